Background: an optimization exercise with open tools, aiming at small area, a short achievable clock period and few clock cycles. Do not read the settings as production practice.
In this exercise RTL edits were held to simulation tests only and were not proved equivalent to the original.
Order is by start time. A run may have started before the one above it ended, and the first run may already hold edits.
The series may have gaps, and a smaller design here may also do less where the tests do not look.
Power and IR drop assume default switching activity.

===== config.mk =====
export PLATFORM = sky130hd
export DESIGN_NAME = Milestone1
export DESIGN_NICKNAME = Milestone1
export VERILOG_FILES = /design/flow/design.v
export SDC_FILE = /design/flow/constraint.sdc
export NUM_CORES = 4
export LEC_CHECK = 0
export CAP_MARGIN = 20
export CORE_MARGIN = 2
export CORE_UTILIZATION = 40
export SLEW_MARGIN = 20

===== constraint.sdc =====
create_clock -name core_clock -period 11.5 [get_ports {CLOCK_50}]
set_input_delay 2.3000 -clock core_clock [delete_from_list [all_inputs] [get_ports {CLOCK_50}]]
set_output_delay 2.3000 -clock core_clock [all_outputs]
set_load 0.01 [all_outputs]

===== design.v =====
`timescale 1ns/100ps
`default_nettype none
module Milestone1(
		input logic CLOCK_50,                    
		input  logic		Resetn,						 
		input logic start,
		output logic finish,
		input logic [15:0] SRAM_read_data,
		output logic [17:0] SRAM_address,
		output logic [15:0] SRAM_write_data,
		output logic SRAM_we_n
);
typedef enum logic [5:0] {
	S_m1_IDLE,
	S_lead_in_1,
	S_lead_in_2,
	S_lead_in_3,
	S_lead_in_4,
	S_lead_in_5,
	S_lead_in_6,
	S_lead_in_7,
	S_lead_in_8,
	S_lead_in_9,
	S_lead_in_10,
	S_lead_in_11,
	S_lead_in_12,
	S_lead_in_13,
	S_lead_in_14,
	S_lead_in_15,
	S_lead_in_16,
	S_lead_in_17,
	S_lead_in_18,
	S_lead_in_19,
	S_lead_in_20,
	S_lead_in_21,
	S_lead_in_22,
	S_common_0,
	S_common_1,
	S_common_2,
	S_common_3,
	S_common_4,
	S_common_5,
	S_common_6,
	S_common_7,
	S_common_8,
	S_common_9,
	S_common_10,
	S_common_11,
	S_lead_out_common_0,
	S_lead_out_common_1,
	S_lead_out_common_2,
	S_lead_out_common_3,
	S_lead_out_common_4,
	S_lead_out_common_5,
	S_lead_out_0,
	S_lead_out_1,
	S_lead_out_2,
	S_lead_out_3,
	S_lead_out_4,
	S_lead_out_5,
	S_lead_out_6,
	S_lead_out_7,
	S_lead_out_8,
	S_lead_out_9
}m1_state_type;
m1_state_type state;
logic [7:0] sram_u_data [5:0];
logic [7:0] u0_buf;
logic [7:0] sram_v_data [5:0];
logic [15:0] u_buf;
logic [15:0] v_buf;
logic [32:0] y_even;
logic [32:0] y_odd;
logic [31:0] u_prime_odd;
logic [31:0] u_prime_even;
logic [31:0] v_prime_odd;
logic [31:0] v_prime_even;
logic [31:0] sum_u_prime;
logic [31:0] sum_v_prime;
logic [31:0] y_multi_buf_even; 
logic [31:0] y_multi_buf_odd; 
logic [31:0] multi_sum_even;
logic [31:0] multi_sum_odd;
logic [17:0] y_addr;
logic [17:0] u_addr;
logic [17:0] v_addr;
logic [17:0] RGB_addr;
logic [17:0] uv_stop_addr;
logic [17:0] y_addr_finish_row;
logic [17:0] y_addr_into_common_out;
logic [7:0] R_even;
logic [7:0] G_even;
logic [7:0] B_even;
logic [7:0] R_odd;
logic [7:0] G_odd;
logic [7:0] B_odd;
logic [7:0] R_odd_buf;
logic [31:0] op1,op2,op3,op4,op5,op6,op7,op8;
logic [31:0] m1,m2,m3,m4;
logic [7:0] R_even_data;
logic [7:0] G_even_data;
logic [7:0] B_even_data;
logic [7:0] R_odd_data;
logic [7:0] G_odd_data;
logic [7:0] B_odd_data;
assign m1=op1*op2;
assign m2=op3*op4;
assign m3=op5*op6;
assign m4=op7*op8;
assign R_even_data=(multi_sum_even[31]==1'b1)?8'd0:((|multi_sum_even[30:24])?8'd255:multi_sum_even[23:16]);
assign G_even_data=(multi_sum_even[31]==1'b1)?8'd0:((|multi_sum_even[30:24])?8'd255:multi_sum_even[23:16]);
assign B_even_data=(multi_sum_even[31]==1'b1)?8'd0:((|multi_sum_even[30:24])?8'd255:multi_sum_even[23:16]);
assign R_odd_data=(multi_sum_odd[31]==1'b1)?8'd0:((|multi_sum_odd[30:24])?8'd255:multi_sum_odd[23:16]);
assign G_odd_data=(multi_sum_odd[31]==1'b1)?8'd0:((|multi_sum_odd[30:24])?8'd255:multi_sum_odd[23:16]);
assign B_odd_data=(multi_sum_odd[31]==1'b1)?8'd0:((|multi_sum_odd[30:24])?8'd255:multi_sum_odd[23:16]);
always_ff @ (posedge CLOCK_50 or negedge Resetn) begin
	if (~Resetn) begin
		finish<=1'b0;
		SRAM_we_n <= 1'b1;  
		SRAM_write_data <= 16'd0;
		SRAM_address <= 18'd0;
		sram_u_data[0]<=8'd0;
		sram_u_data[1]<=8'd0;
		sram_u_data[2]<=8'd0;
		sram_u_data[3]<=8'd0;
		sram_u_data[4]<=8'd0;
		sram_u_data[5]<=8'd0;
		u0_buf<=8'd0;
		sram_v_data[0]<=8'd0;
		sram_v_data[1]<=8'd0;
		sram_v_data[2]<=8'd0;
		sram_v_data[3]<=8'd0;
		sram_v_data[4]<=8'd0;
		sram_v_data[5]<=8'd0;
		u_buf<=16'd0;
		v_buf<=16'd0;
		y_even<=32'd0;
		y_odd<=32'd0;
		u_prime_odd<=32'd0;
		u_prime_even<=32'd0;
		v_prime_odd<=32'd0;
		v_prime_even<=32'd0;
		sum_u_prime<=32'd0;
		sum_v_prime<=32'd0;
		y_multi_buf_even<=32'd0;
		y_multi_buf_odd<=32'd0;
		multi_sum_even<=32'd0;
		multi_sum_odd<=32'd0;
		y_addr<=18'd0;
		u_addr<=18'd38400;
		v_addr<=18'd57600;
		RGB_addr<=18'd146944;
		uv_stop_addr<=18'd79;  
		y_addr_finish_row<=18'd159;  
		y_addr_into_common_out<=18'd156;  
		R_even<=8'd0;
		G_even<=8'd0;
		B_even<=8'd0;
		R_odd<=8'd0;
		G_odd<=8'd0;
		B_odd<=8'd0;
		R_odd_buf<=8'd0;
		state<=S_m1_IDLE;
	end 
	else begin
	y_even[31:8] <= 24'd0;
	case (state)
		S_m1_IDLE: begin
			if (start==1'b1)begin
				SRAM_address<=u_addr;
				u_addr<=u_addr+18'd1;
				state<=S_lead_in_1;
			end
		end
		S_lead_in_1: begin
			SRAM_address<=v_addr;
			v_addr<=v_addr+18'd1;
			state<=S_lead_in_2;
		end
		S_lead_in_2: begin
			state<=S_lead_in_3;
		end
		S_lead_in_3: begin
			u_buf<=SRAM_read_data;
			sram_u_data[0]<= sram_u_data[1];
			sram_u_data[1]<= sram_u_data[2];
			sram_u_data[2]<= sram_u_data[3];
			sram_u_data[3]<= sram_u_data[4];
			sram_u_data[4]<= sram_u_data[5];
			sram_u_data[5]<= SRAM_read_data[15:8];
			state<=S_lead_in_4;
		end
		S_lead_in_4: begin
			v_buf<=SRAM_read_data;
			SRAM_address<=u_addr;
			u_addr<=u_addr+18'd1;
			sram_u_data[0]<= sram_u_data[1];
			sram_u_data[1]<= sram_u_data[2];
			sram_u_data[2]<= sram_u_data[3];
			sram_u_data[3]<= sram_u_data[4];
			sram_u_data[4]<= sram_u_data[5];
			sram_u_data[5]<= u_buf[15:8];
			sram_v_data[0]<= sram_v_data[1];
			sram_v_data[1]<= sram_v_data[2];
			sram_v_data[2]<= sram_v_data[3];
			sram_v_data[3]<= sram_v_data[4];
			sram_v_data[4]<= sram_v_data[5];
			sram_v_data[5]<= SRAM_read_data[15:8];
			state<=S_lead_in_5;
		end
		S_lead_in_5: begin
			SRAM_address<=v_addr;
			v_addr<=v_addr+18'd1;
			sram_u_data[0]<= sram_u_data[1];
			sram_u_data[1]<= sram_u_data[2];
			sram_u_data[2]<= sram_u_data[3];
			sram_u_data[3]<= sram_u_data[4];
			sram_u_data[4]<= sram_u_data[5];
			sram_u_data[5]<= u_buf[15:8];
			sram_v_data[0]<= sram_v_data[1];
			sram_v_data[1]<= sram_v_data[2];
			sram_v_data[2]<= sram_v_data[3];
			sram_v_data[3]<= sram_v_data[4];
			sram_v_data[4]<= sram_v_data[5];
			sram_v_data[5]<= v_buf[15:8];
			state<=S_lead_in_6;
		end
		S_lead_in_6: begin
			sram_u_data[0]<= sram_u_data[1];
			sram_u_data[1]<= sram_u_data[2];
			sram_u_data[2]<= sram_u_data[3];
			sram_u_data[3]<= sram_u_data[4];
			sram_u_data[4]<= sram_u_data[5];
			sram_u_data[5]<= u_buf[7:0];
			sram_v_data[0]<= sram_v_data[1];
			sram_v_data[1]<= sram_v_data[2];
			sram_v_data[2]<= sram_v_data[3];
			sram_v_data[3]<= sram_v_data[4];
			sram_v_data[4]<= sram_v_data[5];
			sram_v_data[5]<= v_buf[15:8];
			state<=S_lead_in_7;
		end
		S_lead_in_7: begin
			u_buf<=SRAM_read_data;
			sram_u_data[0]<= sram_u_data[1];
			sram_u_data[1]<= sram_u_data[2];
			sram_u_data[2]<= sram_u_data[3];
			sram_u_data[3]<= sram_u_data[4];
			sram_u_data[4]<= sram_u_data[5];
			sram_u_data[5]<= SRAM_read_data[15:8];
			sram_v_data[0]<= sram_v_data[1];
			sram_v_data[1]<= sram_v_data[2];
			sram_v_data[2]<= sram_v_data[3];
			sram_v_data[3]<= sram_v_data[4];
			sram_v_data[4]<= sram_v_data[5];
			sram_v_data[5]<= v_buf[7:0];
			state<=S_lead_in_8;
			end
		S_lead_in_8: begin
			v_buf<=SRAM_read_data;
			sram_u_data[0]<= sram_u_data[1];
			sram_u_data[1]<= sram_u_data[2];
			sram_u_data[2]<= sram_u_data[3];
			sram_u_data[3]<= sram_u_data[4];
			sram_u_data[4]<= sram_u_data[5];
			sram_u_data[5]<= u_buf[7:0];
			sram_v_data[0]<= sram_v_data[1];
			sram_v_data[1]<= sram_v_data[2];
			sram_v_data[2]<= sram_v_data[3];
			sram_v_data[3]<= sram_v_data[4];
			sram_v_data[4]<= sram_v_data[5];
			sram_v_data[5]<= SRAM_read_data[15:8];
			state<=S_lead_in_9;
		end
		S_lead_in_9: begin
			u0_buf<=sram_u_data[0];
			sram_v_data[0]<= sram_v_data[1];
			sram_v_data[1]<= sram_v_data[2];
			sram_v_data[2]<= sram_v_data[3];
			sram_v_data[3]<= sram_v_data[4];
			sram_v_data[4]<= sram_v_data[5];
			sram_v_data[5]<= v_buf[7:0];
			state<=S_lead_in_10;
		end
		S_lead_in_10: begin
			sum_u_prime<=m1;
			sum_v_prime<=m2;
			state<=S_lead_in_11;
		end
		S_lead_in_11:begin
			SRAM_address<=u_addr;
			sum_u_prime<=sum_u_prime-m1;
			sum_v_prime<=sum_v_prime-m2;
			state<=S_lead_in_12;
		end
		S_lead_in_12:begin
			SRAM_address<=v_addr;
			sum_u_prime<=sum_u_prime+m1;
			sum_v_prime<=sum_v_prime+m2;
			state<=S_lead_in_13;
		end
		S_lead_in_13:begin
			SRAM_address<=y_addr;
			y_addr<=y_addr+18'd1;
			sum_u_prime<=sum_u_prime+m1;
			sum_v_prime<=sum_v_prime+m2;
			state<=S_lead_in_14;
		end
		S_lead_in_14:begin
			sum_u_prime<=sum_u_prime-m1;
			sum_v_prime<=sum_v_prime-m2;
			sram_u_data[0]<= sram_u_data[1];
			sram_u_data[1]<= sram_u_data[2];
			sram_u_data[2]<= sram_u_data[3];
			sram_u_data[3]<= sram_u_data[4];
			sram_u_data[4]<= sram_u_data[5];
			sram_u_data[5]<= SRAM_read_data[15:8];
			state<=S_lead_in_15;
		end
		S_lead_in_15:begin
			u0_buf<=sram_u_data[0];
			sum_u_prime<=sum_u_prime+m1+32'd128;
			sum_v_prime<=sum_v_prime+m2+32'd128;
			sram_v_data[0]<= sram_v_data[1];
			sram_v_data[1]<= sram_v_data[2];
			sram_v_data[2]<= sram_v_data[3];
			sram_v_data[3]<= sram_v_data[4];
			sram_v_data[4]<= sram_v_data[5];
			sram_v_data[5]<= SRAM_read_data[15:8];
			state<=S_lead_in_16;
		end
		S_lead_in_16:begin
			y_even[7:0]<= SRAM_read_data[15:8];
			y_odd[7:0]<= SRAM_read_data[7:0];
			u_prime_odd<={{8{sum_u_prime[31]}},sum_u_prime[31:8]};  
			u_prime_even<={24'd0,sram_u_data[1]};
			v_prime_odd<={{8{sum_v_prime[31]}},sum_v_prime[31:8]};  
			v_prime_even<={24'd0,sram_v_data[1]};
			sum_u_prime<=m1;
			sum_v_prime<=m2;
			state<=S_lead_in_17;
		end
		S_lead_in_17:begin
			SRAM_address<=u_addr;
			u_addr<=u_addr+18'd1;
			sum_u_prime<=sum_u_prime-m1;
			sum_v_prime<=sum_v_prime-m2;
			y_multi_buf_even<=m3;
			y_multi_buf_odd<=m4;
			multi_sum_even<=m3;
			multi_sum_odd<=m4;
			state<=S_lead_in_18;
		end
		S_lead_in_18:begin
			SRAM_address<=v_addr;
			v_addr<=v_addr+18'd1;
			sum_u_prime<=sum_u_prime+m1;
			sum_v_prime<=sum_v_prime+m2;
			multi_sum_even<=multi_sum_even+m3;
			multi_sum_odd<=multi_sum_odd+m4;
			state<=S_lead_in_19;
		end
		S_lead_in_19:begin
			SRAM_address<=y_addr;
			y_addr<=y_addr+18'd1;
			sum_u_prime<=sum_u_prime+m1;
			sum_v_prime<=sum_v_prime+m2;
			multi_sum_even<=y_multi_buf_even-m3;
			multi_sum_odd<=y_multi_buf_odd-m4;
			R_even<=R_even_data;
			R_odd<=R_odd_data;
			state<=S_lead_in_20;
		end
		S_lead_in_20:begin
			sram_u_data[0]<= sram_u_data[1];
			sram_u_data[1]<= sram_u_data[2];
			sram_u_data[2]<= sram_u_data[3];
			sram_u_data[3]<= sram_u_data[4];
			sram_u_data[4]<= sram_u_data[5];
			sram_u_data[5]<= SRAM_read_data[7:0];
			sum_u_prime<=sum_u_prime-m1;
			sum_v_prime<=sum_v_prime-m2;
			multi_sum_even<=multi_sum_even-m3;
			multi_sum_odd<=multi_sum_odd-m4;
			R_odd_buf<=R_odd;
			state<=S_lead_in_21;
		end
		S_lead_in_21:begin
			sram_v_data[0]<= sram_v_data[1];
			sram_v_data[1]<= sram_v_data[2];
			sram_v_data[2]<= sram_v_data[3];
			sram_v_data[3]<= sram_v_data[4];
			sram_v_data[4]<= sram_v_data[5];
			sram_v_data[5]<= SRAM_read_data[7:0];
			sum_u_prime<=sum_u_prime+m1+32'd128;
			sum_v_prime<=sum_v_prime+m2+32'd128;
			u0_buf<=sram_u_data[0];
			multi_sum_even<=y_multi_buf_even+m3;
			multi_sum_odd<=y_multi_buf_odd+m4;
			G_even<=G_even_data;
			G_odd<=G_odd_data;
			state<=S_common_0;
		end
		S_common_0:begin
			y_even[7:0]<= SRAM_read_data[15:8];
			y_odd[7:0]<= SRAM_read_data[7:0];
			u_prime_odd<={{8{sum_u_prime[31]}},sum_u_prime[31:8]};  
			u_prime_even<={24'd0,sram_u_data[1]};
			v_prime_odd<={{8{sum_v_prime[31]}},sum_v_prime[31:8]};  
			v_prime_even<={24'd0,sram_v_data[1]};
			sum_u_prime<=m1;
			sum_v_prime<=m2;
			B_even<=B_even_data;
			B_odd<=B_odd_data;
			SRAM_we_n <= 1'b0;
			SRAM_address<=RGB_addr;
			RGB_addr<=RGB_addr+18'd1;
			SRAM_write_data <= {{R_even}, {G_even}};
			state<=S_common_1;
		end
		S_common_1:begin
			SRAM_address<=u_addr;
			SRAM_we_n <= 1'b1;
			sum_u_prime<=sum_u_prime-m1;
			sum_v_prime<=sum_v_prime-m2;
			y_multi_buf_even<=m3;
			y_multi_buf_odd<=m4;
			multi_sum_even<=m3;
			multi_sum_odd<=m4;
			state<=S_common_2;
		end
		S_common_2:begin
			SRAM_address<=v_addr;
			sum_u_prime<=sum_u_prime+m1;
			sum_v_prime<=sum_v_prime+m2;
			multi_sum_even<=multi_sum_even+m3;
			multi_sum_odd<=multi_sum_odd+m4;
			state<=S_common_3;
		end
		S_common_3:begin
			SRAM_address<=y_addr;
			y_addr<=y_addr+18'd1;
			sum_u_prime<=sum_u_prime+m1;
			sum_v_prime<=sum_v_prime+m2;
			multi_sum_even<=y_multi_buf_even-m3;
			multi_sum_odd<=y_multi_buf_odd-m4;
			R_even<=R_even_data;
			R_odd<=R_odd_data;
			state<=S_common_4;
		end
		S_common_4:begin
			sram_u_data[0]<= sram_u_data[1];
			sram_u_data[1]<= sram_u_data[2];
			sram_u_data[2]<= sram_u_data[3];
			sram_u_data[3]<= sram_u_data[4];
			sram_u_data[4]<= sram_u_data[5];
			sram_u_data[5]<= SRAM_read_data[15:8];
			sum_u_prime<=sum_u_prime-m1;
			sum_v_prime<=sum_v_prime-m2;
			multi_sum_even<=multi_sum_even-m3;
			multi_sum_odd<=multi_sum_odd-m4;
			R_odd_buf<=R_odd;
			SRAM_we_n <= 1'b0;
			SRAM_address<=RGB_addr;
			RGB_addr<=RGB_addr+18'd1;
			SRAM_write_data <= {{B_even}, {R_odd_buf}};
			state<=S_common_5;
		end
		S_common_5:begin
			sram_v_data[0]<= sram_v_data[1];
			sram_v_data[1]<= sram_v_data[2];
			sram_v_data[2]<= sram_v_data[3];
			sram_v_data[3]<= sram_v_data[4];
			sram_v_data[4]<= sram_v_data[5];
			sram_v_data[5]<= SRAM_read_data[15:8];
			sum_u_prime<=sum_u_prime+m1+32'd128;
			sum_v_prime<=sum_v_prime+m2+32'd128;
			u0_buf<=sram_u_data[0];
			multi_sum_even<=y_multi_buf_even+m3;
			multi_sum_odd<=y_multi_buf_odd+m4;
			G_even<=G_even_data;
			G_odd<=G_odd_data;
			SRAM_address<=RGB_addr;
			RGB_addr<=RGB_addr+18'd1;
			SRAM_address<=RGB_addr;
			RGB_addr<=RGB_addr+18'd1;
			SRAM_write_data <= {{G_odd}, {B_odd}};
			state<=S_common_6;
		end
		S_common_6:begin
			y_even[7:0]<= SRAM_read_data[15:8];
			y_odd[7:0]<= SRAM_read_data[7:0];
			u_prime_odd<={{8{sum_u_prime[31]}},sum_u_prime[31:8]};  
			u_prime_even<={24'd0,sram_u_data[1]};
			v_prime_odd<={{8{sum_v_prime[31]}},sum_v_prime[31:8]};  
			v_prime_even<={24'd0,sram_v_data[1]};
			sum_u_prime<=m1;
			sum_v_prime<=m2;		
			B_even<=B_even_data;
			B_odd<=B_odd_data;
			SRAM_address<=RGB_addr;
			RGB_addr<=RGB_addr+18'd1;
			SRAM_write_data <= {{R_even}, {G_even}};
			state<=S_common_7;
		end
		S_common_7:begin
			if (u_addr<uv_stop_addr+18'd38400)begin  
				SRAM_address<=u_addr;
				u_addr<=u_addr+18'd1;
			end
			else 
				SRAM_address<=u_addr;
			SRAM_we_n <= 1'b1;
			sum_u_prime<=sum_u_prime-m1;
			sum_v_prime<=sum_v_prime-m2;
			y_multi_buf_even<=m3;
			y_multi_buf_odd<=m4;
			multi_sum_even<=m3;
			multi_sum_odd<=m4;
			state<=S_common_8;
		end
		S_common_8:begin
			if (v_addr<uv_stop_addr+18'd57600)begin  
				SRAM_address<=v_addr;
				v_addr<=v_addr+18'd1;
			end
			else begin
				SRAM_address<=v_addr;
				uv_stop_addr<=uv_stop_addr+18'd80;
			end
			sum_u_prime<=sum_u_prime+m1;
			sum_v_prime<=sum_v_prime+m2;
			multi_sum_even<=multi_sum_even+m3;
			multi_sum_odd<=multi_sum_odd+m4;
			state<=S_common_9;
		end
		S_common_9:begin
			SRAM_address<=y_addr;
			y_addr<=y_addr+18'd1;
			sum_u_prime<=sum_u_prime+m1;
			sum_v_prime<=sum_v_prime+m2;
			multi_sum_even<=y_multi_buf_even-m3;
			multi_sum_odd<=y_multi_buf_odd-m4;
			R_even<=R_even_data;
			R_odd<=R_odd_data;
			state<=S_common_10;
		end
		S_common_10:begin
			sram_u_data[0]<= sram_u_data[1];
			sram_u_data[1]<= sram_u_data[2];
			sram_u_data[2]<= sram_u_data[3];
			sram_u_data[3]<= sram_u_data[4];
			sram_u_data[4]<= sram_u_data[5];
			sram_u_data[5]<= SRAM_read_data[7:0];
			sum_u_prime<=sum_u_prime-m1;
			sum_v_prime<=sum_v_prime-m2;
			multi_sum_even<=multi_sum_even-m3;
			multi_sum_odd<=multi_sum_odd-m4;
			R_odd_buf<=R_odd;
			SRAM_we_n <= 1'b0;
			SRAM_address<=RGB_addr;
			RGB_addr<=RGB_addr+18'd1;
			SRAM_write_data <= {{B_even}, {R_odd_buf}};
			state<=S_common_11;
		end
		S_common_11:begin
			sram_v_data[0]<= sram_v_data[1];
			sram_v_data[1]<= sram_v_data[2];
			sram_v_data[2]<= sram_v_data[3];
			sram_v_data[3]<= sram_v_data[4];
			sram_v_data[4]<= sram_v_data[5];
			sram_v_data[5]<= SRAM_read_data[7:0];
			sum_u_prime<=sum_u_prime+m1+32'd128;
			sum_v_prime<=sum_v_prime+m2+32'd128;
			u0_buf<=sram_u_data[0];
			multi_sum_even<=y_multi_buf_even+m3;
			multi_sum_odd<=y_multi_buf_odd+m4;
			G_even<=G_even_data;
			G_odd<=G_odd_data;
			SRAM_address<=RGB_addr;
			RGB_addr<=RGB_addr+18'd1;
			SRAM_write_data <= {{G_odd}, {B_odd}};
			if (y_addr<y_addr_into_common_out)   
				state<=S_common_0;
			else begin
				y_addr_into_common_out<=y_addr_into_common_out+18'd160;
				state<=S_lead_out_common_0;
			end
		end
		S_lead_out_common_0:begin
			y_even[7:0]<= SRAM_read_data[15:8];
			y_odd[7:0]<= SRAM_read_data[7:0];
			u_prime_odd<={{8{sum_u_prime[31]}},sum_u_prime[31:8]};  
			u_prime_even<={24'd0,sram_u_data[1]};
			v_prime_odd<={{8{sum_v_prime[31]}},sum_v_prime[31:8]};  
			v_prime_even<={24'd0,sram_v_data[1]};
			sum_u_prime<=m1;
			sum_v_prime<=m2;
			B_even<=B_even_data;
			B_odd<=B_odd_data;
			SRAM_address<=RGB_addr;
			RGB_addr<=RGB_addr+18'd1;
			SRAM_write_data <= {{R_even}, {G_even}};
			state<=S_lead_out_common_1;
		end
		S_lead_out_common_1:begin
			SRAM_address<=u_addr;
			SRAM_we_n <= 1'b1;
			sum_u_prime<=sum_u_prime-m1;
			sum_v_prime<=sum_v_prime-m2;
			y_multi_buf_even<=m3;
			y_multi_buf_odd<=m4;
			multi_sum_even<=m3;
			multi_sum_odd<=m4;
			state<=S_lead_out_common_2;
		end
		S_lead_out_common_2:begin
			SRAM_address<=v_addr;
			sum_u_prime<=sum_u_prime+m1;
			sum_v_prime<=sum_v_prime+m2;
			multi_sum_even<=multi_sum_even+m3;
			multi_sum_odd<=multi_sum_odd+m4;
			state<=S_lead_out_common_3;
		end
		S_lead_out_common_3:begin
			SRAM_address<=y_addr; 
			sum_u_prime<=sum_u_prime+m1;
			sum_v_prime<=sum_v_prime+m2;
			multi_sum_even<=y_multi_buf_even-m3;
			multi_sum_odd<=y_multi_buf_odd-m4;
			R_even<=R_even_data;
			R_odd<=R_odd_data;
			state<=S_lead_out_common_4;
		end
		S_lead_out_common_4:begin
			sram_u_data[0]<= sram_u_data[1];
			sram_u_data[1]<= sram_u_data[2];
			sram_u_data[2]<= sram_u_data[3];
			sram_u_data[3]<= sram_u_data[4];
			sram_u_data[4]<= sram_u_data[5];
			sram_u_data[5]<= SRAM_read_data[7:0];
			sum_u_prime<=sum_u_prime-m1;
			sum_v_prime<=sum_v_prime-m2;
			multi_sum_even<=multi_sum_even-m3;
			multi_sum_odd<=multi_sum_odd-m4;
			R_odd_buf<=R_odd;
			SRAM_we_n <= 1'b0;
			SRAM_address<=RGB_addr;
			RGB_addr<=RGB_addr+18'd1;
			SRAM_write_data <= {{B_even}, {R_odd_buf}};
			state<=S_lead_out_common_5;
		end
		S_lead_out_common_5:begin
			sram_v_data[0]<= sram_v_data[1];
			sram_v_data[1]<= sram_v_data[2];
			sram_v_data[2]<= sram_v_data[3];
			sram_v_data[3]<= sram_v_data[4];
			sram_v_data[4]<= sram_v_data[5];
			sram_v_data[5]<= SRAM_read_data[7:0];
			sum_u_prime<=sum_u_prime+m1+32'd128;
			sum_v_prime<=sum_v_prime+m2+32'd128;
			u0_buf<=sram_u_data[0];
			multi_sum_even<=y_multi_buf_even+m3;
			multi_sum_odd<=y_multi_buf_odd+m4;
			G_even<=G_even_data;
			G_odd<=G_odd_data;
			SRAM_address<=RGB_addr;
			RGB_addr<=RGB_addr+18'd1;
			SRAM_write_data <= {{G_odd}, {B_odd}};
			if (y_addr<y_addr_finish_row) begin
				y_addr<=y_addr+18'd1; 
				state<=S_lead_out_common_0;
			end
			else begin     
				state<=S_lead_out_0;
				y_addr_finish_row<=y_addr_finish_row+18'd160;
			end
		end
		S_lead_out_0:begin
			y_even[7:0]<= SRAM_read_data[15:8];
			y_odd[7:0]<= SRAM_read_data[7:0];
			u_prime_odd<={{8{sum_u_prime[31]}},sum_u_prime[31:8]};  
			u_prime_even<={24'd0,sram_u_data[1]};
			v_prime_odd<={{8{sum_v_prime[31]}},sum_v_prime[31:8]};  
			v_prime_even<={24'd0,sram_v_data[1]};
			B_even<=B_even_data;
			B_odd<=B_odd_data;
			SRAM_address<=RGB_addr;
			RGB_addr<=RGB_addr+18'd1;
			SRAM_write_data <= {{R_even}, {G_even}};
			state<=S_lead_out_1;
		end
		S_lead_out_1:begin
			y_multi_buf_even<=m3;
			y_multi_buf_odd<=m4;
			multi_sum_even<=m3;
			multi_sum_odd<=m4;
			SRAM_address<=RGB_addr;
			RGB_addr<=RGB_addr+18'd1;
			SRAM_write_data <= {{B_even}, {R_odd_buf}};
			state<=S_lead_out_2;
		end
		S_lead_out_2:begin
			multi_sum_even<=multi_sum_even+m3;
			multi_sum_odd<=multi_sum_odd+m4;
			SRAM_address<=RGB_addr;
			RGB_addr<=RGB_addr+18'd1;
			SRAM_write_data <= {{G_odd}, {B_odd}};
			state<=S_lead_out_3;
		end
		S_lead_out_3:begin
			SRAM_we_n <= 1'b1;
			multi_sum_even<=y_multi_buf_even-m3;
			multi_sum_odd<=y_multi_buf_odd-m4;
			R_even<=R_even_data;
			R_odd<=R_odd_data;
			state<=S_lead_out_4;
		end
		S_lead_out_4:begin
			multi_sum_even<=multi_sum_even-m3;
			multi_sum_odd<=multi_sum_odd-m4;
			R_odd_buf<=R_odd;
			state<=S_lead_out_5;
		end
		S_lead_out_5:begin
			multi_sum_even<=y_multi_buf_even+m3;
			multi_sum_odd<=y_multi_buf_odd+m4;
			G_even<=G_even_data;
			G_odd<=G_odd_data;
			state<=S_lead_out_6;
		end
		S_lead_out_6:begin
			B_even<=B_even_data;
			B_odd<=B_odd_data;
			SRAM_we_n <= 1'b0;
			SRAM_address<=RGB_addr;
			RGB_addr<=RGB_addr+18'd1;
			SRAM_write_data <= {{R_even}, {G_even}};
			state<=S_lead_out_7;
		end
		S_lead_out_7:begin
			SRAM_address<=RGB_addr;
			RGB_addr<=RGB_addr+18'd1;
			SRAM_write_data <= {{B_even}, {R_odd_buf}};
			state<=S_lead_out_8;
		end
		S_lead_out_8:begin
			SRAM_we_n <= 1'b0;
			SRAM_address<=RGB_addr;
			RGB_addr<=RGB_addr+18'd1;
			SRAM_write_data <= {{G_odd}, {B_odd}};
			state<=S_lead_out_9;
		end
		S_lead_out_9:begin
			SRAM_we_n <= 1'b1;
			if(y_addr < 18'd38399) begin
				u_addr<=u_addr+18'd1;
				v_addr<=v_addr+18'd1;
				y_addr<=y_addr+18'd1;
				state<=S_m1_IDLE;
			end
			else 
			finish<=1'b1;
		end
		default: state <= S_m1_IDLE;		
	endcase
	end
end
always_comb begin
	op1=32'd0;
	op2=32'd0;
	op3=32'd0;
	op4=32'd0;
	op5=32'd0;
	op6=32'd0;
	op7=32'd0;
	op8=32'd0;
	if (state==S_lead_in_10)begin
		op1={24'd0,sram_u_data[5]};
		op2=32'd21;
		op3={24'd0,sram_v_data[5]};
		op4=32'd21;
	end
	else if (state==S_lead_in_11) begin
		op1={24'd0,sram_u_data[4]};
		op2=32'd52;
		op3={24'd0,sram_v_data[4]};
		op4=32'd52;
	end
	else if (state==S_lead_in_12) begin
		op1={24'd0,sram_u_data[3]};
		op2=32'd159;
		op3={24'd0,sram_v_data[3]};
		op4=32'd159;
	end
	else if (state==S_lead_in_13) begin
		op1={24'd0,sram_u_data[2]};
		op2=32'd159;
		op3={24'd0,sram_v_data[2]};
		op4=32'd159;
	end
	else if (state==S_lead_in_14) begin
		op1={24'd0,sram_u_data[1]};
		op2=32'd52;
		op3={24'd0,sram_v_data[1]};
		op4=32'd52;
	end
	else if (state==S_lead_in_15) begin
		op1={24'd0,u0_buf};
		op2=32'd21;
		op3={24'd0,sram_v_data[0]};
		op4=32'd21;
	end
	else if ((state==S_lead_in_16) | (state==S_common_0) | (state==S_common_6)
				| (state==S_lead_out_common_0))begin
		op1={24'd0,sram_u_data[5]};
		op2=32'd21;
		op3={24'd0,sram_v_data[5]};
		op4=32'd21;
	end
	else if ((state==S_lead_in_17) | (state==S_common_1) | (state==S_common_7)
				| (state==S_lead_out_common_1))begin
		op1={24'd0,sram_u_data[4]};
		op2=32'd52;
		op3={24'd0,sram_v_data[4]};
		op4=32'd52;
		op5=y_even-32'd16;
		op6=32'd76284;
		op7=y_odd-32'd16;
		op8=32'd76284;
	end
	else if ((state==S_lead_in_18) | (state==S_common_2) | (state==S_common_8)
				| (state==S_lead_out_common_2))begin
		op1={24'd0,sram_u_data[3]};
		op2=32'd159;
		op3={24'd0,sram_v_data[3]};
		op4=32'd159;
		op5=v_prime_even-32'd128;
		op6=32'd104595;
		op7=v_prime_odd-32'd128;
		op8=32'd104595;
	end
	else if ((state==S_lead_in_19) | (state==S_common_3) | (state==S_common_9)
				| (state==S_lead_out_common_3))begin
		op1={24'd0,sram_u_data[2]};
		op2=32'd159;
		op3={24'd0,sram_v_data[2]};
		op4=32'd159;
		op5=u_prime_even-32'd128;
		op6=32'd25624;
		op7=u_prime_odd-32'd128;
		op8=32'd25624;
	end
	else if ((state==S_lead_in_20) | (state==S_common_4) | (state==S_common_10)
				| (state==S_lead_out_common_4))begin
		op1={24'd0,sram_u_data[1]};
		op2=32'd52;
		op3={24'd0,sram_v_data[1]};
		op4=32'd52;
		op5=v_prime_even-32'd128;
		op6=32'd53281;
		op7=v_prime_odd-32'd128;
		op8=32'd53281;
	end
	else if ((state==S_lead_in_21) | (state==S_common_5) | (state==S_common_11)
				| (state==S_lead_out_common_5))begin
		op1={24'd0,u0_buf};
		op2=32'd21;
		op3={24'd0,sram_v_data[0]};
		op4=32'd21;
		op5=u_prime_even-32'd128;
		op6=32'd132251;
		op7=u_prime_odd-32'd128;
		op8=32'd132251;
	end
	else if (state==S_lead_out_1)begin
		op5=y_even-32'd16;
		op6=32'd76284;
		op7=y_odd-32'd16;
		op8=32'd76284;
	end
	else if (state==S_lead_out_2)begin
		op5=v_prime_even-32'd128;
		op6=32'd104595;
		op7=v_prime_odd-32'd128;
		op8=32'd104595;
	end
	else if (state==S_lead_out_3)begin
		op5=u_prime_even-32'd128;
		op6=32'd25624;
		op7=u_prime_odd-32'd128;
		op8=32'd25624;
	end
	else if (state==S_lead_out_4)begin
		op5=v_prime_even-32'd128;
		op6=32'd53281;
		op7=v_prime_odd-32'd128;
		op8=32'd53281;
	end
	else if (state==S_lead_out_5)begin
		op5=u_prime_even-32'd128;
		op6=32'd132251;
		op7=u_prime_odd-32'd128;
		op8=32'd132251;
	end
end 
endmodule

===== run.sh =====
#!/bin/bash
# synth_recipe.tcl (not shown) runs the flow's synth.tcl, then flattens the netlist and writes it again
# the make line also repeats each setting of config.mk as NAME=value (left out here)
make -C /OpenROAD-flow-scripts/flow DESIGN_CONFIG=/design/flow/config.mk WORK_HOME=/design/flow/orfs CLKGATE_MAP_FILE= SYNTH_SCRIPT=/design/flow/synth_recipe.tcl finish

==> run_results.csv, run 1 <==
group,metric,value,unit
critical_path,cpMaxStageDelayCell,"buf_4",
timing,hold_violations,0,
logic_synthesis,synth_cell_types,119,
clocking,cts-root-buf,"clkbuf_16",
timing,rsz0062_at_grt,"yes",
final_layout,drive_above_1_share,0.0989,
drt,wl_per_cell,21.2,um
logic_synthesis,synth_compound_area_frac,0.171,
critical_path,cp_max_fo,39,
placed_design,place_area,72400,um2
drt,drt-pass1-iter-count,12,
logic_synthesis,synthAdderAreaFrac,0.258,
logic_synthesis,ys_async_sr_fraction,1.00,
global_route,antenna_found_initial,5,
logic_synthesis,synth.area.top_cells,"dfrtp_1, fa_1, ha_1",
timing,skew,87.7,ps
logic_synthesis,synth_enable_flop_cells,0,
drt,drt_drc_violations_left,0,
logic_synthesis,yosysWarnings,3,
outcome,status,"timing/DRC/antenna clean",
clocking,cts_buffer_depth,3,
drt,avgViaCountPerCell,5.65,
placed_design,io_buffers,54,
clocking,insertion_delay,750,ps
timing,max_freq,91.0,MHz
clocking,clk_transition_reported_paths,60,ps
drt,drt-initial-drc-count,5831,
floorplanning,start_util,0.403,
logic_synthesis,synthesis.area,68300,um2
flow_run,maxCapViolations,0,
logic_synthesis,ys_seq_elements,618,
timing,slew_viol_final,0,
timing,period_needed,10990,ps
placed_design,dp_hpwl,166,mm
global_route,grt_pass1_wl,343,mm
critical_path,required,12040,ps
floorplanning,die_w,417,um
floorplanning,core_region_area,169000,um2
critical_path,worst-setup-path-type,"reg -> reg",
logic_synthesis,synth_xor_area_frac,0.0725,
critical_path,cp-end-kind,"flip-flop",
logic_synthesis,yosys.area_share.simple,0.158,
timing,finalCritPeriodShare,0.955,
logic_synthesis,synth_nets,9018,
clocking,ctsHtreeMaxLevel,3,
logic_synthesis,ys.flop_type,"dfrtp_1",
logic_synthesis,synth_top_family_by_area,"adder cells",
drt,vias,57918,
floorplanning,placementRows,151,
floorplanning,die_area,174000,um2
logic_synthesis,postSynthAreaPerCell,8.61,um2
drt,antenna_left,0,
logic_synthesis,yosysTopAreaCell,"dfrtp_1",
clocking,clock-sinks,618,
floorplanning,die_height,417,um
final_layout,fin_area,75500,um2
worst_hold_path,min_path_type,"reg -> reg",
clocking,cts_tree,"done",
final_layout,fin_nets,9058,
global_route,grt-ovfl-total,0,
timing,worst_pin_slew,1040,ps
critical_path,crit_arrival,11530,ps
timing,final-setup-viol-count,0,
final_layout,post-route-util,0.445,
placed_design,gp_congestion,0.967,
logic_synthesis,synth-seq-area-share,0.227,
timing,relSlewSlack,0.308,
final_layout,areaGrowthSynthToFinish,10.5,%
logic_synthesis,muxShareOfSynthArea,0.0366,
logic_synthesis,synth_cells,7927,
drt,routed_wl,217,mm
critical_path,cp-start-kind,"flip-flop",
global_route,grt_pass1_vias,58225,
floorplanning,io_pins,55,
global_route,grt_util_all_layers,0.249,
critical_path,cpPeakStageDelay,630,ps
global_route,grt_max_degree,125,
timing,holdWs,463,ps
logic_synthesis,synth_top_area_share,0.220,
clocking,cts_buffers,78,
cell families after synthesis:
| kind of cell | count (synthesis) |
|---|---|
| buf+inv | 1375 |
| mux | 223 |
| flops | 618 |
| compound gates | 1756 |
| simple gates | 2321 |
| xor+xnor | 562 |
| fa+ha+maj | 1072 |
area by class of cell:
class,count,area (um2)
diodes,1,2.50
clock buffers,110,2190
clock inverters,35,519
fillers,16548,94000
inverters,998,3750
multi-input cells,5934,48000
flip-flops and latches,618,15500
well taps,2218,2780
repair buffers,337,2770
critical path: cells and delay by family (launching register included):
kind,cells,cell delay [ps]
adder cells (fa/ha/maj),8,3400
AO/OA/AOI/OAI,10,2320
AND/OR/NAND/NOR,13,2220
buffers and inverters,9,1570
XOR/XNOR,3,730
flip-flops,1,510
cell usage in the layout, fill, tap and decap left out, types with 79 or more instances in the layout:
cell       synthesis  routed
nand2b_1         128     128
fa_1             559     559
a21o_1           123     122
nand3_1          118     117
mux2_2           211     211
buf_4              6     273
dfrtp_1          600     596
inv_1            994     994
nand2_1          654     651
nor3_1           143     140
o21ai_0          404     399
a21oi_1          410     401
xnor2_1          370     369
nor2_1           834     824
clkbuf_16          0      79
ha_1             513     512
xor2_1           189     189
synthesized netlist by cell type, types with 18 or more instances:
| library cell | number |
|---|---|
| a21oi_1 | 410 |
| a21boi_0 | 37 |
| nand2_1 | 654 |
| nor2_1 | 834 |
| o221ai_1 | 69 |
| nand3_1 | 118 |
| o21a_1 | 62 |
| o22ai_1 | 64 |
| nor3b_1 | 20 |
| or3_1 | 41 |
| and3_1 | 57 |
| dfstp_2 | 18 |
| buf_1 | 38 |
| nand4_1 | 69 |
| dfrtp_1 | 600 |
| nor2b_1 | 63 |
| and2_1 | 42 |
| a222oi_1 | 56 |
| xnor2_1 | 370 |
| nor3_1 | 143 |
| o211ai_1 | 29 |
| inv_1 | 994 |
| a21o_1 | 123 |
| ha_1 | 513 |
| a31oi_1 | 50 |
| a22oi_1 | 59 |
| clkbuf_1 | 296 |
| o21bai_1 | 58 |
| fa_1 | 559 |
| a211oi_1 | 31 |
| xor2_1 | 189 |
| nor4_1 | 33 |
| a211o_1 | 30 |
| o31ai_1 | 25 |
| buf_2 | 28 |
| a221oi_1 | 43 |
| nand2b_1 | 128 |
| o21ai_1 | 21 |
| or2_2 | 23 |
| mux2_2 | 211 |
| o21ai_0 | 404 |
metrics by stage:
step	worst slack, ps	TNS, ps	cells
final	513	0	10251
after global routing	-80.9	-117	10251
after CTS	220	0	10244
after detailed placement	268	0	10099
after global placement	364	0	10099
after floorplan	913	0	7927
state kept, by name, summed over array words and instances (netlist names), 24 cells and up:
name              flops
y_multi_buf_even     32
sum_u_prime          32
sram_u_data          48
sum_v_prime          32
y_multi_buf_odd      32
v_prime_odd          24
sram_v_data          48
multi_sum_odd        32
multi_sum_even       32
u_prime_odd          24
repair_timing:
item / 4_1_cts / 5_1_grt
setup buffers: 0 / 5
endpoints found under the setup margin: 0 / 25
hold buffers: 0 / 0
resized for setup: 0 / 56
final timing paths:
| kind | start | endpoint | slack, ps | cells past startpoint |
|---|---|---|---|---|
| hold / removal | finish | finish | 460 | 1 |
| min in group asynchronous | Resetn | multi_sum_even[22] | 1560 | 1 |
| hold reg to reg | finish | finish | 460 | 1 |
| setup / recovery | state[0] | multi_sum_even[29] | 510 | 43 |
| setup reg to reg | state[0] | multi_sum_even[29] | 510 | 43 |
| max in group asynchronous | Resetn | sum_v_prime[21] | 7560 | 3 |
metal layers:
metal | up-vias | GRT usage | routed length, um
li1 | 27015 | - | -
met1 | 28592 | 0.348 | 98400
met2 | 1907 | 0.396 | 97600
met3 | 400 | 0.0293 | 13000
met4 | 4 | 0.0897 | 8100
met5 | - | 0 | 27
Testbench counts, summed over its fixed seeds: cycles 940,800.
Power of run 1 is left out: the tool's default activity adds up to more than one toggle a clock period on the data nets, which glitch-free logic cannot reach.
==> inputs of run 2 (changes only) <==
==> design.v (replaced) <==
`timescale 1ns/100ps
`default_nettype none
module Milestone1(
		input  logic        CLOCK_50,
		input  logic        Resetn,
		input  logic        start,
		output logic        finish,
		input  logic [15:0] SRAM_read_data,
		output logic [17:0] SRAM_address,
		output logic [15:0] SRAM_write_data,
		output logic        SRAM_we_n
);
localparam logic [2:0] S_IDLE = 3'd0, S_PRO = 3'd1, S_RUN = 3'd2, S_DONE = 3'd3;
logic [2:0]  state;
logic [3:0]  ph;         
logic [6:0]  kcol;       
logic [15:0] ya;         
logic [15:0] ua;         
logic [16:0] rgb;        
logic [7:0]  wu [0:5];
logic [7:0]  wv [0:5];
logic [7:0]  pu, pv;     
logic [15:0] yw;         
logic [9:0]  uo, vo;     
logic [7:0]  bbuf;       
logic        fir_v;
logic [7:0]  f0, f1, f2, f3, f4, f5;
logic [8:0]  fp1, fp2, fp3;
logic [17:0] fsum;
logic [9:0]  fout;
always_comb begin
	if (fir_v) begin
		f0 = wv[0]; f1 = wv[1]; f2 = wv[2]; f3 = wv[3]; f4 = wv[4]; f5 = wv[5];
	end else begin
		f0 = wu[0]; f1 = wu[1]; f2 = wu[2]; f3 = wu[3]; f4 = wu[4]; f5 = wu[5];
	end
	fp1 = {1'b0, f2} + {1'b0, f3};
	fp2 = {1'b0, f1} + {1'b0, f4};
	fp3 = {1'b0, f0} + {1'b0, f5};
	fp1n = ~fp1; fp2n = ~fp2; fp3n = ~fp3;
	fout = fsum[17:8];
end
logic f_1, f_2, f_3, f_4, f_5, f_6, f_7, f_8;
logic f_9, f_10, f_11, f_12, f_13, f_14, f_15, f_16;
logic f_17, f_18, f_19, f_20, f_21, f_22, f_23, f_24;
logic f_25, f_26, f_27, f_28, f_29, f_30, f_31, f_32;
logic f_33, f_34, f_35, f_36, f_37, f_38, f_39, f_40;
logic f_41, f_42, f_43, f_44, f_45, f_46, f_47, f_48;
logic f_49, f_50, f_51, f_52, f_53, f_54, f_55, f_56;
logic f_57, f_58, f_59, f_60, f_61, f_62, f_63, f_64;
logic f_65, f_66, f_67, f_68, f_69, f_70, f_71, f_72;
logic f_73, f_74, f_75, f_76, f_77, f_78, f_79, f_80;
logic f_81, f_82, f_83, f_84, f_85, f_86, f_87, f_88;
logic f_89, f_90, f_91, f_92, f_93, f_94, f_95, f_96;
logic f_97, f_98, f_99, f_100, f_101, f_102, f_103, f_104;
logic f_105, f_106, f_107, f_108, f_109, f_110, f_111, f_112;
logic f_113, f_114, f_115, f_116, f_117, f_118, f_119, f_120;
logic f_121, f_122, f_123, f_124, f_125, f_126, f_127, f_128;
logic f_129, f_130, f_131, f_132, f_133, f_134, f_135, f_136;
logic f_137, f_138, f_139, f_140, f_141, f_142;
m1_ha u_f_1 (.a(fp1n[7]), .b(fp1[2]), .s(f_1), .co(f_2));
m1_ha u_f_3 (.a(fp1n[8]), .b(fp1[3]), .s(f_3), .co(f_4));
m1_ha u_f_5 (.a(fp1n[5]), .b(fp1[0]), .s(f_5), .co(f_6));
m1_fa u_f_7 (.a(fp1n[6]), .b(fp1[1]), .c(fp2n[4]), .s(f_7), .co(f_8));
m1_fa u_f_9 (.a(fp2[2]), .b(fp2n[0]), .c(fp3[6]), .s(f_9), .co(f_10));
m1_fa u_f_11 (.a(f_1), .b(fp1[0]), .c(fp2n[5]), .s(f_11), .co(f_12));
m1_fa u_f_13 (.a(fp2[3]), .b(fp2n[1]), .c(fp3[7]), .s(f_13), .co(f_14));
m1_ha u_f_15 (.a(fp3[5]), .b(fp3[3]), .s(f_15), .co(f_16));
m1_fa u_f_17 (.a(f_2), .b(f_3), .c(fp1[1]), .s(f_17), .co(f_18));
m1_fa u_f_19 (.a(fp2n[6]), .b(fp2[4]), .c(fp2n[2]), .s(f_19), .co(f_20));
m1_fa u_f_21 (.a(fp3[8]), .b(fp3[6]), .c(fp3[4]), .s(f_21), .co(f_22));
m1_fa u_f_23 (.a(f_4), .b(fp1[4]), .c(fp1[2]), .s(f_23), .co(f_24));
m1_fa u_f_25 (.a(fp2n[7]), .b(fp2[5]), .c(fp2n[3]), .s(f_25), .co(f_26));
assign f_27 = ~(fp3[7] ^ fp3[5]);
assign f_28 = fp3[7] | fp3[5];
m1_fa u_f_29 (.a(fp1[5]), .b(fp1[3]), .c(fp2n[8]), .s(f_29), .co(f_30));
m1_fa u_f_31 (.a(fp2[6]), .b(fp2n[4]), .c(fp3[8]), .s(f_31), .co(f_32));
assign f_33 = ~fp3[6];
assign f_34 = fp3[6];
m1_fa u_f_35 (.a(fp1[6]), .b(fp1[4]), .c(fp2[7]), .s(f_35), .co(f_36));
m1_ha u_f_37 (.a(fp1[7]), .b(fp1[5]), .s(f_37), .co(f_38));
m1_ha u_f_39 (.a(fp1n[2]), .b(fp2n[0]), .s(f_39), .co(f_40));
m1_ha u_f_41 (.a(fp1n[3]), .b(fp2n[1]), .s(f_41), .co(f_42));
m1_fa u_f_43 (.a(fp1n[4]), .b(fp2n[2]), .c(fp2[0]), .s(f_43), .co(f_44));
m1_ha u_f_45 (.a(fp3[4]), .b(fp3[2]), .s(f_45), .co(f_46));
m1_fa u_f_47 (.a(f_5), .b(fp2n[3]), .c(fp2[1]), .s(f_47), .co(f_48));
m1_fa u_f_49 (.a(fp3[5]), .b(fp3[3]), .c(fp3[1]), .s(f_49), .co(f_50));
m1_fa u_f_51 (.a(f_6), .b(f_7), .c(f_9), .s(f_51), .co(f_52));
assign f_53 = ~(fp3[4] ^ fp3[2]);
assign f_54 = fp3[4] | fp3[2];
m1_fa u_f_55 (.a(f_8), .b(f_10), .c(f_11), .s(f_55), .co(f_56));
assign f_57 = ~(f_13 ^ f_15);
assign f_58 = f_13 | f_15;
m1_fa u_f_59 (.a(f_12), .b(f_14), .c(f_16), .s(f_59), .co(f_60));
m1_fa u_f_61 (.a(f_17), .b(f_19), .c(f_21), .s(f_61), .co(f_62));
m1_fa u_f_63 (.a(f_18), .b(f_20), .c(f_22), .s(f_63), .co(f_64));
m1_fa u_f_65 (.a(f_23), .b(f_25), .c(f_27), .s(f_65), .co(f_66));
m1_fa u_f_67 (.a(f_24), .b(f_26), .c(f_28), .s(f_67), .co(f_68));
m1_fa u_f_69 (.a(f_29), .b(f_31), .c(f_33), .s(f_69), .co(f_70));
m1_fa u_f_71 (.a(f_30), .b(f_32), .c(f_34), .s(f_71), .co(f_72));
m1_fa u_f_73 (.a(f_35), .b(fp2n[5]), .c(fp3[7]), .s(f_73), .co(f_74));
m1_fa u_f_75 (.a(f_36), .b(f_37), .c(fp2[8]), .s(f_75), .co(f_76));
assign f_77 = ~(fp2n[6] ^ fp3[8]);
assign f_78 = fp2n[6] | fp3[8];
m1_fa u_f_79 (.a(f_38), .b(fp1[8]), .c(fp1[6]), .s(f_79), .co(f_80));
assign f_81 = ~fp2n[7];
assign f_82 = fp2n[7];
m1_ha u_f_83 (.a(fp1[7]), .b(fp2n[8]), .s(f_83), .co(f_84));
m1_ha u_f_85 (.a(f_39), .b(fp3[2]), .s(f_85), .co(f_86));
m1_fa u_f_87 (.a(f_40), .b(f_41), .c(fp3[3]), .s(f_87), .co(f_88));
m1_fa u_f_89 (.a(f_42), .b(f_43), .c(f_45), .s(f_89), .co(f_90));
m1_fa u_f_91 (.a(f_44), .b(f_46), .c(f_47), .s(f_91), .co(f_92));
m1_fa u_f_93 (.a(f_48), .b(f_50), .c(f_51), .s(f_93), .co(f_94));
m1_fa u_f_95 (.a(f_52), .b(f_54), .c(f_55), .s(f_95), .co(f_96));
m1_fa u_f_97 (.a(f_56), .b(f_58), .c(f_59), .s(f_97), .co(f_98));
m1_fa u_f_99 (.a(f_60), .b(f_62), .c(f_63), .s(f_99), .co(f_100));
m1_fa u_f_101 (.a(f_64), .b(f_66), .c(f_67), .s(f_101), .co(f_102));
m1_fa u_f_103 (.a(f_68), .b(f_70), .c(f_71), .s(f_103), .co(f_104));
m1_fa u_f_105 (.a(f_72), .b(f_74), .c(f_75), .s(f_105), .co(f_106));
m1_fa u_f_107 (.a(f_76), .b(f_78), .c(f_79), .s(f_107), .co(f_108));
m1_fa u_f_109 (.a(f_80), .b(f_82), .c(f_83), .s(f_109), .co(f_110));
m1_ha u_f_111 (.a(fp1n[0]), .b(fp3[0]), .s(f_111), .co(f_112));
m1_ha u_f_113 (.a(fp1n[1]), .b(fp3[1]), .s(f_113), .co(f_114));
assign f_115 = ~(f_85 ^ fp3[0]);
assign f_116 = f_85 | fp3[0];
m1_fa u_f_117 (.a(f_86), .b(f_87), .c(fp3[1]), .s(f_117), .co(f_118));
m1_fa u_f_119 (.a(f_88), .b(f_89), .c(fp3[0]), .s(f_119), .co(f_120));
m1_fa u_f_121 (.a(f_90), .b(f_91), .c(f_49), .s(f_121), .co(f_122));
m1_fa u_f_123 (.a(f_92), .b(f_93), .c(f_53), .s(f_123), .co(f_124));
m1_fa u_f_125 (.a(f_94), .b(f_95), .c(f_57), .s(f_125), .co(f_126));
m1_fa u_f_127 (.a(f_96), .b(f_97), .c(f_61), .s(f_127), .co(f_128));
m1_fa u_f_129 (.a(f_98), .b(f_99), .c(f_65), .s(f_129), .co(f_130));
m1_fa u_f_131 (.a(f_100), .b(f_101), .c(f_69), .s(f_131), .co(f_132));
m1_fa u_f_133 (.a(f_102), .b(f_103), .c(f_73), .s(f_133), .co(f_134));
m1_fa u_f_135 (.a(f_104), .b(f_105), .c(f_77), .s(f_135), .co(f_136));
m1_fa u_f_137 (.a(f_106), .b(f_107), .c(f_81), .s(f_137), .co(f_138));
assign f_139 = ~(f_108 ^ f_109);
assign f_140 = f_108 | f_109;
m1_fa u_f_141 (.a(f_110), .b(f_84), .c(fp1[8]), .s(f_141), .co(f_142));
assign fsum = {1'b1, f_142, f_140, f_138, f_136, f_134, f_132, f_130, f_128, f_126, f_124, f_122, f_120, f_118, f_116, f_114, f_112, f_111} + {1'b0, 1'b1, f_141, f_139, f_137, f_135, f_133, f_131, f_129, f_127, f_125, f_123, f_121, f_119, f_117, f_115, f_113, 1'b1};
logic        sel_hi, sel_odd;
logic [7:0]  py;
logic [9:0]  xu, xv, xun, xvn;
logic [7:0]  pyn;
logic [8:0]  fp1n, fp2n, fp3n;
logic [27:0] sr, sg, sb;
logic [7:0]  cr, cg, cb;
function automatic logic [7:0] clip(input logic [27:0] s);
	clip = s[27] ? 8'd0 : ((|s[26:24]) ? 8'd255 : s[23:16]);
endfunction
always_comb begin
	py = sel_hi ? yw[15:8] : yw[7:0];
	xu = sel_odd ? {~uo[9], uo[8:0]} : {2'b10, wu[2]};
	xv = sel_odd ? {~vo[9], vo[8:0]} : {2'b10, wv[2]};
	pyn = ~py; xun = ~xu; xvn = ~xv;
	cr = clip(sr);
	cg = clip(sg);
	cb = clip(sb);
end
logic csr_1, csr_2, csr_3, csr_4, csr_5, csr_6, csr_7, csr_8;
logic csr_9, csr_10, csr_11, csr_12, csr_13, csr_14, csr_15, csr_16;
logic csr_17, csr_18, csr_19, csr_20, csr_21, csr_22, csr_23, csr_24;
logic csr_25, csr_26, csr_27, csr_28, csr_29, csr_30, csr_31, csr_32;
logic csr_33, csr_34, csr_35, csr_36, csr_37, csr_38, csr_39, csr_40;
logic csr_41, csr_42, csr_43, csr_44, csr_45, csr_46, csr_47, csr_48;
logic csr_49, csr_50, csr_51, csr_52, csr_53, csr_54, csr_55, csr_56;
logic csr_57, csr_58, csr_59, csr_60, csr_61, csr_62, csr_63, csr_64;
logic csr_65, csr_66, csr_67, csr_68, csr_69, csr_70, csr_71, csr_72;
logic csr_73, csr_74, csr_75, csr_76, csr_77, csr_78, csr_79, csr_80;
logic csr_81, csr_82, csr_83, csr_84, csr_85, csr_86, csr_87, csr_88;
logic csr_89, csr_90, csr_91, csr_92, csr_93, csr_94, csr_95, csr_96;
logic csr_97, csr_98, csr_99, csr_100, csr_101, csr_102, csr_103, csr_104;
logic csr_105, csr_106, csr_107, csr_108, csr_109, csr_110, csr_111, csr_112;
logic csr_113, csr_114, csr_115, csr_116, csr_117, csr_118, csr_119, csr_120;
logic csr_121, csr_122, csr_123, csr_124, csr_125, csr_126, csr_127, csr_128;
logic csr_129, csr_130, csr_131, csr_132, csr_133, csr_134, csr_135, csr_136;
logic csr_137, csr_138, csr_139, csr_140, csr_141, csr_142, csr_143, csr_144;
logic csr_145, csr_146, csr_147, csr_148, csr_149, csr_150, csr_151, csr_152;
logic csr_153, csr_154, csr_155, csr_156, csr_157, csr_158, csr_159, csr_160;
logic csr_161, csr_162, csr_163, csr_164, csr_165, csr_166, csr_167, csr_168;
logic csr_169, csr_170, csr_171, csr_172, csr_173, csr_174, csr_175, csr_176;
logic csr_177, csr_178, csr_179, csr_180, csr_181, csr_182, csg_1, csg_2;
logic csg_3, csg_4, csg_5, csg_6, csg_7, csg_8, csg_9, csg_10;
logic csg_11, csg_12, csg_13, csg_14, csg_15, csg_16, csg_17, csg_18;
logic csg_19, csg_20, csg_21, csg_22, csg_23, csg_24, csg_25, csg_26;
logic csg_27, csg_28, csg_29, csg_30, csg_31, csg_32, csg_33, csg_34;
logic csg_35, csg_36, csg_37, csg_38, csg_39, csg_40, csg_41, csg_42;
logic csg_43, csg_44, csg_45, csg_46, csg_47, csg_48, csg_49, csg_50;
logic csg_51, csg_52, csg_53, csg_54, csg_55, csg_56, csg_57, csg_58;
logic csg_59, csg_60, csg_61, csg_62, csg_63, csg_64, csg_65, csg_66;
logic csg_67, csg_68, csg_69, csg_70, csg_71, csg_72, csg_73, csg_74;
logic csg_75, csg_76, csg_77, csg_78, csg_79, csg_80, csg_81, csg_82;
logic csg_83, csg_84, csg_85, csg_86, csg_87, csg_88, csg_89, csg_90;
logic csg_91, csg_92, csg_93, csg_94, csg_95, csg_96, csg_97, csg_98;
logic csg_99, csg_100, csg_101, csg_102, csg_103, csg_104, csg_105, csg_106;
logic csg_107, csg_108, csg_109, csg_110, csg_111, csg_112, csg_113, csg_114;
logic csg_115, csg_116, csg_117, csg_118, csg_119, csg_120, csg_121, csg_122;
logic csg_123, csg_124, csg_125, csg_126, csg_127, csg_128, csg_129, csg_130;
logic csg_131, csg_132, csg_133, csg_134, csg_135, csg_136, csg_137, csg_138;
logic csg_139, csg_140, csg_141, csg_142, csg_143, csg_144, csg_145, csg_146;
logic csg_147, csg_148, csg_149, csg_150, csg_151, csg_152, csg_153, csg_154;
logic csg_155, csg_156, csg_157, csg_158, csg_159, csg_160, csg_161, csg_162;
logic csg_163, csg_164, csg_165, csg_166, csg_167, csg_168, csg_169, csg_170;
logic csg_171, csg_172, csg_173, csg_174, csg_175, csg_176, csg_177, csg_178;
logic csg_179, csg_180, csg_181, csg_182, csg_183, csg_184, csg_185, csg_186;
logic csg_187, csg_188, csg_189, csg_190, csg_191, csg_192, csg_193, csg_194;
logic csg_195, csg_196, csg_197, csg_198, csg_199, csg_200, csg_201, csg_202;
logic csg_203, csg_204, csg_205, csg_206, csg_207, csg_208, csg_209, csg_210;
logic csg_211, csg_212, csg_213, csg_214, csg_215, csg_216, csg_217, csg_218;
logic csg_219, csg_220, csg_221, csg_222, csg_223, csg_224, csg_225, csg_226;
logic csb_1, csb_2, csb_3, csb_4, csb_5, csb_6, csb_7, csb_8;
logic csb_9, csb_10, csb_11, csb_12, csb_13, csb_14, csb_15, csb_16;
logic csb_17, csb_18, csb_19, csb_20, csb_21, csb_22, csb_23, csb_24;
logic csb_25, csb_26, csb_27, csb_28, csb_29, csb_30, csb_31, csb_32;
logic csb_33, csb_34, csb_35, csb_36, csb_37, csb_38, csb_39, csb_40;
logic csb_41, csb_42, csb_43, csb_44, csb_45, csb_46, csb_47, csb_48;
logic csb_49, csb_50, csb_51, csb_52, csb_53, csb_54, csb_55, csb_56;
logic csb_57, csb_58, csb_59, csb_60, csb_61, csb_62, csb_63, csb_64;
logic csb_65, csb_66, csb_67, csb_68, csb_69, csb_70, csb_71, csb_72;
logic csb_73, csb_74, csb_75, csb_76, csb_77, csb_78, csb_79, csb_80;
logic csb_81, csb_82, csb_83, csb_84, csb_85, csb_86, csb_87, csb_88;
logic csb_89, csb_90, csb_91, csb_92, csb_93, csb_94, csb_95, csb_96;
logic csb_97, csb_98, csb_99, csb_100, csb_101, csb_102, csb_103, csb_104;
logic csb_105, csb_106, csb_107, csb_108, csb_109, csb_110, csb_111, csb_112;
logic csb_113, csb_114, csb_115, csb_116, csb_117, csb_118, csb_119, csb_120;
logic csb_121, csb_122, csb_123, csb_124, csb_125, csb_126, csb_127, csb_128;
logic csb_129, csb_130, csb_131, csb_132, csb_133, csb_134, csb_135, csb_136;
logic csb_137, csb_138, csb_139, csb_140, csb_141, csb_142, csb_143, csb_144;
logic csb_145, csb_146, csb_147, csb_148;
m1_fa u_csr_1 (.a(py[4]), .b(py[2]), .c(py[0]), .s(csr_1), .co(csr_2));
m1_fa u_csr_3 (.a(py[5]), .b(py[3]), .c(py[1]), .s(csr_3), .co(csr_4));
m1_fa u_csr_5 (.a(py[6]), .b(py[4]), .c(py[2]), .s(csr_5), .co(csr_6));
m1_fa u_csr_7 (.a(py[7]), .b(py[5]), .c(py[3]), .s(csr_7), .co(csr_8));
m1_ha u_csr_9 (.a(py[0]), .b(xv[9]), .s(csr_9), .co(csr_10));
m1_fa u_csr_11 (.a(py[6]), .b(py[4]), .c(py[1]), .s(csr_11), .co(csr_12));
m1_ha u_csr_13 (.a(xvn[6]), .b(xv[4]), .s(csr_13), .co(csr_14));
m1_fa u_csr_15 (.a(py[7]), .b(py[5]), .c(py[2]), .s(csr_15), .co(csr_16));
m1_ha u_csr_17 (.a(xvn[7]), .b(xv[5]), .s(csr_17), .co(csr_18));
m1_fa u_csr_19 (.a(py[6]), .b(py[3]), .c(xvn[8]), .s(csr_19), .co(csr_20));
m1_fa u_csr_21 (.a(py[7]), .b(py[4]), .c(xvn[9]), .s(csr_21), .co(csr_22));
m1_ha u_csr_23 (.a(pyn[4]), .b(xvn[6]), .s(csr_23), .co(csr_24));
m1_fa u_csr_25 (.a(pyn[5]), .b(xvn[7]), .c(xv[5]), .s(csr_25), .co(csr_26));
m1_ha u_csr_27 (.a(xv[3]), .b(xv[0]), .s(csr_27), .co(csr_28));
m1_fa u_csr_29 (.a(pyn[6]), .b(xvn[8]), .c(xv[6]), .s(csr_29), .co(csr_30));
m1_ha u_csr_31 (.a(xv[4]), .b(xv[1]), .s(csr_31), .co(csr_32));
m1_fa u_csr_33 (.a(pyn[7]), .b(py[0]), .c(xvn[9]), .s(csr_33), .co(csr_34));
m1_fa u_csr_35 (.a(xv[7]), .b(xv[5]), .c(xv[2]), .s(csr_35), .co(csr_36));
m1_fa u_csr_37 (.a(py[1]), .b(xv[8]), .c(xv[6]), .s(csr_37), .co(csr_38));
m1_fa u_csr_39 (.a(py[2]), .b(py[0]), .c(xv[9]), .s(csr_39), .co(csr_40));
m1_ha u_csr_41 (.a(xv[7]), .b(xv[4]), .s(csr_41), .co(csr_42));
m1_fa u_csr_43 (.a(py[3]), .b(py[1]), .c(xv[8]), .s(csr_43), .co(csr_44));
assign csr_45 = ~(xv[5] ^ xvn[1]);
assign csr_46 = xv[5] | xvn[1];
m1_fa u_csr_47 (.a(csr_1), .b(xv[9]), .c(xv[6]), .s(csr_47), .co(csr_48));
assign csr_49 = ~(xvn[2] ^ xv[0]);
assign csr_50 = xvn[2] | xv[0];
m1_fa u_csr_51 (.a(csr_2), .b(csr_3), .c(xv[7]), .s(csr_51), .co(csr_52));
assign csr_53 = ~(xvn[3] ^ xv[1]);
assign csr_54 = xvn[3] | xv[1];
m1_fa u_csr_55 (.a(csr_4), .b(csr_5), .c(xv[8]), .s(csr_55), .co(csr_56));
m1_fa u_csr_57 (.a(xvn[4]), .b(xv[2]), .c(xvn[0]), .s(csr_57), .co(csr_58));
m1_fa u_csr_59 (.a(csr_6), .b(csr_7), .c(csr_9), .s(csr_59), .co(csr_60));
m1_fa u_csr_61 (.a(xvn[5]), .b(xv[3]), .c(xvn[1]), .s(csr_61), .co(csr_62));
m1_fa u_csr_63 (.a(csr_8), .b(csr_10), .c(csr_11), .s(csr_63), .co(csr_64));
m1_fa u_csr_65 (.a(csr_13), .b(xvn[2]), .c(xv[0]), .s(csr_65), .co(csr_66));
m1_fa u_csr_67 (.a(csr_12), .b(csr_14), .c(csr_15), .s(csr_67), .co(csr_68));
m1_fa u_csr_69 (.a(csr_17), .b(xvn[3]), .c(xv[1]), .s(csr_69), .co(csr_70));
m1_fa u_csr_71 (.a(csr_16), .b(csr_18), .c(csr_19), .s(csr_71), .co(csr_72));
m1_fa u_csr_73 (.a(xv[6]), .b(xvn[4]), .c(xv[2]), .s(csr_73), .co(csr_74));
m1_fa u_csr_75 (.a(csr_20), .b(csr_21), .c(xv[7]), .s(csr_75), .co(csr_76));
assign csr_77 = ~(xvn[5] ^ xv[3]);
assign csr_78 = xvn[5] | xv[3];
m1_fa u_csr_79 (.a(csr_22), .b(py[5]), .c(xv[8]), .s(csr_79), .co(csr_80));
m1_ha u_csr_81 (.a(xvn[6]), .b(xv[4]), .s(csr_81), .co(csr_82));
m1_fa u_csr_83 (.a(py[6]), .b(xv[9]), .c(xvn[7]), .s(csr_83), .co(csr_84));
assign csr_85 = ~xv[5];
assign csr_86 = xv[5];
m1_fa u_csr_87 (.a(py[7]), .b(xvn[8]), .c(xv[6]), .s(csr_87), .co(csr_88));
m1_ha u_csr_89 (.a(pyn[0]), .b(xvn[2]), .s(csr_89), .co(csr_90));
m1_ha u_csr_91 (.a(pyn[1]), .b(xvn[3]), .s(csr_91), .co(csr_92));
m1_fa u_csr_93 (.a(pyn[2]), .b(xvn[4]), .c(xv[2]), .s(csr_93), .co(csr_94));
m1_fa u_csr_95 (.a(pyn[3]), .b(xvn[5]), .c(xv[3]), .s(csr_95), .co(csr_96));
m1_fa u_csr_97 (.a(csr_23), .b(xv[4]), .c(xv[2]), .s(csr_97), .co(csr_98));
m1_fa u_csr_99 (.a(csr_24), .b(csr_25), .c(csr_27), .s(csr_99), .co(csr_100));
m1_fa u_csr_101 (.a(csr_26), .b(csr_28), .c(csr_29), .s(csr_101), .co(csr_102));
m1_fa u_csr_103 (.a(csr_30), .b(csr_32), .c(csr_33), .s(csr_103), .co(csr_104));
m1_fa u_csr_105 (.a(csr_34), .b(csr_36), .c(csr_37), .s(csr_105), .co(csr_106));
m1_fa u_csr_107 (.a(csr_38), .b(csr_39), .c(csr_41), .s(csr_107), .co(csr_108));
m1_fa u_csr_109 (.a(csr_40), .b(csr_42), .c(csr_43), .s(csr_109), .co(csr_110));
m1_fa u_csr_111 (.a(csr_44), .b(csr_46), .c(csr_47), .s(csr_111), .co(csr_112));
m1_fa u_csr_113 (.a(csr_48), .b(csr_50), .c(csr_51), .s(csr_113), .co(csr_114));
m1_fa u_csr_115 (.a(csr_52), .b(csr_54), .c(csr_55), .s(csr_115), .co(csr_116));
m1_fa u_csr_117 (.a(csr_56), .b(csr_58), .c(csr_59), .s(csr_117), .co(csr_118));
m1_fa u_csr_119 (.a(csr_60), .b(csr_62), .c(csr_63), .s(csr_119), .co(csr_120));
m1_fa u_csr_121 (.a(csr_64), .b(csr_66), .c(csr_67), .s(csr_121), .co(csr_122));
m1_fa u_csr_123 (.a(csr_68), .b(csr_70), .c(csr_71), .s(csr_123), .co(csr_124));
m1_fa u_csr_125 (.a(csr_72), .b(csr_74), .c(csr_75), .s(csr_125), .co(csr_126));
m1_fa u_csr_127 (.a(csr_76), .b(csr_78), .c(csr_79), .s(csr_127), .co(csr_128));
m1_fa u_csr_129 (.a(csr_80), .b(csr_82), .c(csr_83), .s(csr_129), .co(csr_130));
m1_fa u_csr_131 (.a(csr_84), .b(csr_86), .c(csr_87), .s(csr_131), .co(csr_132));
m1_fa u_csr_133 (.a(csr_88), .b(xvn[9]), .c(xv[7]), .s(csr_133), .co(csr_134));
m1_ha u_csr_135 (.a(csr_89), .b(xv[0]), .s(csr_135), .co(csr_136));
m1_fa u_csr_137 (.a(csr_90), .b(csr_91), .c(xv[1]), .s(csr_137), .co(csr_138));
m1_fa u_csr_139 (.a(csr_92), .b(csr_93), .c(xv[0]), .s(csr_139), .co(csr_140));
m1_fa u_csr_141 (.a(csr_94), .b(csr_95), .c(xv[1]), .s(csr_141), .co(csr_142));
assign csr_143 = ~(csr_96 ^ csr_97);
assign csr_144 = csr_96 | csr_97;
assign csr_145 = ~(csr_98 ^ csr_99);
assign csr_146 = csr_98 | csr_99;
m1_fa u_csr_147 (.a(csr_100), .b(csr_101), .c(csr_31), .s(csr_147), .co(csr_148));
m1_fa u_csr_149 (.a(csr_102), .b(csr_103), .c(csr_35), .s(csr_149), .co(csr_150));
m1_fa u_csr_151 (.a(csr_104), .b(csr_105), .c(xv[3]), .s(csr_151), .co(csr_152));
m1_fa u_csr_153 (.a(csr_106), .b(csr_107), .c(xvn[0]), .s(csr_153), .co(csr_154));
m1_fa u_csr_155 (.a(csr_108), .b(csr_109), .c(csr_45), .s(csr_155), .co(csr_156));
m1_fa u_csr_157 (.a(csr_110), .b(csr_111), .c(csr_49), .s(csr_157), .co(csr_158));
m1_fa u_csr_159 (.a(csr_112), .b(csr_113), .c(csr_53), .s(csr_159), .co(csr_160));
m1_fa u_csr_161 (.a(csr_114), .b(csr_115), .c(csr_57), .s(csr_161), .co(csr_162));
m1_fa u_csr_163 (.a(csr_116), .b(csr_117), .c(csr_61), .s(csr_163), .co(csr_164));
m1_fa u_csr_165 (.a(csr_118), .b(csr_119), .c(csr_65), .s(csr_165), .co(csr_166));
m1_fa u_csr_167 (.a(csr_120), .b(csr_121), .c(csr_69), .s(csr_167), .co(csr_168));
m1_fa u_csr_169 (.a(csr_122), .b(csr_123), .c(csr_73), .s(csr_169), .co(csr_170));
m1_fa u_csr_171 (.a(csr_124), .b(csr_125), .c(csr_77), .s(csr_171), .co(csr_172));
m1_fa u_csr_173 (.a(csr_126), .b(csr_127), .c(csr_81), .s(csr_173), .co(csr_174));
m1_fa u_csr_175 (.a(csr_128), .b(csr_129), .c(csr_85), .s(csr_175), .co(csr_176));
assign csr_177 = ~(csr_130 ^ csr_131);
assign csr_178 = csr_130 | csr_131;
assign csr_179 = ~(csr_132 ^ csr_133);
assign csr_180 = csr_132 | csr_133;
m1_ha u_csr_181 (.a(csr_134), .b(xv[8]), .s(csr_181), .co(csr_182));
assign sr = {1'b1, csr_182, csr_180, csr_178, csr_176, csr_174, csr_172, csr_170, csr_168, csr_166, csr_164, csr_162, csr_160, csr_158, csr_156, csr_154, csr_152, csr_150, csr_148, csr_146, csr_144, csr_142, csr_140, csr_138, csr_136, csr_135, xvn[1], xvn[0]} + {1'b0, xv[9], csr_181, csr_179, csr_177, csr_175, csr_173, csr_171, csr_169, csr_167, csr_165, csr_163, csr_161, csr_159, csr_157, csr_155, csr_153, csr_151, csr_149, csr_147, csr_145, csr_143, csr_141, csr_139, csr_137, 1'b1, 1'b0, 1'b1};
m1_ha u_csg_1 (.a(py[5]), .b(py[3]), .s(csg_1), .co(csg_2));
m1_ha u_csg_3 (.a(py[7]), .b(py[5]), .s(csg_3), .co(csg_4));
m1_ha u_csg_5 (.a(py[6]), .b(py[4]), .s(csg_5), .co(csg_6));
m1_ha u_csg_7 (.a(py[7]), .b(py[5]), .s(csg_7), .co(csg_8));
m1_ha u_csg_9 (.a(pyn[7]), .b(py[0]), .s(csg_9), .co(csg_10));
m1_ha u_csg_11 (.a(py[2]), .b(py[0]), .s(csg_11), .co(csg_12));
m1_fa u_csg_13 (.a(py[3]), .b(py[1]), .c(xu[9]), .s(csg_13), .co(csg_14));
m1_ha u_csg_15 (.a(xun[7]), .b(xun[2]), .s(csg_15), .co(csg_16));
m1_fa u_csg_17 (.a(py[4]), .b(py[2]), .c(py[0]), .s(csg_17), .co(csg_18));
m1_fa u_csg_19 (.a(xun[8]), .b(xun[3]), .c(xu[0]), .s(csg_19), .co(csg_20));
m1_ha u_csg_21 (.a(xvn[8]), .b(xvn[1]), .s(csg_21), .co(csg_22));
m1_fa u_csg_23 (.a(csg_1), .b(py[1]), .c(xun[9]), .s(csg_23), .co(csg_24));
m1_fa u_csg_25 (.a(xun[4]), .b(xu[1]), .c(xvn[9]), .s(csg_25), .co(csg_26));
assign csg_27 = ~(xvn[2] ^ xv[0]);
assign csg_28 = xvn[2] | xv[0];
m1_fa u_csg_29 (.a(csg_2), .b(py[6]), .c(py[4]), .s(csg_29), .co(csg_30));
m1_fa u_csg_31 (.a(py[2]), .b(xun[5]), .c(xu[2]), .s(csg_31), .co(csg_32));
m1_fa u_csg_33 (.a(xun[0]), .b(xvn[3]), .c(xv[1]), .s(csg_33), .co(csg_34));
m1_fa u_csg_35 (.a(csg_3), .b(py[3]), .c(py[0]), .s(csg_35), .co(csg_36));
m1_fa u_csg_37 (.a(xun[6]), .b(xu[3]), .c(xun[1]), .s(csg_37), .co(csg_38));
m1_fa u_csg_39 (.a(xvn[4]), .b(xv[2]), .c(xvn[0]), .s(csg_39), .co(csg_40));
m1_fa u_csg_41 (.a(csg_4), .b(csg_5), .c(py[1]), .s(csg_41), .co(csg_42));
m1_fa u_csg_43 (.a(xun[7]), .b(xu[4]), .c(xun[2]), .s(csg_43), .co(csg_44));
m1_fa u_csg_45 (.a(xvn[5]), .b(xv[3]), .c(xvn[1]), .s(csg_45), .co(csg_46));
m1_fa u_csg_47 (.a(csg_6), .b(csg_7), .c(py[2]), .s(csg_47), .co(csg_48));
m1_fa u_csg_49 (.a(xun[8]), .b(xu[5]), .c(xun[3]), .s(csg_49), .co(csg_50));
m1_fa u_csg_51 (.a(xvn[6]), .b(xv[4]), .c(xvn[2]), .s(csg_51), .co(csg_52));
m1_fa u_csg_53 (.a(csg_8), .b(py[6]), .c(py[3]), .s(csg_53), .co(csg_54));
m1_fa u_csg_55 (.a(xun[9]), .b(xu[6]), .c(xun[4]), .s(csg_55), .co(csg_56));
m1_fa u_csg_57 (.a(xvn[7]), .b(xv[5]), .c(xvn[3]), .s(csg_57), .co(csg_58));
m1_fa u_csg_59 (.a(py[7]), .b(py[4]), .c(xu[7]), .s(csg_59), .co(csg_60));
m1_fa u_csg_61 (.a(xun[5]), .b(xvn[8]), .c(xv[6]), .s(csg_61), .co(csg_62));
m1_fa u_csg_63 (.a(py[5]), .b(xu[8]), .c(xun[6]), .s(csg_63), .co(csg_64));
m1_ha u_csg_65 (.a(xvn[9]), .b(xv[7]), .s(csg_65), .co(csg_66));
m1_ha u_csg_67 (.a(py[6]), .b(xu[9]), .s(csg_67), .co(csg_68));
m1_ha u_csg_69 (.a(pyn[3]), .b(xu[2]), .s(csg_69), .co(csg_70));
m1_fa u_csg_71 (.a(pyn[4]), .b(xu[3]), .c(xun[1]), .s(csg_71), .co(csg_72));
m1_fa u_csg_73 (.a(pyn[5]), .b(xu[4]), .c(xun[2]), .s(csg_73), .co(csg_74));
m1_fa u_csg_75 (.a(pyn[6]), .b(xu[5]), .c(xun[3]), .s(csg_75), .co(csg_76));
m1_ha u_csg_77 (.a(xvn[8]), .b(xvn[3]), .s(csg_77), .co(csg_78));
m1_fa u_csg_79 (.a(csg_9), .b(xu[6]), .c(xun[4]), .s(csg_79), .co(csg_80));
assign csg_81 = ~(xvn[9] ^ xvn[4]);
assign csg_82 = xvn[9] | xvn[4];
m1_fa u_csg_83 (.a(csg_10), .b(py[1]), .c(xu[7]), .s(csg_83), .co(csg_84));
m1_fa u_csg_85 (.a(xun[5]), .b(xun[0]), .c(xvn[5]), .s(csg_85), .co(csg_86));
m1_fa u_csg_87 (.a(csg_11), .b(xu[8]), .c(xun[6]), .s(csg_87), .co(csg_88));
assign csg_89 = ~(xun[1] ^ xvn[6]);
assign csg_90 = xun[1] | xvn[6];
m1_fa u_csg_91 (.a(csg_12), .b(csg_13), .c(csg_15), .s(csg_91), .co(csg_92));
assign csg_93 = ~(xvn[7] ^ xvn[0]);
assign csg_94 = xvn[7] | xvn[0];
m1_fa u_csg_95 (.a(csg_14), .b(csg_16), .c(csg_17), .s(csg_95), .co(csg_96));
assign csg_97 = ~(csg_19 ^ csg_21);
assign csg_98 = csg_19 | csg_21;
m1_fa u_csg_99 (.a(csg_18), .b(csg_20), .c(csg_22), .s(csg_99), .co(csg_100));
m1_fa u_csg_101 (.a(csg_23), .b(csg_25), .c(csg_27), .s(csg_101), .co(csg_102));
m1_fa u_csg_103 (.a(csg_24), .b(csg_26), .c(csg_28), .s(csg_103), .co(csg_104));
m1_fa u_csg_105 (.a(csg_29), .b(csg_31), .c(csg_33), .s(csg_105), .co(csg_106));
m1_fa u_csg_107 (.a(csg_30), .b(csg_32), .c(csg_34), .s(csg_107), .co(csg_108));
m1_fa u_csg_109 (.a(csg_35), .b(csg_37), .c(csg_39), .s(csg_109), .co(csg_110));
m1_fa u_csg_111 (.a(csg_36), .b(csg_38), .c(csg_40), .s(csg_111), .co(csg_112));
m1_fa u_csg_113 (.a(csg_41), .b(csg_43), .c(csg_45), .s(csg_113), .co(csg_114));
m1_fa u_csg_115 (.a(csg_42), .b(csg_44), .c(csg_46), .s(csg_115), .co(csg_116));
m1_fa u_csg_117 (.a(csg_47), .b(csg_49), .c(csg_51), .s(csg_117), .co(csg_118));
m1_fa u_csg_119 (.a(csg_48), .b(csg_50), .c(csg_52), .s(csg_119), .co(csg_120));
m1_fa u_csg_121 (.a(csg_53), .b(csg_55), .c(csg_57), .s(csg_121), .co(csg_122));
m1_fa u_csg_123 (.a(csg_54), .b(csg_56), .c(csg_58), .s(csg_123), .co(csg_124));
m1_fa u_csg_125 (.a(csg_59), .b(csg_61), .c(xvn[4]), .s(csg_125), .co(csg_126));
m1_fa u_csg_127 (.a(csg_60), .b(csg_62), .c(csg_63), .s(csg_127), .co(csg_128));
assign csg_129 = ~(csg_65 ^ xvn[5]);
assign csg_130 = csg_65 | xvn[5];
m1_fa u_csg_131 (.a(csg_64), .b(csg_66), .c(csg_67), .s(csg_131), .co(csg_132));
m1_fa u_csg_133 (.a(xun[7]), .b(xv[8]), .c(xvn[6]), .s(csg_133), .co(csg_134));
m1_fa u_csg_135 (.a(csg_68), .b(py[7]), .c(xun[8]), .s(csg_135), .co(csg_136));
assign csg_137 = ~(xv[9] ^ xvn[7]);
assign csg_138 = xv[9] | xvn[7];
m1_ha u_csg_139 (.a(csg_69), .b(xun[0]), .s(csg_139), .co(csg_140));
m1_fa u_csg_141 (.a(csg_70), .b(csg_71), .c(xvn[6]), .s(csg_141), .co(csg_142));
m1_fa u_csg_143 (.a(csg_72), .b(csg_73), .c(xvn[7]), .s(csg_143), .co(csg_144));
m1_fa u_csg_145 (.a(csg_74), .b(csg_75), .c(csg_77), .s(csg_145), .co(csg_146));
m1_fa u_csg_147 (.a(csg_76), .b(csg_78), .c(csg_79), .s(csg_147), .co(csg_148));
m1_fa u_csg_149 (.a(csg_80), .b(csg_82), .c(csg_83), .s(csg_149), .co(csg_150));
m1_fa u_csg_151 (.a(csg_84), .b(csg_86), .c(csg_87), .s(csg_151), .co(csg_152));
m1_fa u_csg_153 (.a(csg_88), .b(csg_90), .c(csg_91), .s(csg_153), .co(csg_154));
m1_fa u_csg_155 (.a(csg_92), .b(csg_94), .c(csg_95), .s(csg_155), .co(csg_156));
m1_fa u_csg_157 (.a(csg_96), .b(csg_98), .c(csg_99), .s(csg_157), .co(csg_158));
m1_fa u_csg_159 (.a(csg_100), .b(csg_102), .c(csg_103), .s(csg_159), .co(csg_160));
m1_fa u_csg_161 (.a(csg_104), .b(csg_106), .c(csg_107), .s(csg_161), .co(csg_162));
m1_fa u_csg_163 (.a(csg_108), .b(csg_110), .c(csg_111), .s(csg_163), .co(csg_164));
m1_fa u_csg_165 (.a(csg_112), .b(csg_114), .c(csg_115), .s(csg_165), .co(csg_166));
m1_fa u_csg_167 (.a(csg_116), .b(csg_118), .c(csg_119), .s(csg_167), .co(csg_168));
m1_fa u_csg_169 (.a(csg_120), .b(csg_122), .c(csg_123), .s(csg_169), .co(csg_170));
m1_fa u_csg_171 (.a(csg_124), .b(csg_126), .c(csg_127), .s(csg_171), .co(csg_172));
m1_fa u_csg_173 (.a(csg_128), .b(csg_130), .c(csg_131), .s(csg_173), .co(csg_174));
m1_fa u_csg_175 (.a(csg_132), .b(csg_134), .c(csg_135), .s(csg_175), .co(csg_176));
m1_fa u_csg_177 (.a(csg_136), .b(csg_138), .c(xun[9]), .s(csg_177), .co(csg_178));
m1_ha u_csg_179 (.a(pyn[0]), .b(xvn[2]), .s(csg_179), .co(csg_180));
m1_fa u_csg_181 (.a(pyn[1]), .b(xu[0]), .c(xvn[3]), .s(csg_181), .co(csg_182));
m1_fa u_csg_183 (.a(pyn[2]), .b(xu[1]), .c(xvn[4]), .s(csg_183), .co(csg_184));
m1_fa u_csg_185 (.a(csg_139), .b(xvn[5]), .c(xvn[0]), .s(csg_185), .co(csg_186));
m1_fa u_csg_187 (.a(csg_140), .b(csg_141), .c(xvn[1]), .s(csg_187), .co(csg_188));
m1_fa u_csg_189 (.a(csg_142), .b(csg_143), .c(xvn[2]), .s(csg_189), .co(csg_190));
assign csg_191 = ~(csg_144 ^ csg_145);
assign csg_192 = csg_144 | csg_145;
m1_fa u_csg_193 (.a(csg_146), .b(csg_147), .c(csg_81), .s(csg_193), .co(csg_194));
m1_fa u_csg_195 (.a(csg_148), .b(csg_149), .c(csg_85), .s(csg_195), .co(csg_196));
m1_fa u_csg_197 (.a(csg_150), .b(csg_151), .c(csg_89), .s(csg_197), .co(csg_198));
m1_fa u_csg_199 (.a(csg_152), .b(csg_153), .c(csg_93), .s(csg_199), .co(csg_200));
m1_fa u_csg_201 (.a(csg_154), .b(csg_155), .c(csg_97), .s(csg_201), .co(csg_202));
m1_fa u_csg_203 (.a(csg_156), .b(csg_157), .c(csg_101), .s(csg_203), .co(csg_204));
m1_fa u_csg_205 (.a(csg_158), .b(csg_159), .c(csg_105), .s(csg_205), .co(csg_206));
m1_fa u_csg_207 (.a(csg_160), .b(csg_161), .c(csg_109), .s(csg_207), .co(csg_208));
m1_fa u_csg_209 (.a(csg_162), .b(csg_163), .c(csg_113), .s(csg_209), .co(csg_210));
m1_fa u_csg_211 (.a(csg_164), .b(csg_165), .c(csg_117), .s(csg_211), .co(csg_212));
m1_fa u_csg_213 (.a(csg_166), .b(csg_167), .c(csg_121), .s(csg_213), .co(csg_214));
m1_fa u_csg_215 (.a(csg_168), .b(csg_169), .c(csg_125), .s(csg_215), .co(csg_216));
m1_fa u_csg_217 (.a(csg_170), .b(csg_171), .c(csg_129), .s(csg_217), .co(csg_218));
m1_fa u_csg_219 (.a(csg_172), .b(csg_173), .c(csg_133), .s(csg_219), .co(csg_220));
m1_fa u_csg_221 (.a(csg_174), .b(csg_175), .c(csg_137), .s(csg_221), .co(csg_222));
m1_fa u_csg_223 (.a(csg_176), .b(csg_177), .c(xvn[8]), .s(csg_223), .co(csg_224));
m1_ha u_csg_225 (.a(csg_178), .b(xvn[9]), .s(csg_225), .co(csg_226));
assign sg = {1'b1, csg_226, csg_224, csg_222, csg_220, csg_218, csg_216, csg_214, csg_212, csg_210, csg_208, csg_206, csg_204, csg_202, csg_200, csg_198, csg_196, csg_194, csg_192, csg_190, csg_188, csg_186, csg_184, csg_182, csg_180, csg_179, xvn[1], xvn[0]} + {1'b0, 1'b1, csg_225, csg_223, csg_221, csg_219, csg_217, csg_215, csg_213, csg_211, csg_209, csg_207, csg_205, csg_203, csg_201, csg_199, csg_197, csg_195, csg_193, csg_191, csg_189, csg_187, csg_185, csg_183, csg_181, 1'b1, 1'b0, 1'b1};
m1_ha u_csb_1 (.a(py[5]), .b(py[3]), .s(csb_1), .co(csb_2));
m1_ha u_csb_3 (.a(py[6]), .b(py[4]), .s(csb_3), .co(csb_4));
m1_fa u_csb_5 (.a(py[7]), .b(py[5]), .c(py[3]), .s(csb_5), .co(csb_6));
m1_ha u_csb_7 (.a(pyn[4]), .b(xun[6]), .s(csb_7), .co(csb_8));
m1_fa u_csb_9 (.a(pyn[5]), .b(xun[7]), .c(xun[5]), .s(csb_9), .co(csb_10));
m1_ha u_csb_11 (.a(xu[2]), .b(xu[0]), .s(csb_11), .co(csb_12));
m1_fa u_csb_13 (.a(pyn[6]), .b(xun[8]), .c(xun[6]), .s(csb_13), .co(csb_14));
m1_ha u_csb_15 (.a(xu[3]), .b(xu[1]), .s(csb_15), .co(csb_16));
m1_fa u_csb_17 (.a(pyn[7]), .b(py[0]), .c(xun[9]), .s(csb_17), .co(csb_18));
m1_fa u_csb_19 (.a(xun[7]), .b(xu[4]), .c(xu[2]), .s(csb_19), .co(csb_20));
m1_fa u_csb_21 (.a(py[1]), .b(xun[8]), .c(xu[5]), .s(csb_21), .co(csb_22));
assign csb_23 = ~(xu[3] ^ xu[0]);
assign csb_24 = xu[3] | xu[0];
m1_fa u_csb_25 (.a(py[2]), .b(py[0]), .c(xun[9]), .s(csb_25), .co(csb_26));
m1_fa u_csb_27 (.a(xu[6]), .b(xu[4]), .c(xu[1]), .s(csb_27), .co(csb_28));
m1_fa u_csb_29 (.a(py[3]), .b(py[1]), .c(xu[7]), .s(csb_29), .co(csb_30));
m1_ha u_csb_31 (.a(xu[5]), .b(xu[2]), .s(csb_31), .co(csb_32));
m1_fa u_csb_33 (.a(py[4]), .b(py[2]), .c(py[0]), .s(csb_33), .co(csb_34));
m1_fa u_csb_35 (.a(xu[8]), .b(xu[6]), .c(xu[3]), .s(csb_35), .co(csb_36));
m1_fa u_csb_37 (.a(csb_1), .b(py[1]), .c(xu[9]), .s(csb_37), .co(csb_38));
assign csb_39 = ~(xu[7] ^ xu[4]);
assign csb_40 = xu[7] | xu[4];
m1_fa u_csb_41 (.a(csb_2), .b(csb_3), .c(py[2]), .s(csb_41), .co(csb_42));
assign csb_43 = ~(xu[8] ^ xu[5]);
assign csb_44 = xu[8] | xu[5];
m1_fa u_csb_45 (.a(csb_4), .b(csb_5), .c(py[0]), .s(csb_45), .co(csb_46));
assign csb_47 = ~(xu[9] ^ xu[6]);
assign csb_48 = xu[9] | xu[6];
m1_fa u_csb_49 (.a(csb_6), .b(py[6]), .c(py[4]), .s(csb_49), .co(csb_50));
m1_fa u_csb_51 (.a(py[1]), .b(xu[7]), .c(xu[0]), .s(csb_51), .co(csb_52));
m1_fa u_csb_53 (.a(py[7]), .b(py[5]), .c(py[2]), .s(csb_53), .co(csb_54));
m1_ha u_csb_55 (.a(xu[8]), .b(xu[1]), .s(csb_55), .co(csb_56));
m1_fa u_csb_57 (.a(py[6]), .b(py[3]), .c(xu[9]), .s(csb_57), .co(csb_58));
m1_ha u_csb_59 (.a(pyn[1]), .b(xun[3]), .s(csb_59), .co(csb_60));
m1_ha u_csb_61 (.a(pyn[2]), .b(xun[4]), .s(csb_61), .co(csb_62));
m1_fa u_csb_63 (.a(pyn[3]), .b(xun[5]), .c(xun[3]), .s(csb_63), .co(csb_64));
m1_fa u_csb_65 (.a(csb_7), .b(xun[4]), .c(xu[1]), .s(csb_65), .co(csb_66));
m1_fa u_csb_67 (.a(csb_8), .b(csb_9), .c(csb_11), .s(csb_67), .co(csb_68));
m1_fa u_csb_69 (.a(csb_10), .b(csb_12), .c(csb_13), .s(csb_69), .co(csb_70));
m1_fa u_csb_71 (.a(csb_14), .b(csb_16), .c(csb_17), .s(csb_71), .co(csb_72));
m1_fa u_csb_73 (.a(csb_18), .b(csb_20), .c(csb_21), .s(csb_73), .co(csb_74));
m1_fa u_csb_75 (.a(csb_22), .b(csb_24), .c(csb_25), .s(csb_75), .co(csb_76));
m1_fa u_csb_77 (.a(csb_26), .b(csb_28), .c(csb_29), .s(csb_77), .co(csb_78));
m1_fa u_csb_79 (.a(csb_30), .b(csb_32), .c(csb_33), .s(csb_79), .co(csb_80));
m1_fa u_csb_81 (.a(csb_34), .b(csb_36), .c(csb_37), .s(csb_81), .co(csb_82));
m1_fa u_csb_83 (.a(csb_38), .b(csb_40), .c(csb_41), .s(csb_83), .co(csb_84));
m1_fa u_csb_85 (.a(csb_42), .b(csb_44), .c(csb_45), .s(csb_85), .co(csb_86));
m1_fa u_csb_87 (.a(csb_46), .b(csb_48), .c(csb_49), .s(csb_87), .co(csb_88));
m1_fa u_csb_89 (.a(csb_50), .b(csb_52), .c(csb_53), .s(csb_89), .co(csb_90));
m1_fa u_csb_91 (.a(csb_54), .b(csb_56), .c(csb_57), .s(csb_91), .co(csb_92));
m1_fa u_csb_93 (.a(csb_58), .b(py[7]), .c(py[4]), .s(csb_93), .co(csb_94));
m1_ha u_csb_95 (.a(py[5]), .b(xu[4]), .s(csb_95), .co(csb_96));
m1_ha u_csb_97 (.a(py[6]), .b(xu[5]), .s(csb_97), .co(csb_98));
m1_ha u_csb_99 (.a(py[7]), .b(xu[6]), .s(csb_99), .co(csb_100));
m1_ha u_csb_101 (.a(pyn[0]), .b(xun[2]), .s(csb_101), .co(csb_102));
assign csb_103 = ~(csb_59 ^ xun[1]);
assign csb_104 = csb_59 | xun[1];
m1_fa u_csb_105 (.a(csb_60), .b(csb_61), .c(xun[2]), .s(csb_105), .co(csb_106));
m1_fa u_csb_107 (.a(csb_62), .b(csb_63), .c(xu[0]), .s(csb_107), .co(csb_108));
assign csb_109 = ~(csb_64 ^ csb_65);
assign csb_110 = csb_64 | csb_65;
assign csb_111 = ~(csb_66 ^ csb_67);
assign csb_112 = csb_66 | csb_67;
m1_fa u_csb_113 (.a(csb_68), .b(csb_69), .c(csb_15), .s(csb_113), .co(csb_114));
m1_fa u_csb_115 (.a(csb_70), .b(csb_71), .c(csb_19), .s(csb_115), .co(csb_116));
m1_fa u_csb_117 (.a(csb_72), .b(csb_73), .c(csb_23), .s(csb_117), .co(csb_118));
m1_fa u_csb_119 (.a(csb_74), .b(csb_75), .c(csb_27), .s(csb_119), .co(csb_120));
m1_fa u_csb_121 (.a(csb_76), .b(csb_77), .c(csb_31), .s(csb_121), .co(csb_122));
m1_fa u_csb_123 (.a(csb_78), .b(csb_79), .c(csb_35), .s(csb_123), .co(csb_124));
m1_fa u_csb_125 (.a(csb_80), .b(csb_81), .c(csb_39), .s(csb_125), .co(csb_126));
m1_fa u_csb_127 (.a(csb_82), .b(csb_83), .c(csb_43), .s(csb_127), .co(csb_128));
m1_fa u_csb_129 (.a(csb_84), .b(csb_85), .c(csb_47), .s(csb_129), .co(csb_130));
m1_fa u_csb_131 (.a(csb_86), .b(csb_87), .c(csb_51), .s(csb_131), .co(csb_132));
m1_fa u_csb_133 (.a(csb_88), .b(csb_89), .c(csb_55), .s(csb_133), .co(csb_134));
m1_fa u_csb_135 (.a(csb_90), .b(csb_91), .c(xu[2]), .s(csb_135), .co(csb_136));
m1_fa u_csb_137 (.a(csb_92), .b(csb_93), .c(xu[3]), .s(csb_137), .co(csb_138));
assign csb_139 = ~(csb_94 ^ csb_95);
assign csb_140 = csb_94 | csb_95;
assign csb_141 = ~(csb_96 ^ csb_97);
assign csb_142 = csb_96 | csb_97;
assign csb_143 = ~(csb_98 ^ csb_99);
assign csb_144 = csb_98 | csb_99;
m1_ha u_csb_145 (.a(csb_100), .b(xu[7]), .s(csb_145), .co(csb_146));
assign csb_147 = ~xu[8];
assign csb_148 = xu[8];
assign sb = {1'b1, csb_148, csb_146, csb_144, csb_142, csb_140, csb_138, csb_136, csb_134, csb_132, csb_130, csb_128, csb_126, csb_124, csb_122, csb_120, csb_118, csb_116, csb_114, csb_112, csb_110, csb_108, csb_106, csb_104, csb_102, csb_101, xun[1], xun[0]} + {1'b0, xu[9], csb_147, csb_145, csb_143, csb_141, csb_139, csb_137, csb_135, csb_133, csb_131, csb_129, csb_127, csb_125, csb_123, csb_121, csb_119, csb_117, csb_115, csb_113, csb_111, csb_109, csb_107, csb_105, csb_103, xun[0], 1'b0, 1'b1};
always_comb begin
	fir_v   = (ph == 4'd2) || (ph == 4'd5);
	sel_hi  = (ph == 4'd3) || (ph == 4'd6);
	sel_odd = !sel_hi;
end
wire edge_dup = (kcol >= 7'd78);
always_ff @(posedge CLOCK_50 or negedge Resetn) begin
	if (!Resetn) begin
		state     <= S_IDLE;
		ph        <= 4'd0;
		kcol      <= 7'd0;
		ya        <= 16'd0;
		ua        <= 16'd38400;
		rgb       <= 17'h03E00;
		finish    <= 1'b0;
		SRAM_we_n <= 1'b1;
	end else begin
		case (state)
		S_IDLE: begin
			if (start) begin
				state <= S_PRO;
				ph    <= 4'd0;
			end
		end
		S_PRO: begin
			ph <= ph + 4'd1;
			if (ph == 4'd0 || ph == 4'd4) ua <= ua + 16'd1;
			if (ph == 4'd5) begin
				ya    <= ya + 16'd1;
				state <= S_RUN;
				ph    <= 4'd0;
			end
		end
		S_RUN: begin
			ph <= (ph == 4'd9) ? 4'd0 : ph + 4'd1;
			if (ph == 4'd1 && !edge_dup) ua <= ua + 16'd1;
			if (ph == 4'd2 || (ph == 4'd9 && kcol != 7'd79)) ya <= ya + 16'd1;
			if (ph >= 4'd3 && ph <= 4'd8) begin
				SRAM_we_n <= 1'b0;
				rgb <= rgb + 17'd1;
			end else
				SRAM_we_n <= 1'b1;
			if (ph == 4'd9) begin
				if (kcol == 7'd79) begin
					kcol <= 7'd0;
					if (ya == 16'd38400) begin
						state  <= S_DONE;
						finish <= 1'b1;
					end else begin
						state <= S_PRO;
						ph    <= 4'd0;
					end
				end else
					kcol <= kcol + 7'd1;
			end
		end
		default: begin
			SRAM_we_n <= 1'b1;
		end
		endcase
	end
end
wire [16:0] va = {1'b0, ua} + 17'd19200;
always_ff @(posedge CLOCK_50) begin
	case (state)
	S_IDLE: SRAM_address <= {1'b0, va};
	S_PRO: begin
		case (ph)
			4'd0, 4'd4: SRAM_address <= {2'b00, ua};
			4'd3:       SRAM_address <= {1'b0, va};
			4'd5:       SRAM_address <= {2'b00, ya};
			default: ;
		endcase
	end
	S_RUN: begin
		case (ph)
			4'd0: SRAM_address <= {1'b0, va};
			4'd1: SRAM_address <= {2'b00, ua};
			4'd2: SRAM_address <= {2'b00, ya};
			4'd9: SRAM_address <= (kcol == 7'd79) ? {1'b0, va} : {2'b00, ya};
			default: SRAM_address <= {1'b1, rgb};
		endcase
	end
	default: ;
	endcase
end
logic u_load, u_dup, u_pend, v_load, v_dup, v_pend;
wire  first = (kcol == 7'd0);
always_comb begin
	v_load = (state == S_PRO && ph == 4'd2) || (state == S_RUN && ((first && ph == 4'd0) || (ph == 4'd3 && !edge_dup)));
	v_dup  = (state == S_PRO && (ph == 4'd3 || ph == 4'd4)) || (state == S_RUN && edge_dup && (ph == 4'd3 || ph == 4'd6));
	v_pend = (state == S_PRO && ph == 4'd5) || (state == S_RUN && ((first && ph == 4'd1) || (ph == 4'd6 && !edge_dup)));
	u_load = (state == S_PRO && ph == 4'd3) || (state == S_RUN && ((first && ph == 4'd1) || (ph == 4'd4 && !edge_dup)));
	u_dup  = (state == S_PRO && (ph == 4'd4 || ph == 4'd5)) || (state == S_RUN && edge_dup && (ph == 4'd4 || ph == 4'd6));
	u_pend = (state == S_RUN && ((first && (ph == 4'd0 || ph == 4'd2)) || (ph == 4'd6 && !edge_dup)));
end
always_ff @(posedge CLOCK_50) begin
	if (u_load || u_dup || u_pend) begin
		wu[0] <= wu[1]; wu[1] <= wu[2]; wu[2] <= wu[3]; wu[3] <= wu[4]; wu[4] <= wu[5];
		if (u_load) wu[5] <= SRAM_read_data[15:8];
		else if (u_pend) wu[5] <= pu;
	end
	if (u_load) pu <= SRAM_read_data[7:0];
	if (v_load || v_dup || v_pend) begin
		wv[0] <= wv[1]; wv[1] <= wv[2]; wv[2] <= wv[3]; wv[3] <= wv[4]; wv[4] <= wv[5];
		if (v_load) wv[5] <= SRAM_read_data[15:8];
		else if (v_pend) wv[5] <= pv;
	end
	if (v_load) pv <= SRAM_read_data[7:0];
	if (state == S_RUN && (ph == 4'd2 || ph == 4'd5))
		yw <= SRAM_read_data;
	if (state == S_RUN && (ph == 4'd2 || ph == 4'd5)) vo <= fout;
	if (state == S_RUN && (ph == 4'd3 || ph == 4'd6)) uo <= fout;
	if (state == S_RUN) begin
		case (ph)
			4'd3, 4'd6: begin SRAM_write_data <= {cr, cg}; bbuf <= cb; end
			4'd4, 4'd7: SRAM_write_data <= {bbuf, cr};
			4'd5, 4'd8: SRAM_write_data <= {cg, cb};
			default: ;
		endcase
	end
end
endmodule
module m1_fa(input logic a, input logic b, input logic c, output logic s, output logic co);
	assign {co, s} = {1'b0, a} + {1'b0, b} + {1'b0, c};
endmodule
module m1_ha(input logic a, input logic b, output logic s, output logic co);
	assign {co, s} = {1'b0, a} + {1'b0, b};
endmodule
--- a/config.mk
+++ b/config.mk
@@ -10,2 +10,4 @@
 export CORE_UTILIZATION = 40
 export SLEW_MARGIN = 20
+export SYNTH_HIERARCHICAL = 1
+export SYNTH_MINIMUM_KEEP_SIZE = 0
==> run 2 against run 1 <==
Compared with the run above: largest cell class unchanged; register-to-register slack better by 2600 ps; highest routed layer is now met4; via count down 74%; die area down 67%; final cell count down 73%; clock skew down 58 ps; non-clock buffer count down 245; worst hold slack worse by 19 ps; count of clock-buffer cells in the layout down 77; final area down 67%; synthesized cell count down 76%.
==> run_results.csv, run 2 <==
group,metric,value,unit
critical_path,reg2reg_depth,27,
timing,period_needed,8360,ps
flow_run,maxCapViolations,0,
clocking,insertion_delay,570,ps
critical_path,crit_arrival,8660,ps
logic_synthesis,synth.most_common_cell,"fa_1",
floorplanning,io_pins,55,
logic_synthesis,ys.flop_type,"edfxtp_1",
drt,drt-initial-drc-count,1276,
clocking,cts_resized,0,
timing,final-setup-viol-count,0,
logic_synthesis,synth_cell_types,78,
clocking,cts_setup_buffers,0,
critical_path,cp-start-kind,"flip-flop",
placed_design,gp_congestion,0.864,
drt,avgViaCountPerCell,5.45,
drt,drt_drc_violations_left,0,
logic_synthesis,ys_async_sr_fraction,0.252,
critical_path,worst-setup-path-type,"reg -> reg",
logic_synthesis,synth.area.top_cells,"edfxtp_1, fa_1, ha_1",
timing,finalCritPeriodShare,0.727,
floorplanning,die_height,240,um
final_layout,layout_commonest_cell,"fa_1",
clocking,cts_buffers,27,
logic_synthesis,yosys-top-cells-count,"fa_1, ha_1, inv_1",
global_route,grt_pass1_wl,88.0,mm
logic_synthesis,yosysTopAreaCell,"edfxtp_1",
clocking,ctsHtreeMaxLevel,1,
critical_path,required,11790,ps
global_route,grt_util_all_layers,0.197,
timing,slew_viol_final,0,
logic_synthesis,postSynthAreaPerCell,11.9,um2
floorplanning,placementRows,86,
floorplanning,core_region_area,55100,um2
drt,drt-pass1-iter-count,8,
logic_synthesis,synth_top_area_share,0.256,
logic_synthesis,synth_nets,2370,
timing,worst_pin_slew,915,ps
logic_synthesis,synthesis.area,22300,um2
final_layout,n_antenna_cell,0,
final_layout,fin_nets,2449,
logic_synthesis,synth_cells,1879,
global_route,grt_pass1_vias,15485,
global_route,grt-ovfl-total,0,
critical_path,cp-end-kind,"flip-flop",
final_layout,stdcell_count,2727,
clocking,cts_buffer_depth,3,
timing,relSlewSlack,0.385,
floorplanning,start_util,0.404,
clocking,cts-root-buf,"clkbuf_16",
global_route,antenna_found_initial,0,
final_layout,drive_above_1_share,0.0950,
logic_synthesis,synth_enable_flop_cells,190,
clocking,cts_tree,"done",
drt,antenna_left,0,
placed_design,dp_cells,2677,
final_layout,fillers,5129,
floorplanning,die_w,240,um
critical_path,cp_max_fo,31,
timing,tns,0,ps
floorplanning,die_area,57600,um2
clocking,clk_transition_reported_paths,60,ps
timing,skew,29.8,ps
final_layout,mostFrequentLayoutCells,"fa_1, ha_1, inv_1",
logic_synthesis,synth-seq-area-share,0.329,
drt,routed_wl,55.3,mm
placed_design,dp_hpwl,43.9,mm
final_layout,reg_top3,"wu (48), wv (48), SRAM_address (18)",
global_route,grt_max_degree,65,
timing,hold_violations,0,
worst_hold_path,min_path_cells,0,
logic_synthesis,yosysWarnings,9,
clocking,clock-sinks,254,
placed_design,io_buffers,54,
worst_hold_path,min_path_type,"reg -> reg",
timing,max_freq,120,MHz
timing,rsz0062_at_grt,"no",
final_layout,areaGrowthSynthToFinish,11.1,%
clocking,ctsHoldBuffers,0,
drt,vias,14863,
outcome,status,"timing/DRC/antenna clean",
drt,wl_per_cell,20.3,um
logic_synthesis,ys_seq_elements,254,
[run 2: changes by cell type in the layout (fill, tap and decap cells not counted), sizes merged, moves of 244 or more]
| cell | change |
|---|---|
| inv | -796 |
| nor2 | -738 |
| nand2 | -568 |
| dfrtp | -546 |
| o21ai | -359 |
| a21oi | -336 |
| ha | -304 |
| fa | -296 |
| xnor2 | -294 |
| buf | -244 |
[run 2: worst paths after layout]
| kind | start | endpoint | slack [ps] |
|---|---|---|---|
| setup / recovery | ph[2] | vo[8] | 3140 |
| hold / removal | wv[4][6] | wv[3][6] | 440 |
| setup reg to reg | ph[2] | vo[8] | 3140 |
| hold reg to reg | wv[4][6] | wv[3][6] | 440 |
| max in group asynchronous | Resetn | rgb[15] | 9010 |
| min in group asynchronous | Resetn | ua[13] | 1920 |
[run 2: cell type report]
type / count / area, um2 / area share
Clock buffer: 33 / 708 / 0.0286
Inverter: 200 / 751 / 0.0303
Timing Repair Buffer: 92 / 825 / 0.0333
Clock inverter: 17 / 173 / 0.00698
Sequential cell: 254 / 7320 / 0.296
Tap cell: 748 / 936 / 0.0378
Multi-Input combinational cell: 1383 / 14000 / 0.567
[run 2: critical path, stage by stage (launching register included)]
cell      delay, ps
dfrtp_1         810
nand2_1         140
nor2_1          120
a21oi_1         100
nor2_4          520
buf_4           500
mux2_2          390
ha_1            310
inv_1            60
nor2_1          110
nor2_1           70
o21bai_1        120
a21oi_1         110
xnor2_1         450
inv_1           130
fa_1            580
fa_1            440
fa_1            520
fa_1            430
ha_1            200
or4_1           510
a21oi_1         170
o21ai_0         190
nand2_1         100
o21ai_0         190
o41ai_1         450
o21bai_1        160
xnor2_1         170
[run 2: cells by family after synthesis]
group | synth area share
flops | 0.329
mux | 0.0451
compound gates | 0.104
xor+xnor | 0.0424
simple gates | 0.0838
fa+ha+maj | 0.354
buf+inv | 0.0421
[run 2: metal layers]
metal,vias to the layer above,share of wire,global-route usage
li1,6868,-,-
met1,7529,0.45,0.274
met2,405,0.48,0.329
met3,61,0.049,0.0263
met4,0,0.017,0.0414
met5,-,0,0
[run 2: modules after synthesis (local to each module, per instance)]
module,area (um2),cells
m1_ha,12.5,1
m1_fa,20.0,1
Milestone1,16400,1566
[run 2: stage by stage]
| step | area (um2) | util | setup WS, ps | hold slack, ps |
|---|---|---|---|---|
| 3_5_place_dp | 23900 | 0.433 | 3160 | 427 |
| 6_report | 24700 | 0.449 | 3140 | 444 |
| 4_1_cts | 24700 | 0.449 | 3120 | 443 |
| 5_1_grt | 24700 | 0.449 | 2600 | 454 |
| 3_3_place_gp | 23800 | 0.433 | 3240 | 423 |
| 2_1_floorplan | 22300 | - | 3760 | 420 |
Testbench counts for the RTL of run 2, summed over its fixed seeds: cycles 773,764.
Power of run 2 is left out for the same reason.
==> inputs of run 3 (changes only) <==
--- a/design.v
+++ b/design.v
@@ -11,6 +11,6 @@
 		output logic        SRAM_we_n
 );
-localparam logic [2:0] S_IDLE = 3'd0, S_PRO = 3'd1, S_RUN = 3'd2, S_DONE = 3'd3;
-logic [2:0]  state;
+localparam logic [1:0] S_IDLE = 2'd0, S_PRO = 2'd1, S_RUN = 2'd2, S_DONE = 2'd3;
+logic [1:0]  state;
 logic [3:0]  ph;         
 logic [6:0]  kcol;       
@@ -21,21 +21,28 @@
 logic [7:0]  wv [0:5];
 logic [7:0]  pu, pv;     
-logic [15:0] yw;         
-logic [9:0]  uo, vo;     
+logic [7:0]  ylo;        
+logic [9:0]  vo;         
 logic [7:0]  bbuf;       
-logic        fir_v;
-logic [7:0]  f0, f1, f2, f3, f4, f5;
+wire run   = (state == S_RUN);
+wire pro   = (state == S_PRO);
+wire first = (kcol == 7'd0);
+wire edge_dup = (kcol >= 7'd78);
+logic        fsel_v;     
 logic [8:0]  fp1, fp2, fp3;
+always_ff @(posedge CLOCK_50) begin
+	if (fsel_v) begin
+		fp1 <= {1'b0, wv[2]} + {1'b0, wv[3]};
+		fp2 <= {1'b0, wv[1]} + {1'b0, wv[4]};
+		fp3 <= {1'b0, wv[0]} + {1'b0, wv[5]};
+	end else begin
+		fp1 <= {1'b0, wu[2]} + {1'b0, wu[3]};
+		fp2 <= {1'b0, wu[1]} + {1'b0, wu[4]};
+		fp3 <= {1'b0, wu[0]} + {1'b0, wu[5]};
+	end
+end
+logic [8:0]  fp1n, fp2n, fp3n;
 logic [17:0] fsum;
 logic [9:0]  fout;
 always_comb begin
-	if (fir_v) begin
-		f0 = wv[0]; f1 = wv[1]; f2 = wv[2]; f3 = wv[3]; f4 = wv[4]; f5 = wv[5];
-	end else begin
-		f0 = wu[0]; f1 = wu[1]; f2 = wu[2]; f3 = wu[3]; f4 = wu[4]; f5 = wu[5];
-	end
-	fp1 = {1'b0, f2} + {1'b0, f3};
-	fp2 = {1'b0, f1} + {1'b0, f4};
-	fp3 = {1'b0, f0} + {1'b0, f5};
 	fp1n = ~fp1; fp2n = ~fp2; fp3n = ~fp3;
 	fout = fsum[17:8];
@@ -139,9 +146,6 @@
 m1_fa u_f_141 (.a(f_110), .b(f_84), .c(fp1[8]), .s(f_141), .co(f_142));
 assign fsum = {1'b1, f_142, f_140, f_138, f_136, f_134, f_132, f_130, f_128, f_126, f_124, f_122, f_120, f_118, f_116, f_114, f_112, f_111} + {1'b0, 1'b1, f_141, f_139, f_137, f_135, f_133, f_131, f_129, f_127, f_125, f_123, f_121, f_119, f_117, f_115, f_113, 1'b1};
-logic        sel_hi, sel_odd;
-logic [7:0]  py;
+logic [7:0]  py, pyn;
 logic [9:0]  xu, xv, xun, xvn;
-logic [7:0]  pyn;
-logic [8:0]  fp1n, fp2n, fp3n;
 logic [27:0] sr, sg, sb;
 logic [7:0]  cr, cg, cb;
@@ -150,7 +154,4 @@
 endfunction
 always_comb begin
-	py = sel_hi ? yw[15:8] : yw[7:0];
-	xu = sel_odd ? {~uo[9], uo[8:0]} : {2'b10, wu[2]};
-	xv = sel_odd ? {~vo[9], vo[8:0]} : {2'b10, wv[2]};
 	pyn = ~py; xun = ~xu; xvn = ~xv;
 	cr = clip(sr);
@@ -537,10 +538,4 @@
 assign csb_148 = xu[8];
 assign sb = {1'b1, csb_148, csb_146, csb_144, csb_142, csb_140, csb_138, csb_136, csb_134, csb_132, csb_130, csb_128, csb_126, csb_124, csb_122, csb_120, csb_118, csb_116, csb_114, csb_112, csb_110, csb_108, csb_106, csb_104, csb_102, csb_101, xun[1], xun[0]} + {1'b0, xu[9], csb_147, csb_145, csb_143, csb_141, csb_139, csb_137, csb_135, csb_133, csb_131, csb_129, csb_127, csb_125, csb_123, csb_121, csb_119, csb_117, csb_115, csb_113, csb_111, csb_109, csb_107, csb_105, csb_103, xun[0], 1'b0, 1'b1};
-always_comb begin
-	fir_v   = (ph == 4'd2) || (ph == 4'd5);
-	sel_hi  = (ph == 4'd3) || (ph == 4'd6);
-	sel_odd = !sel_hi;
-end
-wire edge_dup = (kcol >= 7'd78);
 always_ff @(posedge CLOCK_50 or negedge Resetn) begin
 	if (!Resetn) begin
@@ -553,5 +548,7 @@
 		finish    <= 1'b0;
 		SRAM_we_n <= 1'b1;
+		fsel_v    <= 1'b0;
 	end else begin
+		fsel_v <= run && (ph == 4'd0 || ph == 4'd3);
 		case (state)
 		S_IDLE: begin
@@ -564,5 +561,5 @@
 			ph <= ph + 4'd1;
 			if (ph == 4'd0 || ph == 4'd4) ua <= ua + 16'd1;
-			if (ph == 4'd5) begin
+			if (ph == 4'd6) begin
 				ya    <= ya + 16'd1;
 				state <= S_RUN;
@@ -600,36 +597,26 @@
 end
 wire [16:0] va = {1'b0, ua} + 17'd19200;
+logic sel_va, sel_ya, sel_rgb;
+always_comb begin
+	sel_va  = (state == S_IDLE) || (pro && ph == 4'd3) ||
+	          (run && (ph == 4'd0 || (ph == 4'd9 && kcol == 7'd79)));
+	sel_ya  = (pro && ph == 4'd6) ||
+	          (run && (ph == 4'd2 || (ph == 4'd9 && kcol != 7'd79)));
+	sel_rgb = run && ph >= 4'd3 && ph <= 4'd8;
+end
 always_ff @(posedge CLOCK_50) begin
-	case (state)
-	S_IDLE: SRAM_address <= {1'b0, va};
-	S_PRO: begin
-		case (ph)
-			4'd0, 4'd4: SRAM_address <= {2'b00, ua};
-			4'd3:       SRAM_address <= {1'b0, va};
-			4'd5:       SRAM_address <= {2'b00, ya};
-			default: ;
-		endcase
-	end
-	S_RUN: begin
-		case (ph)
-			4'd0: SRAM_address <= {1'b0, va};
-			4'd1: SRAM_address <= {2'b00, ua};
-			4'd2: SRAM_address <= {2'b00, ya};
-			4'd9: SRAM_address <= (kcol == 7'd79) ? {1'b0, va} : {2'b00, ya};
-			default: SRAM_address <= {1'b1, rgb};
-		endcase
-	end
-	default: ;
-	endcase
+	if (sel_rgb)     SRAM_address <= {1'b1, rgb};
+	else if (sel_ya) SRAM_address <= {2'b00, ya};
+	else if (sel_va) SRAM_address <= {1'b0, va};
+	else             SRAM_address <= {2'b00, ua};
 end
 logic u_load, u_dup, u_pend, v_load, v_dup, v_pend;
-wire  first = (kcol == 7'd0);
 always_comb begin
-	v_load = (state == S_PRO && ph == 4'd2) || (state == S_RUN && ((first && ph == 4'd0) || (ph == 4'd3 && !edge_dup)));
-	v_dup  = (state == S_PRO && (ph == 4'd3 || ph == 4'd4)) || (state == S_RUN && edge_dup && (ph == 4'd3 || ph == 4'd6));
-	v_pend = (state == S_PRO && ph == 4'd5) || (state == S_RUN && ((first && ph == 4'd1) || (ph == 4'd6 && !edge_dup)));
-	u_load = (state == S_PRO && ph == 4'd3) || (state == S_RUN && ((first && ph == 4'd1) || (ph == 4'd4 && !edge_dup)));
-	u_dup  = (state == S_PRO && (ph == 4'd4 || ph == 4'd5)) || (state == S_RUN && edge_dup && (ph == 4'd4 || ph == 4'd6));
-	u_pend = (state == S_RUN && ((first && (ph == 4'd0 || ph == 4'd2)) || (ph == 4'd6 && !edge_dup)));
+	v_load = (pro && (ph == 4'd2 || ph == 4'd6)) || (run && ph == 4'd3 && !edge_dup);
+	v_dup  = (pro && (ph == 4'd3 || ph == 4'd4)) || (run && edge_dup && (ph == 4'd3 || ph == 4'd6));
+	v_pend = (pro && ph == 4'd5) || (run && ((first && ph == 4'd0) || (ph == 4'd6 && !edge_dup)));
+	u_load = (pro && ph == 4'd3) || (run && ((first && ph == 4'd0) || (ph == 4'd4 && !edge_dup)));
+	u_dup  = (pro && (ph == 4'd4 || ph == 4'd5)) || (run && edge_dup && (ph == 4'd4 || ph == 4'd6));
+	u_pend = (pro && ph == 4'd6) || (run && ((first && ph == 4'd1) || (ph == 4'd6 && !edge_dup)));
 end
 always_ff @(posedge CLOCK_50) begin
@@ -646,16 +633,27 @@
 	end
 	if (v_load) pv <= SRAM_read_data[7:0];
-	if (state == S_RUN && (ph == 4'd2 || ph == 4'd5))
-		yw <= SRAM_read_data;
-	if (state == S_RUN && (ph == 4'd2 || ph == 4'd5)) vo <= fout;
-	if (state == S_RUN && (ph == 4'd3 || ph == 4'd6)) uo <= fout;
-	if (state == S_RUN) begin
-		case (ph)
-			4'd3, 4'd6: begin SRAM_write_data <= {cr, cg}; bbuf <= cb; end
-			4'd4, 4'd7: SRAM_write_data <= {bbuf, cr};
-			4'd5, 4'd8: SRAM_write_data <= {cg, cb};
-			default: ;
-		endcase
-	end
+end
+always_ff @(posedge CLOCK_50) begin
+	if (ph == 4'd2 || ph == 4'd5) ylo <= SRAM_read_data[7:0];
+	if (ph == 4'd2 || ph == 4'd5) vo <= fout;
+	case (ph)
+		4'd2, 4'd5: begin
+			py <= SRAM_read_data[15:8];
+			xu <= {2'b10, wu[2]};
+			xv <= {2'b10, wv[2]};
+		end
+		4'd3, 4'd6: begin
+			py <= ylo;
+			xu <= {~fout[9], fout[8:0]};
+			xv <= {~vo[9], vo[8:0]};
+		end
+		default: ;
+	endcase
+	bbuf <= cb;
+	case (ph)
+		4'd3, 4'd6: SRAM_write_data <= {cr, cg};
+		4'd4, 4'd7: SRAM_write_data <= {bbuf, cr};
+		default:    SRAM_write_data <= {cg, cb};
+	endcase
 end
 endmodule
==> run 3 against run 2 <==
Compared with the run above: still clean on timing, DRC and antenna; via count fell by 0.29%; final cell count grew 3.6%; critical path depth down 12; fmax up 31%; routed wire length up 0.87%; sequential share of layout area grew 1.2 points; final area up 2.0%; setup slack improved by 2000 ps.
==> run_results.csv, run 3 <==
group,metric,value,unit
outcome,status,"timing/DRC/antenna clean",
drt,drt_drc_violations_left,0,
final_layout,mostFrequentLayoutCells,"fa_1, ha_1, inv_1",
critical_path,rr_startpoint,"py[5]",
drt,drt-pass1-iter-count,5,
clocking,cts_buffers,31,
timing,relSlewSlack,0.275,
timing,tns,0,ps
critical_path,r2r_slack,5120,ps
timing,period_needed,6380,ps
global_route,antenna_found_initial,0,
clocking,cts-root-buf,"clkbuf_16",
clocking,clk_transition_reported_paths,60,ps
clocking,clock-sinks,292,
critical_path,cp_max_fo,16,
final_layout,n_antenna_cell,0,
floorplanning,placementRows,87,
logic_synthesis,synth.most_common_cell,"fa_1",
floorplanning,die_w,243,um
floorplanning,start_util,0.404,
clocking,ctsHtreeMaxLevel,1,
logic_synthesis,synth-seq-area-share,0.341,
critical_path,crit_arrival,6810,ps
timing,final-setup-viol-count,0,
timing,finalCritPeriodShare,0.555,
floorplanning,die_area,58900,um2
global_route,grt_util_all_layers,0.195,
logic_synthesis,synth_top_area_share,0.234,
logic_synthesis,ys.flop_type,"edfxtp_1",
logic_synthesis,synth_cell_types,70,
floorplanning,core_region_area,56400,um2
logic_synthesis,postSynthAreaPerCell,11.5,um2
critical_path,cp-start-kind,"flip-flop",
final_layout,drive_above_1_share,0.0580,
placed_design,io_buffers,54,
floorplanning,io_pins,55,
worst_hold_path,hold_end,"wu[4][4]",
critical_path,required,11930,ps
critical_path,r2r-end,"SRAM_write_data[2]",
critical_path,crit_chain,"ha_1, fa_1, fa_1, fa_1, fa_1, ha_1, nand3_1, a2111oi_0, nand2_1, a31o_2, a31oi_2, nor4b_1, nand3b_1, o41ai_1, o211ai_1",
timing,worst_pin_slew,1090,ps
logic_synthesis,yosysTopAreaCell,"fa_1",
placed_design,gp_congestion,0.877,
final_layout,reg_top3,"wu (48), wv (48), SRAM_address (18)",
global_route,grt_max_degree,66,
clocking,ctsHoldBuffers,0,
logic_synthesis,synth_nets,2496,
placed_design,dp_hpwl,44.3,mm
global_route,grt-ovfl-total,0,
global_route,grt_pass1_vias,16243,
critical_path,worst-setup-path-type,"reg -> reg",
logic_synthesis,synth_cells,1978,
logic_synthesis,synth.area.top_cells,"fa_1, edfxtp_1, ha_1",
critical_path,cp-end-kind,"flip-flop",
critical_path,cpPeakStageDelay,980,ps
critical_path,cp.depth,15,
final_layout,layout_commonest_cell,"fa_1",
clocking,cts_setup_buffers,0,
clocking,cts_tree,"done",
clocking,cts_resized,0,
logic_synthesis,yosys-top-cells-count,"fa_1, ha_1, inv_1",
worst_hold_path,min_path_cells,0,
timing,slew_viol_final,0,
logic_synthesis,ys_async_sr_fraction,0.223,
clocking,insertion_delay,600,ps
drt,routed_wl,55.8,mm
drt,vias,14820,
worst_hold_path,hp-start,"wu[5][4]",
timing,skew,26.8,ps
global_route,grt_pass1_wl,90.9,mm
floorplanning,die_height,243,um
timing,rsz0062_at_grt,"no",
critical_path,crit_family,"adder cells",
critical_path,worst-path-buf-inv,0,
logic_synthesis,yosysWarnings,9,
critical_path,cpMostUsedCell,"fa_1",
logic_synthesis,synth_enable_flop_cells,158,
final_layout,areaGrowthSynthToFinish,10.7,%
critical_path,cpMaxStageDelayCell,"edfxtp_1",
critical_path,reg2reg_depth,15,
clocking,cts_buffer_depth,3,
worst_hold_path,min_path_type,"reg -> reg",
timing,max_freq,157,MHz
final_layout,fin_nets,2561,
timing,hold_violations,0,
drt,wl_per_cell,19.8,um
flow_run,maxCapViolations,0,
logic_synthesis,synthesis.area,22800,um2
drt,antenna_left,0,
logic_synthesis,ys_seq_elements,292,
drt,drt-initial-drc-count,1022,
drt,avgViaCountPerCell,5.25,
-- run 3: cell types whose count changed after synthesis, sizes merged, moves of 16 or more --
cell,change
a222oi,-18
dfxtp,+69
edfxtp,-32
ha,+24
mux2,-32
nand2,+47
nor3,-16
o21ai,+29
o21bai,-16
-- run 3: layout make-up --
cell class,count,area (um2)
fill,5283,31100
timing repair buffer,65,618
clock inverter,14,118
inverter,203,762
tap,756,946
clock buffer,44,856
sequential,292,7760
multi-input combinational,1450,14200
-- run 3: logic make-up after synthesis --
kind of cell | Yosys count | share of synthesized area
flip-flops | 292 | 0.341
multiplexers | 55 | 0.0260
buffers and inverters | 236 | 0.0398
XOR/XNOR | 115 | 0.0442
AND/OR/NAND/NOR | 441 | 0.0928
AO/OA/AOI/OAI | 340 | 0.0951
adder cells (fa/ha/maj) | 499 | 0.361
-- run 3: metrics by stage --
stage                     hold slack, ps  area [um2]  setup WS, ps   util  instances
after global routing                 464       25200          4570  0.448       2824
after floorplan                      409       22800          6110      -       1978
after CTS                            455       25200          5200  0.447       2824
final                                453       25200          5120  0.448       2824
after global placement               427       24200          5180  0.430       2766
after detailed placement             439       24300          5220  0.430       2766
-- run 3: worst max-delay path by stage --
stage | start | endpoint | slack (ps)
floorplan | py[7] | SRAM_write_data[3] | 6110
global placement | py[5] | SRAM_write_data[11] | 5180
detailed placement | py[5] | SRAM_write_data[3] | 5220
CTS | py[5] | SRAM_write_data[3] | 5200
global route | py[5] | SRAM_write_data[7] | 4570
finish | py[5] | SRAM_write_data[2] | 5120
-- run 3: Yosys stat by module, one instance, submodules excluded --
module      flip-flops and latches  area (um2)
m1_fa                            0        20.0
Milestone1                     292       16900
m1_ha                            0        12.5
-- run 3: layer usage --
layer | vias to the layer above | track usage | share of wire
li1 | 6992 | - | -
met3 | 53 | 0.0172 | 0.033
met1 | 7489 | 0.271 | 0.46
met2 | 286 | 0.334 | 0.49
met4 | 0 | 0.0377 | 0.018
met5 | - | 0 | 0
-- run 3: worst register-to-register path, stage by stage (launching register included) --
cell and delay, ps:
edfxtp_1 980, ha_1 400, fa_1 450, fa_1 470, fa_1 590, fa_1 430, ha_1 370, nand3_1 100
a2111oi_0 420, nand2_1 100, a31o_2 250, a31oi_2 330, nor4b_1 90, nand3b_1 570, o41ai_1 550, o211ai_1 140
Testbench counts for the RTL of run 3, summed over its fixed seeds: cycles 774,724.
Power of run 3 is left out for the same reason.
==> inputs of run 4 (changes only) <==
--- a/config.mk
+++ b/config.mk
@@ -6,4 +6,5 @@
 export NUM_CORES = 4
 export LEC_CHECK = 0
+export ABC_CLOCK_PERIOD_IN_PS = 4000
 export CAP_MARGIN = 20
 export CORE_MARGIN = 2
==> run 4 against run 3 <==
Compared with the run above: still clean on timing, DRC and antenna; final cell count did not move; first-iteration DRC count did not move; non-clock buffer count did not move; global-route usage did not move; sequential share of layout area did not move; setup slack did not move; via count did not move; clock skew did not move; die area did not move; synthesized area did not move; routed wire length did not move; core utilization did not move; critical path type unchanged.
==> run_results.csv, run 4 <==
group,metric,value,unit
clocking,cts-root-buf,"clkbuf_16",
critical_path,worst-setup-path-type,"reg -> reg",
clocking,cts_setup_buffers,0,
clocking,cts_tree,"done",
timing,finalCritPeriodShare,0.555,
critical_path,cp_max_fo,16,
outcome,status,"timing/DRC/antenna clean",
timing,hold_violations,0,
floorplanning,io_pins,55,
logic_synthesis,synth_cells,1978,
clocking,cts_buffer_depth,3,
worst_hold_path,min_path_cells,0,
global_route,grt_max_degree,66,
floorplanning,die_height,243,um
final_layout,areaGrowthSynthToFinish,10.7,%
worst_hold_path,hold_end,"wu[4][4]",
clocking,cts_buffers,31,
worst_hold_path,min_path_type,"reg -> reg",
clocking,clock-sinks,292,
final_layout,drive_above_1_share,0.0580,
floorplanning,die_area,58900,um2
clocking,cts_resized,0,
drt,drt-initial-drc-count,1022,
timing,final-setup-viol-count,0,
logic_synthesis,ys_async_sr_fraction,0.223,
logic_synthesis,synthesis.area,22800,um2
drt,avgViaCountPerCell,5.25,
floorplanning,core_region_area,56400,um2
critical_path,crit_arrival,6810,ps
logic_synthesis,ys.flop_type,"edfxtp_1",
clocking,ctsHoldBuffers,0,
drt,drt_drc_violations_left,0,
drt,wl_per_cell,19.8,um
drt,drt-pass1-iter-count,5,
logic_synthesis,synth_nets,2496,
timing,period_needed,6380,ps
final_layout,reg_top3,"wu (48), wv (48), SRAM_address (18)",
critical_path,r2r_slack,5120,ps
global_route,antenna_found_initial,0,
logic_synthesis,postSynthAreaPerCell,11.5,um2
floorplanning,die_w,243,um
timing,skew,26.8,ps
critical_path,rr_startpoint,"py[5]",
logic_synthesis,synth-seq-area-share,0.341,
timing,max_freq,157,MHz
logic_synthesis,ys_seq_elements,292,
critical_path,reg2reg_depth,15,
timing,rsz0062_at_grt,"no",
drt,antenna_left,0,
critical_path,required,11930,ps
final_layout,n_antenna_cell,0,
floorplanning,placementRows,87,
placed_design,gp_congestion,0.877,
timing,relSlewSlack,0.275,
critical_path,cp-start-kind,"flip-flop",
drt,routed_wl,55.8,mm
logic_synthesis,yosysTopAreaCell,"fa_1",
logic_synthesis,synth_cell_types,70,
logic_synthesis,synth_enable_flop_cells,158,
critical_path,r2r-end,"SRAM_write_data[2]",
logic_synthesis,synth_top_area_share,0.234,
clocking,ctsHtreeMaxLevel,1,
worst_hold_path,hp-start,"wu[5][4]",
timing,slew_viol_final,0,
clocking,insertion_delay,600,ps
logic_synthesis,yosys-top-cells-count,"fa_1, ha_1, inv_1",
final_layout,layout_commonest_cell,"fa_1",
critical_path,cp-end-kind,"flip-flop",
global_route,grt-ovfl-total,0,
timing,tns,0,ps
clocking,clk_transition_reported_paths,60,ps
placed_design,dp_hpwl,44.3,mm
final_layout,mostFrequentLayoutCells,"fa_1, ha_1, inv_1",
placed_design,io_buffers,54,
flow_run,maxCapViolations,0,
floorplanning,start_util,0.404,
global_route,grt_pass1_wl,90.9,mm
logic_synthesis,yosysWarnings,9,
timing,worst_pin_slew,1090,ps
global_route,grt_pass1_vias,16243,
logic_synthesis,synth.most_common_cell,"fa_1",
global_route,grt_util_all_layers,0.195,
logic_synthesis,synth.area.top_cells,"fa_1, edfxtp_1, ha_1",
drt,vias,14820,
final_layout,fin_nets,2561,
-- run 4: cell counts in the layout (fill, tap and decap cells not counted) --
No cell type changed its count.
-- run 4: cell families (layout without fill, tap and decap cells) --
kind of cell	count (synthesis)	count (layout)	synth area share
adders and majority gates	499	499	0.361
and+or+nand+nor	441	441	0.0928
AOI/OAI and AO/OA	340	340	0.0951
muxes	55	55	0.0260
xor gates and xnor gates	115	115	0.0442
DFF	292	292	0.341
buffers and inverters	236	326	0.0398
-- run 4: layout make-up --
| cell class | instances | area (um2) |
|---|---|---|
| sequential | 292 | 7760 |
| clock inverter | 14 | 118 |
| fill | 5283 | 31100 |
| tap | 756 | 946 |
| clock buffer | 44 | 856 |
| timing repair buffer | 65 | 618 |
| inverter | 203 | 762 |
| multi-input combinational | 1450 | 14200 |
-- run 4: routing by layer --
layer / up-vias / wire [um] / share of wire / global-route usage
met5: - / 0 / 0 / 0
met4: 0 / 1030 / 0.018 / 0.0377
met3: 53 / 1830 / 0.033 / 0.0172
met2: 286 / 27100 / 0.49 / 0.334
met1: 7489 / 25800 / 0.46 / 0.271
li1: 6992 / - / - / -
-- run 4: per-module statistics from Yosys, one instance, submodules excluded --
module	cell area (um2)	flops+latches
Milestone1	16900	292
m1_fa	20.0	0
m1_ha	12.5	0
-- run 4: worst max path at each step --
stage	startpoint	endpoint	slack (ps)
after floorplan	py[7]	SRAM_write_data[3]	6110
after global placement	py[5]	SRAM_write_data[11]	5180
after detailed placement	py[5]	SRAM_write_data[3]	5220
after CTS	py[5]	SRAM_write_data[3]	5200
after global routing	py[5]	SRAM_write_data[7]	4570
final	py[5]	SRAM_write_data[2]	5120
-- run 4: worst max-delay path, cell delays in order, from the launching register on --
cell,delay [ps]
edfxtp_1,980
ha_1,390
fa_1,450
fa_1,460
fa_1,580
fa_1,430
ha_1,370
nand3_1,100
a2111oi_0,420
nand2_1,100
a31o_2,250
a31oi_2,330
nor4b_1,90
nand3b_1,570
o41ai_1,540
o211ai_1,140
-- run 4: through the flow --
| step | setup WS [ps] | hold slack [ps] | cell area, um2 | utilization | cells |
|---|---|---|---|---|---|
| floorplan | 6110 | 409 | 22800 | - | 1978 |
| global placement | 5180 | 427 | 24200 | 0.430 | 2766 |
| detailed placement | 5220 | 439 | 24300 | 0.430 | 2766 |
| CTS | 5200 | 455 | 25200 | 0.447 | 2824 |
| global route | 4570 | 464 | 25200 | 0.448 | 2824 |
| finish | 5120 | 453 | 25200 | 0.448 | 2824 |
Power of run 4 is left out for the same reason.
==> inputs of run 5 (changes only) <==
--- a/design.v
+++ b/design.v
@@ -21,5 +21,5 @@
 logic [7:0]  wv [0:5];
 logic [7:0]  pu, pv;     
-logic [7:0]  ylo;        
+logic [15:0] yw;         
 logic [9:0]  vo;         
 logic [7:0]  bbuf;       
@@ -148,14 +148,27 @@
 logic [7:0]  py, pyn;
 logic [9:0]  xu, xv, xun, xvn;
-logic [27:0] sr, sg, sb;
+logic [11:0] sr_a, sr_b, sg_a, sg_b, sb_a, sb_b;
+logic [15:0] sr_lo, sg_lo, sb_lo;
+logic        sr_c, sg_c, sb_c;
+logic [11:0] rr_a, rr_b, rg_a, rg_b, rb_a, rb_b;
+logic        rr_c, rg_c, rb_c;
+logic [11:0] hr, hg, hb;
 logic [7:0]  cr, cg, cb;
-function automatic logic [7:0] clip(input logic [27:0] s);
-	clip = s[27] ? 8'd0 : ((|s[26:24]) ? 8'd255 : s[23:16]);
+function automatic logic [7:0] clip(input logic [11:0] s);
+	clip = s[11] ? 8'd0 : ((|s[10:8]) ? 8'd255 : s[7:0]);
 endfunction
+always_ff @(posedge CLOCK_50) begin
+	rr_a <= sr_a; rr_b <= sr_b; rr_c <= sr_c;
+	rg_a <= sg_a; rg_b <= sg_b; rg_c <= sg_c;
+	rb_a <= sb_a; rb_b <= sb_b; rb_c <= sb_c;
+end
 always_comb begin
 	pyn = ~py; xun = ~xu; xvn = ~xv;
-	cr = clip(sr);
-	cg = clip(sg);
-	cb = clip(sb);
+	hr = rr_a + rr_b + {11'd0, rr_c};
+	hg = rg_a + rg_b + {11'd0, rg_c};
+	hb = rb_a + rb_b + {11'd0, rb_c};
+	cr = clip(hr);
+	cg = clip(hg);
+	cb = clip(hb);
 end
 logic csr_1, csr_2, csr_3, csr_4, csr_5, csr_6, csr_7, csr_8;
@@ -329,5 +342,7 @@
 assign csr_180 = csr_132 | csr_133;
 m1_ha u_csr_181 (.a(csr_134), .b(xv[8]), .s(csr_181), .co(csr_182));
-assign sr = {1'b1, csr_182, csr_180, csr_178, csr_176, csr_174, csr_172, csr_170, csr_168, csr_166, csr_164, csr_162, csr_160, csr_158, csr_156, csr_154, csr_152, csr_150, csr_148, csr_146, csr_144, csr_142, csr_140, csr_138, csr_136, csr_135, xvn[1], xvn[0]} + {1'b0, xv[9], csr_181, csr_179, csr_177, csr_175, csr_173, csr_171, csr_169, csr_167, csr_165, csr_163, csr_161, csr_159, csr_157, csr_155, csr_153, csr_151, csr_149, csr_147, csr_145, csr_143, csr_141, csr_139, csr_137, 1'b1, 1'b0, 1'b1};
+assign {sr_c, sr_lo} = {1'b0, csr_160, csr_158, csr_156, csr_154, csr_152, csr_150, csr_148, csr_146, csr_144, csr_142, csr_140, csr_138, csr_136, csr_135, xvn[1], xvn[0]} + {1'b0, csr_161, csr_159, csr_157, csr_155, csr_153, csr_151, csr_149, csr_147, csr_145, csr_143, csr_141, csr_139, csr_137, 1'b1, 1'b0, 1'b1};
+assign sr_a = {1'b1, csr_182, csr_180, csr_178, csr_176, csr_174, csr_172, csr_170, csr_168, csr_166, csr_164, csr_162};
+assign sr_b = {1'b0, xv[9], csr_181, csr_179, csr_177, csr_175, csr_173, csr_171, csr_169, csr_167, csr_165, csr_163};
 m1_ha u_csg_1 (.a(py[5]), .b(py[3]), .s(csg_1), .co(csg_2));
 m1_ha u_csg_3 (.a(py[7]), .b(py[5]), .s(csg_3), .co(csg_4));
@@ -451,5 +466,7 @@
 m1_fa u_csg_223 (.a(csg_176), .b(csg_177), .c(xvn[8]), .s(csg_223), .co(csg_224));
 m1_ha u_csg_225 (.a(csg_178), .b(xvn[9]), .s(csg_225), .co(csg_226));
-assign sg = {1'b1, csg_226, csg_224, csg_222, csg_220, csg_218, csg_216, csg_214, csg_212, csg_210, csg_208, csg_206, csg_204, csg_202, csg_200, csg_198, csg_196, csg_194, csg_192, csg_190, csg_188, csg_186, csg_184, csg_182, csg_180, csg_179, xvn[1], xvn[0]} + {1'b0, 1'b1, csg_225, csg_223, csg_221, csg_219, csg_217, csg_215, csg_213, csg_211, csg_209, csg_207, csg_205, csg_203, csg_201, csg_199, csg_197, csg_195, csg_193, csg_191, csg_189, csg_187, csg_185, csg_183, csg_181, 1'b1, 1'b0, 1'b1};
+assign {sg_c, sg_lo} = {1'b0, csg_204, csg_202, csg_200, csg_198, csg_196, csg_194, csg_192, csg_190, csg_188, csg_186, csg_184, csg_182, csg_180, csg_179, xvn[1], xvn[0]} + {1'b0, csg_205, csg_203, csg_201, csg_199, csg_197, csg_195, csg_193, csg_191, csg_189, csg_187, csg_185, csg_183, csg_181, 1'b1, 1'b0, 1'b1};
+assign sg_a = {1'b1, csg_226, csg_224, csg_222, csg_220, csg_218, csg_216, csg_214, csg_212, csg_210, csg_208, csg_206};
+assign sg_b = {1'b0, 1'b1, csg_225, csg_223, csg_221, csg_219, csg_217, csg_215, csg_213, csg_211, csg_209, csg_207};
 m1_ha u_csb_1 (.a(py[5]), .b(py[3]), .s(csb_1), .co(csb_2));
 m1_ha u_csb_3 (.a(py[6]), .b(py[4]), .s(csb_3), .co(csb_4));
@@ -537,5 +554,7 @@
 assign csb_147 = ~xu[8];
 assign csb_148 = xu[8];
-assign sb = {1'b1, csb_148, csb_146, csb_144, csb_142, csb_140, csb_138, csb_136, csb_134, csb_132, csb_130, csb_128, csb_126, csb_124, csb_122, csb_120, csb_118, csb_116, csb_114, csb_112, csb_110, csb_108, csb_106, csb_104, csb_102, csb_101, xun[1], xun[0]} + {1'b0, xu[9], csb_147, csb_145, csb_143, csb_141, csb_139, csb_137, csb_135, csb_133, csb_131, csb_129, csb_127, csb_125, csb_123, csb_121, csb_119, csb_117, csb_115, csb_113, csb_111, csb_109, csb_107, csb_105, csb_103, xun[0], 1'b0, 1'b1};
+assign {sb_c, sb_lo} = {1'b0, csb_126, csb_124, csb_122, csb_120, csb_118, csb_116, csb_114, csb_112, csb_110, csb_108, csb_106, csb_104, csb_102, csb_101, xun[1], xun[0]} + {1'b0, csb_127, csb_125, csb_123, csb_121, csb_119, csb_117, csb_115, csb_113, csb_111, csb_109, csb_107, csb_105, csb_103, xun[0], 1'b0, 1'b1};
+assign sb_a = {1'b1, csb_148, csb_146, csb_144, csb_142, csb_140, csb_138, csb_136, csb_134, csb_132, csb_130, csb_128};
+assign sb_b = {1'b0, xu[9], csb_147, csb_145, csb_143, csb_141, csb_139, csb_137, csb_135, csb_133, csb_131, csb_129};
 always_ff @(posedge CLOCK_50 or negedge Resetn) begin
 	if (!Resetn) begin
@@ -550,5 +569,5 @@
 		fsel_v    <= 1'b0;
 	end else begin
-		fsel_v <= run && (ph == 4'd0 || ph == 4'd3);
+		fsel_v <= (run && (ph == 4'd9 || ph == 4'd2)) || (pro && ph == 4'd7);
 		case (state)
 		S_IDLE: begin
@@ -561,6 +580,6 @@
 			ph <= ph + 4'd1;
 			if (ph == 4'd0 || ph == 4'd4) ua <= ua + 16'd1;
-			if (ph == 4'd6) begin
-				ya    <= ya + 16'd1;
+			if (ph == 4'd1) ya <= ya + 16'd1;
+			if (ph == 4'd7) begin
 				state <= S_RUN;
 				ph    <= 4'd0;
@@ -569,6 +588,6 @@
 		S_RUN: begin
 			ph <= (ph == 4'd9) ? 4'd0 : ph + 4'd1;
-			if (ph == 4'd1 && !edge_dup) ua <= ua + 16'd1;
-			if (ph == 4'd2 || (ph == 4'd9 && kcol != 7'd79)) ya <= ya + 16'd1;
+			if (ph == 4'd0 && !edge_dup) ua <= ua + 16'd1;
+			if (ph == 4'd1 || (ph == 4'd2 && kcol != 7'd79)) ya <= ya + 16'd1;
 			if (ph >= 4'd3 && ph <= 4'd8) begin
 				SRAM_we_n <= 1'b0;
@@ -599,8 +618,7 @@
 logic sel_va, sel_ya, sel_rgb;
 always_comb begin
-	sel_va  = (state == S_IDLE) || (pro && ph == 4'd3) ||
-	          (run && (ph == 4'd0 || (ph == 4'd9 && kcol == 7'd79)));
-	sel_ya  = (pro && ph == 4'd6) ||
-	          (run && (ph == 4'd2 || (ph == 4'd9 && kcol != 7'd79)));
+	sel_va  = (state == S_IDLE) || (pro && (ph == 4'd3 || ph == 4'd7)) ||
+	          (run && ph == 4'd9);
+	sel_ya  = (pro && ph == 4'd1) || (run && (ph == 4'd1 || ph == 4'd2));
 	sel_rgb = run && ph >= 4'd3 && ph <= 4'd8;
 end
@@ -613,10 +631,10 @@
 logic u_load, u_dup, u_pend, v_load, v_dup, v_pend;
 always_comb begin
-	v_load = (pro && (ph == 4'd2 || ph == 4'd6)) || (run && ph == 4'd3 && !edge_dup);
-	v_dup  = (pro && (ph == 4'd3 || ph == 4'd4)) || (run && edge_dup && (ph == 4'd3 || ph == 4'd6));
-	v_pend = (pro && ph == 4'd5) || (run && ((first && ph == 4'd0) || (ph == 4'd6 && !edge_dup)));
-	u_load = (pro && ph == 4'd3) || (run && ((first && ph == 4'd0) || (ph == 4'd4 && !edge_dup)));
-	u_dup  = (pro && (ph == 4'd4 || ph == 4'd5)) || (run && edge_dup && (ph == 4'd4 || ph == 4'd6));
-	u_pend = (pro && ph == 4'd6) || (run && ((first && ph == 4'd1) || (ph == 4'd6 && !edge_dup)));
+	v_load = (pro && (ph == 4'd2 || ph == 4'd6)) || (run && ph == 4'd2 && !edge_dup);
+	v_dup  = (pro && (ph == 4'd3 || ph == 4'd4)) || (run && edge_dup && (ph == 4'd2 || ph == 4'd5));
+	v_pend = (pro && (ph == 4'd5 || ph == 4'd7)) || (run && ph == 4'd5 && !edge_dup);
+	u_load = (pro && (ph == 4'd3 || ph == 4'd7)) || (run && ph == 4'd3 && !edge_dup);
+	u_dup  = (pro && (ph == 4'd4 || ph == 4'd5)) || (run && edge_dup && (ph == 4'd3 || ph == 4'd5));
+	u_pend = (pro && ph == 4'd6) || (run && ((first && ph == 4'd0) || (ph == 4'd5 && !edge_dup)));
 end
 always_ff @(posedge CLOCK_50) begin
@@ -635,14 +653,20 @@
 end
 always_ff @(posedge CLOCK_50) begin
-	if (ph == 4'd2 || ph == 4'd5) ylo <= SRAM_read_data[7:0];
-	if (ph == 4'd2 || ph == 4'd5) vo <= fout;
+	if ((pro && ph == 4'd4) || (run && ph == 4'd5)) yw <= SRAM_read_data;
+	else if (run && ph == 4'd4) yw[7:0] <= SRAM_read_data[7:0];
+	if (ph == 4'd1 || ph == 4'd4) vo <= fout;
 	case (ph)
-		4'd2, 4'd5: begin
+		4'd1: begin
+			py <= yw[15:8];
+			xu <= {2'b10, wu[2]};
+			xv <= {2'b10, wv[2]};
+		end
+		4'd4: begin
 			py <= SRAM_read_data[15:8];
 			xu <= {2'b10, wu[2]};
 			xv <= {2'b10, wv[2]};
 		end
-		4'd3, 4'd6: begin
-			py <= ylo;
+		4'd2, 4'd5: begin
+			py <= yw[7:0];
 			xu <= {~fout[9], fout[8:0]};
 			xv <= {~vo[9], vo[8:0]};
--- a/config.mk
+++ b/config.mk
@@ -6,5 +6,4 @@
 export NUM_CORES = 4
 export LEC_CHECK = 0
-export ABC_CLOCK_PERIOD_IN_PS = 4000
 export CAP_MARGIN = 20
 export CORE_MARGIN = 2
==> run 5 against run 4 <==
Compared with the run above: non-clock buffer count did not move; clock skew rose by 14 ps; setup slack improved by 1700 ps; critical path depth fell by 1; first-iteration DRC count rose by 2.2%; routed wire length rose by 1.4%; count of clock-buffer cells in the layout rose by 12; critical path type unchanged; highest routed layer unchanged.
==> run_results.csv, run 5 <==
group,metric,value,unit
outcome,status,"timing/DRC/antenna clean",
floorplanning,placementRows,90,
final_layout,drive_above_1_share,0.0766,
logic_synthesis,synth_cell_types,81,
floorplanning,die_area,62900,um2
placed_design,gp_congestion,0.904,
global_route,antenna_found_initial,0,
logic_synthesis,ys.flop_type,"edfxtp_1",
clocking,cts-root-buf,"clkbuf_16",
logic_synthesis,synth-seq-area-share,0.384,
logic_synthesis,synth.area.top_cells,"fa_1, edfxtp_1, ha_1",
logic_synthesis,synth_top_area_share,0.223,
timing,period_needed,4710,ps
clocking,ctsHoldBuffers,0,
clocking,cts_resized,0,
critical_path,cp-start-kind,"flip-flop",
placed_design,dp_hpwl,44.1,mm
clocking,cts_buffer_depth,3,
drt,drt-initial-drc-count,1044,
critical_path,cp_max_fo,6,
critical_path,worst-setup-path-type,"reg -> reg",
logic_synthesis,ys_seq_elements,368,
final_layout,layout_commonest_cell,"fa_1",
logic_synthesis,ys_async_sr_fraction,0.177,
drt,drt_drc_violations_left,0,
logic_synthesis,yosysTopAreaCell,"fa_1",
worst_hold_path,min_path_type,"reg -> reg",
drt,antenna_left,0,
floorplanning,die_w,251,um
timing,slew_viol_final,0,
critical_path,required,11840,ps
final_layout,n_antenna_cell,0,
logic_synthesis,synth.most_common_cell,"fa_1",
floorplanning,die_height,251,um
logic_synthesis,postSynthAreaPerCell,12.3,um2
logic_synthesis,synth_top_family_by_area,"adder cells",
critical_path,cp-end-kind,"flip-flop",
logic_synthesis,synth_xor_area_frac,0.0388,
logic_synthesis,yosysWarnings,9,
timing,hold_violations,0,
logic_synthesis,muxShareOfSynthArea,0.0253,
drt,maxUsedRoutingLayer,"met4",
floorplanning,core_region_area,60400,um2
clocking,ctsHtreeMaxLevel,2,
final_layout,reg_top3,"wu (48), wv (48), SRAM_address (18)",
drt,routed_wl,56.6,mm
logic_synthesis,synthesis.area,24400,um2
logic_synthesis,yosys.area_share.simple,0.0691,
final_layout,areaGrowthSynthToFinish,12.0,%
placed_design,io_buffers,54,
timing,rsz0062_at_grt,"no",
drt,route.met3.wl,2.27,mm
clocking,cts_tree,"done",
global_route,grt_max_degree,66,
logic_synthesis,synth_enable_flop_cells,166,
clocking,clk_transition_reported_paths,60,ps
final_layout,mostFrequentLayoutCells,"fa_1, ha_1, inv_1",
logic_synthesis,synthAdderAreaFrac,0.343,
logic_synthesis,synth_compound_area_frac,0.0981,
clocking,cts_setup_buffers,0,
critical_path,crit_arrival,5050,ps
drt,drt-pass1-iter-count,5,
drt,met2_length,26.8,mm
global_route,grt_util_all_layers,0.185,
logic_synthesis,yosys-top-cells-count,"fa_1, ha_1, inv_1",
global_route,grt_pass1_vias,16061,
timing,tns,0,ps
clocking,clock-sinks,368,
timing,finalCritPeriodShare,0.410,
drt,wl_per_cell,19.7,um
timing,max_freq,212,MHz
floorplanning,io_pins,55,
floorplanning,start_util,0.404,
timing,relSlewSlack,0.298,
drt,m1WireLength,25.6,mm
final_layout,fin_nets,2582,
timing,skew,40.9,ps
logic_synthesis,synth_nets,2510,
logic_synthesis,synth_cells,1985,
timing,final-setup-viol-count,0,
timing,worst_pin_slew,1040,ps
clocking,insertion_delay,600,ps
drt,vias,15045,
drt,avgViaCountPerCell,5.24,
global_route,grt_pass1_wl,89.7,mm
flow_run,maxCapViolations,0,
clocking,cts_buffers,43,
global_route,grt-ovfl-total,0,
[run 5: cell types whose count changed in the layout (fill, tap and decap cells not counted), moves of 9 or more]
cell / previous run / this run
dfxtp_1: 69 / 137
nand2_1: 133 / 100
nor2_1: 107 / 79
a21oi_1: 89 / 67
inv_1: 201 / 219
nand3_1: 35 / 21
clkbuf_16: 32 / 44
nand2b_1: 22 / 10
o21a_1: 19 / 28
or3_1: 14 / 5
[run 5: Yosys stat by module (local to each module, per instance)]
module	times used	flops+latches
Milestone1	1	368
m1_ha	53	0
m1_fa	260	0
[run 5: critical path: stages, from the launching register on]
cell	delay (ps)
dfxtp_1	370
inv_1	70
ha_1	320
fa_1	560
fa_1	420
fa_1	520
fa_1	430
ha_1	290
o21ai_0	80
o21bai_1	190
a31oi_2	200
o311ai_1	440
a21oi_1	150
xnor2_1	160
mux2_2	270
[run 5: final timing paths]
check                         start        to  slack, ps  cells after the start
max in group asynchronous    Resetn     ua[3]       9020                      2
min in group asynchronous    Resetn   kcol[6]       1900                      2
setup reg to reg             fp1[7]     xu[6]       6790                     14
setup / recovery             fp1[7]     xu[6]       6790                     14
hold / removal             wu[3][5]  wu[2][5]        450                      0
hold reg to reg            wu[3][5]  wu[2][5]        450                      0
[run 5: layout make-up]
class | count | area (um2)
Clock buffer | 56 | 1200
Clock inverter | 21 | 293
Fill cell | 5483 | 33100
Inverter | 219 | 822
Multi-Input combinational cell | 1360 | 14000
Sequential cell | 368 | 9370
Tap cell | 782 | 978
Timing Repair Buffer | 65 | 618
[run 5: logic make-up after synthesis]
group | Yosys count
buffers and inverters | 257
multiplexers | 57
flip-flops | 368
adder cells (fa/ha/maj) | 506
AND/OR/NAND/NOR | 337
XOR/XNOR | 108
AO/OA/AOI/OAI | 352
[run 5: per-layer routing]
layer,GRT usage,up-vias
met3,0.0309,108
met5,0,-
li1,-,7039
met2,0.307,313
met4,0.0655,0
met1,0.245,7585
[run 5: through the flow]
stage,util,cell area (um2),setup WS [ps],hold WS [ps],cells
finish,0.452,27300,6790,450,2871
global route,0.452,27300,6550,460,2871
CTS,0.452,27300,6770,452,2871
detailed placement,0.428,25800,6780,439,2794
global placement,0.428,25800,6810,441,2794
floorplan,-,24400,7100,419,1985
Testbench counts for the RTL of run 5, summed over its fixed seeds: cycles 775,684.
Power of run 5 is left out for the same reason.
==> inputs of run 6 (changes only) <==
--- a/design.v
+++ b/design.v
@@ -16,5 +16,4 @@
 logic [6:0]  kcol;       
 logic [15:0] ya;         
-logic [15:0] ua;         
 logic [16:0] rgb;        
 logic [7:0]  wu [0:5];
@@ -563,5 +562,4 @@
 		kcol      <= 7'd0;
 		ya        <= 16'd0;
-		ua        <= 16'd38400;
 		rgb       <= 17'h03E00;
 		finish    <= 1'b0;
@@ -579,5 +577,4 @@
 		S_PRO: begin
 			ph <= ph + 4'd1;
-			if (ph == 4'd0 || ph == 4'd4) ua <= ua + 16'd1;
 			if (ph == 4'd1) ya <= ya + 16'd1;
 			if (ph == 4'd7) begin
@@ -588,5 +585,4 @@
 		S_RUN: begin
 			ph <= (ph == 4'd9) ? 4'd0 : ph + 4'd1;
-			if (ph == 4'd0 && !edge_dup) ua <= ua + 16'd1;
 			if (ph == 4'd1 || (ph == 4'd2 && kcol != 7'd79)) ya <= ya + 16'd1;
 			if (ph >= 4'd3 && ph <= 4'd8) begin
@@ -615,17 +611,24 @@
 	end
 end
-wire [16:0] va = {1'b0, ua} + 17'd19200;
-logic sel_va, sel_ya, sel_rgb;
+logic sel_v, sel_ya, sel_rgb;
+logic [1:0]  uv_off;
+logic [16:0] uv_addr;
 always_comb begin
-	sel_va  = (state == S_IDLE) || (pro && (ph == 4'd3 || ph == 4'd7)) ||
+	sel_v   = (state == S_IDLE) || (pro && (ph == 4'd3 || ph == 4'd7)) ||
 	          (run && ph == 4'd9);
 	sel_ya  = (pro && ph == 4'd1) || (run && (ph == 4'd1 || ph == 4'd2));
 	sel_rgb = run && ph >= 4'd3 && ph <= 4'd8;
+	if (state == S_IDLE || (pro && ph == 4'd0) || (run && kcol == 7'd79))
+		uv_off = 2'd0;
+	else if (pro && ph <= 4'd4)
+		uv_off = 2'd1;
+	else
+		uv_off = 2'd2;
+	uv_addr = {2'b00, ya[15:1]} + (sel_v ? 17'd57600 : 17'd38400) + {15'd0, uv_off};
 end
 always_ff @(posedge CLOCK_50) begin
 	if (sel_rgb)     SRAM_address <= {1'b1, rgb};
 	else if (sel_ya) SRAM_address <= {2'b00, ya};
-	else if (sel_va) SRAM_address <= {1'b0, va};
-	else             SRAM_address <= {2'b00, ua};
+	else             SRAM_address <= {1'b0, uv_addr};
 end
 logic u_load, u_dup, u_pend, v_load, v_dup, v_pend;
==> run 6 against run 5 <==
Compared with the run above: routed wire length is 2.7% lower; synthesized cell count is 0.71% higher; critical path depth is 1 lower; still clean on timing, DRC and antenna; setup slack worse by 250 ps; core utilization is 0.14 points higher.
==> run_results.csv, run 6 <==
group,metric,value,unit
outcome,status,"timing/DRC/antenna clean",
drt,drt-initial-drc-count,910,
global_route,grt.met1_usage,0.253,
drt,wl_per_cell,19.1,um
floorplanning,die_height,248,um
logic_synthesis,synth.area.top_cells,"fa_1, edfxtp_1, ha_1",
clocking,cts_buffer_depth,3,
timing,rsz0062_at_grt,"no",
logic_synthesis,postSynthAreaPerCell,11.9,um2
timing,max_freq,202,MHz
clocking,cts_buffers,42,
clocking,ctsHoldBuffers,0,
global_route,grt_busiest_layer,"met2",
timing,final-setup-viol-count,0,
placed_design,dp_hpwl,42.3,mm
floorplanning,start_util,0.403,
logic_synthesis,synth-seq-area-share,0.378,
final_layout,areaGrowthSynthToFinish,12.5,%
final_layout,regArea,8960,um2
timing,relSlewSlack,0.361,
global_route,grt_pass1_wl,88.7,mm
logic_synthesis,synth_cells,1999,
drt,vias,14995,
final_layout,n_antenna_cell,0,
critical_path,crit_arrival,5250,ps
critical_path,worst-setup-path-type,"reg -> reg",
timing,slew_viol_final,0,
logic_synthesis,synth_cell_types,71,
timing,skew,63.6,ps
critical_path,cp_max_fo,5,
timing,finalCritPeriodShare,0.431,
logic_synthesis,yosysTopAreaCell,"fa_1",
drt,antenna_left,0,
drt,routed_wl,55.1,mm
drt,drt-pass1-iter-count,5,
clocking,cts_tree,"done",
timing,timing.final.ws_setup,6540,ps
global_route,met3_usage,0.0283,
logic_synthesis,muxShareOfSynthArea,0.0195,
global_route,grt-ovfl-total,0,
clocking,ctsHtreeMaxLevel,2,
flow_run,maxCapViolations,0,
logic_synthesis,yosys-top-cells-count,"fa_1, ha_1, inv_1",
final_layout,reg_top3,"wu (48), wv (48), SRAM_address (18)",
placed_design,io_buffers,54,
final_layout,multi_input_area,13800,um2
global_route,grt_max_degree,50,
floorplanning,placementRows,89,
logic_synthesis,yosys.area_share.simple,0.0761,
logic_synthesis,synth_top_area_share,0.230,
critical_path,required,11790,ps
clocking,clk_transition_reported_paths,60,ps
clocking,cts_setup_buffers,0,
floorplanning,die_area,61300,um2
final_layout,fin_nets,2608,
floorplanning,io_pins,55,
logic_synthesis,synth_xor_area_frac,0.0340,
placed_design,post-place-ws,6550,ps
global_route,grt_util_all_layers,0.187,
logic_synthesis,synth_top_family_by_area,"adder cells",
placed_design,gp_congestion,0.862,
logic_synthesis,synthesis.area,23700,um2
drt,avgViaCountPerCell,5.20,
clocking,cts-root-buf,"clkbuf_16",
drt,drt_drc_violations_left,0,
global_route,grt_util_met2,0.312,
floorplanning,die_w,248,um
worst_hold_path,min_path_type,"reg -> reg",
logic_synthesis,ys.flop_type,"edfxtp_1",
logic_synthesis,synth_enable_flop_cells,166,
global_route,grt_pass1_vias,15956,
logic_synthesis,ys_seq_elements,352,
final_layout,mostFrequentLayoutCells,"fa_1, ha_1, inv_1",
timing,tns,0,ps
timing,holdWs,446,ps
timing,period_needed,4960,ps
clocking,clock-sinks,352,
clocking,insertion_delay,600,ps
final_layout,layout_commonest_cell,"fa_1",
logic_synthesis,synth.most_common_cell,"fa_1",
logic_synthesis,ys_async_sr_fraction,0.139,
timing,worst_pin_slew,958,ps
clocking,cts_resized,0,
timing,hold_violations,0,
critical_path,cp-end-kind,"flip-flop",
final_layout,fillers,5356,
logic_synthesis,synth_nets,2530,
logic_synthesis,synthAdderAreaFrac,0.356,
critical_path,cp-start-kind,"flip-flop",
global_route,antenna_found_initial,2,
logic_synthesis,yosysWarnings,9,
logic_synthesis,synth_compound_area_frac,0.0945,
final_layout,drive_above_1_share,0.0673,
floorplanning,core_region_area,58800,um2
==> run 6: cells by family after synthesis <==
kind of cell             after synthesis
adder cells (fa/ha/maj)              512
flip-flops                           352
multiplexers                          42
XOR/XNOR                              92
buffers and inverters                263
AND/OR/NAND/NOR                      381
AO/OA/AOI/OAI                        357
==> run 6: routing by layer <==
| layer | vias to the layer above | wire length, um |
|---|---|---|
| met5 | - | 0 |
| met4 | 0 | 1350 |
| met3 | 85 | 2310 |
| met2 | 311 | 26300 |
| met1 | 7545 | 25100 |
| li1 | 7054 | - |
==> run 6: metrics by stage <==
step            util  area (um2)  std cells
3_5_place_dp   0.429       25200       2806
6_report       0.454       26700       2884
5_1_grt        0.454       26700       2884
3_3_place_gp   0.429       25200       2806
2_1_floorplan      -       23700       1999
4_1_cts        0.454       26700       2884
==> run 6: path summary, 6_finish.rpt <==
kind / startpoint / end / slack, ps / cells past startpoint
min reg2reg: bbuf[3] / SRAM_write_data[11] / 450 / 2
max reg2reg: fp1[8] / xu[9] / 6540 / 13
min in group asynchronous: Resetn / ph[0] / 1790 / 2
max in group asynchronous: Resetn / kcol[2] / 9250 / 2
min: bbuf[3] / SRAM_write_data[11] / 450 / 2
max: fp1[8] / xu[9] / 6540 / 13
==> run 6: cell type report <==
type	instances	area share
clock buffers	53	0.0424
clock inverters	25	0.0107
inverters	226	0.0318
multi-input cells	1384	0.518
flip-flops and latches	352	0.336
well taps	773	0.0363
repair buffers	71	0.0249
==> run 6: critical path: stages (launching register included) <==
cell	delay [ps]
dfxtp_1	400
inv_1	70
ha_1	320
fa_1	490
fa_1	460
fa_1	540
fa_1	430
ha_1	370
nand3_1	120
a211oi_1	70
a311oi_4	410
a21oi_2	160
a31o_1	290
or4b_4	520
==> run 6: Yosys stat by module, one instance, submodules excluded <==
| module | times used | area, um2 | flip-flops and latches | cells inside |
|---|---|---|---|---|
| m1_ha | 53 | 12.5 | 0 | 1 |
| Milestone1 | 1 | 17900 | 352 | 1686 |
| m1_fa | 260 | 20.0 | 0 | 1 |
Testbench counts for the RTL of run 6, summed over its fixed seeds: cycles 775,684.
Power of run 6 is left out for the same reason.
==> inputs of run 7 (changes only) <==
==> flow/run.sh (new file) <==
#!/bin/bash
# Standard layout (unchanged synthesis), with timing repair aiming for a
# setup slack margin so that the achieved period, not just 11.5 ns, is
# optimised.  Each run writes its full output to a log of its own.
set -euo pipefail
bash standard.sh SETUP_SLACK_MARGIN=7.8 finish > standard.log 2>&1
==> standard.sh (new file) <==
#!/bin/bash
# synth_recipe.tcl (not shown) runs the flow's synth.tcl, then flattens the netlist and writes it again
# the make line also repeats each setting of config.mk as NAME=value (left out here)
make -C /OpenROAD-flow-scripts/flow DESIGN_CONFIG=/design/flow/config.mk WORK_HOME=/design/flow/orfs CLKGATE_MAP_FILE= SYNTH_SCRIPT=/design/flow/synth_recipe.tcl "${@:-finish}"
removed: run.sh
==> run 7 against run 6 <==
Compared with the run above: global-route usage grew 0.12 points; first-iteration DRC count up 4.5%; final cell count grew 3.2%; largest cell class unchanged.
==> run_results.csv, run 7 <==
group,metric,value,unit
drt,wl_per_cell,18.9,um
clocking,clk_transition_reported_paths,60,ps
clocking,cts_buffer_depth,3,
critical_path,rr_startpoint,"fp1[6]",
logic_synthesis,synth_cells,1999,
logic_synthesis,ys.flop_type,"edfxtp_1",
placed_design,dp_hpwl,42.2,mm
final_layout,multi_input_area,14100,um2
logic_synthesis,yosysTopAreaCell,"fa_1",
timing,rsz0062_at_grt,"yes",
critical_path,worst-setup-path-type,"reg -> reg",
critical_path,cpMostUsedCell,"fa_1",
drt,routed_wl,56.2,mm
critical_path,crit_family,"adder cells",
logic_synthesis,ys_seq_elements,352,
worst_hold_path,min_path_type,"reg -> reg",
logic_synthesis,yosysWarnings,9,
floorplanning,placementRows,89,
worst_hold_path,min_path_cells,0,
timing,relSlewSlack,0.285,
critical_path,r2r-end,"xu[9]",
floorplanning,die_w,248,um
critical_path,cp-start-kind,"flip-flop",
final_layout,n_antenna_cell,0,
critical_path,cp-end-kind,"flip-flop",
floorplanning,io_pins,55,
final_layout,mostFrequentLayoutCells,"fa_1, ha_1, inv_1",
worst_hold_path,hp-start,"wu[5][6]",
timing,max_freq,223,MHz
critical_path,cpMaxStageDelayCell,"fa_1",
logic_synthesis,synth_nets,2530,
global_route,grt_pass1_wl,89.1,mm
logic_synthesis,synth.area.top_cells,"fa_1, edfxtp_1, ha_1",
clocking,insertion_delay,600,ps
final_layout,reg_top3,"wu (48), wv (48), SRAM_address (18)",
outcome,status,"timing/DRC/antenna clean",
critical_path,crit_start,"fp1[6]",
clocking,cts-root-buf,"clkbuf_16",
logic_synthesis,synth_enable_flop_cells,166,
drt,antenna_left,0,
floorplanning,die_height,248,um
floorplanning,core_region_area,58800,um2
global_route,grt_util_all_layers,0.188,
timing,skew,37.8,ps
logic_synthesis,synth_cell_types,71,
final_layout,drive_above_1_share,0.139,
clocking,ctsHtreeMaxLevel,2,
global_route,grt_max_degree,50,
final_layout,fillers,5329,
logic_synthesis,postSynthAreaPerCell,11.9,um2
critical_path,r2r_slack,7020,ps
global_route,grt_pass1_vias,16268,
critical_path,crit_chain,"inv_4, fa_1, fa_1, fa_1, fa_1, ha_4, a211o_1, a21oi_2, a211oi_2, a311oi_4, a21oi_2, a31o_1, or4b_4",
placed_design,io_buffers,54,
logic_synthesis,synthesis.area,23700,um2
final_layout,fin_nets,2700,
critical_path,worst-path-buf-inv,1,
floorplanning,die_area,61300,um2
timing,period_needed,4480,ps
worst_hold_path,hold_end,"wu[4][6]",
drt,vias,15327,
clocking,ctsHoldBuffers,0,
drt,drt-initial-drc-count,951,
timing,hold_violations,0,
timing,finalCritPeriodShare,0.390,
logic_synthesis,yosys-top-cells-count,"fa_1, ha_1, inv_1",
placed_design,gp_congestion,0.848,
final_layout,regArea,8970,um2
flow_run,maxCapViolations,0,
timing,final-setup-viol-count,0,
drt,drt-pass1-iter-count,5,
logic_synthesis,synth-seq-area-share,0.378,
final_layout,layout_commonest_cell,"fa_1",
floorplanning,start_util,0.403,
clocking,clock-sinks,352,
drt,drt_drc_violations_left,0,
critical_path,cpPeakStageDelay,540,ps
logic_synthesis,synth_top_area_share,0.230,
global_route,antenna_found_initial,0,
critical_path,reg2reg_depth,13,
drt,avgViaCountPerCell,5.15,
timing,slew_viol_final,0,
logic_synthesis,synth.most_common_cell,"fa_1",
critical_path,cp_max_fo,3,
critical_path,required,11810,ps
final_layout,areaGrowthSynthToFinish,16.9,%
global_route,grt-ovfl-total,0,
timing,tns,0,ps
clocking,cts_buffers,42,
clocking,cts_tree,"done",
critical_path,crit_arrival,4800,ps
timing,worst_pin_slew,1070,ps
logic_synthesis,ys_async_sr_fraction,0.139,
==> run 7: cell counts after synthesis <==
Identical to the previous run, type by type.
==> run 7: worst max-delay path by stage <==
stage	end	slack, ps	cells after the start
6_report	xu[9]	7020	13
3_5_place_dp	xu[9]	6840	13
4_1_cts	xu[9]	6990	13
3_3_place_gp	xu[9]	6850	13
5_1_grt	xu[2]	6900	18
2_1_floorplan	xu[9]	7120	12
==> run 7: layer usage <==
metal	GRT usage	part of all wire	vias to the layer above
met1	0.251	0.45	7642
met5	0	0	-
li1	-	-	7227
met3	0.0294	0.049	95
met2	0.316	0.48	363
met4	0.0576	0.027	0
==> run 7: layout make-up <==
cell class,instances,area share
Multi-Input combinational cell,1384,0.509
Clock inverter,22,0.00744
Timing Repair Buffer,163,0.0507
Tap cell,773,0.0349
Sequential cell,352,0.324
Inverter,226,0.0319
Clock buffer,56,0.0428
==> run 7: cells by family after synthesis <==
| logic type | count (synthesis) | synth area share |
|---|---|---|
| flip-flops | 352 | 0.378 |
| AND/OR/NAND/NOR | 381 | 0.0761 |
| AO/OA/AOI/OAI | 357 | 0.0945 |
| XOR/XNOR | 92 | 0.0340 |
| adder cells (fa/ha/maj) | 512 | 0.356 |
| multiplexers | 42 | 0.0195 |
| buffers and inverters | 263 | 0.0417 |
==> run 7: metrics by stage <==
| stage | hold WS [ps] | setup WS [ps] | instance area (um2) | util | cells |
|---|---|---|---|---|---|
| floorplan | 415 | 7120 | 23900 | - | 1999 |
| global placement | 437 | 6850 | 25400 | 0.431 | 2805 |
| detailed placement | 440 | 6840 | 25400 | 0.432 | 2806 |
| CTS | 454 | 6990 | 27200 | 0.463 | 2936 |
| global route | 460 | 6900 | 27700 | 0.472 | 2976 |
| finish | 452 | 7020 | 27700 | 0.472 | 2976 |
==> run 7: repair_timing <==
| action | in CTS | in global routing |
|---|---|---|
| setup endpoints to repair | 61 | 30 |
| cloned | 0 | 1 |
| gates resized for setup | 72 | 40 |
| pin swaps | 24 | 25 |
| setup buffers | 52 | 39 |
==> run 7: per-module statistics from Yosys (local to each module, per instance) <==
module | cells inside | cell area, um2 | flip-flops and latches
Milestone1 | 1686 | 17900 | 352
m1_fa | 1 | 20.0 | 0
m1_ha | 1 | 12.5 | 0
Power of run 7 is left out for the same reason.
==> inputs of run 8 (changes only) <==
--- a/design.v
+++ b/design.v
@@ -28,21 +28,34 @@
 wire edge_dup = (kcol >= 7'd78);
 logic        fsel_v;     
-logic [8:0]  fp1, fp2, fp3;
-always_ff @(posedge CLOCK_50) begin
+logic [7:0]  f0, f1, f2, f3, f4, f5;
+logic [8:0]  fa, fb, fc;
+logic [9:0]  fe1, fe2, fe3;
+logic [11:0] fa5;
+logic [8:0]  fbr;
+always_comb begin
 	if (fsel_v) begin
-		fp1 <= {1'b0, wv[2]} + {1'b0, wv[3]};
-		fp2 <= {1'b0, wv[1]} + {1'b0, wv[4]};
-		fp3 <= {1'b0, wv[0]} + {1'b0, wv[5]};
+		f0 = wv[0]; f1 = wv[1]; f2 = wv[2]; f3 = wv[3]; f4 = wv[4]; f5 = wv[5];
 	end else begin
-		fp1 <= {1'b0, wu[2]} + {1'b0, wu[3]};
-		fp2 <= {1'b0, wu[1]} + {1'b0, wu[4]};
-		fp3 <= {1'b0, wu[0]} + {1'b0, wu[5]};
+		f0 = wu[0]; f1 = wu[1]; f2 = wu[2]; f3 = wu[3]; f4 = wu[4]; f5 = wu[5];
 	end
+	fa = {1'b0, f2} + {1'b0, f3};
+	fb = {1'b0, f1} + {1'b0, f4};
+	fc = {1'b0, f0} + {1'b0, f5};
+end
+always_ff @(posedge CLOCK_50) begin
+	fe1 <= {1'b0, fc} - {1'b0, fa};
+	fe2 <= {1'b0, fc} - {1'b0, fb};
+	fe3 <= {1'b0, fb} + {1'b0, fc};
+	fa5 <= {3'd0, fa} + {1'b0, fa, 2'b00};
+	fbr <= fb;
 end
-logic [8:0]  fp1n, fp2n, fp3n;
+logic [9:0]  ge1, ge2, ge1n, ge2n;
+logic [8:0]  fbrn;
 logic [17:0] fsum;
 logic [9:0]  fout;
 always_comb begin
-	fp1n = ~fp1; fp2n = ~fp2; fp3n = ~fp3;
+	ge1 = {~fe1[9], fe1[8:0]}; ge1n = ~ge1;
+	ge2 = {~fe2[9], fe2[8:0]}; ge2n = ~ge2;
+	fbrn = ~fbr;
 	fout = fsum[17:8];
 end
@@ -55,95 +68,51 @@
 logic f_49, f_50, f_51, f_52, f_53, f_54, f_55, f_56;
 logic f_57, f_58, f_59, f_60, f_61, f_62, f_63, f_64;
-logic f_65, f_66, f_67, f_68, f_69, f_70, f_71, f_72;
-logic f_73, f_74, f_75, f_76, f_77, f_78, f_79, f_80;
-logic f_81, f_82, f_83, f_84, f_85, f_86, f_87, f_88;
-logic f_89, f_90, f_91, f_92, f_93, f_94, f_95, f_96;
-logic f_97, f_98, f_99, f_100, f_101, f_102, f_103, f_104;
-logic f_105, f_106, f_107, f_108, f_109, f_110, f_111, f_112;
-logic f_113, f_114, f_115, f_116, f_117, f_118, f_119, f_120;
-logic f_121, f_122, f_123, f_124, f_125, f_126, f_127, f_128;
-logic f_129, f_130, f_131, f_132, f_133, f_134, f_135, f_136;
-logic f_137, f_138, f_139, f_140, f_141, f_142;
-m1_ha u_f_1 (.a(fp1n[7]), .b(fp1[2]), .s(f_1), .co(f_2));
-m1_ha u_f_3 (.a(fp1n[8]), .b(fp1[3]), .s(f_3), .co(f_4));
-m1_ha u_f_5 (.a(fp1n[5]), .b(fp1[0]), .s(f_5), .co(f_6));
-m1_fa u_f_7 (.a(fp1n[6]), .b(fp1[1]), .c(fp2n[4]), .s(f_7), .co(f_8));
-m1_fa u_f_9 (.a(fp2[2]), .b(fp2n[0]), .c(fp3[6]), .s(f_9), .co(f_10));
-m1_fa u_f_11 (.a(f_1), .b(fp1[0]), .c(fp2n[5]), .s(f_11), .co(f_12));
-m1_fa u_f_13 (.a(fp2[3]), .b(fp2n[1]), .c(fp3[7]), .s(f_13), .co(f_14));
-m1_ha u_f_15 (.a(fp3[5]), .b(fp3[3]), .s(f_15), .co(f_16));
-m1_fa u_f_17 (.a(f_2), .b(f_3), .c(fp1[1]), .s(f_17), .co(f_18));
-m1_fa u_f_19 (.a(fp2n[6]), .b(fp2[4]), .c(fp2n[2]), .s(f_19), .co(f_20));
-m1_fa u_f_21 (.a(fp3[8]), .b(fp3[6]), .c(fp3[4]), .s(f_21), .co(f_22));
-m1_fa u_f_23 (.a(f_4), .b(fp1[4]), .c(fp1[2]), .s(f_23), .co(f_24));
-m1_fa u_f_25 (.a(fp2n[7]), .b(fp2[5]), .c(fp2n[3]), .s(f_25), .co(f_26));
-assign f_27 = ~(fp3[7] ^ fp3[5]);
-assign f_28 = fp3[7] | fp3[5];
-m1_fa u_f_29 (.a(fp1[5]), .b(fp1[3]), .c(fp2n[8]), .s(f_29), .co(f_30));
-m1_fa u_f_31 (.a(fp2[6]), .b(fp2n[4]), .c(fp3[8]), .s(f_31), .co(f_32));
-assign f_33 = ~fp3[6];
-assign f_34 = fp3[6];
-m1_fa u_f_35 (.a(fp1[6]), .b(fp1[4]), .c(fp2[7]), .s(f_35), .co(f_36));
-m1_ha u_f_37 (.a(fp1[7]), .b(fp1[5]), .s(f_37), .co(f_38));
-m1_ha u_f_39 (.a(fp1n[2]), .b(fp2n[0]), .s(f_39), .co(f_40));
-m1_ha u_f_41 (.a(fp1n[3]), .b(fp2n[1]), .s(f_41), .co(f_42));
-m1_fa u_f_43 (.a(fp1n[4]), .b(fp2n[2]), .c(fp2[0]), .s(f_43), .co(f_44));
-m1_ha u_f_45 (.a(fp3[4]), .b(fp3[2]), .s(f_45), .co(f_46));
-m1_fa u_f_47 (.a(f_5), .b(fp2n[3]), .c(fp2[1]), .s(f_47), .co(f_48));
-m1_fa u_f_49 (.a(fp3[5]), .b(fp3[3]), .c(fp3[1]), .s(f_49), .co(f_50));
-m1_fa u_f_51 (.a(f_6), .b(f_7), .c(f_9), .s(f_51), .co(f_52));
-assign f_53 = ~(fp3[4] ^ fp3[2]);
-assign f_54 = fp3[4] | fp3[2];
-m1_fa u_f_55 (.a(f_8), .b(f_10), .c(f_11), .s(f_55), .co(f_56));
-assign f_57 = ~(f_13 ^ f_15);
-assign f_58 = f_13 | f_15;
-m1_fa u_f_59 (.a(f_12), .b(f_14), .c(f_16), .s(f_59), .co(f_60));
-m1_fa u_f_61 (.a(f_17), .b(f_19), .c(f_21), .s(f_61), .co(f_62));
-m1_fa u_f_63 (.a(f_18), .b(f_20), .c(f_22), .s(f_63), .co(f_64));
-m1_fa u_f_65 (.a(f_23), .b(f_25), .c(f_27), .s(f_65), .co(f_66));
-m1_fa u_f_67 (.a(f_24), .b(f_26), .c(f_28), .s(f_67), .co(f_68));
-m1_fa u_f_69 (.a(f_29), .b(f_31), .c(f_33), .s(f_69), .co(f_70));
-m1_fa u_f_71 (.a(f_30), .b(f_32), .c(f_34), .s(f_71), .co(f_72));
-m1_fa u_f_73 (.a(f_35), .b(fp2n[5]), .c(fp3[7]), .s(f_73), .co(f_74));
-m1_fa u_f_75 (.a(f_36), .b(f_37), .c(fp2[8]), .s(f_75), .co(f_76));
-assign f_77 = ~(fp2n[6] ^ fp3[8]);
-assign f_78 = fp2n[6] | fp3[8];
-m1_fa u_f_79 (.a(f_38), .b(fp1[8]), .c(fp1[6]), .s(f_79), .co(f_80));
-assign f_81 = ~fp2n[7];
-assign f_82 = fp2n[7];
-m1_ha u_f_83 (.a(fp1[7]), .b(fp2n[8]), .s(f_83), .co(f_84));
-m1_ha u_f_85 (.a(f_39), .b(fp3[2]), .s(f_85), .co(f_86));
-m1_fa u_f_87 (.a(f_40), .b(f_41), .c(fp3[3]), .s(f_87), .co(f_88));
-m1_fa u_f_89 (.a(f_42), .b(f_43), .c(f_45), .s(f_89), .co(f_90));
-m1_fa u_f_91 (.a(f_44), .b(f_46), .c(f_47), .s(f_91), .co(f_92));
-m1_fa u_f_93 (.a(f_48), .b(f_50), .c(f_51), .s(f_93), .co(f_94));
-m1_fa u_f_95 (.a(f_52), .b(f_54), .c(f_55), .s(f_95), .co(f_96));
-m1_fa u_f_97 (.a(f_56), .b(f_58), .c(f_59), .s(f_97), .co(f_98));
-m1_fa u_f_99 (.a(f_60), .b(f_62), .c(f_63), .s(f_99), .co(f_100));
-m1_fa u_f_101 (.a(f_64), .b(f_66), .c(f_67), .s(f_101), .co(f_102));
-m1_fa u_f_103 (.a(f_68), .b(f_70), .c(f_71), .s(f_103), .co(f_104));
-m1_fa u_f_105 (.a(f_72), .b(f_74), .c(f_75), .s(f_105), .co(f_106));
-m1_fa u_f_107 (.a(f_76), .b(f_78), .c(f_79), .s(f_107), .co(f_108));
-m1_fa u_f_109 (.a(f_80), .b(f_82), .c(f_83), .s(f_109), .co(f_110));
-m1_ha u_f_111 (.a(fp1n[0]), .b(fp3[0]), .s(f_111), .co(f_112));
-m1_ha u_f_113 (.a(fp1n[1]), .b(fp3[1]), .s(f_113), .co(f_114));
-assign f_115 = ~(f_85 ^ fp3[0]);
-assign f_116 = f_85 | fp3[0];
-m1_fa u_f_117 (.a(f_86), .b(f_87), .c(fp3[1]), .s(f_117), .co(f_118));
-m1_fa u_f_119 (.a(f_88), .b(f_89), .c(fp3[0]), .s(f_119), .co(f_120));
-m1_fa u_f_121 (.a(f_90), .b(f_91), .c(f_49), .s(f_121), .co(f_122));
-m1_fa u_f_123 (.a(f_92), .b(f_93), .c(f_53), .s(f_123), .co(f_124));
-m1_fa u_f_125 (.a(f_94), .b(f_95), .c(f_57), .s(f_125), .co(f_126));
-m1_fa u_f_127 (.a(f_96), .b(f_97), .c(f_61), .s(f_127), .co(f_128));
-m1_fa u_f_129 (.a(f_98), .b(f_99), .c(f_65), .s(f_129), .co(f_130));
-m1_fa u_f_131 (.a(f_100), .b(f_101), .c(f_69), .s(f_131), .co(f_132));
-m1_fa u_f_133 (.a(f_102), .b(f_103), .c(f_73), .s(f_133), .co(f_134));
-m1_fa u_f_135 (.a(f_104), .b(f_105), .c(f_77), .s(f_135), .co(f_136));
-m1_fa u_f_137 (.a(f_106), .b(f_107), .c(f_81), .s(f_137), .co(f_138));
-assign f_139 = ~(f_108 ^ f_109);
-assign f_140 = f_108 | f_109;
-m1_fa u_f_141 (.a(f_110), .b(f_84), .c(fp1[8]), .s(f_141), .co(f_142));
-assign fsum = {1'b1, f_142, f_140, f_138, f_136, f_134, f_132, f_130, f_128, f_126, f_124, f_122, f_120, f_118, f_116, f_114, f_112, f_111} + {1'b0, 1'b1, f_141, f_139, f_137, f_135, f_133, f_131, f_129, f_127, f_125, f_123, f_121, f_119, f_117, f_115, f_113, 1'b1};
+logic f_65, f_66, f_67, f_68, f_69, f_70;
+m1_fa u_f_1 (.a(ge1[6]), .b(ge2[4]), .c(fe3[2]), .s(f_1), .co(f_2));
+m1_fa u_f_3 (.a(ge1[7]), .b(ge2[5]), .c(fe3[3]), .s(f_3), .co(f_4));
+m1_ha u_f_5 (.a(fa5[2]), .b(fbrn[1]), .s(f_5), .co(f_6));
+m1_fa u_f_7 (.a(ge1[8]), .b(ge2[6]), .c(fe3[4]), .s(f_7), .co(f_8));
+m1_ha u_f_9 (.a(fa5[3]), .b(fbrn[2]), .s(f_9), .co(f_10));
+m1_fa u_f_11 (.a(ge1[9]), .b(ge2[7]), .c(fe3[5]), .s(f_11), .co(f_12));
+assign f_13 = ~(fa5[4] ^ fbrn[3]);
+assign f_14 = fa5[4] | fbrn[3];
+m1_fa u_f_15 (.a(ge2[8]), .b(fe3[6]), .c(fa5[5]), .s(f_15), .co(f_16));
+assign f_17 = ~fbrn[4];
+assign f_18 = fbrn[4];
+m1_fa u_f_19 (.a(ge2[9]), .b(fe3[7]), .c(fa5[6]), .s(f_19), .co(f_20));
+m1_ha u_f_21 (.a(fe3[8]), .b(fa5[7]), .s(f_21), .co(f_22));
+m1_ha u_f_23 (.a(fe3[9]), .b(fa5[8]), .s(f_23), .co(f_24));
+m1_ha u_f_25 (.a(ge1[5]), .b(ge2[3]), .s(f_25), .co(f_26));
+m1_fa u_f_27 (.a(f_1), .b(fa5[1]), .c(fbrn[0]), .s(f_27), .co(f_28));
+m1_fa u_f_29 (.a(f_2), .b(f_3), .c(f_5), .s(f_29), .co(f_30));
+m1_fa u_f_31 (.a(f_4), .b(f_6), .c(f_7), .s(f_31), .co(f_32));
+m1_fa u_f_33 (.a(f_8), .b(f_10), .c(f_11), .s(f_33), .co(f_34));
+m1_fa u_f_35 (.a(f_12), .b(f_14), .c(f_15), .s(f_35), .co(f_36));
+m1_fa u_f_37 (.a(f_16), .b(f_18), .c(f_19), .s(f_37), .co(f_38));
+m1_fa u_f_39 (.a(f_20), .b(f_21), .c(fbrn[6]), .s(f_39), .co(f_40));
+m1_fa u_f_41 (.a(f_22), .b(f_23), .c(fbrn[7]), .s(f_41), .co(f_42));
+m1_fa u_f_43 (.a(f_24), .b(fa5[9]), .c(fbrn[8]), .s(f_43), .co(f_44));
+m1_ha u_f_45 (.a(ge1[4]), .b(ge2[2]), .s(f_45), .co(f_46));
+m1_fa u_f_47 (.a(f_25), .b(fe3[1]), .c(fa5[0]), .s(f_47), .co(f_48));
+assign f_49 = ~(f_26 ^ f_27);
+assign f_50 = f_26 | f_27;
+assign f_51 = ~(f_28 ^ f_29);
+assign f_52 = f_28 | f_29;
+m1_fa u_f_53 (.a(f_30), .b(f_31), .c(f_9), .s(f_53), .co(f_54));
+m1_fa u_f_55 (.a(f_32), .b(f_33), .c(f_13), .s(f_55), .co(f_56));
+m1_fa u_f_57 (.a(f_34), .b(f_35), .c(f_17), .s(f_57), .co(f_58));
+m1_fa u_f_59 (.a(f_36), .b(f_37), .c(fbrn[5]), .s(f_59), .co(f_60));
+assign f_61 = ~(f_38 ^ f_39);
+assign f_62 = f_38 | f_39;
+assign f_63 = ~(f_40 ^ f_41);
+assign f_64 = f_40 | f_41;
+assign f_65 = ~(f_42 ^ f_43);
+assign f_66 = f_42 | f_43;
+m1_ha u_f_67 (.a(f_44), .b(fa5[10]), .s(f_67), .co(f_68));
+assign f_69 = ~fa5[11];
+assign f_70 = fa5[11];
+assign fsum = {f_70, f_68, f_66, f_64, f_62, f_60, f_58, f_56, f_54, f_52, f_50, f_48, f_46, f_45, ge1[3], ge1[2], ge1[1], ge1[0]} + {1'b1, f_69, f_67, f_65, f_63, f_61, f_59, f_57, f_55, f_53, f_51, f_49, f_47, fe3[0], ge2[1], ge2[0], 1'b0, 1'b0};
 logic [7:0]  py, pyn;
+logic [9:0]  ur, vr;     
 logic [9:0]  xu, xv, xun, xvn;
 logic [11:0] sr_a, sr_b, sg_a, sg_b, sb_a, sb_b;
@@ -163,5 +132,7 @@
 end
 always_comb begin
-	pyn = ~py; xun = ~xu; xvn = ~xv;
+	pyn = ~py;
+	xu = {~ur[9], ur[8:0]}; xun = ~xu;
+	xv = {~vr[9], vr[8:0]}; xvn = ~xv;
 	hr = rr_a + rr_b + {11'd0, rr_c};
 	hg = rg_a + rg_b + {11'd0, rg_c};
@@ -662,16 +633,16 @@
 		4'd1: begin
 			py <= yw[15:8];
-			xu <= {2'b10, wu[2]};
-			xv <= {2'b10, wv[2]};
+			ur <= {2'b00, wu[2]};
+			vr <= {2'b00, wv[2]};
 		end
 		4'd4: begin
 			py <= SRAM_read_data[15:8];
-			xu <= {2'b10, wu[2]};
-			xv <= {2'b10, wv[2]};
+			ur <= {2'b00, wu[2]};
+			vr <= {2'b00, wv[2]};
 		end
 		4'd2, 4'd5: begin
 			py <= yw[7:0];
-			xu <= {~fout[9], fout[8:0]};
-			xv <= {~vo[9], vo[8:0]};
+			ur <= fout;
+			vr <= vo;
 		end
 		default: ;
==> run 8 against run 7 <==
Compared with the run above: first-iteration DRC count increased by 7.2%; synthesized area grew 2.3%; fmax increased by 21%; via count up 0.38%; sequential share of layout area increased by 1.1 points; critical path depth fell by 1; synthesized cell count rose by 0.50%; count of clock-buffer cells in the layout unchanged; routed wire length up 1.1%; critical path type unchanged; critical endpoint is now ur[7]; largest cell class unchanged.
==> run_results.csv, run 8 <==
group,metric,value,unit
outcome,status,"timing/DRC/antenna clean",
worst_hold_path,min_path_type,"reg -> reg",
drt,drt_drc_violations_left,0,
floorplanning,core_region_area,60100,um2
clocking,cts-root-buf,"clkbuf_16",
floorplanning,die_area,62600,um2
worst_hold_path,hold_end,"wu[2][2]",
logic_synthesis,yosys-top-cells-count,"fa_1, ha_1, inv_1",
drt,drt-initial-drc-count,1019,
floorplanning,die_w,250,um
final_layout,layout_commonest_cell,"fa_1",
logic_synthesis,synth_enable_flop_cells,166,
logic_synthesis,synth.area.top_cells,"edfxtp_1, fa_1, dfxtp_1",
worst_hold_path,hp-start,"wu[3][2]",
logic_synthesis,synth_nets,2512,
drt,antenna_left,0,
drt,avgViaCountPerCell,5.18,
logic_synthesis,yosysWarnings,9,
drt,wl_per_cell,19.1,um
logic_synthesis,yosysTopAreaCell,"edfxtp_1",
final_layout,fillers,5479,
critical_path,cp-end-kind,"flip-flop",
clocking,ctsHtreeMaxLevel,2,
flow_run,maxCapViolations,0,
timing,skew,49.7,ps
global_route,grt_pass1_wl,90.5,mm
logic_synthesis,synth-seq-area-share,0.387,
global_route,grt-ovfl-total,0,
clocking,clk_transition_reported_paths,60,ps
timing,period_needed,3700,ps
timing,worst_pin_slew,997,ps
placed_design,dp_hpwl,43.0,mm
timing,relSlewSlack,0.333,
placed_design,gp_congestion,0.876,
placed_design,io_buffers,54,
floorplanning,start_util,0.403,
final_layout,drive_above_1_share,0.165,
final_layout,n_antenna_cell,0,
final_layout,reg_top3,"wu (48), wv (48), SRAM_address (18)",
final_layout,areaGrowthSynthToFinish,15.8,%
logic_synthesis,synth_top_area_share,0.205,
logic_synthesis,synth_cells,2009,
timing,max_freq,270,MHz
timing,rsz0062_at_grt,"yes",
critical_path,cp-start-kind,"flip-flop",
drt,routed_wl,56.8,mm
logic_synthesis,synth_cell_types,89,
global_route,grt_util_all_layers,0.184,
drt,vias,15386,
clocking,cts_tree,"done",
timing,tns,0,ps
critical_path,required,11790,ps
critical_path,reg2reg_depth,12,
floorplanning,die_height,250,um
global_route,grt_max_degree,50,
worst_hold_path,min_path_cells,0,
logic_synthesis,ys.flop_type,"edfxtp_1",
critical_path,crit_arrival,3990,ps
logic_synthesis,ys_async_sr_fraction,0.131,
logic_synthesis,synthesis.area,24300,um2
timing,slew_viol_final,0,
final_layout,mostFrequentLayoutCells,"fa_1, ha_1, inv_1",
logic_synthesis,ys_seq_elements,373,
critical_path,worst-setup-path-type,"reg -> reg",
timing,holdWs,434,ps
timing,final-setup-viol-count,0,
logic_synthesis,postSynthAreaPerCell,12.1,um2
clocking,clock-sinks,373,
clocking,cts_buffer_depth,3,
final_layout,fin_nets,2656,
clocking,cts_buffers,41,
critical_path,cp_max_fo,4,
critical_path,r2r-end,"ur[7]",
timing,hold_violations,0,
clocking,insertion_delay,580,ps
global_route,antenna_found_initial,3,
floorplanning,io_pins,55,
drt,drt-pass1-iter-count,5,
timing,finalCritPeriodShare,0.322,
global_route,grt_pass1_vias,16302,
critical_path,rr_startpoint,"fe3[4]",
critical_path,r2r_slack,7800,ps
floorplanning,placementRows,90,
run 8: cell types whose count changed after synthesis, moves of 15 or more:
cell	before	now
o21ai_1	1	23
dfxtp_1	137	158
a21oi_1	93	108
nor2_1	114	84
o21ai_0	114	58
fa_1	273	242
mux2_2	33	79
nand3_1	51	33
o21bai_1	5	32
run 8: Yosys stat by module, one instance, submodules excluded:
module | area [um2] | cells
m1_ha | 12.5 | 1
m1_fa | 20.0 | 1
Milestone1 | 19100 | 1732
run 8: worst max-delay path by stage:
stage	start	endpoint	slack, ps	depth (start not counted)
2_1_floorplan	py[3]	rg_c	7810	10
3_3_place_gp	py[5]	rb_c	7290	9
3_5_place_dp	fsel_v	fe1[8]	7310	12
4_1_cts	state[1]	SRAM_address[14]	7640	16
5_1_grt	fe3[4]	ur[7]	7680	12
6_report	fe3[4]	ur[7]	7800	12
run 8: cell type report:
class / instances / area (um2) / area share
Inverter: 228 / 875 / 0.0311
Sequential cell: 373 / 9390 / 0.334
Multi-Input combinational cell: 1373 / 14300 / 0.510
Timing Repair Buffer: 136 / 1150 / 0.0411
Tap cell: 782 / 978 / 0.0348
Clock inverter: 20 / 171 / 0.00610
Clock buffer: 56 / 1180 / 0.0421
run 8: per-stage QoR:
step	cell area, um2	setup slack (ps)	utilization	std cells
finish	28100	7800	0.467	2968
global route	28100	7680	0.467	2968
CTS	27500	7640	0.456	2928
detailed placement	25800	7310	0.428	2822
global placement	25800	7290	0.428	2822
floorplan	24300	7810	-	2009
run 8: cells by family after synthesis:
group | synth area share
xor gates and xnor gates | 0.0394
buffers and inverters | 0.0422
AOI/OAI and AO/OA | 0.101
muxes | 0.0391
and+or+nand+nor | 0.0673
adders and majority gates | 0.325
DFF | 0.387
run 8: layer usage:
metal / GRT usage / vias to the layer above / wire, um
met2: 0.317 / 299 / 28100
met4: 0.0595 / 0 / 1590
met1: 0.243 / 7751 / 25100
met5: 0 / - / 0
met3: 0.0213 / 99 / 2040
li1: - / 7237 / -
run 8: worst max-delay path: stages (launching register included):
cell and delay [ps]:
dfxtp_2 320, fa_1 560, fa_1 450, fa_1 620
ha_4 200, nor3_4 50, a31oi_2 170, o2111ai_2 150
and3_4 250, nor2_4 130, a21oi_4 80, xnor2_2 170
mux2_4 270
run 8: timing repair:
item                                   CTS  global route
hold buffers                             0             0
setup endpoints to repair               73            28
pin swaps                               16            36
gates resized for setup                 63            76
setup buffers                           30            40
endpoints found under the hold margin    0             0
Testbench counts for the RTL of run 8, summed over its fixed seeds: cycles 775,684.
Power of run 8 is left out for the same reason.
==> inputs of run 9 (changes only) <==
--- a/design.v
+++ b/design.v
@@ -116,13 +116,13 @@
 logic [9:0]  ur, vr;     
 logic [9:0]  xu, xv, xun, xvn;
-logic [11:0] sr_a, sr_b, sg_a, sg_b, sb_a, sb_b;
-logic [15:0] sr_lo, sg_lo, sb_lo;
+logic [15:0] sr_a, sr_b, sg_a, sg_b, sb_a, sb_b;
+logic [11:0] sr_lo, sg_lo, sb_lo;
 logic        sr_c, sg_c, sb_c;
-logic [11:0] rr_a, rr_b, rg_a, rg_b, rb_a, rb_b;
+logic [15:0] rr_a, rr_b, rg_a, rg_b, rb_a, rb_b;
 logic        rr_c, rg_c, rb_c;
-logic [11:0] hr, hg, hb;
+logic [15:0] hr, hg, hb;
 logic [7:0]  cr, cg, cb;
-function automatic logic [7:0] clip(input logic [11:0] s);
-	clip = s[11] ? 8'd0 : ((|s[10:8]) ? 8'd255 : s[7:0]);
+function automatic logic [7:0] clip(input logic [15:0] h);
+	clip = h[15] ? 8'd0 : ((|h[14:12]) ? 8'd255 : h[11:4]);
 endfunction
 always_ff @(posedge CLOCK_50) begin
@@ -135,7 +135,7 @@
 	xu = {~ur[9], ur[8:0]}; xun = ~xu;
 	xv = {~vr[9], vr[8:0]}; xvn = ~xv;
-	hr = rr_a + rr_b + {11'd0, rr_c};
-	hg = rg_a + rg_b + {11'd0, rg_c};
-	hb = rb_a + rb_b + {11'd0, rb_c};
+	hr = rr_a + rr_b + {15'd0, rr_c};
+	hg = rg_a + rg_b + {15'd0, rg_c};
+	hb = rb_a + rb_b + {15'd0, rb_c};
 	cr = clip(hr);
 	cg = clip(hg);
@@ -312,7 +312,7 @@
 assign csr_180 = csr_132 | csr_133;
 m1_ha u_csr_181 (.a(csr_134), .b(xv[8]), .s(csr_181), .co(csr_182));
-assign {sr_c, sr_lo} = {1'b0, csr_160, csr_158, csr_156, csr_154, csr_152, csr_150, csr_148, csr_146, csr_144, csr_142, csr_140, csr_138, csr_136, csr_135, xvn[1], xvn[0]} + {1'b0, csr_161, csr_159, csr_157, csr_155, csr_153, csr_151, csr_149, csr_147, csr_145, csr_143, csr_141, csr_139, csr_137, 1'b1, 1'b0, 1'b1};
-assign sr_a = {1'b1, csr_182, csr_180, csr_178, csr_176, csr_174, csr_172, csr_170, csr_168, csr_166, csr_164, csr_162};
-assign sr_b = {1'b0, xv[9], csr_181, csr_179, csr_177, csr_175, csr_173, csr_171, csr_169, csr_167, csr_165, csr_163};
+assign {sr_c, sr_lo} = {1'b0, csr_152, csr_150, csr_148, csr_146, csr_144, csr_142, csr_140, csr_138, csr_136, csr_135, xvn[1], xvn[0]} + {1'b0, csr_153, csr_151, csr_149, csr_147, csr_145, csr_143, csr_141, csr_139, csr_137, 1'b1, 1'b0, 1'b1};
+assign sr_a = {1'b1, csr_182, csr_180, csr_178, csr_176, csr_174, csr_172, csr_170, csr_168, csr_166, csr_164, csr_162, csr_160, csr_158, csr_156, csr_154};
+assign sr_b = {1'b0, xv[9], csr_181, csr_179, csr_177, csr_175, csr_173, csr_171, csr_169, csr_167, csr_165, csr_163, csr_161, csr_159, csr_157, csr_155};
 m1_ha u_csg_1 (.a(py[5]), .b(py[3]), .s(csg_1), .co(csg_2));
 m1_ha u_csg_3 (.a(py[7]), .b(py[5]), .s(csg_3), .co(csg_4));
@@ -436,7 +436,7 @@
 m1_fa u_csg_223 (.a(csg_176), .b(csg_177), .c(xvn[8]), .s(csg_223), .co(csg_224));
 m1_ha u_csg_225 (.a(csg_178), .b(xvn[9]), .s(csg_225), .co(csg_226));
-assign {sg_c, sg_lo} = {1'b0, csg_204, csg_202, csg_200, csg_198, csg_196, csg_194, csg_192, csg_190, csg_188, csg_186, csg_184, csg_182, csg_180, csg_179, xvn[1], xvn[0]} + {1'b0, csg_205, csg_203, csg_201, csg_199, csg_197, csg_195, csg_193, csg_191, csg_189, csg_187, csg_185, csg_183, csg_181, 1'b1, 1'b0, 1'b1};
-assign sg_a = {1'b1, csg_226, csg_224, csg_222, csg_220, csg_218, csg_216, csg_214, csg_212, csg_210, csg_208, csg_206};
-assign sg_b = {1'b0, 1'b1, csg_225, csg_223, csg_221, csg_219, csg_217, csg_215, csg_213, csg_211, csg_209, csg_207};
+assign {sg_c, sg_lo} = {1'b0, csg_196, csg_194, csg_192, csg_190, csg_188, csg_186, csg_184, csg_182, csg_180, csg_179, xvn[1], xvn[0]} + {1'b0, csg_197, csg_195, csg_193, csg_191, csg_189, csg_187, csg_185, csg_183, csg_181, 1'b1, 1'b0, 1'b1};
+assign sg_a = {1'b1, csg_226, csg_224, csg_222, csg_220, csg_218, csg_216, csg_214, csg_212, csg_210, csg_208, csg_206, csg_204, csg_202, csg_200, csg_198};
+assign sg_b = {1'b0, 1'b1, csg_225, csg_223, csg_221, csg_219, csg_217, csg_215, csg_213, csg_211, csg_209, csg_207, csg_205, csg_203, csg_201, csg_199};
 m1_ha u_csb_1 (.a(py[5]), .b(py[3]), .s(csb_1), .co(csb_2));
 m1_ha u_csb_3 (.a(py[6]), .b(py[4]), .s(csb_3), .co(csb_4));
@@ -524,7 +524,7 @@
 assign csb_147 = ~xu[8];
 assign csb_148 = xu[8];
-assign {sb_c, sb_lo} = {1'b0, csb_126, csb_124, csb_122, csb_120, csb_118, csb_116, csb_114, csb_112, csb_110, csb_108, csb_106, csb_104, csb_102, csb_101, xun[1], xun[0]} + {1'b0, csb_127, csb_125, csb_123, csb_121, csb_119, csb_117, csb_115, csb_113, csb_111, csb_109, csb_107, csb_105, csb_103, xun[0], 1'b0, 1'b1};
-assign sb_a = {1'b1, csb_148, csb_146, csb_144, csb_142, csb_140, csb_138, csb_136, csb_134, csb_132, csb_130, csb_128};
-assign sb_b = {1'b0, xu[9], csb_147, csb_145, csb_143, csb_141, csb_139, csb_137, csb_135, csb_133, csb_131, csb_129};
+assign {sb_c, sb_lo} = {1'b0, csb_118, csb_116, csb_114, csb_112, csb_110, csb_108, csb_106, csb_104, csb_102, csb_101, xun[1], xun[0]} + {1'b0, csb_119, csb_117, csb_115, csb_113, csb_111, csb_109, csb_107, csb_105, csb_103, xun[0], 1'b0, 1'b1};
+assign sb_a = {1'b1, csb_148, csb_146, csb_144, csb_142, csb_140, csb_138, csb_136, csb_134, csb_132, csb_130, csb_128, csb_126, csb_124, csb_122, csb_120};
+assign sb_b = {1'b0, xu[9], csb_147, csb_145, csb_143, csb_141, csb_139, csb_137, csb_135, csb_133, csb_131, csb_129, csb_127, csb_125, csb_123, csb_121};
 always_ff @(posedge CLOCK_50 or negedge Resetn) begin
 	if (!Resetn) begin
==> run 9 against run 8 <==
Compared with the run above: still clean on timing, DRC and antenna; sequential share of layout area up 1.5 points; critical path depth decreased by 1; routed wire length is 0.36% lower; synthesized area is 2.0% higher; critical path type unchanged; highest routed layer unchanged.
==> run_results.csv, run 9 <==
group,metric,value,unit
clocking,cts_buffer_depth,3,
timing,slew_viol_final,0,
floorplanning,io_pins,55,
logic_synthesis,synth_nets,2544,
placed_design,dp_cells,2862,
logic_synthesis,ys_async_sr_fraction,0.123,
clocking,insertion_delay,590,ps
worst_hold_path,min_path_type,"reg -> reg",
critical_path,r2r-end,"vo[9]",
floorplanning,die_w,253,um
logic_synthesis,synthesis.area,24700,um2
timing,finalCritPeriodShare,0.326,
clocking,cts_tree,"done",
timing,tns,0,ps
timing,skew,21.1,ps
clocking,ctsHtreeMaxLevel,2,
drt,antenna_left,0,
floorplanning,start_util,0.403,
timing,final-setup-viol-count,0,
logic_synthesis,ys.flop_type,"dfxtp_1",
logic_synthesis,synth.most_common_cell,"ha_1",
final_layout,n_antenna_cell,0,
logic_synthesis,synth_cell_types,87,
worst_hold_path,hold_end,"SRAM_write_data[15]",
final_layout,layout_commonest_cell,"ha_1",
critical_path,cpPeakStageDelay,580,ps
floorplanning,die_area,63900,um2
drt,drt-pass1-iter-count,5,
placed_design,gp_congestion,0.864,
critical_path,required,11830,ps
clocking,clk_transition_reported_paths,60,ps
logic_synthesis,synth_cells,2044,
critical_path,crit_arrival,4070,ps
final_layout,mostFrequentLayoutCells,"ha_1, fa_1, inv_1",
drt,drt_drc_violations_left,0,
outcome,status,"timing/DRC/antenna clean",
global_route,grt_util_all_layers,0.179,
final_layout,drive_above_1_share,0.134,
logic_synthesis,synth_top_area_share,0.201,
final_layout,areaGrowthSynthToFinish,14.1,%
final_layout,stdcell_count,2969,
placed_design,dp_hpwl,42.1,mm
global_route,grt_pass1_vias,16176,
final_layout,fin_nets,2642,
logic_synthesis,yosys-top-cells-count,"ha_1, fa_1, inv_1",
clocking,cts_buffers,46,
floorplanning,die_height,253,um
global_route,grt_max_degree,50,
critical_path,r2r_slack,7750,ps
drt,wl_per_cell,19.1,um
drt,avgViaCountPerCell,5.22,
critical_path,cp-end-kind,"flip-flop",
global_route,antenna_found_initial,2,
logic_synthesis,synth-seq-area-share,0.399,
final_layout,reg_top3,"wu (48), wv (48), SRAM_address (18)",
clocking,clock-sinks,397,
floorplanning,placementRows,91,
logic_synthesis,postSynthAreaPerCell,12.1,um2
logic_synthesis,yosysWarnings,9,
logic_synthesis,synth.area.top_cells,"edfxtp_1, fa_1, dfxtp_1",
critical_path,worst-setup-path-type,"reg -> reg",
drt,routed_wl,56.6,mm
logic_synthesis,ys_seq_elements,397,
critical_path,cp_max_fo,3,
final_layout,multi_input_area,14100,um2
drt,drt-initial-drc-count,692,
critical_path,cpMaxStageDelayCell,"fa_2",
floorplanning,core_region_area,61400,um2
timing,hold_violations,0,
logic_synthesis,synth_enable_flop_cells,166,
drt,vias,15513,
critical_path,cp-start-kind,"flip-flop",
worst_hold_path,min_path_cells,2,
clocking,cts-root-buf,"clkbuf_16",
global_route,grt_pass1_wl,89.0,mm
timing,rsz0062_at_grt,"yes",
critical_path,crit_chain,"fa_2, fa_1, fa_1, ha_4, nand4_1, or2_4, a21oi_4, o2111a_2, o31ai_4, and3_4, or2_4",
global_route,grt-ovfl-total,0,
final_layout,regArea,9870,um2
logic_synthesis,yosysTopAreaCell,"edfxtp_1",
placed_design,io_buffers,54,
critical_path,reg2reg_depth,11,
final_layout,fillers,5505,
critical_path,rr_startpoint,"fe1[8]",
timing,max_freq,267,MHz
flow_run,maxCapViolations,0,
timing,worst_pin_slew,979,ps
timing,period_needed,3750,ps
timing,relSlewSlack,0.346,
worst_hold_path,hp-start,"bbuf[7]",
## run 9: cell types whose count changed in the layout (fill, tap and decap cells not counted), sizes merged, moves of 7 or more
cell	change
a21oi	+7
buf	-46
clkbuf	+8
dfxtp	+24
o21ai	-9
or2	+7
## run 9: modules after synthesis (local to each module, per instance)
module / times used / flops+latches
Milestone1: 1 / 397
m1_ha: 48 / 0
m1_fa: 229 / 0
## run 9: how the worst max path moves through the flow
stage / end / cells past startpoint / slack (ps) / startpoint
after floorplan: vo[9] / 13 / 7820 / fe1[9]
after global placement: fa5[10] / 16 / 7510 / fsel_v
after detailed placement: fa5[10] / 15 / 7430 / fsel_v
after CTS: fa5[10] / 15 / 7750 / fsel_v
after global routing: fa5[10] / 15 / 7620 / fsel_v
final: vo[9] / 11 / 7750 / fe1[8]
## run 9: critical path: cells and delay by family, from the launching register on
family | cells | cell delay [ps]
adders and majority gates | 4 | 1840
and+or+nand+nor | 4 | 750
AOI/OAI and AO/OA | 3 | 580
DFF | 1 | 330
## run 9: layout make-up
| class | count | share of cell area |
|---|---|---|
| Clock buffer | 64 | 0.0460 |
| Tap cell | 790 | 0.0350 |
| Multi-Input combinational cell | 1383 | 0.501 |
| Clock inverter | 21 | 0.00896 |
| Inverter | 223 | 0.0298 |
| Timing Repair Buffer | 91 | 0.0291 |
| Sequential cell | 397 | 0.350 |
## run 9: repair_timing
item / CTS / global route
hold buffers: 0 / 0
endpoints found under the hold margin: 0 / 0
gates cloned: 1 / 2
setup buffers: 5 / 14
setup endpoints to repair: 60 / 104
resized for setup: 65 / 39
pin swaps: 17 / 19
## run 9: logic make-up after synthesis
group | synth area share
adders and majority gates | 0.315
and+or+nand+nor | 0.0657
xor gates and xnor gates | 0.0400
DFF | 0.399
buffers and inverters | 0.0424
muxes | 0.0391
AOI/OAI and AO/OA | 0.0992
## run 9: per-layer routing
layer / track usage / share of wire / vias up
met1: 0.247 / 0.46 / 7825
met2: 0.293 / 0.48 / 319
met4: 0.0529 / 0.024 / 0
met3: 0.0251 / 0.040 / 92
li1: - / - / 7277
met5: 0 / 0 / -
## run 9: through the flow
stage	hold WS, ps	setup slack, ps	cell area [um2]	utilization
after floorplan	415	7820	24800	-
final	436	7750	28200	0.460
after global placement	423	7510	26200	0.427
after global routing	452	7620	28200	0.460
after CTS	438	7750	27900	0.455
after detailed placement	424	7430	26200	0.427
Testbench counts for the RTL of run 9, summed over its fixed seeds: cycles 775,684.
Power of run 9 is left out for the same reason.
==> inputs of run 10 (changes only) <==
==> design.v: back to that of run 8 <==
--- a/flow/run.sh
+++ b/flow/run.sh
@@ -4,3 +4,3 @@
 # optimised.  Each run writes its full output to a log of its own.
 set -euo pipefail
-bash standard.sh SETUP_SLACK_MARGIN=7.8 finish > standard.log 2>&1
+bash standard.sh SETUP_SLACK_MARGIN=7.5 finish > standard.log 2>&1
--- a/config.mk
+++ b/config.mk
@@ -8,5 +8,5 @@
 export CAP_MARGIN = 20
 export CORE_MARGIN = 2
-export CORE_UTILIZATION = 40
+export CORE_UTILIZATION = 60
 export SLEW_MARGIN = 20
 export SYNTH_HIERARCHICAL = 1
==> run 10 against run 9 <==
Compared with the run above: still clean on timing, DRC and antenna; count of clock-buffer cells in the layout decreased by 14; global-route usage rose by 9.2 points; synthesized area fell by 2.0%; first-iteration DRC count rose by 26%; setup slack got worse by 160 ps; via count down 1.9%; clock skew is 6.5 ps higher; critical path depth is 10 lower; final area is 3.4% lower; worst hold slack better by 8.1 ps; register-to-register slack lost 150 ps; critical path type is now reg -> out; highest routed layer unchanged.
==> run_results.csv, run 10 <==
group,metric,value,unit
placed_design,post-place-ws,7250,ps
clocking,cts_buffer_depth,3,
final_layout,n_antenna_cell,0,
final_layout,areaGrowthSynthToFinish,12.3,%
clocking,clock-sinks,373,
final_layout,post-route-util,0.684,
final_layout,layout_commonest_cell,"fa_1",
critical_path,crit_chain,"clkdlybuf4s50_1",
placed_design,io_buffers,54,
worst_hold_path,min_path_type,"reg -> reg",
logic_synthesis,yosysTopAreaCell,"edfxtp_1",
global_route,grt_pass1_vias,15887,
floorplanning,placementRows,73,
timing,slew_viol_final,0,
global_route,grt_pass1_wl,86.4,mm
final_layout,mostFrequentLayoutCells,"fa_1, ha_1, inv_1",
drt,avgViaCountPerCell,5.68,
timing,rsz0062_at_grt,"no",
critical_path,worst-path-buf-inv,1,
logic_synthesis,synthesis.area,24300,um2
critical_path,cpPeakStageDelay,530,ps
logic_synthesis,postSynthAreaPerCell,12.1,um2
timing,final-setup-viol-count,0,
logic_synthesis,synth_nets,2512,
flow_run,maxCapViolations,0,
final_layout,fillers,3004,
timing,period_needed,3910,ps
clocking,cts_tree,"done",
drt,drt-pass1-iter-count,5,
clocking,ctsHtreeMaxLevel,2,
placed_design,gp_congestion,0.921,
final_layout,reg_top3,"wu (48), wv (48), SRAM_address (18)",
logic_synthesis,synth.area.top_cells,"edfxtp_1, fa_1, dfxtp_1",
drt,wl_per_cell,20.5,um
timing,tns,0,ps
floorplanning,die_area,42100,um2
floorplanning,start_util,0.609,
outcome,status,"timing/DRC/antenna clean",
final_layout,regArea,9390,um2
logic_synthesis,ys_seq_elements,373,
drt,antenna_left,0,
timing,finalCritPeriodShare,0.340,
drt,drt_drc_violations_left,0,
timing,timing.final.ws_setup,7590,ps
critical_path,required,9200,ps
drt,drt-initial-drc-count,875,
timing,hold_violations,0,
drt,vias,15225,
logic_synthesis,synth_cells,2009,
logic_synthesis,synth-seq-area-share,0.387,
drt,routed_wl,55.0,mm
critical_path,cp-start-kind,"flip-flop",
critical_path,cp_max_fo,2,
timing,skew,27.6,ps
timing,worst_pin_slew,1020,ps
critical_path,cpMaxStageDelayCell,"dfstp_2",
logic_synthesis,ys_async_sr_fraction,0.131,
floorplanning,core_region_area,39800,um2
critical_path,worst-setup-path-type,"reg -> out",
timing,relSlewSlack,0.319,
clocking,cts_buffers,40,
clocking,cts-root-buf,"clkbuf_16",
clocking,clk_transition_reported_paths,60,ps
placed_design,dp_hpwl,41.7,mm
global_route,grt-ovfl-total,0,
logic_synthesis,synth_top_area_share,0.205,
final_layout,drive_above_1_share,0.121,
logic_synthesis,ys.flop_type,"edfxtp_1",
logic_synthesis,synth_cell_types,89,
logic_synthesis,yosys-top-cells-count,"fa_1, ha_1, inv_1",
critical_path,crit_arrival,1610,ps
final_layout,multi_input_area,14000,um2
global_route,antenna_found_initial,1,
critical_path,crit_family,"flip-flops",
logic_synthesis,synth_enable_flop_cells,166,
final_layout,fin_nets,2629,
global_route,grt_util_all_layers,0.271,
clocking,ctsHoldBuffers,0,
floorplanning,die_w,205,um
critical_path,cp-end-kind,"output pin",
floorplanning,die_height,205,um
clocking,insertion_delay,580,ps
logic_synthesis,yosysWarnings,9,
timing,max_freq,256,MHz
floorplanning,io_pins,55,
global_route,grt_max_degree,50,
-- run 10: cells by family after synthesis --
family	share of synthesized area
compound gates	0.101
flops	0.387
fa+ha+maj	0.325
simple gates	0.0673
mux	0.0391
buf+inv	0.0422
xor+xnor	0.0394
-- run 10: final timing paths --
check,startpoint,to,slack (ps),depth (start not counted)
worst min-delay path,wu[4][5],wu[3][5],440,0
max in group asynchronous,Resetn,fsel_v,9170,2
worst max-delay path,SRAM_we_n,SRAM_we_n,7590,1
min in group asynchronous,Resetn,rgb[5],1840,2
worst min register to register,wu[4][5],wu[3][5],440,0
worst max register to register,fe2[9],ur[6],7600,11
-- run 10: modules after synthesis, one instance, submodules excluded --
module | area [um2] | flops+latches | copies in the design | cells
Milestone1 | 19100 | 373 | 1 | 1732
m1_ha | 12.5 | 0 | 48 | 1
m1_fa | 20.0 | 0 | 229 | 1
-- run 10: stage by stage --
stage | hold WS [ps] | instance area [um2] | cells
2_1_floorplan | 419 | 24300 | 2009
3_3_place_gp | 424 | 25400 | 2563
3_5_place_dp | 427 | 25400 | 2563
4_1_cts | 444 | 26900 | 2645
5_1_grt | 450 | 27200 | 2681
6_report | 444 | 27200 | 2681
-- run 10: per-layer routing --
layer	up-vias	track usage	wire, um
li1	7177	-	-
met1	7633	0.354	23500
met2	316	0.463	27300
met3	99	0.0441	2350
met4	0	0.0899	1810
met5	-	0	0
-- run 10: what timing repair did --
item,CTS,global route
gates resized for setup,6,14
buffers inserted,10,36
pin swaps,0,1
endpoints found under the hold margin,0,0
setup endpoints to repair,20,28
-- run 10: area by class of cell --
| class | count | share of cell area |
|---|---|---|
| Sequential cell | 373 | 0.344 |
| Tap cell | 525 | 0.0241 |
| Multi-Input combinational cell | 1373 | 0.513 |
| Inverter | 228 | 0.0317 |
| Clock inverter | 22 | 0.0103 |
| Clock buffer | 50 | 0.0396 |
| Timing Repair Buffer | 110 | 0.0367 |
Testbench counts for the RTL of run 10, summed over its fixed seeds: cycles 775,684.
Power of run 10 is left out for the same reason.
==> inputs of run 11 (changes only) <==
--- a/flow/run.sh
+++ b/flow/run.sh
@@ -4,3 +4,3 @@
 # optimised.  Each run writes its full output to a log of its own.
 set -euo pipefail
-bash standard.sh SETUP_SLACK_MARGIN=7.5 finish > standard.log 2>&1
+bash standard.sh SETUP_SLACK_MARGIN=8.0 finish > standard.log 2>&1
==> run 11 against run 10 <==
Compared with the run above: non-clock buffer count increased by 70; core utilization up 3.8 points; clock skew decreased by 8.3 ps; register-to-register slack gained 160 ps; sequential share of layout area decreased by 1.7 points; critical path type is now reg -> reg; critical endpoint is now ur[7]; highest routed layer unchanged.
==> run_results.csv, run 11 <==
group,metric,value,unit
outcome,status,"timing/DRC/antenna clean",
logic_synthesis,synth_cell_types,89,
drt,drt-initial-drc-count,929,
floorplanning,die_area,42100,um2
logic_synthesis,synth_top_area_share,0.205,
final_layout,reg_top3,"wu (48), wv (48), SRAM_address (18)",
global_route,grt_max_degree,50,
timing,relSlewSlack,0.347,
floorplanning,start_util,0.609,
floorplanning,io_pins,55,
logic_synthesis,synthesis.area,24300,um2
floorplanning,die_height,205,um
clocking,cts-root-buf,"clkbuf_16",
global_route,antenna_found_initial,1,
logic_synthesis,ys.flop_type,"edfxtp_1",
final_layout,mostFrequentLayoutCells,"fa_1, ha_1, inv_1",
logic_synthesis,synth_top_family_by_area,"adder cells",
flow_run,maxCapViolations,0,
placed_design,dp_hpwl,41.3,mm
clocking,cts_buffer_depth,3,
clocking,insertion_delay,570,ps
critical_path,required,11800,ps
global_route,grt_pass1_vias,16325,
global_route,grt_pass1_wl,89.6,mm
critical_path,cp_max_fo,3,
critical_path,worst-setup-path-type,"reg -> reg",
logic_synthesis,yosysWarnings,9,
logic_synthesis,synth_xor_area_frac,0.0394,
timing,max_freq,267,MHz
floorplanning,core_region_area,39800,um2
global_route,grt_util_all_layers,0.283,
logic_synthesis,ys_seq_elements,373,
timing,period_needed,3740,ps
timing,slew_viol_final,0,
floorplanning,die_w,205,um
drt,drt-pass1-iter-count,5,
logic_synthesis,yosysTopAreaCell,"edfxtp_1",
critical_path,cp-end-kind,"flip-flop",
placed_design,gp_congestion,0.898,
drt,avgViaCountPerCell,5.70,
drt,vias,15678,
logic_synthesis,synthAdderAreaFrac,0.325,
timing,tns,0,ps
drt,wl_per_cell,21.0,um
final_layout,drive_above_1_share,0.219,
clocking,ctsHtreeMaxLevel,2,
logic_synthesis,synth_enable_flop_cells,166,
critical_path,r2r_slack,7760,ps
timing,skew,19.3,ps
logic_synthesis,synth.area.top_cells,"edfxtp_1, fa_1, dfxtp_1",
drt,drt_drc_violations_left,0,
drt,antenna_left,0,
floorplanning,placementRows,73,
logic_synthesis,synth_nets,2512,
clocking,cts_buffers,40,
timing,final-setup-viol-count,0,
logic_synthesis,synth_cells,2009,
clocking,clk_transition_reported_paths,60,ps
timing,hold_violations,0,
drt,routed_wl,57.7,mm
final_layout,fin_nets,2699,
critical_path,crit_arrival,4040,ps
logic_synthesis,yosys-top-cells-count,"fa_1, ha_1, inv_1",
clocking,cts_tree,"done",
timing,rsz0062_at_grt,"yes",
logic_synthesis,ys_async_sr_fraction,0.131,
critical_path,cp-start-kind,"flip-flop",
timing,finalCritPeriodShare,0.325,
worst_hold_path,min_path_type,"reg -> reg",
timing,worst_pin_slew,976,ps
logic_synthesis,synth-seq-area-share,0.387,
logic_synthesis,yosys.area_share.simple,0.0673,
logic_synthesis,muxShareOfSynthArea,0.0391,
final_layout,areaGrowthSynthToFinish,18.5,%
global_route,grt-ovfl-total,0,
placed_design,io_buffers,54,
logic_synthesis,synth_compound_area_frac,0.101,
final_layout,layout_commonest_cell,"fa_1",
logic_synthesis,postSynthAreaPerCell,12.1,um2
clocking,clock-sinks,373,
-- run 11: cell counts after synthesis --
No cell type changed its count.
-- run 11: cell type report --
type,instances,area [um2]
clock inverter,12,156
antenna,1,2.50
timing repair buffer,180,1580
sequential,373,9400
tap,525,657
fill,2804,11100
inverter,228,893
multi-input combinational,1373,14900
clock buffer,60,1140
-- run 11: per-layer routing --
layer	GRT usage	vias to the layer above	share of wire
li1	-	7331	-
met1	0.358	7842	0.41
met2	0.489	369	0.50
met3	0.0449	136	0.042
met4	0.107	0	0.040
met5	0	-	0
-- run 11: worst max-delay path, stage by stage, from the launching register on --
cell       delay (ps)
dfxtp_2           330
inv_2              50
fa_2              540
fa_1              450
fa_1              520
ha_4              300
o21a_1            180
o2111ai_4         160
and3_4            230
nor2_4            200
a21oi_4           100
xnor2_4           170
mux2_4            270
-- run 11: worst paths after layout --
kind                           from  endpoint  cells past startpoint
max                          fe1[9]     ur[7]                     12
min                        wv[4][6]  wv[3][6]                      0
max reg2reg                  fe1[9]     ur[7]                     12
min reg2reg                wv[4][6]  wv[3][6]                      0
max in group asynchronous    Resetn    fsel_v                      2
min in group asynchronous    Resetn    rgb[5]                      2
-- run 11: logic make-up after synthesis --
| kind of cell | count (synthesis) |
|---|---|
| adders and majority gates | 484 |
| DFF | 373 |
| AOI/OAI and AO/OA | 363 |
| and+or+nand+nor | 332 |
| buffers and inverters | 263 |
| xor gates and xnor gates | 109 |
| muxes | 85 |
-- run 11: per-stage QoR --
stage           util  area, um2  worst slack [ps]  cells  hold slack (ps)
2_1_floorplan      -      24300              7900   2009              419
3_3_place_gp   0.639      25400              7380   2565              423
3_5_place_dp   0.639      25400              7300   2565              427
4_1_cts        0.695      27700              7820   2700              441
5_1_grt        0.722      28700              7640   2752              453
6_report       0.722      28700              7760   2752              440
-- run 11: timing repair --
item	4_1_cts	5_1_grt
hold buffers	0	0
endpoints found under the setup margin	85	41
setup buffers	63	50
pin swaps	52	82
cloned	0	1
resized for setup	148	135
-- run 11: per-module statistics from Yosys (local to each module, per instance) --
module      cells inside  flip-flops and latches  times used
Milestone1          1732                     373           1
m1_fa                  1                       0         229
m1_ha                  1                       0          48
Power of run 11 is left out for the same reason.
==> inputs of run 12 (changes only) <==
--- a/design.v
+++ b/design.v
@@ -23,4 +23,6 @@
 logic [9:0]  vo;         
 logic [7:0]  bbuf;       
+logic        we;         
+assign SRAM_we_n = ~we;
 wire run   = (state == S_RUN);
 wire pro   = (state == S_PRO);
@@ -32,5 +34,4 @@
 logic [9:0]  fe1, fe2, fe3;
 logic [11:0] fa5;
-logic [8:0]  fbr;
 always_comb begin
 	if (fsel_v) begin
@@ -48,8 +49,6 @@
 	fe3 <= {1'b0, fb} + {1'b0, fc};
 	fa5 <= {3'd0, fa} + {1'b0, fa, 2'b00};
-	fbr <= fb;
 end
-logic [9:0]  ge1, ge2, ge1n, ge2n;
-logic [8:0]  fbrn;
+logic [9:0]  ge1, ge2, ge1n, ge2n, fe3n;
 logic [17:0] fsum;
 logic [9:0]  fout;
@@ -57,5 +56,5 @@
 	ge1 = {~fe1[9], fe1[8:0]}; ge1n = ~ge1;
 	ge2 = {~fe2[9], fe2[8:0]}; ge2n = ~ge2;
-	fbrn = ~fbr;
+	fe3n = ~fe3;
 	fout = fsum[17:8];
 end
@@ -68,49 +67,51 @@
 logic f_49, f_50, f_51, f_52, f_53, f_54, f_55, f_56;
 logic f_57, f_58, f_59, f_60, f_61, f_62, f_63, f_64;
-logic f_65, f_66, f_67, f_68, f_69, f_70;
-m1_fa u_f_1 (.a(ge1[6]), .b(ge2[4]), .c(fe3[2]), .s(f_1), .co(f_2));
-m1_fa u_f_3 (.a(ge1[7]), .b(ge2[5]), .c(fe3[3]), .s(f_3), .co(f_4));
-m1_ha u_f_5 (.a(fa5[2]), .b(fbrn[1]), .s(f_5), .co(f_6));
-m1_fa u_f_7 (.a(ge1[8]), .b(ge2[6]), .c(fe3[4]), .s(f_7), .co(f_8));
-m1_ha u_f_9 (.a(fa5[3]), .b(fbrn[2]), .s(f_9), .co(f_10));
-m1_fa u_f_11 (.a(ge1[9]), .b(ge2[7]), .c(fe3[5]), .s(f_11), .co(f_12));
-assign f_13 = ~(fa5[4] ^ fbrn[3]);
-assign f_14 = fa5[4] | fbrn[3];
-m1_fa u_f_15 (.a(ge2[8]), .b(fe3[6]), .c(fa5[5]), .s(f_15), .co(f_16));
-assign f_17 = ~fbrn[4];
-assign f_18 = fbrn[4];
-m1_fa u_f_19 (.a(ge2[9]), .b(fe3[7]), .c(fa5[6]), .s(f_19), .co(f_20));
-m1_ha u_f_21 (.a(fe3[8]), .b(fa5[7]), .s(f_21), .co(f_22));
-m1_ha u_f_23 (.a(fe3[9]), .b(fa5[8]), .s(f_23), .co(f_24));
-m1_ha u_f_25 (.a(ge1[5]), .b(ge2[3]), .s(f_25), .co(f_26));
-m1_fa u_f_27 (.a(f_1), .b(fa5[1]), .c(fbrn[0]), .s(f_27), .co(f_28));
-m1_fa u_f_29 (.a(f_2), .b(f_3), .c(f_5), .s(f_29), .co(f_30));
-m1_fa u_f_31 (.a(f_4), .b(f_6), .c(f_7), .s(f_31), .co(f_32));
-m1_fa u_f_33 (.a(f_8), .b(f_10), .c(f_11), .s(f_33), .co(f_34));
-m1_fa u_f_35 (.a(f_12), .b(f_14), .c(f_15), .s(f_35), .co(f_36));
-m1_fa u_f_37 (.a(f_16), .b(f_18), .c(f_19), .s(f_37), .co(f_38));
-m1_fa u_f_39 (.a(f_20), .b(f_21), .c(fbrn[6]), .s(f_39), .co(f_40));
-m1_fa u_f_41 (.a(f_22), .b(f_23), .c(fbrn[7]), .s(f_41), .co(f_42));
-m1_fa u_f_43 (.a(f_24), .b(fa5[9]), .c(fbrn[8]), .s(f_43), .co(f_44));
-m1_ha u_f_45 (.a(ge1[4]), .b(ge2[2]), .s(f_45), .co(f_46));
-m1_fa u_f_47 (.a(f_25), .b(fe3[1]), .c(fa5[0]), .s(f_47), .co(f_48));
-assign f_49 = ~(f_26 ^ f_27);
-assign f_50 = f_26 | f_27;
-assign f_51 = ~(f_28 ^ f_29);
-assign f_52 = f_28 | f_29;
-m1_fa u_f_53 (.a(f_30), .b(f_31), .c(f_9), .s(f_53), .co(f_54));
-m1_fa u_f_55 (.a(f_32), .b(f_33), .c(f_13), .s(f_55), .co(f_56));
-m1_fa u_f_57 (.a(f_34), .b(f_35), .c(f_17), .s(f_57), .co(f_58));
-m1_fa u_f_59 (.a(f_36), .b(f_37), .c(fbrn[5]), .s(f_59), .co(f_60));
-assign f_61 = ~(f_38 ^ f_39);
-assign f_62 = f_38 | f_39;
-assign f_63 = ~(f_40 ^ f_41);
-assign f_64 = f_40 | f_41;
+logic f_65, f_66, f_67, f_68, f_69, f_70, f_71, f_72;
+logic f_73, f_74;
+m1_ha u_f_1 (.a(ge1[5]), .b(ge2[3]), .s(f_1), .co(f_2));
+m1_fa u_f_3 (.a(ge1[6]), .b(ge2[4]), .c(ge2[1]), .s(f_3), .co(f_4));
+m1_fa u_f_5 (.a(ge1[7]), .b(ge2[5]), .c(ge2[2]), .s(f_5), .co(f_6));
+m1_ha u_f_7 (.a(fe3n[3]), .b(fa5[2]), .s(f_7), .co(f_8));
+m1_fa u_f_9 (.a(ge1[8]), .b(ge2[6]), .c(ge2[3]), .s(f_9), .co(f_10));
+m1_ha u_f_11 (.a(fe3n[4]), .b(fa5[3]), .s(f_11), .co(f_12));
+m1_fa u_f_13 (.a(ge1[9]), .b(ge2[7]), .c(ge2[4]), .s(f_13), .co(f_14));
+assign f_15 = ~(fe3n[5] ^ fa5[4]);
+assign f_16 = fe3n[5] | fa5[4];
+m1_fa u_f_17 (.a(ge2[8]), .b(ge2[5]), .c(fe3n[6]), .s(f_17), .co(f_18));
+assign f_19 = ~fa5[5];
+assign f_20 = fa5[5];
+m1_fa u_f_21 (.a(ge2[9]), .b(ge2[6]), .c(fe3n[7]), .s(f_21), .co(f_22));
+m1_ha u_f_23 (.a(ge2[7]), .b(fe3n[8]), .s(f_23), .co(f_24));
+m1_ha u_f_25 (.a(ge2[8]), .b(fe3n[9]), .s(f_25), .co(f_26));
+m1_ha u_f_27 (.a(ge1[4]), .b(ge2[2]), .s(f_27), .co(f_28));
+m1_fa u_f_29 (.a(f_1), .b(ge2[0]), .c(fe3n[1]), .s(f_29), .co(f_30));
+m1_fa u_f_31 (.a(f_2), .b(f_3), .c(fe3n[2]), .s(f_31), .co(f_32));
+m1_fa u_f_33 (.a(f_4), .b(f_5), .c(f_7), .s(f_33), .co(f_34));
+m1_fa u_f_35 (.a(f_6), .b(f_8), .c(f_9), .s(f_35), .co(f_36));
+m1_fa u_f_37 (.a(f_10), .b(f_12), .c(f_13), .s(f_37), .co(f_38));
+m1_fa u_f_39 (.a(f_14), .b(f_16), .c(f_17), .s(f_39), .co(f_40));
+m1_fa u_f_41 (.a(f_18), .b(f_20), .c(f_21), .s(f_41), .co(f_42));
+m1_fa u_f_43 (.a(f_22), .b(f_23), .c(fa5[7]), .s(f_43), .co(f_44));
+m1_fa u_f_45 (.a(f_24), .b(f_25), .c(fa5[8]), .s(f_45), .co(f_46));
+m1_fa u_f_47 (.a(f_26), .b(ge2[9]), .c(fa5[9]), .s(f_47), .co(f_48));
+m1_ha u_f_49 (.a(f_27), .b(fe3n[0]), .s(f_49), .co(f_50));
+m1_fa u_f_51 (.a(f_28), .b(f_29), .c(fa5[0]), .s(f_51), .co(f_52));
+m1_fa u_f_53 (.a(f_30), .b(f_31), .c(fa5[1]), .s(f_53), .co(f_54));
+assign f_55 = ~(f_32 ^ f_33);
+assign f_56 = f_32 | f_33;
+m1_fa u_f_57 (.a(f_34), .b(f_35), .c(f_11), .s(f_57), .co(f_58));
+m1_fa u_f_59 (.a(f_36), .b(f_37), .c(f_15), .s(f_59), .co(f_60));
+m1_fa u_f_61 (.a(f_38), .b(f_39), .c(f_19), .s(f_61), .co(f_62));
+m1_fa u_f_63 (.a(f_40), .b(f_41), .c(fa5[6]), .s(f_63), .co(f_64));
 assign f_65 = ~(f_42 ^ f_43);
 assign f_66 = f_42 | f_43;
-m1_ha u_f_67 (.a(f_44), .b(fa5[10]), .s(f_67), .co(f_68));
-assign f_69 = ~fa5[11];
-assign f_70 = fa5[11];
-assign fsum = {f_70, f_68, f_66, f_64, f_62, f_60, f_58, f_56, f_54, f_52, f_50, f_48, f_46, f_45, ge1[3], ge1[2], ge1[1], ge1[0]} + {1'b1, f_69, f_67, f_65, f_63, f_61, f_59, f_57, f_55, f_53, f_51, f_49, f_47, fe3[0], ge2[1], ge2[0], 1'b0, 1'b0};
+assign f_67 = ~(f_44 ^ f_45);
+assign f_68 = f_44 | f_45;
+assign f_69 = ~(f_46 ^ f_47);
+assign f_70 = f_46 | f_47;
+m1_ha u_f_71 (.a(f_48), .b(fa5[10]), .s(f_71), .co(f_72));
+assign f_73 = ~fa5[11];
+assign f_74 = fa5[11];
+assign fsum = {f_74, f_72, f_70, f_68, f_66, f_64, f_62, f_60, f_58, f_56, f_54, f_52, f_50, f_49, ge1[3], ge1[2], ge1[1], ge1[0]} + {1'b1, f_73, f_71, f_69, f_67, f_65, f_63, f_61, f_59, f_57, f_55, f_53, f_51, 1'b1, ge2[1], ge2[0], 1'b0, 1'b0};
 logic [7:0]  py, pyn;
 logic [9:0]  ur, vr;     
@@ -535,5 +536,5 @@
 		rgb       <= 17'h03E00;
 		finish    <= 1'b0;
-		SRAM_we_n <= 1'b1;
+		we        <= 1'b0;
 		fsel_v    <= 1'b0;
 	end else begin
@@ -558,8 +559,8 @@
 			if (ph == 4'd1 || (ph == 4'd2 && kcol != 7'd79)) ya <= ya + 16'd1;
 			if (ph >= 4'd3 && ph <= 4'd8) begin
-				SRAM_we_n <= 1'b0;
+				we  <= 1'b1;
 				rgb <= rgb + 17'd1;
 			end else
-				SRAM_we_n <= 1'b1;
+				we  <= 1'b0;
 			if (ph == 4'd9) begin
 				if (kcol == 7'd79) begin
@@ -577,5 +578,5 @@
 		end
 		default: begin
-			SRAM_we_n <= 1'b1;
+			we <= 1'b0;
 		end
 		endcase
@@ -646,5 +647,8 @@
 			vr <= vo;
 		end
-		default: ;
+		default: begin
+			ur <= fout;
+			vr <= vo;
+		end
 	endcase
 	bbuf <= cb;
--- a/flow/run.sh
+++ b/flow/run.sh
@@ -4,3 +4,3 @@
 # optimised.  Each run writes its full output to a log of its own.
 set -euo pipefail
-bash standard.sh SETUP_SLACK_MARGIN=8.0 finish > standard.log 2>&1
+bash standard.sh SETUP_SLACK_MARGIN=7.8 finish > standard.log 2>&1
--- a/config.mk
+++ b/config.mk
@@ -8,5 +8,5 @@
 export CAP_MARGIN = 20
 export CORE_MARGIN = 2
-export CORE_UTILIZATION = 60
+export CORE_UTILIZATION = 40
 export SLEW_MARGIN = 20
 export SYNTH_HIERARCHICAL = 1
==> run 12 against run 11 <==
Compared with the run above: sequential cell count fell by 9; setup slack better by 80 ps; final area fell by 5.2%; final cell count up 4.4%; register-to-register slack improved by 80 ps; routed wire length down 4.2%; fmax is 2.2% higher; worst hold slack improved by 3.5 ps; core utilization decreased by 26 points.
==> run_results.csv, run 12 <==
group,metric,value,unit
placed_design,dp_cells,2753,
clocking,cts_tree,"done",
logic_synthesis,ys.flop_type,"dfxtp_1",
placed_design,gp_congestion,0.887,
clocking,clock-sinks,364,
critical_path,r2r_slack,7840,ps
placed_design,dp_hpwl,42.2,mm
floorplanning,die_area,61000,um2
flow_run,maxCapViolations,0,
worst_hold_path,hp-start,"wv[5][3]",
timing,tns,0,ps
final_layout,stdcell_count,2873,
drt,drt-initial-drc-count,907,
timing,final-setup-viol-count,0,
global_route,antenna_found_initial,0,
global_route,grt_max_degree,50,
timing,skew,27.3,ps
logic_synthesis,yosys.area_share.simple,0.0645,
logic_synthesis,synth.most_common_cell,"fa_1",
floorplanning,die_height,247,um
critical_path,required,11980,ps
final_layout,layout_commonest_cell,"fa_1",
drt,wl_per_cell,19.3,um
clocking,clk_transition_reported_paths,60,ps
final_layout,fin_area,27200,um2
logic_synthesis,synthAdderAreaFrac,0.335,
clocking,cts_buffer_depth,3,
drt,routed_wl,55.3,mm
critical_path,cp-start-kind,"flip-flop",
logic_synthesis,synth_compound_area_frac,0.0949,
logic_synthesis,postSynthAreaPerCell,12.1,um2
critical_path,cp-end-kind,"flip-flop",
clocking,ctsHtreeMaxLevel,2,
worst_hold_path,min_path_cells,0,
final_layout,fillers,5241,
logic_synthesis,synthesis.area,23600,um2
critical_path,crit_arrival,4140,ps
final_layout,reg_top3,"wu (48), wv (48), SRAM_address (18)",
logic_synthesis,synth_top_area_share,0.207,
worst_hold_path,hold_end,"wv[4][3]",
drt,vias,14855,
clocking,ctsHoldBuffers,0,
final_layout,n_antenna_cell,0,
logic_synthesis,synth.area.top_cells,"fa_1, edfxtp_1, dfxtp_1",
global_route,grt-ovfl-total,0,
placed_design,place_area,25100,um2
critical_path,rr_startpoint,"fe1[8]",
timing,period_needed,3660,ps
critical_path,crit_chain,"fa_1, fa_1, fa_1, ha_4, a41oi_2, o21ai_2, a41oi_2, o21ai_2, buf_4, o21a_1, nor2_2, xnor2_2, mux2_2",
clocking,cts_buffers,43,
critical_path,cpMaxStageDelayCell,"fa_1",
logic_synthesis,ys_seq_elements,364,
timing,hold_violations,0,
logic_synthesis,yosysTopAreaCell,"fa_1",
logic_synthesis,synth_xor_area_frac,0.0423,
timing,worst_pin_slew,831,ps
final_layout,areaGrowthSynthToFinish,15.4,%
critical_path,cp_max_fo,4,
logic_synthesis,ys_async_sr_fraction,0.135,
floorplanning,die_w,247,um
timing,slew_viol_final,0,
timing,rsz0062_at_grt,"yes",
logic_synthesis,synth_cells,1951,
critical_path,worst-setup-path-type,"reg -> reg",
timing,finalCritPeriodShare,0.318,
floorplanning,start_util,0.402,
logic_synthesis,synth_nets,2455,
logic_synthesis,yosys-top-cells-count,"fa_1, ha_1, inv_1",
clocking,cts-root-buf,"clkbuf_16",
worst_hold_path,min_path_type,"reg -> reg",
timing,relSlewSlack,0.445,
logic_synthesis,synth_top_family_by_area,"adder cells",
logic_synthesis,muxShareOfSynthArea,0.0407,
global_route,grt_pass1_wl,86.7,mm
final_layout,fin_nets,2571,
critical_path,reg2reg_depth,13,
outcome,status,"timing/DRC/antenna clean",
drt,antenna_left,0,
logic_synthesis,synth_enable_flop_cells,146,
final_layout,mostFrequentLayoutCells,"fa_1, ha_1, inv_1",
placed_design,io_buffers,54,
clocking,insertion_delay,590,ps
logic_synthesis,yosysWarnings,9,
floorplanning,core_region_area,58700,um2
timing,holdWs,444,ps
logic_synthesis,synth_cell_types,80,
global_route,grt_pass1_vias,15606,
critical_path,cpPeakStageDelay,560,ps
floorplanning,io_pins,55,
final_layout,drive_above_1_share,0.153,
drt,drt_drc_violations_left,0,
timing,max_freq,273,MHz
global_route,grt_util_all_layers,0.184,
logic_synthesis,synth-seq-area-share,0.381,
critical_path,cpMostUsedCell,"fa_1",
drt,drt-pass1-iter-count,6,
drt,avgViaCountPerCell,5.17,
critical_path,r2r-end,"ur[6]",
floorplanning,placementRows,89,
run 12: what timing repair did:
| item | in CTS | in global routing |
|---|---|---|
| gates resized for setup | 69 | 72 |
| setup buffers | 17 | 21 |
| pin swaps | 11 | 21 |
| setup endpoints to repair | 151 | 73 |
| gates cloned | 2 | 1 |
| hold endpoints to repair | 0 | 0 |
run 12: stage by stage:
| stage | util | worst slack [ps] |
|---|---|---|
| 4_1_cts | 0.457 | 7700 |
| 3_3_place_gp | 0.427 | 7470 |
| 5_1_grt | 0.464 | 7660 |
| 2_1_floorplan | - | 7740 |
| 6_report | 0.464 | 7840 |
| 3_5_place_dp | 0.427 | 7350 |
run 12: area by class of cell:
type | count | area (um2) | area share
multi-input combinational | 1334 | 14000 | 0.514
tap | 773 | 967 | 0.0355
timing repair buffer | 106 | 983 | 0.0361
sequential | 364 | 9030 | 0.331
inverter | 218 | 833 | 0.0306
clock inverter | 19 | 253 | 0.00928
clock buffer | 59 | 1190 | 0.0435
run 12: worst max path at each step:
stage | endpoint | cells after the start | slack, ps | startpoint
global route | vo[9] | 13 | 7660 | fe1[9]
detailed placement | rg_c | 10 | 7350 | py[7]
global placement | rg_c | 10 | 7470 | py[7]
floorplan | fa5[10] | 17 | 7740 | fsel_v
finish | ur[6] | 13 | 7840 | fe1[8]
CTS | rg_c | 10 | 7700 | ur[7]
run 12: cell families after synthesis:
| kind of cell | count (synthesis) |
|---|---|
| AOI/OAI and AO/OA | 335 |
| xor gates and xnor gates | 114 |
| adders and majority gates | 485 |
| buffers and inverters | 254 |
| DFF | 364 |
| muxes | 86 |
| and+or+nand+nor | 313 |
run 12: Yosys stat by module (local to each module, per instance):
| module | cell area (um2) | flops+latches | copies in the design | cells |
|---|---|---|---|---|
| Milestone1 | 18400 | 364 | 1 | 1671 |
| m1_ha | 12.5 | 0 | 49 | 1 |
| m1_fa | 20.0 | 0 | 231 | 1 |
run 12: metal layers:
metal  global-route usage  routed length, um  part of all wire  vias up
li1                     -                  -                 -     6967
met1                0.247              25300              0.46     7472
met2                0.306              26400              0.48      323
met3               0.0319               2220             0.040       93
met4               0.0546               1440             0.026        0
met5                    0                  0                 0        -
run 12: critical path, delay by kind of cell (launching register included):
kind                       cells  cell delay [ps]
adders and majority gates      4             1770
AOI/OAI and AO/OA              5              800
DFF                            1              320
muxes                          1              280
buffers and inverters          1              160
and+or+nand+nor                1              120
xor gates and xnor gates       1              110
Testbench counts for the RTL of run 12, summed over its fixed seeds: cycles 775,684.
Power of run 12 is left out for the same reason.
==> inputs of run 13 (changes only) <==
--- a/config.mk
+++ b/config.mk
@@ -9,4 +9,5 @@
 export CORE_MARGIN = 2
 export CORE_UTILIZATION = 40
+export CTS_BUF_LIST = sky130_fd_sc_hd__clkbuf_4 sky130_fd_sc_hd__clkbuf_8
 export SLEW_MARGIN = 20
 export SYNTH_HIERARCHICAL = 1
==> run 13 against run 12 <==
Compared with the run above: still clean on timing, DRC and antenna; critical path type unchanged; sequential share of layout area increased by 0.079 points; sequential cell count unchanged; count of clock-buffer cells in the layout increased by 37; non-clock buffer count decreased by 4.
==> run_results.csv, run 13 <==
group,metric,value,unit
outcome,status,"timing/DRC/antenna clean",
critical_path,required,12060,ps
drt,vias,14930,
critical_path,cpPeakStageDelay,560,ps
critical_path,worst-setup-path-type,"reg -> reg",
logic_synthesis,ys_seq_elements,364,
global_route,grt_util_all_layers,0.186,
logic_synthesis,synthesis.area,23600,um2
timing,relSlewSlack,0.447,
drt,drt_drc_violations_left,0,
logic_synthesis,synth_enable_flop_cells,146,
clocking,cts_tree,"done",
drt,avgViaCountPerCell,5.13,
floorplanning,die_height,247,um
global_route,antenna_found_initial,1,
critical_path,crit_chain,"buf_6, ha_4, fa_2, fa_1, fa_1, fa_1, ha_1, nand4_1, nor2_1, o211ai_1, o2111ai_1",
logic_synthesis,synth_cells,1951,
floorplanning,start_util,0.402,
final_layout,areaGrowthSynthToFinish,15.1,%
logic_synthesis,synth.most_common_cell,"fa_1",
logic_synthesis,yosysWarnings,9,
logic_synthesis,synth-seq-area-share,0.381,
logic_synthesis,yosys-top-cells-count,"fa_1, ha_1, inv_1",
timing,slew_viol_final,0,
placed_design,io_buffers,54,
timing,skew,37.9,ps
final_layout,layout_commonest_cell,"fa_1",
clocking,ctsHoldBuffers,0,
final_layout,post-route-util,0.463,
final_layout,fin_nets,2591,
global_route,grt_max_degree,50,
final_layout,multi_input_area,14000,um2
worst_hold_path,min_path_type,"reg -> reg",
logic_synthesis,postSynthAreaPerCell,12.1,um2
clocking,ctsHtreeMaxLevel,3,
timing,period_needed,3670,ps
final_layout,reg_top3,"wu (48), wv (48), SRAM_address (18)",
logic_synthesis,ys.flop_type,"dfxtp_1",
timing,max_freq,272,MHz
clocking,cts_buffers,66,
drt,drt-pass1-iter-count,8,
floorplanning,die_w,247,um
logic_synthesis,synth_top_area_share,0.207,
logic_synthesis,synth.area.top_cells,"fa_1, edfxtp_1, dfxtp_1",
final_layout,regArea,9020,um2
critical_path,crit_arrival,4230,ps
drt,drt-initial-drc-count,1055,
placed_design,dp_hpwl,42.2,mm
clocking,cts_buffer_depth,3,
logic_synthesis,yosysTopAreaCell,"fa_1",
global_route,grt_pass1_vias,15783,
global_route,grt-ovfl-total,0,
floorplanning,core_region_area,58700,um2
flow_run,maxCapViolations,0,
floorplanning,die_area,61000,um2
placed_design,gp_congestion,0.887,
final_layout,fillers,5254,
timing,rsz0062_at_grt,"yes",
logic_synthesis,ys_async_sr_fraction,0.135,
timing,tns,0,ps
logic_synthesis,synth_cell_types,80,
critical_path,cpMaxStageDelayCell,"fa_1",
final_layout,drive_above_1_share,0.170,
timing,hold_violations,0,
global_route,grt_pass1_wl,86.7,mm
clocking,clk_transition_reported_paths,70,ps
critical_path,cp-end-kind,"flip-flop",
final_layout,mostFrequentLayoutCells,"fa_1, ha_1, inv_1",
drt,routed_wl,55.5,mm
clocking,insertion_delay,650,ps
floorplanning,placementRows,89,
timing,final-setup-viol-count,0,
logic_synthesis,synth_nets,2455,
critical_path,cp_max_fo,13,
drt,antenna_left,0,
timing,worst_pin_slew,827,ps
timing,finalCritPeriodShare,0.319,
clocking,clock-sinks,364,
drt,wl_per_cell,19.1,um
critical_path,cp-start-kind,"flip-flop",
floorplanning,io_pins,55,
critical_path,cpMostUsedCell,"fa_1",
clocking,cts-root-buf,"clkbuf_8",
[run 13: cell counts after synthesis]
No cell type changed its count.
[run 13: cells by family (layout without fill, tap and decap cells)]
logic type,Yosys count,count (layout),synth area share
simple gates,313,315,0.0645
compound gates,335,335,0.0949
other cells,0,1,0
fa+ha+maj,485,485,0.335
flops,364,364,0.381
mux,86,86,0.0407
buf+inv,254,438,0.0416
xor+xnor,114,114,0.0423
[run 13: per-module statistics from Yosys, one instance, submodules excluded]
module | cells | flops+latches | cell area [um2]
Milestone1 | 1671 | 364 | 18400
m1_ha | 1 | 0 | 12.5
m1_fa | 1 | 0 | 20.0
[run 13: layer usage]
layer / routed length, um / vias up / track usage / part of all wire
met5: 0 / - / 0 / 0
met4: 1650 / 0 / 0.0739 / 0.030
met3: 3160 / 105 / 0.0398 / 0.057
met2: 26300 / 395 / 0.304 / 0.47
met1: 24400 / 7415 / 0.242 / 0.44
li1: - / 7015 / - / -
[run 13: final cells by class]
type | count | share of cell area
sequential | 364 | 0.332
timing repair buffer | 102 | 0.0344
multi-input combinational | 1335 | 0.515
tap | 773 | 0.0356
inverter | 218 | 0.0305
clock inverter | 22 | 0.00838
clock buffer | 96 | 0.0438
antenna | 1 | 0.0000921
[run 13: final timing paths]
check / from / end / slack [ps] / cells after the start
worst min register to register: wu[4][4] / wu[3][4] / 440 / 0
worst min-delay path: wu[4][4] / wu[3][4] / 440 / 0
worst max register to register: py[5] / rg_c / 7830 / 11
max in group asynchronous: Resetn / fsel_v / 9230 / 2
min in group asynchronous: Resetn / kcol[0] / 1770 / 2
worst max-delay path: py[5] / rg_c / 7830 / 11
[run 13: what timing repair did]
action,CTS,global route
buffers inserted,17,17
endpoints found under the hold margin,0,0
setup endpoints to repair,151,90
resized for setup,64,64
pin swaps,11,17
cloned,2,2
[run 13: critical path, delay by kind of cell, from the launching register on]
| family | cells | cell delay [ps] |
|---|---|---|
| buffers and inverters | 1 | 240 |
| AO/OA/AOI/OAI | 2 | 240 |
| flip-flops | 1 | 350 |
| adder cells (fa/ha/maj) | 6 | 2450 |
| AND/OR/NAND/NOR | 2 | 310 |
[run 13: through the flow]
step                std cells  cell area (um2)  setup WS [ps]  hold WS [ps]
floorplan                1951            23600           7740           420
global placement         2753            25100           7470           425
CTS                      2890            26800           7580           442
finish                   2911            27200           7830           440
global route             2911            27200           7700           442
detailed placement       2753            25100           7350           430
Power of run 13 is left out for the same reason.
==> inputs of run 14 (changes only) <==
--- a/design.v
+++ b/design.v
@@ -117,13 +117,13 @@
 logic [9:0]  ur, vr;     
 logic [9:0]  xu, xv, xun, xvn;
-logic [11:0] sr_a, sr_b, sg_a, sg_b, sb_a, sb_b;
+logic [10:0] sr_a, sr_b, sg_a, sg_b, sb_a, sb_b;
 logic [15:0] sr_lo, sg_lo, sb_lo;
 logic        sr_c, sg_c, sb_c;
-logic [11:0] rr_a, rr_b, rg_a, rg_b, rb_a, rb_b;
+logic [10:0] rr_a, rr_b, rg_a, rg_b, rb_a, rb_b;
 logic        rr_c, rg_c, rb_c;
-logic [11:0] hr, hg, hb;
+logic [10:0] hr, hg, hb;
 logic [7:0]  cr, cg, cb;
-function automatic logic [7:0] clip(input logic [11:0] s);
-	clip = s[11] ? 8'd0 : ((|s[10:8]) ? 8'd255 : s[7:0]);
+function automatic logic [7:0] clip(input logic [10:0] s);
+	clip = s[10] ? 8'd0 : ((|s[9:8]) ? 8'd255 : s[7:0]);
 endfunction
 always_ff @(posedge CLOCK_50) begin
@@ -136,7 +136,7 @@
 	xu = {~ur[9], ur[8:0]}; xun = ~xu;
 	xv = {~vr[9], vr[8:0]}; xvn = ~xv;
-	hr = rr_a + rr_b + {11'd0, rr_c};
-	hg = rg_a + rg_b + {11'd0, rg_c};
-	hb = rb_a + rb_b + {11'd0, rb_c};
+	hr = rr_a + rr_b + {10'd0, rr_c};
+	hg = rg_a + rg_b + {10'd0, rg_c};
+	hb = rb_a + rb_b + {10'd0, rb_c};
 	cr = clip(hr);
 	cg = clip(hg);
@@ -314,6 +314,6 @@
 m1_ha u_csr_181 (.a(csr_134), .b(xv[8]), .s(csr_181), .co(csr_182));
 assign {sr_c, sr_lo} = {1'b0, csr_160, csr_158, csr_156, csr_154, csr_152, csr_150, csr_148, csr_146, csr_144, csr_142, csr_140, csr_138, csr_136, csr_135, xvn[1], xvn[0]} + {1'b0, csr_161, csr_159, csr_157, csr_155, csr_153, csr_151, csr_149, csr_147, csr_145, csr_143, csr_141, csr_139, csr_137, 1'b1, 1'b0, 1'b1};
-assign sr_a = {1'b1, csr_182, csr_180, csr_178, csr_176, csr_174, csr_172, csr_170, csr_168, csr_166, csr_164, csr_162};
-assign sr_b = {1'b0, xv[9], csr_181, csr_179, csr_177, csr_175, csr_173, csr_171, csr_169, csr_167, csr_165, csr_163};
+assign sr_a = {csr_182, csr_180, csr_178, csr_176, csr_174, csr_172, csr_170, csr_168, csr_166, csr_164, csr_162};
+assign sr_b = {xv[9], csr_181, csr_179, csr_177, csr_175, csr_173, csr_171, csr_169, csr_167, csr_165, csr_163};
 m1_ha u_csg_1 (.a(py[5]), .b(py[3]), .s(csg_1), .co(csg_2));
 m1_ha u_csg_3 (.a(py[7]), .b(py[5]), .s(csg_3), .co(csg_4));
@@ -438,6 +438,6 @@
 m1_ha u_csg_225 (.a(csg_178), .b(xvn[9]), .s(csg_225), .co(csg_226));
 assign {sg_c, sg_lo} = {1'b0, csg_204, csg_202, csg_200, csg_198, csg_196, csg_194, csg_192, csg_190, csg_188, csg_186, csg_184, csg_182, csg_180, csg_179, xvn[1], xvn[0]} + {1'b0, csg_205, csg_203, csg_201, csg_199, csg_197, csg_195, csg_193, csg_191, csg_189, csg_187, csg_185, csg_183, csg_181, 1'b1, 1'b0, 1'b1};
-assign sg_a = {1'b1, csg_226, csg_224, csg_222, csg_220, csg_218, csg_216, csg_214, csg_212, csg_210, csg_208, csg_206};
-assign sg_b = {1'b0, 1'b1, csg_225, csg_223, csg_221, csg_219, csg_217, csg_215, csg_213, csg_211, csg_209, csg_207};
+assign sg_a = {csg_226, csg_224, csg_222, csg_220, csg_218, csg_216, csg_214, csg_212, csg_210, csg_208, csg_206};
+assign sg_b = {1'b1, csg_225, csg_223, csg_221, csg_219, csg_217, csg_215, csg_213, csg_211, csg_209, csg_207};
 m1_ha u_csb_1 (.a(py[5]), .b(py[3]), .s(csb_1), .co(csb_2));
 m1_ha u_csb_3 (.a(py[6]), .b(py[4]), .s(csb_3), .co(csb_4));
@@ -526,6 +526,6 @@
 assign csb_148 = xu[8];
 assign {sb_c, sb_lo} = {1'b0, csb_126, csb_124, csb_122, csb_120, csb_118, csb_116, csb_114, csb_112, csb_110, csb_108, csb_106, csb_104, csb_102, csb_101, xun[1], xun[0]} + {1'b0, csb_127, csb_125, csb_123, csb_121, csb_119, csb_117, csb_115, csb_113, csb_111, csb_109, csb_107, csb_105, csb_103, xun[0], 1'b0, 1'b1};
-assign sb_a = {1'b1, csb_148, csb_146, csb_144, csb_142, csb_140, csb_138, csb_136, csb_134, csb_132, csb_130, csb_128};
-assign sb_b = {1'b0, xu[9], csb_147, csb_145, csb_143, csb_141, csb_139, csb_137, csb_135, csb_133, csb_131, csb_129};
+assign sb_a = {csb_148, csb_146, csb_144, csb_142, csb_140, csb_138, csb_136, csb_134, csb_132, csb_130, csb_128};
+assign sb_b = {xu[9], csb_147, csb_145, csb_143, csb_141, csb_139, csb_137, csb_135, csb_133, csb_131, csb_129};
 always_ff @(posedge CLOCK_50 or negedge Resetn) begin
 	if (!Resetn) begin
--- a/config.mk
+++ b/config.mk
@@ -9,5 +9,4 @@
 export CORE_MARGIN = 2
 export CORE_UTILIZATION = 40
-export CTS_BUF_LIST = sky130_fd_sc_hd__clkbuf_4 sky130_fd_sc_hd__clkbuf_8
 export SLEW_MARGIN = 20
 export SYNTH_HIERARCHICAL = 1
==> run 14 against run 13 <==
Compared with the run above: sequential share of layout area fell by 0.099 points; synthesized area barely moved; critical path depth did not move; synthesized cell count rose by 2.9%; first-iteration DRC count fell by 20%; via count fell by 0.50%; setup slack got worse by 90 ps; final cell count rose by 0.48%; worst hold slack got worse by 5.6 ps; final area rose by 0.31%; largest cell class unchanged; critical path type unchanged.
==> run_results.csv, run 14 <==
group,metric,value,unit
outcome,status,"timing/DRC/antenna clean",
critical_path,crit_chain,"fa_1, fa_1, fa_1, ha_2, or4_4, o221ai_4, a211o_4, o211ai_4, o41a_4, a21oi_4, xnor2_2",
timing,final-setup-viol-count,0,
timing,rsz0062_at_grt,"yes",
global_route,grt_max_degree,50,
logic_synthesis,synth_nets,2508,
critical_path,crit_start,"fe2[1]",
drt,antenna_left,0,
placed_design,io_buffers,54,
clocking,clk_transition_reported_paths,60,ps
timing,period_needed,3760,ps
global_route,grt_pass1_vias,15419,
timing,hold_violations,0,
timing,slew_viol_final,0,
logic_synthesis,yosysTopAreaCell,"fa_1",
final_layout,layout_commonest_cell,"fa_1",
drt,routed_wl,52.5,mm
critical_path,worst-setup-path-type,"reg -> reg",
final_layout,drive_above_1_share,0.141,
floorplanning,die_w,247,um
critical_path,crit_arrival,4060,ps
floorplanning,die_height,247,um
logic_synthesis,yosys-top-cells-count,"fa_1, ha_1, inv_1",
flow_run,maxCapViolations,0,
drt,drt-pass1-iter-count,5,
timing,max_freq,266,MHz
clocking,ctsHtreeMaxLevel,2,
clocking,cts_tree,"done",
clocking,clock-sinks,364,
clocking,cts_buffer_depth,3,
timing,tns,0,ps
critical_path,cpMaxStageDelayCell,"fa_1",
critical_path,crit_end,"vo[8]",
timing,finalCritPeriodShare,0.327,
logic_synthesis,synth_cells,2007,
critical_path,cp.depth,11,
logic_synthesis,synth.most_common_cell,"fa_1",
critical_path,crit_family,"adder cells",
critical_path,reg2reg_depth,11,
final_layout,mostFrequentLayoutCells,"fa_1, ha_1, inv_1",
critical_path,cp_max_fo,3,
final_layout,n_antenna_cell,0,
placed_design,post-place-ws,7310,ps
logic_synthesis,synth_cell_types,73,
clocking,cts-root-buf,"clkbuf_16",
floorplanning,die_area,61000,um2
clocking,insertion_delay,560,ps
global_route,grt-ovfl-total,0,
critical_path,r2r_slack,7740,ps
global_route,grt_util_all_layers,0.175,
global_route,grt_pass1_wl,83.0,mm
critical_path,cpMostUsedCell,"fa_1",
global_route,antenna_found_initial,2,
drt,vias,14856,
final_layout,reg_top3,"wu (48), wv (48), SRAM_address (18)",
final_layout,areaGrowthSynthToFinish,15.4,%
critical_path,rr_startpoint,"fe2[1]",
worst_hold_path,min_path_type,"reg -> reg",
floorplanning,placementRows,89,
logic_synthesis,synth_top_area_share,0.207,
critical_path,r2r-end,"vo[8]",
drt,drt_drc_violations_left,0,
timing,worst_pin_slew,1040,ps
logic_synthesis,ys.flop_type,"dfxtp_1",
placed_design,gp_congestion,0.914,
drt,drt-initial-drc-count,844,
critical_path,cp-start-kind,"flip-flop",
drt,avgViaCountPerCell,5.08,
timing,skew,15.6,ps
logic_synthesis,ys_seq_elements,364,
drt,wl_per_cell,18.0,um
floorplanning,core_region_area,58700,um2
critical_path,worst-path-buf-inv,0,
clocking,cts_buffers,41,
final_layout,fin_nets,2621,
critical_path,cp-end-kind,"flip-flop",
timing,timing.final.ws_setup,7740,ps
timing,relSlewSlack,0.309,
critical_path,cpPeakStageDelay,550,ps
placed_design,dp_hpwl,40.2,mm
logic_synthesis,ys_async_sr_fraction,0.135,
floorplanning,start_util,0.402,
logic_synthesis,synth.area.top_cells,"fa_1, edfxtp_1, dfxtp_1",
logic_synthesis,synth_enable_flop_cells,146,
logic_synthesis,synth-seq-area-share,0.381,
logic_synthesis,postSynthAreaPerCell,11.8,um2
logic_synthesis,synthesis.area,23600,um2
worst_hold_path,min_path_cells,2,
floorplanning,io_pins,55,
critical_path,required,11800,ps
logic_synthesis,yosysWarnings,9,
[run 14: cell type report]
cell class / count / area [um2]
Fill cell: 5280 / 31400
Multi-Input combinational cell: 1381 / 14000
Sequential cell: 364 / 9030
Clock buffer: 55 / 1110
Timing Repair Buffer: 110 / 1060
Tap cell: 773 / 967
Inverter: 222 / 855
Clock inverter: 20 / 235
[run 14: stage by stage]
stage	area, um2	std cells	hold WS [ps]	util
after global routing	27300	2925	446	0.464
after floorplan	23600	2007	408	-
final	27300	2925	435	0.464
after detailed placement	25100	2809	421	0.428
after CTS	26700	2901	435	0.455
after global placement	25100	2809	417	0.428
[run 14: worst min path at each step]
stage | endpoint | slack, ps | startpoint
6_report | vr[2] | 430 | vo[2]
5_1_grt | wv[0][0] | 450 | wv[1][0]
4_1_cts | vr[5] | 440 | vo[5]
3_5_place_dp | vr[5] | 420 | vo[5]
3_3_place_gp | vr[6] | 420 | vo[6]
2_1_floorplan | vr[0] | 410 | vo[0]
[run 14: Yosys stat by module (local to each module, per instance)]
module | flip-flops and latches | area, um2 | cells inside
Milestone1 | 364 | 18400 | 1727
m1_fa | 0 | 20.0 | 1
m1_ha | 0 | 12.5 | 1
[run 14: tightest hold or removal path, delay by kind of cell, from the launching register on]
| family | cells | cell delay, ps |
|---|---|---|
| flops | 1 | 320 |
| simple gates | 2 | 80 |
[run 14: what timing repair did]
action / CTS / global route
gates resized for setup: 64 / 80
hold buffers: 0 / 0
endpoints found under the setup margin: 67 / 29
cloned: 2 / 1
setup buffers: 15 / 23
pin swaps: 9 / 18
[run 14: cell families after synthesis]
group | count (synthesis) | synth area share
fa+ha+maj | 483 | 0.333
compound gates | 314 | 0.0873
simple gates | 399 | 0.0801
mux | 75 | 0.0354
flops | 364 | 0.381
buf+inv | 262 | 0.0418
xor+xnor | 110 | 0.0408
[run 14: layer usage]
| metal | vias to the layer above | track usage | wire length, um |
|---|---|---|---|
| li1 | 7083 | - | - |
| met1 | 7427 | 0.239 | 23900 |
| met2 | 265 | 0.285 | 25100 |
| met3 | 77 | 0.0342 | 2270 |
| met4 | 4 | 0.0450 | 1200 |
| met5 | - | 0 | 19 |
Testbench counts for the RTL of run 14, summed over its fixed seeds: cycles 775,684.
Power of run 14 is not shown: the default activity estimate is doubtful for this run.
==> inputs of run 15 (changes only) <==
--- a/config.mk
+++ b/config.mk
@@ -6,4 +6,5 @@
 export NUM_CORES = 4
 export LEC_CHECK = 0
+export ABC_AREA = 1
 export CAP_MARGIN = 20
 export CORE_MARGIN = 2
==> run 15 against run 14 <==
Compared with the run above: first-iteration DRC count up 17%; final cell count up 19%; sequential share of layout area down 1.7 points; still clean on timing, DRC and antenna; routed wire length up 17%; die area up 5.7%.
==> run_results.csv, run 15 <==
group,metric,value,unit
global_route,grt_pass1_wl,98.4,mm
logic_synthesis,yosysWarnings,9,
timing,slew_viol_final,0,
logic_synthesis,synthesis.area,25000,um2
critical_path,cp-end-kind,"flip-flop",
logic_synthesis,synth.area.top_cells,"fa_1, edfxtp_1, dfxtp_1",
global_route,grt-ovfl-total,0,
drt,drt-pass1-iter-count,6,
floorplanning,die_w,254,um
floorplanning,io_pins,55,
critical_path,worst-setup-path-type,"reg -> reg",
final_layout,drive_above_1_share,0.107,
global_route,antenna_found_initial,0,
worst_hold_path,min_path_type,"reg -> reg",
flow_run,maxCapViolations,0,
floorplanning,die_height,254,um
clocking,ctsHoldBuffers,0,
logic_synthesis,synth-seq-area-share,0.360,
global_route,grt_pass1_vias,18209,
logic_synthesis,ys_async_sr_fraction,0.135,
critical_path,required,11990,ps
clocking,ctsHtreeMaxLevel,2,
timing,skew,30.1,ps
drt,routed_wl,61.5,mm
logic_synthesis,ys_seq_elements,364,
logic_synthesis,synth_cells,2496,
final_layout,areaGrowthSynthToFinish,14.9,%
worst_hold_path,hp-start,"vo[4]",
critical_path,rr_startpoint,"vr[1]",
timing,rsz0062_at_grt,"yes",
drt,drt_drc_violations_left,0,
final_layout,fin_nets,3121,
critical_path,r2r_slack,7910,ps
worst_hold_path,hold_end,"vr[4]",
final_layout,reg_top3,"wu (48), wv (48), SRAM_address (18)",
logic_synthesis,yosys-top-cells-count,"nand2_1, inv_1, fa_1",
drt,antenna_left,0,
placed_design,gp_congestion,0.905,
global_route,grt_max_degree,50,
floorplanning,placementRows,91,
floorplanning,core_region_area,61700,um2
logic_synthesis,synth_nets,2997,
logic_synthesis,synth_cell_types,52,
drt,drt-initial-drc-count,985,
timing,finalCritPeriodShare,0.312,
outcome,status,"timing/DRC/antenna clean",
final_layout,n_antenna_cell,0,
final_layout,fillers,5802,
clocking,insertion_delay,600,ps
timing,tns,0,ps
critical_path,cp_max_fo,8,
floorplanning,start_util,0.405,
clocking,clk_transition_reported_paths,60,ps
floorplanning,die_area,64400,um2
clocking,clock-sinks,364,
drt,vias,17600,
drt,wl_per_cell,17.6,um
logic_synthesis,synth.most_common_cell,"nand2_1",
logic_synthesis,postSynthAreaPerCell,10.0,um2
drt,avgViaCountPerCell,5.04,
logic_synthesis,yosysTopAreaCell,"fa_1",
logic_synthesis,synth_top_area_share,0.196,
critical_path,cp-start-kind,"flip-flop",
critical_path,crit_arrival,4080,ps
timing,max_freq,279,MHz
final_layout,mostFrequentLayoutCells,"nand2_1, inv_1, fa_1",
clocking,cts_buffer_depth,3,
clocking,cts_buffers,43,
worst_hold_path,min_path_cells,2,
critical_path,reg2reg_depth,9,
logic_synthesis,ys.flop_type,"dfxtp_1",
placed_design,io_buffers,54,
clocking,cts-root-buf,"clkbuf_16",
timing,period_needed,3590,ps
placed_design,dp_hpwl,47.2,mm
critical_path,r2r-end,"rg_c",
final_layout,layout_commonest_cell,"nand2_1",
timing,relSlewSlack,0.356,
timing,final-setup-viol-count,0,
timing,worst_pin_slew,966,ps
clocking,cts_tree,"done",
global_route,grt_util_all_layers,0.196,
logic_synthesis,synth_enable_flop_cells,146,
timing,hold_violations,0,
[run 15: cell count changes in the layout (fill, tap and decap cells not counted), sizes merged, moves of 26 or more]
cell / change
nand2b: -26
o21ai: +31
mux2: -27
xor2: +41
xnor2: -59
inv: +167
nand3: +145
nand2: +310
[run 15: per-layer routing]
layer	vias up	global-route usage	routed length, um
met4	0	0.0536	1530
met5	-	0	0
met3	91	0.0231	2690
met2	455	0.326	28700
li1	8459	-	-
met1	8595	0.270	28600
[run 15: cell type report]
cell class                      count  area (um2)  share of cell area
Sequential cell                   364        9020               0.315
Multi-Input combinational cell   1708       14600               0.508
Tap cell                          837        1050              0.0365
Clock buffer                       55        1200              0.0420
Clock inverter                     23         308              0.0107
Timing Repair Buffer              114        1060              0.0369
Inverter                          389        1480              0.0514
[run 15: how the worst max path moves through the flow]
stage	from	to	slack, ps	depth (start not counted)
2_1_floorplan	py[3]	rg_c	7800	9
3_3_place_gp	fsel_v	fe2[9]	7360	16
3_5_place_dp	fsel_v	fe2[9]	7320	16
4_1_cts	fe2[6]	ur[3]	7800	11
5_1_grt	fsel_v	fe3[9]	7680	18
6_report	vr[1]	rg_c	7910	9
[run 15: Yosys stat by module, one instance, submodules excluded]
module / copies in the design / flops+latches / cell area, um2
m1_fa: 231 / 0 / 20.0
Milestone1: 1 / 364 / 19700
m1_ha: 49 / 0 / 12.5
[run 15: cells by family after synthesis]
kind of cell | after synthesis | share of synthesized area
adders and majority gates | 482 | 0.315
AOI/OAI and AO/OA | 288 | 0.0666
and+or+nand+nor | 805 | 0.140
xor gates and xnor gates | 92 | 0.0326
muxes | 41 | 0.0185
buffers and inverters | 424 | 0.0666
DFF | 364 | 0.360
[run 15: what timing repair did]
action | 4_1_cts | 5_1_grt
setup buffers | 29 | 21
pin swaps | 2 | 12
cloned | 2 | 1
endpoints found under the setup margin | 57 | 62
resized for setup | 51 | 61
[run 15: critical path, stage by stage, from the launching register on]
cell	delay (ps)
dfxtp_1	690
inv_1	340
ha_1	290
fa_1	400
fa_1	580
fa_1	440
ha_1	320
a21oi_1	170
o21ai_0	100
o21bai_1	150
[run 15: per-stage QoR]
stage | instance area, um2 | hold WS, ps | std cells | util | worst slack (ps)
4_1_cts | 28300 | 441 | 3468 | 0.458 | 7800
5_1_grt | 28700 | 452 | 3490 | 0.465 | 7680
3_5_place_dp | 26400 | 427 | 3359 | 0.428 | 7320
2_1_floorplan | 25000 | 412 | 2496 | - | 7800
6_report | 28700 | 439 | 3490 | 0.465 | 7910
3_3_place_gp | 26400 | 422 | 3359 | 0.428 | 7360
Power of run 15 is not shown: default switching activity piles up to over one toggle a cycle in this logic, so the estimate is an artifact.
==> inputs of run 16 (changes only) <==
==> design.v: back to that of run 12 <==
==> flow/run.sh (replaced) <==
#!/bin/bash
# Standard layout (unchanged synthesis), with timing repair aiming for a
# setup slack margin so that the achieved period, not just 11.5 ns, is
# optimised, and plain buffers on the ports.  Each run writes its full
# output to a log of its own.
set -euo pipefail
bash standard.sh SETUP_SLACK_MARGIN=8.0 "BUFFER_PORTS_ARGS=-buffer_cell sky130_fd_sc_hd__buf_2" finish > standard.log 2>&1
--- a/config.mk
+++ b/config.mk
@@ -6,5 +6,4 @@
 export NUM_CORES = 4
 export LEC_CHECK = 0
-export ABC_AREA = 1
 export CAP_MARGIN = 20
 export CORE_MARGIN = 2
==> run 16 against run 15 <==
Compared with the run above: non-clock buffer count rose by 29; critical path type unchanged; via count decreased by 14%; die area shrank 5.4%; register-to-register slack got worse by 60 ps; routed wire length decreased by 9.4%; final cell count down 17%; critical endpoint is now ur[7]; first-iteration DRC count is 0.30% higher; core utilization increased by 1.2 points; sequential cell count did not move; still clean; clock skew grew 27 ps.
==> run_results.csv, run 16 <==
group,metric,value,unit
drt,antenna_left,0,
global_route,grt_max_degree,50,
critical_path,cp-end-kind,"flip-flop",
floorplanning,placementRows,89,
timing,hold_violations,0,
floorplanning,io_pins,55,
timing,period_needed,3650,ps
critical_path,cpMostUsedCell,"fa_1",
floorplanning,die_height,247,um
final_layout,areaGrowthSynthToFinish,18.6,%
logic_synthesis,postSynthAreaPerCell,12.1,um2
logic_synthesis,synth-seq-area-share,0.381,
critical_path,cp.depth,13,
timing,final-setup-viol-count,0,
critical_path,reg2reg_depth,13,
timing,tns,0,ps
critical_path,worst-path-buf-inv,2,
logic_synthesis,synth.most_common_cell,"fa_1",
critical_path,crit_family,"adder cells",
timing,worst_pin_slew,835,ps
drt,wl_per_cell,19.1,um
global_route,antenna_found_initial,0,
logic_synthesis,synthesis.area,23600,um2
critical_path,cpPeakStageDelay,570,ps
critical_path,cpMaxStageDelayCell,"fa_1",
critical_path,rr_startpoint,"fe1[8]",
drt,drt-pass1-iter-count,9,
placed_design,dp_hpwl,41.3,mm
logic_synthesis,yosys-top-cells-count,"fa_1, ha_1, inv_1",
placed_design,io_buffers,54,
clocking,clock-sinks,364,
worst_hold_path,min_path_type,"reg -> reg",
clocking,insertion_delay,590,ps
clocking,cts_buffer_depth,3,
clocking,cts_buffers,42,
drt,drt_drc_violations_left,0,
logic_synthesis,synth_top_area_share,0.207,
global_route,grt-ovfl-total,0,
critical_path,cp-start-kind,"flip-flop",
critical_path,crit_end,"ur[7]",
floorplanning,die_area,61000,um2
clocking,ctsHtreeMaxLevel,2,
logic_synthesis,synth_enable_flop_cells,146,
timing,rsz0062_at_grt,"yes",
final_layout,fin_nets,2607,
final_layout,drive_above_1_share,0.226,
logic_synthesis,ys_async_sr_fraction,0.135,
clocking,cts_tree,"done",
logic_synthesis,ys.flop_type,"dfxtp_1",
critical_path,cp_max_fo,3,
outcome,status,"timing/DRC/antenna clean",
timing,slew_viol_final,0,
clocking,ctsHoldBuffers,0,
logic_synthesis,ys_seq_elements,364,
logic_synthesis,synth_cell_types,80,
logic_synthesis,yosysWarnings,9,
timing,finalCritPeriodShare,0.318,
critical_path,crit_start,"fe1[8]",
final_layout,layout_commonest_cell,"fa_1",
final_layout,mostFrequentLayoutCells,"fa_1, ha_1, inv_1",
logic_synthesis,yosysTopAreaCell,"fa_1",
critical_path,crit_chain,"fa_1, fa_1, fa_1, ha_4, a41oi_2, o21ai_1, a41oi_2, buf_6, o21ai_4, o41ai_4, buf_4, xnor2_2, mux2_4",
drt,vias,15203,
critical_path,required,11980,ps
floorplanning,start_util,0.402,
global_route,grt_util_all_layers,0.184,
clocking,cts-root-buf,"clkbuf_16",
flow_run,maxCapViolations,0,
worst_hold_path,min_path_cells,0,
placed_design,gp_congestion,0.871,
floorplanning,core_region_area,58700,um2
logic_synthesis,synth.area.top_cells,"fa_1, edfxtp_1, dfxtp_1",
timing,relSlewSlack,0.442,
critical_path,worst-setup-path-type,"reg -> reg",
global_route,grt_pass1_vias,15645,
final_layout,n_antenna_cell,0,
global_route,grt_pass1_wl,86.7,mm
timing,skew,57.1,ps
timing,max_freq,274,MHz
logic_synthesis,synth_nets,2455,
clocking,clk_transition_reported_paths,60,ps
drt,drt-initial-drc-count,988,
drt,avgViaCountPerCell,5.22,
critical_path,r2r-end,"ur[7]",
logic_synthesis,synth_cells,1951,
final_layout,reg_top3,"wu (48), wv (48), SRAM_address (18)",
critical_path,r2r_slack,7850,ps
critical_path,crit_arrival,4130,ps
drt,routed_wl,55.7,mm
floorplanning,die_w,247,um
run 16: worst min-delay path by stage:
stage             start        to  slack [ps]
3_5_place_dp   wv[3][7]  wv[2][7]         430
2_1_floorplan  wv[1][0]  wv[0][0]         420
3_3_place_gp   wv[1][6]  wv[0][6]         420
6_report       wu[3][3]  wu[2][3]         440
5_1_grt        wu[3][5]  wu[2][5]         450
4_1_cts        wu[5][5]  wu[4][5]         440
run 16: modules after synthesis, one instance, submodules excluded:
module / cells / cell area, um2 / times used
m1_fa: 1 / 20.0 / 231
m1_ha: 1 / 12.5 / 49
Milestone1: 1671 / 18400 / 1
run 16: per-layer routing:
metal / part of all wire / global-route usage
met1: 0.44 / 0.242
met2: 0.48 / 0.308
met3: 0.052 / 0.0340
met4: 0.028 / 0.0581
met5: 0 / 0
run 16: worst reg2reg max path: cells and delay by family (launching register included):
family,cells,cell delay (ps)
buf+inv,2,330
mux,1,280
flops,1,320
fa+ha+maj,4,1770
xor+xnor,1,70
compound gates,5,820
run 16: cell type report:
cell class / count / area [um2]
fillers: 5111 / 30700
multi-input cells: 1334 / 14600
flip-flops and latches: 364 / 9030
clock buffers: 59 / 1230
repair buffers: 143 / 1110
well taps: 773 / 967
inverters: 218 / 847
clock inverters: 19 / 226
run 16: logic make-up after synthesis:
kind of cell    synth area share
compound gates            0.0949
xor+xnor                  0.0423
fa+ha+maj                  0.335
buf+inv                   0.0416
flops                      0.381
mux                       0.0407
simple gates              0.0645
run 16: repair_timing:
item	CTS	global route
resized for setup	87	120
hold endpoints to repair	0	0
buffers inserted	38	38
endpoints found under the setup margin	122	79
cloned	2	2
pin swaps	23	77
run 16: through the flow:
step	hold slack [ps]	std cells	instance area [um2]	setup WS (ps)	util
2_1_floorplan	420	1951	23700	7930	-
3_3_place_gp	424	2752	24900	7390	0.424
3_5_place_dp	429	2752	24900	7450	0.424
4_1_cts	443	2870	27000	7770	0.461
5_1_grt	450	2910	28000	7700	0.477
6_report	444	2910	28000	7850	0.477
Testbench counts for the RTL of run 16, summed over its fixed seeds: cycles 775,684.
Power of run 16 is left out for the same reason.
==> inputs of run 17 (changes only) <==
==> flow/run.sh (replaced) <==
#!/bin/bash
# Standard layout (unchanged synthesis), with timing repair aiming for a
# setup slack margin so that the achieved period, not just 11.5 ns, is
# optimised.  Each run writes its full output to a log of its own.
set -euo pipefail
bash standard.sh SETUP_SLACK_MARGIN=7.8 "BUFFER_PORTS_ARGS=-buffer_cell sky130_fd_sc_hd__buf_2" finish > standard.log 2>&1
==> run 17 against run 16 <==
Compared with the run above: via count down 2.2%; non-clock buffer count shrank 43; core utilization is 1.5 points lower; register-to-register slack worse by 30 ps; final area down 3.2%; global-route usage fell by 0.12 points; sequential cell count unchanged; critical endpoint is now ur[6].
==> run_results.csv, run 17 <==
group,metric,value,unit
logic_synthesis,synth_top_family_by_area,"adder cells",
final_layout,fin_nets,2566,
logic_synthesis,synth_enable_flop_cells,146,
timing,hold_violations,0,
clocking,ctsHoldBuffers,0,
clocking,cts_tree,"done",
critical_path,cp.depth,13,
logic_synthesis,ys_async_sr_fraction,0.135,
final_layout,reg_top3,"wu (48), wv (48), SRAM_address (18)",
floorplanning,die_height,247,um
global_route,grt_pass1_wl,86.0,mm
critical_path,cpMaxStageDelayCell,"fa_1",
logic_synthesis,synth_compound_area_frac,0.0949,
placed_design,dp_hpwl,41.5,mm
final_layout,stdcell_count,2870,
global_route,grt-ovfl-total,0,
placed_design,dp_cells,2751,
clocking,cts_buffers,43,
logic_synthesis,yosys-top-cells-count,"fa_1, ha_1, inv_1",
floorplanning,start_util,0.402,
final_layout,drive_above_1_share,0.179,
timing,timing.final.ws_setup,7810,ps
drt,antenna_left,0,
floorplanning,die_area,61000,um2
placed_design,io_buffers,54,
clocking,cts-root-buf,"clkbuf_16",
logic_synthesis,synth_nets,2455,
final_layout,fillers,5229,
clocking,clk_transition_reported_paths,60,ps
logic_synthesis,yosysTopAreaCell,"fa_1",
timing,finalCritPeriodShare,0.321,
timing,max_freq,271,MHz
critical_path,cp_max_fo,4,
logic_synthesis,synth_cell_types,80,
outcome,status,"timing/DRC/antenna clean",
logic_synthesis,synth_cells,1951,
critical_path,worst-path-buf-inv,1,
worst_hold_path,min_path_cells,0,
critical_path,reg2reg_depth,13,
critical_path,cp-start-kind,"flip-flop",
clocking,clock-sinks,364,
timing,slew_viol_final,0,
critical_path,required,11970,ps
flow_run,maxCapViolations,0,
final_layout,mostFrequentLayoutCells,"fa_1, ha_1, inv_1",
logic_synthesis,synth.most_common_cell,"fa_1",
final_layout,n_antenna_cell,0,
clocking,cts_buffer_depth,3,
final_layout,regArea,9020,um2
critical_path,crit_arrival,4160,ps
timing,relSlewSlack,0.422,
timing,rsz0062_at_grt,"yes",
placed_design,post-place-ws,7400,ps
global_route,grt_util_all_layers,0.183,
final_layout,areaGrowthSynthToFinish,14.8,%
critical_path,cpPeakStageDelay,570,ps
drt,drt-pass1-iter-count,6,
logic_synthesis,yosys.area_share.simple,0.0645,
critical_path,crit_chain,"fa_1, fa_2, fa_1, ha_4, a41oi_2, o21ai_2, a41oi_2, o21ai_4, buf_4, o21a_1, nor2_2, xnor2_2, mux2_2",
worst_hold_path,min_path_type,"reg -> reg",
logic_synthesis,postSynthAreaPerCell,12.1,um2
logic_synthesis,ys_seq_elements,364,
drt,drt-initial-drc-count,856,
drt,drt_drc_violations_left,0,
logic_synthesis,yosysWarnings,9,
clocking,ctsHtreeMaxLevel,2,
logic_synthesis,ys.flop_type,"dfxtp_1",
critical_path,cp-end-kind,"flip-flop",
global_route,grt_max_degree,50,
final_layout,multi_input_area,14000,um2
timing,period_needed,3690,ps
logic_synthesis,synth_top_area_share,0.207,
logic_synthesis,muxShareOfSynthArea,0.0407,
global_route,antenna_found_initial,0,
drt,routed_wl,54.9,mm
drt,avgViaCountPerCell,5.18,
placed_design,gp_congestion,0.898,
logic_synthesis,synth_xor_area_frac,0.0423,
global_route,grt_pass1_vias,15430,
timing,skew,24.2,ps
logic_synthesis,synthesis.area,23600,um2
drt,wl_per_cell,19.1,um
logic_synthesis,synth-seq-area-share,0.381,
timing,worst_pin_slew,864,ps
drt,vias,14866,
logic_synthesis,synth.area.top_cells,"fa_1, edfxtp_1, dfxtp_1",
critical_path,crit_family,"adder cells",
timing,tns,0,ps
floorplanning,die_w,247,um
clocking,insertion_delay,590,ps
logic_synthesis,synthAdderAreaFrac,0.335,
critical_path,worst-setup-path-type,"reg -> reg",
floorplanning,placementRows,89,
floorplanning,io_pins,55,
timing,final-setup-viol-count,0,
final_layout,layout_commonest_cell,"fa_1",
floorplanning,core_region_area,58700,um2
run 17: layout make-up:
| cell class | instances | share of cell area |
|---|---|---|
| well taps | 773 | 0.0357 |
| multi-input cells | 1335 | 0.518 |
| clock inverters | 29 | 0.0147 |
| repair buffers | 100 | 0.0263 |
| clock buffers | 51 | 0.0419 |
| flip-flops and latches | 364 | 0.333 |
| inverters | 218 | 0.0307 |
run 17: cell families after synthesis:
family / Yosys count
AO/OA/AOI/OAI: 335
adder cells (fa/ha/maj): 485
multiplexers: 86
buffers and inverters: 254
flip-flops: 364
AND/OR/NAND/NOR: 313
XOR/XNOR: 114
run 17: final timing paths:
check | to | slack [ps] | start
max | ur[6] | 7810 | fe2[6]
min | wv[0][4] | 440 | wv[1][4]
max reg2reg | ur[6] | 7810 | fe2[6]
min reg2reg | wv[0][4] | 440 | wv[1][4]
max in group asynchronous | fsel_v | 9190 | Resetn
min in group asynchronous | kcol[6] | 1830 | Resetn
run 17: repair_timing:
action | in CTS | in global routing
cloned | 1 | 3
gates resized for setup | 44 | 59
setup buffers | 21 | 14
setup endpoints to repair | 113 | 113
pin swaps | 17 | 23
run 17: per-stage QoR:
step | util | hold slack, ps | instance area (um2)
after floorplan | - | 420 | 23600
after global placement | 0.422 | 423 | 24800
after detailed placement | 0.422 | 429 | 24800
after CTS | 0.456 | 439 | 26700
after global routing | 0.462 | 447 | 27100
final | 0.462 | 441 | 27100
run 17: routing by layer:
layer | global-route usage | part of all wire | vias up
met1 | 0.245 | 0.45 | 7509
met3 | 0.0344 | 0.050 | 76
li1 | - | - | 6960
met5 | 0 | 0 | -
met4 | 0.0429 | 0.020 | 0
met2 | 0.307 | 0.48 | 321
run 17: worst reg2reg max path: cells and delay by family (launching register included):
kind | cells | cell delay [ps]
flops | 1 | 360
buf+inv | 1 | 160
compound gates | 5 | 780
fa+ha+maj | 4 | 1790
mux | 1 | 270
xor+xnor | 1 | 100
simple gates | 1 | 120
run 17: per-module statistics from Yosys (local to each module, per instance):
module | cell area (um2) | copies in the design | cells inside
Milestone1 | 18400 | 1 | 1671
m1_fa | 20.0 | 231 | 1
m1_ha | 12.5 | 49 | 1
Power of run 17 is left out for the same reason.
==> inputs of run 18 (changes only) <==
==> design.v (replaced) <==
`timescale 1ns/100ps
`default_nettype none
module Milestone1(
		input  logic        CLOCK_50,
		input  logic        Resetn,
		input  logic        start,
		output logic        finish,
		input  logic [15:0] SRAM_read_data,
		output logic [17:0] SRAM_address,
		output logic [15:0] SRAM_write_data,
		output logic        SRAM_we_n
);
localparam logic [1:0] S_IDLE = 2'd0, S_PRO = 2'd1, S_RUN = 2'd2, S_DONE = 2'd3;
logic [1:0]  state;
logic [3:0]  ph;         
logic [6:0]  kcol;       
logic [15:0] ya;         
logic [16:0] rgb;        
logic [7:0]  wu [0:5];
logic [7:0]  wv [0:5];
logic [7:0]  pu, pv;     
logic [15:0] yw;         
logic [9:0]  vo;         
logic [7:0]  bbuf;       
logic        we;         
assign SRAM_we_n = ~we;
wire run   = (state == S_RUN);
wire pro   = (state == S_PRO);
wire first = (kcol == 7'd0);
wire edge_dup = (kcol >= 7'd78);
logic        fsel_v;     
logic [7:0]  f0, f1, f2, f3, f4, f5;
logic [8:0]  fa, fb, fc;
logic [9:0]  fe1, fe2, fe3;
logic [11:0] fa5;
always_comb begin
	if (fsel_v) begin
		f0 = wv[0]; f1 = wv[1]; f2 = wv[2]; f3 = wv[3]; f4 = wv[4]; f5 = wv[5];
	end else begin
		f0 = wu[0]; f1 = wu[1]; f2 = wu[2]; f3 = wu[3]; f4 = wu[4]; f5 = wu[5];
	end
	fa = {1'b0, f2} + {1'b0, f3};
	fb = {1'b0, f1} + {1'b0, f4};
	fc = {1'b0, f0} + {1'b0, f5};
end
always_ff @(posedge CLOCK_50) begin
	fe1 <= {1'b0, fc} - {1'b0, fa};
	fe2 <= {1'b0, fc} - {1'b0, fb};
	fe3 <= {1'b0, fb} + {1'b0, fc};
	fa5 <= {3'd0, fa} + {1'b0, fa, 2'b00};
end
logic [9:0]  ge1, ge2, ge1n, ge2n, fe3n;
logic [17:0] fsum;
logic [9:0]  fout;
always_comb begin
	ge1 = {~fe1[9], fe1[8:0]}; ge1n = ~ge1;
	ge2 = {~fe2[9], fe2[8:0]}; ge2n = ~ge2;
	fe3n = ~fe3;
	fout = fsum[17:8];
end
logic f_1, f_2, f_3, f_4, f_5, f_6, f_7, f_8;
logic f_9, f_10, f_11, f_12, f_13, f_14, f_15, f_16;
logic f_17, f_18, f_19, f_20, f_21, f_22, f_23, f_24;
logic f_25, f_26, f_27, f_28, f_29, f_30, f_31, f_32;
logic f_33, f_34, f_35, f_36, f_37, f_38, f_39, f_40;
logic f_41, f_42, f_43, f_44, f_45, f_46, f_47, f_48;
logic f_49, f_50, f_51, f_52, f_53, f_54, f_55, f_56;
logic f_57, f_58, f_59, f_60, f_61, f_62, f_63, f_64;
logic f_65, f_66, f_67, f_68, f_69, f_70, f_71, f_72;
logic f_73, f_74;
m1_ha u_f_1 (.a(ge1[5]), .b(ge2[3]), .s(f_1), .co(f_2));
m1_fa u_f_3 (.a(ge1[6]), .b(ge2[4]), .c(ge2[1]), .s(f_3), .co(f_4));
m1_fa u_f_5 (.a(ge1[7]), .b(ge2[5]), .c(ge2[2]), .s(f_5), .co(f_6));
m1_ha u_f_7 (.a(fe3n[3]), .b(fa5[2]), .s(f_7), .co(f_8));
m1_fa u_f_9 (.a(ge1[8]), .b(ge2[6]), .c(ge2[3]), .s(f_9), .co(f_10));
m1_ha u_f_11 (.a(fe3n[4]), .b(fa5[3]), .s(f_11), .co(f_12));
m1_fa u_f_13 (.a(ge1[9]), .b(ge2[7]), .c(ge2[4]), .s(f_13), .co(f_14));
assign f_15 = ~(fe3n[5] ^ fa5[4]);
assign f_16 = fe3n[5] | fa5[4];
m1_fa u_f_17 (.a(ge2[8]), .b(ge2[5]), .c(fe3n[6]), .s(f_17), .co(f_18));
assign f_19 = ~fa5[5];
assign f_20 = fa5[5];
m1_fa u_f_21 (.a(ge2[9]), .b(ge2[6]), .c(fe3n[7]), .s(f_21), .co(f_22));
m1_ha u_f_23 (.a(ge2[7]), .b(fe3n[8]), .s(f_23), .co(f_24));
m1_ha u_f_25 (.a(ge2[8]), .b(fe3n[9]), .s(f_25), .co(f_26));
m1_ha u_f_27 (.a(ge1[4]), .b(ge2[2]), .s(f_27), .co(f_28));
m1_fa u_f_29 (.a(f_1), .b(ge2[0]), .c(fe3n[1]), .s(f_29), .co(f_30));
m1_fa u_f_31 (.a(f_2), .b(f_3), .c(fe3n[2]), .s(f_31), .co(f_32));
m1_fa u_f_33 (.a(f_4), .b(f_5), .c(f_7), .s(f_33), .co(f_34));
m1_fa u_f_35 (.a(f_6), .b(f_8), .c(f_9), .s(f_35), .co(f_36));
m1_fa u_f_37 (.a(f_10), .b(f_12), .c(f_13), .s(f_37), .co(f_38));
m1_fa u_f_39 (.a(f_14), .b(f_16), .c(f_17), .s(f_39), .co(f_40));
m1_fa u_f_41 (.a(f_18), .b(f_20), .c(f_21), .s(f_41), .co(f_42));
m1_fa u_f_43 (.a(f_22), .b(f_23), .c(fa5[7]), .s(f_43), .co(f_44));
m1_fa u_f_45 (.a(f_24), .b(f_25), .c(fa5[8]), .s(f_45), .co(f_46));
m1_fa u_f_47 (.a(f_26), .b(ge2[9]), .c(fa5[9]), .s(f_47), .co(f_48));
m1_ha u_f_49 (.a(f_27), .b(fe3n[0]), .s(f_49), .co(f_50));
m1_fa u_f_51 (.a(f_28), .b(f_29), .c(fa5[0]), .s(f_51), .co(f_52));
m1_fa u_f_53 (.a(f_30), .b(f_31), .c(fa5[1]), .s(f_53), .co(f_54));
assign f_55 = ~(f_32 ^ f_33);
assign f_56 = f_32 | f_33;
m1_fa u_f_57 (.a(f_34), .b(f_35), .c(f_11), .s(f_57), .co(f_58));
m1_fa u_f_59 (.a(f_36), .b(f_37), .c(f_15), .s(f_59), .co(f_60));
m1_fa u_f_61 (.a(f_38), .b(f_39), .c(f_19), .s(f_61), .co(f_62));
m1_fa u_f_63 (.a(f_40), .b(f_41), .c(fa5[6]), .s(f_63), .co(f_64));
assign f_65 = ~(f_42 ^ f_43);
assign f_66 = f_42 | f_43;
assign f_67 = ~(f_44 ^ f_45);
assign f_68 = f_44 | f_45;
assign f_69 = ~(f_46 ^ f_47);
assign f_70 = f_46 | f_47;
m1_ha u_f_71 (.a(f_48), .b(fa5[10]), .s(f_71), .co(f_72));
assign f_73 = ~fa5[11];
assign f_74 = fa5[11];
assign fsum = {f_74, f_72, f_70, f_68, f_66, f_64, f_62, f_60, f_58, f_56, f_54, f_52, f_50, f_49, ge1[3], ge1[2], ge1[1], ge1[0]} + {1'b1, f_73, f_71, f_69, f_67, f_65, f_63, f_61, f_59, f_57, f_55, f_53, f_51, 1'b1, ge2[1], ge2[0], 1'b0, 1'b0};
logic [7:0]  py, pyn;
logic [9:0]  py3, py3n;  
logic [11:0] vr3;        
logic [11:0] xv3, xv3n;
logic [9:0]  ur, vr;     
logic [9:0]  xu, xv, xun, xvn;
logic [10:0] sr_a, sr_b, sg_a, sg_b, sb_a, sb_b;
logic [15:0] sr_lo, sg_lo, sb_lo;
logic        sr_c, sg_c, sb_c;
logic [10:0] rr_a, rr_b, rg_a, rg_b, rb_a, rb_b;
logic        rr_c, rg_c, rb_c;
logic [10:0] hr, hg, hb;
logic [7:0]  cr, cg, cb;
function automatic logic [7:0] clip(input logic [10:0] s);
	clip = s[10] ? 8'd0 : ((|s[9:8]) ? 8'd255 : s[7:0]);
endfunction
always_ff @(posedge CLOCK_50) begin
	rr_a <= sr_a; rr_b <= sr_b; rr_c <= sr_c;
	rg_a <= sg_a; rg_b <= sg_b; rg_c <= sg_c;
	rb_a <= sb_a; rb_b <= sb_b; rb_c <= sb_c;
end
always_comb begin
	pyn = ~py; py3n = ~py3;
	xv3 = {~vr3[11], vr3[10:0]}; xv3n = ~xv3;
	xu = {~ur[9], ur[8:0]}; xun = ~xu;
	xv = {~vr[9], vr[8:0]}; xvn = ~xv;
	hr = rr_a + rr_b + {10'd0, rr_c};
	hg = rg_a + rg_b + {10'd0, rg_c};
	hb = rb_a + rb_b + {10'd0, rb_c};
	cr = clip(hr);
	cg = clip(hg);
	cb = clip(hb);
end
logic csr_1, csr_2, csr_3, csr_4, csr_5, csr_6, csr_7, csr_8;
logic csr_9, csr_10, csr_11, csr_12, csr_13, csr_14, csr_15, csr_16;
logic csr_17, csr_18, csr_19, csr_20, csr_21, csr_22, csr_23, csr_24;
logic csr_25, csr_26, csr_27, csr_28, csr_29, csr_30, csr_31, csr_32;
logic csr_33, csr_34, csr_35, csr_36, csr_37, csr_38, csr_39, csr_40;
logic csr_41, csr_42, csr_43, csr_44, csr_45, csr_46, csr_47, csr_48;
logic csr_49, csr_50, csr_51, csr_52, csr_53, csr_54, csr_55, csr_56;
logic csr_57, csr_58, csr_59, csr_60, csr_61, csr_62, csr_63, csr_64;
logic csr_65, csr_66, csr_67, csr_68, csr_69, csr_70, csr_71, csr_72;
logic csr_73, csr_74, csr_75, csr_76, csr_77, csr_78, csr_79, csr_80;
logic csr_81, csr_82, csr_83, csr_84, csr_85, csr_86, csr_87, csr_88;
logic csr_89, csr_90, csr_91, csr_92, csr_93, csr_94, csr_95, csr_96;
logic csr_97, csr_98, csr_99, csr_100, csr_101, csr_102, csr_103, csr_104;
logic csr_105, csr_106, csr_107, csr_108, csr_109, csr_110, csr_111, csr_112;
logic csr_113, csr_114, csr_115, csr_116, csr_117, csr_118, csr_119, csr_120;
logic csr_121, csr_122, csr_123, csr_124, csr_125, csr_126, csr_127, csr_128;
logic csr_129, csr_130, csr_131, csr_132, csr_133, csr_134, csr_135, csr_136;
logic csr_137, csr_138, csr_139, csr_140, csr_141, csr_142, csg_1, csg_2;
logic csg_3, csg_4, csg_5, csg_6, csg_7, csg_8, csg_9, csg_10;
logic csg_11, csg_12, csg_13, csg_14, csg_15, csg_16, csg_17, csg_18;
logic csg_19, csg_20, csg_21, csg_22, csg_23, csg_24, csg_25, csg_26;
logic csg_27, csg_28, csg_29, csg_30, csg_31, csg_32, csg_33, csg_34;
logic csg_35, csg_36, csg_37, csg_38, csg_39, csg_40, csg_41, csg_42;
logic csg_43, csg_44, csg_45, csg_46, csg_47, csg_48, csg_49, csg_50;
logic csg_51, csg_52, csg_53, csg_54, csg_55, csg_56, csg_57, csg_58;
logic csg_59, csg_60, csg_61, csg_62, csg_63, csg_64, csg_65, csg_66;
logic csg_67, csg_68, csg_69, csg_70, csg_71, csg_72, csg_73, csg_74;
logic csg_75, csg_76, csg_77, csg_78, csg_79, csg_80, csg_81, csg_82;
logic csg_83, csg_84, csg_85, csg_86, csg_87, csg_88, csg_89, csg_90;
logic csg_91, csg_92, csg_93, csg_94, csg_95, csg_96, csg_97, csg_98;
logic csg_99, csg_100, csg_101, csg_102, csg_103, csg_104, csg_105, csg_106;
logic csg_107, csg_108, csg_109, csg_110, csg_111, csg_112, csg_113, csg_114;
logic csg_115, csg_116, csg_117, csg_118, csg_119, csg_120, csg_121, csg_122;
logic csg_123, csg_124, csg_125, csg_126, csg_127, csg_128, csg_129, csg_130;
logic csg_131, csg_132, csg_133, csg_134, csg_135, csg_136, csg_137, csg_138;
logic csg_139, csg_140, csg_141, csg_142, csg_143, csg_144, csg_145, csg_146;
logic csg_147, csg_148, csg_149, csg_150, csg_151, csg_152, csg_153, csg_154;
logic csg_155, csg_156, csg_157, csg_158, csg_159, csg_160, csg_161, csg_162;
logic csg_163, csg_164, csg_165, csg_166, csg_167, csg_168, csg_169, csg_170;
logic csg_171, csg_172, csg_173, csg_174, csg_175, csg_176, csg_177, csg_178;
logic csg_179, csg_180, csg_181, csg_182, csg_183, csg_184, csg_185, csg_186;
logic csg_187, csg_188, csg_189, csg_190, csg_191, csg_192, csg_193, csg_194;
logic csg_195, csg_196, csg_197, csg_198, csb_1, csb_2, csb_3, csb_4;
logic csb_5, csb_6, csb_7, csb_8, csb_9, csb_10, csb_11, csb_12;
logic csb_13, csb_14, csb_15, csb_16, csb_17, csb_18, csb_19, csb_20;
logic csb_21, csb_22, csb_23, csb_24, csb_25, csb_26, csb_27, csb_28;
logic csb_29, csb_30, csb_31, csb_32, csb_33, csb_34, csb_35, csb_36;
logic csb_37, csb_38, csb_39, csb_40, csb_41, csb_42, csb_43, csb_44;
logic csb_45, csb_46, csb_47, csb_48, csb_49, csb_50, csb_51, csb_52;
logic csb_53, csb_54, csb_55, csb_56, csb_57, csb_58, csb_59, csb_60;
logic csb_61, csb_62, csb_63, csb_64, csb_65, csb_66, csb_67, csb_68;
logic csb_69, csb_70, csb_71, csb_72, csb_73, csb_74, csb_75, csb_76;
logic csb_77, csb_78, csb_79, csb_80, csb_81, csb_82, csb_83, csb_84;
logic csb_85, csb_86, csb_87, csb_88, csb_89, csb_90, csb_91, csb_92;
logic csb_93, csb_94, csb_95, csb_96, csb_97, csb_98, csb_99, csb_100;
logic csb_101, csb_102, csb_103, csb_104, csb_105, csb_106, csb_107, csb_108;
logic csb_109, csb_110, csb_111, csb_112, csb_113, csb_114, csb_115, csb_116;
logic csb_117, csb_118, csb_119, csb_120, csb_121, csb_122, csb_123, csb_124;
logic csb_125, csb_126, csb_127, csb_128, csb_129, csb_130, csb_131, csb_132;
logic csb_133, csb_134, csb_135, csb_136, csb_137, csb_138, csb_139, csb_140;
logic csb_141, csb_142, csb_143, csb_144, csb_145, csb_146, csb_147, csb_148;
logic csb_149, csb_150;
m1_ha u_csr_1 (.a(py[0]), .b(py3n[7]), .s(csr_1), .co(csr_2));
m1_ha u_csr_3 (.a(py[1]), .b(py3n[8]), .s(csr_3), .co(csr_4));
m1_ha u_csr_5 (.a(py[2]), .b(py3n[9]), .s(csr_5), .co(csr_6));
m1_ha u_csr_7 (.a(pyn[5]), .b(xv[3]), .s(csr_7), .co(csr_8));
m1_ha u_csr_9 (.a(pyn[6]), .b(xv[4]), .s(csr_9), .co(csr_10));
m1_fa u_csr_11 (.a(pyn[7]), .b(py3n[0]), .c(xv[5]), .s(csr_11), .co(csr_12));
m1_fa u_csr_13 (.a(py3n[1]), .b(xv[6]), .c(xv[3]), .s(csr_13), .co(csr_14));
m1_fa u_csr_15 (.a(py3n[2]), .b(xv[7]), .c(xv[4]), .s(csr_15), .co(csr_16));
m1_ha u_csr_17 (.a(xv3[11]), .b(xv3[0]), .s(csr_17), .co(csr_18));
m1_fa u_csr_19 (.a(py3n[3]), .b(py3[0]), .c(xv[8]), .s(csr_19), .co(csr_20));
m1_ha u_csr_21 (.a(xv[5]), .b(xv3[1]), .s(csr_21), .co(csr_22));
m1_fa u_csr_23 (.a(py3n[4]), .b(py3[1]), .c(xv[9]), .s(csr_23), .co(csr_24));
assign csr_25 = ~(xv[6] ^ xv3[2]);
assign csr_26 = xv[6] | xv3[2];
m1_fa u_csr_27 (.a(py3n[5]), .b(py3[2]), .c(xv[7]), .s(csr_27), .co(csr_28));
assign csr_29 = ~xv3[3];
assign csr_30 = xv3[3];
m1_fa u_csr_31 (.a(py3n[6]), .b(py3[3]), .c(xv[8]), .s(csr_31), .co(csr_32));
assign csr_33 = ~(xv3[4] ^ xv3[0]);
assign csr_34 = xv3[4] | xv3[0];
m1_fa u_csr_35 (.a(csr_1), .b(py3[4]), .c(xv[9]), .s(csr_35), .co(csr_36));
assign csr_37 = ~(xv3[5] ^ xv3[1]);
assign csr_38 = xv3[5] | xv3[1];
m1_fa u_csr_39 (.a(csr_2), .b(csr_3), .c(py3[5]), .s(csr_39), .co(csr_40));
assign csr_41 = ~(xv3[6] ^ xv3[2]);
assign csr_42 = xv3[6] | xv3[2];
m1_fa u_csr_43 (.a(csr_4), .b(csr_5), .c(py3[6]), .s(csr_43), .co(csr_44));
assign csr_45 = ~(xv3[7] ^ xv3[3]);
assign csr_46 = xv3[7] | xv3[3];
m1_fa u_csr_47 (.a(csr_6), .b(py[3]), .c(py3[7]), .s(csr_47), .co(csr_48));
m1_ha u_csr_49 (.a(xv3[8]), .b(xv3[4]), .s(csr_49), .co(csr_50));
m1_fa u_csr_51 (.a(py[4]), .b(py3[8]), .c(xv3[9]), .s(csr_51), .co(csr_52));
assign csr_53 = ~xv3[5];
assign csr_54 = xv3[5];
m1_fa u_csr_55 (.a(py[5]), .b(py3[9]), .c(xv3[10]), .s(csr_55), .co(csr_56));
m1_ha u_csr_57 (.a(py[6]), .b(xv3[11]), .s(csr_57), .co(csr_58));
m1_ha u_csr_59 (.a(pyn[4]), .b(xv[2]), .s(csr_59), .co(csr_60));
m1_fa u_csr_61 (.a(csr_7), .b(xv[0]), .c(xv3[7]), .s(csr_61), .co(csr_62));
m1_fa u_csr_63 (.a(csr_8), .b(csr_9), .c(xv[1]), .s(csr_63), .co(csr_64));
m1_fa u_csr_65 (.a(csr_10), .b(csr_11), .c(xv[2]), .s(csr_65), .co(csr_66));
m1_fa u_csr_67 (.a(csr_12), .b(csr_13), .c(xv3[10]), .s(csr_67), .co(csr_68));
m1_fa u_csr_69 (.a(csr_14), .b(csr_15), .c(csr_17), .s(csr_69), .co(csr_70));
m1_fa u_csr_71 (.a(csr_16), .b(csr_18), .c(csr_19), .s(csr_71), .co(csr_72));
m1_fa u_csr_73 (.a(csr_20), .b(csr_22), .c(csr_23), .s(csr_73), .co(csr_74));
m1_fa u_csr_75 (.a(csr_24), .b(csr_26), .c(csr_27), .s(csr_75), .co(csr_76));
m1_fa u_csr_77 (.a(csr_28), .b(csr_30), .c(csr_31), .s(csr_77), .co(csr_78));
m1_fa u_csr_79 (.a(csr_32), .b(csr_34), .c(csr_35), .s(csr_79), .co(csr_80));
m1_fa u_csr_81 (.a(csr_36), .b(csr_38), .c(csr_39), .s(csr_81), .co(csr_82));
m1_fa u_csr_83 (.a(csr_40), .b(csr_42), .c(csr_43), .s(csr_83), .co(csr_84));
m1_fa u_csr_85 (.a(csr_44), .b(csr_46), .c(csr_47), .s(csr_85), .co(csr_86));
m1_fa u_csr_87 (.a(csr_48), .b(csr_50), .c(csr_51), .s(csr_87), .co(csr_88));
m1_fa u_csr_89 (.a(csr_52), .b(csr_54), .c(csr_55), .s(csr_89), .co(csr_90));
m1_fa u_csr_91 (.a(csr_56), .b(csr_57), .c(xv3[7]), .s(csr_91), .co(csr_92));
m1_fa u_csr_93 (.a(csr_58), .b(py[7]), .c(xv3[8]), .s(csr_93), .co(csr_94));
m1_ha u_csr_95 (.a(pyn[0]), .b(xv3[2]), .s(csr_95), .co(csr_96));
m1_ha u_csr_97 (.a(pyn[1]), .b(xv3[3]), .s(csr_97), .co(csr_98));
m1_fa u_csr_99 (.a(pyn[2]), .b(xv[0]), .c(xv3[4]), .s(csr_99), .co(csr_100));
m1_fa u_csr_101 (.a(pyn[3]), .b(xv[1]), .c(xv3[5]), .s(csr_101), .co(csr_102));
assign csr_103 = ~(csr_59 ^ xv3[6]);
assign csr_104 = csr_59 | xv3[6];
assign csr_105 = ~(csr_60 ^ csr_61);
assign csr_106 = csr_60 | csr_61;
m1_fa u_csr_107 (.a(csr_62), .b(csr_63), .c(xv3[8]), .s(csr_107), .co(csr_108));
m1_fa u_csr_109 (.a(csr_64), .b(csr_65), .c(xv3[9]), .s(csr_109), .co(csr_110));
assign csr_111 = ~(csr_66 ^ csr_67);
assign csr_112 = csr_66 | csr_67;
assign csr_113 = ~(csr_68 ^ csr_69);
assign csr_114 = csr_68 | csr_69;
m1_fa u_csr_115 (.a(csr_70), .b(csr_71), .c(csr_21), .s(csr_115), .co(csr_116));
m1_fa u_csr_117 (.a(csr_72), .b(csr_73), .c(csr_25), .s(csr_117), .co(csr_118));
m1_fa u_csr_119 (.a(csr_74), .b(csr_75), .c(csr_29), .s(csr_119), .co(csr_120));
m1_fa u_csr_121 (.a(csr_76), .b(csr_77), .c(csr_33), .s(csr_121), .co(csr_122));
m1_fa u_csr_123 (.a(csr_78), .b(csr_79), .c(csr_37), .s(csr_123), .co(csr_124));
m1_fa u_csr_125 (.a(csr_80), .b(csr_81), .c(csr_41), .s(csr_125), .co(csr_126));
m1_fa u_csr_127 (.a(csr_82), .b(csr_83), .c(csr_45), .s(csr_127), .co(csr_128));
m1_fa u_csr_129 (.a(csr_84), .b(csr_85), .c(csr_49), .s(csr_129), .co(csr_130));
m1_fa u_csr_131 (.a(csr_86), .b(csr_87), .c(csr_53), .s(csr_131), .co(csr_132));
m1_fa u_csr_133 (.a(csr_88), .b(csr_89), .c(xv3[6]), .s(csr_133), .co(csr_134));
assign csr_135 = ~(csr_90 ^ csr_91);
assign csr_136 = csr_90 | csr_91;
assign csr_137 = ~(csr_92 ^ csr_93);
assign csr_138 = csr_92 | csr_93;
m1_ha u_csr_139 (.a(csr_94), .b(xv3[9]), .s(csr_139), .co(csr_140));
assign csr_141 = ~xv3[10];
assign csr_142 = xv3[10];
assign {sr_c, sr_lo} = {1'b0, csr_120, csr_118, csr_116, csr_114, csr_112, csr_110, csr_108, csr_106, csr_104, csr_102, csr_100, csr_98, csr_96, csr_95, xv3[1], xv3[0]} + {1'b0, csr_121, csr_119, csr_117, csr_115, csr_113, csr_111, csr_109, csr_107, csr_105, csr_103, csr_101, csr_99, csr_97, 1'b1, 1'b0, 1'b0};
assign sr_a = {csr_142, csr_140, csr_138, csr_136, csr_134, csr_132, csr_130, csr_128, csr_126, csr_124, csr_122};
assign sr_b = {xv3[11], csr_141, csr_139, csr_137, csr_135, csr_133, csr_131, csr_129, csr_127, csr_125, csr_123};
m1_fa u_csg_1 (.a(py3n[3]), .b(py3[0]), .c(xu[9]), .s(csg_1), .co(csg_2));
m1_fa u_csg_3 (.a(py3n[4]), .b(py3[1]), .c(xun[8]), .s(csg_3), .co(csg_4));
m1_ha u_csg_5 (.a(xun[3]), .b(xu[0]), .s(csg_5), .co(csg_6));
m1_fa u_csg_7 (.a(py3n[5]), .b(py3[2]), .c(xun[9]), .s(csg_7), .co(csg_8));
m1_fa u_csg_9 (.a(xun[4]), .b(xu[1]), .c(xvn[9]), .s(csg_9), .co(csg_10));
m1_fa u_csg_11 (.a(py3n[6]), .b(py3[3]), .c(xun[5]), .s(csg_11), .co(csg_12));
m1_fa u_csg_13 (.a(xu[2]), .b(xun[0]), .c(xvn[3]), .s(csg_13), .co(csg_14));
m1_fa u_csg_15 (.a(py[0]), .b(py3n[7]), .c(py3[4]), .s(csg_15), .co(csg_16));
m1_fa u_csg_17 (.a(xun[6]), .b(xu[3]), .c(xun[1]), .s(csg_17), .co(csg_18));
m1_ha u_csg_19 (.a(xvn[4]), .b(xv3n[2]), .s(csg_19), .co(csg_20));
m1_fa u_csg_21 (.a(py[1]), .b(py3n[8]), .c(py3[5]), .s(csg_21), .co(csg_22));
m1_fa u_csg_23 (.a(xun[7]), .b(xu[4]), .c(xun[2]), .s(csg_23), .co(csg_24));
assign csg_25 = ~(xvn[5] ^ xv3n[3]);
assign csg_26 = xvn[5] | xv3n[3];
m1_fa u_csg_27 (.a(py[2]), .b(py3n[9]), .c(py3[6]), .s(csg_27), .co(csg_28));
m1_fa u_csg_29 (.a(xun[8]), .b(xu[5]), .c(xun[3]), .s(csg_29), .co(csg_30));
assign csg_31 = ~(xvn[6] ^ xv3n[4]);
assign csg_32 = xvn[6] | xv3n[4];
m1_fa u_csg_33 (.a(py[3]), .b(py3[7]), .c(xun[9]), .s(csg_33), .co(csg_34));
m1_fa u_csg_35 (.a(xu[6]), .b(xun[4]), .c(xvn[7]), .s(csg_35), .co(csg_36));
m1_fa u_csg_37 (.a(py[4]), .b(py3[8]), .c(xu[7]), .s(csg_37), .co(csg_38));
m1_ha u_csg_39 (.a(xun[5]), .b(xvn[8]), .s(csg_39), .co(csg_40));
m1_fa u_csg_41 (.a(py[5]), .b(py3[9]), .c(xu[8]), .s(csg_41), .co(csg_42));
m1_ha u_csg_43 (.a(pyn[3]), .b(xu[2]), .s(csg_43), .co(csg_44));
m1_fa u_csg_45 (.a(pyn[4]), .b(xu[3]), .c(xun[1]), .s(csg_45), .co(csg_46));
m1_fa u_csg_47 (.a(pyn[5]), .b(xu[4]), .c(xun[2]), .s(csg_47), .co(csg_48));
m1_fa u_csg_49 (.a(pyn[6]), .b(xu[5]), .c(xun[3]), .s(csg_49), .co(csg_50));
m1_ha u_csg_51 (.a(xvn[8]), .b(xvn[3]), .s(csg_51), .co(csg_52));
m1_fa u_csg_53 (.a(pyn[7]), .b(py3n[0]), .c(xu[6]), .s(csg_53), .co(csg_54));
m1_fa u_csg_55 (.a(xun[4]), .b(xvn[9]), .c(xvn[4]), .s(csg_55), .co(csg_56));
m1_fa u_csg_57 (.a(py3n[1]), .b(xu[7]), .c(xun[5]), .s(csg_57), .co(csg_58));
assign csg_59 = ~(xun[0] ^ xvn[5]);
assign csg_60 = xun[0] | xvn[5];
m1_fa u_csg_61 (.a(py3n[2]), .b(xu[8]), .c(xun[6]), .s(csg_61), .co(csg_62));
assign csg_63 = ~(xun[1] ^ xvn[6]);
assign csg_64 = xun[1] | xvn[6];
m1_fa u_csg_65 (.a(csg_1), .b(xun[7]), .c(xun[2]), .s(csg_65), .co(csg_66));
assign csg_67 = ~(xvn[7] ^ xvn[0]);
assign csg_68 = xvn[7] | xvn[0];
m1_fa u_csg_69 (.a(csg_2), .b(csg_3), .c(csg_5), .s(csg_69), .co(csg_70));
assign csg_71 = ~(xvn[8] ^ xvn[1]);
assign csg_72 = xvn[8] | xvn[1];
m1_fa u_csg_73 (.a(csg_4), .b(csg_6), .c(csg_7), .s(csg_73), .co(csg_74));
m1_fa u_csg_75 (.a(csg_9), .b(xvn[2]), .c(xv3n[0]), .s(csg_75), .co(csg_76));
m1_fa u_csg_77 (.a(csg_8), .b(csg_10), .c(csg_11), .s(csg_77), .co(csg_78));
assign csg_79 = ~(csg_13 ^ xv3n[1]);
assign csg_80 = csg_13 | xv3n[1];
m1_fa u_csg_81 (.a(csg_12), .b(csg_14), .c(csg_15), .s(csg_81), .co(csg_82));
assign csg_83 = ~(csg_17 ^ csg_19);
assign csg_84 = csg_17 | csg_19;
m1_fa u_csg_85 (.a(csg_16), .b(csg_18), .c(csg_20), .s(csg_85), .co(csg_86));
m1_fa u_csg_87 (.a(csg_21), .b(csg_23), .c(csg_25), .s(csg_87), .co(csg_88));
m1_fa u_csg_89 (.a(csg_22), .b(csg_24), .c(csg_26), .s(csg_89), .co(csg_90));
m1_fa u_csg_91 (.a(csg_27), .b(csg_29), .c(csg_31), .s(csg_91), .co(csg_92));
m1_fa u_csg_93 (.a(csg_28), .b(csg_30), .c(csg_32), .s(csg_93), .co(csg_94));
m1_fa u_csg_95 (.a(csg_33), .b(csg_35), .c(xv3n[5]), .s(csg_95), .co(csg_96));
m1_fa u_csg_97 (.a(csg_34), .b(csg_36), .c(csg_37), .s(csg_97), .co(csg_98));
assign csg_99 = ~(csg_39 ^ xv3n[6]);
assign csg_100 = csg_39 | xv3n[6];
m1_fa u_csg_101 (.a(csg_38), .b(csg_40), .c(csg_41), .s(csg_101), .co(csg_102));
m1_fa u_csg_103 (.a(xun[6]), .b(xvn[9]), .c(xv3n[7]), .s(csg_103), .co(csg_104));
m1_fa u_csg_105 (.a(csg_42), .b(py[6]), .c(xu[9]), .s(csg_105), .co(csg_106));
m1_ha u_csg_107 (.a(xun[7]), .b(xv3n[8]), .s(csg_107), .co(csg_108));
m1_ha u_csg_109 (.a(py[7]), .b(xun[8]), .s(csg_109), .co(csg_110));
m1_ha u_csg_111 (.a(csg_43), .b(xun[0]), .s(csg_111), .co(csg_112));
m1_fa u_csg_113 (.a(csg_44), .b(csg_45), .c(xvn[6]), .s(csg_113), .co(csg_114));
m1_fa u_csg_115 (.a(csg_46), .b(csg_47), .c(xvn[7]), .s(csg_115), .co(csg_116));
m1_fa u_csg_117 (.a(csg_48), .b(csg_49), .c(csg_51), .s(csg_117), .co(csg_118));
m1_fa u_csg_119 (.a(csg_50), .b(csg_52), .c(csg_53), .s(csg_119), .co(csg_120));
m1_fa u_csg_121 (.a(csg_54), .b(csg_56), .c(csg_57), .s(csg_121), .co(csg_122));
m1_fa u_csg_123 (.a(csg_58), .b(csg_60), .c(csg_61), .s(csg_123), .co(csg_124));
m1_fa u_csg_125 (.a(csg_62), .b(csg_64), .c(csg_65), .s(csg_125), .co(csg_126));
m1_fa u_csg_127 (.a(csg_66), .b(csg_68), .c(csg_69), .s(csg_127), .co(csg_128));
m1_fa u_csg_129 (.a(csg_70), .b(csg_72), .c(csg_73), .s(csg_129), .co(csg_130));
m1_fa u_csg_131 (.a(csg_74), .b(csg_76), .c(csg_77), .s(csg_131), .co(csg_132));
m1_fa u_csg_133 (.a(csg_78), .b(csg_80), .c(csg_81), .s(csg_133), .co(csg_134));
m1_fa u_csg_135 (.a(csg_82), .b(csg_84), .c(csg_85), .s(csg_135), .co(csg_136));
m1_fa u_csg_137 (.a(csg_86), .b(csg_88), .c(csg_89), .s(csg_137), .co(csg_138));
m1_fa u_csg_139 (.a(csg_90), .b(csg_92), .c(csg_93), .s(csg_139), .co(csg_140));
m1_fa u_csg_141 (.a(csg_94), .b(csg_96), .c(csg_97), .s(csg_141), .co(csg_142));
m1_fa u_csg_143 (.a(csg_98), .b(csg_100), .c(csg_101), .s(csg_143), .co(csg_144));
m1_fa u_csg_145 (.a(csg_102), .b(csg_104), .c(csg_105), .s(csg_145), .co(csg_146));
m1_fa u_csg_147 (.a(csg_106), .b(csg_108), .c(csg_109), .s(csg_147), .co(csg_148));
m1_fa u_csg_149 (.a(csg_110), .b(xun[9]), .c(xv3n[10]), .s(csg_149), .co(csg_150));
m1_ha u_csg_151 (.a(pyn[0]), .b(xvn[2]), .s(csg_151), .co(csg_152));
m1_fa u_csg_153 (.a(pyn[1]), .b(xu[0]), .c(xvn[3]), .s(csg_153), .co(csg_154));
m1_fa u_csg_155 (.a(pyn[2]), .b(xu[1]), .c(xvn[4]), .s(csg_155), .co(csg_156));
m1_fa u_csg_157 (.a(csg_111), .b(xvn[5]), .c(xvn[0]), .s(csg_157), .co(csg_158));
m1_fa u_csg_159 (.a(csg_112), .b(csg_113), .c(xvn[1]), .s(csg_159), .co(csg_160));
m1_fa u_csg_161 (.a(csg_114), .b(csg_115), .c(xvn[2]), .s(csg_161), .co(csg_162));
assign csg_163 = ~(csg_116 ^ csg_117);
assign csg_164 = csg_116 | csg_117;
m1_fa u_csg_165 (.a(csg_118), .b(csg_119), .c(csg_55), .s(csg_165), .co(csg_166));
m1_fa u_csg_167 (.a(csg_120), .b(csg_121), .c(csg_59), .s(csg_167), .co(csg_168));
m1_fa u_csg_169 (.a(csg_122), .b(csg_123), .c(csg_63), .s(csg_169), .co(csg_170));
m1_fa u_csg_171 (.a(csg_124), .b(csg_125), .c(csg_67), .s(csg_171), .co(csg_172));
m1_fa u_csg_173 (.a(csg_126), .b(csg_127), .c(csg_71), .s(csg_173), .co(csg_174));
m1_fa u_csg_175 (.a(csg_128), .b(csg_129), .c(csg_75), .s(csg_175), .co(csg_176));
m1_fa u_csg_177 (.a(csg_130), .b(csg_131), .c(csg_79), .s(csg_177), .co(csg_178));
m1_fa u_csg_179 (.a(csg_132), .b(csg_133), .c(csg_83), .s(csg_179), .co(csg_180));
m1_fa u_csg_181 (.a(csg_134), .b(csg_135), .c(csg_87), .s(csg_181), .co(csg_182));
m1_fa u_csg_183 (.a(csg_136), .b(csg_137), .c(csg_91), .s(csg_183), .co(csg_184));
m1_fa u_csg_185 (.a(csg_138), .b(csg_139), .c(csg_95), .s(csg_185), .co(csg_186));
m1_fa u_csg_187 (.a(csg_140), .b(csg_141), .c(csg_99), .s(csg_187), .co(csg_188));
m1_fa u_csg_189 (.a(csg_142), .b(csg_143), .c(csg_103), .s(csg_189), .co(csg_190));
m1_fa u_csg_191 (.a(csg_144), .b(csg_145), .c(csg_107), .s(csg_191), .co(csg_192));
m1_fa u_csg_193 (.a(csg_146), .b(csg_147), .c(xv3n[9]), .s(csg_193), .co(csg_194));
assign csg_195 = ~(csg_148 ^ csg_149);
assign csg_196 = csg_148 | csg_149;
m1_ha u_csg_197 (.a(csg_150), .b(xv3n[11]), .s(csg_197), .co(csg_198));
assign {sg_c, sg_lo} = {1'b0, csg_176, csg_174, csg_172, csg_170, csg_168, csg_166, csg_164, csg_162, csg_160, csg_158, csg_156, csg_154, csg_152, csg_151, xvn[1], xvn[0]} + {1'b0, csg_177, csg_175, csg_173, csg_171, csg_169, csg_167, csg_165, csg_163, csg_161, csg_159, csg_157, csg_155, csg_153, 1'b1, 1'b0, 1'b1};
assign sg_a = {csg_198, csg_196, csg_194, csg_192, csg_190, csg_188, csg_186, csg_184, csg_182, csg_180, csg_178};
assign sg_b = {1'b1, csg_197, csg_195, csg_193, csg_191, csg_189, csg_187, csg_185, csg_183, csg_181, csg_179};
m1_ha u_csb_1 (.a(pyn[7]), .b(py3n[0]), .s(csb_1), .co(csb_2));
m1_ha u_csb_3 (.a(py3n[1]), .b(xun[8]), .s(csb_3), .co(csb_4));
m1_ha u_csb_5 (.a(pyn[4]), .b(xun[6]), .s(csb_5), .co(csb_6));
m1_fa u_csb_7 (.a(pyn[5]), .b(xun[7]), .c(xun[5]), .s(csb_7), .co(csb_8));
m1_ha u_csb_9 (.a(xu[2]), .b(xu[0]), .s(csb_9), .co(csb_10));
m1_fa u_csb_11 (.a(pyn[6]), .b(xun[8]), .c(xun[6]), .s(csb_11), .co(csb_12));
m1_ha u_csb_13 (.a(xu[3]), .b(xu[1]), .s(csb_13), .co(csb_14));
m1_fa u_csb_15 (.a(csb_1), .b(xun[9]), .c(xun[7]), .s(csb_15), .co(csb_16));
assign csb_17 = ~(xu[4] ^ xu[2]);
assign csb_18 = xu[4] | xu[2];
m1_fa u_csb_19 (.a(csb_2), .b(csb_3), .c(xu[5]), .s(csb_19), .co(csb_20));
assign csb_21 = ~(xu[3] ^ xu[0]);
assign csb_22 = xu[3] | xu[0];
m1_fa u_csb_23 (.a(csb_4), .b(py3n[2]), .c(xun[9]), .s(csb_23), .co(csb_24));
m1_fa u_csb_25 (.a(xu[6]), .b(xu[4]), .c(xu[1]), .s(csb_25), .co(csb_26));
m1_fa u_csb_27 (.a(py3n[3]), .b(py3[0]), .c(xu[7]), .s(csb_27), .co(csb_28));
m1_ha u_csb_29 (.a(xu[5]), .b(xu[2]), .s(csb_29), .co(csb_30));
m1_fa u_csb_31 (.a(py3n[4]), .b(py3[1]), .c(xu[8]), .s(csb_31), .co(csb_32));
m1_ha u_csb_33 (.a(xu[6]), .b(xu[3]), .s(csb_33), .co(csb_34));
m1_fa u_csb_35 (.a(py3n[5]), .b(py3[2]), .c(xu[9]), .s(csb_35), .co(csb_36));
assign csb_37 = ~(xu[7] ^ xu[4]);
assign csb_38 = xu[7] | xu[4];
m1_fa u_csb_39 (.a(py3n[6]), .b(py3[3]), .c(xu[8]), .s(csb_39), .co(csb_40));
assign csb_41 = ~xu[5];
assign csb_42 = xu[5];
m1_fa u_csb_43 (.a(py[0]), .b(py3n[7]), .c(py3[4]), .s(csb_43), .co(csb_44));
assign csb_45 = ~(xu[9] ^ xu[6]);
assign csb_46 = xu[9] | xu[6];
m1_fa u_csb_47 (.a(py[1]), .b(py3n[8]), .c(py3[5]), .s(csb_47), .co(csb_48));
m1_ha u_csb_49 (.a(xu[7]), .b(xu[0]), .s(csb_49), .co(csb_50));
m1_fa u_csb_51 (.a(py[2]), .b(py3n[9]), .c(py3[6]), .s(csb_51), .co(csb_52));
m1_ha u_csb_53 (.a(xu[8]), .b(xu[1]), .s(csb_53), .co(csb_54));
m1_fa u_csb_55 (.a(py[3]), .b(py3[7]), .c(xu[9]), .s(csb_55), .co(csb_56));
assign csb_57 = ~xu[2];
assign csb_58 = xu[2];
m1_fa u_csb_59 (.a(py[4]), .b(py3[8]), .c(xu[3]), .s(csb_59), .co(csb_60));
m1_ha u_csb_61 (.a(pyn[1]), .b(xun[3]), .s(csb_61), .co(csb_62));
m1_ha u_csb_63 (.a(pyn[2]), .b(xun[4]), .s(csb_63), .co(csb_64));
m1_fa u_csb_65 (.a(pyn[3]), .b(xun[5]), .c(xun[3]), .s(csb_65), .co(csb_66));
m1_fa u_csb_67 (.a(csb_5), .b(xun[4]), .c(xu[1]), .s(csb_67), .co(csb_68));
m1_fa u_csb_69 (.a(csb_6), .b(csb_7), .c(csb_9), .s(csb_69), .co(csb_70));
m1_fa u_csb_71 (.a(csb_8), .b(csb_10), .c(csb_11), .s(csb_71), .co(csb_72));
m1_fa u_csb_73 (.a(csb_12), .b(csb_14), .c(csb_15), .s(csb_73), .co(csb_74));
m1_fa u_csb_75 (.a(csb_16), .b(csb_18), .c(csb_19), .s(csb_75), .co(csb_76));
m1_fa u_csb_77 (.a(csb_20), .b(csb_22), .c(csb_23), .s(csb_77), .co(csb_78));
m1_fa u_csb_79 (.a(csb_24), .b(csb_26), .c(csb_27), .s(csb_79), .co(csb_80));
m1_fa u_csb_81 (.a(csb_28), .b(csb_30), .c(csb_31), .s(csb_81), .co(csb_82));
m1_fa u_csb_83 (.a(csb_32), .b(csb_34), .c(csb_35), .s(csb_83), .co(csb_84));
m1_fa u_csb_85 (.a(csb_36), .b(csb_38), .c(csb_39), .s(csb_85), .co(csb_86));
m1_fa u_csb_87 (.a(csb_40), .b(csb_42), .c(csb_43), .s(csb_87), .co(csb_88));
m1_fa u_csb_89 (.a(csb_44), .b(csb_46), .c(csb_47), .s(csb_89), .co(csb_90));
m1_fa u_csb_91 (.a(csb_48), .b(csb_50), .c(csb_51), .s(csb_91), .co(csb_92));
m1_fa u_csb_93 (.a(csb_52), .b(csb_54), .c(csb_55), .s(csb_93), .co(csb_94));
m1_fa u_csb_95 (.a(csb_56), .b(csb_58), .c(csb_59), .s(csb_95), .co(csb_96));
m1_fa u_csb_97 (.a(csb_60), .b(py[5]), .c(py3[9]), .s(csb_97), .co(csb_98));
m1_ha u_csb_99 (.a(py[6]), .b(xu[5]), .s(csb_99), .co(csb_100));
m1_ha u_csb_101 (.a(py[7]), .b(xu[6]), .s(csb_101), .co(csb_102));
m1_ha u_csb_103 (.a(pyn[0]), .b(xun[2]), .s(csb_103), .co(csb_104));
assign csb_105 = ~(csb_61 ^ xun[1]);
assign csb_106 = csb_61 | xun[1];
m1_fa u_csb_107 (.a(csb_62), .b(csb_63), .c(xun[2]), .s(csb_107), .co(csb_108));
m1_fa u_csb_109 (.a(csb_64), .b(csb_65), .c(xu[0]), .s(csb_109), .co(csb_110));
assign csb_111 = ~(csb_66 ^ csb_67);
assign csb_112 = csb_66 | csb_67;
assign csb_113 = ~(csb_68 ^ csb_69);
assign csb_114 = csb_68 | csb_69;
m1_fa u_csb_115 (.a(csb_70), .b(csb_71), .c(csb_13), .s(csb_115), .co(csb_116));
m1_fa u_csb_117 (.a(csb_72), .b(csb_73), .c(csb_17), .s(csb_117), .co(csb_118));
m1_fa u_csb_119 (.a(csb_74), .b(csb_75), .c(csb_21), .s(csb_119), .co(csb_120));
m1_fa u_csb_121 (.a(csb_76), .b(csb_77), .c(csb_25), .s(csb_121), .co(csb_122));
m1_fa u_csb_123 (.a(csb_78), .b(csb_79), .c(csb_29), .s(csb_123), .co(csb_124));
m1_fa u_csb_125 (.a(csb_80), .b(csb_81), .c(csb_33), .s(csb_125), .co(csb_126));
m1_fa u_csb_127 (.a(csb_82), .b(csb_83), .c(csb_37), .s(csb_127), .co(csb_128));
m1_fa u_csb_129 (.a(csb_84), .b(csb_85), .c(csb_41), .s(csb_129), .co(csb_130));
m1_fa u_csb_131 (.a(csb_86), .b(csb_87), .c(csb_45), .s(csb_131), .co(csb_132));
m1_fa u_csb_133 (.a(csb_88), .b(csb_89), .c(csb_49), .s(csb_133), .co(csb_134));
m1_fa u_csb_135 (.a(csb_90), .b(csb_91), .c(csb_53), .s(csb_135), .co(csb_136));
m1_fa u_csb_137 (.a(csb_92), .b(csb_93), .c(csb_57), .s(csb_137), .co(csb_138));
assign csb_139 = ~(csb_94 ^ csb_95);
assign csb_140 = csb_94 | csb_95;
m1_fa u_csb_141 (.a(csb_96), .b(csb_97), .c(xu[4]), .s(csb_141), .co(csb_142));
assign csb_143 = ~(csb_98 ^ csb_99);
assign csb_144 = csb_98 | csb_99;
assign csb_145 = ~(csb_100 ^ csb_101);
assign csb_146 = csb_100 | csb_101;
m1_ha u_csb_147 (.a(csb_102), .b(xu[7]), .s(csb_147), .co(csb_148));
assign csb_149 = ~xu[8];
assign csb_150 = xu[8];
assign {sb_c, sb_lo} = {1'b0, csb_128, csb_126, csb_124, csb_122, csb_120, csb_118, csb_116, csb_114, csb_112, csb_110, csb_108, csb_106, csb_104, csb_103, xun[1], xun[0]} + {1'b0, csb_129, csb_127, csb_125, csb_123, csb_121, csb_119, csb_117, csb_115, csb_113, csb_111, csb_109, csb_107, csb_105, xun[0], 1'b0, 1'b1};
assign sb_a = {csb_150, csb_148, csb_146, csb_144, csb_142, csb_140, csb_138, csb_136, csb_134, csb_132, csb_130};
assign sb_b = {xu[9], csb_149, csb_147, csb_145, csb_143, csb_141, csb_139, csb_137, csb_135, csb_133, csb_131};
always_ff @(posedge CLOCK_50 or negedge Resetn) begin
	if (!Resetn) begin
		state     <= S_IDLE;
		ph        <= 4'd0;
		kcol      <= 7'd0;
		ya        <= 16'd0;
		rgb       <= 17'h03E00;
		finish    <= 1'b0;
		we        <= 1'b0;
		fsel_v    <= 1'b0;
	end else begin
		fsel_v <= (run && (ph == 4'd9 || ph == 4'd2)) || (pro && ph == 4'd7);
		case (state)
		S_IDLE: begin
			if (start) begin
				state <= S_PRO;
				ph    <= 4'd0;
			end
		end
		S_PRO: begin
			ph <= ph + 4'd1;
			if (ph == 4'd1) ya <= ya + 16'd1;
			if (ph == 4'd7) begin
				state <= S_RUN;
				ph    <= 4'd0;
			end
		end
		S_RUN: begin
			ph <= (ph == 4'd9) ? 4'd0 : ph + 4'd1;
			if (ph == 4'd1 || (ph == 4'd2 && kcol != 7'd79)) ya <= ya + 16'd1;
			if (ph >= 4'd3 && ph <= 4'd8) begin
				we  <= 1'b1;
				rgb <= rgb + 17'd1;
			end else
				we  <= 1'b0;
			if (ph == 4'd9) begin
				if (kcol == 7'd79) begin
					kcol <= 7'd0;
					if (ya == 16'd38400) begin
						state  <= S_DONE;
						finish <= 1'b1;
					end else begin
						state <= S_PRO;
						ph    <= 4'd0;
					end
				end else
					kcol <= kcol + 7'd1;
			end
		end
		default: begin
			we <= 1'b0;
		end
		endcase
	end
end
logic sel_v, sel_ya, sel_rgb;
logic [1:0]  uv_off;
logic [16:0] uv_addr;
always_comb begin
	sel_v   = (state == S_IDLE) || (pro && (ph == 4'd3 || ph == 4'd7)) ||
	          (run && ph == 4'd9);
	sel_ya  = (pro && ph == 4'd1) || (run && (ph == 4'd1 || ph == 4'd2));
	sel_rgb = run && ph >= 4'd3 && ph <= 4'd8;
	if (state == S_IDLE || (pro && ph == 4'd0) || (run && kcol == 7'd79))
		uv_off = 2'd0;
	else if (pro && ph <= 4'd4)
		uv_off = 2'd1;
	else
		uv_off = 2'd2;
	uv_addr = {2'b00, ya[15:1]} + (sel_v ? 17'd57600 : 17'd38400) + {15'd0, uv_off};
end
always_ff @(posedge CLOCK_50) begin
	if (sel_rgb)     SRAM_address <= {1'b1, rgb};
	else if (sel_ya) SRAM_address <= {2'b00, ya};
	else             SRAM_address <= {1'b0, uv_addr};
end
logic u_load, u_dup, u_pend, v_load, v_dup, v_pend;
always_comb begin
	v_load = (pro && (ph == 4'd2 || ph == 4'd6)) || (run && ph == 4'd2 && !edge_dup);
	v_dup  = (pro && (ph == 4'd3 || ph == 4'd4)) || (run && edge_dup && (ph == 4'd2 || ph == 4'd5));
	v_pend = (pro && (ph == 4'd5 || ph == 4'd7)) || (run && ph == 4'd5 && !edge_dup);
	u_load = (pro && (ph == 4'd3 || ph == 4'd7)) || (run && ph == 4'd3 && !edge_dup);
	u_dup  = (pro && (ph == 4'd4 || ph == 4'd5)) || (run && edge_dup && (ph == 4'd3 || ph == 4'd5));
	u_pend = (pro && ph == 4'd6) || (run && ((first && ph == 4'd0) || (ph == 4'd5 && !edge_dup)));
end
always_ff @(posedge CLOCK_50) begin
	if (u_load || u_dup || u_pend) begin
		wu[0] <= wu[1]; wu[1] <= wu[2]; wu[2] <= wu[3]; wu[3] <= wu[4]; wu[4] <= wu[5];
		if (u_load) wu[5] <= SRAM_read_data[15:8];
		else if (u_pend) wu[5] <= pu;
	end
	if (u_load) pu <= SRAM_read_data[7:0];
	if (v_load || v_dup || v_pend) begin
		wv[0] <= wv[1]; wv[1] <= wv[2]; wv[2] <= wv[3]; wv[3] <= wv[4]; wv[4] <= wv[5];
		if (v_load) wv[5] <= SRAM_read_data[15:8];
		else if (v_pend) wv[5] <= pv;
	end
	if (v_load) pv <= SRAM_read_data[7:0];
end
logic       py_ld;
logic [7:0] py_nx;
logic [9:0] ur_nx, vr_nx;
always_comb begin
	py_ld = (ph == 4'd1) || (ph == 4'd2) || (ph == 4'd4) || (ph == 4'd5);
	case (ph)
		4'd1:    py_nx = yw[15:8];
		4'd4:    py_nx = SRAM_read_data[15:8];
		default: py_nx = yw[7:0];
	endcase
	if (ph == 4'd1 || ph == 4'd4) begin
		ur_nx = {2'b00, wu[2]};
		vr_nx = {2'b00, wv[2]};
	end else begin
		ur_nx = fout;
		vr_nx = vo;
	end
end
always_ff @(posedge CLOCK_50) begin
	if ((pro && ph == 4'd4) || (run && ph == 4'd5)) yw <= SRAM_read_data;
	else if (run && ph == 4'd4) yw[7:0] <= SRAM_read_data[7:0];
	if (ph == 4'd1 || ph == 4'd4) vo <= fout;
	if (py_ld) begin
		py  <= py_nx;
		py3 <= {2'b00, py_nx} + {1'b0, py_nx, 1'b0};
	end
	ur  <= ur_nx;
	vr  <= vr_nx;
	vr3 <= {{2{vr_nx[9]}}, vr_nx} + {vr_nx[9], vr_nx, 1'b0};
	bbuf <= cb;
	case (ph)
		4'd3, 4'd6: SRAM_write_data <= {cr, cg};
		4'd4, 4'd7: SRAM_write_data <= {bbuf, cr};
		default:    SRAM_write_data <= {cg, cb};
	endcase
end
endmodule
module m1_fa(input logic a, input logic b, input logic c, output logic s, output logic co);
	assign {co, s} = {1'b0, a} + {1'b0, b} + {1'b0, c};
endmodule
module m1_ha(input logic a, input logic b, output logic s, output logic co);
	assign {co, s} = {1'b0, a} + {1'b0, b};
endmodule
==> run 18 against run 17 <==
Compared with the run above: final area is 3.2% higher; fmax is 2.9% lower; routed wire length is 7.8% higher; sequential share of layout area is 0.64 points higher; setup slack worse by 110 ps; critical path depth is 1 higher; largest cell class unchanged; die area is 2.4% higher; sequential cell count is 19 higher.
==> run_results.csv, run 18 <==
group,metric,value,unit
timing,period_needed,3800,ps
clocking,insertion_delay,580,ps
critical_path,worst-setup-path-type,"reg -> reg",
final_layout,layout_commonest_cell,"inv_1",
drt,drt-initial-drc-count,964,
placed_design,dp_hpwl,45.4,mm
logic_synthesis,synth_top_family_by_area,"adder cells",
logic_synthesis,yosysWarnings,9,
floorplanning,die_height,250,um
timing,hold_violations,0,
logic_synthesis,synth.most_common_cell,"inv_1",
drt,antenna_left,0,
timing,worst_pin_slew,1070,ps
drt,vias,15820,
drt,routed_wl,59.2,mm
timing,tns,0,ps
clocking,cts_buffer_depth,3,
clocking,clock-sinks,383,
logic_synthesis,synthAdderAreaFrac,0.306,
logic_synthesis,synth-seq-area-share,0.392,
global_route,grt_max_degree,50,
global_route,grt_pass1_wl,91.5,mm
logic_synthesis,synth_nets,2629,
timing,finalCritPeriodShare,0.330,
final_layout,fin_nets,2767,
drt,drt-pass1-iter-count,5,
logic_synthesis,synthesis.area,24200,um2
power_and_ir_drop,p_per_area,153,nW/um2
critical_path,crit_arrival,4270,ps
global_route,grt-ovfl-total,0,
flow_run,maxCapViolations,0,
final_layout,mostFrequentLayoutCells,"inv_1, ha_1, fa_1",
clocking,ctsHoldBuffers,0,
clocking,cts_tree,"done",
critical_path,crit_start,"fe1[6]",
final_layout,reg_top3,"wu (48), wv (48), SRAM_address (18)",
logic_synthesis,synth_cell_types,82,
clocking,clk_transition_reported_paths,60,ps
logic_synthesis,yosys.area_share.simple,0.0846,
drt,drt_drc_violations_left,0,
logic_synthesis,postSynthAreaPerCell,11.3,um2
logic_synthesis,yosysTopAreaCell,"edfxtp_1",
critical_path,required,11970,ps
timing,skew,28.4,ps
drt,avgViaCountPerCell,5.10,
clocking,cts-root-buf,"clkbuf_16",
floorplanning,io_pins,55,
floorplanning,die_w,250,um
placed_design,gp_congestion,0.936,
logic_synthesis,muxShareOfSynthArea,0.0277,
worst_hold_path,min_path_type,"reg -> reg",
final_layout,drive_above_1_share,0.167,
timing,final-setup-viol-count,0,
floorplanning,core_region_area,60000,um2
critical_path,cp-end-kind,"flip-flop",
worst_hold_path,hp-start,"wv[4][2]",
logic_synthesis,ys_seq_elements,383,
worst_hold_path,min_path_cells,0,
timing,relSlewSlack,0.288,
critical_path,cp_max_fo,3,
global_route,grt_pass1_vias,16131,
logic_synthesis,synth_top_area_share,0.193,
logic_synthesis,synth_cells,2144,
final_layout,areaGrowthSynthToFinish,15.8,%
clocking,ctsHtreeMaxLevel,2,
floorplanning,placementRows,90,
critical_path,cp-start-kind,"flip-flop",
global_route,antenna_found_initial,0,
outcome,status,"timing/DRC/antenna clean",
logic_synthesis,ys.flop_type,"dfxtp_1",
drt,wl_per_cell,19.1,um
placed_design,io_buffers,54,
floorplanning,die_area,62400,um2
timing,rsz0062_at_grt,"yes",
clocking,cts_buffers,44,
logic_synthesis,synth.area.top_cells,"edfxtp_1, fa_1, dfxtp_1",
power_and_ir_drop,peakVddDrop,0.000125,V
critical_path,rr_startpoint,"fe1[6]",
logic_synthesis,yosys-top-cells-count,"inv_1, ha_1, fa_1",
timing,slew_viol_final,0,
logic_synthesis,ys_async_sr_fraction,0.128,
global_route,grt_util_all_layers,0.189,
floorplanning,start_util,0.403,
power_and_ir_drop,cellLeakagePower,12.2,nW
logic_synthesis,synth_xor_area_frac,0.0457,
timing,max_freq,263,MHz
power_and_ir_drop,totalPowerFinal,0.00428,W
logic_synthesis,synth_compound_area_frac,0.0956,
timing,holdWs,441,ps
logic_synthesis,synth_enable_flop_cells,155,
critical_path,reg2reg_depth,14,
-- run 18: cell count changes after synthesis, moves of 10 or more --
cell,previous run,this run
fa_1,244,206
o21ai_0,74,91
dfxtp_1,169,179
mux2_2,80,55
nand2_1,69,189
a21oi_1,88,103
inv_1,217,267
ha_1,241,260
a21o_1,27,38
-- run 18: critical path, stage by stage, from the launching register on --
cell	delay (ps)
dfxtp_1	310
fa_1	560
fa_1	450
fa_1	530
ha_4	200
nor4_4	210
a221oi_2	90
buf_4	160
o211ai_1	230
buf_4	170
a31oi_4	110
a21o_1	230
a21oi_2	180
xnor2_2	90
and2_1	160
-- run 18: area by class of cell --
type,instances,area [um2]
Inverter,269,1050
Sequential cell,383,9490
Timing Repair Buffer,130,921
Antenna cell,1,2.50
Clock inverter,20,218
Timing Repair inverter,1,5.00
Tap cell,782,978
Fill cell,5412,32000
Multi-Input combinational cell,1453,14100
Clock buffer,61,1250
-- run 18: path summary, 6_finish.rpt --
check                            to  slack, ps
setup / recovery              ur[9]       7700
hold / removal             wv[3][2]        440
setup reg to reg              ur[9]       7700
hold reg to reg            wv[3][2]        440
max in group asynchronous     ph[0]       9160
min in group asynchronous   kcol[1]       1840
-- run 18: cells by family (layout without fill, tap and decap cells) --
family                     Yosys count  in the layout
adders and majority gates          467            467
and+or+nand+nor                    439            439
DFF                                383            383
AOI/OAI and AO/OA                  361            361
buffers and inverters              308            481
xor gates and xnor gates           126            126
muxes                               60             60
other                                0              1
-- run 18: what timing repair did --
| item | 4_1_cts | 5_1_grt |
|---|---|---|
| gates resized for setup | 46 | 88 |
| gates cloned | 3 | 0 |
| pin swaps | 21 | 46 |
| buffers inserted | 24 | 41 |
| hold endpoints to repair | 0 | 0 |
| endpoints found under the setup margin | 86 | 38 |
-- run 18: routing by layer --
metal | part of all wire | global-route usage | routed length (um)
met4 | 0.027 | 0.0508 | 1630
met1 | 0.46 | 0.264 | 27000
met5 | 0 | 0 | 0
met2 | 0.46 | 0.298 | 26900
met3 | 0.061 | 0.0421 | 3610
-- run 18: per-stage QoR --
stage	utilization	cell area (um2)	std cells	setup WS (ps)
final	0.466	28000	3100	7700
after CTS	0.454	27300	3058	7770
after global placement	0.423	25400	2950	7150
after floorplan	-	24200	2144	7450
after global routing	0.466	28000	3099	7560
after detailed placement	0.423	25400	2950	7110
-- run 18: where the power goes --
part,switching (W),internal (W)
clock network,0.000578,0.000815
logic,0.000741,0.000541
registers,0.0000596,0.00154
total,0.00138,0.00290
-- run 18: per-module statistics from Yosys (local to each module, per instance) --
module / area (um2) / cells / flops+latches / copies in the design
m1_fa: 20.0 / 1 / 0 / 191
Milestone1: 19800 / 1907 / 383 / 1
m1_ha: 12.5 / 1 / 0 / 46
Testbench counts for the RTL of run 18, summed over its fixed seeds: cycles 775,684.
==> inputs of run 19 (changes only) <==
==> design.v: back to that of run 12 <==
--- a/config.mk
+++ b/config.mk
@@ -6,4 +6,5 @@
 export NUM_CORES = 4
 export LEC_CHECK = 0
+export ABC_CLOCK_PERIOD_IN_PS = 3000
 export CAP_MARGIN = 20
 export CORE_MARGIN = 2
==> run 19 against run 18 <==
Compared with the run above: still clean on timing, DRC and antenna; sequential share of layout area is 0.64 points lower; final area is 3.1% lower; synthesized cell count shrank 9.0%; highest routed layer unchanged; critical path depth fell by 1.
==> run_results.csv, run 19 <==
group,metric,value,unit
timing,worst_pin_slew,864,ps
timing,finalCritPeriodShare,0.321,
placed_design,gp_congestion,0.898,
final_layout,areaGrowthSynthToFinish,14.8,%
critical_path,crit_chain,"fa_1, fa_2, fa_1, ha_4, a41oi_2, o21ai_2, a41oi_2, o21ai_4, buf_4, o21a_1, nor2_2, xnor2_2, mux2_2",
logic_synthesis,ys.flop_type,"dfxtp_1",
global_route,grt_max_degree,50,
clocking,ctsHtreeMaxLevel,2,
logic_synthesis,yosysTopAreaCell,"fa_1",
global_route,grt-ovfl-total,0,
clocking,clock-sinks,364,
timing,hold_violations,0,
drt,routed_wl,54.9,mm
logic_synthesis,yosysWarnings,9,
logic_synthesis,muxShareOfSynthArea,0.0407,
floorplanning,start_util,0.402,
logic_synthesis,synthesis.area,23600,um2
timing,period_needed,3690,ps
timing,relSlewSlack,0.422,
drt,drt-pass1-iter-count,6,
clocking,cts_tree,"done",
final_layout,layout_commonest_cell,"fa_1",
logic_synthesis,yosys-top-cells-count,"fa_1, ha_1, inv_1",
logic_synthesis,synth_xor_area_frac,0.0423,
floorplanning,placementRows,89,
drt,drt_drc_violations_left,0,
global_route,grt_pass1_vias,15430,
clocking,clk_transition_reported_paths,60,ps
logic_synthesis,synth.most_common_cell,"fa_1",
critical_path,crit_arrival,4160,ps
final_layout,fin_nets,2566,
critical_path,reg2reg_depth,13,
critical_path,required,11970,ps
global_route,met3_usage,0.0344,
logic_synthesis,synth_compound_area_frac,0.0949,
floorplanning,die_area,61000,um2
final_layout,n_antenna_cell,0,
critical_path,crit_start,"fe2[6]",
clocking,cts-root-buf,"clkbuf_16",
clocking,ctsHoldBuffers,0,
logic_synthesis,synthAdderAreaFrac,0.335,
timing,final-setup-viol-count,0,
final_layout,multi_input_area,14000,um2
timing,skew,24.2,ps
worst_hold_path,min_path_type,"reg -> reg",
critical_path,cp-start-kind,"flip-flop",
critical_path,worst-path-buf-inv,1,
logic_synthesis,synth-seq-area-share,0.381,
logic_synthesis,ys_async_sr_fraction,0.135,
logic_synthesis,synth_top_family_by_area,"adder cells",
global_route,grt_util_all_layers,0.183,
global_route,grt_busiest_layer,"met2",
drt,antenna_left,0,
global_route,grt.met1_usage,0.245,
critical_path,crit_family,"adder cells",
floorplanning,die_w,247,um
timing,slew_viol_final,0,
logic_synthesis,postSynthAreaPerCell,12.1,um2
timing,rsz0062_at_grt,"yes",
floorplanning,io_pins,55,
drt,wl_per_cell,19.1,um
critical_path,crit_end,"ur[6]",
logic_synthesis,synth_cell_types,80,
final_layout,fillers,5229,
critical_path,cpMaxStageDelayCell,"fa_1",
global_route,antenna_found_initial,0,
critical_path,cp_max_fo,4,
final_layout,regArea,9020,um2
timing,tns,0,ps
critical_path,cp.depth,13,
clocking,insertion_delay,590,ps
critical_path,r2r_slack,7810,ps
placed_design,dp_hpwl,41.5,mm
floorplanning,core_region_area,58700,um2
final_layout,stdcell_count,2870,
final_layout,drive_above_1_share,0.179,
critical_path,r2r-end,"ur[6]",
global_route,grt_util_met2,0.307,
logic_synthesis,yosys.area_share.simple,0.0645,
timing,max_freq,271,MHz
logic_synthesis,synth_nets,2455,
placed_design,dp_cells,2751,
critical_path,cp-end-kind,"flip-flop",
logic_synthesis,ys_seq_elements,364,
placed_design,io_buffers,54,
critical_path,cpPeakStageDelay,570,ps
drt,vias,14866,
clocking,cts_buffers,43,
logic_synthesis,synth_enable_flop_cells,146,
drt,avgViaCountPerCell,5.18,
final_layout,mostFrequentLayoutCells,"fa_1, ha_1, inv_1",
drt,drt-initial-drc-count,856,
flow_run,maxCapViolations,0,
global_route,grt_pass1_wl,86.0,mm
critical_path,rr_startpoint,"fe2[6]",
final_layout,reg_top3,"wu (48), wv (48), SRAM_address (18)",
logic_synthesis,synth_top_area_share,0.207,
logic_synthesis,synth.area.top_cells,"fa_1, edfxtp_1, dfxtp_1",
critical_path,worst-setup-path-type,"reg -> reg",
outcome,status,"timing/DRC/antenna clean",
clocking,cts_buffer_depth,3,
logic_synthesis,synth_cells,1951,
floorplanning,die_height,247,um
[run 19: changes by cell type after synthesis, moves of 9 or more]
cell | previous run | this run
nand3_1 | 34 | 25
a21o_1 | 38 | 27
a21oi_1 | 103 | 88
inv_1 | 267 | 217
o21ai_0 | 91 | 74
fa_1 | 206 | 244
dfxtp_1 | 179 | 169
mux2_2 | 55 | 80
edfxtp_1 | 155 | 146
ha_1 | 260 | 241
nand2_1 | 189 | 69
nor2b_1 | 14 | 23
[run 19: kinds of logic (layout without fill, tap and decap cells)]
| logic type | count (synthesis) | count (layout) |
|---|---|---|
| compound gates | 335 | 335 |
| simple gates | 313 | 315 |
| flops | 364 | 364 |
| fa+ha+maj | 485 | 485 |
| xor+xnor | 114 | 114 |
| buf+inv | 254 | 398 |
| mux | 86 | 86 |
[run 19: what timing repair did]
item / 4_1_cts / 5_1_grt
pin swaps: 17 / 23
cloned: 1 / 3
resized for setup: 44 / 59
setup endpoints to repair: 113 / 113
buffers inserted: 21 / 14
[run 19: final cells by class]
class	instances	area share
Multi-Input combinational cell	1335	0.518
Sequential cell	364	0.333
Clock inverter	29	0.0147
Timing Repair Buffer	100	0.0263
Tap cell	773	0.0357
Clock buffer	51	0.0419
Inverter	218	0.0307
[run 19: worst register-to-register path, stage by stage (launching register included)]
cell and delay (ps):
dfxtp_4 360, fa_1 570, fa_2 450, fa_1 540
ha_4 230, a41oi_2 180, o21ai_2 80, a41oi_2 240
o21ai_4 110, buf_4 160, o21a_1 170, nor2_2 120
xnor2_2 100, mux2_2 270
[run 19: layer usage]
metal | routed length [um] | up-vias
met5 | 0 | -
met4 | 1120 | 0
met3 | 2760 | 76
met2 | 26600 | 321
met1 | 24500 | 7509
li1 | - | 6960
[run 19: stage by stage]
stage / utilization / area [um2] / setup WS [ps] / hold WS [ps]
floorplan: - / 23600 / 7740 / 420
global placement: 0.422 / 24800 / 7480 / 423
detailed placement: 0.422 / 24800 / 7400 / 429
CTS: 0.456 / 26700 / 7680 / 439
global route: 0.462 / 27100 / 7660 / 447
finish: 0.462 / 27100 / 7810 / 441
[run 19: worst min-delay path by stage]
stage                     startpoint  endpoint  slack [ps]  depth (start not counted)
after floorplan             wv[1][0]  wv[0][0]         420                          0
after global placement      wv[1][4]  wv[0][4]         420                          0
after detailed placement    wv[5][1]  wv[4][1]         430                          0
after CTS                   wu[1][4]  wu[0][4]         440                          0
after global routing        wv[5][5]  wv[4][5]         450                          0
final                       wv[1][4]  wv[0][4]         440                          0
[run 19: modules after synthesis (local to each module, per instance)]
| module | cells inside | area [um2] |
|---|---|---|
| m1_fa | 1 | 20.0 |
| m1_ha | 1 | 12.5 |
| Milestone1 | 1671 | 18400 |
Testbench counts for the RTL of run 19, summed over its fixed seeds: cycles 775,684.
Power of run 19 is left out: the tool's default activity adds up to more than one toggle a clock period on the data nets, which glitch-free logic cannot reach.
==> inputs of run 20 (changes only) <==
--- a/config.mk
+++ b/config.mk
@@ -6,8 +6,8 @@
 export NUM_CORES = 4
 export LEC_CHECK = 0
-export ABC_CLOCK_PERIOD_IN_PS = 3000
 export CAP_MARGIN = 20
 export CORE_MARGIN = 2
 export CORE_UTILIZATION = 40
+export GPL_TIMING_DRIVEN = 1
 export SLEW_MARGIN = 20
 export SYNTH_HIERARCHICAL = 1
==> run 20 against run 19 <==
Compared with the run above: setup slack stayed put; synthesized cell count unchanged; sequential cell count unchanged; final cell count did not move; clock skew did not move.
==> run_results.csv, run 20 <==
group,metric,value,unit
drt,routed_wl,54.9,mm
clocking,clock-sinks,364,
timing,final-setup-viol-count,0,
drt,drt-pass1-iter-count,6,
critical_path,cpMaxStageDelayCell,"fa_1",
timing,relSlewSlack,0.422,
final_layout,n_antenna_cell,0,
clocking,insertion_delay,590,ps
final_layout,areaGrowthSynthToFinish,14.8,%
critical_path,crit_arrival,4160,ps
logic_synthesis,synth.most_common_cell,"fa_1",
timing,period_needed,3690,ps
final_layout,post-route-util,0.462,
critical_path,worst-setup-path-type,"reg -> reg",
logic_synthesis,synth.area.top_cells,"fa_1, edfxtp_1, dfxtp_1",
clocking,ctsHtreeMaxLevel,2,
drt,drt-initial-drc-count,856,
global_route,grt_max_degree,50,
critical_path,cp-end-kind,"flip-flop",
drt,avgViaCountPerCell,5.18,
timing,skew,24.2,ps
final_layout,fillers,5229,
placed_design,io_buffers,54,
final_layout,layout_commonest_cell,"fa_1",
placed_design,dp_hpwl,41.5,mm
clocking,cts_tree,"done",
logic_synthesis,ys_seq_elements,364,
floorplanning,placementRows,89,
placed_design,gp_congestion,0.898,
global_route,grt_pass1_wl,86.0,mm
placed_design,dp_cells,2751,
final_layout,stdcell_count,2870,
logic_synthesis,synth-seq-area-share,0.381,
logic_synthesis,yosys.area_share.simple,0.0645,
worst_hold_path,min_path_type,"reg -> reg",
drt,antenna_left,0,
global_route,antenna_found_initial,0,
flow_run,maxCapViolations,0,
final_layout,drive_above_1_share,0.179,
clocking,cts_buffers,43,
logic_synthesis,ys_async_sr_fraction,0.135,
floorplanning,core_region_area,58700,um2
logic_synthesis,synth_nets,2455,
floorplanning,die_height,247,um
logic_synthesis,ys.flop_type,"dfxtp_1",
logic_synthesis,synthAdderAreaFrac,0.335,
floorplanning,io_pins,55,
drt,drt_drc_violations_left,0,
logic_synthesis,postSynthAreaPerCell,12.1,um2
global_route,grt-ovfl-total,0,
logic_synthesis,synth_enable_flop_cells,146,
timing,slew_viol_final,0,
logic_synthesis,yosys-top-cells-count,"fa_1, ha_1, inv_1",
global_route,grt_pass1_vias,15430,
final_layout,reg_top3,"wu (48), wv (48), SRAM_address (18)",
critical_path,required,11970,ps
logic_synthesis,synthesis.area,23600,um2
floorplanning,die_w,247,um
logic_synthesis,synth_xor_area_frac,0.0423,
floorplanning,die_area,61000,um2
logic_synthesis,yosysTopAreaCell,"fa_1",
logic_synthesis,synth_top_family_by_area,"adder cells",
drt,vias,14866,
timing,max_freq,271,MHz
clocking,cts_buffer_depth,3,
final_layout,fin_nets,2566,
global_route,grt_util_all_layers,0.183,
clocking,cts-root-buf,"clkbuf_16",
floorplanning,start_util,0.402,
clocking,clk_transition_reported_paths,60,ps
critical_path,cpPeakStageDelay,570,ps
logic_synthesis,synth_top_area_share,0.207,
drt,wl_per_cell,19.1,um
logic_synthesis,synth_cells,1951,
logic_synthesis,yosysWarnings,9,
critical_path,cp_max_fo,4,
final_layout,mostFrequentLayoutCells,"fa_1, ha_1, inv_1",
timing,hold_violations,0,
outcome,status,"timing/DRC/antenna clean",
logic_synthesis,synth_compound_area_frac,0.0949,
logic_synthesis,muxShareOfSynthArea,0.0407,
timing,rsz0062_at_grt,"yes",
logic_synthesis,synth_cell_types,80,
timing,worst_pin_slew,864,ps
timing,finalCritPeriodShare,0.321,
critical_path,crit_chain,"fa_1, fa_2, fa_1, ha_4, a41oi_2, o21ai_2, a41oi_2, o21ai_4, buf_4, o21a_1, nor2_2, xnor2_2, mux2_2",
critical_path,cp-start-kind,"flip-flop",
timing,tns,0,ps
[run 20: cell counts after synthesis]
No cell type changed its count.
[run 20: cell type report]
class	count	area (um2)	area share
Clock buffer	51	1140	0.0419
Clock inverter	29	399	0.0147
Inverter	218	833	0.0307
Multi-Input combinational cell	1335	14000	0.518
Sequential cell	364	9020	0.333
Tap cell	773	967	0.0357
Timing Repair Buffer	100	712	0.0263
[run 20: cell families after synthesis]
logic type,after synthesis
buffers and inverters,254
and+or+nand+nor,313
xor gates and xnor gates,114
adders and majority gates,485
AOI/OAI and AO/OA,335
muxes,86
DFF,364
[run 20: final timing paths]
kind / startpoint / end / slack, ps / cells past startpoint
max: fe2[6] / ur[6] / 7810 / 13
min: wv[1][4] / wv[0][4] / 440 / 0
max reg2reg: fe2[6] / ur[6] / 7810 / 13
min reg2reg: wv[1][4] / wv[0][4] / 440 / 0
max in group asynchronous: Resetn / fsel_v / 9190 / 2
min in group asynchronous: Resetn / kcol[6] / 1830 / 2
[run 20: modules after synthesis (local to each module, per instance)]
module / flip-flops and latches / cells / copies in the design
Milestone1: 364 / 1671 / 1
m1_fa: 0 / 1 / 231
m1_ha: 0 / 1 / 49
[run 20: worst max-delay path: cells and delay by family (launching register included)]
family / cells / cell delay [ps]
simple gates: 1 / 120
compound gates: 5 / 780
buf+inv: 1 / 160
mux: 1 / 270
xor+xnor: 1 / 100
flops: 1 / 360
fa+ha+maj: 4 / 1790
[run 20: routing by layer]
layer	share of wire	GRT usage	up-vias
met1	0.45	0.245	7509
li1	-	-	6960
met3	0.050	0.0344	76
met4	0.020	0.0429	0
met5	0	0	-
met2	0.48	0.307	321
[run 20: repair_timing]
| item | 4_1_cts | 5_1_grt |
|---|---|---|
| cloned | 1 | 3 |
| setup endpoints to repair | 113 | 113 |
| pin swaps | 17 | 23 |
| hold buffers | 0 | 0 |
| setup buffers | 21 | 14 |
| resized for setup | 44 | 59 |
[run 20: through the flow]
| stage | cell area [um2] | hold slack [ps] | setup WS (ps) |
|---|---|---|---|
| after global placement | 24800 | 423 | 7480 |
| after detailed placement | 24800 | 429 | 7400 |
| final | 27100 | 441 | 7810 |
| after global routing | 27100 | 447 | 7660 |
| after floorplan | 23600 | 420 | 7740 |
| after CTS | 26700 | 439 | 7680 |
Power of run 20 is left out for the same reason.
==> inputs of run 21 (changes only) <==
--- a/config.mk
+++ b/config.mk
@@ -9,5 +9,5 @@
 export CORE_MARGIN = 2
 export CORE_UTILIZATION = 40
-export GPL_TIMING_DRIVEN = 1
+export PLACE_DENSITY = 0.75
 export SLEW_MARGIN = 20
 export SYNTH_HIERARCHICAL = 1
==> run 21 against run 20 <==
Compared with the run above: still clean; critical path depth decreased by 3; first-iteration DRC count increased by 10%; global-route usage decreased by 0.30 points; fmax decreased by 1.7%; clock skew increased by 2.5 ps; final cell count increased by 0.21%; non-clock buffer count increased by 12; core utilization decreased by 0.27 points; critical path type unchanged.
==> run_results.csv, run 21 <==
group,metric,value,unit
critical_path,r2r_slack,7750,ps
critical_path,cp-start-kind,"flip-flop",
final_layout,fillers,5138,
critical_path,cpMostUsedCell,"fa_1",
drt,drt-pass1-iter-count,5,
placed_design,dp_cells,2751,
critical_path,worst-setup-path-type,"reg -> reg",
global_route,grt-ovfl-total,0,
critical_path,crit_arrival,4180,ps
floorplanning,start_util,0.402,
logic_synthesis,synth_top_area_share,0.207,
timing,finalCritPeriodShare,0.326,
logic_synthesis,ys.flop_type,"dfxtp_1",
logic_synthesis,yosysTopAreaCell,"fa_1",
global_route,grt_util_all_layers,0.180,
timing,period_needed,3750,ps
timing,final-setup-viol-count,0,
timing,holdWs,437,ps
clocking,insertion_delay,590,ps
final_layout,areaGrowthSynthToFinish,14.2,%
final_layout,n_antenna_cell,0,
floorplanning,io_pins,55,
critical_path,cp-end-kind,"flip-flop",
critical_path,crit_chain,"inv_1, fa_1, fa_1, fa_1, fa_1, ha_1, a21oi_1, nor2b_1, o21ai_0, o2111ai_1",
global_route,grt_pass1_vias,15914,
logic_synthesis,synth-seq-area-share,0.381,
logic_synthesis,synth.most_common_cell,"fa_1",
clocking,ctsHtreeMaxLevel,2,
logic_synthesis,yosysWarnings,9,
drt,drt_drc_violations_left,0,
timing,relSlewSlack,0.426,
clocking,clock-sinks,364,
global_route,grt_max_degree,50,
flow_run,maxCapViolations,0,
timing,max_freq,267,MHz
placed_design,dp_hpwl,40.5,mm
placed_design,gp_congestion,0.929,
worst_hold_path,min_path_type,"reg -> reg",
logic_synthesis,synth_cells,1951,
timing,slew_viol_final,0,
logic_synthesis,synth_nets,2455,
outcome,status,"timing/DRC/antenna clean",
critical_path,crit_family,"adder cells",
logic_synthesis,yosys-top-cells-count,"fa_1, ha_1, inv_1",
floorplanning,core_region_area,58700,um2
placed_design,io_buffers,54,
drt,vias,14966,
drt,routed_wl,53.9,mm
critical_path,cpPeakStageDelay,600,ps
final_layout,post-route-util,0.459,
final_layout,fin_nets,2575,
global_route,antenna_found_initial,0,
drt,wl_per_cell,18.7,um
final_layout,layout_commonest_cell,"fa_1",
critical_path,required,11930,ps
final_layout,stdcell_count,2876,
critical_path,cp_max_fo,7,
timing,skew,26.7,ps
clocking,cts-root-buf,"clkbuf_16",
floorplanning,die_area,61000,um2
timing,rsz0062_at_grt,"yes",
floorplanning,die_height,247,um
logic_synthesis,postSynthAreaPerCell,12.1,um2
timing,hold_violations,0,
drt,avgViaCountPerCell,5.20,
final_layout,drive_above_1_share,0.174,
logic_synthesis,ys_seq_elements,364,
drt,drt-initial-drc-count,943,
floorplanning,placementRows,89,
clocking,clk_transition_reported_paths,60,ps
drt,antenna_left,0,
logic_synthesis,synth_enable_flop_cells,146,
floorplanning,die_w,247,um
logic_synthesis,ys_async_sr_fraction,0.135,
logic_synthesis,synthesis.area,23600,um2
critical_path,cpMaxStageDelayCell,"fa_1",
global_route,grt_pass1_wl,86.0,mm
critical_path,worst-path-buf-inv,1,
clocking,cts_buffer_depth,3,
timing,worst_pin_slew,859,ps
final_layout,reg_top3,"wu (48), wv (48), SRAM_address (18)",
clocking,cts_buffers,41,
final_layout,mostFrequentLayoutCells,"fa_1, ha_1, inv_1",
timing,tns,0,ps
logic_synthesis,synth_cell_types,80,
logic_synthesis,synth.area.top_cells,"fa_1, edfxtp_1, dfxtp_1",
clocking,cts_tree,"done",
[run 21: kinds of logic after synthesis]
group                    share of synthesized area
AO/OA/AOI/OAI                               0.0949
XOR/XNOR                                    0.0423
adder cells (fa/ha/maj)                      0.335
buffers and inverters                       0.0416
flip-flops                                   0.381
multiplexers                                0.0407
AND/OR/NAND/NOR                             0.0645
[run 21: routing by layer]
layer	vias to the layer above	wire, um	track usage
li1	6979	-	-
met1	7486	22900	0.230
met2	387	26400	0.306
met3	114	2930	0.0360
met4	0	1700	0.0583
met5	-	0	0
[run 21: metrics by stage]
step | worst slack [ps] | area, um2
floorplan | 7740 | 23600
global placement | 7420 | 24800
detailed placement | 7320 | 24800
CTS | 7750 | 26600
global route | 7660 | 26900
finish | 7750 | 26900
[run 21: worst register-to-register path, cell delays in order (launching register included)]
cell	delay [ps]
dfxtp_2	510
inv_1	230
fa_1	510
fa_1	450
fa_1	600
fa_1	450
ha_1	310
a21oi_1	130
nor2b_1	50
o21ai_0	200
o2111ai_1	170
[run 21: final cells by class]
cell class | count | area (um2) | share of cell area
inverter | 218 | 837 | 0.0311
clock buffer | 59 | 1200 | 0.0444
tap | 773 | 967 | 0.0359
sequential | 364 | 9020 | 0.335
clock inverter | 16 | 196 | 0.00729
multi-input combinational | 1334 | 13900 | 0.517
timing repair buffer | 112 | 797 | 0.0296
[run 21: what timing repair did]
item / CTS / global route
pin swaps: 11 / 8
gates resized for setup: 40 / 47
setup endpoints to repair: 94 / 74
gates cloned: 1 / 2
hold buffers: 0 / 0
buffers inserted: 25 / 22
[run 21: worst paths after layout]
path	cells past startpoint	from	to
setup / recovery	10	ur[9]	rg_c
hold / removal	0	wv[5][6]	wv[4][6]
setup reg to reg	10	ur[9]	rg_c
hold reg to reg	0	wv[5][6]	wv[4][6]
max in group asynchronous	2	Resetn	fsel_v
min in group asynchronous	2	Resetn	rgb[14]
[run 21: modules after synthesis, one instance, submodules excluded]
module / cells / copies in the design
Milestone1: 1671 / 1
m1_ha: 1 / 49
m1_fa: 1 / 231
Power of run 21 is left out for the same reason.
==> inputs of run 22 (changes only) <==
==> flow/run.sh (replaced) <==
#!/bin/bash
# Standard layout (unchanged synthesis), with timing repair aiming for a
# setup slack margin so that the achieved period, not just 11.5 ns, is
# optimised.  Each run writes its full output to a log of its own.
set -euo pipefail
bash standard.sh SETUP_SLACK_MARGIN=7.6 "BUFFER_PORTS_ARGS=-buffer_cell sky130_fd_sc_hd__buf_2" finish > standard.log 2>&1
--- a/config.mk
+++ b/config.mk
@@ -9,5 +9,4 @@
 export CORE_MARGIN = 2
 export CORE_UTILIZATION = 40
-export PLACE_DENSITY = 0.75
 export SLEW_MARGIN = 20
 export SYNTH_HIERARCHICAL = 1
==> run 22 against run 21 <==
Compared with the run above: final area is 1.6% lower; fmax is 0.25% higher; core utilization is 0.73 points lower; register-to-register slack hardly changed; die area stayed put; clock skew is 12 ps higher; non-clock buffer count is 26 lower; worst hold slack better by 1.5 ps; routed wire length is 1.7% lower; count of clock-buffer cells in the layout is 1 higher; final cell count is 0.80% lower; critical endpoint unchanged; highest routed layer is now met5.
==> run_results.csv, run 22 <==
group,metric,value,unit
logic_synthesis,synth_xor_area_frac,0.0423,
timing,worst_pin_slew,984,ps
clocking,cts_buffers,43,
clocking,cts_tree,"done",
global_route,grt_pass1_wl,84.9,mm
logic_synthesis,muxShareOfSynthArea,0.0407,
final_layout,regArea,9010,um2
placed_design,dp_hpwl,40.5,mm
critical_path,required,11990,ps
final_layout,areaGrowthSynthToFinish,12.4,%
critical_path,cpMostUsedCell,"fa_1",
drt,drt-initial-drc-count,770,
drt,wl_per_cell,18.6,um
critical_path,r2r_slack,7760,ps
clocking,cts-root-buf,"clkbuf_16",
drt,routed_wl,53.0,mm
logic_synthesis,synth_cell_types,80,
placed_design,gp_congestion,0.900,
timing,final-setup-viol-count,0,
floorplanning,io_pins,55,
timing,skew,38.6,ps
clocking,ctsHoldBuffers,0,
timing,finalCritPeriodShare,0.325,
drt,avgViaCountPerCell,5.12,
clocking,clk_transition_reported_paths,60,ps
logic_synthesis,synth_top_area_share,0.207,
logic_synthesis,synth.most_common_cell,"fa_1",
logic_synthesis,synth_enable_flop_cells,146,
critical_path,cp_max_fo,6,
final_layout,fillers,5399,
logic_synthesis,yosys.area_share.simple,0.0645,
final_layout,reg_top3,"wu (48), wv (48), SRAM_address (18)",
placed_design,post-place-ws,7190,ps
logic_synthesis,yosysWarnings,9,
logic_synthesis,ys_async_sr_fraction,0.135,
drt,drt-pass1-iter-count,6,
logic_synthesis,synthesis.area,23600,um2
clocking,clock-sinks,364,
timing,tns,0,ps
logic_synthesis,synth.area.top_cells,"fa_1, edfxtp_1, dfxtp_1",
logic_synthesis,yosys-top-cells-count,"fa_1, ha_1, inv_1",
final_layout,multi_input_area,13800,um2
clocking,insertion_delay,590,ps
timing,max_freq,267,MHz
floorplanning,die_height,247,um
critical_path,cpPeakStageDelay,570,ps
final_layout,mostFrequentLayoutCells,"fa_1, ha_1, inv_1",
timing,relSlewSlack,0.344,
outcome,status,"timing/DRC/antenna clean",
clocking,ctsHtreeMaxLevel,2,
critical_path,crit_chain,"inv_1, fa_1, fa_1, fa_1, fa_1, ha_1, nand4_1, nor2_1, o211ai_1, o2111ai_1",
drt,vias,14598,
critical_path,cpMaxStageDelayCell,"fa_1",
flow_run,maxCapViolations,0,
critical_path,crit_arrival,4230,ps
final_layout,layout_commonest_cell,"fa_1",
drt,drt_drc_violations_left,0,
global_route,grt_pass1_vias,15414,
logic_synthesis,synth_cells,1951,
clocking,cts_buffer_depth,3,
timing,hold_violations,0,
logic_synthesis,ys.flop_type,"dfxtp_1",
drt,antenna_left,0,
worst_hold_path,min_path_type,"reg -> reg",
global_route,grt-ovfl-total,0,
critical_path,worst-setup-path-type,"reg -> reg",
floorplanning,start_util,0.402,
logic_synthesis,synth_nets,2455,
critical_path,cp-end-kind,"flip-flop",
final_layout,n_antenna_cell,0,
critical_path,crit_family,"adder cells",
floorplanning,placementRows,89,
timing,period_needed,3740,ps
global_route,grt_util_all_layers,0.179,
critical_path,cp-start-kind,"flip-flop",
floorplanning,die_area,61000,um2
floorplanning,core_region_area,58700,um2
logic_synthesis,ys_seq_elements,364,
placed_design,io_buffers,54,
final_layout,drive_above_1_share,0.145,
logic_synthesis,synthAdderAreaFrac,0.335,
logic_synthesis,synth_top_family_by_area,"adder cells",
global_route,grt_max_degree,50,
logic_synthesis,yosysTopAreaCell,"fa_1",
critical_path,worst-path-buf-inv,1,
global_route,antenna_found_initial,1,
timing,timing.final.ws_setup,7760,ps
final_layout,post-route-util,0.452,
logic_synthesis,synth_compound_area_frac,0.0949,
logic_synthesis,postSynthAreaPerCell,12.1,um2
logic_synthesis,synth-seq-area-share,0.381,
final_layout,fin_nets,2550,
floorplanning,die_w,247,um
timing,rsz0062_at_grt,"yes",
timing,slew_viol_final,0,
## run 22: cell types whose count changed in the layout (fill, tap and decap cells not counted), moves of 5 or more
cell,previous run,this run
a21oi_2,18,10
o21ai_1,9,4
inv_1,209,215
clkbuf_1,9,14
dfxtp_1,154,159
a21oi_1,73,81
buf_4,51,30
## run 22: Yosys stat by module, one instance, submodules excluded
module	area (um2)	cells inside
m1_fa	20.0	1
Milestone1	18400	1671
m1_ha	12.5	1
## run 22: layout make-up
type,instances,share of cell area
multi-input cells,1333,0.521
inverters,218,0.0311
repair buffers,86,0.0204
clock inverters,19,0.00731
clock buffers,60,0.0441
flip-flops and latches,364,0.340
well taps,773,0.0365
## run 22: worst paths after layout
check,cells after the start,to,start
min,0,wv[2][5],wv[3][5]
min in group asynchronous,2,fsel_v,Resetn
max in group asynchronous,2,fsel_v,Resetn
max,10,rg_c,ur[4]
max reg2reg,10,rg_c,ur[4]
min reg2reg,0,wv[2][5],wv[3][5]
## run 22: layer usage
layer / vias to the layer above / GRT usage / share of wire
met1: 7263 / 0.243 / 0.46
met2: 293 / 0.292 / 0.46
li1: 6930 / - / -
met5: - / 0 / 0.00025
met4: 2 / 0.0574 / 0.031
met3: 110 / 0.0291 / 0.046
## run 22: worst register-to-register path, cell delays in order (launching register included)
cell and delay [ps]:
dfxtp_2 520, inv_1 320, fa_1 580, fa_1 430, fa_1 540, fa_1 440
ha_1 310, nand4_1 120, nor2_1 170, o211ai_1 120, o2111ai_1 130
## run 22: repair_timing
action | CTS | global route
setup buffers | 12 | 9
gates cloned | 0 | 1
endpoints found under the setup margin | 21 | 109
gates resized for setup | 16 | 32
pin swaps | 5 | 8
## run 22: cell families after synthesis
logic type,after synthesis
AO/OA/AOI/OAI,335
XOR/XNOR,114
adder cells (fa/ha/maj),485
buffers and inverters,254
flip-flops,364
multiplexers,86
AND/OR/NAND/NOR,313
## run 22: stage by stage
step	area, um2	instances	hold WS (ps)
floorplan	23600	1951	420
global placement	24800	2752	424
detailed placement	24800	2752	428
CTS	26300	2843	439
global route	26500	2853	444
finish	26500	2853	438
Power of run 22 is left out for the same reason.
==> inputs of run 23 (changes only) <==
==> flow/run.sh (replaced) <==
#!/bin/bash
# Standard layout (unchanged synthesis), with timing repair aiming for a
# setup slack margin so that the achieved period, not just 11.5 ns, is
# optimised.  Each run writes its full output to a log of its own.
set -euo pipefail
bash standard.sh SETUP_SLACK_MARGIN=7.9 "BUFFER_PORTS_ARGS=-buffer_cell sky130_fd_sc_hd__buf_2" finish > standard.log 2>&1
==> run 23 against run 22 <==
Compared with the run above: core utilization grew 1.8 points; non-clock buffer count grew 53; via count grew 2.5%; first-iteration DRC count grew 18%; clock skew shrank 15 ps; synthesized area is the same; die area is the same; sequential cell count is the same; register-to-register slack gained 60 ps; highest routed layer is now met4; final area grew 3.9%.
==> run_results.csv, run 23 <==
group,metric,value,unit
global_route,grt_pass1_wl,86.2,mm
final_layout,areaGrowthSynthToFinish,16.8,%
critical_path,cp-end-kind,"flip-flop",
timing,max_freq,272,MHz
floorplanning,die_w,247,um
timing,tns,0,ps
logic_synthesis,yosysTopAreaCell,"fa_1",
outcome,status,"timing/DRC/antenna clean",
timing,relSlewSlack,0.179,
clocking,insertion_delay,590,ps
logic_synthesis,synthesis.area,23600,um2
flow_run,maxCapViolations,0,
logic_synthesis,ys_seq_elements,364,
logic_synthesis,ys.flop_type,"dfxtp_1",
timing,hold_violations,0,
critical_path,cpMaxStageDelayCell,"fa_1",
clocking,clock-sinks,364,
logic_synthesis,synth_cells,1951,
final_layout,layout_commonest_cell,"fa_1",
placed_design,io_buffers,54,
final_layout,drive_above_1_share,0.209,
timing,worst_pin_slew,1230,ps
critical_path,crit_arrival,4010,ps
drt,routed_wl,55.1,mm
final_layout,reg_top3,"wu (48), wv (48), SRAM_address (18)",
drt,drt_drc_violations_left,0,
clocking,clk_transition_reported_paths,60,ps
critical_path,cpMostUsedCell,"fa_1",
floorplanning,io_pins,55,
logic_synthesis,synth_cell_types,80,
critical_path,worst-setup-path-type,"reg -> reg",
clocking,ctsHtreeMaxLevel,2,
drt,avgViaCountPerCell,5.15,
drt,drt-pass1-iter-count,5,
critical_path,worst-path-buf-inv,3,
logic_synthesis,postSynthAreaPerCell,12.1,um2
logic_synthesis,synth_top_area_share,0.207,
timing,finalCritPeriodShare,0.320,
clocking,cts_tree,"done",
floorplanning,core_region_area,58700,um2
floorplanning,placementRows,89,
timing,rsz0062_at_grt,"yes",
worst_hold_path,min_path_type,"reg -> reg",
clocking,cts_buffer_depth,3,
critical_path,cp_max_fo,3,
drt,wl_per_cell,19.0,um
logic_synthesis,synth-seq-area-share,0.381,
timing,final-setup-viol-count,0,
clocking,cts_buffers,41,
floorplanning,die_area,61000,um2
critical_path,cpPeakStageDelay,550,ps
logic_synthesis,yosys-top-cells-count,"fa_1, ha_1, inv_1",
drt,antenna_left,0,
final_layout,mostFrequentLayoutCells,"fa_1, ha_1, inv_1",
global_route,grt_max_degree,50,
logic_synthesis,synth_nets,2455,
critical_path,required,11830,ps
logic_synthesis,synth.most_common_cell,"fa_1",
logic_synthesis,ys_async_sr_fraction,0.135,
critical_path,crit_family,"adder cells",
global_route,grt-ovfl-total,0,
critical_path,crit_chain,"inv_2, fa_1, fa_1, fa_1, ha_4, a41oi_2, o21ai_1, a41oi_2, o21ai_4, o41ai_4, buf_4, o21ai_4, xnor2_2, inv_1",
placed_design,dp_hpwl,41.3,mm
placed_design,gp_congestion,0.888,
logic_synthesis,yosysWarnings,9,
logic_synthesis,synth.area.top_cells,"fa_1, edfxtp_1, dfxtp_1",
clocking,ctsHoldBuffers,0,
global_route,antenna_found_initial,1,
drt,drt-initial-drc-count,910,
floorplanning,start_util,0.402,
global_route,grt_pass1_vias,15708,
timing,slew_viol_final,0,
critical_path,cp-start-kind,"flip-flop",
clocking,cts-root-buf,"clkbuf_16",
drt,vias,14959,
timing,period_needed,3680,ps
final_layout,fin_nets,2603,
logic_synthesis,synth_enable_flop_cells,146,
global_route,grt_util_all_layers,0.183,
floorplanning,die_height,247,um
timing,skew,23.4,ps
run 23: cell counts after synthesis:
No cell type changed its count.
run 23: what timing repair did:
| action | in CTS | in global routing |
|---|---|---|
| gates resized for setup | 63 | 107 |
| cloned | 2 | 3 |
| pin swaps | 20 | 40 |
| buffers inserted | 21 | 48 |
| endpoints found under the setup margin | 118 | 114 |
run 23: routing by layer:
| metal | track usage | vias to the layer above | share of wire | routed length [um] |
|---|---|---|---|---|
| met2 | 0.293 | 352 | 0.47 | 25700 |
| met1 | 0.252 | 7468 | 0.45 | 25000 |
| met3 | 0.0322 | 100 | 0.051 | 2820 |
| li1 | - | 7039 | - | - |
| met5 | 0 | - | 0 | 0 |
| met4 | 0.0604 | 0 | 0.030 | 1670 |
run 23: area by class of cell:
class	count	area, um2
antenna	1	2.50
clock buffer	60	1190
clock inverter	15	155
fill	5214	31100
inverter	218	847
multi-input combinational	1335	14300
sequential	364	9030
tap	773	967
timing repair buffer	139	1090
run 23: path summary, 6_finish.rpt:
kind | startpoint | end | cells past startpoint | slack, ps
max in group asynchronous | Resetn | rgb[16] | 2 | 9220
worst max register to register | fe1[9] | vo[9] | 14 | 7820
worst min register to register | wu[5][5] | wu[4][5] | 0 | 440
worst min-delay path | wu[5][5] | wu[4][5] | 0 | 440
worst max-delay path | fe1[9] | vo[9] | 14 | 7820
min in group asynchronous | Resetn | kcol[3] | 2 | 1820
run 23: per-stage QoR:
step                std cells  setup WS (ps)  hold WS [ps]   util  instance area, um2
floorplan                1951           7890           420      -               23700
global placement         2755           7490           424  0.423               24800
detailed placement       2755           7420           430  0.423               24800
CTS                      2853           7750           441  0.454               26700
global route             2904           7660           451  0.470               27600
finish                   2905           7820           437  0.470               27600
run 23: modules after synthesis, one instance, submodules excluded:
| module | copies in the design | flip-flops and latches | cell area (um2) |
|---|---|---|---|
| Milestone1 | 1 | 364 | 18400 |
| m1_fa | 231 | 0 | 20.0 |
| m1_ha | 49 | 0 | 12.5 |
run 23: cell families (layout without fill, tap and decap cells):
kind of cell	after synthesis	in the layout	synth area share
adder cells (fa/ha/maj)	485	485	0.335
flip-flops	364	364	0.381
AO/OA/AOI/OAI	335	335	0.0949
AND/OR/NAND/NOR	313	315	0.0645
buffers and inverters	254	432	0.0416
XOR/XNOR	114	114	0.0423
multiplexers	86	86	0.0407
other	0	1	0
Power of run 23 is left out for the same reason.
==> inputs of run 24 (changes only) <==
==> flow/run.sh (replaced) <==
#!/bin/bash
# Standard layout (unchanged synthesis), with timing repair aiming for a
# setup slack margin so that the achieved period, not just 11.5 ns, is
# optimised.  Each run writes its full output to a log of its own.
set -euo pipefail
bash standard.sh SETUP_SLACK_MARGIN=7.4 "BUFFER_PORTS_ARGS=-buffer_cell sky130_fd_sc_hd__buf_2" finish > standard.log 2>&1
==> run 24 against run 23 <==
Compared with the run above: via count decreased by 2.2%; still clean; synthesized cell count unchanged; first-iteration DRC count decreased by 7.3%; sequential cell count unchanged; global-route usage decreased by 0.51 points; largest cell class unchanged; worst hold slack improved by 1.8 ps; final cell count decreased by 2.0%; setup slack got worse by 270 ps; routed wire length decreased by 4.4%; non-clock buffer count decreased by 58.
==> run_results.csv, run 24 <==
group,metric,value,unit
timing,max_freq,253,MHz
clocking,cts_tree,"done",
timing,final-setup-viol-count,0,
clocking,clk_transition_reported_paths,60,ps
critical_path,worst-path-buf-inv,1,
logic_synthesis,ys.flop_type,"dfxtp_1",
floorplanning,die_w,247,um
global_route,grt-ovfl-total,0,
logic_synthesis,synth_cells,1951,
final_layout,areaGrowthSynthToFinish,11.6,%
global_route,grt_util_all_layers,0.178,
floorplanning,die_area,61000,um2
critical_path,r2r_slack,7550,ps
critical_path,rr_startpoint,"ur[3]",
final_layout,regArea,9010,um2
critical_path,cp-start-kind,"flip-flop",
logic_synthesis,synth_enable_flop_cells,146,
worst_hold_path,hold_end,"wv[2][7]",
drt,vias,14626,
outcome,status,"timing/DRC/antenna clean",
worst_hold_path,min_path_type,"reg -> reg",
critical_path,worst-setup-path-type,"reg -> reg",
clocking,clock-sinks,364,
timing,slew_viol_final,0,
drt,avgViaCountPerCell,5.14,
clocking,ctsHoldBuffers,0,
floorplanning,start_util,0.402,
clocking,cts-root-buf,"clkbuf_16",
critical_path,crit_chain,"inv_1, fa_1, fa_1, fa_1, fa_1, ha_1, nand4_1, nor2_1, o211ai_1, o2111ai_1",
critical_path,crit_arrival,4440,ps
logic_synthesis,synth-seq-area-share,0.381,
final_layout,n_antenna_cell,0,
logic_synthesis,yosysWarnings,9,
logic_synthesis,ys_async_sr_fraction,0.135,
drt,drt_drc_violations_left,0,
global_route,antenna_found_initial,0,
floorplanning,io_pins,55,
global_route,grt_max_degree,50,
critical_path,cpMaxStageDelayCell,"dfxtp_1",
logic_synthesis,synth_nets,2455,
timing,hold_violations,0,
critical_path,required,11990,ps
placed_design,io_buffers,54,
final_layout,reg_top3,"wu (48), wv (48), SRAM_address (18)",
critical_path,cpMostUsedCell,"fa_1",
clocking,cts_buffer_depth,3,
logic_synthesis,yosysTopAreaCell,"fa_1",
drt,routed_wl,52.7,mm
logic_synthesis,postSynthAreaPerCell,12.1,um2
logic_synthesis,ys_seq_elements,364,
critical_path,cp-end-kind,"flip-flop",
logic_synthesis,yosys-top-cells-count,"fa_1, ha_1, inv_1",
critical_path,cpPeakStageDelay,660,ps
timing,period_needed,3950,ps
critical_path,crit_family,"adder cells",
critical_path,cp_max_fo,6,
placed_design,gp_congestion,0.900,
floorplanning,placementRows,89,
final_layout,fillers,5420,
placed_design,dp_hpwl,40.5,mm
worst_hold_path,min_path_cells,0,
critical_path,r2r-end,"rg_c",
timing,rsz0062_at_grt,"no",
final_layout,mostFrequentLayoutCells,"fa_1, ha_1, inv_1",
drt,antenna_left,0,
global_route,grt_pass1_vias,15358,
drt,drt-pass1-iter-count,8,
final_layout,layout_commonest_cell,"fa_1",
clocking,ctsHtreeMaxLevel,2,
clocking,cts_buffers,43,
drt,drt-initial-drc-count,844,
global_route,grt_pass1_wl,84.6,mm
floorplanning,core_region_area,58700,um2
logic_synthesis,synth_cell_types,80,
clocking,insertion_delay,590,ps
worst_hold_path,hp-start,"wv[3][7]",
timing,finalCritPeriodShare,0.343,
final_layout,fin_nets,2545,
final_layout,multi_input_area,13700,um2
logic_synthesis,synth.area.top_cells,"fa_1, edfxtp_1, dfxtp_1",
final_layout,drive_above_1_share,0.131,
logic_synthesis,synth.most_common_cell,"fa_1",
timing,tns,0,ps
timing,skew,39.5,ps
critical_path,cp.depth,10,
flow_run,maxCapViolations,0,
drt,wl_per_cell,18.5,um
timing,worst_pin_slew,988,ps
critical_path,reg2reg_depth,10,
logic_synthesis,synth_top_area_share,0.207,
final_layout,fin_area,26300,um2
placed_design,place_area,24800,um2
logic_synthesis,synthesis.area,23600,um2
timing,relSlewSlack,0.341,
floorplanning,die_height,247,um
[run 24: changes by cell type in the layout (fill, tap and decap cells not counted), moves of 15 or more]
cell     delta
buf_4      -43
a21oi_1    +24
a21oi_2    -20
ha_1       +20
xnor2_1    +18
xnor2_2    -18
dfxtp_1    +15
[run 24: area by class of cell]
class                   count  area share
clock buffers              60      0.0444
clock inverters            19     0.00736
multi-input cells        1333       0.520
inverters                 218      0.0311
well taps                 773      0.0367
flip-flops and latches    364       0.342
repair buffers             81      0.0182
[run 24: per-module statistics from Yosys (local to each module, per instance)]
module / copies in the design / cells / cell area (um2) / flip-flops and latches
Milestone1: 1 / 1671 / 18400 / 364
m1_fa: 231 / 1 / 20.0 / 0
m1_ha: 49 / 1 / 12.5 / 0
[run 24: cells by family after synthesis]
| kind of cell | share of synthesized area |
|---|---|
| buf+inv | 0.0416 |
| simple gates | 0.0645 |
| compound gates | 0.0949 |
| flops | 0.381 |
| xor+xnor | 0.0423 |
| fa+ha+maj | 0.335 |
| mux | 0.0407 |
[run 24: repair_timing]
action | 4_1_cts | 5_1_grt
endpoints found under the hold margin | 0 | 0
endpoints found under the setup margin | 5 | 22
setup buffers | 7 | 10
pin swaps | 1 | 3
gates cloned | 0 | 0
gates resized for setup | 4 | 17
[run 24: per-stage QoR]
step	instances	setup slack, ps	hold WS [ps]	util
after global placement	2752	7270	424	0.422
final	2848	7550	439	0.449
after global routing	2848	7400	444	0.449
after detailed placement	2752	7190	428	0.422
after floorplan	1951	7630	420	-
after CTS	2838	7450	439	0.447
[run 24: routing by layer]
metal,global-route usage,share of wire,vias to the layer above
met4,0.0551,0.029,0
li1,-,-,6923
met2,0.291,0.46,299
met3,0.0269,0.043,105
met5,0,0,-
met1,0.243,0.47,7299
[run 24: worst max-delay path by stage]
stage	from	to	slack, ps
3_3_place_gp	fe2[6]	ur[8]	7270
4_1_cts	fe2[6]	vo[9]	7450
3_5_place_dp	fe2[6]	ur[8]	7190
2_1_floorplan	fsel_v	fa5[10]	7630
5_1_grt	fsel_v	fe2[9]	7400
6_report	ur[3]	rg_c	7550
Power of run 24 is left out for the same reason.
==> inputs of run 25 (changes only) <==
==> flow/run.sh (replaced) <==
#!/bin/bash
# Standard layout (unchanged synthesis), with timing repair aiming for a
# setup slack margin so that the achieved period, not just 11.5 ns, is
# optimised.  Each run writes its full output to a log of its own.
set -euo pipefail
bash standard.sh SETUP_SLACK_MARGIN=7.2 "BUFFER_PORTS_ARGS=-buffer_cell sky130_fd_sc_hd__buf_2" finish > standard.log 2>&1
==> run 25 against run 24 <==
Compared with the run above: worst hold slack got worse by 1.2 ps; first-iteration DRC count fell by 1.5%; non-clock buffer count rose by 2; die area did not move; count of clock-buffer cells in the layout did not move; fmax fell by 2.9%; sequential cell count did not move; highest routed layer unchanged.
==> run_results.csv, run 25 <==
group,metric,value,unit
outcome,status,"timing/DRC/antenna clean",
logic_synthesis,synthesis.area,23600,um2
timing,worst_pin_slew,1020,ps
critical_path,required,11980,ps
drt,drt-initial-drc-count,831,
global_route,met3_usage,0.0260,
logic_synthesis,ys.flop_type,"dfxtp_1",
worst_hold_path,min_path_type,"reg -> reg",
final_layout,layout_commonest_cell,"fa_1",
floorplanning,core_region_area,58700,um2
logic_synthesis,synth_cell_types,80,
drt,wl_per_cell,18.4,um
logic_synthesis,ys_async_sr_fraction,0.135,
flow_run,maxCapViolations,0,
clocking,ctsHoldBuffers,0,
critical_path,cp-end-kind,"flip-flop",
placed_design,post-place-ws,7190,ps
final_layout,n_antenna_cell,0,
global_route,grt_max_degree,50,
drt,antenna_left,0,
final_layout,regArea,9000,um2
logic_synthesis,yosysTopAreaCell,"fa_1",
final_layout,drive_above_1_share,0.128,
drt,drt-pass1-iter-count,6,
logic_synthesis,synth-seq-area-share,0.381,
critical_path,cpMaxStageDelayCell,"fa_1",
floorplanning,die_w,247,um
logic_synthesis,synth.most_common_cell,"fa_1",
placed_design,io_buffers,54,
logic_synthesis,ys_seq_elements,364,
drt,drt_drc_violations_left,0,
global_route,grt_busiest_layer,"met2",
drt,routed_wl,52.5,mm
critical_path,reg2reg_depth,13,
floorplanning,placementRows,89,
final_layout,fillers,5422,
critical_path,cpPeakStageDelay,520,ps
global_route,grt.met1_usage,0.243,
timing,rsz0062_at_grt,"yes",
floorplanning,die_area,61000,um2
final_layout,fin_area,26300,um2
global_route,grt_util_all_layers,0.177,
clocking,cts_tree,"done",
global_route,grt_pass1_wl,84.2,mm
floorplanning,start_util,0.402,
logic_synthesis,synth_cells,1951,
drt,vias,14610,
timing,final-setup-viol-count,0,
global_route,grt-ovfl-total,0,
final_layout,areaGrowthSynthToFinish,11.4,%
logic_synthesis,synth_enable_flop_cells,146,
global_route,grt_util_met2,0.289,
logic_synthesis,synth_nets,2455,
timing,skew,39.5,ps
clocking,clock-sinks,364,
clocking,ctsHtreeMaxLevel,2,
final_layout,reg_top3,"wu (48), wv (48), SRAM_address (18)",
logic_synthesis,yosysWarnings,9,
timing,relSlewSlack,0.322,
critical_path,cp_max_fo,5,
global_route,antenna_found_initial,0,
critical_path,worst-setup-path-type,"reg -> reg",
critical_path,crit_arrival,4550,ps
timing,period_needed,4070,ps
final_layout,mostFrequentLayoutCells,"fa_1, ha_1, inv_1",
timing,holdWs,437,ps
logic_synthesis,synth_top_area_share,0.207,
clocking,clk_transition_reported_paths,70,ps
drt,avgViaCountPerCell,5.13,
timing,tns,0,ps
logic_synthesis,postSynthAreaPerCell,12.1,um2
worst_hold_path,min_path_cells,0,
critical_path,cpMostUsedCell,"fa_1",
final_layout,multi_input_area,13700,um2
placed_design,gp_congestion,0.900,
timing,hold_violations,0,
timing,max_freq,246,MHz
clocking,cts_buffer_depth,3,
clocking,cts_buffers,43,
global_route,grt_pass1_vias,15324,
critical_path,crit_chain,"fa_1, fa_1, fa_1, ha_1, a41oi_1, o21ai_0, a41oi_2, o21ai_2, o41ai_4, o21ai_1, xnor2_1, buf_4, nor2_2",
timing,finalCritPeriodShare,0.354,
logic_synthesis,synth.area.top_cells,"fa_1, edfxtp_1, dfxtp_1",
clocking,cts-root-buf,"clkbuf_16",
floorplanning,io_pins,55,
timing,timing.final.ws_setup,7430,ps
clocking,insertion_delay,590,ps
timing,slew_viol_final,0,
placed_design,place_area,24800,um2
floorplanning,die_height,247,um
critical_path,cp-start-kind,"flip-flop",
placed_design,dp_hpwl,40.5,mm
logic_synthesis,yosys-top-cells-count,"fa_1, ha_1, inv_1",
final_layout,fin_nets,2547,
## run 25: Yosys stat by module, one instance, submodules excluded
module,cells,area (um2),times used
Milestone1,1671,18400,1
m1_fa,1,20.0,231
m1_ha,1,12.5,49
## run 25: per-layer routing
metal / routed length [um] / up-vias
met1: 24500 / 7273
li1: - / 6929
met4: 1510 / 0
met2: 24200 / 304
met3: 2250 / 104
met5: 0 / -
## run 25: cell type report
class                      instances  area share
inverter                         218      0.0311
clock buffer                      60      0.0445
sequential                       364       0.342
timing repair buffer              83      0.0190
clock inverter                    19     0.00737
tap                              773      0.0368
multi-input combinational       1333       0.519
## run 25: path summary, 6_finish.rpt
| check | startpoint | end | slack (ps) |
|---|---|---|---|
| max | fe2[6] | ur[9] | 7430 |
| min | wv[3][7] | wv[2][7] | 440 |
| max reg2reg | fe2[6] | ur[9] | 7430 |
| min reg2reg | wv[3][7] | wv[2][7] | 440 |
| max in group asynchronous | Resetn | fsel_v | 9220 |
| min in group asynchronous | Resetn | fsel_v | 1820 |
## run 25: what timing repair did
action / in CTS / in global routing
setup buffers: 0 / 19
resized for setup: 1 / 4
setup endpoints to repair: 1 / 5
pin swaps: 0 / 2
hold endpoints to repair: 0 / 0
## run 25: worst max-delay path: cells and delay by family, from the launching register on
kind | cells | cell delay, ps
buf+inv | 1 | 150
xor+xnor | 1 | 160
fa+ha+maj | 4 | 1780
simple gates | 1 | 230
flops | 1 | 400
compound gates | 6 | 1280
## run 25: cell families (layout without fill, tap and decap cells)
| kind of cell | Yosys count | after routing | synth area share |
|---|---|---|---|
| buffers and inverters | 254 | 380 | 0.0416 |
| adder cells (fa/ha/maj) | 485 | 485 | 0.335 |
| flip-flops | 364 | 364 | 0.381 |
| AND/OR/NAND/NOR | 313 | 313 | 0.0645 |
| multiplexers | 86 | 86 | 0.0407 |
| AO/OA/AOI/OAI | 335 | 335 | 0.0949 |
| XOR/XNOR | 114 | 114 | 0.0423 |
## run 25: metrics by stage
stage	util	cells
finish	0.448	2850
global route	0.448	2850
CTS	0.445	2831
detailed placement	0.422	2752
global placement	0.422	2752
floorplan	-	1951
Power of run 25 is left out for the same reason.
==> inputs of run 26 (changes only) <==
==> run.sh (new file) <==
#!/bin/bash
# synth_recipe.tcl (not shown) runs the flow's synth.tcl, then flattens the netlist and writes it again
# the make line also repeats each setting of config.mk as NAME=value (left out here)
make -C /OpenROAD-flow-scripts/flow DESIGN_CONFIG=/design/flow/config.mk WORK_HOME=/design/flow/orfs CLKGATE_MAP_FILE= SYNTH_SCRIPT=/design/flow/synth_recipe.tcl finish
--- a/config.mk
+++ b/config.mk
@@ -9,4 +9,5 @@
 export CORE_MARGIN = 2
 export CORE_UTILIZATION = 40
+export SETUP_SLACK_MARGIN = 5
 export SLEW_MARGIN = 20
 export SYNTH_HIERARCHICAL = 1
removed: flow/run.sh
removed: standard.sh
==> run 26 against run 25 <==
Compared with the run above: routed wire length grew 0.18%; sequential cell count unchanged; via count decreased by 1.3%; still clean; critical path type unchanged; first-iteration DRC count grew 17%; sequential share of layout area fell by 0.15 points; register-to-register slack worse by 230 ps; non-clock buffer count is 21 lower; final cell count decreased by 0.77%; die area unchanged; core utilization grew 0.20 points.
==> run_results.csv, run 26 <==
group,metric,value,unit
outcome,status,"timing/DRC/antenna clean",
final_layout,fin_nets,2525,
logic_synthesis,ys_async_sr_fraction,0.135,
logic_synthesis,synth_top_area_share,0.207,
clocking,insertion_delay,580,ps
timing,relSlewSlack,0.345,
critical_path,cp-end-kind,"flip-flop",
global_route,grt_pass1_wl,84.2,mm
global_route,grt_util_met2,0.285,
drt,drt_drc_violations_left,0,
worst_hold_path,hold_end,"wv[2][6]",
clocking,cts_buffer_depth,3,
global_route,grt.met1_usage,0.245,
timing,final-setup-viol-count,0,
timing,slew_viol_final,0,
floorplanning,io_pins,55,
critical_path,cp_max_fo,5,
drt,avgViaCountPerCell,5.10,
timing,timing.final.ws_setup,7210,ps
global_route,antenna_found_initial,0,
logic_synthesis,yosysWarnings,9,
final_layout,fillers,5350,
logic_synthesis,ys.flop_type,"dfxtp_1",
final_layout,mostFrequentLayoutCells,"fa_1, ha_1, inv_1",
logic_synthesis,synth.area.top_cells,"fa_1, edfxtp_1, dfxtp_1",
global_route,grt_pass1_vias,15056,
clocking,cts_resized,0,
global_route,grt_util_all_layers,0.178,
logic_synthesis,synth_nets,2455,
final_layout,reg_top3,"wu (48), wv (48), SRAM_address (18)",
drt,drt-pass1-iter-count,7,
clocking,cts_tree,"done",
timing,rsz0062_at_grt,"no",
clocking,cts_buffers,42,
critical_path,crit_arrival,4730,ps
final_layout,post-route-util,0.450,
timing,period_needed,4290,ps
final_layout,regArea,9000,um2
clocking,ctsHtreeMaxLevel,2,
floorplanning,die_area,61000,um2
critical_path,r2r-end,"ur[9]",
flow_run,maxCapViolations,0,
placed_design,post-place-ws,7200,ps
logic_synthesis,muxShareOfSynthArea,0.0407,
critical_path,worst-setup-path-type,"reg -> reg",
drt,wl_per_cell,18.6,um
logic_synthesis,synth.most_common_cell,"fa_1",
logic_synthesis,synthesis.area,23600,um2
logic_synthesis,synth_cells,1951,
drt,routed_wl,52.6,mm
placed_design,gp_congestion,0.884,
timing,hold_violations,0,
timing,worst_pin_slew,982,ps
logic_synthesis,postSynthAreaPerCell,12.1,um2
worst_hold_path,min_path_cells,0,
critical_path,required,11930,ps
placed_design,io_buffers,54,
floorplanning,die_height,247,um
critical_path,reg2reg_depth,12,
global_route,grt_busiest_layer,"met2",
drt,drt-initial-drc-count,969,
critical_path,r2r_slack,7210,ps
timing,finalCritPeriodShare,0.373,
drt,vias,14419,
final_layout,multi_input_area,13600,um2
floorplanning,die_w,247,um
global_route,grt_max_degree,50,
floorplanning,placementRows,89,
logic_synthesis,yosysTopAreaCell,"fa_1",
critical_path,rr_startpoint,"fe2[6]",
logic_synthesis,synth-seq-area-share,0.381,
drt,antenna_left,0,
critical_path,cp-start-kind,"flip-flop",
timing,skew,17.5,ps
logic_synthesis,synth_compound_area_frac,0.0949,
floorplanning,core_region_area,58700,um2
global_route,met3_usage,0.0347,
logic_synthesis,synth_cell_types,80,
floorplanning,start_util,0.402,
worst_hold_path,min_path_type,"reg -> reg",
final_layout,drive_above_1_share,0.0920,
final_layout,n_antenna_cell,0,
clocking,cts-root-buf,"clkbuf_16",
logic_synthesis,yosys-top-cells-count,"fa_1, ha_1, inv_1",
clocking,clock-sinks,364,
final_layout,areaGrowthSynthToFinish,11.9,%
logic_synthesis,synthAdderAreaFrac,0.335,
placed_design,dp_hpwl,41.0,mm
logic_synthesis,yosys.area_share.simple,0.0645,
logic_synthesis,synth_top_family_by_area,"adder cells",
timing,tns,0,ps
clocking,cts_setup_buffers,0,
clocking,ctsHoldBuffers,0,
global_route,grt-ovfl-total,0,
logic_synthesis,ys_seq_elements,364,
logic_synthesis,synth_enable_flop_cells,146,
final_layout,layout_commonest_cell,"fa_1",
timing,max_freq,233,MHz
logic_synthesis,synth_xor_area_frac,0.0423,
clocking,clk_transition_reported_paths,60,ps
worst_hold_path,hp-start,"wv[3][6]",
==> run 26: area by class of cell <==
cell class / instances / share of cell area
Inverter: 218 / 0.0310
Clock inverter: 21 / 0.00957
Multi-Input combinational cell: 1333 / 0.516
Timing Repair Buffer: 62 / 0.0225
Sequential cell: 364 / 0.341
Clock buffer: 57 / 0.0434
Tap cell: 773 / 0.0366
==> run 26: stage by stage <==
stage / instances / instance area, um2 / hold slack [ps]
after global placement: 2750 / 25000 / 424
after CTS: 2828 / 26400 / 443
after detailed placement: 2750 / 25000 / 430
after floorplan: 1951 / 23600 / 420
after global routing: 2828 / 26400 / 451
final: 2828 / 26400 / 440
==> run 26: cell families (layout without fill, tap and decap cells) <==
| kind of cell | Yosys count | in the layout |
|---|---|---|
| adder cells (fa/ha/maj) | 485 | 485 |
| AND/OR/NAND/NOR | 313 | 313 |
| flip-flops | 364 | 364 |
| AO/OA/AOI/OAI | 335 | 335 |
| XOR/XNOR | 114 | 114 |
| multiplexers | 86 | 86 |
| buffers and inverters | 254 | 358 |
==> run 26: critical path, stage by stage (launching register included) <==
cell and delay, ps:
dfxtp_1 390, fa_1 450, fa_1 520, fa_1 420, ha_1 370, a41oi_1 190
o21ai_0 100, a41oi_1 370, o21ai_1 250, o41ai_4 330, o21ai_0 190, xnor2_1 170
nor2_1 370
==> run 26: worst max path at each step <==
stage | start | endpoint | slack [ps]
finish | fe2[6] | ur[9] | 7210
global route | py[3] | rg_c | 7040
CTS | fe2[6] | ur[8] | 7180
detailed placement | fe2[6] | ur[9] | 7200
global placement | fe2[6] | ur[8] | 7260
floorplan | fsel_v | fa5[10] | 7630
==> run 26: per-layer routing <==
layer / vias up / part of all wire / wire length, um
met5: - / 0 / 0
met1: 7143 / 0.46 / 24100
met3: 80 / 0.053 / 2780
met4: 0 / 0.025 / 1310
li1: 6877 / - / -
met2: 319 / 0.46 / 24400
==> run 26: Yosys stat by module (local to each module, per instance) <==
module / cells inside / cell area (um2) / times used / flip-flops and latches
Milestone1: 1671 / 18400 / 1 / 364
m1_fa: 1 / 20.0 / 231 / 0
m1_ha: 1 / 12.5 / 49 / 0
Power of run 26 is left out for the same reason.

## afterwards: timing with drivers on the ports
How much do the figures lean on ideal ports? The routed layouts below were timed once more, with nothing changed but the port constraints. Step 1: set_driving_cell puts a clkbuf_16 on CLOCK_50 and a buf_2 on each other input, an assumption about the parent block. Step 2, shift: input delay + t, output delay - t, t = (earliest + latest rising clock arrival at the registers) / 2. This alone moves slack from input paths to output paths. a / b / c = ideal / step 1 / step 2; a / b = the first two.
run | t, ns | setup slack, ns | cell pins on the clock port's net
run 1 | 0.787 | 0.513 / 0.513 / 0.513 | 1
run 2 | 0.608 | 3.139 / 3.139 / 3.139 | 1
run 3 | 0.643 | 5.120 / 5.120 / 5.120 | 1
run 4 | 0.643 | 5.120 / 5.120 / 5.120 | 1
run 5 | 0.638 | 6.787 / 6.787 / 6.787 | 1
run 6 | 0.631 | 6.539 / 6.539 / 6.539 | 1
run 7 | 0.642 | 7.016 / 7.016 / 7.016 | 1
run 8 | 0.620 | 7.799 / 7.795 / 7.584 | 1
run 9 | 0.642 | 7.752 / 7.752 / 7.620 | 1
run 10 | 0.624 | 7.590 / 7.532 / 7.538 | 1
run 11 | 0.615 | 7.760 / 7.760 / 7.551 | 1
run 12 | 0.635 | 7.840 / 7.840 / 7.586 | 1
run 13 | 0.681 | 7.827 / 7.827 / 7.570 | 1
run 14 | 0.615 | 7.737 / 7.737 / 7.737 | 1
run 15 | 0.647 | 7.911 / 7.866 / 7.725 | 1
run 16 | 0.621 | 7.847 / 7.847 / 7.847 | 1
run 17 | 0.635 | 7.812 / 7.812 / 7.812 | 1
run 18 | 0.637 | 7.701 / 7.701 / 7.225 | 1
run 19 | 0.635 | 7.812 / 7.812 / 7.812 | 1
run 20 | 0.635 | 7.812 / 7.812 / 7.812 | 1
run 21 | 0.629 | 7.749 / 7.749 / 7.749 | 1
run 22 | 0.631 | 7.758 / 7.758 / 7.758 | 1
run 23 | 0.633 | 7.819 / 7.819 / 7.819 | 1
run 24 | 0.632 | 7.551 / 7.551 / 7.551 | 1
run 25 | 0.633 | 7.433 / 7.433 / 7.433 | 1
run 26 | 0.629 | 7.207 / 7.207 / 7.207 | 1
After both steps setup and hold are still met in every run listed. The setup slack of run 18, which loses most, moves by 0.000 ns with the drivers and by -0.476 ns with both steps.
